From an optimization exercise on the open Yosys and OpenROAD flow, aimed at small area and a short achievable clock period; shortcuts taken in it are not production practice. At most, simulation tests tie the RTL to the original design; equivalence was not proved. The runs stand in the order in which they began. Some may have run side by side, so a run need not build on the results above it, and the first need not be the original design. Not every run is shown, and edits may drop behaviour that the tests do not exercise. Only the layout flow was run in runs 2, 3, 6 to 14, 17, 18, 20 to 23, 29 to 32, 34, 38, 40, 42 to 48 and 50 to 52; the RTL was not checked for function there. Power figures rest on the tool's default switching activity, not on a simulated workload.

### flow/design.v
module HA(input a, b,
output sum, cout);
assign sum = a^b;
assign cout = a&b;
endmodule
module vedicmult_2bit(input [1:0] a, b,
output [3:0] out);
wire[3:0] temp;
assign out[0] = a[0]&b[0];
assign temp[0] = a[1]&b[0];
assign temp[1] = a[0]&b[1];
assign temp[2] = a[1]&b[1];
HA h1(temp[0], temp[1], out[1], temp[3]);
HA h2(temp[2], temp[3], out[2], out[3]);
endmodule
module FA_lookahead_4bit(input [3:0] a, b, 
input cin,
output [3:0]sum,
output cout);
integer i;
wire [2:0] c_temp;
reg [3:0] G, P;
always @(*) begin
for(i = 0; i<4; i = i+1) begin
G[i] = a[i]&b[i];
P[i] = a[i]^b[i];
end
end
assign c_temp[0] = G[0]|(P[0]&cin);
assign c_temp[1] = G[1]|(P[1]&c_temp[0]);
assign c_temp[2] = G[2]|(P[2]&c_temp[1]);
assign cout = G[3]|(P[3]&c_temp[2]);
assign sum[0] = P[0]^cin;
assign sum[1] = P[1]^c_temp[0];
assign sum[2] = P[2]^c_temp[1];
assign sum[3] = P[3]^c_temp[2];
endmodule
module FA_lookahead_6bit(input [5:0] a, b, 
input cin,
output [5:0]sum,
output cout);
integer i;
wire [4:0] c_temp;
reg [5:0] G, P;
always @(*) begin
for(i = 0; i<6; i = i+1) begin
G[i] = a[i]&b[i];
P[i] = a[i]^b[i];
end
end
assign c_temp[0] = G[0]|(P[0]&cin);
assign c_temp[1] = G[1]|(P[1]&c_temp[0]);
assign c_temp[2] = G[2]|(P[2]&c_temp[1]);
assign c_temp[3] = G[3]|(P[3]&c_temp[2]);
assign c_temp[4] = G[4]|(P[4]&c_temp[3]);
assign cout =      G[5]|(P[5]&c_temp[4]);
assign sum[0] = P[0]^cin;
assign sum[1] = P[1]^c_temp[0];
assign sum[2] = P[2]^c_temp[1];
assign sum[3] = P[3]^c_temp[2];
assign sum[4] = P[4]^c_temp[3];
assign sum[5] = P[5]^c_temp[4];
endmodule
module FA_lookahead_8bit(input [7:0] a, b, 
input cin,
output [7:0]sum,
output cout);
integer i;
wire [6:0] c_temp;
reg [7:0] G, P;
always @(*) begin
for(i = 0; i<8; i = i+1) begin
G[i] = a[i]&b[i];
P[i] = a[i]^b[i];
end
end
assign c_temp[0] = G[0]|(P[0]&cin);
assign c_temp[1] = G[1]|(P[1]&c_temp[0]);
assign c_temp[2] = G[2]|(P[2]&c_temp[1]);
assign c_temp[3] = G[3]|(P[3]&c_temp[2]);
assign c_temp[4] = G[4]|(P[4]&c_temp[3]);
assign c_temp[5] = G[5]|(P[5]&c_temp[4]);
assign c_temp[6] = G[6]|(P[6]&c_temp[5]);
assign cout =      G[7]|(P[7]&c_temp[6]);
assign sum[0] = P[0]^cin;
assign sum[1] = P[1]^c_temp[0];
assign sum[2] = P[2]^c_temp[1];
assign sum[3] = P[3]^c_temp[2];
assign sum[4] = P[4]^c_temp[3];
assign sum[5] = P[5]^c_temp[4];
assign sum[6] = P[6]^c_temp[5];
assign sum[7] = P[7]^c_temp[6];
endmodule
module FA_lookahead_12bit(input [11:0] a, b, 
input cin,
output [11:0]sum,
output cout);
integer i;
wire [10:0] c_temp;
reg [11:0] G, P;
always @(*) begin
for(i = 0; i<12; i = i+1) begin
G[i] = a[i]&b[i];
P[i] = a[i]^b[i];
end
end
assign c_temp[0] = G[0]|(P[0]&cin);
assign c_temp[1] = G[1]|(P[1]&c_temp[0]);
assign c_temp[2] = G[2]|(P[2]&c_temp[1]);
assign c_temp[3] = G[3]|(P[3]&c_temp[2]);
assign c_temp[4] = G[4]|(P[4]&c_temp[3]);
assign c_temp[5] = G[5]|(P[5]&c_temp[4]);
assign c_temp[6] = G[6]|(P[6]&c_temp[5]);
assign c_temp[7] = G[7]|(P[7]&c_temp[6]);
assign c_temp[8] = G[8]|(P[8]&c_temp[7]);
assign c_temp[9] = G[9]|(P[9]&c_temp[8]);
assign c_temp[10] = G[10]|(P[10]&c_temp[9]);
assign cout =      G[11]|(P[11]&c_temp[10]);
assign sum[0] = P[0]^cin;
assign sum[1] = P[1]^c_temp[0];
assign sum[2] = P[2]^c_temp[1];
assign sum[3] = P[3]^c_temp[2];
assign sum[4] = P[4]^c_temp[3];
assign sum[5] = P[5]^c_temp[4];
assign sum[6] = P[6]^c_temp[5];
assign sum[7] = P[7]^c_temp[6];
assign sum[8] = P[8]^c_temp[7];
assign sum[9] = P[9]^c_temp[8];
assign sum[10] = P[10]^c_temp[9];
assign sum[11] = P[11]^c_temp[10];
endmodule
module FA_lookahead_16bit(input [15:0] a, b, 
input cin,
output [15:0]sum,
output cout);
integer i;
wire [14:0] c_temp;
reg [15:0] G, P;
always @(*) begin
for(i = 0; i<16; i = i+1) begin
G[i] = a[i]&b[i];
P[i] = a[i]^b[i];
end
end
assign c_temp[0] = G[0]|(P[0]&cin);
assign c_temp[1] = G[1]|(P[1]&c_temp[0]);
assign c_temp[2] = G[2]|(P[2]&c_temp[1]);
assign c_temp[3] = G[3]|(P[3]&c_temp[2]);
assign c_temp[4] = G[4]|(P[4]&c_temp[3]);
assign c_temp[5] = G[5]|(P[5]&c_temp[4]);
assign c_temp[6] = G[6]|(P[6]&c_temp[5]);
assign c_temp[7] = G[7]|(P[7]&c_temp[6]);
assign c_temp[8] = G[8]|(P[8]&c_temp[7]);
assign c_temp[9] = G[9]|(P[9]&c_temp[8]);
assign c_temp[10] = G[10]|(P[10]&c_temp[9]);
assign c_temp[11] = G[11]|(P[11]&c_temp[10]);
assign c_temp[12] = G[12]|(P[12]&c_temp[11]);
assign c_temp[13] = G[13]|(P[13]&c_temp[12]);
assign c_temp[14] = G[14]|(P[14]&c_temp[13]);
assign cout =      G[15]|(P[15]&c_temp[14]);
assign sum[0] = P[0]^cin;
assign sum[1] = P[1]^c_temp[0];
assign sum[2] = P[2]^c_temp[1];
assign sum[3] = P[3]^c_temp[2];
assign sum[4] = P[4]^c_temp[3];
assign sum[5] = P[5]^c_temp[4];
assign sum[6] = P[6]^c_temp[5];
assign sum[7] = P[7]^c_temp[6];
assign sum[8] = P[8]^c_temp[7];
assign sum[9] = P[9]^c_temp[8];
assign sum[10] = P[10]^c_temp[9];
assign sum[11] = P[11]^c_temp[10];
assign sum[12] = P[12]^c_temp[11];
assign sum[13] = P[13]^c_temp[12];
assign sum[14] = P[14]^c_temp[13];
assign sum[15] = P[15]^c_temp[14];
endmodule
module FA_lookahead_24bit(input [23:0] a, b, 
input cin,
output [23:0]sum,
output cout);
integer i;
wire [22:0] c_temp;
reg [23:0] G, P;
always @(*) begin
for(i = 0; i<24; i = i+1) begin
G[i] = a[i]&b[i];
P[i] = a[i]^b[i];
end
end
assign c_temp[0] = G[0]|(P[0]&cin);
assign c_temp[1] = G[1]|(P[1]&c_temp[0]);
assign c_temp[2] = G[2]|(P[2]&c_temp[1]);
assign c_temp[3] = G[3]|(P[3]&c_temp[2]);
assign c_temp[4] = G[4]|(P[4]&c_temp[3]);
assign c_temp[5] = G[5]|(P[5]&c_temp[4]);
assign c_temp[6] = G[6]|(P[6]&c_temp[5]);
assign c_temp[7] = G[7]|(P[7]&c_temp[6]);
assign c_temp[8] = G[8]|(P[8]&c_temp[7]);
assign c_temp[9] = G[9]|(P[9]&c_temp[8]);
assign c_temp[10] = G[10]|(P[10]&c_temp[9]);
assign c_temp[11] = G[11]|(P[11]&c_temp[10]);
assign c_temp[12] = G[12]|(P[12]&c_temp[11]);
assign c_temp[13] = G[13]|(P[13]&c_temp[12]);
assign c_temp[14] = G[14]|(P[14]&c_temp[13]);
assign c_temp[15] = G[15]|(P[15]&c_temp[14]);
assign c_temp[16] = G[16]|(P[16]&c_temp[15]);
assign c_temp[17] = G[17]|(P[17]&c_temp[16]);
assign c_temp[18] = G[18]|(P[18]&c_temp[17]);
assign c_temp[19] = G[19]|(P[19]&c_temp[18]);
assign c_temp[20] = G[20]|(P[20]&c_temp[19]);
assign c_temp[21] = G[21]|(P[21]&c_temp[20]);
assign c_temp[22] = G[22]|(P[22]&c_temp[21]);
assign cout =      G[23]|(P[23]&c_temp[22]);
assign sum[0] = P[0]^cin;
assign sum[1] = P[1]^c_temp[0];
assign sum[2] = P[2]^c_temp[1];
assign sum[3] = P[3]^c_temp[2];
assign sum[4] = P[4]^c_temp[3];
assign sum[5] = P[5]^c_temp[4];
assign sum[6] = P[6]^c_temp[5];
assign sum[7] = P[7]^c_temp[6];
assign sum[8] = P[8]^c_temp[7];
assign sum[9] = P[9]^c_temp[8];
assign sum[10] = P[10]^c_temp[9];
assign sum[11] = P[11]^c_temp[10];
assign sum[12] = P[12]^c_temp[11];
assign sum[13] = P[13]^c_temp[12];
assign sum[14] = P[14]^c_temp[13];
assign sum[15] = P[15]^c_temp[14];
assign sum[16] = P[16]^c_temp[15];
assign sum[17] = P[17]^c_temp[16];
assign sum[18] = P[18]^c_temp[17];
assign sum[19] = P[19]^c_temp[18];
assign sum[20] = P[20]^c_temp[19];
assign sum[21] = P[21]^c_temp[20];
assign sum[22] = P[22]^c_temp[21];
assign sum[23] = P[23]^c_temp[22];
endmodule
module vedicmult_4bit(input [3:0] a, b,
output [7:0] out);
wire [3:0]q0;	
wire [3:0]q1;	
wire [3:0]q2;
wire [3:0]q3;	
wire [3:0]temp1;
wire [5:0]temp2;
wire [5:0]temp3;
wire [5:0]temp4;
wire [5:0]temp5;
wire [3:0]q4;
wire [5:0]q5;
wire [5:0]q6;
wire cout1, cout2, cout3;
vedicmult_2bit f1(a[1:0],b[1:0],q0[3:0]);
vedicmult_2bit f2(a[3:2],b[1:0],q1[3:0]);
vedicmult_2bit f3(a[1:0],b[3:2],q2[3:0]);
vedicmult_2bit f4(a[3:2],b[3:2],q3[3:0]);
assign temp1 ={2'b0,q0[3:2]};
FA_lookahead_4bit f5(q1[3:0],temp1, 1'b0, q4, cout1);
assign temp2 ={2'b0,q2[3:0]};
assign temp3 ={q3[3:0],2'b0};
FA_lookahead_6bit f6(temp2,temp3,1'b0, q5, cout2);
assign temp4={1'b0,cout1,q4[3:0]};
FA_lookahead_6bit f7(temp4,q5,1'b0, q6, cout3);
assign out[1:0]=q0[1:0];
assign out[7:2]=q6[5:0];
endmodule
module vedicmult_8bit(input[7:0] a,b,
output [15:0] out);
wire [15:0]q0;	
wire [15:0]q1;	
wire [15:0]q2;
wire [15:0]q3;	
wire [7:0]temp1;
wire [11:0]temp2;
wire [11:0]temp3;
wire [11:0]temp4;
wire [7:0]q4;
wire [11:0]q5;
wire [11:0]q6;
wire cout1, cout2, cout3;
vedicmult_4bit f1(a[3:0],b[3:0],q0[15:0]);
vedicmult_4bit f2(a[7:4],b[3:0],q1[15:0]);
vedicmult_4bit f3(a[3:0],b[7:4],q2[15:0]);
vedicmult_4bit f4(a[7:4],b[7:4],q3[15:0]);
assign temp1 ={4'b0,q0[7:4]};
FA_lookahead_8bit f5(q1[7:0],temp1, 1'b0, q4, cout1);
assign temp2 ={4'b0,q2[7:0]};
assign temp3 ={q3[7:0],4'b0};
FA_lookahead_12bit f6(temp2,temp3, 1'b0, q5, cout2);
assign temp4={3'b0, cout1, q4[7:0]};
FA_lookahead_12bit z7(temp4,q5,1'b0, q6, cout3);
assign out[3:0]=q0[3:0];
assign out[15:4]=q6[11:0];
endmodule
module vedicmult_16bit(input[15:0] a,b,
input clk, reset,
output reg [31:0] out);
wire [31:0]q0;	
wire [31:0]q1;	
wire [31:0]q2;
wire [31:0]q3;	
wire [15:0]temp1;
wire [23:0]temp2;
wire [23:0]temp3;
wire [23:0]temp4;
wire [15:0]q4;
wire [23:0]q5;
wire [23:0]q6;
wire cout1, cout2, cout3;
vedicmult_8bit f1(a[7:0],b[7:0],q0[31:0]);
vedicmult_8bit f2(a[15:8],b[7:0],q1[31:0]);
vedicmult_8bit f3(a[7:0],b[15:8],q2[31:0]);
vedicmult_8bit f4(a[15:8],b[15:8],q3[31:0]);
assign temp1 ={8'b0,q0[15:8]};
FA_lookahead_16bit f5(q1[15:0],temp1, 1'b0, q4, cout1);
assign temp2 ={8'b0,q2[15:0]};
assign temp3 ={q3[15:0],8'b0};
FA_lookahead_24bit f6(temp2,temp3, 1'b0, q5, cout2);
assign temp4={7'b0, cout1, q4[15:0]};
FA_lookahead_24bit z7(temp4,q5,1'b0, q6, cout3);
always @(posedge clk) begin
if (reset) begin
out[7:0]<=q0[7:0];
out[31:8]<=q6[23:0];
end
else begin 
out[31:0] <= 32'd0;
end
end
endmodule
### flow/run.sh
#!/bin/bash
# synth_recipe.tcl (not shown) runs the flow's synth.tcl, then flattens the netlist and writes it again
# the make line also repeats each setting of config.mk as NAME=value (left out here)
make -C /OpenROAD-flow-scripts/flow DESIGN_CONFIG=/design/flow/config.mk WORK_HOME=/design/flow/orfs CLKGATE_MAP_FILE= SYNTH_SCRIPT=/design/flow/synth_recipe.tcl finish
### flow/config.mk
export PLATFORM = sky130hd
export DESIGN_NAME = vedicmult_16bit
export DESIGN_NICKNAME = vedicmult_16bit
export VERILOG_FILES = /design/flow/design.v
export SDC_FILE = /design/flow/constraint.sdc
export NUM_CORES = 4
export LEC_CHECK = 0
export CAP_MARGIN = 20
export CORE_MARGIN = 2
export CORE_UTILIZATION = 40
export SLEW_MARGIN = 20
### flow/constraint.sdc
create_clock -name core_clock -period 17.0 [get_ports {clk}]
set_input_delay 3.4000 -clock core_clock [delete_from_list [all_inputs] [get_ports {clk}]]
set_output_delay 3.4000 -clock core_clock [all_outputs]
set_load 0.01 [all_outputs]
==> flow_summary.toml, run 1 <==
[final_layout]
top_regs = "out: 32 flops"
area_growth_syn_to_layout_pct = 11.8
fin_nets = 1826
final_area_um2 = 13200
top_register = "out"
largest_register_ffs = 32
diodes = 0
drive_above_1_share_pct = 4.11
multi_input_area_um2 = 9610
fillers = 2833
regArea_um2 = 641

[place]
dp_slack_ns = -0.495
place.gp.congestion = 0.806
port_buffers = 65
dpl_cell_area_um2 = 13000
dp_hpwl_um = 20200

[power]
power_density_nw_per_um2 = 138
vdd_drop_max_v = 0.000165
seqPwrFrac_pct = 7.0
swShare_pct = 48.6
p_leak_nw = 7.14
pwr-share-comb_pct = 88.0
power.switching_w = 0.000884
p_int_w = 0.000933
clockPowerShare_pct = 5.1

[min_path]
whs_path_depth = 2
holdCritStartpoint = "reset"
hold_path.class = "in -> reg"
holdPathEnd = "out[24]"

[clocking]
cts.clk_slew.worst_paths_ns = 0.06
cts_max_path_buffers = 2
cts_buffers = 5
cts_tree = "yes"
htree_levels = 2
root_buffer = "clkbuf_16"
post-cts-setup-buffers = 0
cts.sink_count = 32

[logic_synthesis]
syn_avg_cell_area_um2 = 9.46
yosysSeqAreaShare_pct = 5.42
yosys_warnings = 15
netlist-cell-type-count = 13
syn_nets = 1761
ys_ff_latch = 32
syn_inst = 1249
syn_area_um2 = 11800

[routing]
num_vias = 7464
wl_per_cell_um = 14.0
antenna_left = 0
drc = 0
dr.first_iter.drc_count = 188
vias_per_cell = 4.39
firstDrtPassIters = 4
wl_um = 23800

[global_route]
antenna_found_initial = 0
overflow = 0
grt_pass1_vias = 7972
grt_pass1_wl_um = 40700
grt_max_degree = 33
grt_usage_pct = 16.9

[die]
initial_core_util_pct = 40.9
rows = 62
ios = 66
core_area_um2 = 28900
die_w_um = 176
die_y_um = 176
dieArea_um2 = 30900

[sta]
setup_ws_ns = 0.495
max_freq_mhz = 60.6
fin_crit_ns = 16.51
rsz0062_at_grt = "false"
setup_viol = 0
fin_setup_tns_ns = 0
hold_violations = 0
period_share_pct = 97.1
report.final.slew_viol_count = 0
slew_headroom_pct = 51.9
worstMarginPinSlew_ns = 0.720
whs_ns = 3.65

[critical_path]
critPathCaptureType = "register"
required_ns = 17.19
cp.arrival_ns = 16.69
path_max_fanout = 2
cpMaxStageDelayCell = "fa_1"
crit_top_cell = "fa_1"
max_stage_delay_ns = 0.49
critical_path_class = "in -> reg"
startpoint_type = "primary input"

[run]
drv_cap = 0

[run_status]
status = "finished clean"
[cell families after synthesis]
family	count (synthesis)	share of synthesized area, %
simple gates	287	14.8
flops	32	5.42
buf+inv	427	13.6
xor+xnor	25	2.03
fa+ha+maj	478	64.2
[cells in the final DEF, fill, tap and decap left out, drive strengths merged]
| master | count |
|---|---|
| ha | 264 |
| and3 | 1 |
| nor2b | 1 |
| and2 | 265 |
| xnor3 | 1 |
| xnor2 | 14 |
| nand2 | 20 |
| buf | 29 |
| inv | 392 |
| clkinv | 3 |
| dfxtp | 32 |
| dlygate4sd2 | 1 |
| xor2 | 10 |
| clkbuf | 5 |
| fa | 214 |
| clkdlybuf4s50 | 63 |
[critical path: cells and delay by family]
kind	cells	cell delay, ns
XOR/XNOR	2	0.36
AND/OR/NAND/NOR	2	0.32
buffers and inverters	7	0.80
adder cells (fa/ha/maj)	36	11.79
[metal layers]
| layer | track usage, % | up-vias | share of wire, % |
|---|---|---|---|
| met4 | 2.38 | 0 | 0.75 |
| met2 | 28.9 | 72 | 48 |
| met5 | 0 | - | 0 |
| li1 | - | 3692 | - |
| met3 | 1.62 | 6 | 2.4 |
| met1 | 23.7 | 3694 | 48 |
[worst max-delay path by stage]
stage | startpoint | endpoint | slack (ns) | depth (start not counted)
after floorplan | b[0] | out[31] | 0.39 | 47
after global placement | a[1] | out[31] | -0.36 | 47
after detailed placement | a[1] | out[31] | -0.49 | 47
after CTS | b[0] | out[31] | 0.007 | 47
after global routing | b[0] | out[31] | 0.01 | 53
final | b[0] | out[31] | 0.49 | 47
[power by group through the flow]
| stage | registers (W) | clock network (W) | logic (W) |
|---|---|---|---|
| 2_1_floorplan | 0.000143 | 0 | 0.000961 |
| 3_3_place_gp | 0.000128 | 0 | 0.00154 |
| 3_5_place_dp | 0.000128 | 0 | 0.00157 |
| 4_1_cts | 0.000127 | 0.0000959 | 0.00159 |
| 5_1_grt | 0.000128 | 0.0000991 | 0.00186 |
| 6_report | 0.000126 | 0.0000923 | 0.00160 |
[cell type report]
cell class	instances	area share [%]
Timing Repair Buffer	93	6.50
Sequential cell	32	4.85
Tap cell	384	3.64
Multi-Input combinational cell	790	72.8
Clock buffer	5	0.947
Clock inverter	3	0.142
Inverter	392	11.1
[timing repair]
item / 4_1_cts / 5_1_grt
gates resized for setup: 5 / 13
hold buffers: 0 / 0
setup endpoints to repair: 1 / 2
[synthesized netlist by cell type]
| cell | n | area (µm²) |
|---|---|---|
| dfxtp_1 | 32 | 641 |
| nand2_1 | 20 | 75.1 |
| and2_1 | 265 | 1660 |
| clkbuf_1 | 35 | 131 |
| xnor3_1 | 1 | 22.5 |
| xnor2_2 | 1 | 16.3 |
| xor2_1 | 10 | 87.6 |
| and3_1 | 1 | 6.26 |
| inv_1 | 392 | 1470 |
| nor2b_1 | 1 | 6.26 |
| ha_1 | 264 | 3300 |
| fa_1 | 214 | 4280 |
| xnor2_1 | 13 | 114 |
[per-stage QoR]
| stage | cells | util (%) | power [W] |
|---|---|---|---|
| 2_1_floorplan | 1249 | - | 0.00110 |
| 3_3_place_gp | 1691 | 45.1 | 0.00167 |
| 3_5_place_dp | 1691 | 45.1 | 0.00169 |
| 4_1_cts | 1699 | 45.7 | 0.00181 |
| 5_1_grt | 1699 | 45.8 | 0.00209 |
| 6_report | 1699 | 45.8 | 0.00182 |
==> run 2: too many edits to list; what changed since run 1 <==
flow/design.v: 332 -> 1505 lines; modules unchanged: 0
  vedicmult_16bit: edited, 36 -> 1497 lines, not shown
  FA: new, 4 lines
  HAN: new, 4 lines
  removed: HA, vedicmult_2bit, FA_lookahead_4bit, FA_lookahead_6bit, FA_lookahead_8bit, FA_lookahead_12bit, FA_lookahead_16bit, FA_lookahead_24bit, vedicmult_4bit, vedicmult_8bit
==> module FA as of run 2 <==
module FA(input x, y, z, output s, c);
assign s = x ^ y ^ z;
assign c = (x & y) | (x & z) | (y & z);
endmodule
==> module HAN as of run 2 <==
module HAN(input x, y, output s, c);
assign s = ~(x ^ y);
assign c = x | y;
endmodule
--- a/flow/config.mk
+++ b/flow/config.mk
@@ -9,3 +9,5 @@
 export CORE_MARGIN = 2
 export CORE_UTILIZATION = 40
 export SLEW_MARGIN = 20
+export SYNTH_HIERARCHICAL = 1
+export SYNTH_MINIMUM_KEEP_SIZE = 0
==> flow_summary.toml, run 2 <==
[run_status]
status = "finished clean"

[logic_synthesis]
synth_most_common_cell = "nand2_1"
ys.flop_type = "dfxtp_1"
async_flop_share_pct = 0
syn_inst = 775
yosys_warnings = 7
yosysSeqAreaShare_pct = 8.68
yosysTopAreaCellShare_pct = 57.0
syn_nets = 1049
netlist-cell-type-count = 37
synth_area_leaders = "fa_1, nand2_1, dfxtp_1"
synth_edf_count = 0
synth_area_leader_cell = "fa_1"
synthTopCellsByCount = "nand2_1, fa_1, inv_1, clkbuf_1, dfxtp_1"
syn_area_um2 = 7380
ys_ff_latch = 32
syn_avg_cell_area_um2 = 9.52

[final_layout]
top_regs = "out: 32 flops"
drive_above_1_share_pct = 2.03
fin_cells = 1018
regArea_um2 = 641
top_register = "out"
fin_nets = 1062
final_common_cell = "nand2_1"
most-common-layout-cells = "nand2_1, fa_1, inv_1"
largest_register_ffs = 32
fillers = 1771
diodes = 0
multi_input_area_um2 = 6180
area_growth_syn_to_layout_pct = 12.2

[clocking]
cts_max_path_buffers = 2
ctsHoldBuffers = 0
root_buffer = "clkbuf_16"
cts_buffers = 5
cts_resized = 0
cts.sink_count = 32
cts.clk_slew.worst_paths_ns = 0.05
cts_tree = "yes"
post-cts-setup-buffers = 0
htree_levels = 2

[place]
dp_hpwl_um = 14900
port_buffers = 65
dp_cells = 1010
place.gp.congestion = 0.859

[sta]
slew_headroom_pct = 39.6
max_freq_mhz = 102
setup_viol = 0
rsz0062_at_grt = "false"
period_share_pct = 57.5
fin_setup_tns_ns = 0
hold_violations = 0
fin_crit_ns = 9.77
worstMarginPinSlew_ns = 0.902
report.final.slew_viol_count = 0

[routing]
dr.first_iter.drc_count = 319
vias_per_cell = 5.23
wl_um = 19300
wl_per_cell_um = 19.0
firstDrtPassIters = 5
drc = 0
antenna_left = 0
num_vias = 5326

[run]
drv_cap = 0

[critical_path]
worst-path-buf-inv = 4
max_stage_delay_ns = 0.88
crit_path_cell_trace = "clkdlybuf4s50_1 -> nand2_1 -> fa_1 -> fa_1 -> fa_1 -> fa_1 -> fa_1 -> fa_1 -> inv_1 -> ha_1 -> inv_1 -> fa_1 -> inv_1 -> ha_1 -> fa_1 -> nand3b_1 -> a221oi_1 -> a32o_1 -> nor2_1 -> fa_1 -> xnor2_1 -> and2_1"
critPathTopFamily = "adder cells"
cp.arrival_ns = 9.94
path_max_fanout = 16
crit_top_cell = "fa_1"
critical_path_class = "in -> reg"
required_ns = 17.17
critPathCaptureType = "register"
startpoint_type = "primary input"
cpMaxStageDelayCell = "clkdlybuf4s50_1"

[power]
vdd_drop_max_v = 0.000158
p_leak_nw = 3.32
power_density_nw_per_um2 = 192

[die]
die_y_um = 140
core_area_um2 = 18000
initial_core_util_pct = 40.9
rows = 49
dieArea_um2 = 19600
die_w_um = 140
ios = 66

[min_path]
hold_path.class = "in -> reg"

[global_route]
grt_pass1_wl_um = 32000
overflow = 0
grt_pass1_vias = 6045
grt_max_degree = 37
grt_usage_pct = 21.2
antenna_found_initial = 0
run 2: worst paths after layout:
check / end / slack, ns / depth (start not counted) / from
worst min-delay path: out[28] / 3.93 / 4 / reset
worst max-delay path: out[26] / 7.23 / 22 / a[2]
run 2: power breakdown:
group | total, W | internal [W] | switching, W
sequential | 0.000122 | 0.000115 | 0.00000724
combinational | 0.00137 | 0.000644 | 0.000724
clock | 0.0000999 | 0.0000688 | 0.0000311
run 2: area by class of cell:
class / count / share of cell area [%]
Clock buffer: 6 / 1.56
Sequential cell: 32 / 7.74
Tap cell: 229 / 3.46
Inverter: 86 / 3.90
Clock inverter: 2 / 0.423
Timing Repair Buffer: 70 / 8.31
Multi-Input combinational cell: 593 / 74.6
run 2: metal layers:
layer	routed length [µm]	vias to the layer above	track usage (%)
met1	7610	2787	26.5
met5	0	-	0
met2	9830	201	37.1
li1	-	2294	-
met3	1160	44	3.68
met4	744	0	7.68
run 2: metrics by stage:
| stage | util (%) | worst slack [ns] | total power [W] | cell area, µm² | hold WS (ns) |
|---|---|---|---|---|---|
| 3_5_place_dp | 45.0 | 6.93 | 0.00150 | 8110 | 4.13 |
| 6_report | 45.9 | 7.23 | 0.00159 | 8280 | 3.93 |
| 5_1_grt | 45.9 | 6.86 | 0.00181 | 8280 | 3.96 |
| 4_1_cts | 45.9 | 7.23 | 0.00162 | 8280 | 3.93 |
| 2_1_floorplan | - | 7.85 | 0.00115 | 7380 | 3.55 |
| 3_3_place_gp | 45.0 | 7.08 | 0.00149 | 8110 | 4.13 |
run 2: Yosys stat by module (local to each module, per instance):
module,cells inside,copies in the design,flops+latches,cell area (µm²)
FA,1,207,0,20.0
HAN,5,11,0,27.5
vedicmult_16bit,513,1,32,2930
run 2: cell families (layout without fill, tap and decap cells):
kind of cell | after synthesis | count (layout) | synth area share (%)
AO/OA/AOI/OAI | 29 | 29 | 2.65
multiplexers | 2 | 2 | 0.271
flip-flops | 32 | 32 | 8.68
AND/OR/NAND/NOR | 311 | 311 | 17.4
adder cells (fa/ha/maj) | 240 | 240 | 62.1
XOR/XNOR | 11 | 11 | 1.31
buffers and inverters | 150 | 164 | 7.63
==> run 3: changes to the inputs <==
--- a/flow/design.v
+++ b/flow/design.v
@@ -809,51 +809,29 @@
 wire p550;
 wire g551;
 wire p552;
-wire g553;
-wire p554;
-wire g555;
-wire p556;
-wire g557;
-wire p558;
-wire g559;
-wire p560;
-wire g561;
-wire p562;
-wire g563;
-wire p564;
-wire g565;
-wire p566;
-wire g567;
-wire p568;
-wire g569;
-wire p570;
-wire g571;
-wire p572;
-wire g573;
-wire p574;
+wire o553;
+wire o554;
+wire o555;
+wire o556;
+wire o557;
+wire o558;
+wire o559;
+wire o560;
+wire o561;
+wire o562;
+wire o563;
+wire o564;
+wire o565;
+wire o566;
+wire o567;
+wire o568;
+wire o569;
+wire o570;
+wire o571;
+wire o572;
+wire o573;
+wire o574;
 wire o575;
-wire o576;
-wire o577;
-wire o578;
-wire o579;
-wire o580;
-wire o581;
-wire o582;
-wire o583;
-wire o584;
-wire o585;
-wire o586;
-wire o587;
-wire o588;
-wire o589;
-wire o590;
-wire o591;
-wire o592;
-wire o593;
-wire o594;
-wire o595;
-wire o596;
-wire o597;
 assign pp0_0 = ~(a[0] & b[0]);
 assign pp0_1 = ~(a[1] & b[0]);
 assign pp0_2 = ~(a[2] & b[0]);
@@ -1392,104 +1370,82 @@
 assign p498 = p472 & p470;
 assign g499 = g475 | (p476 & g473);
 assign p500 = p476 & p474;
-assign g501 = 1'b0 | (p441 & g479);
-assign p502 = p441 & p480;
-assign g503 = g481 | (p482 & g479);
-assign p504 = p482 & p480;
-assign g505 = 1'b0 | (p447 & g483);
-assign p506 = p447 & p484;
-assign g507 = g485 | (p486 & g483);
-assign p508 = p486 & p484;
-assign g509 = g453 | (p454 & g487);
-assign p510 = p454 & p488;
-assign g511 = g489 | (p490 & g487);
-assign p512 = p490 & p488;
-assign g513 = g461 | (p462 & g491);
-assign p514 = p462 & p492;
-assign g515 = g493 | (p494 & g491);
-assign p516 = p494 & p492;
-assign g517 = g469 | (p470 & g495);
-assign p518 = p470 & p496;
-assign g519 = g497 | (p498 & g495);
-assign p520 = p498 & p496;
-assign g521 = 1'b0 | (p477 & g499);
-assign p522 = p477 & p500;
-assign g523 = 1'b0 | (p444 & g503);
-assign p524 = p444 & p504;
-assign g525 = g483 | (p484 & g503);
-assign p526 = p484 & p504;
-assign g527 = g505 | (p506 & g503);
-assign p528 = p506 & p504;
-assign g529 = g507 | (p508 & g503);
-assign p530 = p508 & p504;
-assign g531 = g457 | (p458 & g511);
-assign p532 = p458 & p512;
-assign g533 = g491 | (p492 & g511);
-assign p534 = p492 & p512;
-assign g535 = g513 | (p514 & g511);
-assign p536 = p514 & p512;
-assign g537 = g515 | (p516 & g511);
-assign p538 = p516 & p512;
-assign g539 = g473 | (p474 & g519);
-assign p540 = p474 & p520;
-assign g541 = g499 | (p500 & g519);
-assign p542 = p500 & p520;
-assign g543 = g521 | (p522 & g519);
-assign p544 = p522 & p520;
-assign g545 = g449 | (p450 & g529);
-assign p546 = p450 & p530;
-assign g547 = g487 | (p488 & g529);
-assign p548 = p488 & p530;
-assign g549 = g509 | (p510 & g529);
-assign p550 = p510 & p530;
-assign g551 = g511 | (p512 & g529);
-assign p552 = p512 & p530;
-assign g553 = g531 | (p532 & g529);
-assign p554 = p532 & p530;
-assign g555 = g533 | (p534 & g529);
-assign p556 = p534 & p530;
-assign g557 = g535 | (p536 & g529);
-assign p558 = p536 & p530;
-assign g559 = g537 | (p538 & g529);
-assign p560 = p538 & p530;
-assign g561 = g465 | (p466 & g559);
-assign p562 = p466 & p560;
-assign g563 = g495 | (p496 & g559);
-assign p564 = p496 & p560;
-assign g565 = g517 | (p518 & g559);
-assign p566 = p518 & p560;
-assign g567 = g519 | (p520 & g559);
-assign p568 = p520 & p560;
-assign g569 = g539 | (p540 & g559);
-assign p570 = p540 & p560;
-assign g571 = g541 | (p542 & g559);
-assign p572 = p542 & p560;
-assign g573 = g543 | (p544 & g559);
-assign p574 = p544 & p560;
-assign o575 = p438 ^ ci437;
-assign o576 = p440 ^ g478;
-assign o577 = p441 ^ g479;
-assign o578 = p443 ^ g501;
-assign o579 = p444 ^ g503;
-assign o580 = p446 ^ g523;
-assign o581 = p447 ^ g525;
-assign o582 = p448 ^ g527;
-assign o583 = p450 ^ g529;
-assign o584 = p452 ^ g545;
-assign o585 = p454 ^ g547;
-assign o586 = p456 ^ g549;
-assign o587 = p458 ^ g551;
-assign o588 = p460 ^ g553;
-assign o589 = p462 ^ g555;
-assign o590 = p464 ^ g557;
-assign o591 = p466 ^ g559;
-assign o592 = p468 ^ g561;
-assign o593 = p470 ^ g563;
-assign o594 = p472 ^ g565;
-assign o595 = p474 ^ g567;
-assign o596 = p476 ^ g569;
-assign o597 = p477 ^ g571;
-wire [31:0] prod = {o597, o596, o595, o594, o593, o592, o591, o590, o589, o588, o587, o586, o585, o584, o583, o582, o581, o580, o579, o578, o577, o576, o575, ~s435, ~s433, ~s431, ~s429, ~s427, ~s425, ~s423, ~s421, ~pp0_0};
+assign g501 = g481 | (p482 & g479);
+assign p502 = p482 & p480;
+assign g503 = g485 | (p486 & g483);
+assign p504 = p486 & p484;
+assign g505 = g489 | (p490 & g487);
+assign p506 = p490 & p488;
+assign g507 = g493 | (p494 & g491);
+assign p508 = p494 & p492;
+assign g509 = g497 | (p498 & g495);
+assign p510 = p498 & p496;
+assign g511 = g503 | (p504 & g501);
+assign p512 = p504 & p502;
+assign g513 = g507 | (p508 & g505);
+assign p514 = p508 & p506;
+assign g515 = g513 | (p514 & g511);
+assign p516 = p514 & p512;
+assign g517 = g505 | (p506 & g511);
+assign p518 = p506 & p512;
+assign g519 = g509 | (p510 & g515);
+assign p520 = p510 & p516;
+assign g521 = g483 | (p484 & g501);
+assign p522 = p484 & p502;
+assign g523 = g487 | (p488 & g511);
+assign p524 = p488 & p512;
+assign g525 = g491 | (p492 & g517);
+assign p526 = p492 & p518;
+assign g527 = g495 | (p496 & g515);
+assign p528 = p496 & p516;
+assign g529 = g499 | (p500 & g519);
+assign p530 = p500 & p520;
+assign g531 = 1'b0 | (p441 & g479);
+assign p532 = p441 & p480;
+assign g533 = 1'b0 | (p444 & g501);
+assign p534 = p444 & p502;
+assign g535 = 1'b0 | (p447 & g521);
+assign p536 = p447 & p522;
+assign g537 = g449 | (p450 & g511);
+assign p538 = p450 & p512;
+assign g539 = g453 | (p454 & g523);
+assign p540 = p454 & p524;
+assign g541 = g457 | (p458 & g517);
+assign p542 = p458 & p518;
+assign g543 = g461 | (p462 & g525);
+assign p544 = p462 & p526;
+assign g545 = g465 | (p466 & g515);
+assign p546 = p466 & p516;
+assign g547 = g469 | (p470 & g527);
+assign p548 = p470 & p528;
+assign g549 = g473 | (p474 & g519);
+assign p550 = p474 & p520;
+assign g551 = 1'b0 | (p477 & g529);
+assign p552 = p477 & p530;
+assign o553 = p438 ^ ci437;
+assign o554 = p440 ^ g478;
+assign o555 = p441 ^ g479;
+assign o556 = p443 ^ g531;
+assign o557 = p444 ^ g501;
+assign o558 = p446 ^ g533;
+assign o559 = p447 ^ g521;
+assign o560 = p448 ^ g535;
+assign o561 = p450 ^ g511;
+assign o562 = p452 ^ g537;
+assign o563 = p454 ^ g523;
+assign o564 = p456 ^ g539;
+assign o565 = p458 ^ g517;
+assign o566 = p460 ^ g541;
+assign o567 = p462 ^ g525;
+assign o568 = p464 ^ g543;
+assign o569 = p466 ^ g515;
+assign o570 = p468 ^ g545;
+assign o571 = p470 ^ g527;
+assign o572 = p472 ^ g547;
+assign o573 = p474 ^ g519;
+assign o574 = p476 ^ g549;
+assign o575 = p477 ^ g529;
+wire [31:0] prod = {o575, o574, o573, o572, o571, o570, o569, o568, o567, o566, o565, o564, o563, o562, o561, o560, o559, o558, o557, o556, o555, o554, o553, ~s435, ~s433, ~s431, ~s429, ~s427, ~s425, ~s423, ~s421, ~pp0_0};
 always @(posedge clk) begin
   if (reset) out <= prod;
   else out <= 32'd0;
==> flow_summary.toml, run 3 <==
[logic_synthesis]
synthTopCellsByCount = "nand2_1, fa_1, inv_1, clkbuf_1, dfxtp_1"
synth_area_leader_cell = "fa_1"
syn_area_um2 = 7350
syn_nets = 1040
yosysTopAreaCellShare_pct = 58.6
ys.flop_type = "dfxtp_1"
ys_ff_latch = 32
synth_edf_count = 0
yosys_warnings = 7
yosysSeqAreaShare_pct = 8.72
netlist-cell-type-count = 32
synth_most_common_cell = "nand2_1"
syn_inst = 760
synth_area_leaders = "fa_1, nand2_1, dfxtp_1"
async_flop_share_pct = 0
syn_avg_cell_area_um2 = 9.67

[routing]
wl_met2_um = 9870
dr.first_iter.drc_count = 279
dr.max_layer_used = "met4"
firstDrtPassIters = 4
drc = 0
num_vias = 5223
wl_met3_um = 1210
wl_per_cell_um = 18.8
vias_per_cell = 5.19
antenna_left = 0
wl_um = 18900
drt-met1-wl_um = 7150

[clocking]
root_buffer = "clkbuf_16"
cts.sink_count = 32
cts.clk_slew.worst_paths_ns = 0.06
cts_tree = "yes"
cts_resized = 0
ctsHoldBuffers = 0
cts_buffers = 5
cts_max_path_buffers = 2
post-cts-setup-buffers = 0
htree_levels = 2

[sta]
rsz0062_at_grt = "false"
report.final.slew_viol_count = 0
worstMarginPinSlew_ns = 0.897
hold_violations = 0
fin_crit_ns = 9.78
fin_setup_tns_ns = 0
slew_headroom_pct = 40.0
max_freq_mhz = 102
period_share_pct = 57.5
setup_viol = 0

[critical_path]
required_ns = 17.15
path_max_fanout = 16
startpoint_type = "primary input"
critical_path_class = "in -> reg"
cp.arrival_ns = 9.92
critPathCaptureType = "register"

[global_route]
antenna_found_initial = 0
grt_max_degree = 23
grt_usage_pct = 21.5
grt_pass1_vias = 6142
grt_pass1_wl_um = 32400
overflow = 0

[final_layout]
diodes = 0
fillers = 1760
top_register = "out"
regArea_um2 = 641
top_regs = "out: 32 flops"
fin_nets = 1056
area_growth_syn_to_layout_pct = 12.5
drive_above_1_share_pct = 2.96
final_common_cell = "nand2_1"
largest_register_ffs = 32
multi_input_area_um2 = 6160
fin_cells = 1006
most-common-layout-cells = "nand2_1, fa_1, inv_1"

[run]
drv_cap = 0

[die]
ios = 66
core_area_um2 = 18000
die_w_um = 140
rows = 49
dieArea_um2 = 19500
die_y_um = 140
initial_core_util_pct = 40.8

[power]
vdd_drop_max_v = 0.000153
p_leak_nw = 3.33
power_density_nw_per_um2 = 190

[place]
place.gp.congestion = 0.853
port_buffers = 65
dp_cells = 998
dp_hpwl_um = 14700

[min_path]
hold_path.class = "in -> reg"

[run_status]
status = "finished clean"
## run 3: power by group
part	total [W]	switching, W	internal [W]
combinational	0.00135	0.000716	0.000631
clock	0.000101	0.0000325	0.0000687
sequential	0.000122	0.00000707	0.000115
## run 3: per-module statistics from Yosys, one instance, submodules excluded
module	cell area, µm²	cells inside	copies in the design
HAN	27.5	5	11
vedicmult_16bit	2900	498	1
FA	20.0	1	207
## run 3: critical path: stages
cell,delay [ns]
clkdlybuf4s50_1,0.98
nand2_1,0.19
fa_1,0.54
fa_1,0.43
fa_1,0.46
fa_1,0.42
fa_1,0.43
fa_1,0.51
inv_1,0.04
ha_1,0.17
inv_1,0.07
fa_1,0.16
inv_1,0.04
ha_1,0.18
fa_1,0.40
and3b_1,0.21
o221a_2,0.35
a211oi_1,0.24
a211oi_1,0.12
fa_1,0.39
xnor2_1,0.14
nor2_1,0.05
## run 3: per-stage QoR
stage	hold slack, ns	setup WS [ns]	power [W]	instance area, µm²	util [%]
5_1_grt	4.06	6.86	0.00181	8270	45.9
6_report	4.01	7.22	0.00157	8270	45.9
4_1_cts	4.03	7.23	0.00161	8270	45.9
3_3_place_gp	4.13	6.95	0.00148	8100	45.0
3_5_place_dp	4.14	6.94	0.00150	8100	45.0
2_1_floorplan	3.55	7.79	0.00114	7350	-
## run 3: cell type report
cell class | count | share of cell area [%]
multi-input cells | 581 | 74.4
flip-flops and latches | 32 | 7.75
repair buffers | 72 | 8.50
well taps | 229 | 3.46
inverters | 84 | 3.81
clock buffers | 5 | 1.51
clock inverters | 3 | 0.514
## run 3: path summary, 6_finish.rpt
| kind | slack [ns] | endpoint | startpoint | cells past startpoint |
|---|---|---|---|---|
| worst max-delay path | 7.22 | out[28] | b[1] | 22 |
| worst min-delay path | 4.01 | out[29] | reset | 2 |
## run 3: routing by layer
metal	GRT usage [%]	up-vias
met5	0	-
met4	7.58	0
met3	4.23	38
met2	37.9	200
met1	26.6	2742
li1	-	2243
## run 3: kinds of logic after synthesis
logic type	after synthesis	synth area share, %
AOI/OAI and AO/OA	23	2.54
adders and majority gates	246	63.8
DFF	32	8.72
xor gates and xnor gates	10	1.19
buffers and inverters	147	7.51
and+or+nand+nor	302	16.2
--- run 4: outline of the changes from run 3 ---
flow/design.v: 1461 -> 1524 lines; modules unchanged: 1
  vedicmult_16bit: edited, 1453 -> 1508 lines, shown in part
  XN2: new, 3 lines
  OR2: new, 3 lines
  X2: new, 3 lines
  NR2: new, 3 lines
  removed: HAN
==> module vedicmult_16bit, changes in run 4, first 39 of 398 lines <==
@@ -809,29 +809,51 @@
 wire p550;
 wire g551;
 wire p552;
-wire o553;
-wire o554;
-wire o555;
-wire o556;
-wire o557;
-wire o558;
-wire o559;
-wire o560;
-wire o561;
-wire o562;
-wire o563;
-wire o564;
-wire o565;
-wire o566;
-wire o567;
-wire o568;
-wire o569;
-wire o570;
-wire o571;
-wire o572;
-wire o573;
-wire o574;
+wire g553;
+wire p554;
+wire g555;
+wire p556;
+wire g557;
+wire p558;
+wire g559;
+wire p560;
+wire g561;
+wire p562;
+wire g563;
+wire p564;
+wire g565;
==> module XN2 as of run 4 <==
module XN2(input x, y, output o);
assign o = ~(x ^ y);
endmodule
==> module OR2 as of run 4 <==
module OR2(input x, y, output o);
assign o = x | y;
endmodule
==> module X2 as of run 4 <==
module X2(input x, y, output o);
assign o = x ^ y;
endmodule
==> module NR2 as of run 4 <==
module NR2(input x, y, output o);
assign o = ~(x | y);
endmodule
==> flow_summary.toml, run 4 <==
[die]
ios = 66
initial_core_util_pct = 41.1
die_y_um = 138
die_w_um = 138
core_area_um2 = 17400
dieArea_um2 = 19000
rows = 48

[clocking]
root_buffer = "clkbuf_16"
post-cts-setup-buffers = 0
cts_resized = 0
cts_buffers = 5
cts.sink_count = 32
cts.clk_slew.worst_paths_ns = 0.05
cts_tree = "yes"
ctsHoldBuffers = 0
cts_max_path_buffers = 2
htree_levels = 2

[logic_synthesis]
syn_avg_cell_area_um2 = 9.85
syn_inst = 727
ys_ff_latch = 32
synthTopCellsByCount = "nand2_1, fa_1, clkbuf_1, dfxtp_1, xor2_1"
yosysTopAreaCellShare_pct = 57.9
ys.flop_type = "dfxtp_1"
synth_most_common_cell = "nand2_1"
netlist-cell-type-count = 39
async_flop_share_pct = 0
synth_area_leader_cell = "fa_1"
yosys_warnings = 7
syn_nets = 974
synth_edf_count = 0
synth_area_leaders = "fa_1, nand2_1, dfxtp_1"
yosysSeqAreaShare_pct = 8.94
syn_area_um2 = 7160

[routing]
wl_um = 18700
vias_per_cell = 5.51
firstDrtPassIters = 5
antenna_left = 0
drc = 0
wl_per_cell_um = 19.5
dr.first_iter.drc_count = 310
num_vias = 5297

[critical_path]
cp.depth = 21
critPathTopFamily = "adder cells"
critPathCaptureType = "register"
required_ns = 17.18
path_max_fanout = 16
cp.arrival_ns = 10.11
worst-path-buf-inv = 2
crit_top_cell = "fa_1"
startpoint_type = "primary input"
max_stage_delay_ns = 1.02
critical_path_class = "in -> reg"
crit_path_cell_trace = "clkdlybuf4s50_1 -> nand2_1 -> fa_1 -> fa_1 -> fa_1 -> fa_1 -> fa_1 -> fa_1 -> or2_1 -> fa_1 -> inv_1 -> ha_1 -> ha_1 -> or2_4 -> a31o_4 -> nor4b_4 -> or2_4 -> a221o_1 -> ha_1 -> or3_1 -> and3_1"
cpMaxStageDelayCell = "clkdlybuf4s50_1"

[sta]
setup_ws_ns = 7.06
fin_setup_tns_ns = 0
max_freq_mhz = 101
fin_crit_ns = 9.94
period_share_pct = 58.5
slew_headroom_pct = 38.7
rsz0062_at_grt = "false"
worstMarginPinSlew_ns = 0.916
hold_violations = 0
report.final.slew_viol_count = 0
setup_viol = 0

[global_route]
grt_max_degree = 38
grt_usage_pct = 21.6
antenna_found_initial = 0
grt_pass1_vias = 5860
grt_pass1_wl_um = 30300
overflow = 0

[final_layout]
area_growth_syn_to_layout_pct = 11.8
drive_above_1_share_pct = 2.04
diodes = 0
top_regs = "out: 32 flops"
final_area_um2 = 8010
fillers = 1650
fin_cells = 962
largest_register_ffs = 32
final_common_cell = "nand2_1"
most-common-layout-cells = "nand2_1, fa_1, clkdlybuf4s50_1"
top_register = "out"
fin_nets = 983

[run]
drv_cap = 0

[min_path]
whs_path_depth = 3
hold_path.class = "in -> reg"

[run_status]
status = "finished clean"

[power]
p_leak_nw = 2.82
vdd_drop_max_v = 0.000136
power_density_nw_per_um2 = 200

[place]
dp_hpwl_um = 14100
dp_slack_ns = 6.79
dp_cells = 954
port_buffers = 65
dpl_cell_area_um2 = 7870
place.gp.congestion = 0.889
run 4: cell types whose count changed after synthesis, moves of 9 or more:
cell | previous run | this run
xor2_1 | 4 | 24
inv_1 | 83 | 5
buf_1 | 0 | 9
or2_1 | 0 | 11
ha_1 | 31 | 6
run 4: report_power, final:
group	switching, W	internal, W
Sequential	0.00000612	0.000114
Clock	0.0000316	0.0000583
Combinational	0.000745	0.000644
Total	0.000782	0.000817
run 4: per-stage QoR:
stage	utilization [%]	hold WS [ns]	total power, W
after floorplan	-	3.55	0.00120
after global placement	45.2	4.14	0.00151
after detailed placement	45.2	4.13	0.00153
after CTS	46.0	4.26	0.00163
after global routing	46.0	3.71	0.00180
final	46.0	3.62	0.00160
run 4: cell families after synthesis:
family	Yosys count	synth area share, %
AO/OA/AOI/OAI	31	3.18
AND/OR/NAND/NOR	340	20.2
flip-flops	32	8.94
adder cells (fa/ha/maj)	213	58.9
multiplexers	5	0.699
buffers and inverters	70	3.67
XOR/XNOR	36	4.40
run 4: layer usage:
layer	GRT usage, %	vias up	wire, µm
li1	-	2206	-
met1	25.8	2814	7060
met2	38.7	231	9750
met3	3.79	46	1230
met4	8.28	0	680
met5	0	-	0
run 4: layout make-up:
| type | count | area (µm²) | area share (%) |
|---|---|---|---|
| clock buffer | 8 | 146 | 1.83 |
| inverter | 5 | 18.8 | 0.234 |
| multi-input combinational | 625 | 6260 | 78.2 |
| sequential | 32 | 641 | 8.00 |
| tap | 225 | 282 | 3.52 |
| timing repair buffer | 67 | 661 | 8.25 |
run 4: final timing paths:
kind              endpoint  slack [ns]  startpoint
hold / removal     out[28]        3.62       reset
setup / recovery   out[26]        7.06        a[1]
run 4: Yosys stat by module (local to each module, per instance):
module | area [µm²] | flip-flops and latches
vedicmult_16bit | 2640 | 32
FA | 20.0 | 0
X2 | 8.76 | 0
XN2 | 8.76 | 0
OR2 | 6.26 | 0
NR2 | 3.75 | 0
==> run 5: changes to the inputs <==
==> flow/flow/run.sh (new file) <==
#!/bin/bash
# Own layout flow: the standard ORFS flow, with the port buffers made of
# plain buffers (the default picks a delay cell) and a small clock buffer list.
set -euo pipefail
export BUFFER_PORTS_ARGS="-buffer_cell sky130_fd_sc_hd__buf_2"
bash standard.sh > standard.log 2>&1
==> flow/standard.sh (new file) <==
#!/bin/bash
# synth_recipe.tcl (not shown) runs the flow's synth.tcl, then flattens the netlist and writes it again
# the make line also repeats each setting of config.mk as NAME=value (left out here)
make -C /OpenROAD-flow-scripts/flow DESIGN_CONFIG=/design/flow/config.mk WORK_HOME=/design/flow/orfs CLKGATE_MAP_FILE= SYNTH_SCRIPT=/design/flow/synth_recipe.tcl "${@:-finish}"
removed: flow/run.sh
==> flow_summary.toml, run 5 <==
[logic_synthesis]
synthTopCellsByCount = "nand2_1, fa_1, clkbuf_1, dfxtp_1, xor2_1"
synth_edf_count = 0
yosysSeqAreaShare_pct = 8.94
ys_ff_latch = 32
synth_area_leaders = "fa_1, nand2_1, dfxtp_1"
syn_inst = 727
ys.flop_type = "dfxtp_1"
syn_avg_cell_area_um2 = 9.85
netlist-cell-type-count = 39
async_flop_share_pct = 0
synth_area_leader_cell = "fa_1"
yosys_warnings = 7
syn_nets = 974
yosysTopAreaCellShare_pct = 57.9
synth_most_common_cell = "nand2_1"
syn_area_um2 = 7160

[min_path]
holdCritStartpoint = "b[0]"
hold_path.class = "in -> reg"
whs_path_depth = 2
holdPathEnd = "out[0]"

[routing]
dr.first_iter.drc_count = 298
firstDrtPassIters = 4
wl_per_cell_um = 19.7
num_vias = 5232
antenna_left = 0
vias_per_cell = 5.45
wl_um = 18900
drc = 0

[final_layout]
diodes = 0
multi_input_area_um2 = 6260
most-common-layout-cells = "nand2_1, fa_1, buf_2"
drive_above_1_share_pct = 10.5
fin_nets = 981
regArea_um2 = 641
final_area_um2 = 7670
largest_register_ffs = 32
fillers = 1710
area_growth_syn_to_layout_pct = 7.11
final_common_cell = "nand2_1"
final_util_pct = 44.0
top_regs = "out: 32 flops"
top_register = "out"

[clocking]
post-cts-setup-buffers = 0
ctsHoldBuffers = 0
cts.sink_count = 32
cts.clk_slew.worst_paths_ns = 0.05
htree_levels = 2
cts_tree = "yes"
root_buffer = "clkbuf_16"
cts_resized = 0
cts_buffers = 5
cts_max_path_buffers = 2

[die]
rows = 48
ios = 66
die_y_um = 138
dieArea_um2 = 19000
core_area_um2 = 17400
initial_core_util_pct = 41.1
die_w_um = 138

[place]
dp_hpwl_um = 14300
dpl_cell_area_um2 = 7520
place.gp.congestion = 0.884
port_buffers = 65
dp_slack_ns = 7.49

[critical_path]
path_max_fanout = 16
critPathTopFamily = "adder cells"
required_ns = 17.18
startpoint_type = "primary input"
worst-path-buf-inv = 2
critical_path_class = "in -> reg"
cpMaxStageDelayCell = "fa_1"
critPathCaptureType = "register"
cp.arrival_ns = 9.38
max_stage_delay_ns = 0.55
crit_top_cell = "fa_1"
crit_path_cell_trace = "buf_2 -> nand2_1 -> fa_1 -> fa_1 -> fa_1 -> fa_1 -> fa_1 -> fa_1 -> or2_1 -> fa_1 -> inv_1 -> ha_1 -> ha_1 -> or2_4 -> a31o_4 -> nor4b_4 -> or2_4 -> a221o_1 -> ha_1 -> or3_1 -> and3_1"
startpoint = "b[1]"

[global_route]
grt_pass1_wl_um = 30500
overflow = 0
grt_pass1_vias = 5896
grt_usage_pct = 21.8
grt_max_degree = 38
antenna_found_initial = 0

[sta]
fin_setup_tns_ns = 0
worstMarginPinSlew_ns = 0.512
slew_headroom_pct = 65.9
max_freq_mhz = 109
setup_ws_ns = 7.81
hold_violations = 0
period_share_pct = 54.1
fin_crit_ns = 9.19
rsz0062_at_grt = "false"
report.final.slew_viol_count = 0
setup_viol = 0

[power]
vdd_drop_max_v = 0.000114
power_density_nw_per_um2 = 204
p_leak_nw = 2.85
power_w = 0.00156

[run]
drv_cap = 0

[run_status]
status = "finished clean"
[run 5: final cells by class]
type,count,area share [%]
inverters,5,0.245
well taps,225,3.67
clock buffers,8,1.91
flip-flops and latches,32,8.35
repair buffers,65,4.24
multi-input cells,625,81.6
[run 5: metrics by stage]
step,hold WS [ns],std cells
3_5_place_dp,3.79,952
2_1_floorplan,3.55,727
6_report,3.59,960
3_3_place_gp,3.80,952
4_1_cts,3.57,960
5_1_grt,3.59,960
[run 5: cell families (layout without fill, tap and decap cells)]
logic type	after synthesis	in the layout	synth area share (%)
multiplexers	5	5	0.699
XOR/XNOR	36	36	4.40
AO/OA/AOI/OAI	31	31	3.18
adder cells (fa/ha/maj)	213	213	58.9
buffers and inverters	70	78	3.67
AND/OR/NAND/NOR	340	340	20.2
flip-flops	32	32	8.94
[run 5: worst max path at each step]
stage | endpoint | slack (ns) | cells after the start
after floorplan | out[26] | 7.64 | 22
after global placement | out[26] | 7.56 | 21
after detailed placement | out[26] | 7.49 | 21
after CTS | out[26] | 7.80 | 21
after global routing | out[26] | 7.54 | 21
final | out[26] | 7.81 | 21
[run 5: routing by layer]
layer	global-route usage, %	routed length (µm)	up-vias	part of all wire (%)
li1	-	-	2203	-
met1	26.2	7030	2734	37
met2	38.1	9650	252	51
met3	4.97	1530	43	8.1
met4	8.16	693	0	3.7
met5	0	0	-	0
[run 5: report_power, final]
| group | internal [W] | total [W] | switching, W |
|---|---|---|---|
| combinational | 0.000613 | 0.00135 | 0.000738 |
| sequential | 0.000114 | 0.000119 | 0.00000511 |
| clock | 0.0000583 | 0.0000911 | 0.0000328 |
| total | 0.000786 | 0.00156 | 0.000776 |
[run 5: per-module statistics from Yosys, one instance, submodules excluded]
module | flops+latches | copies in the design | cells | area [µm²]
X2 | 0 | 17 | 1 | 8.76
FA | 0 | 207 | 1 | 20.0
vedicmult_16bit | 32 | 1 | 464 | 2640
OR2 | 0 | 11 | 1 | 6.26
NR2 | 0 | 17 | 1 | 3.75
XN2 | 0 | 11 | 1 | 8.76
--- run 6: outline of the changes from run 5 ---
flow/design.v: 1524 -> 1180 lines; modules unchanged: 5
  vedicmult_16bit: edited, 1508 -> 1164 lines, not shown
==> flow/flow/run.sh (replaced) <==
#!/bin/bash
# Own layout flow: the standard ORFS flow (standard.sh), with the input and
# output port buffers made of plain buf_2 cells (the default picks a delay cell).
set -euo pipefail
export BUFFER_PORTS_ARGS="-buffer_cell sky130_fd_sc_hd__buf_2"
bash standard.sh > standard.log 2>&1
--- a/flow/config.mk
+++ b/flow/config.mk
@@ -8,6 +8,7 @@
 export CAP_MARGIN = 20
 export CORE_MARGIN = 2
 export CORE_UTILIZATION = 40
+export CTS_BUF_LIST = sky130_fd_sc_hd__clkbuf_2 sky130_fd_sc_hd__clkbuf_4
 export SLEW_MARGIN = 20
 export SYNTH_HIERARCHICAL = 1
 export SYNTH_MINIMUM_KEEP_SIZE = 0
==> flow_summary.toml, run 6 <==
[routing]
drt-met1-wl_um = 14200
wl_per_cell_um = 19.7
firstDrtPassIters = 5
dr.max_layer_used = "met4"
num_vias = 9060
drc = 0
vias_per_cell = 6.05
wl_met2_um = 12700
wl_met3_um = 2420
antenna_left = 0
dr.first_iter.drc_count = 1007
wl_um = 29600

[final_layout]
fin_cells = 1498
final_area_um2 = 9850
final_common_cell = "nand2_1"
top_register = "out"
largest_register_ffs = 32
top_regs = "out: 32 flops"
fin_nets = 1339
drive_above_1_share_pct = 7.65
most-common-layout-cells = "nand2_1, fa_1, a21oi_1"
fillers = 2451
area_growth_syn_to_layout_pct = 3.33

[critical_path]
worst-path-buf-inv = 2
crit_path_cell_trace = "buf_2 -> clkinv_1 -> nor2_1 -> a211oi_1 -> o22ai_1 -> fa_1 -> fa_1 -> fa_1 -> or2_1 -> fa_1 -> xor2_1 -> nor2b_1 -> o22ai_2 -> nor4_1 -> o211ai_1 -> and3_1 -> o21a_1"
cp.depth = 17
path_max_fanout = 33
crit_top_cell = "fa_1"
critical_path_class = "in -> reg"
required_ns = 17.24
cpMaxStageDelayCell = "nor2_1"
startpoint = "b[8]"
critPathTopFamily = "simple AND/OR/NAND/NOR gates"
max_stage_delay_ns = 0.98
worstSetupEndpoint = "out[24]"
critPathCaptureType = "register"
cp.arrival_ns = 10.09
startpoint_type = "primary input"

[clocking]
cts.clk_slew.worst_paths_ns = 0.10
cts.sink_count = 32
htree_levels = 2
post-cts-setup-buffers = 0
cts_max_path_buffers = 2
cts_tree = "yes"
ctsHoldBuffers = 0
root_buffer = "clkbuf_4"
cts_resized = 0
cts_buffers = 5

[global_route]
grt_pass1_vias = 7967
grt.met3_usage_pct = 4.11
gr-usage-met2_pct = 34.0
grt_pass1_wl_um = 46300
use_met1_pct = 36.7
overflow = 0
antenna_found_initial = 2
grt.busiest_layer = "met1"
grt_usage_pct = 23.5
grt_max_degree = 96

[logic_synthesis]
syn_nets = 1404
yosysTopAreaCellShare_pct = 25.8
ys.flop_type = "dfxtp_1"
ys_ff_latch = 32
synth_edf_count = 0
syn_inst = 1241
synth_area_leader_cell = "fa_1"
syn_avg_cell_area_um2 = 7.68
synth_area_leaders = "fa_1, nand2_1, dfxtp_1"
synthTopCellsByCount = "nand2_1, clkbuf_1, fa_1, a21oi_1, nor2b_1"
syn_area_um2 = 9540
yosys_warnings = 7
synth_most_common_cell = "nand2_1"
netlist-cell-type-count = 51
async_flop_share_pct = 0
yosysSeqAreaShare_pct = 6.72

[sta]
period_share_pct = 57.9
slew_headroom_pct = 31.0
setup_viol = 0
worstMarginPinSlew_ns = 1.03
max_freq_mhz = 102
fin_setup_tns_ns = 0
hold_violations = 0
rsz0062_at_grt = "false"
report.final.slew_viol_count = 0
fin_crit_ns = 9.85

[power]
vdd_drop_max_v = 0.000138
p_leak_nw = 3.53
p_int_w = 0.000764
clockPowerShare_pct = 2.9
pwr-share-comb_pct = 89.7
power_density_nw_per_um2 = 165
power.switching_w = 0.000866
seqPwrFrac_pct = 7.4
swShare_pct = 53.1

[place]
dpl_cell_area_um2 = 9790
port_buffers = 65
dp_cells = 1488
place.gp.congestion = 0.848
dp_hpwl_um = 20500

[die]
ios = 66
rows = 56
dieArea_um2 = 25100
die_w_um = 158
die_y_um = 158
initial_core_util_pct = 40.7
core_area_um2 = 23400

[run]
drv_cap = 0

[min_path]
hold_path.class = "in -> reg"

[run_status]
status = "finished clean"
run 6: cell types whose count changed after synthesis, sizes merged, moves of 40 or more:
cell,change
maj3,+64
nor2b,+59
o22ai,+56
nand2,-77
clkbuf,+70
fa,-84
a21oi,+81
a211oi,+57
o311a,+56
nor2,+40
o21ai,+52
run 6: logic make-up (layout without fill, tap and decap cells):
| group | count (synthesis) | after routing | share of synthesized area (%) |
|---|---|---|---|
| AOI/OAI and AO/OA | 395 | 395 | 28.5 |
| xor gates and xnor gates | 67 | 67 | 6.15 |
| adders and majority gates | 193 | 193 | 33.3 |
| buffers and inverters | 174 | 110 | 6.86 |
| DFF | 32 | 32 | 6.72 |
| muxes | 2 | 2 | 0.210 |
| other | 0 | 2 | 0 |
| and+or+nand+nor | 378 | 378 | 18.2 |
run 6: area by class of cell:
type	instances	area, µm²	share of cell area, %
multi-input cells	1035	8240	83.7
flip-flops and latches	32	641	6.50
repair buffers	77	415	4.22
well taps	319	399	4.05
inverters	25	93.8	0.952
clock buffers	7	52.6	0.533
diodes	2	5.00	0.0508
clock inverters	1	3.75	0.0381
run 6: stage by stage:
step                      hold WS, ns  setup WS, ns  utilization, %  total power (W)
after floorplan                  3.55          7.84               -          0.00128
after global placement           3.79          6.92            41.8          0.00157
after detailed placement         3.78          6.83            41.8          0.00158
after CTS                        3.41          7.21            42.1          0.00164
after global routing             3.43          6.79            42.1          0.00184
final                            3.42          7.15            42.1          0.00163
run 6: worst min-delay path by stage:
stage / endpoint / cells after the start / start
floorplan: out[23] / 2 / reset
global placement: out[24] / 2 / reset
detailed placement: out[24] / 2 / reset
CTS: out[24] / 2 / reset
global route: out[24] / 2 / reset
finish: out[24] / 2 / reset
run 6: Yosys stat by module (local to each module, per instance):
module | cell area, µm² | cells
vedicmult_16bit | 6660 | 1057
FA | 20.0 | 1
X2 | 8.76 | 1
XN2 | 8.76 | 1
OR2 | 6.26 | 1
NR2 | 3.75 | 1
run 6: power groups by stage:
stage | clock, W | sequential [W] | combinational, W
global placement | 0 | 0.000122 | 0.00145
floorplan | 0 | 0.000139 | 0.00114
detailed placement | 0 | 0.000122 | 0.00146
finish | 0.0000473 | 0.000120 | 0.00146
CTS | 0.0000507 | 0.000120 | 0.00146
global route | 0.0000526 | 0.000123 | 0.00166
--- run 7: outline of the changes from run 6 ---
flow/design.v: 1180 -> 1166 lines; modules unchanged: 2
  vedicmult_16bit: edited, 1164 -> 1152 lines, not shown
  HA: new, 4 lines
  A2: new, 3 lines
  removed: XN2, OR2, NR2
==> module HA as of run 7 <==
module HA(input x, y, output s, c);
assign s = x ^ y;
assign c = x & y;
endmodule
==> module A2 as of run 7 <==
module A2(input x, y, output o);
assign o = x & y;
endmodule
==> flow_summary.toml, run 7 <==
[logic_synthesis]
synth_area_leaders = "fa_1, a221oi_1, nand2_1"
async_flop_share_pct = 0
yosysTopAreaCellShare_pct = 29.4
netlist-cell-type-count = 45
synth_edf_count = 0
syn_avg_cell_area_um2 = 7.53
synth_compound_area_share_pct = 23.4
yosysSeqAreaShare_pct = 7.66
synthSimpleGateAreaFrac_pct = 23.3
synthAdderAreaFrac_pct = 32.1
yosys_warnings = 7
synth_area_leader_cell = "fa_1"
ys_ff_latch = 32
synthTopCellsByCount = "nand2_1, fa_1, a21oi_1, nor2_1, clkbuf_1"
synth_top_family_by_area = "adder cells"
synth.area.mux_share_pct = 2.51
syn_area_um2 = 8370
syn_nets = 1286
synth_most_common_cell = "nand2_1"
syn_inst = 1111
ys.flop_type = "dfxtp_1"
synth_xor_area_share_pct = 4.29

[global_route]
grt_pass1_wl_um = 40500
overflow = 0
grt_usage_pct = 23.1
grt_max_degree = 39
grt_pass1_vias = 7416
antenna_found_initial = 0

[power]
p_leak_nw = 3.64
clockPowerShare_pct = 3.7
power.switching_w = 0.000868
vdd_drop_max_v = 0.000167
swShare_pct = 51.3
seqPwrFrac_pct = 7.2
pwr-share-comb_pct = 89.1
p_int_w = 0.000823
power_w = 0.00169
power_density_nw_per_um2 = 194

[routing]
firstDrtPassIters = 5
dr.first_iter.drc_count = 622
antenna_left = 0
wl_um = 24900
vias_per_cell = 5.85
num_vias = 7807
wl_per_cell_um = 18.6
drc = 0

[critical_path]
path_max_fanout = 25
required_ns = 17.27
critPathCaptureType = "register"
startpoint_type = "primary input"
critical_path_class = "in -> reg"
startpoint = "b[1]"
cp.arrival_ns = 9.80

[sta]
rsz0062_at_grt = "false"
fin_setup_tns_ns = 0
fin_crit_ns = 9.53
max_freq_mhz = 105
period_share_pct = 56.1
setup_ws_ns = 7.47
setup_viol = 0
report.final.slew_viol_count = 0
slew_headroom_pct = 38.7
hold_violations = 0
worstMarginPinSlew_ns = 0.917
whs_ns = 3.55

[place]
dp_slack_ns = 7.08
dpl_cell_area_um2 = 8610
port_buffers = 65
dp_hpwl_um = 17800
place.gp.congestion = 0.848

[final_layout]
top_register = "out"
fin_nets = 1239
area_growth_syn_to_layout_pct = 3.99
largest_register_ffs = 32
final_area_um2 = 8700
final_common_cell = "nand2_1"
diodes = 0
drive_above_1_share_pct = 9.01
top_regs = "out: 32 flops"
most-common-layout-cells = "nand2_1, fa_1, a21oi_1"

[die]
ios = 66
core_area_um2 = 20400
die_y_um = 149
rows = 52
dieArea_um2 = 22100
initial_core_util_pct = 41.1
die_w_um = 149

[clocking]
cts_buffers = 5
root_buffer = "clkbuf_4"
cts_resized = 0
post-cts-setup-buffers = 0
htree_levels = 2
cts.sink_count = 32
cts_max_path_buffers = 2
ctsHoldBuffers = 0
cts.clk_slew.worst_paths_ns = 0.10
cts_tree = "yes"

[run]
drv_cap = 0

[run_status]
status = "finished clean"

[min_path]
holdCritStartpoint = "reset"
hold_path.class = "in -> reg"
## run 7: cell families (layout without fill, tap and decap cells)
group | Yosys count | in the layout
compound gates | 274 | 274
xor+xnor | 41 | 41
fa+ha+maj | 141 | 141
buf+inv | 146 | 100
flops | 32 | 32
mux | 21 | 21
simple gates | 456 | 456
## run 7: critical path, stage by stage
cell,delay [ns]
buf_2,0.39
and2_1,0.50
nand2_1,0.10
a21oi_1,0.14
nor2_1,0.05
a221oi_1,0.30
fa_1,0.50
fa_1,0.47
fa_1,0.43
fa_1,0.47
ha_1,0.22
fa_1,0.39
ha_1,0.21
ha_1,0.20
ha_1,0.22
o211a_1,0.29
o41ai_4,0.29
o31ai_4,0.14
a31oi_1,0.31
inv_1,0.08
ha_1,0.19
or3_1,0.35
and3_1,0.16
## run 7: cell type report
type / instances / area [µm²]
Timing Repair Buffer: 74 / 397
Clock inverter: 2 / 35.0
Fill cell: 2089 / 11700
Clock buffer: 6 / 45.0
Sequential cell: 32 / 641
Inverter: 18 / 67.6
Tap cell: 270 / 338
Multi-Input combinational cell: 933 / 7180
## run 7: stage by stage
stage               instances  util (%)
floorplan                1111         -
global placement         1326      42.3
detailed placement       1326      42.3
CTS                      1334      42.7
global route             1335      42.7
finish                   1335      42.7
## run 7: modules after synthesis (local to each module, per instance)
| module | flip-flops and latches | area [µm²] |
|---|---|---|
| HA | 0 | 12.5 |
| vedicmult_16bit | 32 | 5480 |
| A2 | 0 | 6.26 |
| FA | 0 | 20.0 |
| X2 | 0 | 8.76 |
## run 7: final timing paths
kind / end / slack, ns / cells after the start
setup / recovery: out[26] / 7.47 / 23
hold / removal: out[29] / 3.55 / 3
## run 7: routing by layer
metal  global-route usage [%]  share of wire (%)  vias to the layer above
li1                         -                  -                     3678
met1                     30.8                 42                     3805
met2                     38.8                 49                      274
met3                     2.33                5.1                       50
met4                     9.24                4.1                        0
met5                        0                  0                        -
## run 7: power groups by stage
stage | combinational, W | sequential (W) | clock (W)
floorplan | 0.00119 | 0.000140 | 0
global placement | 0.00150 | 0.000123 | 0
detailed placement | 0.00151 | 0.000123 | 0
CTS | 0.00152 | 0.000122 | 0.0000660
global route | 0.00171 | 0.000125 | 0.0000702
finish | 0.00151 | 0.000121 | 0.0000623
--- run 8: outline of the changes from run 7 ---
flow/design.v: 1166 -> 1172 lines; modules unchanged: 4
  vedicmult_16bit: edited, 1152 -> 1152 lines, not shown
  BSEL: new, 3 lines, not shown
  BSEL1: new, 3 lines, not shown
--- a/flow/flow/run.sh
+++ b/flow/flow/run.sh
@@ -3,4 +3,5 @@
 # output port buffers made of plain buf_2 cells (the default picks a delay cell).
 set -euo pipefail
 export BUFFER_PORTS_ARGS="-buffer_cell sky130_fd_sc_hd__buf_2"
+export PRE_FLOORPLAN_TCL="$PWD/flow/pre_floorplan.tcl"
 bash standard.sh > standard.log 2>&1
==> flow/flow/pre_floorplan.tcl (new file) <==
# Synthesis (abc) maps each Booth selector to an a22oi_2; the _1 cell is the
# same function in less area and easily drives the single gate it feeds.
set swaps {sky130_fd_sc_hd__a22oi_2 sky130_fd_sc_hd__a22oi_1}
set n 0
foreach inst [[ord::get_db_block] getInsts] {
  set m [[$inst getMaster] getName]
  if { [dict exists $swaps $m] } {
    replace_cell [get_cells [$inst getName]] [dict get $swaps $m]
    incr n
  }
}
puts "pre_floorplan: resized $n cells"
==> flow_summary.toml, run 8 <==
[logic_synthesis]
yosys_warnings = 7
syn_inst = 659
syn_nets = 834

[clocking]
cts_buffers = 5
cts_resized = 0
cts.clk_slew.worst_paths_ns = 0.11
cts_tree = "yes"
htree_levels = 2
root_buffer = "clkbuf_4"
post-cts-setup-buffers = 0
ctsHoldBuffers = 0
cts.sink_count = 32
cts_max_path_buffers = 2

[critical_path]
path_max_fanout = 24
startpoint_type = "primary input"
startpoint = "b[1]"
crit_path_cell_trace = "buf_2 -> inv_1 -> nor2_1 -> a22oi_1 -> xnor2_1 -> fa_1 -> fa_1 -> fa_1 -> fa_1 -> fa_1 -> ha_1 -> fa_1 -> ha_1 -> ha_1 -> ha_1 -> o211a_1 -> o41ai_4 -> o31ai_4 -> a31oi_1 -> inv_1 -> ha_1 -> or3_1 -> and3_1"
critPathCaptureType = "register"
cpMaxStageDelayCell = "nor2_1"
max_stage_delay_ns = 0.77
required_ns = 17.26
critical_path_class = "in -> reg"
crit_top_cell = "fa_1"
cp.arrival_ns = 10.55

[final_layout]
largest_register_ffs = 32
final_common_cell = "xnor2_1"
fillers = 1615
drive_above_1_share_pct = 13.3
fin_nets = 917
final_util_pct = 45.9
most-common-layout-cells = "xnor2_1, fa_1, a22oi_1"
top_regs = "out: 32 flops"
top_register = "out"

[die]
die_w_um = 135
die_y_um = 135
core_area_um2 = 16700
dieArea_um2 = 18300
rows = 47
initial_core_util_pct = 41.2
ios = 66

[global_route]
grt_usage_pct = 22.2
grt_max_degree = 39
grt_pass1_wl_um = 31500
grt_pass1_vias = 5756
overflow = 0
antenna_found_initial = 1

[sta]
fin_crit_ns = 10.29
whs_ns = 3.55
max_freq_mhz = 97.2
report.final.slew_viol_count = 0
worstMarginPinSlew_ns = 1.11
slew_headroom_pct = 26.0
rsz0062_at_grt = "false"
setup_ws_ns = 6.71
fin_setup_tns_ns = 0
hold_violations = 0
setup_viol = 0
period_share_pct = 60.5

[routing]
wl_um = 19300
firstDrtPassIters = 6
drc = 0
wl_per_cell_um = 20.1
dr.first_iter.drc_count = 401
vias_per_cell = 5.77
num_vias = 5558
antenna_left = 0

[place]
place.gp.congestion = 0.846
port_buffers = 65
dp_slack_ns = 6.36
dp_hpwl_um = 14300

[min_path]
holdCritStartpoint = "reset"
whs_path_depth = 3
hold_path.class = "in -> reg"

[run]
drv_cap = 0

[run_status]
status = "finished clean"
==> run 8: path summary, 6_finish.rpt <==
check,end
setup / recovery,out[26]
hold / removal,out[27]
==> run 8: worst max-delay path: cells and delay by family <==
family / cells / cell delay (ns)
buf+inv: 3 / 0.71
xor+xnor: 1 / 0.21
compound gates: 5 / 1.23
fa+ha+maj: 11 / 3.71
simple gates: 3 / 1.29
==> run 8: layout make-up <==
type / count / area, µm² / share of cell area (%)
diodes: 1 / 2.50 / 0.0327
clock buffers: 6 / 45.0 / 0.588
clock inverters: 2 / 35.0 / 0.457
inverters: 17 / 63.8 / 0.833
multi-input cells: 605 / 6150 / 80.3
flip-flops and latches: 32 / 641 / 8.36
well taps: 220 / 275 / 3.59
repair buffers: 81 / 445 / 5.82
==> run 8: through the flow <==
step	std cells	instance area, µm²
2_1_floorplan	659	6880
3_3_place_gp	955	7580
3_5_place_dp	955	7580
4_1_cts	963	7660
5_1_grt	964	7660
6_report	964	7660
==> run 8: routing by layer <==
layer	wire length (µm)	global-route usage [%]	part of all wire, %
met4	461	7.81	2.4
met2	8880	34.6	46
met1	8500	31.0	44
met5	0	0	0
met3	1500	4.12	7.8
Power of run 8 is not shown: the default activity estimate is doubtful for this run.
## Run 9: large edit since run 8, in outline
flow/design.v: 1172 -> 1186 lines; modules unchanged: 2
  vedicmult_16bit: edited, 1152 -> 1164 lines, not shown
  XN2: new, 3 lines
  OR2: new, 3 lines
  NR2: new, 3 lines
  BSELN: new, 3 lines, not shown
  BSELN1: new, 3 lines
  removed: HA, A2, BSEL, BSEL1
==> module XN2 as of run 9 <==
module XN2(input x, y, output o);
assign o = ~(x ^ y);
endmodule
==> module OR2 as of run 9 <==
module OR2(input x, y, output o);
assign o = x | y;
endmodule
==> module NR2 as of run 9 <==
module NR2(input x, y, output o);
assign o = ~(x | y);
endmodule
==> module BSELN1 as of run 9 <==
module BSELN1(input s, neg, x, output o);
assign o = ~((s & x) ^ neg);
endmodule
==> flow_summary.toml, run 9 <==
[run_status]
status = "finished clean"

[final_layout]
fin_cells = 976
multi_input_area_um2 = 6050
regArea_um2 = 641
top_register = "out"
most-common-layout-cells = "xor2_1, fa_1, a22oi_1"
top_regs = "out: 32 flops"
drive_above_1_share_pct = 12.1
fin_nets = 917
final_common_cell = "xor2_1"
largest_register_ffs = 32
fillers = 1625

[logic_synthesis]
yosys_warnings = 7
syn_nets = 840
syn_inst = 677

[routing]
num_vias = 5527
firstDrtPassIters = 5
antenna_left = 0
wl_per_cell_um = 19.2
drc = 0
dr.max_layer_used = "met4"
vias_per_cell = 5.66
wl_um = 18700
drt-met1-wl_um = 8560
wl_met2_um = 8760
wl_met3_um = 1230
dr.first_iter.drc_count = 427

[critical_path]
required_ns = 17.24
critical_path_class = "in -> reg"
path_max_fanout = 22
critPathCaptureType = "register"
cp.arrival_ns = 10.37
startpoint_type = "primary input"

[place]
place.gp.congestion = 0.834
port_buffers = 65
dp_cells = 967
dp_hpwl_um = 14000

[clocking]
cts.clk_slew.worst_paths_ns = 0.09
post-cts-setup-buffers = 0
htree_levels = 2
ctsHoldBuffers = 0
root_buffer = "clkbuf_4"
cts_tree = "yes"
cts.sink_count = 32
cts_buffers = 5
cts_resized = 0
cts_max_path_buffers = 2

[run]
drv_cap = 0

[sta]
setup_viol = 0
whs_ns = 3.41
fin_crit_ns = 10.12
max_freq_mhz = 98.8
report.final.slew_viol_count = 0
period_share_pct = 59.6
rsz0062_at_grt = "false"
hold_violations = 0
worstMarginPinSlew_ns = 0.977
slew_headroom_pct = 34.6
fin_setup_tns_ns = 0

[global_route]
antenna_found_initial = 1
overflow = 0
grt_pass1_wl_um = 30200
grt_pass1_vias = 5490
grt_usage_pct = 21.1
grt_max_degree = 37

[die]
dieArea_um2 = 18000
ios = 66
core_area_um2 = 16600
rows = 47
initial_core_util_pct = 40.8
die_y_um = 134
die_w_um = 134

[min_path]
hold_path.class = "in -> reg"
==> run 9: cell type report <==
type	count	area share, %
multi-input combinational	619	80.6
tap	220	3.66
sequential	32	8.53
inverter	20	1.00
clock buffer	7	0.700
antenna	1	0.0333
clock inverter	1	0.0500
timing repair buffer	76	5.43
==> run 9: metrics by stage <==
| step | area, µm² | setup slack [ns] | util, % |
|---|---|---|---|
| 2_1_floorplan | 6770 | 7.85 | - |
| 3_3_place_gp | 7430 | 6.81 | 44.8 |
| 3_5_place_dp | 7440 | 6.53 | 44.9 |
| 4_1_cts | 7500 | 6.90 | 45.2 |
| 5_1_grt | 7510 | 6.42 | 45.3 |
| 6_report | 7510 | 6.88 | 45.3 |
==> run 9: final timing paths <==
check	startpoint	endpoint	slack [ns]	cells after the start
setup / recovery	b[1]	out[24]	6.88	22
hold / removal	reset	out[24]	3.41	2
==> run 9: routing by layer <==
metal | vias to the layer above | track usage (%)
li1 | 2518 | -
met1 | 2767 | 31.0
met2 | 229 | 34.4
met3 | 13 | 1.93
met4 | 0 | 4.39
met5 | - | 0
==> run 9: critical path, stage by stage <==
cell and delay (ns):
buf_2 0.46, inv_1 0.25, nor2_1 0.81, a22oi_1 0.18, xor2_1 0.21, fa_1 0.47
fa_1 0.43, fa_1 0.43, fa_1 0.42, fa_1 0.50, or2_1 0.25, fa_1 0.42
or2_1 0.25, inv_1 0.06, ha_1 0.13, ha_1 0.13, or2_4 0.13, a311oi_4 0.12
nor4_1 0.70, o211ai_1 0.20, and3_1 0.24, o21a_1 0.16
Power of run 9 is not shown: the default activity estimate is doubtful for this run.
==> run 10: too many edits to list; what changed since run 9 <==
flow/design.v: 1186 -> 1524 lines; modules unchanged: 5
  vedicmult_16bit: edited, 1164 -> 1508 lines, not shown
  removed: BSELN, BSELN1
==> flow_summary.toml, run 10 <==
[logic_synthesis]
yosysSeqAreaShare_pct = 8.99
netlist-cell-type-count = 31
synth_area_leaders = "fa_1, nand2_1, dfxtp_1"
yosysTopAreaCellShare_pct = 58.1
ys_ff_latch = 32
ys.flop_type = "dfxtp_1"
syn_avg_cell_area_um2 = 9.68
syn_inst = 736
synth_area_leader_cell = "fa_1"
yosys_warnings = 7
synthTopCellsByCount = "nand2_1, fa_1, clkbuf_1, xor2_1, dfxtp_1"
async_flop_share_pct = 0
syn_nets = 977
synth_edf_count = 0
synth_most_common_cell = "nand2_1"
syn_area_um2 = 7130

[sta]
fin_setup_tns_ns = 0
whs_ns = 3.48
rsz0062_at_grt = "false"
period_share_pct = 52.8
report.final.slew_viol_count = 0
setup_ws_ns = 8.03
setup_viol = 0
hold_violations = 0
max_freq_mhz = 111
fin_crit_ns = 8.97

[place]
dpl_cell_area_um2 = 7490
port_buffers = 65
place.gp.congestion = 0.831
dp_hpwl_um = 13800
dp_slack_ns = 7.62

[die]
die_w_um = 137
rows = 48
dieArea_um2 = 18900
initial_core_util_pct = 41.1
ios = 66
core_area_um2 = 17400
die_y_um = 137

[clocking]
post-cts-setup-buffers = 0
cts_buffers = 5
cts_tree = "yes"
cts_max_path_buffers = 2
cts.clk_slew.worst_paths_ns = 0.12
htree_levels = 2
cts_resized = 0
root_buffer = "clkbuf_4"
cts.sink_count = 32
ctsHoldBuffers = 0

[global_route]
antenna_found_initial = 1
grt_pass1_wl_um = 29500
overflow = 0
grt_usage_pct = 21.2
grt_pass1_vias = 5564
grt_max_degree = 33

[critical_path]
startpoint_type = "primary input"
cp.arrival_ns = 9.31
critical_path_class = "in -> reg"
path_max_fanout = 16
critPathCaptureType = "register"
required_ns = 17.34

[run]
drv_cap = 0

[final_layout]
top_regs = "out: 32 flops"
final_area_um2 = 7550
final_common_cell = "nand2_1"
most-common-layout-cells = "nand2_1, fa_1, buf_2"
drive_above_1_share_pct = 10.1
fin_nets = 984
largest_register_ffs = 32
area_growth_syn_to_layout_pct = 5.99
top_register = "out"

[routing]
vias_per_cell = 5.27
wl_um = 17900
wl_per_cell_um = 18.5
antenna_left = 0
drc = 0
num_vias = 5112
firstDrtPassIters = 5
dr.first_iter.drc_count = 300

[run_status]
status = "finished clean"

[min_path]
hold_path.class = "in -> reg"
[run 10: path summary, 6_finish.rpt]
path | slack, ns | to | depth (start not counted) | from
worst max-delay path | 8.03 | out[29] | 19 | b[4]
worst min-delay path | 3.48 | out[0] | 2 | a[0]
[run 10: logic make-up after synthesis]
| family | share of synthesized area [%] |
|---|---|
| buffers and inverters | 4.00 |
| other | 0.0526 |
| adder cells (fa/ha/maj) | 58.1 |
| flip-flops | 8.99 |
| XOR/XNOR | 6.27 |
| AO/OA/AOI/OAI | 2.77 |
| AND/OR/NAND/NOR | 19.8 |
[run 10: critical path: stages]
cell,delay (ns)
buf_2,0.36
nand2_1,0.14
fa_1,0.53
fa_1,0.46
fa_1,0.54
fa_1,0.44
fa_1,0.49
or2_1,0.26
fa_1,0.42
fa_1,0.43
xor2_1,0.21
nor2b_1,0.20
nand3_1,0.09
a21oi_1,0.39
a221o_1,0.28
nand2_1,0.13
o21ai_0,0.24
xor2_1,0.15
and2_1,0.13
[run 10: modules after synthesis (local to each module, per instance)]
module | area [µm²] | cells
FA | 20.0 | 1
NR2 | 3.75 | 1
OR2 | 6.26 | 1
X2 | 8.76 | 1
XN2 | 8.76 | 1
vedicmult_16bit | 2400 | 450
[run 10: final cells by class]
type / count / area [µm²]
diodes: 1 / 2.50
clock buffers: 5 / 37.5
clock inverters: 3 / 23.8
fillers: 1685 / 9800
inverters: 11 / 41.3
multi-input cells: 628 / 6200
flip-flops and latches: 32 / 641
well taps: 225 / 282
repair buffers: 65 / 325
[run 10: per-stage QoR]
stage | utilization, % | cells
CTS | 43.5 | 969
floorplan | - | 736
finish | 43.5 | 970
global placement | 43.2 | 961
global route | 43.5 | 970
detailed placement | 43.2 | 961
[run 10: layer usage]
layer	share of wire, %	GRT usage [%]
met3	7.6	3.64
met1	39	26.6
met2	51	36.5
met5	0	0
met4	3.3	8.25
Power of run 10 is not shown: the default activity estimate is doubtful for this run.
==> run 11: too many edits to list; what changed since run 10 <==
flow/design.v: 1524 -> 1277 lines; modules unchanged: 5
  vedicmult_16bit: edited, 1508 -> 1255 lines, not shown
  BSELN: new, 3 lines
  BSELN1: new, 3 lines
==> module BSELN as of run 11 <==
module BSELN(input one, two, neg, x, y, output o);
assign o = ~(((one & x) | (two & y)) ^ neg);
endmodule
==> module BSELN1 as of run 11 <==
module BSELN1(input s, neg, x, output o);
assign o = ~((s & x) ^ neg);
endmodule
--- a/flow/config.mk
+++ b/flow/config.mk
@@ -8,7 +8,7 @@
 export CAP_MARGIN = 20
 export CORE_MARGIN = 2
 export CORE_UTILIZATION = 40
-export CTS_BUF_LIST = sky130_fd_sc_hd__clkbuf_2 sky130_fd_sc_hd__clkbuf_4
+export CTS_BUF_LIST = sky130_fd_sc_hd__clkbuf_4 sky130_fd_sc_hd__clkbuf_8
 export SLEW_MARGIN = 20
 export SYNTH_HIERARCHICAL = 1
 export SYNTH_MINIMUM_KEEP_SIZE = 0
==> flow_summary.toml, run 11 <==
[run_status]
status = "finished clean"

[sta]
hold_violations = 0
setup_ws_ns = 7.77
max_freq_mhz = 108
fin_setup_tns_ns = 0
slew_headroom_pct = 33.5
fin_crit_ns = 9.23
report.final.slew_viol_count = 0
rsz0062_at_grt = "false"
worstMarginPinSlew_ns = 0.994
period_share_pct = 54.3
whs_ns = 3.59
setup_viol = 0

[critical_path]
startpoint_type = "primary input"
critical_path_class = "in -> reg"
required_ns = 17.22
cp.arrival_ns = 9.44
path_max_fanout = 22
critPathCaptureType = "register"

[clocking]
ctsHoldBuffers = 0
cts_buffers = 5
cts.clk_slew.worst_paths_ns = 0.08
cts.sink_count = 32
post-cts-setup-buffers = 0
cts_resized = 0
cts_tree = "yes"
root_buffer = "clkbuf_8"
htree_levels = 2
cts_max_path_buffers = 2

[final_layout]
final_util_pct = 46.0
drive_above_1_share_pct = 12.8
top_register = "out"
fillers = 1610
final_common_cell = "xor2_1"
fin_nets = 923
diodes = 0
multi_input_area_um2 = 6170
top_regs = "out: 32 flops"
most-common-layout-cells = "xor2_1, a22oi_1, fa_1"
regArea_um2 = 641
largest_register_ffs = 32

[die]
initial_core_util_pct = 41.2
dieArea_um2 = 18300
core_area_um2 = 16700
ios = 66
die_w_um = 135
die_y_um = 135
rows = 47

[global_route]
grt_usage_pct = 21.3
grt_pass1_vias = 5900
grt_pass1_wl_um = 30500
use_met1_pct = 28.9
grt.met3_usage_pct = 4.00
antenna_found_initial = 0
grt.busiest_layer = "met2"
grt_max_degree = 37
overflow = 0
gr-usage-met2_pct = 35.0

[run]
drv_cap = 0

[routing]
wl_per_cell_um = 18.4
num_vias = 5556
antenna_left = 0
dr.first_iter.drc_count = 392
drc = 0
wl_um = 18300
firstDrtPassIters = 6
vias_per_cell = 5.58

[min_path]
hold_path.class = "in -> reg"
whs_path_depth = 2

[place]
dp_hpwl_um = 13400
port_buffers = 65
place.gp.congestion = 0.877
dp_slack_ns = 7.41

[logic_synthesis]
yosys_warnings = 7
syn_inst = 695
syn_nets = 843
[run 11: cell type report]
class,count,share of cell area [%]
Clock buffer,8,1.27
Inverter,17,0.831
Sequential cell,32,8.35
Multi-Input combinational cell,641,80.5
Timing Repair Buffer,78,5.51
Tap cell,220,3.59
[run 11: critical path: stages]
cell and delay, ns:
buf_2 0.46, inv_1 0.24, nor2_1 0.82, a22oi_1 0.19
xor2_1 0.22, fa_1 0.54, fa_1 0.43, fa_1 0.49
fa_1 0.56, xor2_1 0.29, and4_2 0.32, a221o_1 0.20
a21oi_4 0.08, o31ai_4 0.45, a311oi_2 0.18, o31ai_1 0.29
xor2_1 0.10, and2_1 0.16
[run 11: worst paths after layout]
kind / start / to / slack [ns]
setup / recovery: b[1] / out[31] / 7.77
hold / removal: reset / out[2] / 3.59
[run 11: routing by layer]
layer | vias up | wire (µm)
met1 | 2762 | 7890
met3 | 24 | 1340
met2 | 224 | 8780
li1 | 2546 | -
met4 | 0 | 293
met5 | - | 0
[run 11: stage by stage]
step	instance area, µm²	instances
after CTS	7670	996
after global placement	7560	988
after floorplan	6880	695
after detailed placement	7570	988
final	7670	996
after global routing	7670	996
Power of run 11 is not shown: the default activity estimate is doubtful for this run.
--- run 12: outline of the changes from run 11 ---
flow/design.v: 1277 -> 1618 lines; modules unchanged: 5
  vedicmult_16bit: edited, 1255 -> 1602 lines, not shown
  removed: BSELN, BSELN1
==> flow_summary.toml, run 12 <==
[sta]
report.final.slew_viol_count = 0
setup_ws_ns = 8.53
fin_setup_tns_ns = 0
hold_violations = 0
rsz0062_at_grt = "false"
max_freq_mhz = 118
setup_viol = 0
fin_crit_ns = 8.47
period_share_pct = 49.8

[logic_synthesis]
synth_most_common_cell = "nand2_1"
synth_edf_count = 0
synth_top_family_by_area = "adder cells"
syn_avg_cell_area_um2 = 9.55
netlist-cell-type-count = 36
yosys_warnings = 7
synthTopCellsByCount = "nand2_1, fa_1, clkbuf_1, xor2_1, dfxtp_1"
yosysSeqAreaShare_pct = 8.80
async_flop_share_pct = 0
synth_xor_area_share_pct = 8.54
syn_nets = 993
synth_area_leader_cell = "fa_1"
synth.area.mux_share_pct = 0
yosysTopAreaCellShare_pct = 54.2
ys.flop_type = "dfxtp_1"
synthSimpleGateAreaFrac_pct = 20.4
syn_area_um2 = 7280
synthAdderAreaFrac_pct = 54.2
synth_compound_area_share_pct = 4.49
synth_area_leaders = "fa_1, nand2_1, dfxtp_1"
syn_inst = 762
ys_ff_latch = 32

[routing]
antenna_left = 0
drc = 0
firstDrtPassIters = 6
num_vias = 5308
vias_per_cell = 5.32
dr.first_iter.drc_count = 276
wl_per_cell_um = 19.9
wl_um = 19900

[clocking]
cts.clk_slew.worst_paths_ns = 0.07
cts.sink_count = 32
cts_tree = "yes"
htree_levels = 2
ctsHoldBuffers = 0
cts_resized = 0
post-cts-setup-buffers = 0
cts_buffers = 5
root_buffer = "clkbuf_8"
cts_max_path_buffers = 2

[final_layout]
drive_above_1_share_pct = 10.8
final_util_pct = 43.2
top_regs = "out: 32 flops"
final_common_cell = "nand2_1"
top_register = "out"
final_area_um2 = 7740
diodes = 0
fin_nets = 1000
area_growth_syn_to_layout_pct = 6.38
most-common-layout-cells = "nand2_1, fa_1, buf_2"
largest_register_ffs = 32

[place]
port_buffers = 65
dpl_cell_area_um2 = 7650
dp_slack_ns = 8.25
dp_hpwl_um = 15000
place.gp.congestion = 0.827

[power]
vdd_drop_max_v = 0.000139
p_leak_nw = 2.94
power_w = 0.00155
power_density_nw_per_um2 = 200

[critical_path]
critical_path_class = "in -> reg"
critPathCaptureType = "register"
startpoint_type = "primary input"
path_max_fanout = 16
required_ns = 17.24
cp.arrival_ns = 8.71

[global_route]
gr-usage-met2_pct = 40.7
grt_usage_pct = 22.1
antenna_found_initial = 0
grt.met3_usage_pct = 3.07
overflow = 0
grt_pass1_wl_um = 32800
use_met1_pct = 26.6
grt_pass1_vias = 6144
grt.busiest_layer = "met2"
grt_max_degree = 33

[run_status]
status = "finished clean"

[die]
ios = 66
rows = 49
die_y_um = 139
core_area_um2 = 17900
die_w_um = 139
initial_core_util_pct = 40.7
dieArea_um2 = 19300

[min_path]
hold_path.class = "in -> reg"

[run]
drv_cap = 0
run 12: Yosys stat by module, one instance, submodules excluded:
module	cells inside	cell area [µm²]	times used
OR2	1	6.26	16
XN2	1	8.76	16
NR2	1	3.75	27
vedicmult_16bit	451	2510	1
X2	1	8.76	55
FA	1	20.0	197
run 12: where the power goes:
group | switching (W) | internal, W
Clock | 0.0000306 | 0.0000361
Combinational | 0.000762 | 0.000598
Sequential | 0.00000540 | 0.000114
run 12: worst max-delay path: stages:
cell and delay [ns]:
buf_2 0.32, nand2_1 0.14, fa_1 0.59, fa_1 0.46
fa_1 0.51, fa_1 0.44, fa_1 0.50, fa_1 0.55
xor2_1 0.33, a21oi_1 0.15, o21a_1 0.22, nor2_1 0.19
nor3_4 0.07, o31ai_4 0.11, a311oi_2 0.17, o31ai_1 0.26
xor2_1 0.16, and2_1 0.12
run 12: stage by stage:
stage	instances	hold WS, ns
after detailed placement	991	3.79
after floorplan	762	3.53
after global routing	998	3.62
final	998	3.60
after global placement	991	3.80
after CTS	998	3.61
run 12: final cells by class:
| type | instances | area [µm²] |
|---|---|---|
| fillers | 1740 | 10200 |
| multi-input cells | 662 | 6380 |
| flip-flops and latches | 32 | 641 |
| repair buffers | 65 | 325 |
| well taps | 229 | 287 |
| clock buffers | 7 | 96.3 |
| inverters | 3 | 11.3 |
run 12: final timing paths:
check	cells past startpoint	start	endpoint	slack [ns]
max	18	b[2]	out[31]	8.53
min	2	reset	out[3]	3.60
run 12: metal layers:
metal,routed length (µm),vias to the layer above,part of all wire (%)
met3,1070,36,5.4
met2,10700,177,54
met1,7580,2789,38
li1,-,2306,-
met4,486,0,2.4
met5,0,-,0
run 12: logic make-up (layout without fill, tap and decap cells):
logic type | Yosys count | after routing
AOI/OAI and AO/OA | 42 | 42
buffers and inverters | 68 | 75
DFF | 32 | 32
adders and majority gates | 197 | 197
and+or+nand+nor | 351 | 351
xor gates and xnor gates | 71 | 71
other | 1 | 1
==> run 13: changes to the inputs <==
--- a/flow/flow/run.sh
+++ b/flow/flow/run.sh
@@ -4,4 +4,5 @@
 set -euo pipefail
 export BUFFER_PORTS_ARGS="-buffer_cell sky130_fd_sc_hd__buf_2"
 export PRE_FLOORPLAN_TCL="$PWD/flow/pre_floorplan.tcl"
+export SETUP_SLACK_MARGIN=9
 bash standard.sh > standard.log 2>&1
==> flow_summary.toml, run 13 <==
[run_status]
status = "finished clean"

[final_layout]
drive_above_1_share_pct = 17.9
final_area_um2 = 8210
largest_register_ffs = 32
top_regs = "out: 32 flops"
fin_cells = 1004
diodes = 0
fin_nets = 1005
top_register = "out"
most-common-layout-cells = "nand2_1, fa_1, xor2_1"
area_growth_syn_to_layout_pct = 12.8
final_common_cell = "nand2_1"

[critical_path]
path_max_fanout = 16
cpMaxStageDelayCell = "fa_1"
max_stage_delay_ns = 0.55
required_ns = 17.16
worst-path-buf-inv = 1
critPathCaptureType = "register"
startpoint_type = "primary input"
crit_top_cell = "fa_1"
cp.depth = 17
critical_path_class = "in -> reg"
crit_path_cell_trace = "buf_8 -> nand2_1 -> or2_1 -> fa_1 -> fa_1 -> fa_2 -> fa_1 -> fa_1 -> xor2_2 -> and4_4 -> a221o_1 -> a21oi_4 -> o21ai_2 -> a21o_1 -> a21o_1 -> xor2_1 -> and2_1"
critPathTopFamily = "adder cells"
cp.arrival_ns = 8.05

[routing]
dr.first_iter.drc_count = 183
num_vias = 5245
vias_per_cell = 5.22
wl_per_cell_um = 18.1
firstDrtPassIters = 4
drc = 0
wl_um = 18100
antenna_left = 0

[sta]
fin_crit_ns = 7.89
hold_violations = 0
whs_ns = 3.46
max_freq_mhz = 127
rsz0062_at_grt = "true"
report.final.slew_viol_count = 0
fin_setup_tns_ns = 0
period_share_pct = 46.4
setup_viol = 0

[clocking]
cts.clk_slew.worst_paths_ns = 0.07
htree_levels = 2
cts_buffers = 5
root_buffer = "clkbuf_8"
cts_max_path_buffers = 2
ctsHoldBuffers = 0
cts_tree = "yes"
cts.sink_count = 32

[min_path]
hold_path.class = "in -> reg"
whs_path_depth = 2
holdCritStartpoint = "b[0]"
holdPathEnd = "out[0]"

[die]
core_area_um2 = 17900
die_w_um = 139
ios = 66
die_y_um = 139
initial_core_util_pct = 40.7
dieArea_um2 = 19300
rows = 49

[logic_synthesis]
synthTopCellsByCount = "nand2_1, fa_1, clkbuf_1, xor2_1, dfxtp_1"
synth_edf_count = 0
async_flop_share_pct = 0
ys_ff_latch = 32
syn_nets = 993
ys.flop_type = "dfxtp_1"
netlist-cell-type-count = 36
synth_area_leaders = "fa_1, nand2_1, dfxtp_1"
yosysTopAreaCellShare_pct = 54.2
yosysSeqAreaShare_pct = 8.80
yosys_warnings = 7
synth_most_common_cell = "nand2_1"
syn_inst = 762
syn_avg_cell_area_um2 = 9.55
synth_area_leader_cell = "fa_1"
syn_area_um2 = 7280

[global_route]
overflow = 0
grt_usage_pct = 19.9
grt_max_degree = 33
grt_pass1_vias = 5953
grt_pass1_wl_um = 30600
antenna_found_initial = 0

[run]
drv_cap = 0

[place]
dpl_cell_area_um2 = 7790
dp_cells = 991
dp_hpwl_um = 14400
port_buffers = 65
place.gp.congestion = 0.836
run 13: layer usage:
layer / part of all wire (%) / track usage (%)
met1: 40 / 24.1
met2: 54 / 37.3
met3: 2.8 / 2.11
met4: 3.4 / 6.11
met5: 0 / 0
run 13: worst max-delay path by stage:
stage | start | endpoint | slack, ns
3_3_place_gp | b[0] | out[31] | 8.49
6_report | b[0] | out[22] | 9.11
3_5_place_dp | b[0] | out[31] | 8.47
4_1_cts | a[13] | out[29] | 9.00
5_1_grt | b[9] | out[22] | 8.99
2_1_floorplan | a[15] | out[29] | 8.97
run 13: modules after synthesis, one instance, submodules excluded:
| module | times used | area (µm²) | flops+latches | cells |
|---|---|---|---|---|
| X2 | 55 | 8.76 | 0 | 1 |
| vedicmult_16bit | 1 | 2510 | 32 | 451 |
| OR2 | 16 | 6.26 | 0 | 1 |
| NR2 | 27 | 3.75 | 0 | 1 |
| FA | 197 | 20.0 | 0 | 1 |
| XN2 | 16 | 8.76 | 0 | 1 |
run 13: cell type report:
type | instances | area [µm²]
Sequential cell | 32 | 641
Inverter | 3 | 11.3
Multi-Input combinational cell | 662 | 6560
Clock buffer | 6 | 76.3
Clock inverter | 2 | 35.0
Timing Repair Buffer | 70 | 597
Tap cell | 229 | 287
Fill cell | 1753 | 9690
run 13: what timing repair did:
item	CTS	global route
setup endpoints to repair	9	8
resized for setup	31	61
setup buffers	3	2
pin swaps	2	19
run 13: metrics by stage:
| step | utilization [%] | setup slack, ns |
|---|---|---|
| 2_1_floorplan | - | 8.97 |
| 3_3_place_gp | 43.5 | 8.49 |
| 3_5_place_dp | 43.5 | 8.47 |
| 4_1_cts | 44.8 | 9.00 |
| 5_1_grt | 45.8 | 8.99 |
| 6_report | 45.8 | 9.11 |
run 13: cells by family after synthesis:
logic type / count (synthesis) / share of synthesized area [%]
compound gates: 42 / 4.49
xor+xnor: 71 / 8.54
fa+ha+maj: 197 / 54.2
buf+inv: 68 / 3.51
flops: 32 / 8.80
other cells: 1 / 0.0515
simple gates: 351 / 20.4
Power of run 13 is not shown: the default activity estimate is doubtful for this run.
==> run 14: changes to the inputs <==
--- a/flow/flow/run.sh
+++ b/flow/flow/run.sh
@@ -4,5 +4,5 @@
 set -euo pipefail
 export BUFFER_PORTS_ARGS="-buffer_cell sky130_fd_sc_hd__buf_2"
 export PRE_FLOORPLAN_TCL="$PWD/flow/pre_floorplan.tcl"
-export SETUP_SLACK_MARGIN=9
+export SETUP_SLACK_MARGIN=10
 bash standard.sh > standard.log 2>&1
==> flow_summary.toml, run 14 <==
[die]
initial_core_util_pct = 40.7
dieArea_um2 = 19300
die_y_um = 139
core_area_um2 = 17900
die_w_um = 139
rows = 49
ios = 66

[sta]
period_share_pct = 45.9
max_freq_mhz = 128
report.final.slew_viol_count = 0
rsz0062_at_grt = "true"
fin_setup_tns_ns = 0
setup_viol = 0
hold_violations = 0
fin_crit_ns = 7.80

[logic_synthesis]
synth.area.mux_share_pct = 0
synthAdderAreaFrac_pct = 54.2
synthSimpleGateAreaFrac_pct = 20.4
yosysSeqAreaShare_pct = 8.80
synth_compound_area_share_pct = 4.49
synth_most_common_cell = "nand2_1"
synth_edf_count = 0
async_flop_share_pct = 0
ys_ff_latch = 32
yosys_warnings = 7
netlist-cell-type-count = 36
syn_area_um2 = 7280
synth_xor_area_share_pct = 8.54
ys.flop_type = "dfxtp_1"
synth_area_leader_cell = "fa_1"
syn_nets = 993
yosysTopAreaCellShare_pct = 54.2
synth_top_family_by_area = "adder cells"
syn_avg_cell_area_um2 = 9.55
syn_inst = 762
synthTopCellsByCount = "nand2_1, fa_1, clkbuf_1, xor2_1, dfxtp_1"
synth_area_leaders = "fa_1, nand2_1, dfxtp_1"

[final_layout]
drive_above_1_share_pct = 28.8
final_common_cell = "nand2_1"
fin_nets = 1068
largest_register_ffs = 32
top_regs = "out: 32 flops"
fillers = 1646
regArea_um2 = 641
top_register = "out"
multi_input_area_um2 = 6720
diodes = 0
area_growth_syn_to_layout_pct = 26.0
most-common-layout-cells = "nand2_1, fa_1, buf_4"

[routing]
antenna_left = 0
firstDrtPassIters = 4
drt-met1-wl_um = 7310
dr.first_iter.drc_count = 240
wl_met3_um = 772
num_vias = 5454
dr.max_layer_used = "met4"
wl_um = 18700
drc = 0
wl_per_cell_um = 17.6
vias_per_cell = 5.11
wl_met2_um = 10000

[clocking]
cts_buffers = 5
cts_tree = "yes"
cts.clk_slew.worst_paths_ns = 0.07
root_buffer = "clkbuf_8"
htree_levels = 2
cts.sink_count = 32
ctsHoldBuffers = 0
cts_max_path_buffers = 2

[min_path]
holdPathEnd = "out[0]"
hold_path.class = "in -> reg"
holdCritStartpoint = "a[0]"
whs_path_depth = 2

[global_route]
overflow = 0
antenna_found_initial = 0
grt_usage_pct = 20.7
grt_pass1_wl_um = 31800
grt_pass1_vias = 6230
grt_max_degree = 33

[critical_path]
critPathTopFamily = "adder cells"
required_ns = 17.17
path_max_fanout = 6
startpoint_type = "primary input"
critical_path_class = "in -> reg"
max_stage_delay_ns = 0.57
crit_path_cell_trace = "bufbuf_16 -> nand2_1 -> fa_2 -> fa_2 -> fa_2 -> fa_2 -> fa_2 -> xor2_2 -> and4_4 -> a221o_1 -> a21oi_4 -> buf_4 -> o21ai_2 -> a21o_1 -> a21o_1 -> xor2_1 -> and2_1"
cpMaxStageDelayCell = "fa_2"
crit_top_cell = "fa_2"
worst-path-buf-inv = 2
cp.arrival_ns = 7.97
critPathCaptureType = "register"

[place]
place.gp.congestion = 0.800
dp_hpwl_um = 14300
port_buffers = 65

[run]
drv_cap = 0

[run_status]
status = "finished clean"
run 14: layer usage:
layer | global-route usage (%) | up-vias
met5 | 0 | -
met4 | 6.38 | 0
met3 | 1.80 | 41
met2 | 38.7 | 158
met1 | 25.5 | 2821
li1 | - | 2434
run 14: kinds of logic after synthesis:
logic type,Yosys count
and+or+nand+nor,351
AOI/OAI and AO/OA,42
other,1
DFF,32
buffers and inverters,68
adders and majority gates,197
xor gates and xnor gates,71
run 14: per-module statistics from Yosys, one instance, submodules excluded:
module / area (µm²) / copies in the design
NR2: 3.75 / 27
FA: 20.0 / 197
vedicmult_16bit: 2510 / 1
XN2: 8.76 / 16
X2: 8.76 / 55
OR2: 6.26 / 16
run 14: stage by stage:
stage                     instance area, µm²  hold WS (ns)  instances  util [%]  setup slack [ns]
after global placement                  7820          3.79        991      43.7              8.57
after global routing                    9170          3.46       1067      51.2              9.05
after CTS                               8890          3.43       1049      49.7              9.16
final                                   9170          3.47       1067      51.2              9.20
after floorplan                         7890          3.53        762         -              8.97
after detailed placement                7820          3.79        991      43.7              8.47
run 14: how the worst max path moves through the flow:
stage / start / end / slack (ns) / cells after the start
after global placement: a[15] / out[31] / 8.57 / 16
after global routing: b[9] / out[31] / 9.05 / 16
final: a[11] / out[22] / 9.20 / 17
after detailed placement: a[15] / out[31] / 8.47 / 15
after floorplan: a[15] / out[29] / 8.97 / 19
after CTS: b[3] / out[31] / 9.16 / 17
run 14: cell type report:
type | instances | share of cell area (%)
Timing Repair Buffer | 133 | 15.5
Clock buffer | 5 | 0.750
Tap cell | 229 | 3.12
Sequential cell | 32 | 6.98
Clock inverter | 3 | 0.205
Multi-Input combinational cell | 662 | 73.3
Inverter | 3 | 0.123
run 14: timing repair:
action | 4_1_cts | 5_1_grt
setup endpoints to repair | 20 | 22
hold endpoints to repair | 0 | 0
cloned | 1 | 1
setup buffers | 49 | 17
pin swaps | 43 | 24
resized for setup | 139 | 32
Power of run 14 is not shown: the default activity estimate is doubtful for this run.
==> run 15: changes to the inputs <==
--- a/flow/design.v
+++ b/flow/design.v
@@ -1333,14 +1333,14 @@
 FA u_s329 (.x(c244), .y(s247), .z(c246), .s(s329), .c(c330));
 FA u_s331 (.x(c248), .y(s251), .z(c250), .s(s331), .c(c332));
 FA u_s333 (.x(c252), .y(s255), .z(c254), .s(s333), .c(c334));
-FA u_s335 (.x(c256), .y(s259), .z(c258), .s(s335), .c(c336));
+FA u_s335 (.x(c256), .y(c258), .z(s259), .s(s335), .c(c336));
 FA u_s337 (.x(c260), .y(s263), .z(c262), .s(s337), .c(c338));
 FA u_s339 (.x(c264), .y(s267), .z(c266), .s(s339), .c(c340));
 FA u_s341 (.x(c268), .y(s271), .z(c270), .s(s341), .c(c342));
 FA u_s343 (.x(c272), .y(s275), .z(c274), .s(s343), .c(c344));
 FA u_s345 (.x(c276), .y(s279), .z(c278), .s(s345), .c(c346));
 FA u_s347 (.x(c280), .y(s283), .z(s285), .s(s347), .c(c348));
-FA u_s349 (.x(s287), .y(c284), .z(s289), .s(s349), .c(c350));
+FA u_s349 (.x(c284), .y(s287), .z(s289), .s(s349), .c(c350));
 FA u_s351 (.x(s291), .y(c288), .z(c290), .s(s351), .c(c352));
 FA u_s353 (.x(c292), .y(s295), .z(c294), .s(s353), .c(c354));
 FA u_s355 (.x(c296), .y(s299), .z(s301), .s(s355), .c(c356));
@@ -1566,35 +1566,35 @@
 assign p609 = p585 & p579;
 assign g610 = g586 | (p587 & g578);
 assign p611 = p587 & p579;
-X2 u_o612 (.x(p429), .y(ci427), .o(o612));
-X2 u_o613 (.x(p431), .y(g483), .o(o613));
-X2 u_o614 (.x(p433), .y(g484), .o(o614));
-X2 u_o615 (.x(p435), .y(g512), .o(o615));
-X2 u_o616 (.x(p437), .y(g514), .o(o616));
-X2 u_o617 (.x(p439), .y(g540), .o(o617));
-X2 u_o618 (.x(p441), .y(g542), .o(o618));
-X2 u_o619 (.x(p443), .y(g544), .o(o619));
-X2 u_o620 (.x(p445), .y(g546), .o(o620));
-X2 u_o621 (.x(p447), .y(g564), .o(o621));
-X2 u_o622 (.x(p449), .y(g566), .o(o622));
-X2 u_o623 (.x(p451), .y(g568), .o(o623));
-X2 u_o624 (.x(p453), .y(g570), .o(o624));
-X2 u_o625 (.x(p455), .y(g572), .o(o625));
-X2 u_o626 (.x(p457), .y(g574), .o(o626));
-X2 u_o627 (.x(p459), .y(g576), .o(o627));
-X2 u_o628 (.x(p461), .y(g578), .o(o628));
-X2 u_o629 (.x(p463), .y(g588), .o(o629));
-X2 u_o630 (.x(p465), .y(g590), .o(o630));
-X2 u_o631 (.x(p467), .y(g592), .o(o631));
-X2 u_o632 (.x(p469), .y(g594), .o(o632));
-X2 u_o633 (.x(p471), .y(g596), .o(o633));
-X2 u_o634 (.x(p473), .y(g598), .o(o634));
-X2 u_o635 (.x(p475), .y(g600), .o(o635));
-X2 u_o636 (.x(p477), .y(g602), .o(o636));
-X2 u_o637 (.x(p479), .y(g604), .o(o637));
-X2 u_o638 (.x(p481), .y(g606), .o(o638));
-X2 u_o639 (.x(p482), .y(g608), .o(o639));
-wire [31:0] prod = {o639, o638, o637, o636, o635, o634, o633, o632, o631, o630, o629, o628, o627, o626, o625, o624, o623, o622, o621, o620, o619, o618, o617, o616, o615, o614, o613, o612, ~s425, ~s423, ~s421, ~pp0_0};
+XN2 u_o612 (.x(p429), .y(ci427), .o(o612));
+XN2 u_o613 (.x(p431), .y(g483), .o(o613));
+XN2 u_o614 (.x(p433), .y(g484), .o(o614));
+XN2 u_o615 (.x(p435), .y(g512), .o(o615));
+XN2 u_o616 (.x(p437), .y(g514), .o(o616));
+XN2 u_o617 (.x(p439), .y(g540), .o(o617));
+XN2 u_o618 (.x(p441), .y(g542), .o(o618));
+XN2 u_o619 (.x(p443), .y(g544), .o(o619));
+XN2 u_o620 (.x(p445), .y(g546), .o(o620));
+XN2 u_o621 (.x(p447), .y(g564), .o(o621));
+XN2 u_o622 (.x(p449), .y(g566), .o(o622));
+XN2 u_o623 (.x(p451), .y(g568), .o(o623));
+XN2 u_o624 (.x(p453), .y(g570), .o(o624));
+XN2 u_o625 (.x(p455), .y(g572), .o(o625));
+XN2 u_o626 (.x(p457), .y(g574), .o(o626));
+XN2 u_o627 (.x(p459), .y(g576), .o(o627));
+XN2 u_o628 (.x(p461), .y(g578), .o(o628));
+XN2 u_o629 (.x(p463), .y(g588), .o(o629));
+XN2 u_o630 (.x(p465), .y(g590), .o(o630));
+XN2 u_o631 (.x(p467), .y(g592), .o(o631));
+XN2 u_o632 (.x(p469), .y(g594), .o(o632));
+XN2 u_o633 (.x(p471), .y(g596), .o(o633));
+XN2 u_o634 (.x(p473), .y(g598), .o(o634));
+XN2 u_o635 (.x(p475), .y(g600), .o(o635));
+XN2 u_o636 (.x(p477), .y(g602), .o(o636));
+XN2 u_o637 (.x(p479), .y(g604), .o(o637));
+XN2 u_o638 (.x(p481), .y(g606), .o(o638));
+XN2 u_o639 (.x(p482), .y(g608), .o(o639));
+wire [31:0] prod = {~o639, ~o638, ~o637, ~o636, ~o635, ~o634, ~o633, ~o632, ~o631, ~o630, ~o629, ~o628, ~o627, ~o626, ~o625, ~o624, ~o623, ~o622, ~o621, ~o620, ~o619, ~o618, ~o617, ~o616, ~o615, ~o614, ~o613, ~o612, ~s425, ~s423, ~s421, ~pp0_0};
 always @(posedge clk) begin
   if (reset) out <= prod;
   else out <= 32'd0;
--- a/flow/flow/run.sh
+++ b/flow/flow/run.sh
@@ -4,5 +4,4 @@
 set -euo pipefail
 export BUFFER_PORTS_ARGS="-buffer_cell sky130_fd_sc_hd__buf_2"
 export PRE_FLOORPLAN_TCL="$PWD/flow/pre_floorplan.tcl"
-export SETUP_SLACK_MARGIN=10
 bash standard.sh > standard.log 2>&1
==> flow_summary.toml, run 15 <==
[critical_path]
required_ns = 17.24
crit_path_cell_trace = "buf_2 -> nand2_1 -> fa_1 -> fa_1 -> fa_1 -> fa_1 -> fa_1 -> fa_1 -> xor2_1 -> a21oi_1 -> o21a_1 -> nor2_1 -> nor3_4 -> o31ai_4 -> a311oi_2 -> o31ai_1 -> xnor2_1 -> nor2b_1"
startpoint_type = "primary input"
crit_top_cell = "fa_1"
cpMaxStageDelayCell = "fa_1"
critical_path_class = "in -> reg"
max_stage_delay_ns = 0.61
cp.arrival_ns = 8.63
path_max_fanout = 16
worstSetupEndpoint = "out[31]"
startpoint = "a[11]"
critPathCaptureType = "register"

[clocking]
root_buffer = "clkbuf_8"
htree_levels = 2
cts.sink_count = 32
ctsHoldBuffers = 0
cts_resized = 0
cts.clk_slew.worst_paths_ns = 0.06
cts_buffers = 5
cts_max_path_buffers = 2
post-cts-setup-buffers = 0
cts_tree = "yes"

[final_layout]
fillers = 1775
final_common_cell = "nand2_1"
fin_nets = 1000
diodes = 0
final_area_um2 = 7740
top_regs = "out: 32 flops"
drive_above_1_share_pct = 10.9
largest_register_ffs = 32
final_util_pct = 43.3
most-common-layout-cells = "nand2_1, fa_1, buf_2"
area_growth_syn_to_layout_pct = 6.40
top_register = "out"

[routing]
firstDrtPassIters = 5
drt-met1-wl_um = 7350
dr.max_layer_used = "met4"
antenna_left = 0
drc = 0
num_vias = 5331
wl_met3_um = 1220
wl_um = 18700
wl_met2_um = 9690
dr.first_iter.drc_count = 361
vias_per_cell = 5.34
wl_per_cell_um = 18.7

[logic_synthesis]
synth_area_leaders = "fa_1, nand2_1, dfxtp_1"
yosysSeqAreaShare_pct = 8.80
synth_most_common_cell = "nand2_1"
synthTopCellsByCount = "nand2_1, fa_1, clkbuf_1, xnor2_1, nor2b_1"
ys.flop_type = "dfxtp_1"
syn_nets = 993
ys_ff_latch = 32
syn_area_um2 = 7280
synth_area_leader_cell = "fa_1"
syn_inst = 762
netlist-cell-type-count = 35
syn_avg_cell_area_um2 = 9.55
async_flop_share_pct = 0
yosys_warnings = 7
yosysTopAreaCellShare_pct = 54.2
synth_edf_count = 0

[sta]
hold_violations = 0
max_freq_mhz = 119
report.final.slew_viol_count = 0
setup_viol = 0
fin_setup_tns_ns = 0
whs_ns = 3.58
setup_ws_ns = 8.60
period_share_pct = 49.4
rsz0062_at_grt = "false"
fin_crit_ns = 8.40

[place]
port_buffers = 65
place.gp.congestion = 0.831
dp_hpwl_um = 14500
dpl_cell_area_um2 = 7650
dp_slack_ns = 8.31

[power]
power_density_nw_per_um2 = 201
vdd_drop_max_v = 0.000149
p_leak_nw = 2.83

[die]
dieArea_um2 = 19300
die_y_um = 139
core_area_um2 = 17900
initial_core_util_pct = 40.7
die_w_um = 139
rows = 49
ios = 66

[min_path]
hold_path.class = "in -> reg"

[global_route]
gr-usage-met2_pct = 37.9
grt_pass1_wl_um = 31600
grt.busiest_layer = "met2"
overflow = 0
antenna_found_initial = 0
grt.met3_usage_pct = 2.97
grt_pass1_vias = 6044
grt_max_degree = 33
grt_usage_pct = 21.0
use_met1_pct = 26.8

[run_status]
status = "finished clean"

[run]
drv_cap = 0
==> run 15: kinds of logic (layout without fill, tap and decap cells) <==
| kind of cell | after synthesis | after routing | synth area share [%] |
|---|---|---|---|
| buf+inv | 68 | 76 | 3.51 |
| other cells | 1 | 1 | 0.0515 |
| flops | 32 | 32 | 8.80 |
| simple gates | 351 | 351 | 20.4 |
| fa+ha+maj | 197 | 197 | 54.2 |
| compound gates | 42 | 42 | 4.49 |
| xor+xnor | 71 | 71 | 8.54 |
==> run 15: worst min-delay path by stage <==
stage            start  endpoint  slack, ns  depth (start not counted)
3_5_place_dp   out[14]   out[14]       3.79                          1
5_1_grt           b[0]    out[0]       3.58                          2
4_1_cts           b[0]    out[0]       3.56                          2
6_report         reset   out[31]       3.58                          2
2_1_floorplan    reset   out[24]       3.53                          1
3_3_place_gp   out[14]   out[14]       3.79                          1
==> run 15: per-stage QoR <==
| stage | std cells | total power (W) |
|---|---|---|
| after detailed placement | 991 | 0.00152 |
| after CTS | 999 | 0.00159 |
| final | 999 | 0.00156 |
| after global placement | 991 | 0.00151 |
| after global routing | 999 | 0.00176 |
| after floorplan | 762 | 0.00126 |
==> run 15: report_power, final <==
group / switching, W / internal (W) / leakage, nW
registers: 0.00000539 / 0.000114 / 0.266
clock network: 0.0000263 / 0.0000361 / 0.0523
logic: 0.000748 / 0.000629 / 2.51
total: 0.000780 / 0.000779 / 2.83
==> run 15: worst max-delay path: cells and delay by family <==
kind / cells / cell delay (ns)
compound gates: 5 / 0.92
buf+inv: 1 / 0.34
simple gates: 4 / 0.50
xor+xnor: 2 / 0.43
fa+ha+maj: 6 / 3.03
==> run 15: layout make-up <==
| cell class | count | area [µm²] | share of cell area (%) |
|---|---|---|---|
| Inverter | 3 | 11.3 | 0.145 |
| Timing Repair Buffer | 65 | 325 | 4.20 |
| Clock buffer | 8 | 97.6 | 1.26 |
| Tap cell | 229 | 287 | 3.70 |
| Multi-Input combinational cell | 662 | 6380 | 82.4 |
| Sequential cell | 32 | 641 | 8.27 |
==> run 15: modules after synthesis (local to each module, per instance) <==
module	cell area, µm²	times used	flip-flops and latches
OR2	6.26	16	0
NR2	3.75	27	0
vedicmult_16bit	2510	1	32
FA	20.0	197	0
XN2	8.76	44	0
X2	8.76	27	0
==> run 16: changes to the inputs <==
--- a/flow/flow/run.sh
+++ b/flow/flow/run.sh
@@ -4,4 +4,5 @@
 set -euo pipefail
 export BUFFER_PORTS_ARGS="-buffer_cell sky130_fd_sc_hd__buf_2"
 export PRE_FLOORPLAN_TCL="$PWD/flow/pre_floorplan.tcl"
+export SETUP_SLACK_MARGIN=9
 bash standard.sh > standard.log 2>&1
==> flow_summary.toml, run 16 <==
[logic_synthesis]
synthSimpleGateAreaFrac_pct = 20.4
synth_top_family_by_area = "adder cells"
async_flop_share_pct = 0
ys.flop_type = "dfxtp_1"
syn_nets = 993
yosysSeqAreaShare_pct = 8.80
syn_area_um2 = 7280
synthAdderAreaFrac_pct = 54.2
synth_edf_count = 0
synth_compound_area_share_pct = 4.49
synth_area_leader_cell = "fa_1"
synth_most_common_cell = "nand2_1"
synth_area_leaders = "fa_1, nand2_1, dfxtp_1"
syn_avg_cell_area_um2 = 9.55
netlist-cell-type-count = 35
synthTopCellsByCount = "nand2_1, fa_1, clkbuf_1, xnor2_1, nor2b_1"
yosysTopAreaCellShare_pct = 54.2
ys_ff_latch = 32
yosys_warnings = 7
synth_xor_area_share_pct = 8.54
synth.area.mux_share_pct = 0
syn_inst = 762

[sta]
rsz0062_at_grt = "true"
hold_violations = 0
period_share_pct = 46.2
setup_ws_ns = 9.14
report.final.slew_viol_count = 0
max_freq_mhz = 127
setup_viol = 0
fin_crit_ns = 7.86
fin_setup_tns_ns = 0

[critical_path]
path_max_fanout = 16
critPathCaptureType = "register"
required_ns = 17.22
cp.arrival_ns = 8.08
critical_path_class = "in -> reg"
startpoint_type = "primary input"

[final_layout]
area_growth_syn_to_layout_pct = 13.3
diodes = 0
final_area_um2 = 8250
largest_register_ffs = 32
top_register = "out"
fin_nets = 1007
drive_above_1_share_pct = 18.0
most-common-layout-cells = "nand2_1, fa_1, xnor2_1"
final_common_cell = "nand2_1"
top_regs = "out: 32 flops"

[place]
dp_slack_ns = 8.53
dpl_cell_area_um2 = 7770
place.gp.congestion = 0.832
port_buffers = 65
dp_hpwl_um = 14700

[clocking]
cts_buffers = 5
cts_max_path_buffers = 2
cts_tree = "yes"
cts.clk_slew.worst_paths_ns = 0.07
htree_levels = 2
root_buffer = "clkbuf_8"
cts.sink_count = 32

[routing]
wl_um = 18700
num_vias = 5318
drc = 0
antenna_left = 0
dr.first_iter.drc_count = 208
firstDrtPassIters = 4
wl_per_cell_um = 18.5
vias_per_cell = 5.29

[die]
core_area_um2 = 17900
die_y_um = 139
ios = 66
initial_core_util_pct = 40.7
rows = 49
die_w_um = 139
dieArea_um2 = 19300

[run_status]
status = "finished clean"

[global_route]
grt_max_degree = 33
overflow = 0
grt_pass1_vias = 6027
antenna_found_initial = 0
grt_usage_pct = 20.7
grt_pass1_wl_um = 31400

[min_path]
hold_path.class = "in -> reg"

[run]
drv_cap = 0
## run 16: changes by cell type in the layout (fill, tap and decap cells not counted), sizes merged
| cell | before | now |
|---|---|---|
| buf | 65 | 70 |
| clkinv | 0 | 2 |
## run 16: metrics by stage
stage | hold WS, ns | instances | util [%]
final | 3.46 | 1006 | 46.1
after global routing | 3.44 | 1006 | 46.1
after CTS | 3.51 | 999 | 44.3
after detailed placement | 3.79 | 991 | 43.4
after global placement | 3.79 | 991 | 43.4
after floorplan | 3.53 | 762 | -
## run 16: cell type report
class	count	area, µm²
timing repair buffer	72	638
clock buffer	6	82.6
tap	229	287
fill	1759	9660
clock inverter	2	10.0
multi-input combinational	662	6580
sequential	32	641
inverter	3	11.3
## run 16: kinds of logic after synthesis
group | count (synthesis)
flip-flops | 32
buffers and inverters | 68
adder cells (fa/ha/maj) | 197
XOR/XNOR | 71
AO/OA/AOI/OAI | 42
AND/OR/NAND/NOR | 351
other | 1
## run 16: per-layer routing
| layer | share of wire (%) | track usage (%) | up-vias | wire length, µm |
|---|---|---|---|---|
| met1 | 36 | 24.5 | 2816 | 6700 |
| met5 | 0 | 0 | - | 0 |
| met3 | 3.7 | 1.52 | 42 | 682 |
| li1 | - | - | 2314 | - |
| met2 | 57 | 39.6 | 146 | 10600 |
| met4 | 3.8 | 7.02 | 0 | 702 |
## run 16: what timing repair did
| action | CTS | global route |
|---|---|---|
| pin swaps | 0 | 19 |
| setup endpoints to repair | 7 | 9 |
| gates resized for setup | 26 | 75 |
| hold buffers | 0 | 0 |
| gates cloned | 0 | 0 |
| buffers inserted | 0 | 7 |
## run 16: worst paths after layout
path  start       to  slack [ns]  cells after the start
max   a[12]  out[31]        9.14                     17
min    b[0]   out[0]        3.46                      2
## run 16: critical path: stages
cell	delay, ns
buf_6	0.17
nand2_1	0.10
or2_1	0.26
fa_1	0.59
fa_1	0.44
fa_2	0.36
fa_1	0.47
fa_1	0.55
xor2_2	0.20
and4_4	0.26
a221o_1	0.19
a21oi_4	0.06
o31ai_4	0.35
a311oi_2	0.15
o31ai_1	0.31
xnor2_1	0.10
nor2b_1	0.10
## run 16: per-module statistics from Yosys, one instance, submodules excluded
module           flip-flops and latches  copies in the design  cells  cell area [µm²]
FA                                    0                   197      1             20.0
NR2                                   0                    27      1             3.75
OR2                                   0                    16      1             6.26
X2                                    0                    27      1             8.76
XN2                                   0                    44      1             8.76
vedicmult_16bit                      32                     1    451             2510
Power of run 16 is not shown: the default activity estimate is doubtful for this run.
==> run 17: too many edits to list; what changed since run 16 <==
flow/design.v: 1618 -> 1277 lines; modules unchanged: 5
  vedicmult_16bit: edited, 1602 -> 1255 lines, not shown
  BSELN: new, 3 lines, not shown
  BSELN1: new, 3 lines
==> module BSELN1 as of run 17 <==
module BSELN1(input s, neg, x, output o);
assign o = ~((s & x) ^ neg);
endmodule
--- a/flow/flow/run.sh
+++ b/flow/flow/run.sh
@@ -4,5 +4,4 @@
 set -euo pipefail
 export BUFFER_PORTS_ARGS="-buffer_cell sky130_fd_sc_hd__buf_2"
 export PRE_FLOORPLAN_TCL="$PWD/flow/pre_floorplan.tcl"
-export SETUP_SLACK_MARGIN=9
 bash standard.sh > standard.log 2>&1
--- a/flow/config.mk
+++ b/flow/config.mk
@@ -9,6 +9,6 @@
 export CORE_MARGIN = 2
 export CORE_UTILIZATION = 40
 export CTS_BUF_LIST = sky130_fd_sc_hd__clkbuf_4 sky130_fd_sc_hd__clkbuf_8
-export SLEW_MARGIN = 20
+export SLEW_MARGIN = 70
 export SYNTH_HIERARCHICAL = 1
 export SYNTH_MINIMUM_KEEP_SIZE = 0
==> flow_summary.toml, run 17 <==
[critical_path]
path_max_fanout = 23
crit_top_cell = "fa_1"
required_ns = 17.21
startpoint_type = "primary input"
critPathCaptureType = "register"
cp.arrival_ns = 8.79
max_stage_delay_ns = 0.57
critical_path_class = "in -> reg"
cpMaxStageDelayCell = "fa_1"
crit_path_cell_trace = "buf_4 -> inv_1 -> nand3_1 -> o21ai_0 -> buf_4 -> a22oi_1 -> xor2_1 -> fa_1 -> fa_1 -> fa_1 -> fa_1 -> xor2_1 -> and4_2 -> a221o_1 -> a21oi_4 -> o31ai_4 -> buf_2 -> a311oi_2 -> o31ai_1 -> xnor2_1 -> nor2b_1"

[logic_synthesis]
yosys_warnings = 7
syn_nets = 843
syn_inst = 695

[clocking]
post-cts-setup-buffers = 0
cts.sink_count = 32
cts_resized = 0
root_buffer = "clkbuf_8"
ctsHoldBuffers = 0
cts_buffers = 5
cts.clk_slew.worst_paths_ns = 0.08
htree_levels = 2
cts_tree = "yes"
cts_max_path_buffers = 2

[routing]
dr.first_iter.drc_count = 418
num_vias = 5604
wl_per_cell_um = 19.1
vias_per_cell = 5.60
wl_um = 19200
antenna_left = 0
drc = 0
firstDrtPassIters = 6

[sta]
hold_violations = 0
worstMarginPinSlew_ns = 0.428
slew_headroom_pct = 71.5
report.final.slew_viol_count = 0
period_share_pct = 50.5
fin_setup_tns_ns = 0
rsz0062_at_grt = "false"
max_freq_mhz = 117
fin_crit_ns = 8.58
setup_viol = 0

[final_layout]
top_regs = "out: 32 flops"
largest_register_ffs = 32
final_common_cell = "xor2_1"
most-common-layout-cells = "xor2_1, a22oi_1, fa_1"
fin_nets = 928
diodes = 0
fillers = 1609
top_register = "out"
drive_above_1_share_pct = 13.4
fin_cells = 1001

[place]
place.gp.congestion = 0.862
port_buffers = 65
dp_hpwl_um = 13700
dp_cells = 989

[global_route]
grt_usage_pct = 22.0
overflow = 0
grt_pass1_vias = 6001
grt_max_degree = 37
grt_pass1_wl_um = 31600
antenna_found_initial = 0

[die]
rows = 47
dieArea_um2 = 18300
initial_core_util_pct = 41.2
die_w_um = 135
core_area_um2 = 16700
die_y_um = 135
ios = 66

[run_status]
status = "finished clean"

[min_path]
whs_path_depth = 2
holdPathEnd = "out[7]"
holdCritStartpoint = "reset"
hold_path.class = "in -> reg"

[run]
drv_cap = 0
-- run 17: cell count changes in the layout (fill, tap and decap cells not counted), sizes merged, moves of 13 or more --
cell / before / now
fa: 197 / 114
a22oi: 0 / 120
nand2: 261 / 38
inv: 3 / 17
buf: 70 / 83
xor2: 27 / 171
-- run 17: area by class of cell --
cell class | count | area, µm² | area share (%)
Clock buffer | 6 | 82.6 | 1.06
Clock inverter | 2 | 10.0 | 0.129
Inverter | 17 | 63.8 | 0.821
Multi-Input combinational cell | 641 | 6190 | 79.7
Sequential cell | 32 | 641 | 8.24
Tap cell | 220 | 275 | 3.54
Timing Repair Buffer | 83 | 505 | 6.50
-- run 17: critical path, delay by kind of cell --
kind                       cells  cell delay (ns)
and+or+nand+nor                3             0.49
buffers and inverters          4             0.96
xor gates and xnor gates       3             0.67
adders and majority gates      4             1.98
AOI/OAI and AO/OA              7             1.24
-- run 17: metrics by stage --
step / setup slack (ns) / instance area (µm²) / hold slack, ns / utilization (%)
after CTS: 8.41 / 7720 / 3.49 / 46.2
after detailed placement: 8.11 / 7630 / 3.79 / 45.7
after global routing: 8.13 / 7770 / 3.51 / 46.5
after global placement: 7.55 / 7560 / 3.79 / 45.3
final: 8.42 / 7770 / 3.49 / 46.5
after floorplan: 8.37 / 6880 / 3.53 / -
-- run 17: metal layers --
metal	GRT usage [%]	share of wire, %	vias to the layer above
li1	-	-	2562
met1	30.6	43	2829
met2	36.3	48	193
met3	3.44	7.3	20
met4	5.38	1.7	0
met5	0	0	-
-- run 17: how the worst max path moves through the flow --
stage,startpoint,to,slack [ns]
final,b[5],out[31],8.42
after global routing,b[5],out[31],8.13
after CTS,b[5],out[31],8.41
after detailed placement,b[5],out[31],8.11
after global placement,b[3],out[31],7.55
after floorplan,b[2],out[31],8.37
Power of run 17 is not shown: the default activity estimate is doubtful for this run.
==> run 18: too many edits to list; what changed since run 17 <==
flow/design.v: 1277 -> 1618 lines; modules unchanged: 5
  vedicmult_16bit: edited, 1255 -> 1602 lines, not shown
  removed: BSELN, BSELN1
--- a/flow/config.mk
+++ b/flow/config.mk
@@ -9,6 +9,6 @@
 export CORE_MARGIN = 2
 export CORE_UTILIZATION = 40
 export CTS_BUF_LIST = sky130_fd_sc_hd__clkbuf_4 sky130_fd_sc_hd__clkbuf_8
-export SLEW_MARGIN = 70
+export SLEW_MARGIN = 20
 export SYNTH_HIERARCHICAL = 1
 export SYNTH_MINIMUM_KEEP_SIZE = 0
==> flow_summary.toml, run 18 <==
[sta]
report.final.slew_viol_count = 0
max_freq_mhz = 110
fin_crit_ns = 9.06
worstMarginPinSlew_ns = 0.829
period_share_pct = 53.3
rsz0062_at_grt = "false"
hold_violations = 0
setup_ws_ns = 7.94
fin_setup_tns_ns = 0
slew_headroom_pct = 44.7
setup_viol = 0

[global_route]
grt_max_degree = 18
antenna_found_initial = 0
grt_usage_pct = 20.9
grt_pass1_vias = 5725
overflow = 0
grt_pass1_wl_um = 29700

[critical_path]
crit_path_cell_trace = "buf_2 -> and2_1 -> nand2_1 -> fa_1 -> fa_1 -> fa_1 -> fa_1 -> fa_1 -> fa_1 -> xor2_1 -> nand4_1 -> or2_2 -> o21a_1 -> o211a_1 -> o31ai_1 -> xor2_1"
startpoint = "reset"
required_ns = 17.25
critPathCaptureType = "register"
cp.depth = 16
worst-path-buf-inv = 1
path_max_fanout = 17
cp.arrival_ns = 9.31
critical_path_class = "in -> reg"
worstSetupEndpoint = "out[31]"
cpMaxStageDelayCell = "fa_1"
startpoint_type = "primary input"
critPathTopFamily = "adder cells"
crit_top_cell = "fa_1"
max_stage_delay_ns = 0.61

[logic_synthesis]
synth_compound_area_share_pct = 4.18
syn_avg_cell_area_um2 = 9.51
async_flop_share_pct = 0
synth_area_leaders = "fa_1, nand2_1, dfxtp_1"
ys.flop_type = "dfxtp_1"
synth_edf_count = 0
synthAdderAreaFrac_pct = 55.1
ys_ff_latch = 32
yosysTopAreaCellShare_pct = 55.1
syn_area_um2 = 7150
synthTopCellsByCount = "nand2_1, fa_1, xor2_1, clkbuf_1, dfxtp_1"
synth_area_leader_cell = "fa_1"
synth_top_family_by_area = "adder cells"
synthSimpleGateAreaFrac_pct = 19.2
synth.area.mux_share_pct = 0
yosys_warnings = 7
syn_nets = 983
yosysSeqAreaShare_pct = 8.96
netlist-cell-type-count = 34
synth_most_common_cell = "nand2_1"
syn_inst = 752
synth_xor_area_share_pct = 8.69

[clocking]
ctsHoldBuffers = 0
htree_levels = 2
cts.clk_slew.worst_paths_ns = 0.09
cts_buffers = 5
cts.sink_count = 32
cts_tree = "yes"
root_buffer = "clkbuf_8"
post-cts-setup-buffers = 0
cts_max_path_buffers = 2
cts_resized = 0

[routing]
vias_per_cell = 5.27
firstDrtPassIters = 5
antenna_left = 0
num_vias = 5201
wl_per_cell_um = 18.1
wl_um = 17800
drc = 0
dr.first_iter.drc_count = 409

[die]
ios = 66
rows = 48
initial_core_util_pct = 41.1
dieArea_um2 = 19000
die_y_um = 138
core_area_um2 = 17400
die_w_um = 138

[final_layout]
most-common-layout-cells = "nand2_1, fa_1, buf_2"
final_common_cell = "nand2_1"
top_regs = "out: 32 flops"
diodes = 0
fillers = 1732
final_util_pct = 43.8
area_growth_syn_to_layout_pct = 6.60
multi_input_area_um2 = 6240
top_register = "out"
regArea_um2 = 641
fin_nets = 992
largest_register_ffs = 32
drive_above_1_share_pct = 10.2

[place]
port_buffers = 65
dp_hpwl_um = 13900
place.gp.congestion = 0.832
dp_slack_ns = 7.61

[power]
vdd_drop_max_v = 0.0000533
clockPowerShare_pct = 8.8
power.switching_w = 0.000396
p_int_w = 0.000404
seqPwrFrac_pct = 15.4
swShare_pct = 49.5
pwr-share-comb_pct = 75.8
p_leak_nw = 2.39
power_density_nw_per_um2 = 105

[min_path]
hold_path.class = "in -> reg"

[run_status]
status = "finished clean"

[run]
drv_cap = 0
[run 18: worst min path at each step]
stage / startpoint / endpoint / depth (start not counted)
after detailed placement: a[0] / out[0] / 2
after floorplan: a[0] / out[0] / 1
after global routing: a[0] / out[0] / 2
after global placement: a[0] / out[0] / 2
after CTS: a[0] / out[0] / 2
final: a[0] / out[0] / 2
[run 18: per-layer routing]
layer  vias to the layer above  track usage [%]  wire, µm
met1                      2706             27.7      7490
met2                       189             34.1      8550
met4                         0             6.69       429
li1                       2277                -         -
met5                         -                0         0
met3                        29             4.82      1360
[run 18: cell type report]
type | instances | share of cell area (%)
well taps | 225 | 3.69
flip-flops and latches | 32 | 8.40
clock inverters | 1 | 0.0985
repair buffers | 66 | 4.37
clock buffers | 7 | 1.18
inverters | 8 | 0.394
multi-input cells | 648 | 81.9
[run 18: cell families after synthesis]
group                    after synthesis
AND/OR/NAND/NOR                      336
adder cells (fa/ha/maj)              197
buffers and inverters                 72
XOR/XNOR                              71
AO/OA/AOI/OAI                         43
flip-flops                            32
other                                  1
[run 18: modules after synthesis, one instance, submodules excluded]
module           copies in the design  cells inside  flip-flops and latches
OR2                                16             1                       0
FA                                197             1                       0
NR2                                27             1                       0
X2                                 55             1                       0
vedicmult_16bit                     1           441                      32
XN2                                16             1                       0
[run 18: power groups by stage]
| stage | combinational [W] | clock [W] | sequential (W) |
|---|---|---|---|
| 3_5_place_dp | 0.000613 | 0 | 0.000126 |
| 6_report | 0.000607 | 0.0000703 | 0.000123 |
| 3_3_place_gp | 0.000606 | 0 | 0.000127 |
| 2_1_floorplan | 0.000451 | 0 | 0.000144 |
| 5_1_grt | 0.000691 | 0.0000777 | 0.000127 |
| 4_1_cts | 0.000616 | 0.0000749 | 0.000124 |
[run 18: metrics by stage]
step | instances | hold slack [ns] | instance area [µm²] | total power (W)
after CTS | 987 | 3.30 | 7620 | 0.000815
after global routing | 987 | 3.32 | 7620 | 0.000896
after floorplan | 752 | 3.55 | 7150 | 0.000594
after detailed placement | 979 | 3.64 | 7530 | 0.000739
final | 987 | 3.31 | 7620 | 0.000800
after global placement | 979 | 3.64 | 7530 | 0.000733
==> run 19: changes to the inputs <==
==> flow/design.v: back to that of run 15 <==
--- a/flow/config.mk
+++ b/flow/config.mk
@@ -9,6 +9,6 @@
 export CORE_MARGIN = 2
 export CORE_UTILIZATION = 40
 export CTS_BUF_LIST = sky130_fd_sc_hd__clkbuf_4 sky130_fd_sc_hd__clkbuf_8
-export SLEW_MARGIN = 20
+export SLEW_MARGIN = 70
 export SYNTH_HIERARCHICAL = 1
 export SYNTH_MINIMUM_KEEP_SIZE = 0
==> flow_summary.toml, run 19 <==
[routing]
num_vias = 5338
wl_um = 18700
antenna_left = 0
firstDrtPassIters = 6
wl_per_cell_um = 18.8
dr.first_iter.drc_count = 361
drc = 0
vias_per_cell = 5.34

[power]
seqPwrFrac_pct = 7.7
vdd_drop_max_v = 0.000149
clockPowerShare_pct = 4.0
p_int_w = 0.000780
power_density_nw_per_um2 = 201
pwr-share-comb_pct = 88.3
swShare_pct = 50.0
power.switching_w = 0.000780
p_leak_nw = 2.83

[logic_synthesis]
synth_most_common_cell = "nand2_1"
yosysSeqAreaShare_pct = 8.80
netlist-cell-type-count = 35
synth_area_leaders = "fa_1, nand2_1, dfxtp_1"
syn_avg_cell_area_um2 = 9.55
syn_inst = 762
ys_ff_latch = 32
synth_edf_count = 0
synth_area_leader_cell = "fa_1"
yosys_warnings = 7
ys.flop_type = "dfxtp_1"
syn_nets = 993
async_flop_share_pct = 0
syn_area_um2 = 7280
synthTopCellsByCount = "nand2_1, fa_1, clkbuf_1, xnor2_1, nor2b_1"
yosysTopAreaCellShare_pct = 54.2

[global_route]
grt_pass1_wl_um = 31600
grt_pass1_vias = 6044
grt.busiest_layer = "met2"
grt_max_degree = 33
use_met1_pct = 26.8
antenna_found_initial = 0
grt_usage_pct = 21.0
grt.met3_usage_pct = 2.97
gr-usage-met2_pct = 37.9
overflow = 0

[clocking]
post-cts-setup-buffers = 0
ctsHoldBuffers = 0
cts_buffers = 5
cts_resized = 0
cts.sink_count = 32
htree_levels = 2
cts.clk_slew.worst_paths_ns = 0.06
root_buffer = "clkbuf_8"
cts_tree = "yes"
cts_max_path_buffers = 2

[final_layout]
most-common-layout-cells = "nand2_1, fa_1, buf_2"
top_regs = "out: 32 flops"
area_growth_syn_to_layout_pct = 6.53
fin_nets = 1000
diodes = 0
top_register = "out"
drive_above_1_share_pct = 10.9
largest_register_ffs = 32
final_common_cell = "nand2_1"

[run]
drv_cap = 0

[die]
die_y_um = 139
core_area_um2 = 17900
initial_core_util_pct = 40.7
rows = 49
dieArea_um2 = 19300
die_w_um = 139
ios = 66

[sta]
period_share_pct = 49.3
fin_setup_tns_ns = 0
hold_violations = 0
report.final.slew_viol_count = 0
setup_ws_ns = 8.61
rsz0062_at_grt = "false"
max_freq_mhz = 119
setup_viol = 0
fin_crit_ns = 8.39

[run_status]
status = "finished clean"

[min_path]
hold_path.class = "in -> reg"

[place]
port_buffers = 65
dp_hpwl_um = 14500
dp_slack_ns = 8.31
place.gp.congestion = 0.831

[critical_path]
startpoint_type = "primary input"
cp.arrival_ns = 8.62
path_max_fanout = 16
required_ns = 17.24
critical_path_class = "in -> reg"
critPathCaptureType = "register"
[run 19: cell count changes in the layout (fill, tap and decap cells not counted), sizes merged, moves of 2 or more]
cell   before  now
a21oi       8   10
and2       16    0
inv         8    3
nand2     263  261
nor2b       1   34
xnor2      16   44
xor2       55   27
[run 19: kinds of logic after synthesis]
kind of cell    Yosys count  synth area share [%]
buf+inv                  68                  3.51
fa+ha+maj               197                  54.2
other cells               1                0.0515
xor+xnor                 71                  8.54
compound gates           42                  4.49
simple gates            351                  20.4
flops                    32                  8.80
[run 19: power groups by stage]
stage | registers [W] | logic (W) | clock network [W]
after floorplan | 0.000137 | 0.00113 | 0
after global placement | 0.000122 | 0.00139 | 0
after detailed placement | 0.000122 | 0.00140 | 0
after CTS | 0.000120 | 0.00140 | 0.0000660
after global routing | 0.000123 | 0.00157 | 0.0000693
final | 0.000120 | 0.00138 | 0.0000624
[run 19: worst paths after layout]
path              cells after the start       to   from  slack (ns)
setup / recovery                     18  out[31]  a[11]        8.61
hold / removal                        2  out[31]  reset        3.50
[run 19: layout make-up]
class / instances / area, µm²
inverter: 3 / 11.3
fill: 1771 / 10100
sequential: 32 / 641
timing repair buffer: 65 / 335
multi-input combinational: 662 / 6380
clock buffer: 8 / 97.6
tap: 229 / 287
[run 19: critical path: stages]
cell,delay (ns)
buf_2,0.34
nand2_1,0.14
fa_1,0.47
fa_1,0.61
fa_1,0.47
fa_1,0.44
fa_1,0.49
fa_1,0.55
xor2_1,0.33
a21oi_1,0.15
o21a_1,0.23
nor2_1,0.19
nor3_4,0.07
o31ai_4,0.11
a311oi_2,0.17
o31ai_1,0.26
xnor2_1,0.10
nor2b_1,0.10
[run 19: stage by stage]
stage / hold slack [ns] / power [W] / cell area [µm²] / util, % / cells
2_1_floorplan: 3.53 / 0.00126 / 7280 / - / 762
4_1_cts: 3.49 / 0.00159 / 7750 / 43.3 / 999
3_3_place_gp: 3.79 / 0.00151 / 7650 / 42.7 / 991
3_5_place_dp: 3.79 / 0.00152 / 7650 / 42.7 / 991
5_1_grt: 3.51 / 0.00176 / 7750 / 43.3 / 999
6_report: 3.50 / 0.00156 / 7750 / 43.3 / 999
[run 19: per-layer routing]
| metal | vias to the layer above | share of wire [%] |
|---|---|---|
| met2 | 205 | 52 |
| met5 | - | 0 |
| li1 | 2307 | - |
| met3 | 28 | 6.4 |
| met1 | 2798 | 39 |
| met4 | 0 | 2.0 |
==> run 20: changes to the inputs <==
==> flow/design.v: back to that of run 18 <==
--- a/flow/flow/run.sh
+++ b/flow/flow/run.sh
@@ -4,4 +4,5 @@
 set -euo pipefail
 export BUFFER_PORTS_ARGS="-buffer_cell sky130_fd_sc_hd__buf_2"
 export PRE_FLOORPLAN_TCL="$PWD/flow/pre_floorplan.tcl"
+export SETUP_SLACK_MARGIN=9
 bash standard.sh > standard.log 2>&1
--- a/flow/config.mk
+++ b/flow/config.mk
@@ -9,6 +9,6 @@
 export CORE_MARGIN = 2
 export CORE_UTILIZATION = 40
 export CTS_BUF_LIST = sky130_fd_sc_hd__clkbuf_4 sky130_fd_sc_hd__clkbuf_8
-export SLEW_MARGIN = 70
+export SLEW_MARGIN = 20
 export SYNTH_HIERARCHICAL = 1
 export SYNTH_MINIMUM_KEEP_SIZE = 0
==> flow_summary.toml, run 20 <==
[logic_synthesis]
syn_area_um2 = 7150
synth_area_leader_cell = "fa_1"
syn_nets = 983
async_flop_share_pct = 0
synth_area_leaders = "fa_1, nand2_1, dfxtp_1"
synth_most_common_cell = "nand2_1"
syn_inst = 752
yosysSeqAreaShare_pct = 8.96
synth_edf_count = 0
ys.flop_type = "dfxtp_1"
ys_ff_latch = 32
synthTopCellsByCount = "nand2_1, fa_1, xor2_1, clkbuf_1, dfxtp_1"
syn_avg_cell_area_um2 = 9.51
yosys_warnings = 7
yosysTopAreaCellShare_pct = 55.1
netlist-cell-type-count = 34

[clocking]
ctsHoldBuffers = 0
cts_buffers = 5
cts_max_path_buffers = 2
cts.sink_count = 32
root_buffer = "clkbuf_8"
cts_tree = "yes"
htree_levels = 2
cts.clk_slew.worst_paths_ns = 0.09

[place]
dp_cells = 979
dp_hpwl_um = 14000
place.gp.congestion = 0.870
port_buffers = 65
dpl_cell_area_um2 = 7660

[critical_path]
critical_path_class = "in -> reg"
critPathTopFamily = "adder cells"
critPathCaptureType = "register"
worst-path-buf-inv = 2
startpoint_type = "primary input"
max_stage_delay_ns = 0.59
crit_path_cell_trace = "buf_12 -> and2_4 -> buf_12 -> nand2_1 -> fa_1 -> fa_2 -> fa_1 -> fa_2 -> fa_1 -> fa_2 -> xor2_2 -> nand4_1 -> or2_4 -> o21a_4 -> o211a_1 -> o31ai_2 -> xor2_1"
cpMaxStageDelayCell = "fa_2"
path_max_fanout = 6
required_ns = 17.26
cp.arrival_ns = 8.24

[die]
die_y_um = 138
initial_core_util_pct = 41.1
die_w_um = 138
core_area_um2 = 17400
dieArea_um2 = 19000
ios = 66
rows = 48

[sta]
period_share_pct = 47.0
max_freq_mhz = 125
report.final.slew_viol_count = 0
fin_crit_ns = 7.98
setup_viol = 0
whs_ns = 3.34
fin_setup_tns_ns = 0
hold_violations = 0
rsz0062_at_grt = "true"

[final_layout]
drive_above_1_share_pct = 26.4
most-common-layout-cells = "nand2_1, fa_1, buf_2"
final_common_cell = "nand2_1"
top_register = "out"
multi_input_area_um2 = 6570
fin_cells = 1048
regArea_um2 = 641
top_regs = "out: 32 flops"
largest_register_ffs = 32
final_area_um2 = 8550
area_growth_syn_to_layout_pct = 19.6
fillers = 1638
fin_nets = 1054
diodes = 0

[global_route]
antenna_found_initial = 0
grt_usage_pct = 22.6
grt_pass1_vias = 6025
overflow = 0
grt_max_degree = 17
grt_pass1_wl_um = 31900

[routing]
dr.first_iter.drc_count = 240
wl_um = 19400
drc = 0
antenna_left = 0
num_vias = 5473
wl_per_cell_um = 18.5
firstDrtPassIters = 5
vias_per_cell = 5.22

[power]
p_leak_nw = 2.87
power_density_nw_per_um2 = 112
vdd_drop_max_v = 0.0000815

[run_status]
status = "finished clean"

[run]
drv_cap = 0

[min_path]
hold_path.class = "in -> reg"
## run 20: cell types whose count changed after synthesis, moves of 2 or more
| cell | previous run | this run |
|---|---|---|
| o21ai_0 | 4 | 2 |
| and2_1 | 0 | 16 |
| xor2_1 | 27 | 55 |
| inv_2 | 0 | 2 |
| inv_1 | 3 | 6 |
| xnor2_1 | 44 | 16 |
| o21ai_1 | 0 | 4 |
| clkbuf_1 | 65 | 54 |
| nor2b_1 | 34 | 1 |
| buf_1 | 0 | 10 |
| nand2_1 | 261 | 263 |
| a21o_1 | 17 | 19 |
## run 20: path summary, 6_finish.rpt
path,endpoint,cells after the start,start,slack (ns)
min,out[0],2,a[0],3.34
max,out[31],17,reset,9.02
## run 20: report_power, final
group	internal (W)	total, W	switching, W	leakage, nW
clock	0.0000278	0.0000657	0.0000379	0.0400
combinational	0.000367	0.000773	0.000406	2.56
sequential	0.000117	0.000123	0.00000634	0.269
total	0.000512	0.000961	0.000450	2.87
## run 20: per-stage QoR
step,total power (W),utilization (%),worst slack (ns)
final,0.000961,49.1,9.02
after CTS,0.000914,47.9,8.93
after detailed placement,0.000770,44.0,7.82
after floorplan,0.000634,-,8.98
after global placement,0.000766,44.0,7.85
after global routing,0.00106,49.1,8.86
## run 20: layout make-up
type,count,share of cell area (%)
clock buffers,5,0.805
inverters,8,0.351
multi-input cells,648,76.9
repair buffers,128,11.0
clock inverters,2,0.146
flip-flops and latches,32,7.49
well taps,225,3.29
## run 20: kinds of logic (layout without fill, tap and decap cells)
group	count (synthesis)	count (layout)	share of synthesized area (%)
other	1	1	0.0524
adders and majority gates	197	197	55.1
buffers and inverters	72	143	3.78
AOI/OAI and AO/OA	43	43	4.18
xor gates and xnor gates	71	71	8.69
DFF	32	32	8.96
and+or+nand+nor	336	336	19.2
## run 20: timing repair
item,in CTS,in global routing
pin swaps,36,47
setup buffers,49,12
endpoints found under the setup margin,17,11
gates cloned,1,0
gates resized for setup,58,29
## run 20: per-layer routing
layer / global-route usage, % / vias to the layer above / part of all wire (%)
met5: 0 / - / 0
met1: 29.1 / 2843 / 40
met3: 4.89 / 30 / 7.4
met4: 6.29 / 0 / 2.1
met2: 38.6 / 213 / 50
li1: - / 2387 / -
## run 20: per-module statistics from Yosys, one instance, submodules excluded
module	flops+latches	cells inside	cell area [µm²]
FA	0	1	20.0
NR2	0	1	3.75
OR2	0	1	6.26
X2	0	1	8.76
XN2	0	1	8.76
vedicmult_16bit	32	441	2380
--- run 21: outline of the changes from run 20 ---
flow/design.v: 1618 -> 1798 lines; modules unchanged: 5
  vedicmult_16bit: edited, 1602 -> 1782 lines, not shown
--- a/flow/flow/run.sh
+++ b/flow/flow/run.sh
@@ -4,5 +4,4 @@
 set -euo pipefail
 export BUFFER_PORTS_ARGS="-buffer_cell sky130_fd_sc_hd__buf_2"
 export PRE_FLOORPLAN_TCL="$PWD/flow/pre_floorplan.tcl"
-export SETUP_SLACK_MARGIN=9
 bash standard.sh > standard.log 2>&1
==> flow_summary.toml, run 21 <==
[die]
die_w_um = 142
core_area_um2 = 18600
ios = 66
initial_core_util_pct = 40.7
die_y_um = 142
rows = 50
dieArea_um2 = 20100

[global_route]
use_met1_pct = 31.1
overflow = 0
gr-usage-met2_pct = 36.1
grt_max_degree = 33
grt_usage_pct = 22.4
antenna_found_initial = 0
grt_pass1_vias = 6313
grt_pass1_wl_um = 34600
grt.met3_usage_pct = 4.22
grt.busiest_layer = "met2"

[logic_synthesis]
async_flop_share_pct = 0
synth_most_common_cell = "nand2_1"
synth_area_leader_cell = "fa_1"
syn_area_um2 = 7590
yosys_warnings = 7
netlist-cell-type-count = 42
syn_nets = 1064
yosysTopAreaCellShare_pct = 52.0
syn_inst = 833
synth_area_leaders = "fa_1, nand2_1, dfxtp_1"
synthTopCellsByCount = "nand2_1, fa_1, clkbuf_1, xnor2_1, nor2b_1"
ys.flop_type = "dfxtp_1"
ys_ff_latch = 32
syn_avg_cell_area_um2 = 9.11
synth_edf_count = 0
yosysSeqAreaShare_pct = 8.44

[clocking]
cts.clk_slew.worst_paths_ns = 0.06
cts_max_path_buffers = 2
cts_buffers = 5
cts_resized = 0
post-cts-setup-buffers = 0
root_buffer = "clkbuf_8"
cts_tree = "yes"
htree_levels = 2
cts.sink_count = 32
ctsHoldBuffers = 0

[routing]
wl_um = 21200
drc = 0
wl_per_cell_um = 19.7
dr.first_iter.drc_count = 337
firstDrtPassIters = 5
antenna_left = 0
num_vias = 5783
vias_per_cell = 5.38

[run_status]
status = "finished clean"

[place]
port_buffers = 65
place.gp.congestion = 0.877
dp_hpwl_um = 16400

[sta]
worstMarginPinSlew_ns = 0.594
period_share_pct = 50.2
fin_setup_tns_ns = 0
fin_crit_ns = 8.53
slew_headroom_pct = 60.3
setup_viol = 0
hold_violations = 0
rsz0062_at_grt = "false"
report.final.slew_viol_count = 0
max_freq_mhz = 117

[critical_path]
critPathCaptureType = "register"
required_ns = 17.17
cp.arrival_ns = 8.70
startpoint_type = "primary input"
path_max_fanout = 16
critical_path_class = "in -> reg"

[final_layout]
top_regs = "out: 32 flops"
drive_above_1_share_pct = 9.05
most-common-layout-cells = "nand2_1, fa_1, buf_2"
fin_nets = 1070
diodes = 0
largest_register_ffs = 32
top_register = "out"
final_common_cell = "nand2_1"
area_growth_syn_to_layout_pct = 6.35

[run]
drv_cap = 0

[min_path]
hold_path.class = "in -> reg"
## run 21: changes by cell type in the layout (fill, tap and decap cells not counted), moves of 15 or more
cell	previous run	this run
buf_4	55	0
xnor2_1	15	44
fa_1	169	197
nor2b_1	1	36
a21oi_1	6	24
xor2_1	42	27
fa_2	28	0
nand2_1	255	276
and2_4	15	0
## run 21: path summary, 6_finish.rpt
check,startpoint,end,slack (ns),cells past startpoint
worst max-delay path,b[1],out[25],8.47,17
worst min-delay path,b[0],out[0],3.59,2
## run 21: cell type report
cell class              instances  area [µm²]
repair buffers                 65         325
flip-flops and latches         32         641
well taps                     234         293
fillers                      1863       10600
clock buffers                   6        76.3
clock inverters                 2        35.0
inverters                       8        30.0
multi-input cells             727        6670
## run 21: per-stage QoR
stage / worst slack [ns] / cells / utilization [%] / instance area [µm²] / hold slack, ns
after global routing: 8.19 / 1074 / 43.3 / 8070 / 3.62
final: 8.47 / 1074 / 43.3 / 8070 / 3.59
after CTS: 8.48 / 1074 / 43.3 / 8070 / 3.58
after global placement: 8.14 / 1066 / 42.7 / 7960 / 3.79
after floorplan: 8.42 / 833 / - / 7590 / 3.53
after detailed placement: 8.19 / 1066 / 42.7 / 7960 / 3.79
## run 21: layer usage
metal / wire, µm / vias to the layer above
met2: 9760 / 265
met4: 584 / 0
met5: 0 / -
met1: 8990 / 2921
li1: - / 2561
met3: 1850 / 36
## run 21: logic make-up after synthesis
group	synth area share [%]
AOI/OAI and AO/OA	6.51
buffers and inverters	3.66
xor gates and xnor gates	8.19
adders and majority gates	52.0
and+or+nand+nor	21.2
DFF	8.44
other	0.0494
## run 21: worst max-delay path, stage by stage
cell and delay [ns]:
buf_2 0.31, nand2_1 0.14, fa_1 0.59, fa_1 0.45
fa_1 0.51, fa_1 0.43, fa_1 0.54, fa_1 0.44
xor2_1 0.22, a21oi_1 0.24, o21ai_1 0.13, a21o_1 0.17
a221o_1 0.33, a41oi_1 0.31, o31ai_1 0.17, xnor2_1 0.25
nor2b_1 0.07
## run 21: Yosys stat by module (local to each module, per instance)
module,cells inside,area [µm²]
vedicmult_16bit,522,2820
OR2,1,6.26
XN2,1,8.76
FA,1,20.0
NR2,1,3.75
X2,1,8.76
Power of run 21 is not shown: the default activity estimate is doubtful for this run.
--- run 22: outline of the changes from run 21 ---
flow/design.v: 1798 -> 1554 lines; modules unchanged: 5
  vedicmult_16bit: edited, 1782 -> 1538 lines, shown in part
==> module vedicmult_16bit, changes in run 22, first 74 of 560 lines <==
@@ -836,156 +836,34 @@
 wire p577;
 wire g578;
 wire p579;
-wire g580;
-wire p581;
-wire g582;
-wire p583;
-wire g584;
-wire p585;
-wire g586;
-wire p587;
-wire g588;
-wire p589;
-wire g590;
-wire p591;
-wire g592;
-wire p593;
-wire g594;
-wire p595;
-wire g596;
-wire p597;
-wire g598;
-wire p599;
-wire g600;
-wire p601;
-wire g602;
-wire p603;
-wire g604;
-wire p605;
-wire g606;
-wire p607;
-wire g608;
-wire p609;
-wire g610;
-wire p611;
-wire g612;
-wire p613;
-wire g614;
-wire p615;
-wire g616;
-wire p617;
-wire g618;
-wire p619;
-wire g620;
-wire p621;
-wire g622;
-wire p623;
-wire g624;
-wire p625;
-wire g626;
-wire p627;
-wire g628;
-wire p629;
-wire g630;
-wire p631;
-wire g632;
-wire p633;
-wire g634;
-wire p635;
-wire g636;
-wire p637;
-wire g638;
-wire p639;
-wire g640;
-wire p641;
-wire g642;
-wire p643;
-wire g644;
-wire p645;
-wire g646;
-wire p647;
-wire g648;
-wire p649;
==> flow_summary.toml, run 22 <==
[logic_synthesis]
syn_avg_cell_area_um2 = 9.45
ys_ff_latch = 32
synth_most_common_cell = "nand2_1"
syn_area_um2 = 7260
ys.flop_type = "dfxtp_1"
synthTopCellsByCount = "nand2_1, fa_1, clkbuf_1, xnor2_1, nor2_1"
syn_inst = 768
yosysSeqAreaShare_pct = 8.82
yosysTopAreaCellShare_pct = 54.3
yosys_warnings = 7
synth_area_leaders = "fa_1, nand2_1, dfxtp_1"
syn_nets = 999
synth_edf_count = 0
netlist-cell-type-count = 29
synth_area_leader_cell = "fa_1"
async_flop_share_pct = 0

[clocking]
cts_buffers = 5
cts.sink_count = 32
cts_max_path_buffers = 2
cts_tree = "yes"
cts_resized = 0
cts.clk_slew.worst_paths_ns = 0.07
htree_levels = 2
ctsHoldBuffers = 0
root_buffer = "clkbuf_8"
post-cts-setup-buffers = 0

[final_layout]
seq_cells = 32
multi_input_area_share_pct = 82.3
regArea_um2 = 641
sh_seq_area_pct = 8.29
clockBufferCount = 8
most-common-layout-cells = "nand2_1, fa_1, buf_2"
area_growth_syn_to_layout_pct = 6.44
bufAreaShareNonClock_pct = 4.21
comb.multi_input.count = 667
multi_input_area_um2 = 6360
largest_register_ffs = 32
top_register = "out"
top_regs = "out: 32 flops"
final_common_cell = "nand2_1"
diodes = 1
largest_class = "multi-input combinational cells"
nNonClkInverters = 4
drive_above_1_share_pct = 10.1
fin_nets = 1006
fillers = 1772
final_util_pct = 43.2
buffers = 65
clkCellAreaFrac_pct = 1.26

[sta]
period_share_pct = 50.2
hold_violations = 0
fin_crit_ns = 8.53
setup_viol = 0
fin_setup_tns_ns = 0
setup_ws_ns = 8.47
report.final.slew_viol_count = 0
max_freq_mhz = 117
rsz0062_at_grt = "false"

[critical_path]
crit_path_cell_trace = "buf_2 -> nand2_1 -> fa_1 -> fa_1 -> fa_1 -> fa_1 -> fa_1 -> fa_1 -> xor2_1 -> and4_1 -> a221o_1 -> and2_1 -> a21oi_1 -> a311oi_1 -> a21o_1 -> xnor2_1 -> nor2b_1"
startpoint_type = "primary input"
cpMaxStageDelayCell = "fa_1"
cp.depth = 17
path_max_fanout = 16
crit_top_cell = "fa_1"
critPathCaptureType = "register"
startpoint = "b[3]"
max_stage_delay_ns = 0.58
worst-path-buf-inv = 1
worstSetupEndpoint = "out[30]"
critical_path_class = "in -> reg"
critPathTopFamily = "adder cells"
required_ns = 17.17
cp.arrival_ns = 8.70

[die]
die_w_um = 139
ios = 66
die_y_um = 139
rows = 49
core_area_um2 = 17900
dieArea_um2 = 19200
initial_core_util_pct = 40.6
tap_cells = 229

[place]
dp_hpwl_um = 14600
place.gp.congestion = 0.825
dp_slack_ns = 8.18
port_buffers = 65

[routing]
drc = 0
firstDrtPassIters = 5
antenna_left = 0
vias_per_cell = 5.27
num_vias = 5303
dr.first_iter.drc_count = 305
wl_per_cell_um = 18.5
wl_um = 18600

[global_route]
antenna_found_initial = 2
grt_pass1_wl_um = 30800
overflow = 0
grt_max_degree = 33
grt_usage_pct = 20.5
grt_pass1_vias = 5744

[power]
swShare_pct = 50.0
power.switching_w = 0.000777
vdd_drop_max_v = 0.000181
power_density_nw_per_um2 = 201
seqPwrFrac_pct = 7.7
pwr-share-comb_pct = 88.2
clockPowerShare_pct = 4.1
p_leak_nw = 2.88
p_int_w = 0.000777

[run]
drv_cap = 0

[min_path]
hold_path.class = "in -> reg"

[run_status]
status = "finished clean"
## run 22: cell types whose count changed after synthesis, sizes merged, moves of 5 or more
| cell | delta |
|---|---|
| buf | -5 |
| o21ai | -12 |
| a21o | +9 |
| a31o | +5 |
| o31ai | -5 |
| a21oi | -16 |
| nor2b | -5 |
| nand2 | -15 |
## run 22: per-module statistics from Yosys, one instance, submodules excluded
module	flip-flops and latches	area [µm²]	times used	cells inside
OR2	0	6.26	16	1
FA	0	20.0	197	1
NR2	0	3.75	27	1
X2	0	8.76	27	1
vedicmult_16bit	32	2490	1	457
XN2	0	8.76	44	1
## run 22: worst min path at each step
stage            start  slack (ns)  cells past startpoint       to
2_1_floorplan    reset        3.53                      1   out[7]
3_3_place_gp   out[10]        3.79                      1  out[10]
3_5_place_dp    out[0]        3.79                      1   out[0]
4_1_cts           b[0]        3.56                      2   out[0]
5_1_grt           b[0]        3.59                      2   out[0]
6_report         reset        3.57                      2   out[3]
## run 22: per-layer routing
| metal | vias to the layer above | track usage, % | routed length [µm] | part of all wire [%] |
|---|---|---|---|---|
| li1 | 2327 | - | - | - |
| met1 | 2742 | 26.2 | 7300 | 39 |
| met2 | 201 | 36.5 | 9640 | 52 |
| met3 | 31 | 2.97 | 1130 | 6.1 |
| met4 | 2 | 6.06 | 493 | 2.7 |
| met5 | - | 0 | 11 | 0.059 |
## run 22: through the flow
step | cells | power [W] | hold slack [ns] | area, µm²
6_report | 1006 | 0.00155 | 3.57 | 7730
5_1_grt | 1005 | 0.00174 | 3.59 | 7730
4_1_cts | 1005 | 0.00158 | 3.56 | 7730
3_5_place_dp | 997 | 0.00151 | 3.79 | 7630
3_3_place_gp | 997 | 0.00149 | 3.79 | 7630
2_1_floorplan | 768 | 0.00124 | 3.53 | 7260
## run 22: power by group through the flow
stage	logic [W]	registers, W	clock network (W)
floorplan	0.00110	0.000137	0
global placement	0.00137	0.000122	0
detailed placement	0.00139	0.000122	0
CTS	0.00139	0.000120	0.0000667
global route	0.00155	0.000122	0.0000703
finish	0.00137	0.000120	0.0000638
## run 22: logic make-up after synthesis
| logic type | count (synthesis) | share of synthesized area (%) |
|---|---|---|
| flops | 32 | 8.82 |
| other cells | 1 | 0.0516 |
| buf+inv | 69 | 3.57 |
| compound gates | 44 | 4.34 |
| xor+xnor | 71 | 8.56 |
| fa+ha+maj | 197 | 54.3 |
| simple gates | 354 | 20.3 |
--- run 23: outline of the changes from run 22 ---
flow/design.v: 1554 -> 1652 lines; modules unchanged: 5
  vedicmult_16bit: edited, 1538 -> 1636 lines, shown in part
==> module vedicmult_16bit, changes in run 23, first 73 of 450 lines <==
@@ -679,11 +679,11 @@
 wire c420;
 wire s421;
 wire c422;
-wire s423;
-wire c424;
-wire s425;
-wire c426;
-wire ci427;
+wire ci423;
+wire g424;
+wire p425;
+wire g426;
+wire p427;
 wire g428;
 wire p429;
 wire g430;
@@ -836,34 +836,82 @@
 wire p577;
 wire g578;
 wire p579;
-wire o580;
-wire o581;
-wire o582;
-wire o583;
-wire o584;
-wire o585;
-wire o586;
-wire o587;
-wire o588;
-wire o589;
-wire o590;
-wire o591;
-wire o592;
-wire o593;
-wire o594;
-wire o595;
-wire o596;
-wire o597;
-wire o598;
-wire o599;
-wire o600;
-wire o601;
-wire o602;
-wire o603;
-wire o604;
-wire o605;
-wire o606;
-wire o607;
+wire g580;
+wire p581;
+wire g582;
+wire p583;
+wire g584;
+wire p585;
+wire g586;
+wire p587;
+wire g588;
+wire p589;
+wire g590;
+wire p591;
+wire g592;
+wire p593;
+wire g594;
+wire p595;
+wire g596;
+wire p597;
+wire g598;
+wire p599;
+wire g600;
+wire p601;
+wire g602;
+wire p603;
==> flow_summary.toml, run 23 <==
[run_status]
status = "finished clean"

[critical_path]
critical_path_class = "in -> reg"
startpoint_type = "primary input"
cp.arrival_ns = 8.67
path_max_fanout = 16
required_ns = 17.22
critPathCaptureType = "register"

[final_layout]
drive_above_1_share_pct = 10.1
fillers = 1764
most-common-layout-cells = "nand2_1, fa_1, buf_2"
final_common_cell = "nand2_1"
fin_nets = 1024
top_regs = "out: 32 flops"
top_register = "out"
diodes = 0
area_growth_syn_to_layout_pct = 6.73
largest_register_ffs = 32

[routing]
vias_per_cell = 5.27
dr.first_iter.drc_count = 323
wl_per_cell_um = 19.1
drc = 0
num_vias = 5402
wl_um = 19600
antenna_left = 0
firstDrtPassIters = 4

[clocking]
ctsHoldBuffers = 0
cts_buffers = 5
post-cts-setup-buffers = 0
cts_resized = 0
cts.sink_count = 32
root_buffer = "clkbuf_8"
cts_max_path_buffers = 2
htree_levels = 2
cts_tree = "yes"
cts.clk_slew.worst_paths_ns = 0.07

[sta]
setup_viol = 0
max_freq_mhz = 118
fin_setup_tns_ns = 0
rsz0062_at_grt = "false"
fin_crit_ns = 8.46
report.final.slew_viol_count = 0
period_share_pct = 49.7
hold_violations = 0

[global_route]
grt_pass1_vias = 6171
antenna_found_initial = 0
overflow = 0
grt_usage_pct = 21.7
grt_max_degree = 33
grt_pass1_wl_um = 32900

[die]
ios = 66
die_y_um = 140
dieArea_um2 = 19500
initial_core_util_pct = 40.9
rows = 49
die_w_um = 140
core_area_um2 = 18000

[logic_synthesis]
ys.flop_type = "dfxtp_1"
ys_ff_latch = 32
synthTopCellsByCount = "nand2_1, fa_1, clkbuf_1, xnor2_1, nor2b_1"
syn_area_um2 = 7350
syn_inst = 788
synth_most_common_cell = "nand2_1"
synth_area_leaders = "fa_1, nand2_1, dfxtp_1"
syn_nets = 1017
syn_avg_cell_area_um2 = 9.32
async_flop_share_pct = 0
synth_area_leader_cell = "fa_1"
yosysTopAreaCellShare_pct = 53.1
netlist-cell-type-count = 33
yosys_warnings = 7
synth_edf_count = 0
yosysSeqAreaShare_pct = 8.72

[min_path]
hold_path.class = "in -> reg"

[place]
dp_hpwl_um = 15200
place.gp.congestion = 0.846
port_buffers = 65

[run]
drv_cap = 0
run 23: changes by cell type after synthesis, moves of 3 or more:
cell | before | now
a21oi_1 | 8 | 14
o21ai_0 | 4 | 7
nor2b_1 | 31 | 35
a21o_1 | 21 | 15
run 23: final timing paths:
path   from      end  slack (ns)  depth (start not counted)
min   reset  out[29]        3.60                          2
max    b[1]  out[31]        8.54                         17
run 23: final cells by class:
type                    instances  area (µm²)  area share, %
flip-flops and latches         32         641           8.17
well taps                     229         287           3.65
inverters                       5        18.8          0.239
clock inverters                 1        30.0          0.383
repair buffers                 65         325           4.15
multi-input cells             686        6440           82.2
clock buffers                   7        96.3           1.23
run 23: Yosys stat by module (local to each module, per instance):
| module | flops+latches | copies in the design | cells | area, µm² |
|---|---|---|---|---|
| OR2 | 0 | 16 | 1 | 6.26 |
| vedicmult_16bit | 32 | 1 | 473 | 2580 |
| FA | 0 | 195 | 1 | 20.0 |
| X2 | 0 | 29 | 1 | 8.76 |
| NR2 | 0 | 29 | 1 | 3.75 |
| XN2 | 0 | 46 | 1 | 8.76 |
run 23: kinds of logic (layout without fill, tap and decap cells):
logic type	count (synthesis)	after routing	synth area share (%)
simple gates	367	367	21.1
buf+inv	70	78	3.58
compound gates	48	48	4.51
flops	32	32	8.72
fa+ha+maj	195	195	53.1
other cells	1	1	0.0510
xor+xnor	75	75	8.94
run 23: routing by layer:
metal / vias to the layer above / part of all wire [%] / track usage (%)
li1: 2393 / - / -
met1: 2782 / 37 / 26.6
met2: 201 / 53 / 39.5
met3: 26 / 7.4 / 3.75
met4: 0 / 2.7 / 5.64
met5: - / 0 / 0
run 23: stage by stage:
stage / utilization [%] / hold WS, ns / setup slack [ns] / std cells / area [µm²]
6_report: 43.6 / 3.60 / 8.54 / 1025 / 7840
5_1_grt: 43.6 / 3.62 / 8.12 / 1025 / 7840
4_1_cts: 43.6 / 3.60 / 8.52 / 1025 / 7840
3_5_place_dp: 42.9 / 3.80 / 8.22 / 1017 / 7710
3_3_place_gp: 42.9 / 3.79 / 8.24 / 1017 / 7710
2_1_floorplan: - / 3.53 / 8.58 / 788 / 7350
run 23: critical path, stage by stage:
cell and delay, ns:
buf_2 0.34, nand2_1 0.14, fa_1 0.58, fa_1 0.46, fa_1 0.52, fa_1 0.43
fa_1 0.49, fa_1 0.55, xor2_1 0.31, nand4_1 0.20, nor2b_1 0.15, nor3_1 0.07
o32ai_1 0.37, o21ai_0 0.18, a32oi_1 0.27, xnor2_1 0.10, nor2b_1 0.10
Power of run 23 is not shown: the default activity estimate is doubtful for this run.
==> run 24: changes to the inputs <==
==> flow/design.v: back to that of run 15 <==
==> flow/flow/run.sh (replaced) <==
#!/bin/bash
# Own layout flow: the standard ORFS flow (standard.sh), with the input and
# output port buffers made of plain buf_2 cells (the default picks a delay cell);
# the output buffers are then cut down to buf_1 before detailed placement.
set -euo pipefail
export BUFFER_PORTS_ARGS="-buffer_cell sky130_fd_sc_hd__buf_2"
export PRE_FLOORPLAN_TCL="$PWD/flow/pre_floorplan.tcl"
export PRE_DETAIL_PLACE_TCL="$PWD/flow/pre_detail_place.tcl"
bash standard.sh > standard.log 2>&1
==> flow/flow/pre_detail_place.tcl (new file) <==
# Output ports drive only the 10 fF pin load and have ample slack: their port
# buffers can be the smallest buffer.
set n 0
foreach inst [[ord::get_db_block] getInsts] {
  set m [[$inst getMaster] getName]
  set name [$inst getName]
  if { $m eq "sky130_fd_sc_hd__buf_2" && [string match "output*" $name] } {
    replace_cell [get_cells $name] sky130_fd_sc_hd__buf_1
    incr n
  }
}
puts "pre_detail_place: resized $n output buffers"
--- a/flow/config.mk
+++ b/flow/config.mk
@@ -8,7 +8,9 @@
 export CAP_MARGIN = 20
 export CORE_MARGIN = 2
 export CORE_UTILIZATION = 40
-export CTS_BUF_LIST = sky130_fd_sc_hd__clkbuf_4 sky130_fd_sc_hd__clkbuf_8
+export CTS_BUF_LIST = sky130_fd_sc_hd__clkbuf_8 sky130_fd_sc_hd__clkbuf_16
+export CTS_CLUSTER_DIAMETER = 200
+export CTS_CLUSTER_SIZE = 32
 export SLEW_MARGIN = 20
 export SYNTH_HIERARCHICAL = 1
 export SYNTH_MINIMUM_KEEP_SIZE = 0
==> flow_summary.toml, run 24 <==
[final_layout]
most-common-layout-cells = "nand2_1, fa_1, xnor2_1"
fin_nets = 1000
final_area_um2 = 7760
diodes = 0
drive_above_1_share_pct = 6.63
top_register = "out"
area_growth_syn_to_layout_pct = 6.60
final_common_cell = "nand2_1"
final_util_pct = 43.3
largest_register_ffs = 32
top_regs = "out: 32 flops"

[routing]
dr.first_iter.drc_count = 262
wl_per_cell_um = 18.8
num_vias = 5275
wl_um = 18800
antenna_left = 0
drc = 0
firstDrtPassIters = 5
vias_per_cell = 5.29

[run_status]
status = "finished clean"

[die]
ios = 66
dieArea_um2 = 19300
initial_core_util_pct = 40.7
core_area_um2 = 17900
die_y_um = 139
rows = 49
die_w_um = 139

[clocking]
cts.sink_count = 32
htree_levels = 2
post-cts-setup-buffers = 0
cts_tree = "yes"
cts_resized = 0
ctsHoldBuffers = 0
cts_buffers = 5
cts.clk_slew.worst_paths_ns = 0.05
root_buffer = "clkbuf_16"
cts_max_path_buffers = 2

[logic_synthesis]
ys.flop_type = "dfxtp_1"
syn_avg_cell_area_um2 = 9.55
synthTopCellsByCount = "nand2_1, fa_1, clkbuf_1, xnor2_1, nor2b_1"
yosys_warnings = 7
synth_area_leaders = "fa_1, nand2_1, dfxtp_1"
yosysSeqAreaShare_pct = 8.80
syn_area_um2 = 7280
async_flop_share_pct = 0
syn_inst = 762
synth_edf_count = 0
syn_nets = 993
synth_most_common_cell = "nand2_1"
yosysTopAreaCellShare_pct = 54.2
synth_area_leader_cell = "fa_1"
ys_ff_latch = 32
netlist-cell-type-count = 35

[place]
dp_hpwl_um = 14500
place.gp.congestion = 0.831
port_buffers = 65
dpl_cell_area_um2 = 7610

[sta]
hold_violations = 0
max_freq_mhz = 119
report.final.slew_viol_count = 0
fin_crit_ns = 8.38
fin_setup_tns_ns = 0
period_share_pct = 49.3
rsz0062_at_grt = "false"
setup_viol = 0

[global_route]
grt_usage_pct = 21.2
overflow = 0
grt_pass1_vias = 6012
grt_max_degree = 33
antenna_found_initial = 0
grt_pass1_wl_um = 31700

[power]
power_w = 0.00158
power_density_nw_per_um2 = 204
p_leak_nw = 2.73
vdd_drop_max_v = 0.000152

[critical_path]
cpMaxStageDelayCell = "fa_1"
cp.arrival_ns = 8.60
critical_path_class = "in -> reg"
critPathCaptureType = "register"
crit_path_cell_trace = "buf_2 -> nand2_1 -> fa_1 -> fa_1 -> fa_1 -> fa_1 -> fa_1 -> fa_1 -> xor2_1 -> a21oi_1 -> o21a_1 -> nor2_1 -> nor3_4 -> o31ai_4 -> a311oi_2 -> o31ai_1 -> xnor2_1 -> nor2b_1"
crit_top_cell = "fa_1"
worst-path-buf-inv = 1
max_stage_delay_ns = 0.60
critPathTopFamily = "adder cells"
path_max_fanout = 16
required_ns = 17.22
startpoint_type = "primary input"

[min_path]
hold_path.class = "in -> reg"

[run]
drv_cap = 0
run 24: cell families (layout without fill, tap and decap cells):
logic type               count (synthesis)  in the layout  share of synthesized area, %
AO/OA/AOI/OAI                           42             42                          4.49
XOR/XNOR                                71             71                          8.54
adder cells (fa/ha/maj)                197            197                          54.2
buffers and inverters                   68             75                          3.51
flip-flops                              32             32                          8.80
other                                    1              1                        0.0515
AND/OR/NAND/NOR                        351            351                          20.4
run 24: metal layers:
metal | track usage [%] | wire [µm] | vias to the layer above
li1 | - | - | 2311
met5 | 0 | 0 | -
met2 | 38.2 | 9880 | 162
met3 | 3.04 | 1010 | 20
met4 | 5.32 | 333 | 0
met1 | 27.0 | 7590 | 2782
run 24: where the power goes:
part / internal, W / switching (W) / total, W
clock: 0.0000612 / 0.0000306 / 0.0000918
combinational: 0.000622 / 0.000748 / 0.00137
sequential: 0.000115 / 0.00000629 / 0.000121
total: 0.000798 / 0.000785 / 0.00158
run 24: cell type report:
type	instances	area, µm²
well taps	229	287
clock buffers	7	153
flip-flops and latches	32	641
repair buffers	65	285
fillers	1766	10100
multi-input cells	662	6380
inverters	3	11.3
run 24: path summary, 6_finish.rpt:
path,start,end,cells past startpoint
worst min-delay path,reset,out[30],2
worst max-delay path,b[4],out[31],18
run 24: Yosys stat by module, one instance, submodules excluded:
module	cells	flops+latches	copies in the design	area, µm²
vedicmult_16bit	451	32	1	2510
FA	1	0	197	20.0
X2	1	0	27	8.76
XN2	1	0	44	8.76
OR2	1	0	16	6.26
NR2	1	0	27	3.75
run 24: stage by stage:
stage	std cells	worst slack [ns]	hold slack [ns]
detailed placement	991	8.31	3.78
finish	998	8.62	3.59
global placement	991	8.31	3.79
floorplan	762	8.51	3.53
global route	998	8.25	3.60
CTS	998	8.60	3.60
==> run 25: changes to the inputs <==
--- a/flow/config.mk
+++ b/flow/config.mk
@@ -8,9 +8,7 @@
 export CAP_MARGIN = 20
 export CORE_MARGIN = 2
 export CORE_UTILIZATION = 40
-export CTS_BUF_LIST = sky130_fd_sc_hd__clkbuf_8 sky130_fd_sc_hd__clkbuf_16
-export CTS_CLUSTER_DIAMETER = 200
-export CTS_CLUSTER_SIZE = 32
+export CTS_BUF_LIST = sky130_fd_sc_hd__clkbuf_4 sky130_fd_sc_hd__clkbuf_8
 export SLEW_MARGIN = 20
 export SYNTH_HIERARCHICAL = 1
 export SYNTH_MINIMUM_KEEP_SIZE = 0
==> flow_summary.toml, run 25 <==
[logic_synthesis]
syn_nets = 993
ys.flop_type = "dfxtp_1"
synth.area.mux_share_pct = 0
netlist-cell-type-count = 35
yosys_warnings = 7
synthAdderAreaFrac_pct = 54.2
synth_top_family_by_area = "adder cells"
synth_xor_area_share_pct = 8.54
synth_area_leaders = "fa_1, nand2_1, dfxtp_1"
yosysTopAreaCellShare_pct = 54.2
syn_avg_cell_area_um2 = 9.55
yosysSeqAreaShare_pct = 8.80
synth_compound_area_share_pct = 4.49
synthTopCellsByCount = "nand2_1, fa_1, clkbuf_1, xnor2_1, nor2b_1"
syn_area_um2 = 7280
async_flop_share_pct = 0
synth_edf_count = 0
ys_ff_latch = 32
synth_most_common_cell = "nand2_1"
synth_area_leader_cell = "fa_1"
syn_inst = 762
synthSimpleGateAreaFrac_pct = 20.4

[sta]
report.final.slew_viol_count = 0
setup_viol = 0
max_freq_mhz = 119
hold_violations = 0
period_share_pct = 49.2
fin_crit_ns = 8.37
rsz0062_at_grt = "false"
fin_setup_tns_ns = 0
whs_ns = 3.57

[global_route]
overflow = 0
grt_max_degree = 33
antenna_found_initial = 0
grt_usage_pct = 21.1
grt_pass1_wl_um = 31700
grt_pass1_vias = 5992

[critical_path]
startpoint = "a[14]"
required_ns = 17.24
path_max_fanout = 16
critical_path_class = "in -> reg"
cp.arrival_ns = 8.61
critPathCaptureType = "register"
startpoint_type = "primary input"

[place]
port_buffers = 65
dp_hpwl_um = 14500
dpl_cell_area_um2 = 7610
place.gp.congestion = 0.831

[power]
seqPwrFrac_pct = 7.8
pwr-share-comb_pct = 88.2
vdd_drop_max_v = 0.000135
power.switching_w = 0.000780
power_w = 0.00155
power_density_nw_per_um2 = 202
clockPowerShare_pct = 4.0
swShare_pct = 50.2
p_int_w = 0.000773
p_leak_nw = 2.71

[final_layout]
most-common-layout-cells = "nand2_1, fa_1, xnor2_1"
multi_input_area_um2 = 6380
final_common_cell = "nand2_1"
drive_above_1_share_pct = 6.63
fillers = 1773
largest_register_ffs = 32
regArea_um2 = 641
final_util_pct = 43.0
diodes = 0
area_growth_syn_to_layout_pct = 5.83
fin_nets = 1000
top_register = "out"
top_regs = "out: 32 flops"
final_area_um2 = 7700

[routing]
drc = 0
vias_per_cell = 5.27
firstDrtPassIters = 4
wl_um = 18800
wl_per_cell_um = 18.8
antenna_left = 0
num_vias = 5262
dr.first_iter.drc_count = 264

[run]
drv_cap = 0

[clocking]
htree_levels = 2
cts_resized = 0
cts_tree = "yes"
ctsHoldBuffers = 0
cts_max_path_buffers = 2
post-cts-setup-buffers = 0
cts.clk_slew.worst_paths_ns = 0.07
cts_buffers = 5
root_buffer = "clkbuf_8"
cts.sink_count = 32

[min_path]
hold_path.class = "in -> reg"
holdCritStartpoint = "reset"

[die]
core_area_um2 = 17900
dieArea_um2 = 19300
rows = 49
die_y_um = 139
die_w_um = 139
initial_core_util_pct = 40.7
ios = 66

[run_status]
status = "finished clean"
-- run 25: kinds of logic after synthesis --
logic type,count (synthesis)
compound gates,42
fa+ha+maj,197
simple gates,351
other cells,1
flops,32
buf+inv,68
xor+xnor,71
-- run 25: layout make-up --
class	count	area share, %
clock buffers	7	1.25
inverters	3	0.146
multi-input cells	662	82.9
flip-flops and latches	32	8.32
well taps	229	3.72
repair buffers	65	3.70
-- run 25: power by group through the flow --
stage / clock [W] / combinational [W] / sequential, W
finish: 0.0000627 / 0.00137 / 0.000121
CTS: 0.0000658 / 0.00139 / 0.000121
detailed placement: 0 / 0.00139 / 0.000123
global placement: 0 / 0.00139 / 0.000122
floorplan: 0 / 0.00113 / 0.000137
global route: 0.0000696 / 0.00156 / 0.000124
-- run 25: worst max-delay path, stage by stage --
cell      delay [ns]
buf_2           0.31
nand2_1         0.14
fa_1            0.58
fa_1            0.45
fa_1            0.52
fa_1            0.46
fa_1            0.49
fa_1            0.57
xor2_1          0.31
nand4_1         0.27
o31ai_4         0.45
a311oi_2        0.17
o31ai_1         0.26
xnor2_1         0.11
nor2b_1         0.10
-- run 25: Yosys stat by module (local to each module, per instance) --
module           flip-flops and latches  cells  copies in the design  cell area (µm²)
X2                                    0      1                    27             8.76
FA                                    0      1                   197             20.0
XN2                                   0      1                    44             8.76
NR2                                   0      1                    27             3.75
vedicmult_16bit                      32    451                     1             2510
OR2                                   0      1                    16             6.26
-- run 25: metrics by stage --
stage / std cells / setup WS, ns
floorplan: 762 / 8.51
global placement: 991 / 8.31
detailed placement: 991 / 8.31
CTS: 998 / 8.63
global route: 998 / 8.28
finish: 998 / 8.63
-- run 25: path summary, 6_finish.rpt --
| check | depth (start not counted) | slack (ns) | to |
|---|---|---|---|
| setup / recovery | 15 | 8.63 | out[31] |
| hold / removal | 2 | 3.57 | out[31] |
-- run 25: layer usage --
metal  GRT usage, %  vias up  wire length, µm
li1               -     2311                -
met1           27.1     2736             7260
met2           38.0      195             9790
met5              0        -                0
met4           5.00        0              332
met3           3.14       20             1380
==> run 26: changes to the inputs <==
--- a/flow/flow/run.sh
+++ b/flow/flow/run.sh
@@ -6,4 +6,5 @@
 export BUFFER_PORTS_ARGS="-buffer_cell sky130_fd_sc_hd__buf_2"
 export PRE_FLOORPLAN_TCL="$PWD/flow/pre_floorplan.tcl"
 export PRE_DETAIL_PLACE_TCL="$PWD/flow/pre_detail_place.tcl"
+export SETUP_SLACK_MARGIN=8.8
 bash standard.sh > standard.log 2>&1
==> flow_summary.toml, run 26 <==
[run_status]
status = "finished clean"

[critical_path]
cp.arrival_ns = 8.20
startpoint = "a[14]"
path_max_fanout = 16
critPathCaptureType = "register"
required_ns = 17.20
critical_path_class = "in -> reg"
startpoint_type = "primary input"

[logic_synthesis]
synthTopCellsByCount = "nand2_1, fa_1, clkbuf_1, xnor2_1, nor2b_1"
syn_inst = 762
async_flop_share_pct = 0
synth_edf_count = 0
synth_area_leader_cell = "fa_1"
yosys_warnings = 7
netlist-cell-type-count = 35
yosysTopAreaCellShare_pct = 54.2
syn_area_um2 = 7280
syn_nets = 993
yosysSeqAreaShare_pct = 8.80
ys_ff_latch = 32
ys.flop_type = "dfxtp_1"
syn_avg_cell_area_um2 = 9.55
synth_most_common_cell = "nand2_1"
synth_area_leaders = "fa_1, nand2_1, dfxtp_1"

[clocking]
ctsHoldBuffers = 0
cts_max_path_buffers = 2
cts.clk_slew.worst_paths_ns = 0.07
htree_levels = 2
root_buffer = "clkbuf_8"
cts_tree = "yes"
cts_buffers = 5
cts.sink_count = 32

[routing]
wl_per_cell_um = 19.0
firstDrtPassIters = 5
num_vias = 5285
wl_um = 19000
drc = 0
antenna_left = 0
dr.first_iter.drc_count = 291
vias_per_cell = 5.29

[min_path]
hold_path.class = "in -> reg"
holdCritStartpoint = "b[0]"

[die]
dieArea_um2 = 19300
initial_core_util_pct = 40.7
core_area_um2 = 17900
rows = 49
die_y_um = 139
ios = 66
die_w_um = 139

[final_layout]
final_common_cell = "nand2_1"
top_regs = "out: 32 flops"
most-common-layout-cells = "nand2_1, fa_1, xnor2_1"
diodes = 0
area_growth_syn_to_layout_pct = 9.28
fillers = 1782
fin_nets = 1001
largest_register_ffs = 32
drive_above_1_share_pct = 9.99
top_register = "out"

[global_route]
grt_max_degree = 33
grt_usage_pct = 21.0
antenna_found_initial = 0
overflow = 0
grt_pass1_wl_um = 31600
grt_pass1_vias = 5962

[sta]
report.final.slew_viol_count = 0
period_share_pct = 47.1
fin_crit_ns = 8.00
hold_violations = 0
fin_setup_tns_ns = 0
setup_viol = 0
rsz0062_at_grt = "false"
max_freq_mhz = 125
setup_ws_ns = 9.00
whs_ns = 3.50

[place]
dp_slack_ns = 8.38
dp_hpwl_um = 15000
port_buffers = 65
place.gp.congestion = 0.815

[run]
drv_cap = 0
==> run 26: cell counts after synthesis <==
No cell type changed its count.
==> run 26: worst max-delay path, cell delays in order <==
cell and delay (ns):
buf_6 0.16, nand2_1 0.10, fa_1 0.56, fa_1 0.45
fa_1 0.49, fa_1 0.43, fa_1 0.55, fa_1 0.46
xor2_2 0.20, a21oi_2 0.18, o21a_1 0.17, nor2_2 0.06
nor3_4 0.19, o31ai_4 0.13, a311oi_2 0.34, o21bai_1 0.11
xnor2_1 0.16, nor2b_1 0.05
==> run 26: worst paths after layout <==
path / slack [ns] / depth (start not counted) / endpoint
max: 9.00 / 18 / out[30]
min: 3.50 / 2 / out[0]
==> run 26: modules after synthesis (local to each module, per instance) <==
| module | times used | cells |
|---|---|---|
| X2 | 27 | 1 |
| OR2 | 16 | 1 |
| vedicmult_16bit | 1 | 451 |
| XN2 | 44 | 1 |
| FA | 197 | 1 |
| NR2 | 27 | 1 |
==> run 26: through the flow <==
stage,std cells,cell area [µm²],util (%)
global route,1000,7950,44.4
finish,1000,7950,44.4
CTS,999,7770,43.4
floorplan,762,7390,-
global placement,991,7670,42.9
detailed placement,991,7630,42.6
==> run 26: layer usage <==
layer / wire length (µm) / vias to the layer above / track usage [%]
li1: - / 2301 / -
met1: 7560 / 2813 / 26.1
met2: 10200 / 142 / 38.3
met3: 852 / 29 / 2.94
met4: 372 / 0 / 5.64
met5: 0 / - / 0
==> run 26: cell type report <==
cell class	instances	area [µm²]	area share, %
Clock buffer	6	82.6	1.04
Multi-Input combinational cell	662	6500	81.7
Timing Repair Buffer	66	420	5.29
Sequential cell	32	641	8.05
Tap cell	229	287	3.60
Clock inverter	2	15.0	0.189
Inverter	3	11.3	0.142
==> run 26: logic make-up (layout without fill, tap and decap cells) <==
family                     Yosys count  count (layout)  synth area share [%]
DFF                                 32              32                  8.80
and+or+nand+nor                    351             351                  20.4
other                                1               1                0.0515
buffers and inverters               68              77                  3.51
adders and majority gates          197             197                  54.2
xor gates and xnor gates            71              71                  8.54
AOI/OAI and AO/OA                   42              42                  4.49
==> run 26: timing repair <==
item,4_1_cts,5_1_grt
setup endpoints to repair,4,7
pin swaps,1,8
setup buffers,0,1
gates resized for setup,15,48
Power of run 26 is not shown: the default activity estimate is doubtful for this run.
==> run 27: changes to the inputs <==
--- a/flow/flow/run.sh
+++ b/flow/flow/run.sh
@@ -6,5 +6,5 @@
 export BUFFER_PORTS_ARGS="-buffer_cell sky130_fd_sc_hd__buf_2"
 export PRE_FLOORPLAN_TCL="$PWD/flow/pre_floorplan.tcl"
 export PRE_DETAIL_PLACE_TCL="$PWD/flow/pre_detail_place.tcl"
-export SETUP_SLACK_MARGIN=8.8
+export SETUP_SLACK_MARGIN=9.3
 bash standard.sh > standard.log 2>&1
==> flow_summary.toml, run 27 <==
[global_route]
grt_max_degree = 33
grt_pass1_vias = 6346
antenna_found_initial = 0
grt_pass1_wl_um = 33100
overflow = 0
grt_usage_pct = 22.0

[final_layout]
top_regs = "out: 32 flops"
area_growth_syn_to_layout_pct = 19.4
fin_nets = 1035
largest_register_ffs = 32
most-common-layout-cells = "nand2_1, fa_1, xnor2_1"
drive_above_1_share_pct = 20.0
diodes = 0
final_common_cell = "nand2_1"
top_register = "out"

[logic_synthesis]
yosys_warnings = 7
yosysTopAreaCellShare_pct = 54.2
ys_ff_latch = 32
async_flop_share_pct = 0
syn_nets = 993
ys.flop_type = "dfxtp_1"
synthTopCellsByCount = "nand2_1, fa_1, clkbuf_1, xnor2_1, nor2b_1"
syn_area_um2 = 7280
netlist-cell-type-count = 35
synth_most_common_cell = "nand2_1"
synth_edf_count = 0
synth_area_leaders = "fa_1, nand2_1, dfxtp_1"
syn_inst = 762
yosysSeqAreaShare_pct = 8.80
synth_area_leader_cell = "fa_1"
syn_avg_cell_area_um2 = 9.55

[run]
drv_cap = 0

[sta]
hold_violations = 0
period_share_pct = 45.1
fin_crit_ns = 7.67
fin_setup_tns_ns = 0
report.final.slew_viol_count = 0
setup_viol = 0
max_freq_mhz = 130
rsz0062_at_grt = "true"

[routing]
vias_per_cell = 5.29
wl_met3_um = 953
wl_per_cell_um = 19.3
firstDrtPassIters = 5
antenna_left = 0
num_vias = 5468
drc = 0
dr.first_iter.drc_count = 329
dr.max_layer_used = "met4"
wl_um = 20000
wl_met2_um = 10900
drt-met1-wl_um = 7530

[critical_path]
critPathCaptureType = "register"
crit_top_cell = "fa_1"
max_stage_delay_ns = 0.61
crit_path_cell_trace = "buf_8 -> nand2_1 -> fa_1 -> fa_1 -> fa_2 -> fa_1 -> fa_1 -> xor2_2 -> and4_4 -> a221o_1 -> a21oi_4 -> o31ai_4 -> a31o_1 -> a21o_1 -> xnor2_1 -> nor2b_1"
cpMaxStageDelayCell = "fa_1"
cp.arrival_ns = 7.85
critical_path_class = "in -> reg"
path_max_fanout = 16
critPathTopFamily = "adder cells"
worst-path-buf-inv = 1
required_ns = 17.17
startpoint_type = "primary input"

[die]
initial_core_util_pct = 40.7
die_w_um = 139
ios = 66
dieArea_um2 = 19300
die_y_um = 139
rows = 49
core_area_um2 = 17900

[clocking]
cts_tree = "yes"
ctsHoldBuffers = 0
cts.clk_slew.worst_paths_ns = 0.06
cts.sink_count = 32
htree_levels = 2
cts_max_path_buffers = 2
root_buffer = "clkbuf_8"
cts_buffers = 5

[place]
port_buffers = 65
dp_hpwl_um = 15000
place.gp.congestion = 0.812

[run_status]
status = "finished clean"

[min_path]
hold_path.class = "in -> reg"
## run 27: cell counts after synthesis
Identical to the previous run, type by type.
## run 27: metrics by stage
step	instance area [µm²]	hold slack, ns	worst slack (ns)	util, %	std cells
global placement	7810	3.79	8.57	43.6	991
global route	8690	3.47	9.14	48.5	1034
detailed placement	7770	3.78	8.50	43.4	991
floorplan	7850	3.53	9.05	-	762
finish	8690	3.48	9.33	48.5	1034
CTS	8490	3.48	9.26	47.4	1026
## run 27: per-layer routing
layer	global-route usage, %	vias to the layer above
met5	0	-
met4	6.06	0
met3	2.69	36
met2	41.9	185
met1	26.2	2878
li1	-	2369
## run 27: timing repair
item | 4_1_cts | 5_1_grt
gates resized for setup | 119 | 29
setup buffers | 27 | 7
cloned | 0 | 1
pin swaps | 28 | 30
endpoints found under the setup margin | 16 | 11
## run 27: cells by family after synthesis
logic type | after synthesis | synth area share (%)
compound gates | 42 | 4.49
simple gates | 351 | 20.4
fa+ha+maj | 197 | 54.2
other cells | 1 | 0.0515
xor+xnor | 71 | 8.54
buf+inv | 68 | 3.51
flops | 32 | 8.80
## run 27: cell type report
cell class | instances | area, µm²
inverters | 3 | 11.3
multi-input cells | 662 | 6690
clock buffers | 5 | 68.8
repair buffers | 100 | 970
clock inverters | 3 | 18.8
fillers | 1687 | 9210
well taps | 229 | 287
flip-flops and latches | 32 | 641
## run 27: path summary, 6_finish.rpt
check | start | to | slack [ns] | cells past startpoint
min | b[0] | out[0] | 3.48 | 2
max | b[9] | out[29] | 9.33 | 16
## run 27: Yosys stat by module, one instance, submodules excluded
| module | cell area (µm²) | flops+latches | times used |
|---|---|---|---|
| NR2 | 3.75 | 0 | 27 |
| XN2 | 8.76 | 0 | 44 |
| vedicmult_16bit | 2510 | 32 | 1 |
| FA | 20.0 | 0 | 197 |
| X2 | 8.76 | 0 | 27 |
| OR2 | 6.26 | 0 | 16 |
Power of run 27 is not shown: the default activity estimate is doubtful for this run.
==> run 28: changes to the inputs <==
--- a/flow/flow/run.sh
+++ b/flow/flow/run.sh
@@ -6,5 +6,4 @@
 export BUFFER_PORTS_ARGS="-buffer_cell sky130_fd_sc_hd__buf_2"
 export PRE_FLOORPLAN_TCL="$PWD/flow/pre_floorplan.tcl"
 export PRE_DETAIL_PLACE_TCL="$PWD/flow/pre_detail_place.tcl"
-export SETUP_SLACK_MARGIN=9.3
 bash standard.sh > standard.log 2>&1
--- a/flow/config.mk
+++ b/flow/config.mk
@@ -8,7 +8,8 @@
 export CAP_MARGIN = 20
 export CORE_MARGIN = 2
 export CORE_UTILIZATION = 40
-export CTS_BUF_LIST = sky130_fd_sc_hd__clkbuf_4 sky130_fd_sc_hd__clkbuf_8
+export CTS_BUF_LIST = sky130_fd_sc_hd__clkbuf_4
+export CTS_CLUSTER_SIZE = 8
 export SLEW_MARGIN = 20
 export SYNTH_HIERARCHICAL = 1
 export SYNTH_MINIMUM_KEEP_SIZE = 0
==> flow_summary.toml, run 28 <==
[run_status]
status = "finished clean"

[clocking]
cts_resized = 0
cts_buffers = 5
ctsHoldBuffers = 0
cts_max_path_buffers = 2
cts.clk_slew.worst_paths_ns = 0.09
post-cts-setup-buffers = 0
cts.sink_count = 32
htree_levels = 2
root_buffer = "clkbuf_4"
cts_tree = "yes"

[final_layout]
area_growth_syn_to_layout_pct = 5.12
fillers = 1775
top_regs = "out: 32 flops"
fin_nets = 1000
top_register = "out"
final_common_cell = "nand2_1"
most-common-layout-cells = "nand2_1, fa_1, xnor2_1"
fin_cells = 998
largest_register_ffs = 32
diodes = 0
final_util_pct = 42.7
multi_input_area_um2 = 6380
drive_above_1_share_pct = 6.37
regArea_um2 = 641

[critical_path]
required_ns = 17.29
cp.arrival_ns = 8.61
worst-path-buf-inv = 1
crit_path_cell_trace = "buf_2 -> nand2_1 -> fa_1 -> fa_1 -> fa_1 -> fa_1 -> fa_1 -> fa_1 -> xor2_1 -> a21oi_1 -> o21a_1 -> nor2_1 -> nor3_4 -> o31ai_4 -> a311oi_2 -> o31ai_1 -> xnor2_1 -> nor2b_1"
cpMaxStageDelayCell = "fa_1"
crit_top_cell = "fa_1"
path_max_fanout = 16
max_stage_delay_ns = 0.61
critPathCaptureType = "register"
startpoint_type = "primary input"
critPathTopFamily = "adder cells"
critical_path_class = "in -> reg"

[die]
ios = 66
die_y_um = 139
dieArea_um2 = 19300
core_area_um2 = 17900
initial_core_util_pct = 40.7
rows = 49
die_w_um = 139

[sta]
fin_crit_ns = 8.32
max_freq_mhz = 120
period_share_pct = 48.9
hold_violations = 0
setup_viol = 0
report.final.slew_viol_count = 0
fin_setup_tns_ns = 0
rsz0062_at_grt = "false"

[routing]
firstDrtPassIters = 5
antenna_left = 0
drc = 0
num_vias = 5286
vias_per_cell = 5.30
wl_per_cell_um = 18.8
wl_um = 18700
dr.first_iter.drc_count = 248

[power]
seqPwrFrac_pct = 7.9
clockPowerShare_pct = 2.6
vdd_drop_max_v = 0.000123
p_int_w = 0.000751
power_w = 0.00153
p_leak_nw = 2.68
swShare_pct = 50.9
pwr-share-comb_pct = 89.6
power.switching_w = 0.000779
power_density_nw_per_um2 = 200

[logic_synthesis]
syn_avg_cell_area_um2 = 9.55
ys.flop_type = "dfxtp_1"
netlist-cell-type-count = 35
ys_ff_latch = 32
syn_area_um2 = 7280
yosysSeqAreaShare_pct = 8.80
syn_inst = 762
synth_area_leaders = "fa_1, nand2_1, dfxtp_1"
yosys_warnings = 7
async_flop_share_pct = 0
syn_nets = 993
synth_area_leader_cell = "fa_1"
synth_edf_count = 0
synthTopCellsByCount = "nand2_1, fa_1, clkbuf_1, xnor2_1, nor2b_1"
yosysTopAreaCellShare_pct = 54.2
synth_most_common_cell = "nand2_1"

[global_route]
grt_pass1_wl_um = 31600
grt_pass1_vias = 6004
grt_max_degree = 33
antenna_found_initial = 0
grt_usage_pct = 21.1
overflow = 0

[place]
place.gp.congestion = 0.831
dp_cells = 991
port_buffers = 65
dp_hpwl_um = 14500

[min_path]
hold_path.class = "in -> reg"

[run]
drv_cap = 0
run 28: cell count changes in the layout (fill, tap and decap cells not counted), sizes merged:
cell,delta
clkinv,-1
buf,-34
clkbuf,-1
run 28: power by group through the flow:
stage | sequential, W | clock [W] | combinational, W
floorplan | 0.000137 | 0 | 0.00113
detailed placement | 0.000123 | 0 | 0.00139
CTS | 0.000121 | 0.0000420 | 0.00139
global route | 0.000123 | 0.0000450 | 0.00156
finish | 0.000120 | 0.0000392 | 0.00137
global placement | 0.000122 | 0 | 0.00139
run 28: area by class of cell:
type | instances | area share [%]
Sequential cell | 32 | 8.37
Clock buffer | 5 | 0.491
Clock inverter | 2 | 0.0981
Inverter | 3 | 0.147
Multi-Input combinational cell | 662 | 83.4
Tap cell | 229 | 3.74
Timing Repair Buffer | 65 | 3.73
run 28: worst paths after layout:
check,slack (ns),to,cells after the start,from
worst max-delay path,8.68,out[31],18,b[4]
worst min-delay path,3.51,out[16],2,reset
run 28: logic make-up (layout without fill, tap and decap cells):
family	Yosys count	count (layout)	share of synthesized area, %
xor gates and xnor gates	71	71	8.54
and+or+nand+nor	351	351	20.4
adders and majority gates	197	197	54.2
other	1	1	0.0515
buffers and inverters	68	75	3.51
AOI/OAI and AO/OA	42	42	4.49
DFF	32	32	8.80
run 28: through the flow:
step	setup WS [ns]	hold WS [ns]	cell area, µm²
4_1_cts	8.70	3.49	7650
6_report	8.68	3.51	7650
3_3_place_gp	8.31	3.79	7650
2_1_floorplan	8.51	3.53	7280
5_1_grt	8.35	3.51	7650
3_5_place_dp	8.31	3.78	7610
run 28: per-layer routing:
metal | part of all wire [%] | global-route usage, % | up-vias
li1 | - | - | 2314
met1 | 40 | 27.0 | 2775
met2 | 52 | 38.0 | 178
met3 | 5.6 | 3.14 | 19
met4 | 1.8 | 5.16 | 0
met5 | 0 | 0 | -
run 28: Yosys stat by module, one instance, submodules excluded:
| module | cells | area, µm² |
|---|---|---|
| XN2 | 1 | 8.76 |
| X2 | 1 | 8.76 |
| NR2 | 1 | 3.75 |
| vedicmult_16bit | 451 | 2510 |
| FA | 1 | 20.0 |
| OR2 | 1 | 6.26 |
==> run 29: changes to the inputs <==
==> flow/design.v: back to that of run 17 <==
--- a/flow/flow/run.sh
+++ b/flow/flow/run.sh
@@ -6,4 +6,5 @@
 export BUFFER_PORTS_ARGS="-buffer_cell sky130_fd_sc_hd__buf_2"
 export PRE_FLOORPLAN_TCL="$PWD/flow/pre_floorplan.tcl"
 export PRE_DETAIL_PLACE_TCL="$PWD/flow/pre_detail_place.tcl"
+export SETUP_SLACK_MARGIN=8.8
 bash standard.sh > standard.log 2>&1
--- a/flow/config.mk
+++ b/flow/config.mk
@@ -10,6 +10,6 @@
 export CORE_UTILIZATION = 40
 export CTS_BUF_LIST = sky130_fd_sc_hd__clkbuf_4
 export CTS_CLUSTER_SIZE = 8
-export SLEW_MARGIN = 20
+export SLEW_MARGIN = 70
 export SYNTH_HIERARCHICAL = 1
 export SYNTH_MINIMUM_KEEP_SIZE = 0
==> flow_summary.toml, run 29 <==
[run_status]
status = "finished clean"

[clocking]
cts_max_path_buffers = 2
cts_tree = "yes"
root_buffer = "clkbuf_4"
htree_levels = 2
cts.clk_slew.worst_paths_ns = 0.11
cts.sink_count = 32
cts_buffers = 5

[critical_path]
critPathCaptureType = "register"
crit_top_cell = "fa_1"
startpoint_type = "primary input"
required_ns = 17.31
cp.depth = 20
critical_path_class = "in -> reg"
critPathTopFamily = "compound AO/OA/AOI/OAI gates"
path_max_fanout = 8
cpMaxStageDelayCell = "fa_1"
worst-path-buf-inv = 3
cp.arrival_ns = 8.37
max_stage_delay_ns = 0.59
crit_path_cell_trace = "buf_6 -> buf_16 -> buf_8 -> xor2_4 -> a22oi_1 -> xor2_1 -> or2_1 -> fa_1 -> fa_1 -> fa_1 -> xor2_1 -> a21o_1 -> a21o_1 -> a221o_1 -> a21oi_4 -> o31ai_4 -> a311oi_2 -> o21bai_1 -> xnor2_1 -> nor2b_1"

[sta]
fin_setup_tns_ns = 0
max_freq_mhz = 124
worstMarginPinSlew_ns = 0.424
setup_viol = 0
setup_ws_ns = 8.94
rsz0062_at_grt = "false"
period_share_pct = 47.4
fin_crit_ns = 8.06
slew_headroom_pct = 71.7
report.final.slew_viol_count = 0
hold_violations = 0

[final_layout]
final_area_um2 = 8370
multi_input_area_um2 = 6490
top_regs = "out: 32 flops"
fin_nets = 954
largest_register_ffs = 32
fin_cells = 1028
top_register = "out"
fillers = 1608
drive_above_1_share_pct = 16.2
final_common_cell = "xor2_1"
regArea_um2 = 641
most-common-layout-cells = "xor2_1, a22oi_1, fa_1"

[routing]
wl_per_cell_um = 19.0
wl_um = 19500
drc = 0
vias_per_cell = 5.61
wl_met2_um = 9490
wl_met3_um = 1300
antenna_left = 0
dr.first_iter.drc_count = 478
num_vias = 5771
dr.max_layer_used = "met4"
firstDrtPassIters = 6
drt-met1-wl_um = 8350

[global_route]
grt_pass1_vias = 5891
grt_max_degree = 37
antenna_found_initial = 1
overflow = 0
grt_usage_pct = 21.4
grt_pass1_wl_um = 30700

[place]
port_buffers = 65
dp_slack_ns = 7.95
dpl_cell_area_um2 = 7730
place.gp.congestion = 0.879
dp_cells = 987
dp_hpwl_um = 14100

[logic_synthesis]
syn_nets = 843
syn_inst = 695
yosys_warnings = 7

[die]
core_area_um2 = 16700
rows = 47
die_w_um = 135
die_y_um = 135
initial_core_util_pct = 41.2
ios = 66
dieArea_um2 = 18300

[min_path]
holdPathEnd = "out[6]"
whs_path_depth = 2
hold_path.class = "in -> reg"
holdCritStartpoint = "reset"

[run]
drv_cap = 0
run 29: cell count changes in the layout (fill, tap and decap cells not counted), moves of 10 or more:
cell	previous run	this run
buf_4	0	32
inv_1	3	16
nand2_1	261	38
fa_1	197	108
xor2_1	27	158
a22oi_1	0	115
buf_2	33	23
run 29: worst max-delay path by stage:
stage	startpoint	endpoint	slack, ns
final	b[5]	out[30]	8.94
after global routing	b[5]	out[30]	8.74
after CTS	b[5]	out[27]	8.81
after detailed placement	b[3]	out[31]	7.95
after global placement	b[1]	out[31]	7.55
after floorplan	b[7]	out[31]	8.82
run 29: through the flow:
step                      util (%)  hold WS (ns)
after floorplan                  -          3.53
after global placement        45.2          3.79
after detailed placement      46.3          3.79
after CTS                     47.4          3.41
after global routing          50.1          3.42
final                         50.1          3.42
run 29: final cells by class:
| class | count | share of cell area (%) |
|---|---|---|
| inverters | 17 | 0.808 |
| clock inverters | 1 | 0.0449 |
| repair buffers | 107 | 9.94 |
| flip-flops and latches | 32 | 7.66 |
| multi-input cells | 643 | 77.6 |
| clock buffers | 7 | 0.628 |
| diodes | 1 | 0.0299 |
| well taps | 220 | 3.29 |
run 29: metal layers:
metal | global-route usage (%) | up-vias
met4 | 6.37 | 0
li1 | - | 2612
met2 | 35.2 | 226
met3 | 3.74 | 21
met5 | 0 | -
met1 | 29.0 | 2912
run 29: timing repair:
action	in CTS	in global routing
hold buffers	0	0
setup endpoints to repair	13	10
pin swaps	7	30
cloned	0	5
buffers inserted	9	14
gates resized for setup	14	43
Power of run 29 is not shown: the default activity estimate is doubtful for this run.
==> run 30: changes to the inputs <==
--- a/flow/flow/run.sh
+++ b/flow/flow/run.sh
@@ -6,5 +6,4 @@
 export BUFFER_PORTS_ARGS="-buffer_cell sky130_fd_sc_hd__buf_2"
 export PRE_FLOORPLAN_TCL="$PWD/flow/pre_floorplan.tcl"
 export PRE_DETAIL_PLACE_TCL="$PWD/flow/pre_detail_place.tcl"
-export SETUP_SLACK_MARGIN=8.8
 bash standard.sh > standard.log 2>&1
==> flow_summary.toml, run 30 <==
[clocking]
cts.clk_slew.worst_paths_ns = 0.12
root_buffer = "clkbuf_4"
cts_tree = "yes"
htree_levels = 2
post-cts-setup-buffers = 0
cts.sink_count = 32
cts_resized = 0
ctsHoldBuffers = 0
cts_max_path_buffers = 2
cts_buffers = 5

[place]
port_buffers = 65
dp_cells = 989
place.gp.congestion = 0.862
dp_hpwl_um = 13700

[sta]
rsz0062_at_grt = "false"
report.final.slew_viol_count = 0
hold_violations = 0
setup_viol = 0
max_freq_mhz = 118
period_share_pct = 49.7
fin_setup_tns_ns = 0
slew_headroom_pct = 70.8
fin_crit_ns = 8.45
worstMarginPinSlew_ns = 0.438

[critical_path]
crit_top_cell = "fa_1"
critPathTopFamily = "adder cells"
cp.depth = 22
path_max_fanout = 23
cp.arrival_ns = 8.75
critPathCaptureType = "register"
startpoint_type = "primary input"
worst-path-buf-inv = 4
crit_path_cell_trace = "buf_4 -> inv_1 -> nand3_1 -> o21ai_0 -> buf_4 -> a22oi_1 -> xor2_1 -> fa_1 -> fa_1 -> fa_1 -> fa_1 -> xor2_1 -> a21o_1 -> a21o_1 -> a221o_1 -> a21oi_4 -> o31ai_4 -> clkbuf_4 -> a311oi_2 -> o21bai_1 -> xnor2_1 -> nor2b_1"
critical_path_class = "in -> reg"
required_ns = 17.30
startpoint = "b[3]"
max_stage_delay_ns = 0.56
cpMaxStageDelayCell = "fa_1"

[final_layout]
largest_register_ffs = 32
top_regs = "out: 32 flops"
most-common-layout-cells = "xor2_1, a22oi_1, fa_1"
drive_above_1_share_pct = 8.97
fin_nets = 927
final_common_cell = "xor2_1"
top_register = "out"
fin_cells = 1001

[global_route]
overflow = 0
antenna_found_initial = 1
grt_pass1_wl_um = 31500
grt_usage_pct = 22.0
grt_max_degree = 37
grt_pass1_vias = 5987

[routing]
antenna_left = 0
wl_um = 19100
vias_per_cell = 5.64
wl_per_cell_um = 19.1
num_vias = 5644
drc = 0
firstDrtPassIters = 5
dr.first_iter.drc_count = 487

[min_path]
hold_path.class = "in -> reg"
holdCritStartpoint = "reset"
whs_path_depth = 2

[logic_synthesis]
syn_nets = 843
yosys_warnings = 7
syn_inst = 695

[die]
die_y_um = 135
rows = 47
core_area_um2 = 16700
initial_core_util_pct = 41.2
ios = 66
die_w_um = 135
dieArea_um2 = 18300

[run_status]
status = "finished clean"

[run]
drv_cap = 0
-- run 30: final timing paths --
kind / to / slack, ns
hold / removal: out[6] / 3.40
setup / recovery: out[30] / 8.55
-- run 30: routing by layer --
layer | part of all wire, % | GRT usage (%)
met4 | 1.7 | 6.37
met1 | 43 | 29.7
met3 | 6.5 | 3.93
met2 | 48 | 36.4
met5 | 0 | 0
-- run 30: metrics by stage --
stage / instance area (µm²) / utilization (%) / hold slack [ns] / setup WS (ns)
after floorplan: 6880 / - / 3.53 / 8.37
after global placement: 7560 / 45.3 / 3.79 / 7.55
after detailed placement: 7590 / 45.4 / 3.78 / 8.09
after CTS: 7640 / 45.7 / 3.40 / 8.52
after global routing: 7690 / 46.0 / 3.42 / 8.19
final: 7690 / 46.0 / 3.40 / 8.55
-- run 30: final cells by class --
| type | count | area [µm²] |
|---|---|---|
| tap | 220 | 275 |
| timing repair buffer | 82 | 469 |
| inverter | 17 | 63.8 |
| clock inverter | 3 | 13.8 |
| multi-input combinational | 641 | 6190 |
| clock buffer | 5 | 37.5 |
| fill | 1638 | 9010 |
| antenna | 1 | 2.50 |
| sequential | 32 | 641 |
Power of run 30 is not shown: the default activity estimate is doubtful for this run.
## Run 31: large edit since run 30, in outline
flow/design.v: 1277 -> 1609 lines; modules unchanged: 5
  vedicmult_16bit: edited, 1255 -> 1578 lines, not shown
  AOI21: new, 3 lines, not shown
  OAI21: new, 3 lines, not shown
  NAND2M: new, 3 lines, not shown
  NOR2M: new, 3 lines, not shown
  INV1: new, 3 lines, not shown
  removed: BSELN, BSELN1
--- a/flow/flow/run.sh
+++ b/flow/flow/run.sh
@@ -6,4 +6,5 @@
 export BUFFER_PORTS_ARGS="-buffer_cell sky130_fd_sc_hd__buf_2"
 export PRE_FLOORPLAN_TCL="$PWD/flow/pre_floorplan.tcl"
 export PRE_DETAIL_PLACE_TCL="$PWD/flow/pre_detail_place.tcl"
+export SETUP_SLACK_MARGIN=8.8
 bash standard.sh > standard.log 2>&1
--- a/flow/config.mk
+++ b/flow/config.mk
@@ -10,6 +10,6 @@
 export CORE_UTILIZATION = 40
 export CTS_BUF_LIST = sky130_fd_sc_hd__clkbuf_4
 export CTS_CLUSTER_SIZE = 8
-export SLEW_MARGIN = 70
+export SLEW_MARGIN = 20
 export SYNTH_HIERARCHICAL = 1
 export SYNTH_MINIMUM_KEEP_SIZE = 0
==> flow_summary.toml, run 31 <==
[logic_synthesis]
netlist-cell-type-count = 19
async_flop_share_pct = 0
synth_most_common_cell = "nand2_1"
yosysTopAreaCellShare_pct = 51.3
syn_area_um2 = 7690
syn_inst = 814
syn_avg_cell_area_um2 = 9.45
synthTopCellsByCount = "nand2_1, fa_1, xor2_1, nor2_1, a21oi_2"
syn_nets = 1045
yosysSeqAreaShare_pct = 8.33
synth_edf_count = 0
synth_area_leader_cell = "fa_1"
ys.flop_type = "dfxtp_1"
ys_ff_latch = 32
synth_area_leaders = "fa_1, nand2_1, dfxtp_1"
yosys_warnings = 7

[die]
rows = 50
dieArea_um2 = 20400
initial_core_util_pct = 41.0
die_w_um = 143
ios = 66
die_y_um = 143
core_area_um2 = 18800

[global_route]
overflow = 0
grt_usage_pct = 20.4
gr-usage-met2_pct = 36.2
grt_pass1_vias = 6136
grt.met3_usage_pct = 3.92
antenna_found_initial = 1
use_met1_pct = 25.8
grt_max_degree = 33
grt_pass1_wl_um = 32000
grt.busiest_layer = "met2"

[sta]
max_freq_mhz = 125
period_share_pct = 46.9
setup_ws_ns = 9.02
hold_violations = 0
fin_setup_tns_ns = 0
fin_crit_ns = 7.98
rsz0062_at_grt = "false"
report.final.slew_viol_count = 0
setup_viol = 0

[critical_path]
crit_top_cell = "fa_1"
critical_path_class = "in -> reg"
path_max_fanout = 16
critPathTopFamily = "adder cells"
worst-path-buf-inv = 2
cp.arrival_ns = 8.23
max_stage_delay_ns = 0.63
required_ns = 17.25
crit_path_cell_trace = "clkbuf_4 -> nand2_1 -> fa_1 -> fa_1 -> fa_1 -> fa_1 -> fa_1 -> fa_2 -> xor2_4 -> nand2_2 -> nor2_2 -> nand2_1 -> o21ai_4 -> inv_2 -> o21ai_2 -> xnor2_1 -> and2b_1"
critPathCaptureType = "register"
startpoint_type = "primary input"
cpMaxStageDelayCell = "fa_2"

[run_status]
status = "finished clean"

[clocking]
cts_tree = "yes"
cts.clk_slew.worst_paths_ns = 0.10
ctsHoldBuffers = 0
cts_buffers = 5
cts_max_path_buffers = 2
root_buffer = "clkbuf_4"
cts.sink_count = 32
htree_levels = 2

[place]
dp_slack_ns = 8.28
place.gp.congestion = 0.838
port_buffers = 65
dp_hpwl_um = 14700
dp_cells = 1048

[routing]
dr.first_iter.drc_count = 261
firstDrtPassIters = 4
drc = 0
vias_per_cell = 5.14
antenna_left = 0
num_vias = 5451
wl_um = 18900
wl_per_cell_um = 17.8

[final_layout]
area_growth_syn_to_layout_pct = 4.99
most-common-layout-cells = "nand2_1, fa_1, a21oi_2"
top_regs = "out: 32 flops"
fin_cells = 1060
drive_above_1_share_pct = 12.0
top_register = "out"
fin_nets = 1056
largest_register_ffs = 32
final_common_cell = "nand2_1"

[min_path]
hold_path.class = "in -> reg"

[run]
drv_cap = 0
-- run 31: final timing paths --
kind	from	end	slack, ns	cells after the start
min	a[0]	out[0]	3.49	2
max	a[14]	out[22]	9.02	17
-- run 31: logic make-up (layout without fill, tap and decap cells) --
kind of cell / count (synthesis) / in the layout / share of synthesized area (%)
adder cells (fa/ha/maj): 197 / 197 / 51.3
AND/OR/NAND/NOR: 364 / 364 / 19.8
flip-flops: 32 / 32 / 8.33
buffers and inverters: 88 / 99 / 6.64
AO/OA/AOI/OAI: 61 / 61 / 5.81
XOR/XNOR: 71 / 71 / 8.09
other: 1 / 2 / 0.0488
-- run 31: area by class of cell --
cell class | count | area [µm²]
well taps | 234 | 293
flip-flops and latches | 32 | 641
multi-input cells | 694 | 6650
clock inverters | 2 | 7.51
clock buffers | 5 | 37.5
repair buffers | 69 | 363
inverters | 23 | 86.3
fillers | 1879 | 10700
diodes | 1 | 2.50
-- run 31: per-stage QoR --
| stage | instance area (µm²) | utilization, % | hold slack, ns |
|---|---|---|---|
| after floorplan | 7760 | - | 3.53 |
| after global placement | 7950 | 42.4 | 3.79 |
| after detailed placement | 7910 | 42.2 | 3.79 |
| after CTS | 7990 | 42.5 | 3.47 |
| after global routing | 8080 | 43.0 | 3.48 |
| final | 8080 | 43.0 | 3.49 |
-- run 31: what timing repair did --
item                       in CTS  in global routing
setup endpoints to repair       6                 12
pin swaps                       1                  4
buffers inserted                2                  2
resized for setup               0                 26
-- run 31: layer usage --
metal  part of all wire, %  up-vias
met3                   6.1       19
li1                      -     2442
met2                    52      175
met5                     0        -
met1                    41     2815
met4                   1.6        0
-- run 31: Yosys stat by module (local to each module, per instance) --
module,flip-flops and latches,times used,cells
AOI21,0,37,1
OR2,0,16,1
OAI21,0,23,1
NOR2M,0,11,1
X2,0,41,1
INV1,0,22,1
vedicmult_16bit,32,1,387
FA,0,197,1
NAND2M,0,23,1
NR2,0,27,1
XN2,0,30,1
Power of run 31 is not shown: the default activity estimate is doubtful for this run.
==> run 32: changes to the inputs <==
--- a/flow/flow/run.sh
+++ b/flow/flow/run.sh
@@ -6,5 +6,4 @@
 export BUFFER_PORTS_ARGS="-buffer_cell sky130_fd_sc_hd__buf_2"
 export PRE_FLOORPLAN_TCL="$PWD/flow/pre_floorplan.tcl"
 export PRE_DETAIL_PLACE_TCL="$PWD/flow/pre_detail_place.tcl"
-export SETUP_SLACK_MARGIN=8.8
 bash standard.sh > standard.log 2>&1
==> flow_summary.toml, run 32 <==
[critical_path]
cp.arrival_ns = 8.65
crit_top_cell = "fa_1"
critPathCaptureType = "register"
cp.depth = 18
startpoint = "b[1]"
critPathTopFamily = "adder cells"
worst-path-buf-inv = 3
crit_path_cell_trace = "buf_2 -> nand2_1 -> fa_1 -> fa_1 -> fa_1 -> fa_1 -> fa_1 -> fa_1 -> xor2_1 -> nand2_1 -> nor2_1 -> nand2_1 -> o21ai_1 -> buf_4 -> inv_1 -> o21ai_1 -> xnor2_1 -> and2b_1"
required_ns = 17.26
worstSetupEndpoint = "out[23]"
startpoint_type = "primary input"
critical_path_class = "in -> reg"
cpMaxStageDelayCell = "fa_1"
path_max_fanout = 16
max_stage_delay_ns = 0.57

[logic_synthesis]
yosysTopAreaCellShare_pct = 51.3
syn_avg_cell_area_um2 = 9.45
synthTopCellsByCount = "nand2_1, fa_1, xor2_1, nor2_1, a21oi_2"
ys.flop_type = "dfxtp_1"
synth_most_common_cell = "nand2_1"
synth_area_leaders = "fa_1, nand2_1, dfxtp_1"
netlist-cell-type-count = 19
synth_area_leader_cell = "fa_1"
async_flop_share_pct = 0
syn_area_um2 = 7690
syn_nets = 1045
ys_ff_latch = 32
syn_inst = 814
yosys_warnings = 7
yosysSeqAreaShare_pct = 8.33
synth_edf_count = 0

[die]
core_area_um2 = 18800
ios = 66
die_y_um = 143
die_w_um = 143
dieArea_um2 = 20400
initial_core_util_pct = 41.0
rows = 50

[run]
drv_cap = 0

[min_path]
hold_path.class = "in -> reg"
whs_path_depth = 2

[clocking]
cts_buffers = 5
root_buffer = "clkbuf_4"
htree_levels = 2
cts_tree = "yes"
post-cts-setup-buffers = 0
cts_max_path_buffers = 2
cts.clk_slew.worst_paths_ns = 0.10
cts.sink_count = 32
ctsHoldBuffers = 0
cts_resized = 0

[sta]
rsz0062_at_grt = "false"
max_freq_mhz = 119
fin_crit_ns = 8.39
period_share_pct = 49.3
whs_ns = 3.50
fin_setup_tns_ns = 0
setup_viol = 0
hold_violations = 0
report.final.slew_viol_count = 0

[global_route]
overflow = 0
grt_usage_pct = 20.1
antenna_found_initial = 1
grt_max_degree = 33
grt_pass1_wl_um = 31300
grt_pass1_vias = 6030

[routing]
firstDrtPassIters = 4
num_vias = 5496
antenna_left = 0
drc = 0
dr.first_iter.drc_count = 193
wl_um = 18500
vias_per_cell = 5.19
wl_per_cell_um = 17.5

[final_layout]
regArea_um2 = 641
fin_nets = 1053
multi_input_area_um2 = 6540
top_register = "out"
largest_register_ffs = 32
final_common_cell = "nand2_1"
drive_above_1_share_pct = 9.36
top_regs = "out: 32 flops"
most-common-layout-cells = "nand2_1, fa_1, xor2_1"
area_growth_syn_to_layout_pct = 3.11
fillers = 1874

[place]
place.gp.congestion = 0.847
dp_hpwl_um = 14700
port_buffers = 65

[run_status]
status = "finished clean"
## run 32: changes by cell type in the layout (fill, tap and decap cells not counted), moves of 2 or more
cell / delta
nor2_2: -3
xor2_1: +6
fa_1: +2
o21ai_1: +7
xor2_2: -5
buf_2: +14
buf_4: -7
fa_2: -2
o21ai_2: -6
nor2_1: +3
clkbuf_4: -9
## run 32: cells by family (layout without fill, tap and decap cells)
logic type,Yosys count,count (layout),share of synthesized area (%)
AND/OR/NAND/NOR,364,364,19.8
other,1,2,0.0488
buffers and inverters,88,97,6.64
XOR/XNOR,71,71,8.09
flip-flops,32,32,8.33
adder cells (fa/ha/maj),197,197,51.3
AO/OA/AOI/OAI,61,61,5.81
## run 32: worst min path at each step
| stage | end | from |
|---|---|---|
| 2_1_floorplan | out[31] | reset |
| 5_1_grt | out[0] | a[0] |
| 6_report | out[0] | a[0] |
| 4_1_cts | out[0] | a[0] |
| 3_3_place_gp | out[10] | out[10] |
| 3_5_place_dp | out[16] | out[16] |
## run 32: Yosys stat by module (local to each module, per instance), a selection
module	cells	flip-flops and latches	cell area [µm²]
NR2	1	0	3.75
AOI21	1	0	8.76
OR2	1	0	6.26
XN2	1	0	8.76
NAND2M	1	0	3.75
INV1	1	0	3.75
FA	1	0	20.0
vedicmult_16bit	387	32	2270
## run 32: cell type report
class                      instances  share of cell area [%]
clock inverter                     3                   0.473
sequential                        32                    8.08
inverter                          23                    1.09
timing repair buffer              66                    3.69
multi-input combinational        694                    82.5
tap                              234                    3.69
antenna                            1                  0.0316
clock buffer                       5                   0.473
## run 32: stage by stage
step | std cells | worst slack (ns) | utilization [%] | cell area, µm²
floorplan | 814 | 8.29 | - | 7690
global placement | 1049 | 8.35 | 42.1 | 7890
detailed placement | 1049 | 8.24 | 41.8 | 7850
CTS | 1057 | 8.65 | 42.2 | 7930
global route | 1058 | 8.35 | 42.3 | 7930
finish | 1058 | 8.61 | 42.3 | 7930
## run 32: routing by layer
layer  GRT usage [%]  vias up  part of all wire (%)
met5               0        -                     0
met1            25.3     2844                    41
met4            6.25        0                   2.6
met3            4.83       31                   7.2
met2            34.2      182                    49
li1                -     2439                     -
Power of run 32 is not shown: the default activity estimate is doubtful for this run.
==> run 33: changes to the inputs <==
==> flow/design.v: back to that of run 15 <==
--- a/flow/flow/run.sh
+++ b/flow/flow/run.sh
@@ -6,4 +6,5 @@
 export BUFFER_PORTS_ARGS="-buffer_cell sky130_fd_sc_hd__buf_2"
 export PRE_FLOORPLAN_TCL="$PWD/flow/pre_floorplan.tcl"
 export PRE_DETAIL_PLACE_TCL="$PWD/flow/pre_detail_place.tcl"
+export SETUP_SLACK_MARGIN=8.8
 bash standard.sh > standard.log 2>&1
==> flow_summary.toml, run 33 <==
[run_status]
status = "finished clean"

[routing]
vias_per_cell = 5.31
wl_um = 18900
drc = 0
wl_per_cell_um = 18.9
firstDrtPassIters = 4
num_vias = 5318
dr.first_iter.drc_count = 233
antenna_left = 0

[critical_path]
crit_path_cell_trace = "buf_2 -> nand2_1 -> fa_1 -> fa_1 -> fa_1 -> fa_1 -> fa_1 -> xor2_1 -> and4_2 -> a221o_1 -> a21oi_4 -> o31ai_4 -> a311oi_2 -> o21bai_1 -> xnor2_1 -> nor2b_1"
worst-path-buf-inv = 1
cpMaxStageDelayCell = "fa_1"
critical_path_class = "in -> reg"
cp.arrival_ns = 8.29
startpoint_type = "primary input"
max_stage_delay_ns = 0.61
path_max_fanout = 16
critPathCaptureType = "register"
required_ns = 17.27
critPathTopFamily = "adder cells"
crit_top_cell = "fa_1"

[clocking]
htree_levels = 2
ctsHoldBuffers = 0
cts.sink_count = 32
cts_buffers = 5
cts_tree = "yes"
root_buffer = "clkbuf_4"
cts.clk_slew.worst_paths_ns = 0.11
cts_max_path_buffers = 2

[die]
rows = 49
ios = 66
core_area_um2 = 17900
die_w_um = 139
initial_core_util_pct = 40.7
die_y_um = 139
dieArea_um2 = 19300

[logic_synthesis]
yosys_warnings = 7
ys.flop_type = "dfxtp_1"
yosysSeqAreaShare_pct = 8.80
synth_most_common_cell = "nand2_1"
async_flop_share_pct = 0
syn_area_um2 = 7280
synth_area_leaders = "fa_1, nand2_1, dfxtp_1"
synthTopCellsByCount = "nand2_1, fa_1, clkbuf_1, xnor2_1, nor2b_1"
syn_nets = 993
yosysTopAreaCellShare_pct = 54.2
ys_ff_latch = 32
synth_edf_count = 0
syn_avg_cell_area_um2 = 9.55
synth_area_leader_cell = "fa_1"
netlist-cell-type-count = 35
syn_inst = 762

[final_layout]
final_common_cell = "nand2_1"
fin_nets = 1001
largest_register_ffs = 32
drive_above_1_share_pct = 8.56
top_register = "out"
most-common-layout-cells = "nand2_1, fa_1, xnor2_1"
top_regs = "out: 32 flops"
area_growth_syn_to_layout_pct = 7.84
fillers = 1783

[min_path]
holdPathEnd = "out[0]"
holdCritStartpoint = "b[0]"
hold_path.class = "in -> reg"
whs_path_depth = 2

[sta]
period_share_pct = 47.2
report.final.slew_viol_count = 0
hold_violations = 0
setup_viol = 0
rsz0062_at_grt = "false"
max_freq_mhz = 125
fin_crit_ns = 8.02
fin_setup_tns_ns = 0

[place]
dp_hpwl_um = 15000
port_buffers = 65
place.gp.congestion = 0.815

[run]
drv_cap = 0

[global_route]
grt_pass1_vias = 5974
antenna_found_initial = 1
grt_pass1_wl_um = 31700
grt_max_degree = 33
grt_usage_pct = 21.0
overflow = 0
==> run 33: cell count changes after synthesis, sizes merged, moves of 14 or more <==
cell,change
buf,-35
o21ai,-18
xnor2,+14
a21oi,-27
xor2,-14
nand2,-17
and2b,-30
nor2b,+33
clkbuf,+35
inv,-20
a21o,+17
==> run 33: worst max path at each step <==
stage          start      end  slack [ns]  depth (start not counted)
2_1_floorplan   b[3]  out[29]        8.80                         18
3_3_place_gp   a[14]  out[29]        8.41                         18
3_5_place_dp   a[14]  out[29]        8.38                         18
4_1_cts         b[4]  out[29]        8.80                         18
5_1_grt        a[10]  out[31]        8.80                         18
6_report        a[1]  out[30]        8.98                         16
==> run 33: area by class of cell <==
type | instances | area [µm²] | area share, %
antenna | 1 | 2.50 | 0.0319
inverter | 3 | 11.3 | 0.143
clock buffer | 5 | 37.5 | 0.478
timing repair buffer | 66 | 395 | 5.04
tap | 229 | 287 | 3.65
clock inverter | 3 | 18.8 | 0.239
sequential | 32 | 641 | 8.16
multi-input combinational | 662 | 6460 | 82.3
==> run 33: logic make-up (layout without fill, tap and decap cells) <==
family | after synthesis | in the layout | share of synthesized area, %
other cells | 1 | 2 | 0.0515
buf+inv | 68 | 77 | 3.51
flops | 32 | 32 | 8.80
xor+xnor | 71 | 71 | 8.54
compound gates | 42 | 42 | 4.49
fa+ha+maj | 197 | 197 | 54.2
simple gates | 351 | 351 | 20.4
==> run 33: metrics by stage <==
stage | hold WS, ns | instance area [µm²] | setup slack, ns | std cells | util, %
6_report | 3.44 | 7850 | 8.98 | 1001 | 43.8
5_1_grt | 3.40 | 7850 | 8.80 | 1001 | 43.8
3_5_place_dp | 3.79 | 7630 | 8.38 | 991 | 42.6
4_1_cts | 3.51 | 7690 | 8.80 | 999 | 43.0
2_1_floorplan | 3.53 | 7390 | 8.80 | 762 | -
3_3_place_gp | 3.80 | 7670 | 8.41 | 991 | 42.9
==> run 33: what timing repair did <==
item / 4_1_cts / 5_1_grt
cloned: 0 / 0
buffers inserted: 0 / 1
pin swaps: 0 / 3
endpoints found under the setup margin: 2 / 8
gates resized for setup: 3 / 52
==> run 33: metal layers <==
metal  global-route usage [%]  part of all wire, %  up-vias
met2                     38.2                   53      168
met3                     2.97                  5.1       29
met4                     5.95                  1.9        0
li1                         -                    -     2304
met1                     26.2                   40     2817
met5                        0                    0        -
Power of run 33 is not shown: the default activity estimate is doubtful for this run.
==> run 34: too many edits to list; what changed since run 33 <==
flow/design.v: 1618 -> 1675 lines; modules unchanged: 5
  vedicmult_16bit: edited, 1602 -> 1656 lines, shown in part
  NAND2M: new, 3 lines
==> module vedicmult_16bit, changes in run 34, first 38 of 696 lines <==
@@ -739,163 +739,190 @@
 wire g480;
 wire p481;
 wire p482;
-wire g483;
-wire g484;
-wire p485;
-wire g486;
-wire p487;
-wire g488;
-wire p489;
-wire g490;
-wire p491;
-wire g492;
-wire p493;
-wire g494;
-wire p495;
-wire g496;
-wire p497;
-wire g498;
-wire p499;
-wire g500;
-wire p501;
-wire g502;
-wire p503;
-wire g504;
-wire p505;
-wire g506;
-wire p507;
-wire g508;
-wire p509;
+wire t483;
+wire t484;
+wire t485;
+wire t486;
+wire t487;
+wire t488;
+wire t489;
==> module NAND2M as of run 34 <==
module NAND2M(input x, y, output o);
assign o = ~(x & y);
endmodule
--- a/flow/config.mk
+++ b/flow/config.mk
@@ -8,7 +8,7 @@
 export CAP_MARGIN = 20
 export CORE_MARGIN = 2
 export CORE_UTILIZATION = 40
-export CTS_BUF_LIST = sky130_fd_sc_hd__clkbuf_4
+export CTS_BUF_LIST = sky130_fd_sc_hd__clkbuf_8
 export CTS_CLUSTER_SIZE = 8
 export SLEW_MARGIN = 20
 export SYNTH_HIERARCHICAL = 1
==> flow_summary.toml, run 34 <==
[run_status]
status = "finished clean"

[clocking]
cts_max_path_buffers = 2
cts_tree = "yes"
cts.sink_count = 32
root_buffer = "clkbuf_8"
htree_levels = 2
cts_buffers = 5
cts.clk_slew.worst_paths_ns = 0.07

[sta]
fin_crit_ns = 7.99
period_share_pct = 47.0
max_freq_mhz = 125
fin_setup_tns_ns = 0
whs_ns = 3.42
setup_viol = 0
hold_violations = 0
rsz0062_at_grt = "false"
report.final.slew_viol_count = 0

[final_layout]
final_common_cell = "nand2_1"
fillers = 1782
fin_nets = 1030
largest_register_ffs = 32
top_regs = "out: 32 flops"
most-common-layout-cells = "nand2_1, fa_1, xnor2_1"
area_growth_syn_to_layout_pct = 7.97
diodes = 0
final_util_pct = 44.2
top_register = "out"
regArea_um2 = 641
drive_above_1_share_pct = 7.38
multi_input_area_um2 = 6500

[logic_synthesis]
syn_area_um2 = 7380
synth_area_leaders = "fa_1, nand2_1, dfxtp_1"
ys.flop_type = "dfxtp_1"
synth_most_common_cell = "nand2_1"
synthTopCellsByCount = "nand2_1, fa_1, clkbuf_1, xnor2_1, nor2b_1"
syn_avg_cell_area_um2 = 9.35
synth_edf_count = 0
async_flop_share_pct = 0
yosysTopAreaCellShare_pct = 53.4
syn_nets = 1020
synth_area_leader_cell = "fa_1"
ys_ff_latch = 32
netlist-cell-type-count = 35
yosys_warnings = 7
syn_inst = 789
yosysSeqAreaShare_pct = 8.68

[die]
die_y_um = 140
initial_core_util_pct = 40.9
ios = 66
die_w_um = 140
dieArea_um2 = 19600
rows = 49
core_area_um2 = 18000

[critical_path]
critical_path_class = "in -> reg"
worst-path-buf-inv = 2
required_ns = 17.20
max_stage_delay_ns = 0.59
cp.arrival_ns = 8.19
cpMaxStageDelayCell = "fa_1"
path_max_fanout = 16
crit_path_cell_trace = "buf_2 -> nand2_1 -> fa_1 -> fa_1 -> fa_1 -> fa_1 -> fa_1 -> nand2_1 -> and4_2 -> a221o_1 -> a21oi_4 -> o31ai_4 -> buf_4 -> a211o_2 -> xnor2_1 -> nor2b_1"
startpoint_type = "primary input"
crit_top_cell = "fa_1"
critPathCaptureType = "register"
critPathTopFamily = "adder cells"

[global_route]
grt_max_degree = 33
overflow = 0
grt_pass1_vias = 5892
antenna_found_initial = 0
grt_pass1_wl_um = 31000
grt_usage_pct = 20.5

[place]
port_buffers = 65
place.gp.congestion = 0.847
dp_hpwl_um = 14200

[routing]
firstDrtPassIters = 4
num_vias = 5442
dr.max_layer_used = "met4"
wl_um = 18700
wl_met3_um = 1240
antenna_left = 0
vias_per_cell = 5.29
dr.first_iter.drc_count = 264
drc = 0
drt-met1-wl_um = 7140
wl_per_cell_um = 18.2
wl_met2_um = 9800

[min_path]
whs_path_depth = 2
holdCritStartpoint = "b[0]"
holdPathEnd = "out[0]"
hold_path.class = "in -> reg"

[run]
drv_cap = 0
[run 34: logic make-up after synthesis]
kind of cell / share of synthesized area [%]
buf+inv: 3.46
other cells: 0.0508
compound gates: 4.43
flops: 8.68
fa+ha+maj: 53.4
simple gates: 21.5
xor+xnor: 8.43
[run 34: metal layers]
| metal | up-vias | global-route usage [%] |
|---|---|---|
| met5 | - | 0 |
| met4 | 0 | 5.89 |
| met3 | 31 | 3.79 |
| met2 | 211 | 36.3 |
| met1 | 2800 | 25.7 |
| li1 | 2400 | - |
[run 34: area by class of cell]
class	instances	area share (%)
Clock inverter	3	0.487
Tap cell	229	3.60
Sequential cell	32	8.04
Clock buffer	5	0.864
Multi-Input combinational cell	689	81.6
Timing Repair Buffer	68	5.26
Inverter	3	0.141
[run 34: how the worst max path moves through the flow]
| stage | slack, ns | cells after the start | start | end |
|---|---|---|---|---|
| after floorplan | 8.80 | 18 | b[2] | out[29] |
| after global placement | 8.54 | 18 | a[14] | out[29] |
| after detailed placement | 8.50 | 18 | b[4] | out[29] |
| after CTS | 8.81 | 18 | b[4] | out[29] |
| after global routing | 8.76 | 18 | a[14] | out[31] |
| final | 9.01 | 16 | a[1] | out[27] |
[run 34: modules after synthesis, one instance, submodules excluded]
| module | cell area [µm²] | flip-flops and latches | copies in the design |
|---|---|---|---|
| vedicmult_16bit | 2510 | 32 | 1 |
| NAND2M | 3.75 | 0 | 27 |
| XN2 | 8.76 | 0 | 44 |
| OR2 | 6.26 | 0 | 16 |
| FA | 20.0 | 0 | 197 |
| NR2 | 3.75 | 0 | 27 |
| X2 | 8.76 | 0 | 27 |
[run 34: stage by stage]
stage          area (µm²)  worst slack [ns]  instances
3_3_place_gp         7750              8.54       1018
5_1_grt              7970              8.76       1029
2_1_floorplan        7410              8.80        789
3_5_place_dp         7710              8.50       1018
6_report             7970              9.01       1029
4_1_cts              7820              8.81       1026
[run 34: repair_timing]
action / CTS / global route
resized for setup: 0 / 58
buffers inserted: 0 / 3
hold buffers: 0 / 0
setup endpoints to repair: 0 / 10
Power of run 34 is not shown: the default activity estimate is doubtful for this run.
## Run 35: large edit since run 34, in outline
flow/design.v: 1675 -> 1618 lines; modules unchanged: 5
  vedicmult_16bit: edited, 1656 -> 1602 lines, not shown
  removed: NAND2M
--- a/flow/flow/run.sh
+++ b/flow/flow/run.sh
@@ -6,5 +6,4 @@
 export BUFFER_PORTS_ARGS="-buffer_cell sky130_fd_sc_hd__buf_2"
 export PRE_FLOORPLAN_TCL="$PWD/flow/pre_floorplan.tcl"
 export PRE_DETAIL_PLACE_TCL="$PWD/flow/pre_detail_place.tcl"
-export SETUP_SLACK_MARGIN=8.8
 bash standard.sh > standard.log 2>&1
--- a/flow/config.mk
+++ b/flow/config.mk
@@ -8,7 +8,7 @@
 export CAP_MARGIN = 20
 export CORE_MARGIN = 2
 export CORE_UTILIZATION = 40
-export CTS_BUF_LIST = sky130_fd_sc_hd__clkbuf_8
+export CTS_BUF_LIST = sky130_fd_sc_hd__clkbuf_4
 export CTS_CLUSTER_SIZE = 8
 export SLEW_MARGIN = 20
 export SYNTH_HIERARCHICAL = 1
==> flow_summary.toml, run 35 <==
[run_status]
status = "finished clean"

[critical_path]
path_max_fanout = 16
cp.arrival_ns = 8.47
startpoint_type = "primary input"
cp.depth = 18
startpoint = "b[3]"
max_stage_delay_ns = 0.54
crit_top_cell = "fa_1"
crit_path_cell_trace = "buf_2 -> nand2_1 -> fa_1 -> fa_1 -> fa_1 -> fa_1 -> fa_1 -> fa_1 -> xor2_1 -> a21oi_1 -> o21a_1 -> nor2_1 -> nor3_4 -> o31ai_4 -> a311oi_2 -> o31ai_1 -> xnor2_1 -> nor2b_1"
critPathCaptureType = "register"
critPathTopFamily = "adder cells"
worstSetupEndpoint = "out[31]"
critical_path_class = "in -> reg"
worst-path-buf-inv = 1
required_ns = 17.29
cpMaxStageDelayCell = "fa_1"

[clocking]
ctsHoldBuffers = 0
cts_tree = "yes"
htree_levels = 2
cts_resized = 0
cts.sink_count = 32
cts_max_path_buffers = 2
cts_buffers = 5
root_buffer = "clkbuf_4"
post-cts-setup-buffers = 0
cts.clk_slew.worst_paths_ns = 0.10

[logic_synthesis]
synth_edf_count = 0
synthTopCellsByCount = "nand2_1, fa_1, clkbuf_1, xnor2_1, nor2b_1"
async_flop_share_pct = 0
yosysTopAreaCellShare_pct = 54.2
netlist-cell-type-count = 35
syn_area_um2 = 7280
yosysSeqAreaShare_pct = 8.80
synth_area_leader_cell = "fa_1"
yosys_warnings = 7
synth_most_common_cell = "nand2_1"
syn_nets = 993
synth_area_leaders = "fa_1, nand2_1, dfxtp_1"
syn_avg_cell_area_um2 = 9.55
ys.flop_type = "dfxtp_1"
syn_inst = 762
ys_ff_latch = 32

[routing]
wl_um = 18800
drc = 0
vias_per_cell = 5.22
wl_per_cell_um = 18.8
num_vias = 5223
firstDrtPassIters = 4
antenna_left = 0
dr.first_iter.drc_count = 300

[sta]
setup_viol = 0
hold_violations = 0
period_share_pct = 48.1
fin_setup_tns_ns = 0
fin_crit_ns = 8.18
max_freq_mhz = 122
rsz0062_at_grt = "false"
whs_ns = 3.55
report.final.slew_viol_count = 0

[power]
power_w = 0.00155
p_leak_nw = 2.70
vdd_drop_max_v = 0.000137
power_density_nw_per_um2 = 201

[place]
port_buffers = 65
dpl_cell_area_um2 = 7610
place.gp.congestion = 0.866
dp_hpwl_um = 14800

[final_layout]
most-common-layout-cells = "nand2_1, fa_1, xnor2_1"
drive_above_1_share_pct = 6.49
top_regs = "out: 32 flops"
largest_register_ffs = 32
multi_input_area_um2 = 6380
top_register = "out"
regArea_um2 = 641
final_util_pct = 42.9
final_common_cell = "nand2_1"
fin_nets = 1000
area_growth_syn_to_layout_pct = 5.57
fillers = 1739
final_area_um2 = 7680

[global_route]
antenna_found_initial = 1
grt_usage_pct = 21.0
overflow = 0
grt_max_degree = 33
grt_pass1_wl_um = 31400
grt_pass1_vias = 5864

[die]
dieArea_um2 = 19300
die_y_um = 139
core_area_um2 = 17900
ios = 66
die_w_um = 139
rows = 49
initial_core_util_pct = 40.7

[min_path]
hold_path.class = "in -> reg"

[run]
drv_cap = 0
[run 35: power by group]
part	internal [W]	switching [W]	leakage (nW)	total [W]
combinational	0.000620	0.000748	2.40	0.00137
sequential	0.000114	0.00000686	0.266	0.000121
clock	0.0000300	0.0000272	0.0403	0.0000572
[run 35: per-layer routing]
layer / track usage (%) / wire (µm) / vias to the layer above
met5: 0 / 0 / -
met4: 9.78 / 914 / 0
met3: 2.35 / 998 / 45
met2: 37.8 / 9980 / 170
met1: 25.3 / 6960 / 2700
li1: - / - / 2308
[run 35: logic make-up after synthesis]
group                      synth area share (%)
other                                    0.0515
buffers and inverters                      3.51
adders and majority gates                  54.2
xor gates and xnor gates                   8.54
DFF                                        8.80
AOI/OAI and AO/OA                          4.49
and+or+nand+nor                            20.4
[run 35: worst min-delay path by stage]
stage | from | to | slack (ns) | depth (start not counted)
floorplan | reset | out[24] | 3.53 | 1
CTS | reset | out[13] | 3.55 | 2
finish | b[0] | out[0] | 3.55 | 2
detailed placement | out[8] | out[8] | 3.78 | 1
global placement | out[23] | out[23] | 3.80 | 1
global route | b[0] | out[0] | 3.54 | 2
[run 35: layout make-up]
class | instances | share of cell area (%)
Antenna cell | 1 | 0.0326
Clock buffer | 5 | 0.489
Clock inverter | 3 | 0.489
Inverter | 3 | 0.147
Multi-Input combinational cell | 662 | 83.1
Sequential cell | 32 | 8.34
Tap cell | 229 | 3.73
Timing Repair Buffer | 65 | 3.71
[run 35: Yosys stat by module, one instance, submodules excluded]
module           flip-flops and latches  cells  area [µm²]  times used
FA                                    0      1        20.0         197
NR2                                   0      1        3.75          27
OR2                                   0      1        6.26          16
X2                                    0      1        8.76          27
XN2                                   0      1        8.76          44
vedicmult_16bit                      32    451        2510           1
[run 35: stage by stage]
step                worst slack [ns]  instances
finish                          8.82       1000
global route                    8.50       1000
CTS                             8.83        999
detailed placement              8.45        991
global placement                8.47        991
floorplan                       8.65        762
==> run 36: changes to the inputs <==
--- a/flow/flow/run.sh
+++ b/flow/flow/run.sh
@@ -6,4 +6,5 @@
 export BUFFER_PORTS_ARGS="-buffer_cell sky130_fd_sc_hd__buf_2"
 export PRE_FLOORPLAN_TCL="$PWD/flow/pre_floorplan.tcl"
 export PRE_DETAIL_PLACE_TCL="$PWD/flow/pre_detail_place.tcl"
+export SETUP_SLACK_MARGIN=8.8
 bash standard.sh > standard.log 2>&1
==> flow_summary.toml, run 36 <==
[final_layout]
largest_register_ffs = 32
final_util_pct = 43.4
top_register = "out"
fin_cells = 1002
top_regs = "out: 32 flops"
fin_nets = 1001
most-common-layout-cells = "nand2_1, fa_1, xnor2_1"
final_common_cell = "nand2_1"
area_growth_syn_to_layout_pct = 6.86
drive_above_1_share_pct = 7.52

[routing]
wl_um = 19300
vias_per_cell = 5.32
dr.first_iter.drc_count = 375
antenna_left = 0
drc = 0
num_vias = 5332
wl_per_cell_um = 19.3
firstDrtPassIters = 4

[critical_path]
required_ns = 17.31
max_stage_delay_ns = 0.56
crit_path_cell_trace = "clkbuf_4 -> nand2_1 -> or2_1 -> fa_1 -> fa_1 -> fa_1 -> fa_1 -> fa_1 -> xor2_2 -> and4_2 -> a221o_1 -> a21oi_4 -> o31ai_4 -> a311oi_2 -> o31ai_1 -> xnor2_1 -> nor2b_1"
critical_path_class = "in -> reg"
critPathCaptureType = "register"
path_max_fanout = 16
worst-path-buf-inv = 1
startpoint_type = "primary input"
startpoint = "a[12]"
cp.arrival_ns = 8.30
critPathTopFamily = "adder cells"
crit_top_cell = "fa_1"
cpMaxStageDelayCell = "fa_1"

[logic_synthesis]
yosysSeqAreaShare_pct = 8.80
synth_top_family_by_area = "adder cells"
syn_area_um2 = 7280
ys_ff_latch = 32
synthTopCellsByCount = "nand2_1, fa_1, clkbuf_1, xnor2_1, nor2b_1"
synthAdderAreaFrac_pct = 54.2
synth_edf_count = 0
yosys_warnings = 7
yosysTopAreaCellShare_pct = 54.2
ys.flop_type = "dfxtp_1"
synth_xor_area_share_pct = 8.54
async_flop_share_pct = 0
netlist-cell-type-count = 35
synth_most_common_cell = "nand2_1"
synthSimpleGateAreaFrac_pct = 20.4
synth_area_leader_cell = "fa_1"
synth_compound_area_share_pct = 4.49
syn_avg_cell_area_um2 = 9.55
synth.area.mux_share_pct = 0
syn_nets = 993
synth_area_leaders = "fa_1, nand2_1, dfxtp_1"
syn_inst = 762

[clocking]
root_buffer = "clkbuf_4"
cts.sink_count = 32
cts_tree = "yes"
cts_max_path_buffers = 2
htree_levels = 2
cts.clk_slew.worst_paths_ns = 0.10
cts_buffers = 5

[sta]
report.final.slew_viol_count = 0
max_freq_mhz = 125
fin_setup_tns_ns = 0
period_share_pct = 47.0
rsz0062_at_grt = "false"
setup_viol = 0
fin_crit_ns = 7.99
hold_violations = 0

[die]
core_area_um2 = 17900
ios = 66
dieArea_um2 = 19300
die_w_um = 139
initial_core_util_pct = 40.7
die_y_um = 139
rows = 49

[power]
power_density_nw_per_um2 = 203
vdd_drop_max_v = 0.000147
p_leak_nw = 2.73

[min_path]
holdPathEnd = "out[0]"
holdCritStartpoint = "b[0]"
whs_path_depth = 2
hold_path.class = "in -> reg"

[run]
drv_cap = 0

[place]
place.gp.congestion = 0.822
dp_hpwl_um = 15100
port_buffers = 65
dp_cells = 991

[global_route]
grt_usage_pct = 21.4
overflow = 0
antenna_found_initial = 0
grt_max_degree = 33
grt_pass1_wl_um = 31900
grt_pass1_vias = 5894

[run_status]
status = "finished clean"
==> run 36: power by group <==
group	switching [W]	total (W)	internal, W
clock	0.0000257	0.0000448	0.0000190
sequential	0.00000632	0.000121	0.000114
combinational	0.000764	0.00141	0.000648
==> run 36: routing by layer <==
layer  track usage (%)  up-vias  share of wire (%)  wire length [µm]
li1                  -     2303                  -                 -
met1              27.1     2792                 39              7570
met2              38.2      199                 51              9920
met3              3.38       38                6.2              1200
met4              5.79        0                3.2               608
met5                 0        -                  0                 0
==> run 36: what timing repair did <==
item,in CTS,in global routing
setup endpoints to repair,0,7
resized for setup,0,37
hold buffers,0,0
hold endpoints to repair,0,0
buffers inserted,0,1
==> run 36: kinds of logic (layout without fill, tap and decap cells) <==
family	after synthesis	in the layout
AOI/OAI and AO/OA	42	42
xor gates and xnor gates	71	71
adders and majority gates	197	197
buffers and inverters	68	77
DFF	32	32
other	1	3
and+or+nand+nor	351	351
==> run 36: Yosys stat by module (local to each module, per instance) <==
| module | cells inside | flip-flops and latches |
|---|---|---|
| OR2 | 1 | 0 |
| FA | 1 | 0 |
| X2 | 1 | 0 |
| vedicmult_16bit | 451 | 32 |
| XN2 | 1 | 0 |
| NR2 | 1 | 0 |
==> run 36: worst max-delay path by stage <==
stage | depth (start not counted) | endpoint
floorplan | 17 | out[31]
CTS | 18 | out[31]
global route | 17 | out[31]
finish | 17 | out[31]
detailed placement | 18 | out[31]
global placement | 17 | out[31]
==> run 36: layout make-up <==
| class | count | area [µm²] |
|---|---|---|
| Antenna cell | 2 | 5.00 |
| Clock buffer | 7 | 52.6 |
| Clock inverter | 1 | 3.75 |
| Fill cell | 1776 | 10100 |
| Inverter | 3 | 11.3 |
| Multi-Input combinational cell | 662 | 6420 |
| Sequential cell | 32 | 641 |
| Tap cell | 229 | 287 |
| Timing Repair Buffer | 66 | 354 |
==> run 36: through the flow <==
step / total power, W / setup WS [ns] / hold WS, ns / area, µm²
finish: 0.00158 / 9.01 / 3.48 / 7780
global route: 0.00177 / 8.79 / 3.45 / 7770
CTS: 0.00154 / 8.84 / 3.51 / 7660
detailed placement: 0.00149 / 8.44 / 3.79 / 7610
global placement: 0.00149 / 8.48 / 3.79 / 7650
floorplan: 0.00126 / 8.80 / 3.53 / 7290
==> run 37: changes to the inputs <==
--- a/flow/flow/run.sh
+++ b/flow/flow/run.sh
@@ -6,5 +6,5 @@
 export BUFFER_PORTS_ARGS="-buffer_cell sky130_fd_sc_hd__buf_2"
 export PRE_FLOORPLAN_TCL="$PWD/flow/pre_floorplan.tcl"
 export PRE_DETAIL_PLACE_TCL="$PWD/flow/pre_detail_place.tcl"
-export SETUP_SLACK_MARGIN=8.8
+export SETUP_SLACK_MARGIN=9.1
 bash standard.sh > standard.log 2>&1
==> flow_summary.toml, run 37 <==
[run_status]
status = "finished clean"

[die]
ios = 66
initial_core_util_pct = 40.7
rows = 49
dieArea_um2 = 19300
die_w_um = 139
die_y_um = 139
core_area_um2 = 17900

[routing]
firstDrtPassIters = 4
antenna_left = 0
num_vias = 5288
wl_per_cell_um = 18.5
wl_um = 18600
drc = 0
dr.first_iter.drc_count = 271
vias_per_cell = 5.27

[place]
place.gp.congestion = 0.823
port_buffers = 65
dp_hpwl_um = 14300

[clocking]
cts_buffers = 5
cts_tree = "yes"
cts.sink_count = 32
cts_max_path_buffers = 2
htree_levels = 2
root_buffer = "clkbuf_4"
cts.clk_slew.worst_paths_ns = 0.11
ctsHoldBuffers = 0

[final_layout]
area_growth_syn_to_layout_pct = 11.2
multi_input_area_um2 = 6520
top_regs = "out: 32 flops"
most-common-layout-cells = "nand2_1, fa_1, xnor2_1"
fin_nets = 1005
final_util_pct = 45.2
diodes = 0
largest_register_ffs = 32
regArea_um2 = 641
final_common_cell = "nand2_1"
top_register = "out"
drive_above_1_share_pct = 11.0
fillers = 1739

[run]
drv_cap = 0

[sta]
rsz0062_at_grt = "false"
fin_crit_ns = 7.79
period_share_pct = 45.8
report.final.slew_viol_count = 0
fin_setup_tns_ns = 0
max_freq_mhz = 128
hold_violations = 0
setup_viol = 0

[logic_synthesis]
synth_compound_area_share_pct = 4.49
synth_area_leader_cell = "fa_1"
yosys_warnings = 7
synth_top_family_by_area = "adder cells"
syn_avg_cell_area_um2 = 9.55
ys.flop_type = "dfxtp_1"
ys_ff_latch = 32
synth_most_common_cell = "nand2_1"
synthSimpleGateAreaFrac_pct = 20.4
yosysSeqAreaShare_pct = 8.80
synth_xor_area_share_pct = 8.54
syn_area_um2 = 7280
yosysTopAreaCellShare_pct = 54.2
synth.area.mux_share_pct = 0
synth_area_leaders = "fa_1, nand2_1, dfxtp_1"
syn_inst = 762
synth_edf_count = 0
synthAdderAreaFrac_pct = 54.2
netlist-cell-type-count = 35
syn_nets = 993
synthTopCellsByCount = "nand2_1, fa_1, clkbuf_1, xnor2_1, nor2b_1"
async_flop_share_pct = 0

[global_route]
grt_pass1_wl_um = 31300
grt_usage_pct = 20.5
grt_max_degree = 33
overflow = 0
grt_pass1_vias = 6008
antenna_found_initial = 0

[critical_path]
crit_path_cell_trace = "buf_4 -> nand2_1 -> fa_1 -> fa_1 -> fa_1 -> fa_1 -> fa_1 -> xor2_2 -> and4_4 -> a221o_1 -> a21oi_4 -> o21ai_2 -> a21o_1 -> a21o_1 -> xnor2_2 -> nor2b_1"
path_max_fanout = 16
required_ns = 17.24
cpMaxStageDelayCell = "fa_1"
startpoint_type = "primary input"
cp.arrival_ns = 8.02
crit_top_cell = "fa_1"
critPathCaptureType = "register"
critical_path_class = "in -> reg"
max_stage_delay_ns = 0.60

[min_path]
whs_path_depth = 2
holdPathEnd = "out[0]"
holdCritStartpoint = "b[0]"
hold_path.class = "in -> reg"
run 37: cell counts after synthesis:
No cell type changed its count.
run 37: area by class of cell:
| cell class | instances | area share (%) |
|---|---|---|
| sequential | 32 | 7.92 |
| multi-input combinational | 662 | 80.6 |
| tap | 229 | 3.54 |
| timing repair buffer | 70 | 6.88 |
| clock inverter | 3 | 0.464 |
| clock buffer | 5 | 0.464 |
| inverter | 3 | 0.139 |
run 37: how the worst max path moves through the flow:
stage               to   from  slack, ns
2_1_floorplan  out[29]  a[15]       8.98
4_1_cts        out[31]  b[10]       9.10
6_report       out[22]  b[10]       9.21
3_3_place_gp   out[31]   b[2]       8.52
3_5_place_dp   out[31]  a[15]       8.54
5_1_grt        out[31]   b[0]       9.07
run 37: layer usage:
metal	up-vias	global-route usage, %	part of all wire (%)
li1	2310	-	-
met1	2767	26.0	40
met2	169	36.6	52
met3	42	2.42	4.9
met4	0	6.96	3.4
met5	-	0	0
run 37: per-module statistics from Yosys, one instance, submodules excluded:
module	times used	flip-flops and latches	area [µm²]	cells
FA	197	0	20.0	1
NR2	27	0	3.75	1
OR2	16	0	6.26	1
X2	27	0	8.76	1
XN2	44	0	8.76	1
vedicmult_16bit	1	32	2510	451
run 37: cell families after synthesis:
family | after synthesis
XOR/XNOR | 71
AND/OR/NAND/NOR | 351
flip-flops | 32
buffers and inverters | 68
adder cells (fa/ha/maj) | 197
AO/OA/AOI/OAI | 42
other | 1
run 37: timing repair:
action | 4_1_cts | 5_1_grt
buffers inserted | 1 | 4
gates cloned | 0 | 0
pin swaps | 1 | 14
gates resized for setup | 32 | 64
setup endpoints to repair | 8 | 8
run 37: through the flow:
stage	std cells	setup slack (ns)	hold WS, ns	cell area, µm²
2_1_floorplan	762	8.98	3.53	7510
3_3_place_gp	991	8.52	3.79	7700
3_5_place_dp	991	8.54	3.78	7660
4_1_cts	1000	9.10	3.47	7840
5_1_grt	1004	9.07	3.42	8090
6_report	1004	9.21	3.42	8090
run 37: critical path, delay by kind of cell:
kind	cells	cell delay (ns)
AOI/OAI and AO/OA	5	1.10
xor gates and xnor gates	2	0.40
adders and majority gates	5	2.50
buffers and inverters	1	0.24
and+or+nand+nor	3	0.37
Power of run 37 is not shown: the default activity estimate is doubtful for this run.
--- run 38: outline of the changes from run 37 ---
flow/design.v: 1618 -> 1675 lines; modules unchanged: 5
  vedicmult_16bit: edited, 1602 -> 1656 lines, shown in part
  NAND2M: new, 3 lines
==> module vedicmult_16bit, changes in run 38, first 35 of 696 lines <==
@@ -739,163 +739,190 @@
 wire g480;
 wire p481;
 wire p482;
-wire g483;
-wire g484;
-wire p485;
-wire g486;
-wire p487;
-wire g488;
-wire p489;
-wire g490;
-wire p491;
-wire g492;
-wire p493;
-wire g494;
-wire p495;
-wire g496;
-wire p497;
-wire g498;
-wire p499;
-wire g500;
-wire p501;
-wire g502;
-wire p503;
-wire g504;
-wire p505;
-wire g506;
-wire p507;
-wire g508;
-wire p509;
+wire t483;
+wire t484;
+wire t485;
+wire t486;
==> module NAND2M as of run 38 <==
module NAND2M(input x, y, output o);
assign o = ~(x & y);
endmodule
--- a/flow/flow/run.sh
+++ b/flow/flow/run.sh
@@ -6,5 +6,5 @@
 export BUFFER_PORTS_ARGS="-buffer_cell sky130_fd_sc_hd__buf_2"
 export PRE_FLOORPLAN_TCL="$PWD/flow/pre_floorplan.tcl"
 export PRE_DETAIL_PLACE_TCL="$PWD/flow/pre_detail_place.tcl"
-export SETUP_SLACK_MARGIN=9.1
+export SETUP_SLACK_MARGIN=8.8
 bash standard.sh > standard.log 2>&1
==> flow_summary.toml, run 38 <==
[clocking]
htree_levels = 2
cts_resized = 0
cts_buffers = 5
post-cts-setup-buffers = 0
cts.clk_slew.worst_paths_ns = 0.10
cts_tree = "yes"
root_buffer = "clkbuf_4"
cts_max_path_buffers = 2
cts.sink_count = 32
ctsHoldBuffers = 0

[final_layout]
top_register = "out"
drive_above_1_share_pct = 6.52
regArea_um2 = 641
top_regs = "out: 32 flops"
most-common-layout-cells = "nand2_1, fa_1, xnor2_1"
final_common_cell = "nand2_1"
largest_register_ffs = 32
fillers = 1808
multi_input_area_um2 = 6480
area_growth_syn_to_layout_pct = 5.73
fin_nets = 1027

[global_route]
grt_pass1_vias = 5958
overflow = 0
grt_pass1_wl_um = 31300
grt_usage_pct = 20.5
grt_max_degree = 33
antenna_found_initial = 1

[sta]
setup_viol = 0
fin_setup_tns_ns = 0
report.final.slew_viol_count = 0
rsz0062_at_grt = "false"
fin_crit_ns = 7.98
whs_ns = 3.48
max_freq_mhz = 125
hold_violations = 0
period_share_pct = 46.9

[die]
core_area_um2 = 18000
rows = 49
initial_core_util_pct = 40.9
dieArea_um2 = 19600
die_y_um = 140
die_w_um = 140
ios = 66

[critical_path]
cp.arrival_ns = 8.25
startpoint_type = "primary input"
critical_path_class = "in -> reg"
critPathCaptureType = "register"
startpoint = "b[11]"
path_max_fanout = 16
required_ns = 17.26

[logic_synthesis]
syn_avg_cell_area_um2 = 9.35
synth_most_common_cell = "nand2_1"
async_flop_share_pct = 0
yosysSeqAreaShare_pct = 8.68
ys.flop_type = "dfxtp_1"
syn_area_um2 = 7380
syn_inst = 789
synth_area_leader_cell = "fa_1"
syn_nets = 1020
netlist-cell-type-count = 35
ys_ff_latch = 32
synthTopCellsByCount = "nand2_1, fa_1, clkbuf_1, xnor2_1, nor2b_1"
synth_area_leaders = "fa_1, nand2_1, dfxtp_1"
yosysTopAreaCellShare_pct = 53.4
synth_edf_count = 0
yosys_warnings = 7

[routing]
antenna_left = 0
vias_per_cell = 5.25
wl_per_cell_um = 18.2
dr.first_iter.drc_count = 350
firstDrtPassIters = 5
drc = 0
num_vias = 5396
wl_um = 18700

[min_path]
holdCritStartpoint = "b[0]"
hold_path.class = "in -> reg"

[place]
dp_hpwl_um = 14500
port_buffers = 65
place.gp.congestion = 0.852

[run_status]
status = "finished clean"

[run]
drv_cap = 0
[run 38: changes by cell type after synthesis]
cell | previous run | this run
nand2_1 | 261 | 288
[run 38: path summary, 6_finish.rpt]
kind,depth (start not counted),endpoint,slack [ns]
worst max-delay path,16,out[29],9.02
worst min-delay path,2,out[0],3.48
[run 38: area by class of cell]
| type | count | area share (%) |
|---|---|---|
| Sequential cell | 32 | 8.21 |
| Timing Repair Buffer | 65 | 3.82 |
| Tap cell | 229 | 3.67 |
| Clock inverter | 2 | 0.449 |
| Antenna cell | 1 | 0.0321 |
| Multi-Input combinational cell | 689 | 83.1 |
| Inverter | 3 | 0.144 |
| Clock buffer | 6 | 0.577 |
[run 38: metrics by stage]
stage / instances / setup WS (ns) / util [%] / area [µm²]
final: 1027 / 9.02 / 43.3 / 7800
after global routing: 1027 / 8.82 / 43.3 / 7800
after CTS: 1026 / 8.95 / 43.2 / 7790
after detailed placement: 1018 / 8.53 / 42.8 / 7710
after global placement: 1018 / 8.66 / 43.0 / 7750
after floorplan: 789 / 8.81 / - / 7380
[run 38: worst max-delay path: stages]
cell	delay (ns)
buf_2	0.38
nand2_1	0.16
fa_1	0.59
fa_1	0.47
fa_1	0.41
fa_1	0.48
fa_1	0.56
nand2_1	0.10
and4_2	0.25
a221o_1	0.39
a21oi_4	0.24
o31ai_4	0.15
a31o_1	0.25
a21o_1	0.19
xnor2_1	0.15
nor2b_1	0.06
[run 38: cell families (layout without fill, tap and decap cells)]
family,count (synthesis),count (layout),synth area share [%]
buffers and inverters,68,76,3.46
XOR/XNOR,71,71,8.43
AND/OR/NAND/NOR,378,378,21.5
other,1,2,0.0508
adder cells (fa/ha/maj),197,197,53.4
flip-flops,32,32,8.68
AO/OA/AOI/OAI,42,42,4.43
[run 38: layer usage]
metal | global-route usage, % | vias to the layer above | wire length (µm)
li1 | - | 2388 | -
met1 | 25.7 | 2814 | 7390
met2 | 37.5 | 169 | 10000
met3 | 2.44 | 25 | 864
met4 | 5.21 | 0 | 415
met5 | 0 | - | 0
[run 38: modules after synthesis, one instance, submodules excluded]
module,copies in the design,area (µm²),cells inside
OR2,16,6.26,1
NAND2M,27,3.75,1
XN2,44,8.76,1
FA,197,20.0,1
NR2,27,3.75,1
X2,27,8.76,1
vedicmult_16bit,1,2510,451
Power of run 38 is not shown: the default activity estimate is doubtful for this run.
==> run 39: changes to the inputs <==
==> flow/design.v: back to that of run 35 <==
--- a/flow/flow/run.sh
+++ b/flow/flow/run.sh
@@ -6,5 +6,5 @@
 export BUFFER_PORTS_ARGS="-buffer_cell sky130_fd_sc_hd__buf_2"
 export PRE_FLOORPLAN_TCL="$PWD/flow/pre_floorplan.tcl"
 export PRE_DETAIL_PLACE_TCL="$PWD/flow/pre_detail_place.tcl"
-export SETUP_SLACK_MARGIN=8.8
+export SETUP_SLACK_MARGIN=8.95
 bash standard.sh > standard.log 2>&1
==> flow_summary.toml, run 39 <==
[critical_path]
required_ns = 17.23
path_max_fanout = 16
critPathCaptureType = "register"
cp.arrival_ns = 8.12
startpoint_type = "primary input"
critical_path_class = "in -> reg"

[clocking]
cts_buffers = 5
htree_levels = 2
ctsHoldBuffers = 0
cts.clk_slew.worst_paths_ns = 0.11
cts.sink_count = 32
cts_max_path_buffers = 2
root_buffer = "clkbuf_4"
cts_tree = "yes"

[global_route]
overflow = 0
grt_max_degree = 33
grt_usage_pct = 21.0
grt_pass1_wl_um = 31800
antenna_found_initial = 0
grt_pass1_vias = 6034

[die]
initial_core_util_pct = 40.7
die_w_um = 139
rows = 49
core_area_um2 = 17900
ios = 66
dieArea_um2 = 19300
die_y_um = 139

[logic_synthesis]
syn_area_um2 = 7280
synth_edf_count = 0
yosysSeqAreaShare_pct = 8.80
syn_nets = 993
syn_avg_cell_area_um2 = 9.55
synthTopCellsByCount = "nand2_1, fa_1, clkbuf_1, xnor2_1, nor2b_1"
netlist-cell-type-count = 35
ys.flop_type = "dfxtp_1"
synth_area_leader_cell = "fa_1"
async_flop_share_pct = 0
synth_area_leaders = "fa_1, nand2_1, dfxtp_1"
syn_inst = 762
yosys_warnings = 7
synth_most_common_cell = "nand2_1"
ys_ff_latch = 32
yosysTopAreaCellShare_pct = 54.2

[final_layout]
top_register = "out"
diodes = 0
most-common-layout-cells = "nand2_1, fa_1, xnor2_1"
final_common_cell = "nand2_1"
top_regs = "out: 32 flops"
fin_nets = 1005
largest_register_ffs = 32
drive_above_1_share_pct = 9.03
area_growth_syn_to_layout_pct = 8.78

[sta]
max_freq_mhz = 127
period_share_pct = 46.4
rsz0062_at_grt = "false"
hold_violations = 0
setup_viol = 0
fin_crit_ns = 7.89
report.final.slew_viol_count = 0
fin_setup_tns_ns = 0
whs_ns = 3.43

[routing]
wl_met2_um = 10100
wl_um = 18900
firstDrtPassIters = 5
num_vias = 5284
antenna_left = 0
wl_met3_um = 923
drt-met1-wl_um = 7390
wl_per_cell_um = 18.9
drc = 0
vias_per_cell = 5.26
dr.max_layer_used = "met4"
dr.first_iter.drc_count = 287

[place]
dp_hpwl_um = 14100
port_buffers = 65
place.gp.congestion = 0.809

[run_status]
status = "finished clean"

[run]
drv_cap = 0

[min_path]
hold_path.class = "in -> reg"
run 39: cell count changes after synthesis:
cell	before	now
nand2_1	288	261
run 39: critical path, stage by stage:
cell and delay, ns:
buf_4 0.22, nand2_1 0.11, or2_1 0.24, fa_1 0.53, fa_1 0.44, fa_1 0.41
fa_1 0.51, fa_1 0.46, xor2_2 0.18, and4_2 0.22, a221o_1 0.38, a21oi_4 0.22
o21ai_2 0.12, a21o_1 0.21, a21o_1 0.18, xnor2_1 0.21, nor2b_1 0.07
run 39: cells by family after synthesis:
group	share of synthesized area, %
AOI/OAI and AO/OA	4.49
DFF	8.80
adders and majority gates	54.2
xor gates and xnor gates	8.54
and+or+nand+nor	20.4
buffers and inverters	3.51
other	0.0515
run 39: what timing repair did:
item	CTS	global route
setup buffers	0	5
pin swaps	1	7
setup endpoints to repair	4	5
gates resized for setup	25	26
run 39: final timing paths:
kind,slack (ns),from,endpoint,cells past startpoint
setup / recovery,9.11,a[13],out[22],17
hold / removal,3.43,b[0],out[0],2
run 39: routing by layer:
metal | global-route usage (%) | vias up
met5 | 0 | -
met4 | 5.95 | 0
met3 | 2.42 | 32
met2 | 38.0 | 157
met1 | 26.6 | 2786
li1 | - | 2309
run 39: area by class of cell:
cell class | count | area, µm²
fill | 1772 | 9980
multi-input combinational | 662 | 6470
sequential | 32 | 641
timing repair buffer | 70 | 437
tap | 229 | 287
clock buffer | 5 | 37.5
clock inverter | 3 | 37.5
inverter | 3 | 11.3
run 39: through the flow:
step                      instances  area (µm²)  setup WS, ns  utilization [%]
after floorplan                 762        7420          8.95                -
after global placement          991        7670          8.58             42.9
after detailed placement        991        7630          8.50             42.6
after CTS                       999        7770          8.95             43.4
after global routing           1004        7920          8.94             44.2
final                          1004        7920          9.11             44.2
run 39: Yosys stat by module, one instance, submodules excluded:
module,copies in the design,flops+latches
OR2,16,0
XN2,44,0
FA,197,0
vedicmult_16bit,1,32
NR2,27,0
X2,27,0
Power of run 39 is not shown: the default activity estimate is doubtful for this run.
==> run 40: changes to the inputs <==
--- a/flow/design.v
+++ b/flow/design.v
@@ -683,11 +683,11 @@
 wire c424;
 wire s425;
 wire c426;
-wire ci427;
-wire g428;
-wire p429;
-wire g430;
-wire p431;
+wire s427;
+wire c428;
+wire s429;
+wire c430;
+wire ci431;
 wire g432;
 wire p433;
 wire g434;
@@ -854,20 +854,20 @@
 wire p595;
 wire g596;
 wire p597;
-wire g598;
-wire p599;
-wire g600;
-wire p601;
-wire g602;
-wire p603;
-wire g604;
-wire p605;
-wire g606;
-wire p607;
-wire g608;
-wire p609;
-wire g610;
-wire p611;
+wire o598;
+wire o599;
+wire o600;
+wire o601;
+wire o602;
+wire o603;
+wire o604;
+wire o605;
+wire o606;
+wire o607;
+wire o608;
+wire o609;
+wire o610;
+wire o611;
 wire o612;
 wire o613;
 wire o614;
@@ -880,22 +880,6 @@
 wire o621;
 wire o622;
 wire o623;
-wire o624;
-wire o625;
-wire o626;
-wire o627;
-wire o628;
-wire o629;
-wire o630;
-wire o631;
-wire o632;
-wire o633;
-wire o634;
-wire o635;
-wire o636;
-wire o637;
-wire o638;
-wire o639;
 assign pp0_0 = ~(a[0] & b[0]);
 assign pp0_1 = ~(a[1] & b[0]);
 assign pp0_2 = ~(a[2] & b[0]);
@@ -1381,11 +1365,9 @@
 OR2 u_c422 (.x(pp0_1), .y(pp1_0), .o(c422));
 FA u_s423 (.x(c422), .y(pp2_0), .z(s365), .s(s423), .c(c424));
 FA u_s425 (.x(c424), .y(s367), .z(c366), .s(s425), .c(c426));
-assign ci427 = ~c426;
-NR2 u_g428 (.x(s369), .y(c368), .o(g428));
-X2 u_p429 (.x(s369), .y(c368), .o(p429));
-NR2 u_g430 (.x(s371), .y(c370), .o(g430));
-X2 u_p431 (.x(s371), .y(c370), .o(p431));
+FA u_s427 (.x(c426), .y(s369), .z(c368), .s(s427), .c(c428));
+FA u_s429 (.x(c428), .y(s371), .z(c370), .s(s429), .c(c430));
+assign ci431 = ~c430;
 NR2 u_g432 (.x(s373), .y(c372), .o(g432));
 X2 u_p433 (.x(s373), .y(c372), .o(p433));
 NR2 u_g434 (.x(s375), .y(c374), .o(g434));
@@ -1437,164 +1419,148 @@
 NR2 u_g480 (.x(pp15_15), .y(c420), .o(g480));
 X2 u_p481 (.x(pp15_15), .y(c420), .o(p481));
 assign p482 = 1'b0;
-assign g483 = g428 | (p429 & ci427);
-assign g484 = g430 | (p431 & g483);
-assign p485 = p431 & p429;
-assign g486 = g434 | (p435 & g432);
-assign p487 = p435 & p433;
-assign g488 = g438 | (p439 & g436);
-assign p489 = p439 & p437;
-assign g490 = g442 | (p443 & g440);
-assign p491 = p443 & p441;
-assign g492 = g446 | (p447 & g444);
-assign p493 = p447 & p445;
-assign g494 = g450 | (p451 & g448);
-assign p495 = p451 & p449;
-assign g496 = g454 | (p455 & g452);
-assign p497 = p455 & p453;
-assign g498 = g458 | (p459 & g456);
-assign p499 = p459 & p457;
-assign g500 = g462 | (p463 & g460);
-assign p501 = p463 & p461;
-assign g502 = g466 | (p467 & g464);
-assign p503 = p467 & p465;
-assign g504 = g470 | (p471 & g468);
-assign p505 = p471 & p469;
-assign g506 = g474 | (p475 & g472);
-assign p507 = p475 & p473;
-assign g508 = g478 | (p479 & g476);
-assign p509 = p479 & p477;
-assign g510 = 1'b0 | (p482 & g480);
-assign p511 = p482 & p481;
-assign g512 = g432 | (p433 & g484);
-assign p513 = p433 & p485;
-assign g514 = g486 | (p487 & g484);
-assign p515 = p487 & p485;
-assign g516 = g440 | (p441 & g488);
-assign p517 = p441 & p489;
-assign g518 = g490 | (p491 & g488);
-assign p519 = p491 & p489;
-assign g520 = g448 | (p449 & g492);
-assign p521 = p449 & p493;
-assign g522 = g494 | (p495 & g492);
-assign p523 = p495 & p493;
-assign g524 = g456 | (p457 & g496);
-assign p525 = p457 & p497;
-assign g526 = g498 | (p499 & g496);
-assign p527 = p499 & p497;
-assign g528 = g464 | (p465 & g500);
-assign p529 = p465 & p501;
-assign g530 = g502 | (p503 & g500);
-assign p531 = p503 & p501;
-assign g532 = g472 | (p473 & g504);
-assign p533 = p473 & p505;
-assign g534 = g506 | (p507 & g504);
-assign p535 = p507 & p505;
-assign g536 = g480 | (p481 & g508);
-assign p537 = p481 & p509;
-assign g538 = g510 | (p511 & g508);
-assign p539 = p511 & p509;
-assign g540 = g436 | (p437 & g514);
-assign p541 = p437 & p515;
-assign g542 = g488 | (p489 & g514);
-assign p543 = p489 & p515;
-assign g544 = g516 | (p517 & g514);
-assign p545 = p517 & p515;
-assign g546 = g518 | (p519 & g514);
-assign p547 = p519 & p515;
-assign g548 = g452 | (p453 & g522);
-assign p549 = p453 & p523;
-assign g550 = g496 | (p497 & g522);
-assign p551 = p497 & p523;
-assign g552 = g524 | (p525 & g522);
-assign p553 = p525 & p523;
-assign g554 = g526 | (p527 & g522);
-assign p555 = p527 & p523;
-assign g556 = g468 | (p469 & g530);
-assign p557 = p469 & p531;
-assign g558 = g504 | (p505 & g530);
-assign p559 = p505 & p531;
-assign g560 = g532 | (p533 & g530);
-assign p561 = p533 & p531;
-assign g562 = g534 | (p535 & g530);
-assign p563 = p535 & p531;
-assign g564 = g444 | (p445 & g546);
-assign p565 = p445 & p547;
-assign g566 = g492 | (p493 & g546);
-assign p567 = p493 & p547;
-assign g568 = g520 | (p521 & g546);
-assign p569 = p521 & p547;
-assign g570 = g522 | (p523 & g546);
-assign p571 = p523 & p547;
-assign g572 = g548 | (p549 & g546);
-assign p573 = p549 & p547;
-assign g574 = g550 | (p551 & g546);
-assign p575 = p551 & p547;
-assign g576 = g552 | (p553 & g546);
-assign p577 = p553 & p547;
-assign g578 = g554 | (p555 & g546);
-assign p579 = p555 & p547;
-assign g580 = g476 | (p477 & g562);
-assign p581 = p477 & p563;
-assign g582 = g508 | (p509 & g562);
-assign p583 = p509 & p563;
-assign g584 = g536 | (p537 & g562);
-assign p585 = p537 & p563;
-assign g586 = g538 | (p539 & g562);
-assign p587 = p539 & p563;
-assign g588 = g460 | (p461 & g578);
-assign p589 = p461 & p579;
-assign g590 = g500 | (p501 & g578);
-assign p591 = p501 & p579;
-assign g592 = g528 | (p529 & g578);
-assign p593 = p529 & p579;
-assign g594 = g530 | (p531 & g578);
-assign p595 = p531 & p579;
-assign g596 = g556 | (p557 & g578);
-assign p597 = p557 & p579;
-assign g598 = g558 | (p559 & g578);
-assign p599 = p559 & p579;
-assign g600 = g560 | (p561 & g578);
-assign p601 = p561 & p579;
-assign g602 = g562 | (p563 & g578);
-assign p603 = p563 & p579;
-assign g604 = g580 | (p581 & g578);
-assign p605 = p581 & p579;
-assign g606 = g582 | (p583 & g578);
-assign p607 = p583 & p579;
-assign g608 = g584 | (p585 & g578);
-assign p609 = p585 & p579;
-assign g610 = g586 | (p587 & g578);
-assign p611 = p587 & p579;
-XN2 u_o612 (.x(p429), .y(ci427), .o(o612));
-XN2 u_o613 (.x(p431), .y(g483), .o(o613));
-XN2 u_o614 (.x(p433), .y(g484), .o(o614));
-XN2 u_o615 (.x(p435), .y(g512), .o(o615));
-XN2 u_o616 (.x(p437), .y(g514), .o(o616));
-XN2 u_o617 (.x(p439), .y(g540), .o(o617));
-XN2 u_o618 (.x(p441), .y(g542), .o(o618));
-XN2 u_o619 (.x(p443), .y(g544), .o(o619));
-XN2 u_o620 (.x(p445), .y(g546), .o(o620));
-XN2 u_o621 (.x(p447), .y(g564), .o(o621));
-XN2 u_o622 (.x(p449), .y(g566), .o(o622));
-XN2 u_o623 (.x(p451), .y(g568), .o(o623));
-XN2 u_o624 (.x(p453), .y(g570), .o(o624));
-XN2 u_o625 (.x(p455), .y(g572), .o(o625));
-XN2 u_o626 (.x(p457), .y(g574), .o(o626));
-XN2 u_o627 (.x(p459), .y(g576), .o(o627));
-XN2 u_o628 (.x(p461), .y(g578), .o(o628));
-XN2 u_o629 (.x(p463), .y(g588), .o(o629));
-XN2 u_o630 (.x(p465), .y(g590), .o(o630));
-XN2 u_o631 (.x(p467), .y(g592), .o(o631));
-XN2 u_o632 (.x(p469), .y(g594), .o(o632));
-XN2 u_o633 (.x(p471), .y(g596), .o(o633));
-XN2 u_o634 (.x(p473), .y(g598), .o(o634));
-XN2 u_o635 (.x(p475), .y(g600), .o(o635));
-XN2 u_o636 (.x(p477), .y(g602), .o(o636));
-XN2 u_o637 (.x(p479), .y(g604), .o(o637));
-XN2 u_o638 (.x(p481), .y(g606), .o(o638));
-XN2 u_o639 (.x(p482), .y(g608), .o(o639));
-wire [31:0] prod = {~o639, ~o638, ~o637, ~o636, ~o635, ~o634, ~o633, ~o632, ~o631, ~o630, ~o629, ~o628, ~o627, ~o626, ~o625, ~o624, ~o623, ~o622, ~o621, ~o620, ~o619, ~o618, ~o617, ~o616, ~o615, ~o614, ~o613, ~o612, ~s425, ~s423, ~s421, ~pp0_0};
+assign g483 = g432 | (p433 & ci431);
+assign g484 = g434 | (p435 & g483);
+assign p485 = p435 & p433;
+assign g486 = g438 | (p439 & g436);
+assign p487 = p439 & p437;
+assign g488 = g442 | (p443 & g440);
+assign p489 = p443 & p441;
+assign g490 = g446 | (p447 & g444);
+assign p491 = p447 & p445;
+assign g492 = g450 | (p451 & g448);
+assign p493 = p451 & p449;
+assign g494 = g454 | (p455 & g452);
+assign p495 = p455 & p453;
+assign g496 = g458 | (p459 & g456);
+assign p497 = p459 & p457;
+assign g498 = g462 | (p463 & g460);
+assign p499 = p463 & p461;
+assign g500 = g466 | (p467 & g464);
+assign p501 = p467 & p465;
+assign g502 = g470 | (p471 & g468);
+assign p503 = p471 & p469;
+assign g504 = g474 | (p475 & g472);
+assign p505 = p475 & p473;
+assign g506 = g478 | (p479 & g476);
+assign p507 = p479 & p477;
+assign g508 = 1'b0 | (p482 & g480);
+assign p509 = p482 & p481;
+assign g510 = g436 | (p437 & g484);
+assign p511 = p437 & p485;
+assign g512 = g486 | (p487 & g484);
+assign p513 = p487 & p485;
+assign g514 = g444 | (p445 & g488);
+assign p515 = p445 & p489;
+assign g516 = g490 | (p491 & g488);
+assign p517 = p491 & p489;
+assign g518 = g452 | (p453 & g492);
+assign p519 = p453 & p493;
+assign g520 = g494 | (p495 & g492);
+assign p521 = p495 & p493;
+assign g522 = g460 | (p461 & g496);
+assign p523 = p461 & p497;
+assign g524 = g498 | (p499 & g496);
+assign p525 = p499 & p497;
+assign g526 = g468 | (p469 & g500);
+assign p527 = p469 & p501;
+assign g528 = g502 | (p503 & g500);
+assign p529 = p503 & p501;
+assign g530 = g476 | (p477 & g504);
+assign p531 = p477 & p505;
+assign g532 = g506 | (p507 & g504);
+assign p533 = p507 & p505;
+assign g534 = g440 | (p441 & g512);
+assign p535 = p441 & p513;
+assign g536 = g488 | (p489 & g512);
+assign p537 = p489 & p513;
+assign g538 = g514 | (p515 & g512);
+assign p539 = p515 & p513;
+assign g540 = g516 | (p517 & g512);
+assign p541 = p517 & p513;
+assign g542 = g456 | (p457 & g520);
+assign p543 = p457 & p521;
+assign g544 = g496 | (p497 & g520);
+assign p545 = p497 & p521;
+assign g546 = g522 | (p523 & g520);
+assign p547 = p523 & p521;
+assign g548 = g524 | (p525 & g520);
+assign p549 = p525 & p521;
+assign g550 = g472 | (p473 & g528);
+assign p551 = p473 & p529;
+assign g552 = g504 | (p505 & g528);
+assign p553 = p505 & p529;
+assign g554 = g530 | (p531 & g528);
+assign p555 = p531 & p529;
+assign g556 = g532 | (p533 & g528);
+assign p557 = p533 & p529;
+assign g558 = g448 | (p449 & g540);
+assign p559 = p449 & p541;
+assign g560 = g492 | (p493 & g540);
+assign p561 = p493 & p541;
+assign g562 = g518 | (p519 & g540);
+assign p563 = p519 & p541;
+assign g564 = g520 | (p521 & g540);
+assign p565 = p521 & p541;
+assign g566 = g542 | (p543 & g540);
+assign p567 = p543 & p541;
+assign g568 = g544 | (p545 & g540);
+assign p569 = p545 & p541;
+assign g570 = g546 | (p547 & g540);
+assign p571 = p547 & p541;
+assign g572 = g548 | (p549 & g540);
+assign p573 = p549 & p541;
+assign g574 = g480 | (p481 & g556);
+assign p575 = p481 & p557;
+assign g576 = g508 | (p509 & g556);
+assign p577 = p509 & p557;
+assign g578 = g464 | (p465 & g572);
+assign p579 = p465 & p573;
+assign g580 = g500 | (p501 & g572);
+assign p581 = p501 & p573;
+assign g582 = g526 | (p527 & g572);
+assign p583 = p527 & p573;
+assign g584 = g528 | (p529 & g572);
+assign p585 = p529 & p573;
+assign g586 = g550 | (p551 & g572);
+assign p587 = p551 & p573;
+assign g588 = g552 | (p553 & g572);
+assign p589 = p553 & p573;
+assign g590 = g554 | (p555 & g572);
+assign p591 = p555 & p573;
+assign g592 = g556 | (p557 & g572);
+assign p593 = p557 & p573;
+assign g594 = g574 | (p575 & g572);
+assign p595 = p575 & p573;
+assign g596 = g576 | (p577 & g572);
+assign p597 = p577 & p573;
+XN2 u_o598 (.x(p433), .y(ci431), .o(o598));
+XN2 u_o599 (.x(p435), .y(g483), .o(o599));
+XN2 u_o600 (.x(p437), .y(g484), .o(o600));
+XN2 u_o601 (.x(p439), .y(g510), .o(o601));
+XN2 u_o602 (.x(p441), .y(g512), .o(o602));
+XN2 u_o603 (.x(p443), .y(g534), .o(o603));
+XN2 u_o604 (.x(p445), .y(g536), .o(o604));
+XN2 u_o605 (.x(p447), .y(g538), .o(o605));
+XN2 u_o606 (.x(p449), .y(g540), .o(o606));
+XN2 u_o607 (.x(p451), .y(g558), .o(o607));
+XN2 u_o608 (.x(p453), .y(g560), .o(o608));
+XN2 u_o609 (.x(p455), .y(g562), .o(o609));
+XN2 u_o610 (.x(p457), .y(g564), .o(o610));
+XN2 u_o611 (.x(p459), .y(g566), .o(o611));
+XN2 u_o612 (.x(p461), .y(g568), .o(o612));
+XN2 u_o613 (.x(p463), .y(g570), .o(o613));
+XN2 u_o614 (.x(p465), .y(g572), .o(o614));
+XN2 u_o615 (.x(p467), .y(g578), .o(o615));
+XN2 u_o616 (.x(p469), .y(g580), .o(o616));
+XN2 u_o617 (.x(p471), .y(g582), .o(o617));
+XN2 u_o618 (.x(p473), .y(g584), .o(o618));
+XN2 u_o619 (.x(p475), .y(g586), .o(o619));
+XN2 u_o620 (.x(p477), .y(g588), .o(o620));
+XN2 u_o621 (.x(p479), .y(g590), .o(o621));
+XN2 u_o622 (.x(p481), .y(g592), .o(o622));
+XN2 u_o623 (.x(p482), .y(g594), .o(o623));
+wire [31:0] prod = {~o623, ~o622, ~o621, ~o620, ~o619, ~o618, ~o617, ~o616, ~o615, ~o614, ~o613, ~o612, ~o611, ~o610, ~o609, ~o608, ~o607, ~o606, ~o605, ~o604, ~o603, ~o602, ~o601, ~o600, ~o599, ~o598, ~s429, ~s427, ~s425, ~s423, ~s421, ~pp0_0};
 always @(posedge clk) begin
   if (reset) out <= prod;
   else out <= 32'd0;
--- a/flow/flow/run.sh
+++ b/flow/flow/run.sh
@@ -6,5 +6,5 @@
 export BUFFER_PORTS_ARGS="-buffer_cell sky130_fd_sc_hd__buf_2"
 export PRE_FLOORPLAN_TCL="$PWD/flow/pre_floorplan.tcl"
 export PRE_DETAIL_PLACE_TCL="$PWD/flow/pre_detail_place.tcl"
-export SETUP_SLACK_MARGIN=8.95
+export SETUP_SLACK_MARGIN=8.8
 bash standard.sh > standard.log 2>&1
==> flow_summary.toml, run 40 <==
[run_status]
status = "finished clean"

[min_path]
holdPathEnd = "out[0]"
holdCritStartpoint = "b[0]"
whs_path_depth = 2
hold_path.class = "in -> reg"

[final_layout]
largest_register_ffs = 32
area_growth_syn_to_layout_pct = 7.53
most-common-layout-cells = "nand2_1, fa_1, xnor2_1"
top_register = "out"
fillers = 1761
diodes = 0
final_util_pct = 43.6
top_regs = "out: 32 flops"
drive_above_1_share_pct = 6.93
fin_nets = 997
final_common_cell = "nand2_1"

[die]
core_area_um2 = 17900
initial_core_util_pct = 40.6
ios = 66
rows = 49
die_w_um = 139
dieArea_um2 = 19200
die_y_um = 139

[logic_synthesis]
synthAdderAreaFrac_pct = 54.9
ys_ff_latch = 32
synthTopCellsByCount = "nand2_1, fa_1, clkbuf_1, xnor2_1"
synth_area_leaders = "fa_1, nand2_1, dfxtp_1"
synth_area_leader_cell = "fa_1"
yosysTopAreaCellShare_pct = 54.9
syn_inst = 757
synth_top_family_by_area = "adder cells"
async_flop_share_pct = 0
syn_nets = 990
synth_most_common_cell = "nand2_1"
syn_avg_cell_area_um2 = 9.59
synth_xor_area_share_pct = 8.08
synth_compound_area_share_pct = 4.79
netlist-cell-type-count = 33
synth_edf_count = 0
syn_area_um2 = 7260
synth.area.mux_share_pct = 0
synthSimpleGateAreaFrac_pct = 19.9
yosysSeqAreaShare_pct = 8.82
ys.flop_type = "dfxtp_1"
yosys_warnings = 7

[critical_path]
cp.arrival_ns = 8.25
critPathCaptureType = "register"
startpoint_type = "primary input"
critical_path_class = "in -> reg"
required_ns = 17.24
path_max_fanout = 16

[sta]
rsz0062_at_grt = "false"
setup_viol = 0
max_freq_mhz = 125
whs_ns = 3.43
fin_setup_tns_ns = 0
hold_violations = 0
period_share_pct = 47.1
fin_crit_ns = 8.01
report.final.slew_viol_count = 0

[power]
vdd_drop_max_v = 0.000178
swShare_pct = 50.4
power.group.top = "combinational cells"
p_clk_w = 0.0000552
seqPwrFrac_pct = 7.5
power_density_nw_per_um2 = 206
power.switching_w = 0.000810
p_leak_nw = 2.73
clockPowerShare_pct = 3.4
p_int_w = 0.000798
pg_comb_w = 0.00143
p_seq_w = 0.000121
pwr-share-comb_pct = 89.1

[routing]
wl_per_cell_um = 19.2
vias_per_cell = 5.34
drc = 0
dr.first_iter.drc_count = 252
wl_um = 19100
num_vias = 5310
firstDrtPassIters = 5
antenna_left = 0

[global_route]
grt_usage_pct = 21.4
grt_pass1_wl_um = 32000
antenna_found_initial = 0
overflow = 0
grt_pass1_vias = 6090
grt_max_degree = 33

[place]
dp_hpwl_um = 14700
place.gp.congestion = 0.825
port_buffers = 65

[clocking]
cts.sink_count = 32
htree_levels = 2
cts_tree = "yes"
cts.clk_slew.worst_paths_ns = 0.10
cts_max_path_buffers = 2
ctsHoldBuffers = 0
root_buffer = "clkbuf_4"
cts_buffers = 5
post-cts-setup-buffers = 0

[run]
drv_cap = 0
run 40: metrics by stage:
stage,area (µm²),worst slack (ns),std cells,total power [W]
6_report,7810,8.99,994,0.00161
5_1_grt,7810,8.81,994,0.00180
3_5_place_dp,7600,8.41,986,0.00153
4_1_cts,7690,8.81,994,0.00160
2_1_floorplan,7320,8.80,757,0.00126
3_3_place_gp,7640,8.46,986,0.00153
run 40: worst max-delay path by stage:
stage	start	depth (start not counted)	to
6_report	b[6]	17	out[28]
5_1_grt	a[15]	17	out[28]
4_1_cts	b[4]	16	out[30]
3_5_place_dp	b[1]	16	out[30]
3_3_place_gp	b[1]	16	out[30]
2_1_floorplan	a[15]	18	out[28]
run 40: final cells by class:
cell class | instances | area (µm²) | share of cell area (%)
repair buffers | 65 | 372 | 4.76
flip-flops and latches | 32 | 641 | 8.21
multi-input cells | 658 | 6420 | 82.3
clock buffers | 5 | 37.5 | 0.481
inverters | 2 | 7.51 | 0.0962
well taps | 229 | 287 | 3.67
clock inverters | 3 | 37.5 | 0.481
run 40: layer usage:
metal	wire, µm	track usage, %
met5	0	0
met4	788	7.66
met3	771	2.62
met2	10300	39.6
met1	7250	25.7
run 40: logic make-up (layout without fill, tap and decap cells):
| family | after synthesis | in the layout |
|---|---|---|
| DFF | 32 | 32 |
| other | 1 | 1 |
| AOI/OAI and AO/OA | 46 | 46 |
| xor gates and xnor gates | 67 | 67 |
| and+or+nand+nor | 345 | 345 |
| adders and majority gates | 199 | 199 |
| buffers and inverters | 67 | 75 |
run 40: modules after synthesis, one instance, submodules excluded:
module | cell area, µm² | flops+latches | cells | copies in the design
OR2 | 6.26 | 0 | 1 | 16
FA | 20.0 | 0 | 1 | 199
NR2 | 3.75 | 0 | 1 | 25
XN2 | 8.76 | 0 | 1 | 42
X2 | 8.76 | 0 | 1 | 25
vedicmult_16bit | 2490 | 32 | 450 | 1
run 40: repair_timing:
item | in CTS | in global routing
endpoints found under the setup margin | 2 | 9
hold endpoints to repair | 0 | 0
pin swaps | 0 | 0
gates resized for setup | 6 | 37
run 40: critical path, cell delays in order:
cell and delay, ns:
buf_4 0.23, nand2_1 0.12, fa_1 0.42, fa_1 0.56, fa_1 0.44, fa_1 0.38
fa_1 0.52, fa_1 0.46, xor2_2 0.19, nand4_1 0.20, nor2_1 0.08, o2bb2ai_1 0.15
or3_4 0.42, o21a_1 0.22, a31o_1 0.23, xnor2_1 0.15, nor2b_1 0.06
==> run 41: changes to the inputs <==
==> flow/design.v: back to that of run 35 <==
==> flow/flow/run.sh (replaced) <==
#!/bin/bash
# Own layout flow: the standard ORFS flow (standard.sh) with these changes:
# - input and output port buffers are plain buf_2 cells (the default picks a
#   delay cell); the output ones are cut to buf_1 before detailed placement
#   (flow/pre_detail_place.tcl), as they drive only the pin load;
# - abc's a22oi_2 cells, if any, become a22oi_1 (flow/pre_floorplan.tcl);
# - the timing repair aims at 8.8 ns of setup slack, so that it speeds up the
#   critical path beyond what the 17 ns clock alone asks for.
# The clock period and all constraints are the design's.
set -euo pipefail
export BUFFER_PORTS_ARGS="-buffer_cell sky130_fd_sc_hd__buf_2"
export PRE_FLOORPLAN_TCL="$PWD/flow/pre_floorplan.tcl"
export PRE_DETAIL_PLACE_TCL="$PWD/flow/pre_detail_place.tcl"
export SETUP_SLACK_MARGIN=8.8
bash standard.sh > standard.log 2>&1
==> flow_summary.toml, run 41 <==
[logic_synthesis]
yosysSeqAreaShare_pct = 8.80
yosysTopAreaCellShare_pct = 54.2
synth_compound_area_share_pct = 4.49
synth_area_leaders = "fa_1, nand2_1, dfxtp_1"
synth.area.mux_share_pct = 0
synthTopCellsByCount = "nand2_1, fa_1, clkbuf_1, xnor2_1, nor2b_1"
syn_inst = 762
synth_top_family_by_area = "adder cells"
netlist-cell-type-count = 35
syn_area_um2 = 7280
ys.flop_type = "dfxtp_1"
synthAdderAreaFrac_pct = 54.2
async_flop_share_pct = 0
synthSimpleGateAreaFrac_pct = 20.4
yosys_warnings = 7
synth_xor_area_share_pct = 8.54
syn_nets = 993
synth_area_leader_cell = "fa_1"
syn_avg_cell_area_um2 = 9.55
ys_ff_latch = 32
synth_edf_count = 0
synth_most_common_cell = "nand2_1"

[routing]
wl_um = 19300
num_vias = 5332
drc = 0
antenna_left = 0
dr.first_iter.drc_count = 375
vias_per_cell = 5.32
firstDrtPassIters = 4
wl_met2_um = 9920
wl_met3_um = 1200
wl_per_cell_um = 19.3
drt-met1-wl_um = 7570
dr.max_layer_used = "met4"

[die]
die_w_um = 139
core_area_um2 = 17900
dieArea_um2 = 19300
rows = 49
die_y_um = 139
initial_core_util_pct = 40.7
ios = 66

[final_layout]
final_area_um2 = 7780
largest_register_ffs = 32
area_growth_syn_to_layout_pct = 6.86
final_util_pct = 43.4
top_regs = "out: 32 flops"
most-common-layout-cells = "nand2_1, fa_1, xnor2_1"
top_register = "out"
fin_nets = 1001
drive_above_1_share_pct = 7.52
final_common_cell = "nand2_1"

[sta]
whs_ns = 3.48
period_share_pct = 47.0
fin_setup_tns_ns = 0
rsz0062_at_grt = "false"
setup_viol = 0
hold_violations = 0
fin_crit_ns = 7.99
max_freq_mhz = 125
report.final.slew_viol_count = 0

[critical_path]
cp.arrival_ns = 8.30
critPathCaptureType = "register"
startpoint_type = "primary input"
critical_path_class = "in -> reg"
required_ns = 17.31
path_max_fanout = 16

[clocking]
ctsHoldBuffers = 0
cts.sink_count = 32
post-cts-setup-buffers = 0
cts_resized = 0
cts_max_path_buffers = 2
root_buffer = "clkbuf_4"
htree_levels = 2
cts_tree = "yes"
cts.clk_slew.worst_paths_ns = 0.10
cts_buffers = 5

[global_route]
overflow = 0
grt_pass1_wl_um = 31900
grt_usage_pct = 21.4
antenna_found_initial = 0
grt_pass1_vias = 5894
grt_max_degree = 33

[power]
power_density_nw_per_um2 = 203
swShare_pct = 50.5
pwr-share-comb_pct = 89.5
p_leak_nw = 2.73
clockPowerShare_pct = 2.8
p_int_w = 0.000781
seqPwrFrac_pct = 7.7
power.switching_w = 0.000796
power_w = 0.00158
vdd_drop_max_v = 0.000147

[run_status]
status = "finished clean"

[min_path]
whs_path_depth = 2
hold_path.class = "in -> reg"

[place]
dp_hpwl_um = 15100
dpl_cell_area_um2 = 7610
place.gp.congestion = 0.822
port_buffers = 65

[run]
drv_cap = 0
[run 41: cell count changes after synthesis, sizes merged, moves of 2 or more]
cell	before	now
o31ai	0	2
xnor2	42	44
nor2b	32	34
xor2	25	27
a31o	3	1
fa	199	197
[run 41: per-module statistics from Yosys, one instance, submodules excluded]
module	area [µm²]	flip-flops and latches	copies in the design	cells
vedicmult_16bit	2510	32	1	451
X2	8.76	0	27	1
XN2	8.76	0	44	1
FA	20.0	0	197	1
NR2	3.75	0	27	1
OR2	6.26	0	16	1
[run 41: metal layers]
layer / vias up / GRT usage [%]
li1: 2303 / -
met1: 2792 / 27.1
met2: 199 / 38.2
met3: 38 / 3.38
met4: 0 / 5.79
met5: - / 0
[run 41: path summary, 6_finish.rpt]
path | start | end | slack [ns]
setup / recovery | a[12] | out[31] | 9.01
hold / removal | b[0] | out[0] | 3.48
[run 41: kinds of logic after synthesis]
family                   after synthesis
AND/OR/NAND/NOR                      351
buffers and inverters                 68
adder cells (fa/ha/maj)              197
flip-flops                            32
other                                  1
AO/OA/AOI/OAI                         42
XOR/XNOR                              71
[run 41: final cells by class]
class | count | area [µm²]
clock inverter | 1 | 3.75
inverter | 3 | 11.3
fill | 1776 | 10100
sequential | 32 | 641
tap | 229 | 287
antenna | 2 | 5.00
timing repair buffer | 66 | 354
clock buffer | 7 | 52.6
multi-input combinational | 662 | 6420
[run 41: per-stage QoR]
stage	cells	setup slack, ns
floorplan	762	8.80
global placement	991	8.48
detailed placement	991	8.44
CTS	999	8.84
global route	1000	8.79
finish	1002	9.01
[run 41: worst max-delay path, cell delays in order]
cell and delay, ns:
clkbuf_4 0.25, nand2_1 0.13, or2_1 0.27, fa_1 0.55
fa_1 0.45, fa_1 0.40, fa_1 0.46, fa_1 0.56
xor2_2 0.21, and4_2 0.29, a221o_1 0.20, a21oi_4 0.07
o31ai_4 0.41, a311oi_2 0.16, o31ai_1 0.27, xnor2_1 0.11
nor2b_1 0.10
[run 41: power by group through the flow]
| stage | registers (W) | logic, W | clock network (W) |
|---|---|---|---|
| 5_1_grt | 0.000124 | 0.00159 | 0.0000511 |
| 2_1_floorplan | 0.000137 | 0.00112 | 0 |
| 6_report | 0.000121 | 0.00141 | 0.0000448 |
| 3_3_place_gp | 0.000122 | 0.00137 | 0 |
| 3_5_place_dp | 0.000123 | 0.00137 | 0 |
| 4_1_cts | 0.000122 | 0.00138 | 0.0000474 |
==> run 42: changes to the inputs <==
--- a/flow/design.v
+++ b/flow/design.v
@@ -1594,10 +1594,75 @@
 XN2 u_o637 (.x(p479), .y(g604), .o(o637));
 XN2 u_o638 (.x(p481), .y(g606), .o(o638));
 XN2 u_o639 (.x(p482), .y(g608), .o(o639));
-wire [31:0] prod = {~o639, ~o638, ~o637, ~o636, ~o635, ~o634, ~o633, ~o632, ~o631, ~o630, ~o629, ~o628, ~o627, ~o626, ~o625, ~o624, ~o623, ~o622, ~o621, ~o620, ~o619, ~o618, ~o617, ~o616, ~o615, ~o614, ~o613, ~o612, ~s425, ~s423, ~s421, ~pp0_0};
+wire rn640;
+wire d641;
+wire d642;
+wire d643;
+wire d644;
+wire d645;
+wire d646;
+wire d647;
+wire d648;
+wire d649;
+wire d650;
+wire d651;
+wire d652;
+wire d653;
+wire d654;
+wire d655;
+wire d656;
+wire d657;
+wire d658;
+wire d659;
+wire d660;
+wire d661;
+wire d662;
+wire d663;
+wire d664;
+wire d665;
+wire d666;
+wire d667;
+wire d668;
+wire d669;
+wire d670;
+wire d671;
+wire d672;
+INV1 u_rn640 (.x(reset), .o(rn640));
+NOR2M u_d641 (.x(pp0_0), .y(rn640), .o(d641));
+NOR2M u_d642 (.x(s421), .y(rn640), .o(d642));
+NOR2M u_d643 (.x(s423), .y(rn640), .o(d643));
+NOR2M u_d644 (.x(s425), .y(rn640), .o(d644));
+NOR2M u_d645 (.x(o612), .y(rn640), .o(d645));
+NOR2M u_d646 (.x(o613), .y(rn640), .o(d646));
+NOR2M u_d647 (.x(o614), .y(rn640), .o(d647));
+NOR2M u_d648 (.x(o615), .y(rn640), .o(d648));
+NOR2M u_d649 (.x(o616), .y(rn640), .o(d649));
+NOR2M u_d650 (.x(o617), .y(rn640), .o(d650));
+NOR2M u_d651 (.x(o618), .y(rn640), .o(d651));
+NOR2M u_d652 (.x(o619), .y(rn640), .o(d652));
+NOR2M u_d653 (.x(o620), .y(rn640), .o(d653));
+NOR2M u_d654 (.x(o621), .y(rn640), .o(d654));
+NOR2M u_d655 (.x(o622), .y(rn640), .o(d655));
+NOR2M u_d656 (.x(o623), .y(rn640), .o(d656));
+NOR2M u_d657 (.x(o624), .y(rn640), .o(d657));
+NOR2M u_d658 (.x(o625), .y(rn640), .o(d658));
+NOR2M u_d659 (.x(o626), .y(rn640), .o(d659));
+NOR2M u_d660 (.x(o627), .y(rn640), .o(d660));
+NOR2M u_d661 (.x(o628), .y(rn640), .o(d661));
+NOR2M u_d662 (.x(o629), .y(rn640), .o(d662));
+NOR2M u_d663 (.x(o630), .y(rn640), .o(d663));
+NOR2M u_d664 (.x(o631), .y(rn640), .o(d664));
+NOR2M u_d665 (.x(o632), .y(rn640), .o(d665));
+NOR2M u_d666 (.x(o633), .y(rn640), .o(d666));
+NOR2M u_d667 (.x(o634), .y(rn640), .o(d667));
+NOR2M u_d668 (.x(o635), .y(rn640), .o(d668));
+NOR2M u_d669 (.x(o636), .y(rn640), .o(d669));
+NOR2M u_d670 (.x(o637), .y(rn640), .o(d670));
+NOR2M u_d671 (.x(o638), .y(rn640), .o(d671));
+NOR2M u_d672 (.x(o639), .y(rn640), .o(d672));
+wire [31:0] prod = {d672, d671, d670, d669, d668, d667, d666, d665, d664, d663, d662, d661, d660, d659, d658, d657, d656, d655, d654, d653, d652, d651, d650, d649, d648, d647, d646, d645, d644, d643, d642, d641};
 always @(posedge clk) begin
-  if (reset) out <= prod;
-  else out <= 32'd0;
+  out <= prod;
 end
 endmodule
 module FA(input x, y, z, output s, c);
@@ -1616,3 +1681,9 @@
 module NR2(input x, y, output o);
 assign o = ~(x | y);
 endmodule
+module NOR2M(input x, y, output o);
+assign o = ~(x | y);
+endmodule
+module INV1(input x, output o);
+assign o = ~x;
+endmodule
==> flow/flow/run.sh (replaced) <==
#!/bin/bash
# Own layout flow: the standard ORFS flow (standard.sh), with the input and
# output port buffers made of plain buf_2 cells (the default picks a delay cell);
# the output buffers are then cut down to buf_1 before detailed placement.
set -euo pipefail
export BUFFER_PORTS_ARGS="-buffer_cell sky130_fd_sc_hd__buf_2"
export PRE_FLOORPLAN_TCL="$PWD/flow/pre_floorplan.tcl"
export PRE_DETAIL_PLACE_TCL="$PWD/flow/pre_detail_place.tcl"
export SETUP_SLACK_MARGIN=8.8
bash standard.sh > standard.log 2>&1
==> flow_summary.toml, run 42 <==
[routing]
firstDrtPassIters = 5
vias_per_cell = 5.27
num_vias = 5265
antenna_left = 0
drc = 0
dr.first_iter.drc_count = 310
wl_per_cell_um = 18.4
wl_um = 18400

[logic_synthesis]
synthTopCellsByCount = "nand2_1, fa_1, clkbuf_1, nor2_1, xnor2_1"
ys_ff_latch = 32
syn_avg_cell_area_um2 = 9.35
async_flop_share_pct = 0
ys.flop_type = "dfxtp_1"
synth_most_common_cell = "nand2_1"
yosys_warnings = 7
synth_area_leader_cell = "fa_1"
synth_edf_count = 0
yosysSeqAreaShare_pct = 8.94
netlist-cell-type-count = 32
syn_nets = 997
yosysTopAreaCellShare_pct = 55.1
syn_area_um2 = 7160
syn_inst = 766
synth_area_leaders = "fa_1, nand2_1, dfxtp_1"

[clocking]
cts_buffers = 5
cts_max_path_buffers = 2
cts.sink_count = 32
htree_levels = 2
cts.clk_slew.worst_paths_ns = 0.12
root_buffer = "clkbuf_4"
post-cts-setup-buffers = 0
ctsHoldBuffers = 0
cts_tree = "yes"

[sta]
fin_setup_tns_ns = 0
report.final.slew_viol_count = 0
fin_crit_ns = 7.99
max_freq_mhz = 125
rsz0062_at_grt = "true"
worstMarginPinSlew_ns = 0.577
hold_violations = 0
slew_headroom_pct = 61.5
period_share_pct = 47.0
setup_viol = 0

[final_layout]
fillers = 1716
largest_register_ffs = 32
final_common_cell = "nand2_1"
top_register = "out"
fin_nets = 1005
top_regs = "out: 32 flops"
most-common-layout-cells = "nand2_1, fa_1, nor2_1"
final_util_pct = 43.8
area_growth_syn_to_layout_pct = 6.62
drive_above_1_share_pct = 6.71
diodes = 0

[die]
initial_core_util_pct = 41.1
ios = 66
die_y_um = 138
dieArea_um2 = 19000
die_w_um = 138
rows = 48
core_area_um2 = 17400

[global_route]
grt_usage_pct = 21.4
overflow = 0
grt_pass1_wl_um = 30400
antenna_found_initial = 0
grt_max_degree = 33
grt_pass1_vias = 5702

[critical_path]
critical_path_class = "in -> reg"
required_ns = 17.32
worst-path-buf-inv = 1
startpoint = "a[13]"
crit_path_cell_trace = "clkbuf_4 -> nand2_1 -> fa_1 -> fa_1 -> fa_1 -> fa_1 -> fa_1 -> fa_1 -> xor2_2 -> nand4_1 -> or2_2 -> o21a_2 -> o211a_1 -> o31ai_1 -> xnor2_1 -> nor2_1"
path_max_fanout = 16
max_stage_delay_ns = 0.56
critPathCaptureType = "register"
crit_top_cell = "fa_1"
startpoint_type = "primary input"
cp.arrival_ns = 8.31
cpMaxStageDelayCell = "fa_1"
critPathTopFamily = "adder cells"

[power]
p_leak_nw = 2.71
vdd_drop_max_v = 0.000161
power_density_nw_per_um2 = 202

[run_status]
status = "finished clean"

[min_path]
holdPathEnd = "out[0]"
whs_path_depth = 3
hold_path.class = "in -> reg"
holdCritStartpoint = "b[0]"

[place]
dp_hpwl_um = 13900
place.gp.congestion = 0.873
port_buffers = 65

[run]
drv_cap = 0
-- run 42: final cells by class --
class	count	area [µm²]	share of cell area (%)
multi-input combinational	664	6300	82.5
sequential	32	641	8.39
timing repair buffer	65	328	4.29
tap	225	282	3.69
clock buffer	5	37.5	0.492
clock inverter	3	23.8	0.311
inverter	6	22.5	0.295
-- run 42: logic make-up after synthesis --
group,after synthesis,share of synthesized area (%)
xor+xnor,71,8.68
other cells,1,0.0524
simple gates,352,19.4
flops,32,8.94
buf+inv,70,3.67
fa+ha+maj,197,55.1
compound gates,43,4.18
-- run 42: how the worst max path moves through the flow --
stage | to | slack (ns) | cells past startpoint
global placement | out[31] | 8.51 | 16
floorplan | out[31] | 8.81 | 17
finish | out[31] | 9.01 | 16
detailed placement | out[31] | 8.49 | 16
CTS | out[29] | 8.91 | 17
global route | out[29] | 8.80 | 18
-- run 42: worst min-delay path, cell delays in order --
cell and delay (ns):
buf_4 0.18, nand2_1 0.09, nor2_1 0.04
-- run 42: per-layer routing --
layer / vias to the layer above / part of all wire [%] / wire length [µm] / GRT usage [%]
met5: - / 0 / 0 / 0
met4: 0 / 2.0 / 371 / 6.07
met3: 29 / 6.2 / 1140 / 4.12
met2: 160 / 49 / 9110 / 36.3
met1: 2754 / 42 / 7810 / 28.2
li1: 2322 / - / - / -
-- run 42: Yosys stat by module (local to each module, per instance) --
module	flops+latches	cells inside	area, µm²
vedicmult_16bit	32	422	2270
XN2	0	1	8.76
NR2	0	1	3.75
NOR2M	0	1	3.75
X2	0	1	8.76
INV1	0	1	3.75
OR2	0	1	6.26
FA	0	1	20.0
-- run 42: report_power, final --
| group | total [W] | switching, W | internal (W) |
|---|---|---|---|
| registers | 0.000120 | 0.00000585 | 0.000114 |
| logic | 0.00138 | 0.000755 | 0.000622 |
| clock network | 0.0000498 | 0.0000336 | 0.0000162 |
| total | 0.00155 | 0.000794 | 0.000752 |
-- run 42: repair_timing --
item                       4_1_cts  5_1_grt
gates resized for setup          0       26
hold endpoints to repair         0        0
setup endpoints to repair        0        6
-- run 42: metrics by stage --
stage,cell area [µm²],hold slack (ns),setup slack (ns),power (W),std cells
3_3_place_gp,7550,3.79,8.51,0.00148,992
5_1_grt,7640,3.36,8.80,0.00174,1000
4_1_cts,7570,3.39,8.91,0.00154,1000
2_1_floorplan,7200,3.70,8.81,0.00123,766
3_5_place_dp,7510,3.78,8.49,0.00149,992
6_report,7640,3.37,9.01,0.00155,1000
==> run 43: changes to the inputs <==
--- a/flow/config.mk
+++ b/flow/config.mk
@@ -8,7 +8,7 @@
 export CAP_MARGIN = 20
 export CORE_MARGIN = 2
 export CORE_UTILIZATION = 40
-export CTS_BUF_LIST = sky130_fd_sc_hd__clkbuf_4
+export CTS_BUF_LIST = sky130_fd_sc_hd__clkbuf_8
 export CTS_CLUSTER_SIZE = 8
 export SLEW_MARGIN = 20
 export SYNTH_HIERARCHICAL = 1
==> flow_summary.toml, run 43 <==
[run_status]
status = "finished clean"

[global_route]
antenna_found_initial = 0
grt_max_degree = 33
overflow = 0
grt_pass1_vias = 5686
grt_usage_pct = 21.4
grt_pass1_wl_um = 30300

[final_layout]
drive_above_1_share_pct = 7.35
fillers = 1700
largest_register_ffs = 32
final_area_um2 = 7760
top_register = "out"
final_common_cell = "nand2_1"
area_growth_syn_to_layout_pct = 8.33
most-common-layout-cells = "nand2_1, fa_1, nor2_1"
fin_nets = 1006
top_regs = "out: 32 flops"
diodes = 0

[power]
seqPwrFrac_pct = 7.5
swShare_pct = 50.7
clockPowerShare_pct = 4.0
pwr-share-comb_pct = 88.5
power_density_nw_per_um2 = 207
p_int_w = 0.000790
power_w = 0.00160
power.switching_w = 0.000812
vdd_drop_max_v = 0.000161
p_leak_nw = 2.76

[die]
die_y_um = 138
dieArea_um2 = 19000
rows = 48
die_w_um = 138
core_area_um2 = 17400
ios = 66
initial_core_util_pct = 41.1

[logic_synthesis]
synth_area_leaders = "fa_1, nand2_1, dfxtp_1"
syn_nets = 997
ys_ff_latch = 32
syn_area_um2 = 7160
syn_inst = 766
netlist-cell-type-count = 32
synth_most_common_cell = "nand2_1"
ys.flop_type = "dfxtp_1"
synthTopCellsByCount = "nand2_1, fa_1, clkbuf_1, nor2_1, xnor2_1"
yosysTopAreaCellShare_pct = 55.1
async_flop_share_pct = 0
yosysSeqAreaShare_pct = 8.94
syn_avg_cell_area_um2 = 9.35
synth_area_leader_cell = "fa_1"
synth_edf_count = 0
yosys_warnings = 7

[sta]
hold_violations = 0
setup_viol = 0
report.final.slew_viol_count = 0
fin_setup_tns_ns = 0
slew_headroom_pct = 61.7
max_freq_mhz = 125
rsz0062_at_grt = "false"
fin_crit_ns = 8.02
period_share_pct = 47.2
setup_ws_ns = 8.98
worstMarginPinSlew_ns = 0.574

[critical_path]
required_ns = 17.24
path_max_fanout = 16
startpoint_type = "primary input"
critPathTopFamily = "adder cells"
cp.arrival_ns = 8.26
critPathCaptureType = "register"
critical_path_class = "in -> reg"
worst-path-buf-inv = 1
cpMaxStageDelayCell = "fa_1"
max_stage_delay_ns = 0.60
crit_top_cell = "fa_1"
crit_path_cell_trace = "buf_2 -> nand2_1 -> fa_1 -> fa_1 -> fa_1 -> fa_1 -> fa_1 -> xor2_1 -> and4_1 -> nor3b_2 -> a21boi_4 -> o21a_2 -> o211a_1 -> o31ai_1 -> xnor2_1 -> nor2_1"

[routing]
antenna_left = 0
vias_per_cell = 5.22
drc = 0
dr.first_iter.drc_count = 282
wl_per_cell_um = 18.4
wl_um = 18500
num_vias = 5228
firstDrtPassIters = 5

[min_path]
hold_path.class = "in -> reg"

[place]
dpl_cell_area_um2 = 7510
port_buffers = 65
dp_slack_ns = 8.49
place.gp.congestion = 0.873
dp_hpwl_um = 13900

[clocking]
cts_tree = "yes"
htree_levels = 2
cts_buffers = 5
cts.clk_slew.worst_paths_ns = 0.08
cts.sink_count = 32
ctsHoldBuffers = 0
cts_max_path_buffers = 2
root_buffer = "clkbuf_8"

[run]
drv_cap = 0
## run 43: cell counts after synthesis
No cell type changed its count.
## run 43: Yosys stat by module (local to each module, per instance), excerpt
module / cells inside / copies in the design / area [µm²]
vedicmult_16bit: 422 / 1 / 2270
FA: 1 / 197 / 20.0
XN2: 1 / 44 / 8.76
X2: 1 / 27 / 8.76
OR2: 1 / 16 / 6.26
NR2: 1 / 27 / 3.75
## run 43: final timing paths
path	slack, ns	cells after the start	start	endpoint
max	8.98	16	a[2]	out[31]
min	3.40	3	b[0]	out[0]
## run 43: final cells by class
type                    count  area [µm²]  share of cell area [%]
multi-input cells         664        6330                    81.6
flip-flops and latches     32         641                    8.26
repair buffers             66         393                    5.06
well taps                 225         282                    3.63
clock buffers               5        68.8                   0.887
clock inverters             3        23.8                   0.306
inverters                   6        22.5                   0.290
## run 43: logic make-up after synthesis
logic type      count (synthesis)  synth area share, %
other cells                     1               0.0524
simple gates                  352                 19.4
flops                          32                 8.94
compound gates                 43                 4.18
fa+ha+maj                     197                 55.1
buf+inv                        70                 3.67
xor+xnor                       71                 8.68
## run 43: power by group through the flow
stage / logic (W) / clock network [W] / registers, W
after floorplan: 0.00109 / 0 / 0.000137
after global placement: 0.00136 / 0 / 0.000122
after detailed placement: 0.00137 / 0 / 0.000123
after CTS: 0.00137 / 0.0000676 / 0.000121
after global routing: 0.00160 / 0.0000703 / 0.000124
final: 0.00142 / 0.0000639 / 0.000120
## run 43: repair_timing
| action | CTS | global route |
|---|---|---|
| setup buffers | 0 | 1 |
| resized for setup | 0 | 55 |
| endpoints found under the setup margin | 0 | 11 |
## run 43: tightest hold or removal path: stages
cell,delay (ns)
buf_6,0.14
nand2_1,0.08
nor2_1,0.04
## run 43: through the flow
| stage | hold WS [ns] | std cells | utilization [%] |
|---|---|---|---|
| 2_1_floorplan | 3.70 | 766 | - |
| 3_3_place_gp | 3.79 | 992 | 43.4 |
| 3_5_place_dp | 3.78 | 992 | 43.1 |
| 4_1_cts | 3.49 | 1000 | 43.7 |
| 5_1_grt | 3.40 | 1001 | 44.5 |
| 6_report | 3.40 | 1001 | 44.5 |
## run 43: routing by layer
| metal | GRT usage (%) | vias up | wire length, µm |
|---|---|---|---|
| met5 | 0 | - | 0 |
| met4 | 5.44 | 0 | 425 |
| met3 | 4.05 | 28 | 1230 |
| met2 | 36.5 | 171 | 9100 |
| met1 | 28.2 | 2709 | 7710 |
| li1 | - | 2320 | - |
==> run 44: changes to the inputs <==
--- a/flow/config.mk
+++ b/flow/config.mk
@@ -8,8 +8,8 @@
 export CAP_MARGIN = 20
 export CORE_MARGIN = 2
 export CORE_UTILIZATION = 40
-export CTS_BUF_LIST = sky130_fd_sc_hd__clkbuf_8
-export CTS_CLUSTER_SIZE = 8
+export CTS_BUF_LIST = sky130_fd_sc_hd__clkbuf_4
+export CTS_CLUSTER_SIZE = 6
 export SLEW_MARGIN = 20
 export SYNTH_HIERARCHICAL = 1
 export SYNTH_MINIMUM_KEEP_SIZE = 0
==> flow_summary.toml, run 44 <==
[power]
power_w = 0.00155
clockPowerShare_pct = 3.2
p_leak_nw = 2.71
power.switching_w = 0.000794
seqPwrFrac_pct = 7.7
power.group.top = "combinational cells"
p_seq_w = 0.000120
pg_comb_w = 0.00138
p_clk_w = 0.0000498
swShare_pct = 51.4
vdd_drop_max_v = 0.000161
pwr-share-comb_pct = 89.0
p_int_w = 0.000752
power_density_nw_per_um2 = 202

[global_route]
grt_max_degree = 33
overflow = 0
antenna_found_initial = 0
grt_usage_pct = 21.4
grt_pass1_wl_um = 30400
grt_pass1_vias = 5702

[logic_synthesis]
synth_edf_count = 0
syn_avg_cell_area_um2 = 9.35
ys.flop_type = "dfxtp_1"
netlist-cell-type-count = 32
ys_ff_latch = 32
yosysSeqAreaShare_pct = 8.94
yosys_warnings = 7
synth_area_leader_cell = "fa_1"
synth_area_leaders = "fa_1, nand2_1, dfxtp_1"
synthTopCellsByCount = "nand2_1, fa_1, clkbuf_1, nor2_1, xnor2_1"
syn_inst = 766
synth_most_common_cell = "nand2_1"
async_flop_share_pct = 0
syn_nets = 997
yosysTopAreaCellShare_pct = 55.1
syn_area_um2 = 7160

[place]
dp_cells = 992
place.gp.congestion = 0.873
dp_slack_ns = 8.49
dp_hpwl_um = 13900
port_buffers = 65
dpl_cell_area_um2 = 7510

[routing]
drc = 0
firstDrtPassIters = 5
num_vias = 5265
wl_um = 18400
wl_per_cell_um = 18.4
antenna_left = 0
vias_per_cell = 5.27
dr.first_iter.drc_count = 310

[sta]
fin_setup_tns_ns = 0
setup_ws_ns = 9.01
period_share_pct = 47.0
whs_ns = 3.37
worstMarginPinSlew_ns = 0.577
hold_violations = 0
max_freq_mhz = 125
fin_crit_ns = 7.99
report.final.slew_viol_count = 0
setup_viol = 0
slew_headroom_pct = 61.5
rsz0062_at_grt = "true"

[min_path]
holdCritStartpoint = "b[0]"
whs_path_depth = 3
hold_path.class = "in -> reg"
holdPathEnd = "out[0]"

[final_layout]
multi_input_area_um2 = 6300
final_util_pct = 43.8
top_regs = "out: 32 flops"
final_common_cell = "nand2_1"
final_area_um2 = 7640
largest_register_ffs = 32
area_growth_syn_to_layout_pct = 6.62
fin_nets = 1005
regArea_um2 = 641
drive_above_1_share_pct = 6.71
top_register = "out"
most-common-layout-cells = "nand2_1, fa_1, nor2_1"
fin_cells = 1000
diodes = 0
fillers = 1716

[clocking]
htree_levels = 2
post-cts-setup-buffers = 0
cts_tree = "yes"
cts_max_path_buffers = 2
cts.clk_slew.worst_paths_ns = 0.12
root_buffer = "clkbuf_4"
cts_buffers = 5
cts.sink_count = 32

[die]
ios = 66
rows = 48
core_area_um2 = 17400
dieArea_um2 = 19000
die_y_um = 138
initial_core_util_pct = 41.1
die_w_um = 138

[critical_path]
critical_path_class = "in -> reg"
path_max_fanout = 16
critPathCaptureType = "register"
startpoint_type = "primary input"
cp.arrival_ns = 8.31
required_ns = 17.32

[run_status]
status = "finished clean"

[run]
drv_cap = 0
-- run 44: cell type report --
| class | instances | area share [%] |
|---|---|---|
| multi-input combinational | 664 | 82.5 |
| sequential | 32 | 8.39 |
| timing repair buffer | 65 | 4.29 |
| tap | 225 | 3.69 |
| clock buffer | 5 | 0.492 |
| clock inverter | 3 | 0.311 |
| inverter | 6 | 0.295 |
-- run 44: routing by layer --
| layer | track usage [%] | vias up | routed length [µm] |
|---|---|---|---|
| li1 | - | 2322 | - |
| met1 | 28.2 | 2754 | 7810 |
| met2 | 36.3 | 160 | 9110 |
| met3 | 4.12 | 29 | 1140 |
| met4 | 6.07 | 0 | 371 |
| met5 | 0 | - | 0 |
-- run 44: worst max-delay path by stage --
stage / start / end / slack [ns]
floorplan: a[14] / out[31] / 8.81
global placement: a[15] / out[31] / 8.51
detailed placement: b[0] / out[31] / 8.49
CTS: b[1] / out[29] / 8.91
global route: b[0] / out[29] / 8.80
finish: a[13] / out[31] / 9.01
-- run 44: timing repair --
item,4_1_cts,5_1_grt
hold buffers,0,0
gates resized for setup,0,26
endpoints found under the setup margin,0,6
-- run 44: Yosys stat by module, one instance, submodules excluded, excerpt --
module,copies in the design,cell area [µm²]
XN2,44,8.76
INV1,1,3.75
FA,197,20.0
OR2,16,6.26
vedicmult_16bit,1,2270
NOR2M,32,3.75
NR2,27,3.75
-- run 44: critical path: stages --
cell and delay, ns:
clkbuf_4 0.24, nand2_1 0.12, fa_1 0.44, fa_1 0.55, fa_1 0.43, fa_1 0.41, fa_1 0.48, fa_1 0.56
xor2_2 0.26, nand4_1 0.18, or2_2 0.32, o21a_2 0.23, o211a_1 0.24, o31ai_1 0.24, xnor2_1 0.10, nor2_1 0.08
-- run 44: cell families (layout without fill, tap and decap cells) --
| kind of cell | count (synthesis) | after routing | synth area share [%] |
|---|---|---|---|
| other | 1 | 1 | 0.0524 |
| DFF | 32 | 32 | 8.94 |
| and+or+nand+nor | 352 | 352 | 19.4 |
| xor gates and xnor gates | 71 | 71 | 8.68 |
| AOI/OAI and AO/OA | 43 | 43 | 4.18 |
| buffers and inverters | 70 | 79 | 3.67 |
| adders and majority gates | 197 | 197 | 55.1 |
==> run 45: changes to the inputs <==
--- a/flow/config.mk
+++ b/flow/config.mk
@@ -9,7 +9,8 @@
 export CORE_MARGIN = 2
 export CORE_UTILIZATION = 40
 export CTS_BUF_LIST = sky130_fd_sc_hd__clkbuf_4
-export CTS_CLUSTER_SIZE = 6
+export CTS_CLUSTER_DIAMETER = 60
+export CTS_CLUSTER_SIZE = 8
 export SLEW_MARGIN = 20
 export SYNTH_HIERARCHICAL = 1
 export SYNTH_MINIMUM_KEEP_SIZE = 0
==> flow_summary.toml, run 45 <==
[final_layout]
drive_above_1_share_pct = 6.71
regArea_um2 = 641
fin_nets = 1005
most-common-layout-cells = "nand2_1, fa_1, nor2_1"
top_regs = "out: 32 flops"
top_register = "out"
area_growth_syn_to_layout_pct = 6.62
largest_register_ffs = 32
fillers = 1716
final_common_cell = "nand2_1"
multi_input_area_um2 = 6300
diodes = 0

[place]
dp_hpwl_um = 13900
port_buffers = 65
place.gp.congestion = 0.873

[sta]
hold_violations = 0
setup_viol = 0
period_share_pct = 47.0
rsz0062_at_grt = "true"
whs_ns = 3.37
fin_crit_ns = 7.99
fin_setup_tns_ns = 0
report.final.slew_viol_count = 0
slew_headroom_pct = 61.5
max_freq_mhz = 125
worstMarginPinSlew_ns = 0.577

[clocking]
cts_tree = "yes"
htree_levels = 2
cts_buffers = 5
cts.clk_slew.worst_paths_ns = 0.12
ctsHoldBuffers = 0
cts.sink_count = 32
cts_max_path_buffers = 2
post-cts-setup-buffers = 0
root_buffer = "clkbuf_4"

[routing]
vias_per_cell = 5.27
num_vias = 5265
firstDrtPassIters = 5
wl_per_cell_um = 18.4
wl_um = 18400
antenna_left = 0
dr.first_iter.drc_count = 310
drc = 0

[logic_synthesis]
yosysTopAreaCellShare_pct = 55.1
syn_avg_cell_area_um2 = 9.35
netlist-cell-type-count = 32
syn_inst = 766
ys_ff_latch = 32
ys.flop_type = "dfxtp_1"
synth_edf_count = 0
syn_area_um2 = 7160
synthTopCellsByCount = "nand2_1, fa_1, clkbuf_1, nor2_1, xnor2_1"
synth_most_common_cell = "nand2_1"
yosysSeqAreaShare_pct = 8.94
yosys_warnings = 7
syn_nets = 997
async_flop_share_pct = 0
synth_area_leaders = "fa_1, nand2_1, dfxtp_1"
synth_area_leader_cell = "fa_1"

[power]
p_leak_nw = 2.71
power_density_nw_per_um2 = 202
power.switching_w = 0.000794
swShare_pct = 51.4
clockPowerShare_pct = 3.2
pwr-share-comb_pct = 89.0
seqPwrFrac_pct = 7.7
vdd_drop_max_v = 0.000161
p_int_w = 0.000752

[critical_path]
cp.arrival_ns = 8.31
startpoint = "a[13]"
max_stage_delay_ns = 0.56
critPathTopFamily = "adder cells"
critPathCaptureType = "register"
path_max_fanout = 16
required_ns = 17.32
crit_top_cell = "fa_1"
worst-path-buf-inv = 1
startpoint_type = "primary input"
cpMaxStageDelayCell = "fa_1"
crit_path_cell_trace = "clkbuf_4 -> nand2_1 -> fa_1 -> fa_1 -> fa_1 -> fa_1 -> fa_1 -> fa_1 -> xor2_2 -> nand4_1 -> or2_2 -> o21a_2 -> o211a_1 -> o31ai_1 -> xnor2_1 -> nor2_1"
critical_path_class = "in -> reg"
cp.depth = 16
worstSetupEndpoint = "out[31]"

[die]
ios = 66
core_area_um2 = 17400
die_y_um = 138
rows = 48
initial_core_util_pct = 41.1
dieArea_um2 = 19000
die_w_um = 138

[global_route]
grt_pass1_vias = 5702
grt_max_degree = 33
antenna_found_initial = 0
grt_pass1_wl_um = 30400
grt_usage_pct = 21.4
overflow = 0

[min_path]
whs_path_depth = 3
hold_path.class = "in -> reg"

[run_status]
status = "finished clean"

[run]
drv_cap = 0
## run 45: cell counts in the layout (fill, tap and decap cells not counted)
No cell type changed its count.
## run 45: what timing repair did
item	CTS	global route
endpoints found under the setup margin	0	6
resized for setup	0	26
hold endpoints to repair	0	0
## run 45: area by class of cell
| cell class | count | share of cell area (%) |
|---|---|---|
| clock buffers | 5 | 0.492 |
| well taps | 225 | 3.69 |
| multi-input cells | 664 | 82.5 |
| repair buffers | 65 | 4.29 |
| flip-flops and latches | 32 | 8.39 |
| inverters | 6 | 0.295 |
| clock inverters | 3 | 0.311 |
## run 45: worst min-delay path by stage
stage	startpoint	slack, ns	to
after floorplan	out[0]	3.70	out[0]
after global placement	out[13]	3.79	out[13]
after detailed placement	out[8]	3.78	out[8]
after CTS	a[0]	3.39	out[0]
after global routing	b[0]	3.36	out[0]
final	b[0]	3.37	out[0]
## run 45: worst min-delay path: cells and delay by family
kind | cells | cell delay, ns
and+or+nand+nor | 2 | 0.13
buffers and inverters | 1 | 0.18
## run 45: cells by family after synthesis
kind of cell	after synthesis	share of synthesized area (%)
AND/OR/NAND/NOR	352	19.4
adder cells (fa/ha/maj)	197	55.1
AO/OA/AOI/OAI	43	4.18
buffers and inverters	70	3.67
flip-flops	32	8.94
other	1	0.0524
XOR/XNOR	71	8.68
## run 45: stage by stage
stage	power, W	std cells	area (µm²)	setup slack [ns]	utilization, %
5_1_grt	0.00174	1000	7640	8.80	43.8
4_1_cts	0.00154	1000	7570	8.91	43.5
3_5_place_dp	0.00149	992	7510	8.49	43.1
2_1_floorplan	0.00123	766	7200	8.81	-
3_3_place_gp	0.00148	992	7550	8.51	43.4
6_report	0.00155	1000	7640	9.01	43.8
## run 45: power groups by stage
stage	clock (W)	sequential (W)	combinational, W
after floorplan	0	0.000137	0.00109
after global placement	0	0.000122	0.00136
after detailed placement	0	0.000123	0.00137
after CTS	0.0000543	0.000121	0.00137
after global routing	0.0000563	0.000124	0.00156
final	0.0000498	0.000120	0.00138
## run 45: metal layers
| layer | global-route usage [%] | wire [µm] |
|---|---|---|
| met1 | 28.2 | 7810 |
| met2 | 36.3 | 9110 |
| met3 | 4.12 | 1140 |
| met4 | 6.07 | 371 |
| met5 | 0 | 0 |
==> run 46: changes to the inputs <==
--- a/flow/config.mk
+++ b/flow/config.mk
@@ -9,7 +9,7 @@
 export CORE_MARGIN = 2
 export CORE_UTILIZATION = 40
 export CTS_BUF_LIST = sky130_fd_sc_hd__clkbuf_4
-export CTS_CLUSTER_DIAMETER = 60
+export CTS_CLUSTER_DIAMETER = 40
 export CTS_CLUSTER_SIZE = 8
 export SLEW_MARGIN = 20
 export SYNTH_HIERARCHICAL = 1
==> flow_summary.toml, run 46 <==
[die]
die_w_um = 138
dieArea_um2 = 19000
die_y_um = 138
core_area_um2 = 17400
initial_core_util_pct = 41.1
ios = 66
rows = 48

[final_layout]
top_regs = "out: 32 flops"
fin_nets = 1005
area_growth_syn_to_layout_pct = 6.62
drive_above_1_share_pct = 6.71
most-common-layout-cells = "nand2_1, fa_1, nor2_1"
largest_register_ffs = 32
final_common_cell = "nand2_1"
diodes = 0
top_register = "out"

[routing]
dr.first_iter.drc_count = 310
wl_per_cell_um = 18.4
drc = 0
firstDrtPassIters = 5
dr.max_layer_used = "met4"
wl_met2_um = 9110
wl_um = 18400
drt-met1-wl_um = 7810
antenna_left = 0
num_vias = 5265
wl_met3_um = 1140
vias_per_cell = 5.27

[logic_synthesis]
syn_inst = 766
syn_avg_cell_area_um2 = 9.35
async_flop_share_pct = 0
synth_edf_count = 0
synth_most_common_cell = "nand2_1"
yosysTopAreaCellShare_pct = 55.1
synthTopCellsByCount = "nand2_1, fa_1, clkbuf_1, nor2_1, xnor2_1"
synth_area_leader_cell = "fa_1"
netlist-cell-type-count = 32
synth_area_leaders = "fa_1, nand2_1, dfxtp_1"
syn_nets = 997
ys_ff_latch = 32
syn_area_um2 = 7160
yosys_warnings = 7
yosysSeqAreaShare_pct = 8.94
ys.flop_type = "dfxtp_1"

[clocking]
htree_levels = 2
cts.clk_slew.worst_paths_ns = 0.12
post-cts-setup-buffers = 0
ctsHoldBuffers = 0
cts.sink_count = 32
root_buffer = "clkbuf_4"
cts_tree = "yes"
cts_buffers = 5
cts_resized = 0
cts_max_path_buffers = 2

[critical_path]
critical_path_class = "in -> reg"
path_max_fanout = 16
cp.arrival_ns = 8.31
required_ns = 17.32
critPathCaptureType = "register"
startpoint_type = "primary input"

[run]
drv_cap = 0

[sta]
whs_ns = 3.37
hold_violations = 0
slew_headroom_pct = 61.5
fin_setup_tns_ns = 0
report.final.slew_viol_count = 0
period_share_pct = 47.0
rsz0062_at_grt = "true"
max_freq_mhz = 125
fin_crit_ns = 7.99
setup_viol = 0
worstMarginPinSlew_ns = 0.577

[global_route]
overflow = 0
grt_pass1_wl_um = 30400
grt_usage_pct = 21.4
grt_max_degree = 33
grt_pass1_vias = 5702
antenna_found_initial = 0

[place]
dp_hpwl_um = 13900
port_buffers = 65
place.gp.congestion = 0.873

[power]
vdd_drop_max_v = 0.000161
p_leak_nw = 2.71
power_density_nw_per_um2 = 202

[min_path]
hold_path.class = "in -> reg"

[run_status]
status = "finished clean"
==> run 46: cell families after synthesis <==
| logic type | after synthesis | synth area share, % |
|---|---|---|
| and+or+nand+nor | 352 | 19.4 |
| adders and majority gates | 197 | 55.1 |
| xor gates and xnor gates | 71 | 8.68 |
| buffers and inverters | 70 | 3.67 |
| AOI/OAI and AO/OA | 43 | 4.18 |
| DFF | 32 | 8.94 |
| other | 1 | 0.0524 |
==> run 46: per-layer routing <==
| layer | vias to the layer above | track usage [%] |
|---|---|---|
| li1 | 2322 | - |
| met1 | 2754 | 28.2 |
| met2 | 160 | 36.3 |
| met3 | 29 | 4.12 |
| met4 | 0 | 6.07 |
| met5 | - | 0 |
==> run 46: critical path, stage by stage <==
cell and delay, ns:
clkbuf_4 0.24, nand2_1 0.12, fa_1 0.44, fa_1 0.55
fa_1 0.43, fa_1 0.41, fa_1 0.48, fa_1 0.56
xor2_2 0.26, nand4_1 0.18, or2_2 0.32, o21a_2 0.23
o211a_1 0.24, o31ai_1 0.24, xnor2_1 0.10, nor2_1 0.08
==> run 46: path summary, 6_finish.rpt <==
kind,start,end,slack [ns],cells after the start
min,b[0],out[0],3.37,3
max,a[13],out[31],9.01,16
==> run 46: Yosys stat by module (local to each module, per instance) <==
module / copies in the design / cells inside
NOR2M: 32 / 1
vedicmult_16bit: 1 / 422
INV1: 1 / 1
XN2: 44 / 1
NR2: 27 / 1
OR2: 16 / 1
FA: 197 / 1
X2: 27 / 1
==> run 46: metrics by stage <==
stage          power (W)  util, %  setup WS (ns)  cell area [µm²]  instances
2_1_floorplan    0.00123        -           8.81             7200        766
3_3_place_gp     0.00148     43.4           8.51             7550        992
3_5_place_dp     0.00149     43.1           8.49             7510        992
4_1_cts          0.00154     43.5           8.91             7570       1000
5_1_grt          0.00174     43.8           8.80             7640       1000
6_report         0.00155     43.8           9.01             7640       1000
==> run 46: cell type report <==
| cell class | instances | area, µm² |
|---|---|---|
| tap | 225 | 282 |
| inverter | 6 | 22.5 |
| sequential | 32 | 641 |
| multi-input combinational | 664 | 6300 |
| clock inverter | 3 | 23.8 |
| clock buffer | 5 | 37.5 |
| timing repair buffer | 65 | 328 |
| fill | 1716 | 9780 |
==> run 46: where the power goes <==
| group | switching [W] | leakage, nW | internal, W |
|---|---|---|---|
| clock | 0.0000336 | 0.0274 | 0.0000162 |
| combinational | 0.000755 | 2.42 | 0.000622 |
| sequential | 0.00000585 | 0.266 | 0.000114 |
| total | 0.000794 | 2.71 | 0.000752 |
==> run 47: changes to the inputs <==
--- a/flow/flow/run.sh
+++ b/flow/flow/run.sh
@@ -6,5 +6,5 @@
 export BUFFER_PORTS_ARGS="-buffer_cell sky130_fd_sc_hd__buf_2"
 export PRE_FLOORPLAN_TCL="$PWD/flow/pre_floorplan.tcl"
 export PRE_DETAIL_PLACE_TCL="$PWD/flow/pre_detail_place.tcl"
-export SETUP_SLACK_MARGIN=8.8
+export SETUP_SLACK_MARGIN=8.7
 bash standard.sh > standard.log 2>&1
--- a/flow/config.mk
+++ b/flow/config.mk
@@ -8,8 +8,7 @@
 export CAP_MARGIN = 20
 export CORE_MARGIN = 2
 export CORE_UTILIZATION = 40
-export CTS_BUF_LIST = sky130_fd_sc_hd__clkbuf_4
-export CTS_CLUSTER_DIAMETER = 40
+export CTS_BUF_LIST = sky130_fd_sc_hd__clkbuf_8
 export CTS_CLUSTER_SIZE = 8
 export SLEW_MARGIN = 20
 export SYNTH_HIERARCHICAL = 1
==> flow_summary.toml, run 47 <==
[routing]
wl_per_cell_um = 18.2
vias_per_cell = 5.31
wl_um = 18200
drc = 0
firstDrtPassIters = 5
dr.first_iter.drc_count = 262
antenna_left = 0
num_vias = 5311

[final_layout]
fillers = 1758
final_common_cell = "nand2_1"
most-common-layout-cells = "nand2_1, fa_1, nor2_1"
final_util_pct = 44.2
drive_above_1_share_pct = 6.58
fin_nets = 1005
area_growth_syn_to_layout_pct = 7.42
top_register = "out"
largest_register_ffs = 32
top_regs = "out: 32 flops"
diodes = 0

[power]
power_w = 0.00157
vdd_drop_max_v = 0.000144
power_density_nw_per_um2 = 204
p_leak_nw = 2.74

[critical_path]
critPathCaptureType = "register"
max_stage_delay_ns = 0.56
critPathTopFamily = "adder cells"
path_max_fanout = 16
startpoint_type = "primary input"
cp.arrival_ns = 8.27
critical_path_class = "in -> reg"
required_ns = 17.18
worst-path-buf-inv = 1
crit_top_cell = "fa_1"
cpMaxStageDelayCell = "fa_1"
startpoint = "b[7]"
crit_path_cell_trace = "buf_2 -> nand2_1 -> fa_1 -> fa_1 -> fa_1 -> fa_1 -> fa_1 -> xor2_1 -> a21o_1 -> a21o_1 -> a221oi_1 -> a21boi_4 -> o21a_1 -> o211a_1 -> o21bai_1 -> xnor2_1 -> nor2_1"

[logic_synthesis]
syn_inst = 766
synth_area_leader_cell = "fa_1"
async_flop_share_pct = 0
syn_nets = 997
syn_area_um2 = 7160
yosysTopAreaCellShare_pct = 55.1
yosysSeqAreaShare_pct = 8.94
ys.flop_type = "dfxtp_1"
syn_avg_cell_area_um2 = 9.35
synth_area_leaders = "fa_1, nand2_1, dfxtp_1"
ys_ff_latch = 32
netlist-cell-type-count = 32
synthTopCellsByCount = "nand2_1, fa_1, clkbuf_1, nor2_1, xnor2_1"
synth_most_common_cell = "nand2_1"
yosys_warnings = 7
synth_edf_count = 0

[sta]
max_freq_mhz = 124
period_share_pct = 47.6
whs_ns = 3.49
setup_viol = 0
fin_setup_tns_ns = 0
hold_violations = 0
worstMarginPinSlew_ns = 0.899
slew_headroom_pct = 39.7
report.final.slew_viol_count = 0
fin_crit_ns = 8.09
rsz0062_at_grt = "false"

[die]
core_area_um2 = 17400
ios = 66
rows = 48
die_w_um = 138
die_y_um = 138
initial_core_util_pct = 41.1
dieArea_um2 = 19000

[min_path]
holdCritStartpoint = "a[0]"
hold_path.class = "in -> reg"

[place]
port_buffers = 65
place.gp.congestion = 0.822
dp_hpwl_um = 13900

[run_status]
status = "finished clean"

[clocking]
root_buffer = "clkbuf_8"
cts.sink_count = 32
cts_tree = "yes"
post-cts-setup-buffers = 0
cts_buffers = 5
cts.clk_slew.worst_paths_ns = 0.08
htree_levels = 2
cts_max_path_buffers = 2

[global_route]
grt_pass1_wl_um = 30300
overflow = 0
grt_pass1_vias = 5706
grt_max_degree = 33
grt_usage_pct = 21.3
antenna_found_initial = 0

[run]
drv_cap = 0
==> run 47: cell counts after synthesis <==
No cell type changed its count.
==> run 47: path summary, 6_finish.rpt <==
path	slack, ns	end	cells after the start
hold / removal	3.49	out[0]	3
setup / recovery	8.91	out[30]	17
==> run 47: cell families (layout without fill, tap and decap cells) <==
group	Yosys count	after routing	share of synthesized area (%)
fa+ha+maj	197	197	55.1
simple gates	352	352	19.4
xor+xnor	71	71	8.68
other cells	1	1	0.0524
buf+inv	70	79	3.67
compound gates	43	43	4.18
flops	32	32	8.94
==> run 47: area by class of cell <==
type | count | area [µm²] | area share (%)
sequential | 32 | 641 | 8.33
clock inverter | 3 | 46.3 | 0.602
tap | 225 | 282 | 3.66
inverter | 6 | 22.5 | 0.293
clock buffer | 5 | 68.8 | 0.894
timing repair buffer | 65 | 328 | 4.26
multi-input combinational | 664 | 6310 | 82.0
==> run 47: per-module statistics from Yosys (local to each module, per instance) <==
module / times used / area [µm²]
vedicmult_16bit: 1 / 2270
FA: 197 / 20.0
X2: 27 / 8.76
XN2: 44 / 8.76
OR2: 16 / 6.26
INV1: 1 / 3.75
NOR2M: 32 / 3.75
NR2: 27 / 3.75
==> run 47: power breakdown <==
part | switching, W | internal (W) | leakage (nW)
sequential | 0.00000583 | 0.000114 | 0.266
clock | 0.0000361 | 0.0000442 | 0.0548
combinational | 0.000745 | 0.000621 | 2.42
total | 0.000787 | 0.000779 | 2.74
==> run 47: routing by layer <==
| layer | global-route usage [%] | vias to the layer above | share of wire [%] |
|---|---|---|---|
| li1 | - | 2320 | - |
| met1 | 27.9 | 2761 | 41 |
| met2 | 36.9 | 205 | 50 |
| met3 | 3.68 | 25 | 7.4 |
| met4 | 4.88 | 0 | 1.8 |
| met5 | 0 | - | 0 |
==> run 47: timing repair <==
| item | 4_1_cts | 5_1_grt |
|---|---|---|
| gates resized for setup | 0 | 24 |
| endpoints found under the hold margin | 0 | 0 |
| hold buffers | 0 | 0 |
| setup endpoints to repair | 0 | 6 |
==> run 47: per-stage QoR <==
stage,cell area [µm²],std cells,setup slack (ns)
floorplan,7160,766,8.71
detailed placement,7490,992,8.42
CTS,7600,1000,8.76
global placement,7530,992,8.44
global route,7690,1000,8.70
finish,7690,1000,8.91
==> run 48: changes to the inputs <==
--- a/flow/flow/run.sh
+++ b/flow/flow/run.sh
@@ -6,5 +6,5 @@
 export BUFFER_PORTS_ARGS="-buffer_cell sky130_fd_sc_hd__buf_2"
 export PRE_FLOORPLAN_TCL="$PWD/flow/pre_floorplan.tcl"
 export PRE_DETAIL_PLACE_TCL="$PWD/flow/pre_detail_place.tcl"
-export SETUP_SLACK_MARGIN=8.7
+export SETUP_SLACK_MARGIN=8.9
 bash standard.sh > standard.log 2>&1
==> flow_summary.toml, run 48 <==
[logic_synthesis]
yosysSeqAreaShare_pct = 8.94
synthTopCellsByCount = "nand2_1, fa_1, clkbuf_1, nor2_1, xnor2_1"
synth_area_leader_cell = "fa_1"
synth_most_common_cell = "nand2_1"
synth_area_leaders = "fa_1, nand2_1, dfxtp_1"
ys_ff_latch = 32
syn_inst = 766
syn_area_um2 = 7160
synth_edf_count = 0
yosys_warnings = 7
ys.flop_type = "dfxtp_1"
netlist-cell-type-count = 32
yosysTopAreaCellShare_pct = 55.1
syn_nets = 997
syn_avg_cell_area_um2 = 9.35
async_flop_share_pct = 0

[routing]
wl_um = 19000
vias_per_cell = 5.26
num_vias = 5349
dr.first_iter.drc_count = 371
wl_per_cell_um = 18.6
antenna_left = 0
drc = 0
firstDrtPassIters = 4

[critical_path]
cp.arrival_ns = 8.13
max_stage_delay_ns = 0.56
startpoint_type = "primary input"
crit_top_cell = "fa_1"
worst-path-buf-inv = 3
critPathCaptureType = "register"
crit_path_cell_trace = "buf_16 -> buf_4 -> nand2_1 -> fa_2 -> fa_1 -> fa_2 -> fa_1 -> fa_1 -> fa_1 -> xor2_2 -> buf_4 -> nand2_1 -> o21a_1 -> nor2_1 -> nor3_1 -> o21a_4 -> o211a_1 -> o31ai_2 -> xnor2_1 -> nor2_1"
critPathTopFamily = "adder cells"
path_max_fanout = 6
critical_path_class = "in -> reg"
required_ns = 17.20
startpoint = "b[2]"
cpMaxStageDelayCell = "fa_1"

[die]
core_area_um2 = 17400
rows = 48
initial_core_util_pct = 41.1
ios = 66
dieArea_um2 = 19000
die_w_um = 138
die_y_um = 138

[clocking]
cts_buffers = 5
cts.sink_count = 32
cts.clk_slew.worst_paths_ns = 0.07
root_buffer = "clkbuf_8"
ctsHoldBuffers = 0
htree_levels = 2
cts_tree = "yes"
cts_max_path_buffers = 2

[min_path]
hold_path.class = "in -> reg"
holdCritStartpoint = "a[0]"
holdPathEnd = "out[0]"
whs_path_depth = 3

[place]
place.gp.congestion = 0.878
dpl_cell_area_um2 = 7540
port_buffers = 65
dp_hpwl_um = 14300
dp_slack_ns = 8.45

[final_layout]
diodes = 0
fin_nets = 1023
drive_above_1_share_pct = 10.6
top_regs = "out: 32 flops"
largest_register_ffs = 32
final_area_um2 = 8080
top_register = "out"
area_growth_syn_to_layout_pct = 12.8
final_common_cell = "nand2_1"
regArea_um2 = 641
multi_input_area_um2 = 6380
fillers = 1676
most-common-layout-cells = "nand2_1, fa_1, nor2_1"

[global_route]
overflow = 0
grt_usage_pct = 21.5
grt_pass1_wl_um = 30700
grt_pass1_vias = 5784
grt_max_degree = 33
antenna_found_initial = 0

[run_status]
status = "finished clean"

[sta]
fin_setup_tns_ns = 0
max_freq_mhz = 126
rsz0062_at_grt = "true"
fin_crit_ns = 7.93
slew_headroom_pct = 36.1
worstMarginPinSlew_ns = 0.952
report.final.slew_viol_count = 0
period_share_pct = 46.6
setup_viol = 0
setup_ws_ns = 9.07
hold_violations = 0

[run]
drv_cap = 0
-- run 48: cell types whose count changed in the layout (fill, tap and decap cells not counted), sizes merged --
cell,change
inv,-1
bufinv,-1
clkbuf,-8
buf,+28
clkinvlp,-1
-- run 48: how the worst max path moves through the flow --
stage          cells after the start  endpoint  slack [ns]
2_1_floorplan                     17   out[30]        8.90
3_3_place_gp                      16   out[30]        8.43
3_5_place_dp                      16   out[30]        8.45
4_1_cts                           16   out[30]        8.90
5_1_grt                           16   out[31]        8.86
6_report                          20   out[31]        9.07
-- run 48: cells by family (layout without fill, tap and decap cells) --
kind of cell,after synthesis,count (layout),synth area share (%)
DFF,32,32,8.94
AOI/OAI and AO/OA,43,43,4.18
and+or+nand+nor,352,352,19.4
xor gates and xnor gates,71,71,8.68
adders and majority gates,197,197,55.1
other,1,1,0.0524
buffers and inverters,70,96,3.67
-- run 48: layout make-up --
type | count | area share (%)
multi-input combinational | 664 | 79.0
timing repair buffer | 83 | 8.12
sequential | 32 | 7.93
clock buffer | 7 | 1.19
tap | 225 | 3.49
inverter | 6 | 0.279
-- run 48: tightest hold or removal path, delay by kind of cell --
family / cells / cell delay (ns)
AND/OR/NAND/NOR: 2 / 0.13
buffers and inverters: 1 / 0.21
-- run 48: stage by stage --
| stage | hold WS (ns) | cells | utilization (%) |
|---|---|---|---|
| after global placement | 3.79 | 992 | 43.5 |
| after floorplan | 3.70 | 766 | - |
| final | 3.49 | 1017 | 46.4 |
| after CTS | 3.46 | 999 | 44.2 |
| after detailed placement | 3.78 | 992 | 43.3 |
| after global routing | 3.54 | 1017 | 46.4 |
-- run 48: Yosys stat by module, one instance, submodules excluded --
module | cell area (µm²) | copies in the design | flops+latches
FA | 20.0 | 197 | 0
INV1 | 3.75 | 1 | 0
NOR2M | 3.75 | 32 | 0
NR2 | 3.75 | 27 | 0
OR2 | 6.26 | 16 | 0
X2 | 8.76 | 27 | 0
XN2 | 8.76 | 44 | 0
vedicmult_16bit | 2270 | 1 | 32
-- run 48: repair_timing --
item	in CTS	in global routing
gates cloned	0	1
endpoints found under the setup margin	6	11
gates resized for setup	23	58
pin swaps	1	20
buffers inserted	0	17
-- run 48: metal layers --
| metal | track usage [%] | routed length (µm) | up-vias |
|---|---|---|---|
| li1 | - | - | 2343 |
| met1 | 30.8 | 8310 | 2769 |
| met2 | 34.9 | 8920 | 218 |
| met3 | 2.87 | 1400 | 19 |
| met4 | 5.44 | 320 | 0 |
| met5 | 0 | 0 | - |
Power of run 48 is not shown: the default activity estimate is doubtful for this run.
==> run 49: changes to the inputs <==
==> flow/design.v: back to that of run 35 <==
==> flow/flow/run.sh (replaced) <==
#!/bin/bash
# Own layout flow: the standard ORFS flow (standard.sh) with these changes:
# - input and output port buffers are plain buf_2 cells (the default picks a
#   delay cell); the output ones are cut to buf_1 before detailed placement
#   (flow/pre_detail_place.tcl), as they drive only the pin load;
# - abc's a22oi_2 cells, if any, become a22oi_1 (flow/pre_floorplan.tcl).
# The clock period and all constraints are the design's.
set -euo pipefail
export BUFFER_PORTS_ARGS="-buffer_cell sky130_fd_sc_hd__buf_2"
export PRE_FLOORPLAN_TCL="$PWD/flow/pre_floorplan.tcl"
export PRE_DETAIL_PLACE_TCL="$PWD/flow/pre_detail_place.tcl"
bash standard.sh > standard.log 2>&1
--- a/flow/config.mk
+++ b/flow/config.mk
@@ -8,7 +8,7 @@
 export CAP_MARGIN = 20
 export CORE_MARGIN = 2
 export CORE_UTILIZATION = 40
-export CTS_BUF_LIST = sky130_fd_sc_hd__clkbuf_8
+export CTS_BUF_LIST = sky130_fd_sc_hd__clkbuf_4
 export CTS_CLUSTER_SIZE = 8
 export SLEW_MARGIN = 20
 export SYNTH_HIERARCHICAL = 1
==> flow_summary.toml, run 49 <==
[critical_path]
startpoint_type = "primary input"
cp.arrival_ns = 8.47
worstSetupEndpoint = "out[31]"
critical_path_class = "in -> reg"
path_max_fanout = 16
required_ns = 17.29
startpoint = "b[3]"
critPathCaptureType = "register"

[clocking]
cts_max_path_buffers = 2
cts_buffers = 5
root_buffer = "clkbuf_4"
cts.clk_slew.worst_paths_ns = 0.10
cts_resized = 0
cts_tree = "yes"
ctsHoldBuffers = 0
post-cts-setup-buffers = 0
cts.sink_count = 32
htree_levels = 2

[final_layout]
most-common-layout-cells = "nand2_1, fa_1, xnor2_1"
top_register = "out"
fillers = 1739
drive_above_1_share_pct = 6.49
area_growth_syn_to_layout_pct = 5.57
final_common_cell = "nand2_1"
top_regs = "out: 32 flops"
final_area_um2 = 7680
final_util_pct = 42.9
fin_nets = 1000
fin_cells = 1000
largest_register_ffs = 32

[logic_synthesis]
ys.flop_type = "dfxtp_1"
synthTopCellsByCount = "nand2_1, fa_1, clkbuf_1, xnor2_1, nor2b_1"
async_flop_share_pct = 0
yosysSeqAreaShare_pct = 8.80
netlist-cell-type-count = 35
yosys_warnings = 7
synth.area.mux_share_pct = 0
syn_area_um2 = 7280
synth_area_leader_cell = "fa_1"
ys_ff_latch = 32
synthSimpleGateAreaFrac_pct = 20.4
synth_compound_area_share_pct = 4.49
synth_edf_count = 0
syn_inst = 762
synth_xor_area_share_pct = 8.54
yosysTopAreaCellShare_pct = 54.2
synthAdderAreaFrac_pct = 54.2
synth_top_family_by_area = "adder cells"
synth_most_common_cell = "nand2_1"
syn_nets = 993
syn_avg_cell_area_um2 = 9.55
synth_area_leaders = "fa_1, nand2_1, dfxtp_1"

[power]
power_w = 0.00155
vdd_drop_max_v = 0.000137
power_density_nw_per_um2 = 201
p_leak_nw = 2.70

[run]
drv_cap = 0

[routing]
dr.first_iter.drc_count = 300
vias_per_cell = 5.22
antenna_left = 0
wl_um = 18800
wl_per_cell_um = 18.8
firstDrtPassIters = 4
drc = 0
num_vias = 5223

[global_route]
grt_usage_pct = 21.0
grt_pass1_wl_um = 31400
overflow = 0
antenna_found_initial = 1
grt_pass1_vias = 5864
grt_max_degree = 33

[die]
dieArea_um2 = 19300
initial_core_util_pct = 40.7
core_area_um2 = 17900
ios = 66
die_y_um = 139
rows = 49
die_w_um = 139

[run_status]
status = "finished clean"

[place]
port_buffers = 65
place.gp.congestion = 0.866
dpl_cell_area_um2 = 7610
dp_slack_ns = 8.45
dp_hpwl_um = 14800
dp_cells = 991

[min_path]
holdCritStartpoint = "b[0]"
hold_path.class = "in -> reg"
whs_path_depth = 2

[sta]
fin_crit_ns = 8.18
setup_ws_ns = 8.82
whs_ns = 3.55
max_freq_mhz = 122
report.final.slew_viol_count = 0
setup_viol = 0
rsz0062_at_grt = "false"
hold_violations = 0
period_share_pct = 48.1
fin_setup_tns_ns = 0
==> run 49: worst min-delay path by stage <==
| stage | to | slack [ns] |
|---|---|---|
| 2_1_floorplan | out[24] | 3.53 |
| 3_3_place_gp | out[23] | 3.80 |
| 3_5_place_dp | out[8] | 3.78 |
| 4_1_cts | out[13] | 3.55 |
| 5_1_grt | out[0] | 3.54 |
| 6_report | out[0] | 3.55 |
==> run 49: cells by family (layout without fill, tap and decap cells) <==
family / count (synthesis) / count (layout)
flops: 32 / 32
fa+ha+maj: 197 / 197
buf+inv: 68 / 76
xor+xnor: 71 / 71
other cells: 1 / 2
compound gates: 42 / 42
simple gates: 351 / 351
==> run 49: metal layers <==
metal / GRT usage (%) / up-vias / routed length [µm]
met5: 0 / - / 0
met4: 9.78 / 0 / 914
met3: 2.35 / 45 / 998
met2: 37.8 / 170 / 9980
met1: 25.3 / 2700 / 6960
li1: - / 2308 / -
==> run 49: power breakdown <==
part | internal (W) | total, W | switching, W | leakage, nW
logic | 0.000620 | 0.00137 | 0.000748 | 2.40
clock network | 0.0000300 | 0.0000572 | 0.0000272 | 0.0403
registers | 0.000114 | 0.000121 | 0.00000686 | 0.266
==> run 49: area by class of cell <==
class | count | area [µm²] | share of cell area [%]
Multi-Input combinational cell | 662 | 6380 | 83.1
Sequential cell | 32 | 641 | 8.34
Tap cell | 229 | 287 | 3.73
Timing Repair Buffer | 65 | 285 | 3.71
Clock buffer | 5 | 37.5 | 0.489
Clock inverter | 3 | 37.5 | 0.489
Inverter | 3 | 11.3 | 0.147
Antenna cell | 1 | 2.50 | 0.0326
==> run 49: modules after synthesis, one instance, submodules excluded <==
module	flip-flops and latches	cells
X2	0	1
OR2	0	1
XN2	0	1
FA	0	1
NR2	0	1
vedicmult_16bit	32	451
==> run 49: critical path, cell delays in order <==
cell	delay, ns
buf_2	0.34
nand2_1	0.14
fa_1	0.46
fa_1	0.54
fa_1	0.47
fa_1	0.41
fa_1	0.48
fa_1	0.53
xor2_1	0.31
a21oi_1	0.14
o21a_1	0.22
nor2_1	0.19
nor3_4	0.07
o31ai_4	0.11
a311oi_2	0.17
o31ai_1	0.28
xnor2_1	0.11
nor2b_1	0.10
==> run 50: changes to the inputs <==
--- a/flow/design.v
+++ b/flow/design.v
@@ -1245,13 +1245,13 @@
 FA u_s159 (.x(s59), .y(s55), .z(s57), .s(s159), .c(c160));
 FA u_s161 (.x(c58), .y(c54), .z(c56), .s(s161), .c(c162));
 FA u_s163 (.x(s63), .y(s9), .z(s61), .s(s163), .c(c164));
-FA u_s165 (.x(s67), .y(s65), .z(c60), .s(s165), .c(c166));
+FA u_s165 (.x(s67), .y(c60), .z(s65), .s(s165), .c(c166));
 FA u_s167 (.x(s15), .y(c62), .z(c64), .s(s167), .c(c168));
 FA u_s169 (.x(c66), .y(s69), .z(s71), .s(s169), .c(c170));
 FA u_s171 (.x(s75), .y(s73), .z(c68), .s(s171), .c(c172));
 FA u_s173 (.x(s21), .y(c70), .z(c72), .s(s173), .c(c174));
-FA u_s175 (.x(s81), .y(s77), .z(s79), .s(s175), .c(c176));
-FA u_s177 (.x(s83), .y(c74), .z(c76), .s(s177), .c(c178));
+FA u_s175 (.x(c74), .y(s77), .z(s79), .s(s175), .c(c176));
+FA u_s177 (.x(s83), .y(s81), .z(c76), .s(s177), .c(c178));
 FA u_s179 (.x(s23), .y(c78), .z(c80), .s(s179), .c(c180));
 FA u_s181 (.x(s89), .y(s85), .z(s87), .s(s181), .c(c182));
 FA u_s183 (.x(s91), .y(c82), .z(c84), .s(s183), .c(c184));
@@ -1290,7 +1290,7 @@
 FA u_s245 (.x(s135), .y(s133), .z(c130), .s(s245), .c(c246));
 FA u_s247 (.x(s137), .y(c132), .z(c134), .s(s247), .c(c248));
 FA u_s249 (.x(s141), .y(s139), .z(c136), .s(s249), .c(c250));
-FA u_s251 (.x(c140), .y(c138), .z(s143), .s(s251), .c(c252));
+FA u_s251 (.x(s143), .y(c138), .z(c140), .s(s251), .c(c252));
 FA u_s253 (.x(s147), .y(s145), .z(c142), .s(s253), .c(c254));
 FA u_s255 (.x(s149), .y(c144), .z(c146), .s(s255), .c(c256));
 FA u_s257 (.x(s153), .y(c148), .z(s151), .s(s257), .c(c258));
@@ -1300,12 +1300,12 @@
 FA u_s265 (.x(s165), .y(s163), .z(c160), .s(s265), .c(c266));
 FA u_s267 (.x(s167), .y(c162), .z(c164), .s(s267), .c(c268));
 FA u_s269 (.x(s171), .y(s169), .z(c166), .s(s269), .c(c270));
-FA u_s271 (.x(c170), .y(c168), .z(s173), .s(s271), .c(c272));
+FA u_s271 (.x(s173), .y(c168), .z(c170), .s(s271), .c(c272));
 FA u_s273 (.x(s177), .y(s175), .z(c172), .s(s273), .c(c274));
 FA u_s275 (.x(s181), .y(c174), .z(s179), .s(s275), .c(c276));
 FA u_s277 (.x(s183), .y(c176), .z(c178), .s(s277), .c(c278));
 FA u_s279 (.x(c182), .y(c180), .z(s185), .s(s279), .c(c280));
-FA u_s281 (.x(c184), .y(s187), .z(s189), .s(s281), .c(c282));
+FA u_s281 (.x(s189), .y(s187), .z(c184), .s(s281), .c(c282));
 FA u_s283 (.x(s193), .y(c186), .z(s191), .s(s283), .c(c284));
 FA u_s285 (.x(c190), .y(c188), .z(s195), .s(s285), .c(c286));
 FA u_s287 (.x(c194), .y(s197), .z(c192), .s(s287), .c(c288));
@@ -1313,7 +1313,7 @@
 FA u_s291 (.x(s205), .y(c198), .z(s203), .s(s291), .c(c292));
 FA u_s293 (.x(s207), .y(c200), .z(c202), .s(s293), .c(c294));
 FA u_s295 (.x(s209), .y(c204), .z(c206), .s(s295), .c(c296));
-FA u_s297 (.x(c208), .y(s211), .z(s213), .s(s297), .c(c298));
+FA u_s297 (.x(s213), .y(s211), .z(c208), .s(s297), .c(c298));
 FA u_s299 (.x(c212), .y(pp15_9), .z(c210), .s(s299), .c(c300));
 FA u_s301 (.x(c214), .y(s215), .z(s217), .s(s301), .c(c302));
 FA u_s303 (.x(pp15_10), .y(pp13_12), .z(pp14_11), .s(s303), .c(c304));
@@ -1333,7 +1333,7 @@
 FA u_s329 (.x(c246), .y(c244), .z(s247), .s(s329), .c(c330));
 FA u_s331 (.x(c250), .y(c248), .z(s251), .s(s331), .c(c332));
 FA u_s333 (.x(c254), .y(c252), .z(s255), .s(s333), .c(c334));
-FA u_s335 (.x(s259), .y(c256), .z(c258), .s(s335), .c(c336));
+FA u_s335 (.x(c258), .y(c256), .z(s259), .s(s335), .c(c336));
 FA u_s337 (.x(c262), .y(c260), .z(s263), .s(s337), .c(c338));
 FA u_s339 (.x(c266), .y(c264), .z(s267), .s(s339), .c(c340));
 FA u_s341 (.x(c270), .y(c268), .z(s271), .s(s341), .c(c342));
@@ -1345,7 +1345,7 @@
 FA u_s353 (.x(c294), .y(c292), .z(s295), .s(s353), .c(c354));
 FA u_s355 (.x(s301), .y(c296), .z(s299), .s(s355), .c(c356));
 FA u_s357 (.x(s305), .y(s303), .z(c300), .s(s357), .c(c358));
-FA u_s359 (.x(s309), .y(c304), .z(s307), .s(s359), .c(c360));
+FA u_s359 (.x(c306), .y(c304), .z(s307), .s(s359), .c(c360));
 FA u_s361 (.x(s311), .y(pp15_12), .z(c308), .s(s361), .c(c362));
 FA u_s363 (.x(pp15_13), .y(pp13_15), .z(pp14_14), .s(s363), .c(c364));
 XN2 u_s365 (.x(pp0_2), .y(pp1_1), .o(s365));
@@ -1367,13 +1367,13 @@
 FA u_s395 (.x(s341), .y(s273), .z(c340), .s(s395), .c(c396));
 FA u_s397 (.x(s343), .y(s277), .z(c342), .s(s397), .c(c398));
 FA u_s399 (.x(s345), .y(s281), .z(c344), .s(s399), .c(c400));
-FA u_s401 (.x(c346), .y(c282), .z(s347), .s(s401), .c(c402));
+FA u_s401 (.x(s347), .y(c282), .z(c346), .s(s401), .c(c402));
 FA u_s403 (.x(c348), .y(c286), .z(s349), .s(s403), .c(c404));
 FA u_s405 (.x(c350), .y(s293), .z(s351), .s(s405), .c(c406));
 FA u_s407 (.x(s353), .y(s297), .z(c352), .s(s407), .c(c408));
 FA u_s409 (.x(c354), .y(c298), .z(s355), .s(s409), .c(c410));
 FA u_s411 (.x(c356), .y(c302), .z(s357), .s(s411), .c(c412));
-FA u_s413 (.x(c358), .y(c306), .z(s359), .s(s413), .c(c414));
+FA u_s413 (.x(s359), .y(s309), .z(c358), .s(s413), .c(c414));
 FA u_s415 (.x(c360), .y(c310), .z(s361), .s(s415), .c(c416));
 FA u_s417 (.x(c362), .y(c312), .z(s363), .s(s417), .c(c418));
 FA u_s419 (.x(c364), .y(pp14_15), .z(pp15_14), .s(s419), .c(c420));
@@ -1594,10 +1594,75 @@
 XN2 u_o637 (.x(p479), .y(g604), .o(o637));
 XN2 u_o638 (.x(p481), .y(g606), .o(o638));
 XN2 u_o639 (.x(p482), .y(g608), .o(o639));
-wire [31:0] prod = {~o639, ~o638, ~o637, ~o636, ~o635, ~o634, ~o633, ~o632, ~o631, ~o630, ~o629, ~o628, ~o627, ~o626, ~o625, ~o624, ~o623, ~o622, ~o621, ~o620, ~o619, ~o618, ~o617, ~o616, ~o615, ~o614, ~o613, ~o612, ~s425, ~s423, ~s421, ~pp0_0};
+wire rn640;
+wire d641;
+wire d642;
+wire d643;
+wire d644;
+wire d645;
+wire d646;
+wire d647;
+wire d648;
+wire d649;
+wire d650;
+wire d651;
+wire d652;
+wire d653;
+wire d654;
+wire d655;
+wire d656;
+wire d657;
+wire d658;
+wire d659;
+wire d660;
+wire d661;
+wire d662;
+wire d663;
+wire d664;
+wire d665;
+wire d666;
+wire d667;
+wire d668;
+wire d669;
+wire d670;
+wire d671;
+wire d672;
+INV1 u_rn640 (.x(reset), .o(rn640));
+NOR2M u_d641 (.x(pp0_0), .y(rn640), .o(d641));
+NOR2M u_d642 (.x(s421), .y(rn640), .o(d642));
+NOR2M u_d643 (.x(s423), .y(rn640), .o(d643));
+NOR2M u_d644 (.x(s425), .y(rn640), .o(d644));
+NOR2M u_d645 (.x(o612), .y(rn640), .o(d645));
+NOR2M u_d646 (.x(o613), .y(rn640), .o(d646));
+NOR2M u_d647 (.x(o614), .y(rn640), .o(d647));
+NOR2M u_d648 (.x(o615), .y(rn640), .o(d648));
+NOR2M u_d649 (.x(o616), .y(rn640), .o(d649));
+NOR2M u_d650 (.x(o617), .y(rn640), .o(d650));
+NOR2M u_d651 (.x(o618), .y(rn640), .o(d651));
+NOR2M u_d652 (.x(o619), .y(rn640), .o(d652));
+NOR2M u_d653 (.x(o620), .y(rn640), .o(d653));
+NOR2M u_d654 (.x(o621), .y(rn640), .o(d654));
+NOR2M u_d655 (.x(o622), .y(rn640), .o(d655));
+NOR2M u_d656 (.x(o623), .y(rn640), .o(d656));
+NOR2M u_d657 (.x(o624), .y(rn640), .o(d657));
+NOR2M u_d658 (.x(o625), .y(rn640), .o(d658));
+NOR2M u_d659 (.x(o626), .y(rn640), .o(d659));
+NOR2M u_d660 (.x(o627), .y(rn640), .o(d660));
+NOR2M u_d661 (.x(o628), .y(rn640), .o(d661));
+NOR2M u_d662 (.x(o629), .y(rn640), .o(d662));
+NOR2M u_d663 (.x(o630), .y(rn640), .o(d663));
+NOR2M u_d664 (.x(o631), .y(rn640), .o(d664));
+NOR2M u_d665 (.x(o632), .y(rn640), .o(d665));
+NOR2M u_d666 (.x(o633), .y(rn640), .o(d666));
+NOR2M u_d667 (.x(o634), .y(rn640), .o(d667));
+NOR2M u_d668 (.x(o635), .y(rn640), .o(d668));
+NOR2M u_d669 (.x(o636), .y(rn640), .o(d669));
+NOR2M u_d670 (.x(o637), .y(rn640), .o(d670));
+NOR2M u_d671 (.x(o638), .y(rn640), .o(d671));
+NOR2M u_d672 (.x(o639), .y(rn640), .o(d672));
+wire [31:0] prod = {d672, d671, d670, d669, d668, d667, d666, d665, d664, d663, d662, d661, d660, d659, d658, d657, d656, d655, d654, d653, d652, d651, d650, d649, d648, d647, d646, d645, d644, d643, d642, d641};
 always @(posedge clk) begin
-  if (reset) out <= prod;
-  else out <= 32'd0;
+  out <= prod;
 end
 endmodule
 module FA(input x, y, z, output s, c);
@@ -1616,3 +1681,9 @@
 module NR2(input x, y, output o);
 assign o = ~(x | y);
 endmodule
+module NOR2M(input x, y, output o);
+assign o = ~(x | y);
+endmodule
+module INV1(input x, output o);
+assign o = ~x;
+endmodule
==> flow/flow/run.sh (replaced) <==
#!/bin/bash
# Own layout flow: the standard ORFS flow (standard.sh), with the input and
# output port buffers made of plain buf_2 cells (the default picks a delay cell);
# the output buffers are then cut down to buf_1 before detailed placement.
set -euo pipefail
export BUFFER_PORTS_ARGS="-buffer_cell sky130_fd_sc_hd__buf_2"
export PRE_FLOORPLAN_TCL="$PWD/flow/pre_floorplan.tcl"
export PRE_DETAIL_PLACE_TCL="$PWD/flow/pre_detail_place.tcl"
export SETUP_SLACK_MARGIN=8.8
bash standard.sh > standard.log 2>&1
--- a/flow/config.mk
+++ b/flow/config.mk
@@ -8,7 +8,7 @@
 export CAP_MARGIN = 20
 export CORE_MARGIN = 2
 export CORE_UTILIZATION = 40
-export CTS_BUF_LIST = sky130_fd_sc_hd__clkbuf_4
+export CTS_BUF_LIST = sky130_fd_sc_hd__clkbuf_8
 export CTS_CLUSTER_SIZE = 8
 export SLEW_MARGIN = 20
 export SYNTH_HIERARCHICAL = 1
==> flow_summary.toml, run 50 <==
[run_status]
status = "finished clean"

[routing]
antenna_left = 0
wl_um = 18100
firstDrtPassIters = 4
drc = 0
wl_per_cell_um = 18.1
num_vias = 5261
vias_per_cell = 5.26
dr.first_iter.drc_count = 238

[die]
ios = 66
die_w_um = 138
die_y_um = 138
dieArea_um2 = 19000
rows = 48
core_area_um2 = 17400
initial_core_util_pct = 41.1

[final_layout]
top_regs = "out: 32 flops"
most-common-layout-cells = "nand2_1, fa_1, nor2_1"
diodes = 0
drive_above_1_share_pct = 6.83
top_register = "out"
fillers = 1708
area_growth_syn_to_layout_pct = 8.33
final_area_um2 = 7760
largest_register_ffs = 32
final_common_cell = "nand2_1"
fin_nets = 1006

[critical_path]
critical_path_class = "in -> reg"
startpoint_type = "primary input"
critPathCaptureType = "register"
path_max_fanout = 16
cp.arrival_ns = 8.18
cp.depth = 18
critPathTopFamily = "adder cells"
worst-path-buf-inv = 1
crit_path_cell_trace = "buf_4 -> nand2_1 -> fa_1 -> fa_1 -> fa_1 -> fa_1 -> fa_1 -> fa_1 -> xor2_2 -> a21oi_1 -> o21a_1 -> nor2_1 -> nor3_1 -> o21a_1 -> o21ai_1 -> a21o_1 -> xnor2_1 -> nor2_1"
max_stage_delay_ns = 0.56
crit_top_cell = "fa_1"
cpMaxStageDelayCell = "fa_1"
required_ns = 17.18

[logic_synthesis]
synth.area.mux_share_pct = 0
ys.flop_type = "dfxtp_1"
yosysTopAreaCellShare_pct = 55.1
synth_top_family_by_area = "adder cells"
synth_compound_area_share_pct = 4.18
synthAdderAreaFrac_pct = 55.1
syn_inst = 766
syn_area_um2 = 7160
syn_avg_cell_area_um2 = 9.35
async_flop_share_pct = 0
synth_xor_area_share_pct = 8.68
synth_area_leader_cell = "fa_1"
synth_edf_count = 0
yosysSeqAreaShare_pct = 8.94
yosys_warnings = 7
synth_most_common_cell = "nand2_1"
synth_area_leaders = "fa_1, nand2_1, dfxtp_1"
netlist-cell-type-count = 32
syn_nets = 997
synthTopCellsByCount = "nand2_1, fa_1, clkbuf_1, nor2_1, xnor2_1"
synthSimpleGateAreaFrac_pct = 19.4
ys_ff_latch = 32

[run]
drv_cap = 0

[power]
vdd_drop_max_v = 0.000158
power_density_nw_per_um2 = 205
p_leak_nw = 2.76

[sta]
period_share_pct = 47.1
slew_headroom_pct = 35.4
fin_crit_ns = 8.01
hold_violations = 0
setup_viol = 0
report.final.slew_viol_count = 0
max_freq_mhz = 125
fin_setup_tns_ns = 0
worstMarginPinSlew_ns = 0.964
rsz0062_at_grt = "true"

[clocking]
root_buffer = "clkbuf_8"
cts.sink_count = 32
cts_buffers = 5
ctsHoldBuffers = 0
htree_levels = 2
cts.clk_slew.worst_paths_ns = 0.08
cts_max_path_buffers = 2
cts_tree = "yes"

[place]
port_buffers = 65
place.gp.congestion = 0.837
dp_hpwl_um = 13700
dpl_cell_area_um2 = 7510

[global_route]
grt_pass1_wl_um = 30000
use_met1_pct = 26.9
grt.met3_usage_pct = 3.75
gr-usage-met2_pct = 36.7
grt_usage_pct = 21.1
grt_max_degree = 33
overflow = 0
antenna_found_initial = 0
grt.busiest_layer = "met2"
grt_pass1_vias = 5725

[min_path]
whs_path_depth = 3
hold_path.class = "in -> reg"
-- run 50: cell types whose count changed in the layout (fill, tap and decap cells not counted), sizes merged, moves of 2 or more --
cell / delta
a21oi: -2
nor2: +33
nand2: +3
buf: -12
clkbuf: +13
inv: +3
nor2b: -33
-- run 50: cell families (layout without fill, tap and decap cells) --
| group | Yosys count | count (layout) |
|---|---|---|
| buf+inv | 70 | 80 |
| compound gates | 43 | 43 |
| other cells | 1 | 1 |
| simple gates | 352 | 352 |
| xor+xnor | 71 | 71 |
| flops | 32 | 32 |
| fa+ha+maj | 197 | 197 |
-- run 50: metrics by stage --
stage	total power (W)	hold WS (ns)	setup WS [ns]	utilization (%)	cells
after floorplan	0.00123	3.70	8.81	-	766
after global placement	0.00147	3.79	8.50	43.4	992
after detailed placement	0.00148	3.79	8.50	43.1	992
after CTS	0.00156	3.49	8.84	43.8	1000
after global routing	0.00176	3.42	8.80	44.5	1001
final	0.00159	3.42	8.99	44.5	1001
-- run 50: layout make-up --
cell class / instances / area, µm² / area share, %
clock buffer: 5 / 68.8 / 0.887
clock inverter: 3 / 46.3 / 0.597
inverter: 6 / 22.5 / 0.290
multi-input combinational: 664 / 6320 / 81.4
sequential: 32 / 641 / 8.26
tap: 225 / 282 / 3.63
timing repair buffer: 66 / 383 / 4.93
-- run 50: worst paths after layout --
| kind | from | to | slack [ns] |
|---|---|---|---|
| worst max-delay path | a[12] | out[29] | 8.99 |
| worst min-delay path | b[0] | out[0] | 3.42 |
-- run 50: layer usage --
layer  part of all wire, %  up-vias  routed length [µm]
li1                      -     2311                   -
met1                    40     2716                7330
met2                    50      197                9130
met3                   6.6       37                1200
met4                   2.6        0                 476
met5                     0        -                   0
-- run 50: repair_timing --
item / CTS / global route
buffers inserted: 0 / 1
endpoints found under the setup margin: 0 / 10
resized for setup: 0 / 48
endpoints found under the hold margin: 0 / 0
-- run 50: power breakdown --
group	switching (W)	internal (W)	total, W
sequential	0.00000620	0.000115	0.000121
clock	0.0000347	0.0000441	0.0000789
combinational	0.000751	0.000636	0.00139
total	0.000792	0.000795	0.00159
==> run 51: changes to the inputs <==
--- a/flow/config.mk
+++ b/flow/config.mk
@@ -7,7 +7,7 @@
 export LEC_CHECK = 0
 export CAP_MARGIN = 20
 export CORE_MARGIN = 2
-export CORE_UTILIZATION = 40
+export CORE_UTILIZATION = 60
 export CTS_BUF_LIST = sky130_fd_sc_hd__clkbuf_8
 export CTS_CLUSTER_SIZE = 8
 export SLEW_MARGIN = 20
==> flow_summary.toml, run 51 <==
[sta]
setup_viol = 0
rsz0062_at_grt = "false"
worstMarginPinSlew_ns = 0.907
report.final.slew_viol_count = 0
hold_violations = 0
slew_headroom_pct = 39.4
fin_setup_tns_ns = 0
fin_crit_ns = 7.99
period_share_pct = 47.0
max_freq_mhz = 125

[global_route]
grt_usage_pct = 31.7
use_met1_pct = 37.8
gr-usage-met2_pct = 57.3
antenna_found_initial = 0
grt_max_degree = 33
grt_pass1_vias = 6039
grt.busiest_layer = "met2"
grt_pass1_wl_um = 30800
overflow = 0
grt.met3_usage_pct = 4.71

[critical_path]
cp.arrival_ns = 8.13
path_max_fanout = 16
crit_path_cell_trace = "buf_4 -> nand2_1 -> fa_2 -> fa_1 -> fa_1 -> fa_2 -> fa_1 -> fa_1 -> xor2_2 -> nand4_1 -> or2_2 -> o21a_1 -> o211a_1 -> o21bai_1 -> xnor2_1 -> nor2_1"
max_stage_delay_ns = 0.60
startpoint_type = "primary input"
critPathCaptureType = "register"
cpMaxStageDelayCell = "fa_1"
required_ns = 17.13
critical_path_class = "in -> reg"
worst-path-buf-inv = 1
critPathTopFamily = "adder cells"
crit_top_cell = "fa_1"

[clocking]
root_buffer = "clkbuf_8"
cts.clk_slew.worst_paths_ns = 0.07
htree_levels = 2
cts_tree = "yes"
cts_buffers = 5
cts.sink_count = 32
cts_max_path_buffers = 2

[final_layout]
fin_cells = 923
top_regs = "out: 32 flops"
fillers = 955
final_area_um2 = 7790
fin_nets = 1010
final_common_cell = "nand2_1"
regArea_um2 = 641
area_growth_syn_to_layout_pct = 8.74
largest_register_ffs = 32
multi_input_area_um2 = 6360
drive_above_1_share_pct = 8.46
top_register = "out"
diodes = 0
most-common-layout-cells = "nand2_1, fa_1, nor2_1"

[routing]
wl_per_cell_um = 20.3
wl_um = 18700
num_vias = 5430
drc = 0
antenna_left = 0
vias_per_cell = 5.88
firstDrtPassIters = 16
dr.first_iter.drc_count = 366

[place]
dp_hpwl_um = 14400
place.gp.congestion = 0.857
dp_cells = 910
dpl_cell_area_um2 = 7410
port_buffers = 65

[die]
core_area_um2 = 11500
dieArea_um2 = 12800
rows = 39
die_y_um = 113
ios = 66
initial_core_util_pct = 62.2
die_w_um = 113

[logic_synthesis]
synth_most_common_cell = "nand2_1"
synth_edf_count = 0
yosysSeqAreaShare_pct = 8.94
synth_area_leaders = "fa_1, nand2_1, dfxtp_1"
yosysTopAreaCellShare_pct = 55.1
syn_area_um2 = 7160
syn_avg_cell_area_um2 = 9.35
ys_ff_latch = 32
yosys_warnings = 7
syn_nets = 997
synth_area_leader_cell = "fa_1"
netlist-cell-type-count = 32
syn_inst = 766
async_flop_share_pct = 0
synthTopCellsByCount = "nand2_1, fa_1, clkbuf_1, nor2_1, xnor2_1"
ys.flop_type = "dfxtp_1"

[run]
drv_cap = 0

[min_path]
hold_path.class = "in -> reg"

[run_status]
status = "finished clean"
[run 51: cell counts after synthesis]
No cell type changed its count.
[run 51: path summary, 6_finish.rpt]
check,slack [ns],from,endpoint,depth (start not counted)
max,9.01,a[10],out[30],16
min,3.40,b[0],out[0],3
[run 51: kinds of logic after synthesis]
| kind of cell | share of synthesized area [%] |
|---|---|
| xor gates and xnor gates | 8.68 |
| AOI/OAI and AO/OA | 4.18 |
| other | 0.0524 |
| and+or+nand+nor | 19.4 |
| adders and majority gates | 55.1 |
| DFF | 8.94 |
| buffers and inverters | 3.67 |
[run 51: routing by layer]
metal	wire [µm]	vias to the layer above
li1	-	2318
met1	6590	2797
met2	10100	263
met3	1320	52
met4	685	0
met5	0	-
[run 51: area by class of cell]
| class | count | share of cell area [%] |
|---|---|---|
| multi-input cells | 664 | 81.7 |
| flip-flops and latches | 32 | 8.23 |
| clock buffers | 7 | 1.24 |
| well taps | 143 | 2.30 |
| repair buffers | 70 | 5.83 |
| inverters | 6 | 0.289 |
| clock inverters | 1 | 0.386 |
[run 51: modules after synthesis, one instance, submodules excluded]
module           times used  area, µm²  cells inside  flops+latches
NR2                      27       3.75             1              0
vedicmult_16bit           1       2270           422             32
NOR2M                    32       3.75             1              0
FA                      197       20.0             1              0
X2                       27       8.76             1              0
INV1                      1       3.75             1              0
OR2                      16       6.26             1              0
XN2                      44       8.76             1              0
[run 51: worst min-delay path, cell delays in order]
cell,delay (ns)
buf_8,0.14
nand2_1,0.07
nor2_1,0.04
[run 51: stage by stage]
step / worst slack, ns / utilization, % / hold WS [ns]
global route: 8.80 / 67.6 / 3.40
CTS: 8.80 / 65.6 / 3.51
global placement: 8.47 / 64.7 / 3.80
finish: 9.01 / 67.6 / 3.40
floorplan: 8.81 / - / 3.70
detailed placement: 8.44 / 64.3 / 3.78
[run 51: timing repair]
item,4_1_cts,5_1_grt
gates cloned,0,0
endpoints found under the setup margin,2,10
hold buffers,0,0
pin swaps,0,7
buffers inserted,0,5
gates resized for setup,7,60
Power of run 51 is not shown: the default activity estimate is doubtful for this run.
==> run 52: changes to the inputs <==
--- a/flow/config.mk
+++ b/flow/config.mk
@@ -7,7 +7,7 @@
 export LEC_CHECK = 0
 export CAP_MARGIN = 20
 export CORE_MARGIN = 2
-export CORE_UTILIZATION = 60
+export CORE_UTILIZATION = 75
 export CTS_BUF_LIST = sky130_fd_sc_hd__clkbuf_8
 export CTS_CLUSTER_SIZE = 8
 export SLEW_MARGIN = 20
==> flow_summary.toml, run 52 <==
[clocking]
htree_levels = 2
cts_tree = "yes"
ctsHoldBuffers = 0
cts_buffers = 5
cts_max_path_buffers = 2
cts.sink_count = 32
cts.clk_slew.worst_paths_ns = 0.07
root_buffer = "clkbuf_8"

[sta]
slew_headroom_pct = 39.9
hold_violations = 0
worstMarginPinSlew_ns = 0.900
setup_viol = 0
fin_setup_tns_ns = 0
setup_ws_ns = 8.90
rsz0062_at_grt = "true"
fin_crit_ns = 8.10
period_share_pct = 47.7
report.final.slew_viol_count = 0
max_freq_mhz = 123

[logic_synthesis]
synth_xor_area_share_pct = 8.68
syn_nets = 997
ys.flop_type = "dfxtp_1"
syn_inst = 766
synthSimpleGateAreaFrac_pct = 19.4
synthAdderAreaFrac_pct = 55.1
ys_ff_latch = 32
synthTopCellsByCount = "nand2_1, fa_1, clkbuf_1, nor2_1, xnor2_1"
synth_top_family_by_area = "adder cells"
yosys_warnings = 7
syn_area_um2 = 7160
synth_most_common_cell = "nand2_1"
synth_area_leaders = "fa_1, nand2_1, dfxtp_1"
yosysTopAreaCellShare_pct = 55.1
yosysSeqAreaShare_pct = 8.94
async_flop_share_pct = 0
netlist-cell-type-count = 32
synth.area.mux_share_pct = 0
synth_compound_area_share_pct = 4.18
syn_avg_cell_area_um2 = 9.35
synth_edf_count = 0
synth_area_leader_cell = "fa_1"

[die]
core_area_um2 = 9240
die_w_um = 102
die_y_um = 102
initial_core_util_pct = 77.5
dieArea_um2 = 10300
rows = 35
ios = 66

[critical_path]
crit_top_cell = "fa_1"
critical_path_class = "in -> reg"
cpMaxStageDelayCell = "fa_1"
required_ns = 17.14
max_stage_delay_ns = 0.55
critPathCaptureType = "register"
crit_path_cell_trace = "buf_4 -> nand2_1 -> or2_1 -> fa_1 -> fa_1 -> fa_1 -> fa_1 -> fa_1 -> xor2_1 -> and4_1 -> nor3b_2 -> a21boi_4 -> o21a_2 -> o211a_1 -> o21bai_1 -> xnor2_1 -> nor2_1"
critPathTopFamily = "adder cells"
worst-path-buf-inv = 1
path_max_fanout = 16
startpoint_type = "primary input"
cp.arrival_ns = 8.24

[final_layout]
multi_input_area_um2 = 6320
fin_nets = 1007
fillers = 573
top_regs = "out: 32 flops"
diodes = 0
area_growth_syn_to_layout_pct = 6.69
top_register = "out"
drive_above_1_share_pct = 7.21
most-common-layout-cells = "nand2_1, fa_1, nor2_1"
largest_register_ffs = 32
regArea_um2 = 641
final_common_cell = "nand2_1"

[place]
dp_hpwl_um = 14200
dp_slack_ns = 8.49
port_buffers = 65
place.gp.congestion = 0.940

[run_status]
status = "finished clean"

[routing]
drc = 0
firstDrtPassIters = 6
vias_per_cell = 6.36
dr.first_iter.drc_count = 499
antenna_left = 0
wl_um = 19400
wl_per_cell_um = 21.4
num_vias = 5759

[global_route]
grt_pass1_vias = 6380
grt_usage_pct = 40.5
grt_max_degree = 33
grt_pass1_wl_um = 30800
antenna_found_initial = 0
overflow = 0

[min_path]
hold_path.class = "in -> reg"

[run]
drv_cap = 0
run 52: final cells by class:
class                      count  area share (%)
multi-input combinational    664            82.7
tap                          129            2.11
timing repair buffer          67            4.86
inverter                       6           0.295
clock buffer                   7            1.26
clock inverter                 1           0.393
sequential                    32            8.38
run 52: metal layers:
metal | GRT usage, % | wire (µm) | vias up
met5 | 0 | 0 | -
met4 | 21.2 | 1060 | 0
met3 | 8.63 | 2160 | 116
met2 | 70.8 | 9920 | 468
met1 | 47.0 | 6250 | 2857
li1 | - | - | 2318
run 52: stage by stage:
| stage | cells | hold slack [ns] | instance area, µm² | util [%] |
|---|---|---|---|---|
| 6_report | 906 | 3.43 | 7640 | 82.7 |
| 2_1_floorplan | 766 | 3.70 | 7200 | - |
| 4_1_cts | 904 | 3.51 | 7520 | 81.4 |
| 3_5_place_dp | 896 | 3.79 | 7390 | 80.0 |
| 3_3_place_gp | 896 | 3.79 | 7430 | 80.4 |
| 5_1_grt | 906 | 3.41 | 7640 | 82.7 |
run 52: final timing paths:
path | start | endpoint | slack (ns) | cells after the start
max | a[12] | out[30] | 8.90 | 17
min | b[0] | out[0] | 3.43 | 3
run 52: kinds of logic after synthesis:
| logic type | after synthesis |
|---|---|
| XOR/XNOR | 71 |
| AND/OR/NAND/NOR | 352 |
| buffers and inverters | 70 |
| adder cells (fa/ha/maj) | 197 |
| AO/OA/AOI/OAI | 43 |
| other | 1 |
| flip-flops | 32 |
run 52: modules after synthesis (local to each module, per instance), excerpt:
module	copies in the design	area, µm²
NR2	27	3.75
INV1	1	3.75
OR2	16	6.26
vedicmult_16bit	1	2270
FA	197	20.0
X2	27	8.76
NOR2M	32	3.75
run 52: what timing repair did:
action,4_1_cts,5_1_grt
endpoints found under the setup margin,4,11
gates resized for setup,3,37
setup buffers,0,2
pin swaps,0,2
Power of run 52 is not shown: the default activity estimate is doubtful for this run.

re-timing with driven ports:
The flow's constraints put no driver on any port. The routed layouts listed below were extracted and timed again, unchanged, in two steps.
Step 1 (the two cells are an assumption about what drives the block):
set clk [get_ports {clk}]
set_driving_cell -lib_cell sky130_fd_sc_hd__clkbuf_16 $clk
set_driving_cell -lib_cell sky130_fd_sc_hd__buf_2 [delete_from_list [all_inputs] $clk]
Step 2 adds t to the input delays and takes it off the output delays; t is the mean of the earliest and latest rising clock arrival at the registers after step 1. Input paths then give back, and output paths get back, about the clock's delay inside the block.
Slacks: no drivers / after step 1 / after step 2; pairs: no drivers / after step 1.
run	t (ns)	slack for setup (ns)	hold slack, ns
run 1	0.332	0.495 / 0.506 / 0.174	3.650 / 3.632 / 3.964
run 2	0.307	7.230 / 7.217 / 6.910	3.931 / 3.918 / 4.151
run 3	0.316	7.221 / 7.213 / 6.898	4.010 / 3.998 / 4.150
run 4	0.327	7.063 / 7.066 / 6.739	3.619 / 3.593 / 3.920
run 5	0.329	7.806 / 7.773 / 7.445	3.586 / 3.564 / 3.808
run 6	0.374	7.149 / 7.155 / 6.781	3.422 / 3.407 / 3.782
run 7	0.401	7.468 / 7.483 / 7.082	3.549 / 3.530 / 3.825
run 8	0.378	6.714 / 6.721 / 6.343	3.550 / 3.535 / 3.817
run 9	0.360	6.876 / 6.875 / 6.515	3.409 / 3.403 / 3.763
run 10	0.415	8.029 / 8.042 / 7.626	3.483 / 3.467 / 3.828
run 11	0.347	7.774 / 7.787 / 7.440	3.591 / 3.573 / 3.813
run 12	0.332	8.528 / 8.547 / 8.215	3.602 / 3.582 / 3.812
run 13	0.297	9.110 / 9.088 / 8.791	3.464 / 3.475 / 3.772
run 14	0.304	9.202 / 9.106 / 8.802	3.467 / 3.477 / 3.781
run 15	0.324	8.605 / 8.597 / 8.273	3.575 / 3.561 / 3.810
run 16	0.303	9.139 / 9.125 / 8.822	3.460 / 3.468 / 3.771
run 17	0.349	8.423 / 8.433 / 8.083	3.494 / 3.480 / 3.817
run 18	0.347	7.939 / 7.954 / 7.608	3.315 / 3.298 / 3.645
run 19	0.324	8.611 / 8.602 / 8.279	3.496 / 3.484 / 3.807
run 20	0.350	9.018 / 8.887 / 8.537	3.335 / 3.321 / 3.671
run 21	0.296	8.469 / 8.471 / 8.175	3.587 / 3.582 / 3.810
run 22	0.319	8.467 / 8.468 / 8.150	3.573 / 3.551 / 3.812
run 23	0.301	8.544 / 8.550 / 8.249	3.601 / 3.594 / 3.814
run 24	0.319	8.620 / 8.636 / 8.317	3.585 / 3.565 / 3.797
run 25	0.325	8.628 / 8.641 / 8.317	3.571 / 3.556 / 3.801
run 26	0.332	9.001 / 8.996 / 8.665	3.500 / 3.499 / 3.805
run 27	0.306	9.327 / 9.247 / 8.941	3.484 / 3.503 / 3.807
run 28	0.377	8.682 / 8.690 / 8.313	3.511 / 3.499 / 3.812
run 29	0.407	8.941 / 8.865 / 8.458	3.417 / 3.402 / 3.810
run 30	0.435	8.551 / 8.560 / 8.125	3.396 / 3.380 / 3.815
run 31	0.385	9.020 / 9.033 / 8.648	3.494 / 3.478 / 3.808
run 32	0.399	8.614 / 8.628 / 8.229	3.498 / 3.479 / 3.808
run 33	0.391	8.977 / 8.984 / 8.594	3.437 / 3.438 / 3.814
run 34	0.345	9.012 / 9.017 / 8.673	3.425 / 3.419 / 3.763
run 35	0.375	8.818 / 8.829 / 8.454	3.553 / 3.536 / 3.816
run 36	0.392	9.009 / 9.012 / 8.620	3.484 / 3.466 / 3.807
run 37	0.354	9.213 / 9.208 / 8.854	3.424 / 3.435 / 3.789
run 38	0.400	9.019 / 9.038 / 8.637	3.481 / 3.464 / 3.810
run 39	0.356	9.112 / 9.106 / 8.750	3.433 / 3.437 / 3.793
run 40	0.352	8.990 / 8.985 / 8.632	3.426 / 3.432 / 3.785
run 41	0.392	9.009 / 9.012 / 8.620	3.484 / 3.466 / 3.807
run 42	0.406	9.007 / 8.999 / 8.592	3.374 / 3.361 / 3.768
run 43	0.340	8.980 / 8.993 / 8.653	3.403 / 3.398 / 3.738
run 44	0.406	9.007 / 8.999 / 8.592	3.374 / 3.361 / 3.768
run 45	0.406	9.007 / 8.999 / 8.592	3.374 / 3.361 / 3.768
run 46	0.406	9.007 / 8.999 / 8.592	3.374 / 3.361 / 3.768
run 47	0.348	8.908 / 8.922 / 8.574	3.490 / 3.479 / 3.810
run 48	0.323	9.072 / 8.995 / 8.672	3.494 / 3.488 / 3.801
run 49	0.375	8.818 / 8.829 / 8.454	3.553 / 3.536 / 3.816
run 50	0.338	8.994 / 9.005 / 8.667	3.418 / 3.415 / 3.753
run 51	0.317	9.005 / 8.993 / 8.676	3.401 / 3.407 / 3.723
run 52	0.312	8.899 / 8.890 / 8.578	3.426 / 3.430 / 3.742
After both steps setup and hold are still met in every run listed. The setup slack of run 29, which loses most, moves by -0.076 ns with the drivers and by -0.483 ns with both steps.
